Context: an optimization exercise on an open-source flow, tuned for small area and a short achievable clock period. The choices shown serve that exercise and are no tape-out recipe. At most, simulation tests tie the RTL to the original design; equivalence was not proved. The runs stand in the order in which they began. Some may have run side by side, so a run need not build on the results above it, and the first need not be the original design. The series may have gaps, and a smaller design here may also do less where the tests do not look. The RTL of runs 2 to 5, 9 to 12, 14, 19 to 21 and 25 to 28 was laid out without a check of its function.

$ cat config.mk
export PLATFORM = sky130hd
export DESIGN_NAME = mproc
export DESIGN_NICKNAME = mproc
export VERILOG_FILES = /design/flow/design.v
export SDC_FILE = /design/flow/constraint.sdc
export NUM_CORES = 4
export LEC_CHECK = 0
export CAP_MARGIN = 20
export CORE_MARGIN = 2
export CORE_UTILIZATION = 40
export SLEW_MARGIN = 20
$ cat constraint.sdc
create_clock -name core_clock -period 10.0 [get_ports {clk}]
set_input_delay 2.0000 -clock core_clock [delete_from_list [all_inputs] [get_ports {clk}]]
set_output_delay 2.0000 -clock core_clock [all_outputs]
set_load 0.01 [all_outputs]
$ cat design.v
module invert (input wire i, output wire o);
   assign o = !i;
endmodule
module and2 (input wire i0, i1, output wire o);
  assign o = i0 & i1;
endmodule
module or2 (input wire i0, i1, output wire o);
  assign o = i0 | i1;
endmodule
module xor2 (input wire i0, i1, output wire o);
  assign o = i0 ^ i1;
endmodule
module nand2 (input wire i0, i1, output wire o);
   wire t;
   and2 and2_0 (i0, i1, t);
   invert invert_0 (t, o);
endmodule
module nor2 (input wire i0, i1, output wire o);
   wire t;
   or2 or2_0 (i0, i1, t);
   invert invert_0 (t, o);
endmodule
module xnor2 (input wire i0, i1, output wire o);
   wire t;
   xor2 xor2_0 (i0, i1, t);
   invert invert_0 (t, o);
endmodule
module and3 (input wire i0, i1, i2, output wire o);
   wire t;
   and2 and2_0 (i0, i1, t);
   and2 and2_1 (i2, t, o);
endmodule
module or3 (input wire i0, i1, i2, output wire o);
   wire t;
   or2 or2_0 (i0, i1, t);
   or2 or2_1 (i2, t, o);
endmodule
module nor3 (input wire i0, i1, i2, output wire o);
   wire t;
   or2 or2_0 (i0, i1, t);
   nor2 nor2_0 (i2, t, o);
endmodule
module nand3 (input wire i0, i1, i2, output wire o);
   wire t;
   and2 and2_0 (i0, i1, t);
   nand2 nand2_1 (i2, t, o);
endmodule
module xor3 (input wire i0, i1, i2, output wire o);
   wire t;
   xor2 xor2_0 (i0, i1, t);
   xor2 xor2_1 (i2, t, o);
endmodule
module xnor3 (input wire i0, i1, i2, output wire o);
   wire t;
   xor2 xor2_0 (i0, i1, t);
   xnor2 xnor2_0 (i2, t, o);
endmodule
module mux2 (input wire i0, i1, j, output wire o);
  assign o = (j==0)?i0:i1;
endmodule
module mux4 (input wire [0:3] i, input wire j1, j0, output wire o);
  wire  t0, t1;
  mux2 mux2_0 (i[0], i[1], j1, t0);
  mux2 mux2_1 (i[2], i[3], j1, t1);
  mux2 mux2_2 (t0, t1, j0, o);
endmodule
module mux8 (input wire [0:7] i, input wire j2, j1, j0, output wire o);
  wire  t0, t1;
  mux4 mux4_0 (i[0:3], j2, j1, t0);
  mux4 mux4_1 (i[4:7], j2, j1, t1);
  mux2 mux2_0 (t0, t1, j0, o);
endmodule
module demux2 (input wire i, j, output wire o0, o1);
  assign o0 = (j==0)?i:1'b0;
  assign o1 = (j==1)?i:1'b0;
endmodule
module demux4 (input wire i, j1, j0, output wire [0:3] o);
  wire  t0, t1;
  demux2 demux2_0 (i, j1, t0, t1);
  demux2 demux2_1 (t0, j0, o[0], o[1]);
  demux2 demux2_2 (t1, j0, o[2], o[3]);
endmodule
module demux8 (input wire i, j2, j1, j0, output wire [0:7] o);
  wire  t0, t1;
  demux2 demux2_0 (i, j2, t0, t1);
  demux4 demux4_0 (t0, j1, j0, o[0:3]);
  demux4 demux4_1 (t1, j1, j0, o[4:7]);
endmodule
module df (input wire clk, in, output wire out);
  reg df_out;
  always@(posedge clk) df_out <= in;
  assign out = df_out;
endmodule
module dfr (input wire clk, reset, in, output wire out);
  wire reset_, df_in;
  invert invert_0 (reset, reset_);
  and2 and2_0 (in, reset_, df_in);
  df df_0 (clk, df_in, out);
endmodule
module dfrl (input wire clk, reset, load, in, output wire out);
  wire _in;
  mux2 mux2_0(out, in, load, _in);
  dfr dfr_1(clk, reset, _in, out);
endmodule
module dfs (input wire clk, set, in, output wire out);
  wire dfr_in,dfr_out;
  invert invert_0(in, dfr_in);
  invert invert_1(dfr_out, out);
  dfr dfr_2(clk, set, dfr_in, dfr_out);
endmodule
module dfsl (input wire clk, set, load, in, output wire out);
  wire _in;
  mux2 mux2_0(out, in, load, _in);
  dfs dfs_1(clk, set, _in, out);
endmodule
module fa (input wire i0, i1, cin, output wire sum, cout);
   wire t0, t1, t2;
   xor3 _i0 (i0, i1, cin, sum);
   and2 _i1 (i0, i1, t0);
   and2 _i2 (i1, cin, t1);
   and2 _i3 (cin, i0, t2);
   or3 _i4 (t0, t1, t2, cout);
endmodule
module addsub (input wire addsub, i0, i1, cin, output wire sumdiff, cout);
  wire t;
  fa _i0 (i0, t, cin, sumdiff, cout);
  xor2 _i1 (i1, addsub, t);
endmodule
module add2 (input wire i0, i1, cin, output wire sum, cout);
	wire w1, w2, w3;
	and2 g1(i0, i1, w1);
	and2 g2(i1, cin, w2);
	and2 g3(cin, i0, w3);
	xor3 g4(i0, i1, cin, sum);
	or3 g5(w1, w2, w3, cout);
endmodule
module mux8_16(input wire [15:0] a,b,c,d,e,f,g,h, input wire [2:0]address,output wire [15:0]y);
mux8 m0({a[0], b[0], c[0], d[0], e[0], f[0], g[0], h[0]}, address[2], address[1], address[0], y[0]);
mux8 m1({a[1], b[1], c[1], d[1], e[1], f[1], g[1], h[1]}, address[2], address[1], address[0], y[1]);
mux8 m2({a[2], b[2], c[2], d[2], e[2], f[2], g[2], h[2]}, address[2], address[1], address[0], y[2]);
mux8 m3({a[3], b[3], c[3], d[3], e[3], f[3], g[3], h[3]}, address[2], address[1], address[0], y[3]);
mux8 m4({a[4], b[4], c[4], d[4], e[4], f[4], g[4], h[4]}, address[2], address[1], address[0], y[4]);
mux8 m5({a[5], b[5], c[5], d[5], e[5], f[5], g[5], h[5]}, address[2], address[1], address[0], y[5]);
mux8 m6({a[6], b[6], c[6], d[6], e[6], f[6], g[6], h[6]}, address[2], address[1], address[0], y[6]);
mux8 m7({a[7], b[7], c[7], d[7], e[7], f[7], g[7], h[7]}, address[2], address[1], address[0], y[7]);
mux8 m8({a[8], b[8], c[8], d[8], e[8], f[8], g[8], h[8]}, address[2], address[1], address[0], y[8]);
mux8 m9({a[9], b[9], c[9], d[9], e[9], f[9], g[9], h[9]}, address[2], address[1], address[0], y[9]);
mux8 m10({a[10], b[10], c[10], d[10], e[10], f[10], g[10], h[10]}, address[2], address[1], address[0], y[10]);
mux8 m11({a[11], b[11], c[11], d[11], e[11], f[11], g[11], h[11]}, address[2], address[1], address[0], y[11]);
mux8 m12({a[12], b[12], c[12], d[12], e[12], f[12], g[12], h[12]}, address[2], address[1], address[0], y[12]);
mux8 m13({a[13], b[13], c[13], d[13], e[13], f[13], g[13], h[13]}, address[2], address[1], address[0], y[13]);
mux8 m14({a[14], b[14], c[14], d[14], e[14], f[14], g[14], h[14]}, address[2], address[1], address[0], y[14]);
mux8 m15({a[15], b[15], c[15], d[15], e[15], f[15], g[15], h[15]}, address[2], address[1], address[0], y[15]);
endmodule
module add16 (input wire [15:0] i0, i1, output wire [15:0] o, output wire cout);
	wire c[15:1];
	add2 a1(i0[0], i1[0], 1'b0, o[0], c[1]);
	add2 a2(i0[1], i1[1], c[1], o[1], c[2]);
	add2 a3(i0[2], i1[2], c[2], o[2], c[3]);
	add2 a4(i0[3], i1[3], c[3], o[3], c[4]);
	add2 a5(i0[4], i1[4], c[4], o[4], c[5]);
	add2 a6(i0[5], i1[5], c[5], o[5], c[6]);
	add2 a7(i0[6], i1[6], c[6], o[6], c[7]);
	add2 a8(i0[7], i1[7], c[7], o[7], c[8]);
	add2 a9(i0[8], i1[8], c[8], o[8], c[9]);
	add2 a10(i0[9], i1[9], c[9], o[9], c[10]);
	add2 a11(i0[10], i1[10], c[10], o[10], c[11]);
	add2 a12(i0[11], i1[11], c[11], o[11], c[12]);
	add2 a13(i0[12], i1[12], c[12], o[12], c[13]);
	add2 a14(i0[13], i1[13], c[13], o[13], c[14]);
	add2 a15(i0[14], i1[14], c[14], o[14], c[15]);
	add2 a16(i0[15], i1[15], c[15], o[15], cout);
endmodule
module sub16 (input wire [15:0] i0, i1, output wire [15:0] o, output wire cout);
	wire c[15:1];
	wire i2[15:0];
	xor2 x1(i1[0], 1'b1, i2[0]);
	xor2 x2(i1[1], 1'b1, i2[1]);
	xor2 x3(i1[2], 1'b1, i2[2]);
	xor2 x4(i1[3], 1'b1, i2[3]);
	xor2 x5(i1[4], 1'b1, i2[4]);
	xor2 x6(i1[5], 1'b1, i2[5]);
	xor2 x7(i1[6], 1'b1, i2[6]);
	xor2 x8(i1[7], 1'b1, i2[7]);
	xor2 x9(i1[8], 1'b1, i2[8]);
	xor2 x10(i1[9], 1'b1, i2[9]);
	xor2 x11(i1[10], 1'b1, i2[10]);
	xor2 x12(i1[11], 1'b1, i2[11]);
	xor2 x13(i1[12], 1'b1, i2[12]);
	xor2 x14(i1[13], 1'b1, i2[13]);
	xor2 x15(i1[14], 1'b1, i2[14]);
	xor2 x16(i1[15], 1'b1, i2[15]);
	add2 a1(i0[0], i2[0], 1'b1, o[0], c[1]);
	add2 a2(i0[1], i2[1], c[1], o[1], c[2]);
	add2 a3(i0[2], i2[2], c[2], o[2], c[3]);
	add2 a4(i0[3], i2[3], c[3], o[3], c[4]);
	add2 a5(i0[4], i2[4], c[4], o[4], c[5]);
	add2 a6(i0[5], i2[5], c[5], o[5], c[6]);
	add2 a7(i0[6], i2[6], c[6], o[6], c[7]);
	add2 a8(i0[7], i2[7], c[7], o[7], c[8]);
	add2 a9(i0[8], i2[8], c[8], o[8], c[9]);
	add2 a10(i0[9], i2[9], c[9], o[9], c[10]);
	add2 a11(i0[10], i2[10], c[10], o[10], c[11]);
	add2 a12(i0[11], i2[11], c[11], o[11], c[12]);
	add2 a13(i0[12], i2[12], c[12], o[12], c[13]);
	add2 a14(i0[13], i2[13], c[13], o[13], c[14]);
	add2 a15(i0[14], i2[14], c[14], o[14], c[15]);
	add2 a16(i0[15], i2[15], c[15], o[15], cout);
endmodule
module and16(input wire [15:0] i0, i1, output wire [15:0] o);
	and2 a1(i0[0], i1[0], o[0]);
	and2 a2(i0[1], i1[1], o[1]);
	and2 a3(i0[2], i1[2], o[2]);
	and2 a4(i0[3], i1[3], o[3]);
	and2 a5(i0[4], i1[4], o[4]);
	and2 a6(i0[5], i1[5], o[5]);
	and2 a7(i0[6], i1[6], o[6]);
	and2 a8(i0[7], i1[7], o[7]);
	and2 a9(i0[8], i1[8], o[8]);
	and2 a10(i0[9], i1[9], o[9]);
	and2 a11(i0[10], i1[10], o[10]);
	and2 a12(i0[11], i1[11], o[11]);
	and2 a13(i0[12], i1[12], o[12]);
	and2 a14(i0[13], i1[13], o[13]);
	and2 a15(i0[14], i1[14], o[14]);
	and2 a16(i0[15], i1[15], o[15]);
endmodule
module or16(input wire [15:0] i0, i1, output wire [15:0] o);
	or2 o1(i0[0], i1[0], o[0]);
	or2 o2(i0[1], i1[1], o[1]);
	or2 o3(i0[2], i1[2], o[2]);
	or2 o4(i0[3], i1[3], o[3]);
	or2 o5(i0[4], i1[4], o[4]);
	or2 o6(i0[5], i1[5], o[5]);
	or2 o7(i0[6], i1[6], o[6]);
	or2 o8(i0[7], i1[7], o[7]);
	or2 o9(i0[8], i1[8], o[8]);
	or2 o10(i0[9], i1[9], o[9]);
	or2 o11(i0[10], i1[10], o[10]);
	or2 o12(i0[11], i1[11], o[11]);
	or2 o13(i0[12], i1[12], o[12]);
	or2 o14(i0[13], i1[13], o[13]);
	or2 o15(i0[14], i1[14], o[14]);
	or2 o16(i0[15], i1[15], o[15]);
endmodule
module xor16(input wire [15:0] i0, i1, output wire [15:0] o);
	xor2 o1(i0[0], i1[0], o[0]);
	xor2 o2(i0[1], i1[1], o[1]);
	xor2 o3(i0[2], i1[2], o[2]);
	xor2 o4(i0[3], i1[3], o[3]);
	xor2 o5(i0[4], i1[4], o[4]);
	xor2 o6(i0[5], i1[5], o[5]);
	xor2 o7(i0[6], i1[6], o[6]);
	xor2 o8(i0[7], i1[7], o[7]);
	xor2 o9(i0[8], i1[8], o[8]);
	xor2 o10(i0[9], i1[9], o[9]);
	xor2 o11(i0[10], i1[10], o[10]);
	xor2 o12(i0[11], i1[11], o[11]);
	xor2 o13(i0[12], i1[12], o[12]);
	xor2 o14(i0[13], i1[13], o[13]);
	xor2 o15(i0[14], i1[14], o[14]);
	xor2 o16(i0[15], i1[15], o[15]);
endmodule
module partialproduct(i,s,o);
	input [15:0] i;
	input [2:0] s;
	output reg [31:0] o;
		always @(*) begin
			case (s)
				3'b000:o=$signed(1'b0);
				3'b001:o=$signed(i);
				3'b010:o=$signed(i);
				3'b011:
					begin
					o=$signed(i);
					o=$signed(i)<<<1;
					end
				3'b100:begin
					o=$signed(i);
					o=$signed(~o+1'b1);
					o=$signed(o)<<<1;
					end
				3'b101:begin
					o=$signed(i);
					o=$signed(~o+1'b1);
					end
				3'b110:begin
					o=$signed(i);
					o=$signed(~o+1'b1);
					end
				3'b111:o=$signed(32'b0);	
			endcase
		end
endmodule
module boothmulitplier(a,b,c);
	input [15:0] a;
	input [15:0] b;
	output [15:0] c;
	wire [31:0] t [7:0];
	partialproduct p0(a,{b[1:0],1'b0},t[0]);
	partialproduct p1(a,b[3:1],t[1]);
	partialproduct p2(a,b[5:3],t[2]);
	partialproduct p3(a,b[7:5],t[3]);
	partialproduct p4(a,b[9:7],t[4]);
	partialproduct p5(a,b[11:9],t[5]);
    partialproduct p6(a,b[13:11],t[6]);
    partialproduct p7(a,b[15:13],t[7]);
	assign c = $signed(t[0])+$signed(t[1]<<<2)+$signed(t[2]<<<4)+$signed(t[3]<<<6)+$signed(t[4]<<<8)+$signed(t[5]<<<10)+$signed(t[6]<<<12)+$signed(t[7]<<<14);
endmodule
module mux16(input wire [1'b0:15]i,input wire j3, j2, j1,j0,output wire o);
wire  t0, t1;
mux8 m0(i[1'b0:7],j3,j2,j1,t0);
mux8 m1(i[8:15],j3,j2,j1,t1);
mux2 m3(t0,t1,j0,o);
endmodule
module multiplexer_16_4(output wire y,input wire a,b,c,d,e,f,g,h,i,j,k,l,m,n,o,p,input wire [1'b0:3]address);
mux16 m0({a, b, c, d, e, f, g, h,i, j, k, l, m, n, o, p}, address[3], address[2], address[1], address[1'b0], y);
endmodule
module rightshift(A,t,Y);
   output [15:1'b0] Y; 
   input [15:1'b0]  A; 
   input [15:0] t; 
   wire [3:0]S;
   assign S= t[3:0];
   multiplexer_16_4  m0(Y[0], A[0], A[1], A[2], A[3], A[4], A[5], A[6], A[7],A[8], A[9], A[10], A[11], A[12], A[13], A[14], A[15],S[3:0]);
   multiplexer_16_4  m1(Y[1], A[1], A[2], A[3], A[4], A[5], A[6], A[7], A[8],A[9], A[10], A[11], A[12], A[13], A[14], A[15], 1'b0,S[3:0]);
   multiplexer_16_4  m2(Y[2], A[2], A[3], A[4], A[5], A[6], A[7], A[8], A[9],A[10], A[11], A[12], A[13], A[14], A[15], 1'b0, 1'b0,S[3:0]);
   multiplexer_16_4  m3(Y[3], A[3], A[4], A[5], A[6], A[7], A[8], A[9], A[10],A[11], A[12], A[13], A[14], A[15],1'b0,1'b0,1'b0,S[3:0]);
   multiplexer_16_4  m4(Y[4], A[4], A[5], A[6], A[7], A[8], A[9], A[10], A[11],A[12], A[13], A[14], A[15],1'b0,1'b0,1'b0,1'b0,S[3:0]);
   multiplexer_16_4  m5(Y[5], A[5], A[6], A[7], A[8], A[9], A[10], A[11], A[12],A[13], A[14], A[15],1'b0,1'b0,1'b0,1'b0,1'b0,S[3:0]);
   multiplexer_16_4  m6(Y[6], A[6], A[7], A[8], A[9], A[10], A[11], A[12], A[13],A[14], A[15],1'b0,1'b0,1'b0,1'b0,1'b0,1'b0,S[3:0]);
   multiplexer_16_4  m7(Y[7], A[7], A[8], A[9], A[10], A[11], A[12], A[13], A[14],A[15],1'b0,1'b0,1'b0,1'b0,1'b0,1'b0,1'b0,S[3:0]);
   multiplexer_16_4  m8(Y[8], A[8], A[9], A[10], A[11], A[12], A[13], A[14], 1'b0,1'b0,1'b0,1'b0,1'b0,1'b0,1'b0,1'b0,1'b0,S[3:0]);
   multiplexer_16_4  m9(Y[9], A[9], A[10], A[11], A[12], A[13], A[14],1'b0,1'b0,1'b0,1'b0,1'b0,1'b0,1'b0,1'b0,1'b0,1'b0,S[3:0]);
   multiplexer_16_4 m10(Y[10],A[10], A[11], A[12], A[13], A[14], A[15],1'b0,1'b0,1'b0,1'b0,1'b0,1'b0,1'b0,1'b0,1'b0,1'b0,S[3:0]);
   multiplexer_16_4 m11(Y[11],A[11], A[12], A[13], A[14], A[15],1'b0,1'b0,1'b0,1'b0,1'b0,1'b0,1'b0,1'b0,1'b0,1'b0,1'b0,S[3:0]);
   multiplexer_16_4 m12(Y[12],A[12], A[13], A[14], A[15],1'b0,1'b0,1'b0,1'b0,1'b0,1'b0,1'b0,1'b0,1'b0,1'b0,1'b0,1'b0,S[3:0]);
   multiplexer_16_4 m13(Y[13],A[13], A[14], A[15],1'b0,1'b0,1'b0,1'b0,1'b0,1'b0,1'b0,1'b0,1'b0,1'b0,1'b0,1'b0,1'b0,S[3:0]);
   multiplexer_16_4 m14(Y[14],A[14], A[15],1'b0,1'b0,1'b0,1'b0,1'b0,1'b0,1'b0,1'b0,1'b0,1'b0,1'b0,1'b0,1'b0,1'b0,S[3:0]);
   multiplexer_16_4 m15(Y[15],A[15],1'b0,1'b0,1'b0,1'b0,1'b0,1'b0,1'b0,1'b0,1'b0,1'b0,1'b0,1'b0,1'b0,1'b0,1'b0,S[3:0]);
endmodule
module leftshift(A,t,Y);
   output [15:1'b0] Y; 
   input [15:1'b0]  A; 
   input [15:0] t; 
   wire [3:0]S;
   assign S= t[3:0];
   multiplexer_16_4  m0(Y[0], A[0], 1'b0,1'b0,1'b0,1'b0,1'b0,1'b0,1'b0,1'b0,1'b0,1'b0,1'b0,1'b0,1'b0,1'b0,1'b0,S[3:0]);
   multiplexer_16_4  m1(Y[1], A[1], A[0],1'b0,1'b0,1'b0,1'b0,1'b0,1'b0,1'b0,1'b0,1'b0,1'b0,1'b0,1'b0,1'b0, 1'b0,S[3:0]);
   multiplexer_16_4  m2(Y[2], A[2], A[1],A[0],1'b0,1'b0,1'b0,1'b0,1'b0,1'b0,1'b0,1'b0,1'b0,1'b0,1'b0,1'b0,1'b0,S[3:0]);
   multiplexer_16_4  m3(Y[3], A[3], A[2], A[1], A[0],1'b0,1'b0,1'b0,1'b0,1'b0,1'b0,1'b0,1'b0,1'b0,1'b0,1'b0,1'b0,S[3:0]);
   multiplexer_16_4  m4(Y[4], A[4], A[3], A[2], A[1], A[0], 1'b0,1'b0,1'b0,1'b0,1'b0,1'b0,1'b0,1'b0,1'b0,1'b0,1'b0,S[3:0]);
   multiplexer_16_4  m5(Y[5], A[5], A[4], A[3], A[2], A[1], A[0],1'b0,1'b0,1'b0,1'b0,1'b0,1'b0,1'b0,1'b0,1'b0,1'b0,S[3:0]);
   multiplexer_16_4  m6(Y[6], A[6], A[5], A[4], A[3], A[2],A[1],A[0],1'b0,1'b0,1'b0,1'b0,1'b0,1'b0,1'b0,1'b0,1'b0,S[3:0]);
   multiplexer_16_4  m7(Y[7], A[7], A[6], A[5], A[4], A[3],A[2],A[1],A[0],1'b0,1'b0,1'b0,1'b0,1'b0,1'b0,1'b0,1'b0,S[3:0]);
   multiplexer_16_4  m8(Y[8], A[8], A[7], A[6], A[5], A[4], A[3], A[2],A[1],A[0],1'b0,1'b0,1'b0,1'b0,1'b0,1'b0,1'b0,S[3:0]);
   multiplexer_16_4  m9(Y[9], A[9], A[8], A[7], A[6], A[5], A[4],A[3],A[2],A[1],A[0],1'b0,1'b0,1'b0,1'b0,1'b0,1'b0,S[3:0]);
   multiplexer_16_4 m10(Y[10],A[10], A[9], A[8], A[7], A[6], A[5],A[4],A[3],A[2],A[1],A[0],1'b0,1'b0,1'b0,1'b0,1'b0,S[3:0]);
   multiplexer_16_4 m11(Y[11],A[11], A[10], A[9], A[8], A[7],A[6],A[5],A[4],A[3],A[2],A[1],A[0],1'b0,1'b0,1'b0,1'b0,S[3:0]);
   multiplexer_16_4 m12(Y[12],A[12], A[11], A[10], A[9],A[8],A[7],A[6],A[5],A[4],A[3],A[2],A[1],A[0],1'b0,1'b0,1'b0,S[3:0]);
   multiplexer_16_4 m13(Y[13],A[13], A[12], A[11],A[10],A[9],A[8],A[7],A[6],A[5],A[4],A[3],A[2],A[1],A[0],1'b0,1'b0,S[3:0]);
   multiplexer_16_4 m14(Y[14],A[14], A[13], A[12],A[11],A[10],A[9],A[8],A[7],A[6],A[5],A[4],A[3],A[2],A[1],A[0],1'b0,S[3:0]);
   multiplexer_16_4 m15(Y[15],A[15], A[14], A[13],A[12],A[11],A[10],A[9],A[8],A[7],A[6],A[5],A[4],A[3],A[2],A[1],A[0],S[3:0]);
endmodule
module alu (input wire [2:0] op, input wire [15:0] i0, i1, output wire [15:0] o, output wire cout);
	wire [15:0] o0, o1, o2, o3,o4,o5,o6,o7;
	wire c0, c1;
	add16 g0(i0, i1, o0, c0);
	sub16 g1(i0, i1, o1, c1);
	and16 g2(i0, i1, o2);
	or16 g3(i0, i1, o3);
    xor16 g4(i0, i1, o4);
	boothmulitplier g5(i0, i1, o5);
	leftshift g6(i0, i1, o6);
	rightshift g7(i0, i1, o7);
	mux8_16 m1(o0[15:0], o1[15:0], o2[15:0], o3[15:0], o4[15:0],o5[15:0],o6[15:0],o7[15:0],{op[0],op[1],op[2]}, o);
	mux2 m2(c0, c1, op[0], cout);
endmodule
module register(input wire clk,reset,load,input wire [15:0]i,output wire [15:0]o);
dfrl d1(clk, reset, load,i[0],o[0]);
dfrl d2(clk, reset, load,i[1],o[1]);
dfrl d3(clk, reset, load,i[2],o[2]);
dfrl d4(clk, reset, load,i[3],o[3]);
dfrl d5(clk, reset, load,i[4],o[4]);
dfrl d6(clk, reset, load,i[5],o[5]);
dfrl d7(clk, reset, load,i[6],o[6]);
dfrl d8(clk, reset, load,i[7],o[7]);
dfrl d9(clk, reset, load,i[8],o[8]);
dfrl d10(clk, reset, load,i[9],o[9]);
dfrl d11(clk, reset, load,i[10],o[10]);
dfrl d12(clk, reset, load,i[11],o[11]);
dfrl d13(clk, reset, load,i[12],o[12]);
dfrl d14(clk, reset, load,i[13],o[13]);
dfrl d15(clk, reset, load,i[14],o[14]);
dfrl d16(clk, reset, load,i[15],o[15]);
endmodule
module mux2_16(input wire [15:0]a,b,input wire sel,output wire [15:0]o);
mux2 m1(a[0],b[0],sel,o[0]);
mux2 m2(a[1],b[1],sel,o[1]);
mux2 m3(a[2],b[2],sel,o[2]);
mux2 m4(a[3],b[3],sel,o[3]);
mux2 m5(a[4],b[4],sel,o[4]);
mux2 m6(a[5],b[5],sel,o[5]);
mux2 m7(a[6],b[6],sel,o[6]);
mux2 m8(a[7],b[7],sel,o[7]);
mux2 m9(a[8],b[8],sel,o[8]);
mux2 m10(a[9],b[9],sel,o[9]);
mux2 m11(a[10],b[10],sel,o[10]);
mux2 m12(a[11],b[11],sel,o[11]);
mux2 m13(a[12],b[12],sel,o[12]);
mux2 m14(a[13],b[13],sel,o[13]);
mux2 m15(a[14],b[14],sel,o[14]);
mux2 m16(a[15],b[15],sel,o[15]);
endmodule
module reg_file (input wire clk, reset, wr, input wire [2:0] rd_addr_a, rd_addr_b, wr_addr, input wire [15:0] d_in, output wire [15:0] d_out_a, d_out_b);
wire [7:0]t;
wire [15:0]t1,t2,t3,t4,t5,t6,t7,t8;
register r0(clk,reset,1'b0,16'h0,t1[15:0]);
register r1(clk,reset,t[1],d_in[15:0],t2[15:0]);
register r2(clk,reset,t[2],d_in[15:0],t3[15:0]);
register r3(clk,reset,t[3],d_in[15:0],t4[15:0]);
register r4(clk,reset,t[4],d_in[15:0],t5[15:0]);
register r5(clk,reset,t[5],d_in[15:0],t6[15:0]);
register r6(clk,reset,t[6],d_in[15:0],t7[15:0]);
register r7(clk,reset,t[7],d_in[15:0],t8[15:0]);
mux8_16 m1(.a(t1[15:0]),.b(t2[15:0]),.c(t3[15:0]),.d(t4[15:0]),.e(t5[15:0]),.f(t6[15:0]),.g(t7[15:0]),.h(t8[15:0]),.address(rd_addr_a[2:0]),.y(d_out_a[15:0]));
mux8_16 m2(.a(t1[15:0]),.b(t2[15:0]),.c(t3[15:0]),.d(t4[15:0]),.e(t5[15:0]),.f(t6[15:0]),.g(t7[15:0]),.h(t8[15:0]),.address(rd_addr_b[2:0]),.y(d_out_b[15:0]));
demux8 d1(wr,wr_addr[0],wr_addr[1],wr_addr[2],{t[0],t[1],t[2],t[3],t[4],t[5],t[6],t[7]});
endmodule
module reg_alu (input wire clk, reset, sel, wr, input wire [2:0] op, input wire [2:0] rd_addr_a,rd_addr_b, wr_addr, input wire [15:0] d_in, output wire [15:0] d_out_a, d_out_b, output wire cout);
wire [15:0]t,t2;
wire t1;
alu p1(op[2:0],d_out_a[15:0],d_out_b[15:0],t[15:0],t1);
dfr p2(clk,reset,t1,cout);
mux2_16 p3(d_in[15:0],t[15:0],sel,t2[15:0]);
reg_file p4(clk,reset,wr,rd_addr_a[2:0],rd_addr_b[2:0], wr_addr[2:0],t2[15:0],d_out_a[15:0],d_out_b[15:0]);
endmodule
module pc_slice (input wire clk, reset, cin, load, inc, sub, offset,
  output wire cout, pc);
  wire in, inc_;
  invert invert_0 (inc, inc_);
  and2 and2_0 (offset, inc_, t);
  addsub addsub_0 (sub, pc, t, cin, in, cout);
  dfrl dfrl_0 (clk, reset, load, in, pc);
endmodule
module pc_slice0 (input wire clk, reset, cin, load, inc, sub, offset,
  output wire cout, pc);
  wire in;
  or2 or2_0 (offset, inc, t);
  addsub addsub_0 (sub, pc, t, cin, in, cout);
  dfrl dfrl_0 (clk, reset, load, in, pc);
endmodule
module pc (input wire clk, reset, inc, add, sub, input wire [15:0] offset,
  output wire [15:0] pc);
  wire load; wire [15:0] c;
  or3 or3_0 (inc, add, sub, load);
  pc_slice0 pc_slice_0 (clk, reset, sub, load, inc, sub, offset[0], c[0], pc[0]);
  pc_slice pc_slice_1 (clk, reset, c[0], load, inc, sub, offset[1], c[1], pc[1]);
  pc_slice pc_slice_2 (clk, reset, c[1], load, inc, sub, offset[2], c[2], pc[2]);
  pc_slice pc_slice_3 (clk, reset, c[2], load, inc, sub, offset[3], c[3], pc[3]);
  pc_slice pc_slice_4 (clk, reset, c[3], load, inc, sub, offset[4], c[4], pc[4]);
  pc_slice pc_slice_5 (clk, reset, c[4], load, inc, sub, offset[5], c[5], pc[5]);
  pc_slice pc_slice_6 (clk, reset, c[5], load, inc, sub, offset[6], c[6], pc[6]);
  pc_slice pc_slice_7 (clk, reset, c[6], load, inc, sub, offset[7], c[7], pc[7]);
  pc_slice pc_slice_8 (clk, reset, c[7], load, inc, sub, offset[8], c[8], pc[8]);
  pc_slice pc_slice_9 (clk, reset, c[8], load, inc, sub, offset[9], c[9], pc[9]);
  pc_slice pc_slice_10 (clk, reset, c[9], load, inc, sub, offset[10], c[10], pc[10]);
  pc_slice pc_slice_11 (clk, reset, c[10], load, inc, sub, offset[11], c[11], pc[11]);
  pc_slice pc_slice_12 (clk, reset, c[11], load, inc, sub, offset[12], c[12], pc[12]);
  pc_slice pc_slice_13 (clk, reset, c[12], load, inc, sub, offset[13], c[13], pc[13]);
  pc_slice pc_slice_14 (clk, reset, c[13], load, inc, sub, offset[14], c[14], pc[14]);
  pc_slice pc_slice_15 (clk, reset, c[14], load, inc, sub, offset[15], c[15], pc[15]);
endmodule
module nor4 (input wire [0:3] i, output wire o);
  wire t;
  or2 or2_0 (i[0], i[1],t);
  nor3 nor3_0 (t, i[2], i[3], o);
endmodule
module ir (input wire clk, reset, load, input wire [15:0] din, output wire [15:0] dout);
  dfrl dfrl_0 (clk, reset, load, din['h0], dout['h0]);
  dfrl dfrl_1 (clk, reset, load, din['h1], dout['h1]);
  dfrl dfrl_2 (clk, reset, load, din['h2], dout['h2]);
  dfrl dfrl_3 (clk, reset, load, din['h3], dout['h3]);
  dfrl dfrl_4 (clk, reset, load, din['h4], dout['h4]);
  dfrl dfrl_5 (clk, reset, load, din['h5], dout['h5]);
  dfrl dfrl_6 (clk, reset, load, din['h6], dout['h6]);
  dfrl dfrl_7 (clk, reset, load, din['h7], dout['h7]);
  dfrl dfrl_8 (clk, reset, load, din['h8], dout['h8]);
  dfrl dfrl_9 (clk, reset, load, din['h9], dout['h9]);
  dfrl dfrl_a (clk, reset, load, din['ha], dout['ha]);
  dfrl dfrl_b (clk, reset, load, din['hb], dout['hb]);
  dfrl dfrl_c (clk, reset, load, din['hc], dout['hc]);
  dfrl dfrl_d (clk, reset, load, din['hd], dout['hd]);
  dfrl dfrl_e (clk, reset, load, din['he], dout['he]);
  dfrl dfrl_f (clk, reset, load, din['hf], dout['hf]);
endmodule
module control_logic (input wire clk, reset, input wire [15:0] cur_ins, output wire [2:0] rd_addr_a, rd_addr_b, wr_addr,
  output wire [2:0] op, output wire sel, jump, pc_inc, load_ir, wr_reg);
  wire s, t, u, v, w, ld_ins_, ld_ins, pc_inc1, pc_inc2, wr_reg1, wr_reg2;
   wire alu_ins;
   dfsl fetch1(clk,reset, 1'b1,t,pc_inc2);
   dfrl fetch2(clk,reset,1'b1,pc_inc2,load_ir);
   dfrl decexec(clk,reset,1'b1,load_ir,t);
   and2 a(t,alu_ins,wr_reg1);
   and2 a1(t,cur_ins[15],wr_reg2);
   or2  b(wr_reg1,wr_reg2,wr_reg);
   assign sel=~cur_ins[15];
   nor4 c(cur_ins[15:12],alu_ins);
   and2 d(t,cur_ins[15],pc_inc1);
   or2 e(pc_inc1,pc_inc2,pc_inc);
   and2 f(t,cur_ins[14],jump);
   assign rd_addr_a=cur_ins[2:0];
   assign rd_addr_b=cur_ins[5:3];
   assign wr_addr=cur_ins[8:6];
   assign op= cur_ins[11:9];
endmodule
module mproc (input wire clk, reset, input wire [15:0] d_in, output wire [6:0] addr, output wire [15:0] d_out);
  wire pc_inc, cout, cout_, sub, sel, sel_addr; wire [2:0] rd_addr_a, rd_addr_b, wr_addr; wire [2:0] op; wire [8:0] _addr;
  wire [15:0] cur_ins, d_out_a, d_out_b;
  and2 and2_0 (jump, cout, sub);
  pc pc_0 (clk, reset, pc_inc, 1'b0, sub, {8'b0, cur_ins[7:0]}, {_addr, addr});
  ir ir_0 (clk, reset, load_ir, d_in, cur_ins);
  control_logic control_logic_0 (clk, reset, cur_ins, rd_addr_a, rd_addr_b, wr_addr, op, sel, jump, pc_inc, load_ir, wr_reg);
  reg_alu reg_alu_0 (clk, reset, sel, wr_reg, op, rd_addr_a, rd_addr_b, wr_addr, d_in, d_out_a, d_out_b, cout);
  assign d_out = d_out_a;
endmodule
$ cat run.sh
#!/bin/bash
# synth_recipe.tcl (not shown) runs the flow's synth.tcl, then flattens the netlist and writes it again
# the make line also repeats each setting of config.mk as NAME=value (left out here)
make -C /OpenROAD-flow-scripts/flow DESIGN_CONFIG=/design/flow/config.mk WORK_HOME=/design/flow/orfs CLKGATE_MAP_FILE= SYNTH_SCRIPT=/design/flow/synth_recipe.tcl finish
==> flow_summary.yaml, run 1 <==
status:
  status: "timing/DRC/antenna clean"
cts:
  cts_tree: "built"
  cts_resized: 0
  root_buffer: "clkbuf_16"
  clock-sinks: 155
  numCtsBuffers: 17
  htree_levels: 4
  path_clk_slew_ns: 0.06
  cts_hold_buffers: 0
  clock_latency_ns: 0.43
  cts_buffer_depth: 2
  postCtsSetupRepairBufs: 0
floorplanning:
  dieArea_sq_um: 40700
  rows: 72
  die_h_um: 202
  initial_core_util: 0.405
  die_w_um: 202
  core_area_sq_um: 38600
  ios: 41
logic_synthesis:
  seq_area_frac_synth: 0.198
  postSynthCellCount: 1919
  yosys_warnings: 10
  yosys-top-cells-area: "dfxtp_1, mux4_2, fa_1, nor2_1, a21oi_1"
  ys_types: 82
  synth_top_area_share: 0.198
  ys_top_cells_by_count: "nor2_1, nand2_1, a21oi_1, dfxtp_1, o21ai_0"
  synth_most_common_cell: "nor2_1"
  syn_nets: 2072
  synth_area_leader_cell: "dfxtp_1"
  syn_area_sq_um: 15700
  ys_ff_latch: 155
  synth.avg_cell_area_sq_um: 8.16
  synth_edf_count: 0
  synth_flop_cell: "dfxtp_1"
  synthArstFlopShare: 0
global_routing:
  antenna_found_initial: 0
  grt.overflow.total: 0
  grt_pass1_vias: 14300
  track_usage: 0.288
  grt_max_degree: 89
  grt_pass1_wl_um: 90200
sta:
  tns_ns: 0
  finalMaxSlewViolations: 0
  final-setup-viol-count: 0
  finalWorstSetupSlack_ns: 0.755
  worst_slew_margin_rel: 0.276
  rsz0062_at_grt: "false"
  period_minus_slack_ns: 9.24
  finClkSkew_ns: 0.00672
  fmax_mhz: 108
  worst_slew_pin_slew_ns: 1.08
  hold_viol: 0
  finalCritPeriodShare: 0.924
placement:
  port_buffers: 40
  place.gp.congestion: 0.964
  placed_cell_area_sq_um: 16300
  dp.final_hpwl_um: 42500
  dp_slack_ns: 0.777
min_path:
  worstHoldPathType: "reg2reg"
route:
  drc_errors: 0
  postRouteAntennaNets: 0
  detail_route.iter0.violations: 1718
  wl_per_cell_um: 25.0
  firstDrtPassIters: 5
  vias: 15200
  routed_wl_um: 59400
  via_per_inst: 6.42
finish:
  drive_gt1_frac: 0.116
  layout.nets: 1995
  fin_util: 0.437
  design_area_sq_um: 16900
  area_growth_pct: 7.83
  num-fill-cells: 3813
  diodes: 0
setup_path:
  worstPathRequired_ns: 10.30
  critPathKind: "reg2reg"
  max_stage_delay_ns: 0.64
  cpMaxStageDelayCell: "dfxtp_2"
  crit_arrival_ns: 9.54
  worstPathMaxFanout: 24
  crit_top_cell: "fa_1"
  critPathTopFamily: "adder cells"
  cp.buffers_inverters: 2
  startpoint_type: "flop"
  end_kind: "flop"
run:
  drv_cap: 0
-- metal layers --
metal  vias to the layer above  wire (um)  track usage
li1                       6799          -            -
met1                      7369      24000        0.388
met2                       903      26500        0.446
met3                       165       5990       0.0571
met5                         -          0            0
met4                         0       2930        0.134
-- cells by family after synthesis --
| logic type | count (synthesis) | synth area share |
|---|---|---|
| xor+xnor | 40 | 0.0233 |
| buf+inv | 273 | 0.0742 |
| simple gates | 580 | 0.160 |
| flops | 155 | 0.198 |
| compound gates | 565 | 0.233 |
| mux | 168 | 0.169 |
| fa+ha+maj | 138 | 0.142 |
-- path summary, 6_finish.rpt --
check	start	endpoint	slack, ns	depth (start not counted)
max	ir_0.dfrl_0.dfr_1.df_0.df_out$_DFF_P_	reg_alu_0.p4.r6.d16.dfr_1.df_0.df_out$_DFF_P_	0.76	26
min	control_logic_0.fetch1.dfs_1.dfr_2.df_0.df_out$_DFF_P_	control_logic_0.fetch2.dfr_1.df_0.df_out$_DFF_P_	0.43	1
max reg2reg	ir_0.dfrl_0.dfr_1.df_0.df_out$_DFF_P_	reg_alu_0.p4.r6.d16.dfr_1.df_0.df_out$_DFF_P_	0.76	26
min reg2reg	control_logic_0.fetch1.dfs_1.dfr_2.df_0.df_out$_DFF_P_	control_logic_0.fetch2.dfr_1.df_0.df_out$_DFF_P_	0.43	1
-- metrics by stage --
step | hold WS, ns | instances
floorplan | 0.394 | 1919
global placement | 0.404 | 2341
detailed placement | 0.415 | 2341
CTS | 0.433 | 2373
global route | 0.451 | 2373
finish | 0.426 | 2373
-- area by class of cell --
cell class | instances | area [sq um] | share of cell area
Clock inverter | 14 | 123 | 0.00726
Inverter | 88 | 330 | 0.0196
Clock buffer | 18 | 439 | 0.0260
Sequential cell | 155 | 3110 | 0.184
Multi-Input combinational cell | 1491 | 11500 | 0.679
Tap cell | 518 | 648 | 0.0384
Timing Repair Buffer | 89 | 766 | 0.0454
-- cells in the final DEF, fill, tap and decap left out, types with 30 or more instances in the layout --
cell,count
a211oi_1,61
mux2i_1,66
nand3_1,41
fa_1,68
a21oi_1,168
inv_1,78
xnor2_1,30
buf_4,50
clkdlybuf4s50_1,39
o21ai_0,117
mux4_2,74
dfxtp_1,148
nand2_1,196
nor2_1,237
ha_1,67
Power of run 1 is not shown: the default activity estimate is doubtful for this run.
==> inputs of run 2 (changes only) <==
==> design.v (replaced) <==
module alu (input wire [2:0] op, input wire [15:0] a, b,
  output wire [15:0] o, output wire mul_sel, output wire [15:0] mul, output wire cout);
  wire [16:0] s = {1'b0, a} + {1'b0, b ^ {16{op[0]}}} + {16'b0, op[0]};
  assign cout = s[16];
  assign mul = a * b;
  wire [3:0] n = b[3:0];
  wire [15:0] ar;
  genvar k;
  generate for (k = 0; k < 16; k = k + 1) begin : rv
    assign ar[k] = a[15-k];
  end endgenerate
  wire [15:0] si = op[0] ? ar : a;
  wire [15:0] sh = si << n;
  wire [15:0] shr;
  generate for (k = 0; k < 16; k = k + 1) begin : rv2
    assign shr[k] = sh[15-k];
  end endgenerate
  wire [15:0] shrq = {shr[15:10], shr[9] & (n != 4'd6), shr[8] & (n != 4'd7), shr[7:0]};
  reg [15:0] r;
  always @(*) begin
    case (op)
      3'd0, 3'd1: r = s[15:0];
      3'd2: r = a & b;
      3'd3: r = a | b;
      3'd4: r = a ^ b;
      3'd6: r = sh;
      3'd7: r = shrq;
      default: r = 16'h0000;
    endcase
  end
  assign o = r;
  assign mul_sel = (op == 3'd5);
endmodule
module reg_file (input wire clk, input wire [7:1] we, input wire [15:0] wdata,
  input wire [2:0] ra, rb, output wire [15:0] qa, qb);
  reg [15:0] r1, r2, r3, r4, r5, r6, r7;
  always @(posedge clk) begin
    if (we[1]) r1 <= wdata;
    if (we[2]) r2 <= wdata;
    if (we[3]) r3 <= wdata;
    if (we[4]) r4 <= wdata;
    if (we[5]) r5 <= wdata;
    if (we[6]) r6 <= wdata;
    if (we[7]) r7 <= wdata;
  end
  function [15:0] rd (input [2:0] x);
    case (x)
      3'd0: rd = 16'h0000;
      3'd1: rd = r1;
      3'd2: rd = r2;
      3'd3: rd = r3;
      3'd4: rd = r4;
      3'd5: rd = r5;
      3'd6: rd = r6;
      default: rd = r7;
    endcase
  endfunction
  assign qa = rd(ra);
  assign qb = rd(rb);
endmodule
module mproc (input wire clk, reset, input wire [15:0] d_in, output wire [6:0] addr, output wire [15:0] d_out);
  reg pa, pb, pc_;           
  reg [15:0] ir;             
  reg op0;                   
  reg carry;
  reg [6:0] pc;
  reg [15:0] opa, opb;
  always @(posedge clk) begin
    pa  <= reset | pc_;
    pb  <= ~reset & pa;
    pc_ <= ~reset & pb;
  end
  always @(posedge clk) ir <= d_in;
  always @(posedge clk)
    if (reset) op0 <= 1'b0;
    else if (pb) op0 <= d_in[9];
  wire ld = ir[15];
  wire is_alu = (ir[15:12] == 4'b0000);
  wire wr = ld | is_alu;
  wire [2:0] rd = ir[8:6];
  wire [15:0] alu_o, mul;
  wire mul_sel, cout;
  alu alu_0 ({ir[11:10], op0}, opa, opb, alu_o, mul_sel, mul, cout);
  always @(posedge clk) carry <= cout;
  wire sel_mul = pc_ & ~ld & mul_sel & ~reset;
  wire [15:0] other = reset ? 16'h0000 : (ld ? d_in : alu_o);
  wire [15:0] wdata = sel_mul ? mul : other;
  wire wen = pc_ & wr;
  wire [7:1] we;
  genvar i;
  generate for (i = 1; i < 8; i = i + 1) begin : g_we
    assign we[i] = reset | (wen & (rd == i));
  end endgenerate
  wire [15:0] qa, qb;
  reg_file rf (clk, we, wdata, d_in[2:0], d_in[5:3], qa, qb);
  wire fwa = wen & (rd == ir[2:0]) & (rd != 3'd0);
  wire fwb = wen & (rd == ir[5:3]) & (rd != 3'd0);
  always @(posedge clk) begin
    if (pb & ~reset) opa <= qa;
    else if (reset | fwa) opa <= wdata;
    if (pb & ~reset) opb <= qb;
    else if (reset | fwb) opb <= wdata;
  end
  wire j = pc_ & ir[14] & carry;
  wire [6:0] delta = ld ? (j ? 7'h7f : 7'h01) : (j ? (~ir[6:0] + 7'h01) : 7'h00);
  always @(posedge clk)
    if (reset) pc <= 7'h00;
    else if (pa) pc <= pc + 7'h01;
    else if (pc_) pc <= pc + delta;
  assign addr = pc;
  assign d_out = opa;
endmodule
--- a/config.mk
+++ b/config.mk
@@ -9,3 +9,4 @@
 export CORE_MARGIN = 2
 export CORE_UTILIZATION = 40
+export SETUP_SLACK_MARGIN = 5
 export SLEW_MARGIN = 20
==> run 2 against run 1 <==
  * Still clean
  * Register-to-register slack gained 3.5 ns
  * Setup slack better by 3.5 ns
  * Flip-flop and latch count up 16
  * First-iteration DRC count fell by 25%
  * Critical endpoint is now opb[14]$_DFFE_PP_
  * Largest cell class unchanged
==> flow_summary.yaml, run 2 <==
sta:
  tns_ns: 0
  worst_slew_margin_rel: 0.235
  finalWorstSetupSlack_ns: 4.28
  fmax_mhz: 175
  final-setup-viol-count: 0
  finalCritPeriodShare: 0.572
  rsz0062_at_grt: "true"
  finClkSkew_ns: 0.0161
  period_minus_slack_ns: 5.72
  finalMaxSlewViolations: 0
  hold_viol: 0
  worst_slew_pin_slew_ns: 1.15
setup_path:
  crit_top_cell: "fa_1"
  worstPathMaxFanout: 6
  startpoint_type: "flop"
  crit_arrival_ns: 5.89
  path_cells: "buf_6, inv_2, buf_4, nor2_1, fa_1, inv_1, fa_1, inv_1, fa_2, fa_1, fa_1, inv_1, fa_1, inv_2, ha_4, a21oi_2, nand2_1, a41oi_2, xnor2_1, o22ai_2, o22ai_1"
  critPathTopFamily: "adder cells"
  critPathKind: "reg2reg"
  worstPathRequired_ns: 10.18
  cp.buffers_inverters: 7
  end_kind: "flop"
  rrSetupSlack_ns: 4.28
  cpMaxStageDelayCell: "edfxtp_1"
  max_stage_delay_ns: 0.54
floorplanning:
  initial_core_util: 0.403
  rows: 71
  core_area_sq_um: 37300
  die_w_um: 198
  dieArea_sq_um: 39100
  ios: 41
  die_h_um: 198
logic_synthesis:
  postSynthCellCount: 1517
  synth_most_common_cell: "inv_1"
  seq_area_frac_synth: 0.324
  ys_types: 78
  ys_top_cells_by_count: "inv_1, edfxtp_1, nor2_1, nand2_1, ha_1"
  synth_flop_cell: "edfxtp_1"
  synth_area_leader_cell: "edfxtp_1"
  synth.avg_cell_area_sq_um: 9.91
  yosys-top-cells-area: "edfxtp_1, fa_1, ha_1, inv_1, mux2_2"
  yosys_warnings: 3
  syn_nets: 1720
  synth_edf_count: 144
  synthArstFlopShare: 0
  syn_area_sq_um: 15000
  synth_top_area_share: 0.288
  ys_ff_latch: 171
cts:
  clock_latency_ns: 0.45
  htree_levels: 4
  cts_hold_buffers: 0
  numCtsBuffers: 17
  cts_buffer_depth: 2
  root_buffer: "clkbuf_16"
  path_clk_slew_ns: 0.07
  clock-sinks: 171
  cts_tree: "built"
global_routing:
  grt_pass1_vias: 12700
  track_usage: 0.269
  grt_pass1_wl_um: 77800
  grt.overflow.total: 0
  grt_max_degree: 44
  antenna_found_initial: 0
finish:
  design_area_sq_um: 18200
  multiInputGateArea_sq_um: 9670
  final_cell_mix: "edfxtp_1, inv_1, nor2_1, nand2_1, buf_4"
  layout.nets: 1814
  num-fill-cells: 3447
  drive_gt1_frac: 0.228
  area_growth_pct: 21.4
  fin_util: 0.489
  diodes: 0
  register_area_sq_um: 4870
  layout_commonest_cell: "edfxtp_1"
placement:
  place.gp.congestion: 0.982
  placed_cell_area_sq_um: 16000
  dp_slack_ns: 3.82
  port_buffers: 40
  dp.final_hpwl_um: 35100
status:
  status: "timing/DRC/antenna clean"
route:
  postRouteAntennaNets: 0
  vias: 12800
  wl_per_cell_um: 25.0
  via_per_inst: 6.10
  routed_wl_um: 52400
  firstDrtPassIters: 6
  detail_route.iter0.violations: 1295
  drc_errors: 0
min_path:
  worstHoldPathType: "reg2reg"
run:
  drv_cap: 0
run 2: cell count changes in the layout (fill, tap and decap cells not counted), moves of 53 or more:
cell	change
inv_1	+60
a21oi_1	-111
mux4_2	-53
dfxtp_1	-122
edfxtp_1	+144
o21ai_0	-68
nand2_1	-78
nor2_1	-117
run 2: worst paths after layout:
path | to | from | cells past startpoint
max | opb[14]$_DFFE_PP_ | opb[6]$_DFFE_PP_ | 21
min | pc[0]$_SDFFE_PP0P_ | pc[0]$_SDFFE_PP0P_ | 2
max reg2reg | opb[14]$_DFFE_PP_ | opb[6]$_DFFE_PP_ | 21
min reg2reg | pc[0]$_SDFFE_PP0P_ | pc[0]$_SDFFE_PP0P_ | 2
run 2: timing repair:
item / in CTS / in global routing
setup endpoints to repair: 91 / 76
resized for setup: 110 / 57
cloned: 6 / 0
endpoints found under the hold margin: 0 / 0
setup buffers: 72 / 26
pin swaps: 31 / 45
run 2: metrics by stage:
step	cells	hold slack, ns
global route	2098	0.529
global placement	1962	0.465
detailed placement	1962	0.479
CTS	2072	0.487
floorplan	1517	0.483
finish	2098	0.490
run 2: area by class of cell:
class | instances | share of cell area
Clock buffer | 17 | 0.0233
Clock inverter | 15 | 0.0110
Inverter | 169 | 0.0401
Multi-Input combinational cell | 1080 | 0.530
Sequential cell | 171 | 0.267
Tap cell | 474 | 0.0325
Timing Repair Buffer | 171 | 0.0956
Timing Repair inverter | 1 | 0.000480
run 2: cell families after synthesis:
family | share of synthesized area
AND/OR/NAND/NOR | 0.103
flip-flops | 0.324
multiplexers | 0.0963
XOR/XNOR | 0.0423
AO/OA/AOI/OAI | 0.170
adder cells (fa/ha/maj) | 0.195
buffers and inverters | 0.0703
run 2: worst reg2reg max path, cell delays in order, from the launching register on:
cell	delay [ns]
edfxtp_1	0.54
buf_6	0.19
inv_2	0.05
buf_4	0.13
nor2_1	0.05
fa_1	0.51
inv_1	0.06
fa_1	0.53
inv_1	0.05
fa_2	0.53
fa_1	0.42
fa_1	0.50
inv_1	0.06
fa_1	0.50
inv_2	0.07
ha_4	0.27
a21oi_2	0.12
nand2_1	0.07
a41oi_2	0.22
xnor2_1	0.16
o22ai_2	0.28
o22ai_1	0.13
run 2: per-layer routing:
| metal | global-route usage | share of wire | routed length (um) |
|---|---|---|---|
| met1 | 0.341 | 0.39 | 20300 |
| met2 | 0.435 | 0.46 | 24300 |
| met3 | 0.0491 | 0.088 | 4630 |
| met4 | 0.147 | 0.061 | 3180 |
| met5 | 0 | 0 | 0 |
Power of run 2 is not shown: the default activity estimate is doubtful for this run.
==> inputs of run 3 (changes only) <==
--- a/design.v
+++ b/design.v
@@ -1,7 +1,213 @@
+module mul16lo (input wire [15:0] a, b, output wire [15:0] p);
+  wire neg0 = b[1];
+  wire one0 = b[0] ^ 1'b0;
+  wire two0 = (b[1] & ~b[0] & ~1'b0) | (~b[1] & b[0] & 1'b0);
+  wire pp0_0 = ((one0 & a[0]) | (two0 & 1'b0)) ^ neg0;
+  wire pp0_1 = ((one0 & a[1]) | (two0 & a[0])) ^ neg0;
+  wire pp0_2 = ((one0 & a[2]) | (two0 & a[1])) ^ neg0;
+  wire pp0_3 = ((one0 & a[3]) | (two0 & a[2])) ^ neg0;
+  wire pp0_4 = ((one0 & a[4]) | (two0 & a[3])) ^ neg0;
+  wire pp0_5 = ((one0 & a[5]) | (two0 & a[4])) ^ neg0;
+  wire pp0_6 = ((one0 & a[6]) | (two0 & a[5])) ^ neg0;
+  wire pp0_7 = ((one0 & a[7]) | (two0 & a[6])) ^ neg0;
+  wire pp0_8 = ((one0 & a[8]) | (two0 & a[7])) ^ neg0;
+  wire pp0_9 = ((one0 & a[9]) | (two0 & a[8])) ^ neg0;
+  wire pp0_10 = ((one0 & a[10]) | (two0 & a[9])) ^ neg0;
+  wire pp0_11 = ((one0 & a[11]) | (two0 & a[10])) ^ neg0;
+  wire pp0_12 = ((one0 & a[12]) | (two0 & a[11])) ^ neg0;
+  wire pp0_13 = ((one0 & a[13]) | (two0 & a[12])) ^ neg0;
+  wire pp0_14 = ((one0 & a[14]) | (two0 & a[13])) ^ neg0;
+  wire pp0_15 = ((one0 & a[15]) | (two0 & a[14])) ^ neg0;
+  wire neg1 = b[3];
+  wire one1 = b[2] ^ b[1];
+  wire two1 = (b[3] & ~b[2] & ~b[1]) | (~b[3] & b[2] & b[1]);
+  wire pp1_0 = ((one1 & a[0]) | (two1 & 1'b0)) ^ neg1;
+  wire pp1_1 = ((one1 & a[1]) | (two1 & a[0])) ^ neg1;
+  wire pp1_2 = ((one1 & a[2]) | (two1 & a[1])) ^ neg1;
+  wire pp1_3 = ((one1 & a[3]) | (two1 & a[2])) ^ neg1;
+  wire pp1_4 = ((one1 & a[4]) | (two1 & a[3])) ^ neg1;
+  wire pp1_5 = ((one1 & a[5]) | (two1 & a[4])) ^ neg1;
+  wire pp1_6 = ((one1 & a[6]) | (two1 & a[5])) ^ neg1;
+  wire pp1_7 = ((one1 & a[7]) | (two1 & a[6])) ^ neg1;
+  wire pp1_8 = ((one1 & a[8]) | (two1 & a[7])) ^ neg1;
+  wire pp1_9 = ((one1 & a[9]) | (two1 & a[8])) ^ neg1;
+  wire pp1_10 = ((one1 & a[10]) | (two1 & a[9])) ^ neg1;
+  wire pp1_11 = ((one1 & a[11]) | (two1 & a[10])) ^ neg1;
+  wire pp1_12 = ((one1 & a[12]) | (two1 & a[11])) ^ neg1;
+  wire pp1_13 = ((one1 & a[13]) | (two1 & a[12])) ^ neg1;
+  wire neg2 = b[5];
+  wire one2 = b[4] ^ b[3];
+  wire two2 = (b[5] & ~b[4] & ~b[3]) | (~b[5] & b[4] & b[3]);
+  wire pp2_0 = ((one2 & a[0]) | (two2 & 1'b0)) ^ neg2;
+  wire pp2_1 = ((one2 & a[1]) | (two2 & a[0])) ^ neg2;
+  wire pp2_2 = ((one2 & a[2]) | (two2 & a[1])) ^ neg2;
+  wire pp2_3 = ((one2 & a[3]) | (two2 & a[2])) ^ neg2;
+  wire pp2_4 = ((one2 & a[4]) | (two2 & a[3])) ^ neg2;
+  wire pp2_5 = ((one2 & a[5]) | (two2 & a[4])) ^ neg2;
+  wire pp2_6 = ((one2 & a[6]) | (two2 & a[5])) ^ neg2;
+  wire pp2_7 = ((one2 & a[7]) | (two2 & a[6])) ^ neg2;
+  wire pp2_8 = ((one2 & a[8]) | (two2 & a[7])) ^ neg2;
+  wire pp2_9 = ((one2 & a[9]) | (two2 & a[8])) ^ neg2;
+  wire pp2_10 = ((one2 & a[10]) | (two2 & a[9])) ^ neg2;
+  wire pp2_11 = ((one2 & a[11]) | (two2 & a[10])) ^ neg2;
+  wire neg3 = b[7];
+  wire one3 = b[6] ^ b[5];
+  wire two3 = (b[7] & ~b[6] & ~b[5]) | (~b[7] & b[6] & b[5]);
+  wire pp3_0 = ((one3 & a[0]) | (two3 & 1'b0)) ^ neg3;
+  wire pp3_1 = ((one3 & a[1]) | (two3 & a[0])) ^ neg3;
+  wire pp3_2 = ((one3 & a[2]) | (two3 & a[1])) ^ neg3;
+  wire pp3_3 = ((one3 & a[3]) | (two3 & a[2])) ^ neg3;
+  wire pp3_4 = ((one3 & a[4]) | (two3 & a[3])) ^ neg3;
+  wire pp3_5 = ((one3 & a[5]) | (two3 & a[4])) ^ neg3;
+  wire pp3_6 = ((one3 & a[6]) | (two3 & a[5])) ^ neg3;
+  wire pp3_7 = ((one3 & a[7]) | (two3 & a[6])) ^ neg3;
+  wire pp3_8 = ((one3 & a[8]) | (two3 & a[7])) ^ neg3;
+  wire pp3_9 = ((one3 & a[9]) | (two3 & a[8])) ^ neg3;
+  wire neg4 = b[9];
+  wire one4 = b[8] ^ b[7];
+  wire two4 = (b[9] & ~b[8] & ~b[7]) | (~b[9] & b[8] & b[7]);
+  wire pp4_0 = ((one4 & a[0]) | (two4 & 1'b0)) ^ neg4;
+  wire pp4_1 = ((one4 & a[1]) | (two4 & a[0])) ^ neg4;
+  wire pp4_2 = ((one4 & a[2]) | (two4 & a[1])) ^ neg4;
+  wire pp4_3 = ((one4 & a[3]) | (two4 & a[2])) ^ neg4;
+  wire pp4_4 = ((one4 & a[4]) | (two4 & a[3])) ^ neg4;
+  wire pp4_5 = ((one4 & a[5]) | (two4 & a[4])) ^ neg4;
+  wire pp4_6 = ((one4 & a[6]) | (two4 & a[5])) ^ neg4;
+  wire pp4_7 = ((one4 & a[7]) | (two4 & a[6])) ^ neg4;
+  wire neg5 = b[11];
+  wire one5 = b[10] ^ b[9];
+  wire two5 = (b[11] & ~b[10] & ~b[9]) | (~b[11] & b[10] & b[9]);
+  wire pp5_0 = ((one5 & a[0]) | (two5 & 1'b0)) ^ neg5;
+  wire pp5_1 = ((one5 & a[1]) | (two5 & a[0])) ^ neg5;
+  wire pp5_2 = ((one5 & a[2]) | (two5 & a[1])) ^ neg5;
+  wire pp5_3 = ((one5 & a[3]) | (two5 & a[2])) ^ neg5;
+  wire pp5_4 = ((one5 & a[4]) | (two5 & a[3])) ^ neg5;
+  wire pp5_5 = ((one5 & a[5]) | (two5 & a[4])) ^ neg5;
+  wire neg6 = b[13];
+  wire one6 = b[12] ^ b[11];
+  wire two6 = (b[13] & ~b[12] & ~b[11]) | (~b[13] & b[12] & b[11]);
+  wire pp6_0 = ((one6 & a[0]) | (two6 & 1'b0)) ^ neg6;
+  wire pp6_1 = ((one6 & a[1]) | (two6 & a[0])) ^ neg6;
+  wire pp6_2 = ((one6 & a[2]) | (two6 & a[1])) ^ neg6;
+  wire pp6_3 = ((one6 & a[3]) | (two6 & a[2])) ^ neg6;
+  wire neg7 = b[15];
+  wire one7 = b[14] ^ b[13];
+  wire two7 = (b[15] & ~b[14] & ~b[13]) | (~b[15] & b[14] & b[13]);
+  wire pp7_0 = ((one7 & a[0]) | (two7 & 1'b0)) ^ neg7;
+  wire pp7_1 = ((one7 & a[1]) | (two7 & a[0])) ^ neg7;
+  wire s0 = pp0_10 ^ pp1_8;
+  wire c0 = pp0_10 & pp1_8;
+  wire s1 = pp0_11 ^ pp1_9;
+  wire c1 = pp0_11 & pp1_9;
+  wire s2 = pp0_12 ^ pp1_10 ^ pp2_8;
+  wire c2 = (pp0_12 & pp1_10) | (pp0_12 & pp2_8) | (pp1_10 & pp2_8);
+  wire s3 = pp3_6 ^ pp4_4;
+  wire c3 = pp3_6 & pp4_4;
+  wire s4 = pp0_13 ^ pp1_11 ^ pp2_9;
+  wire c4 = (pp0_13 & pp1_11) | (pp0_13 & pp2_9) | (pp1_11 & pp2_9);
+  wire s5 = pp3_7 ^ pp4_5;
+  wire c5 = pp3_7 & pp4_5;
+  wire s6 = pp0_14 ^ pp1_12 ^ pp2_10;
+  wire c6 = (pp0_14 & pp1_12) | (pp0_14 & pp2_10) | (pp1_12 & pp2_10);
+  wire s7 = pp3_8 ^ pp4_6 ^ pp5_4;
+  wire c7 = (pp3_8 & pp4_6) | (pp3_8 & pp5_4) | (pp4_6 & pp5_4);
+  wire s8 = pp6_2 ^ pp7_0;
+  wire c8 = pp6_2 & pp7_0;
+  wire s9 = pp0_15 ^ pp1_13 ^ pp2_11;
+  wire s10 = pp3_9 ^ pp4_7 ^ pp5_5;
+  wire s11 = pp6_3 ^ pp7_1;
+  wire s12 = pp0_6 ^ pp1_4;
+  wire c12 = pp0_6 & pp1_4;
+  wire s13 = pp0_7 ^ pp1_5;
+  wire c13 = pp0_7 & pp1_5;
+  wire s14 = pp0_8 ^ pp1_6 ^ pp2_4;
+  wire c14 = (pp0_8 & pp1_6) | (pp0_8 & pp2_4) | (pp1_6 & pp2_4);
+  wire s15 = pp3_2 ^ pp4_0;
+  wire c15 = pp3_2 & pp4_0;
+  wire s16 = pp0_9 ^ pp1_7 ^ pp2_5;
+  wire c16 = (pp0_9 & pp1_7) | (pp0_9 & pp2_5) | (pp1_7 & pp2_5);
+  wire s17 = pp3_3 ^ pp4_1;
+  wire c17 = pp3_3 & pp4_1;
+  wire s18 = s0 ^ pp2_6 ^ pp3_4;
+  wire c18 = (s0 & pp2_6) | (s0 & pp3_4) | (pp2_6 & pp3_4);
+  wire s19 = pp4_2 ^ pp5_0 ^ neg5;
+  wire c19 = (pp4_2 & pp5_0) | (pp4_2 & neg5) | (pp5_0 & neg5);
+  wire s20 = s1 ^ pp2_7 ^ pp3_5;
+  wire c20 = (s1 & pp2_7) | (s1 & pp3_5) | (pp2_7 & pp3_5);
+  wire s21 = pp4_3 ^ pp5_1 ^ c0;
+  wire c21 = (pp4_3 & pp5_1) | (pp4_3 & c0) | (pp5_1 & c0);
+  wire s22 = s2 ^ s3 ^ pp5_2;
+  wire c22 = (s2 & s3) | (s2 & pp5_2) | (s3 & pp5_2);
+  wire s23 = pp6_0 ^ neg6 ^ c1;
+  wire c23 = (pp6_0 & neg6) | (pp6_0 & c1) | (neg6 & c1);
+  wire s24 = s4 ^ s5 ^ pp5_3;
+  wire c24 = (s4 & s5) | (s4 & pp5_3) | (s5 & pp5_3);
+  wire s25 = pp6_1 ^ c2 ^ c3;
+  wire c25 = (pp6_1 & c2) | (pp6_1 & c3) | (c2 & c3);
+  wire s26 = s6 ^ s7 ^ s8;
+  wire c26 = (s6 & s7) | (s6 & s8) | (s7 & s8);
+  wire s27 = neg7 ^ c4 ^ c5;
+  wire c27 = (neg7 & c4) | (neg7 & c5) | (c4 & c5);
+  wire s28 = s9 ^ s10 ^ s11;
+  wire s29 = c6 ^ c7 ^ c8;
+  wire s30 = pp0_4 ^ pp1_2;
+  wire c30 = pp0_4 & pp1_2;
+  wire s31 = pp0_5 ^ pp1_3;
+  wire c31 = pp0_5 & pp1_3;
+  wire s32 = s12 ^ pp2_2 ^ pp3_0;
+  wire c32 = (s12 & pp2_2) | (s12 & pp3_0) | (pp2_2 & pp3_0);
+  wire s33 = s13 ^ pp2_3 ^ pp3_1;
+  wire c33 = (s13 & pp2_3) | (s13 & pp3_1) | (pp2_3 & pp3_1);
+  wire s34 = s14 ^ s15 ^ neg4;
+  wire c34 = (s14 & s15) | (s14 & neg4) | (s15 & neg4);
+  wire s35 = s16 ^ s17 ^ c14;
+  wire c35 = (s16 & s17) | (s16 & c14) | (s17 & c14);
+  wire s36 = s18 ^ s19 ^ c16;
+  wire c36 = (s18 & s19) | (s18 & c16) | (s19 & c16);
+  wire s37 = s20 ^ s21 ^ c18;
+  wire c37 = (s20 & s21) | (s20 & c18) | (s21 & c18);
+  wire s38 = s22 ^ s23 ^ c20;
+  wire c38 = (s22 & s23) | (s22 & c20) | (s23 & c20);
+  wire s39 = s24 ^ s25 ^ c22;
+  wire c39 = (s24 & s25) | (s24 & c22) | (s25 & c22);
+  wire s40 = s26 ^ s27 ^ c24;
+  wire c40 = (s26 & s27) | (s26 & c24) | (s27 & c24);
+  wire s41 = s28 ^ s29 ^ c26;
+  wire s42 = pp0_2 ^ pp1_0;
+  wire c42 = pp0_2 & pp1_0;
+  wire s43 = pp0_3 ^ pp1_1;
+  wire c43 = pp0_3 & pp1_1;
+  wire s44 = s30 ^ pp2_0 ^ neg2;
+  wire c44 = (s30 & pp2_0) | (s30 & neg2) | (pp2_0 & neg2);
+  wire s45 = s31 ^ pp2_1 ^ c30;
+  wire c45 = (s31 & pp2_1) | (s31 & c30) | (pp2_1 & c30);
+  wire s46 = s32 ^ neg3 ^ c31;
+  wire c46 = (s32 & neg3) | (s32 & c31) | (neg3 & c31);
+  wire s47 = s33 ^ c12 ^ c32;
+  wire c47 = (s33 & c12) | (s33 & c32) | (c12 & c32);
+  wire s48 = s34 ^ c13 ^ c33;
+  wire c48 = (s34 & c13) | (s34 & c33) | (c13 & c33);
+  wire s49 = s35 ^ c15 ^ c34;
+  wire c49 = (s35 & c15) | (s35 & c34) | (c15 & c34);
+  wire s50 = s36 ^ c17 ^ c35;
+  wire c50 = (s36 & c17) | (s36 & c35) | (c17 & c35);
+  wire s51 = s37 ^ c19 ^ c36;
+  wire c51 = (s37 & c19) | (s37 & c36) | (c19 & c36);
+  wire s52 = s38 ^ c21 ^ c37;
+  wire c52 = (s38 & c21) | (s38 & c37) | (c21 & c37);
+  wire s53 = s39 ^ c23 ^ c38;
+  wire c53 = (s39 & c23) | (s39 & c38) | (c23 & c38);
+  wire s54 = s40 ^ c25 ^ c39;
+  wire c54 = (s40 & c25) | (s40 & c39) | (c25 & c39);
+  wire s55 = s41 ^ c27 ^ c40;
+  wire [15:0] x = {s55, s54, s53, s52, s51, s50, s49, s48, s47, s46, s45, s44, s43, s42, pp0_1, pp0_0};
+  wire [15:0] y = {c54, c53, c52, c51, c50, c49, c48, c47, c46, c45, c44, c43, c42, neg1, 1'b0, neg0};
+  assign p = x + y;
+endmodule
 module alu (input wire [2:0] op, input wire [15:0] a, b,
   output wire [15:0] o, output wire mul_sel, output wire [15:0] mul, output wire cout);
   wire [16:0] s = {1'b0, a} + {1'b0, b ^ {16{op[0]}}} + {16'b0, op[0]};
   assign cout = s[16];
-  assign mul = a * b;
+  mul16lo m (a, b, mul);
   wire [3:0] n = b[3:0];
   wire [15:0] ar;
==> run 3 against run 2 <==
  * Still clean on timing, DRC and antenna
  * Via count rose by 12%
  * Maximum frequency rose by 1.7%
  * Design area fell by 1.9%
  * Area after synthesis rose by 2.7%
  * Clock-buffer cell count did not move
  * Global-route usage fell by 0.38 points
  * Sequential share of layout area rose by 0.51 points
  * Critical path depth did not move
==> flow_summary.yaml, run 3 <==
logic_synthesis:
  synth_top_family_by_area: "compound AO/OA/AOI/OAI gates"
  synth.avg_cell_area_sq_um: 9.27
  synth-compound-area-share: 0.260
  synth-adder-area-share: 0.113
  seq_area_frac_synth: 0.315
  synth_top_area_share: 0.280
  synth_edf_count: 144
  synth_most_common_cell: "a21oi_1"
  yosys_warnings: 3
  yosys-top-cells-area: "edfxtp_1, ha_1, a21oi_1, fa_1, mux4_2"
  synth_xor_area_frac: 0.0566
  synthSimpleGateAreaFrac: 0.0954
  syn_nets: 1799
  ys_types: 79
  postSynthCellCount: 1664
  syn_area_sq_um: 15400
  synth_flop_cell: "edfxtp_1"
  ys_ff_latch: 171
  synthArstFlopShare: 0
  synth_area_leader_cell: "edfxtp_1"
  ys_top_cells_by_count: "a21oi_1, edfxtp_1, clkbuf_1, nor2_1, nand2_1"
  synthMuxAreaShare: 0.0976
global_routing:
  antenna_found_initial: 0
  grt_busiest_layer: "met2"
  use_met1: 0.367
  met2_usage: 0.416
  track_usage: 0.265
  grt_pass1_wl_um: 82300
  met3_usage: 0.0479
  grt_max_degree: 63
  grt.overflow.total: 0
  grt_pass1_vias: 13200
route:
  detail_route.iter0.violations: 1758
  vias: 14300
  routed_wl_um: 55500
  via_per_inst: 6.50
  postRouteAntennaNets: 0
  drc_errors: 0
  wl_per_cell_um: 25.2
  firstDrtPassIters: 8
cts:
  cts_tree: "built"
  clock-sinks: 171
  numCtsBuffers: 17
  clock_latency_ns: 0.44
  path_clk_slew_ns: 0.07
  htree_levels: 4
  cts_hold_buffers: 0
  cts_buffer_depth: 2
  root_buffer: "clkbuf_16"
setup_path:
  startpoint_type: "flop"
  rrSetupSlack_ns: 4.38
  worstPathRequired_ns: 10.17
  reg2reg_depth: 21
  worstPathMaxFanout: 13
  critPathKind: "reg2reg"
  crit_arrival_ns: 5.79
  end_kind: "flop"
finish:
  drive_gt1_frac: 0.178
  final_cell_mix: "a21oi_1, edfxtp_1, nor2_1, nand2_1, buf_4"
  num-fill-cells: 3592
  multiInputGateArea_sq_um: 9940
  diodes: 0
  register_area_sq_um: 4870
  layout_commonest_cell: "a21oi_1"
  layout.nets: 1810
  area_growth_pct: 16.0
status:
  status: "timing/DRC/antenna clean"
sta:
  finalMaxSlewViolations: 0
  hold_viol: 0
  fmax_mhz: 178
  worst_slew_pin_slew_ns: 1.05
  period_minus_slack_ns: 5.62
  tns_ns: 0
  worst_slew_margin_rel: 0.301
  rsz0062_at_grt: "true"
  finClkSkew_ns: 0.0122
  finalWorstSetupSlack_ns: 4.38
  final-setup-viol-count: 0
  finalCritPeriodShare: 0.562
floorplanning:
  initial_core_util: 0.408
  ios: 41
  rows: 71
  die_w_um: 200
  core_area_sq_um: 37800
  die_h_um: 200
  dieArea_sq_um: 40200
placement:
  dp.final_hpwl_um: 36700
  dp_slack_ns: 3.39
  place.gp.congestion: 0.957
  port_buffers: 40
min_path:
  worstHoldPathType: "reg2reg"
  whs_path_depth: 2
run:
  drv_cap: 0
==> run 3: cell count changes after synthesis, sizes merged, moves of 15 or more <==
cell and delta:
clkbuf +41, o21ai +23, a21oi +114, inv -80, a221oi +25, a22oi +15, buf +19, nor2 -26
o22ai +34, nand2 -35, ha -21, fa -47
==> run 3: area by class of cell <==
cell class                      instances  area share
Clock buffer                           17      0.0238
Sequential cell                       171       0.272
Clock inverter                         15     0.00902
Timing Repair inverter                  1    0.000280
Inverter                               89      0.0226
Tap cell                              511      0.0357
Timing Repair Buffer                  148      0.0813
Multi-Input combinational cell       1247       0.556
==> run 3: final timing paths <==
path | start | to
worst max-delay path | opb[2]$_DFFE_PP_ | rf.r5[15]$_DFFE_PP_
worst min-delay path | pc[0]$_SDFFE_PP0P_ | pc[0]$_SDFFE_PP0P_
worst max register to register | opb[2]$_DFFE_PP_ | rf.r5[15]$_DFFE_PP_
worst min register to register | pc[0]$_SDFFE_PP0P_ | pc[0]$_SDFFE_PP0P_
==> run 3: routing by layer <==
metal	vias to the layer above	share of wire
li1	6321	-
met1	6944	0.41
met2	894	0.45
met3	142	0.10
met4	0	0.033
met5	-	0
==> run 3: through the flow <==
stage               utilization  instance area, sq um  hold WS, ns  instances
finish                    0.473                 17900        0.490       2199
global route              0.473                 17900        0.530       2199
CTS                       0.462                 17500        0.493       2167
detailed placement        0.429                 16200        0.486       2100
global placement          0.429                 16200        0.477       2100
floorplan                     -                 15600        0.492       1664
==> run 3: logic make-up (layout without fill, tap and decap cells) <==
| family | after synthesis | after routing |
|---|---|---|
| compound gates | 611 | 611 |
| simple gates | 316 | 316 |
| buf+inv | 246 | 270 |
| flops | 171 | 171 |
| fa+ha+maj | 119 | 119 |
| mux | 106 | 106 |
| xor+xnor | 95 | 95 |
==> run 3: critical path, cell delays in order, from the launching register on <==
cell      delay, ns
edfxtp_1       0.45
buf_12         0.17
buf_4          0.18
buf_4          0.20
nor2_2         0.17
buf_4          0.27
a22oi_1        0.12
o21a_1         0.14
fa_1           0.50
inv_1          0.05
fa_1           0.46
fa_1           0.49
inv_1          0.05
fa_1           0.36
xor2_1         0.16
xnor2_1        0.19
xnor2_1        0.15
xnor2_1        0.17
xnor3_1        0.48
xnor2_2        0.18
a32oi_2        0.30
inv_2          0.12
==> run 3: timing repair <==
item	in CTS	in global routing
gates resized for setup	75	36
pin swaps	18	15
setup endpoints to repair	74	72
buffers inserted	31	30
cloned	4	2
Power of run 3 is not shown: the default activity estimate is doubtful for this run.
==> inputs of run 4 (changes only) <==
--- a/config.mk
+++ b/config.mk
@@ -9,4 +9,4 @@
 export CORE_MARGIN = 2
 export CORE_UTILIZATION = 40
-export SETUP_SLACK_MARGIN = 5
+export SETUP_SLACK_MARGIN = 4.5
 export SLEW_MARGIN = 20
==> run 4 against run 3 <==
  * Still clean on timing, DRC and antenna
  * Clock skew shrank 0.0025 ns
  * Clock-buffer cell count is the same
  * Register-to-register slack lost 0.02 ns
  * Die area is the same
  * Via count shrank 1.1%
  * Design area shrank 1.3%
  * Sequential share of layout area grew 0.37 points
  * Utilization shrank 0.64 points
  * Non-clock buffer count shrank 4
  * Largest cell class unchanged
  * Highest routed layer unchanged
==> flow_summary.yaml, run 4 <==
floorplanning:
  initial_core_util: 0.408
  die_h_um: 200
  ios: 41
  rows: 71
  core_area_sq_um: 37800
  die_w_um: 200
  dieArea_sq_um: 40200
sta:
  rsz0062_at_grt: "true"
  whs_ns: 0.489
  finalCritPeriodShare: 0.564
  finalMaxSlewViolations: 0
  fmax_mhz: 177
  worst_slew_margin_rel: 0.282
  hold_viol: 0
  period_minus_slack_ns: 5.64
  finClkSkew_ns: 0.00973
  tns_ns: 0
  worst_slew_pin_slew_ns: 1.08
  final-setup-viol-count: 0
cts:
  root_buffer: "clkbuf_16"
  htree_levels: 4
  path_clk_slew_ns: 0.07
  clock-sinks: 171
  cts_tree: "built"
  numCtsBuffers: 17
  cts_buffer_depth: 2
  clock_latency_ns: 0.43
  cts_hold_buffers: 0
logic_synthesis:
  ys_top_cells_by_count: "a21oi_1, edfxtp_1, clkbuf_1, nor2_1, nand2_1"
  yosys_warnings: 3
  postSynthCellCount: 1664
  synth_area_leader_cell: "edfxtp_1"
  syn_area_sq_um: 15400
  ys_ff_latch: 171
  synth_top_area_share: 0.280
  ys_types: 79
  synth_flop_cell: "edfxtp_1"
  synth_most_common_cell: "a21oi_1"
  synth.avg_cell_area_sq_um: 9.27
  synth_edf_count: 144
  syn_nets: 1799
  yosys-top-cells-area: "edfxtp_1, ha_1, a21oi_1, fa_1, mux4_2"
  synthArstFlopShare: 0
  seq_area_frac_synth: 0.315
global_routing:
  grt_pass1_wl_um: 82300
  grt_pass1_vias: 12900
  antenna_found_initial: 0
  grt_max_degree: 70
  grt.overflow.total: 0
  track_usage: 0.266
finish:
  multiInputGateArea_sq_um: 9810
  register_area_sq_um: 4870
  diodes: 0
  layout_commonest_cell: "a21oi_1"
  layout.nets: 1806
  fin_util: 0.467
  num-fill-cells: 3629
  final_cell_mix: "a21oi_1, edfxtp_1, nor2_1, nand2_1"
  drive_gt1_frac: 0.167
  instances_no_fill: 2195
  area_growth_pct: 14.4
route:
  wl_per_cell_um: 24.9
  firstDrtPassIters: 6
  vias: 14100
  postRouteAntennaNets: 0
  routed_wl_um: 54700
  via_per_inst: 6.45
  drc_errors: 0
  detail_route.iter0.violations: 1745
setup_path:
  crit_arrival_ns: 5.80
  end_kind: "flop"
  worstPathMaxFanout: 35
  worstPathRequired_ns: 10.16
  startpoint_type: "flop"
  critPathKind: "reg2reg"
placement:
  dp.final_hpwl_um: 36400
  place.gp.congestion: 0.934
  dp_cells: 2103
  port_buffers: 40
run:
  drv_cap: 0
min_path:
  worstHoldPathType: "reg2reg"
status:
  status: "timing/DRC/antenna clean"
run 4: cell counts after synthesis:
No cell type changed its count.
run 4: routing by layer:
metal	GRT usage	vias to the layer above	routed length (um)
met3	0.0438	156	5350
met5	0	-	0
met2	0.406	822	24500
li1	-	6318	-
met4	0.106	0	2210
met1	0.375	6852	22700
run 4: cell families (layout without fill, tap and decap cells):
group | count (synthesis) | in the layout | share of synthesized area
adder cells (fa/ha/maj) | 119 | 119 | 0.113
XOR/XNOR | 95 | 95 | 0.0566
multiplexers | 106 | 106 | 0.0976
AO/OA/AOI/OAI | 611 | 611 | 0.260
buffers and inverters | 246 | 266 | 0.0622
AND/OR/NAND/NOR | 316 | 316 | 0.0954
flip-flops | 171 | 171 | 0.315
run 4: final timing paths:
path,from,to,slack (ns),cells past startpoint
min,pc[0]$_SDFFE_PP0P_,pc[0]$_SDFFE_PP0P_,0.49,2
max,opb[2]$_DFFE_PP_,rf.r1[15]$_DFFE_PP_,4.36,19
max reg2reg,opb[2]$_DFFE_PP_,rf.r1[15]$_DFFE_PP_,4.36,19
min reg2reg,pc[0]$_SDFFE_PP0P_,pc[0]$_SDFFE_PP0P_,0.49,2
run 4: repair_timing:
action	CTS	global route
gates cloned	4	1
setup endpoints to repair	61	55
pin swaps	7	13
gates resized for setup	45	34
setup buffers	26	29
run 4: cell type report:
class	count	area share
Inverter	89	0.0212
Sequential cell	171	0.276
Clock inverter	15	0.00744
Timing Repair Buffer	144	0.0794
Tap cell	511	0.0362
Timing Repair inverter	1	0.000283
Multi-Input combinational cell	1247	0.556
Clock buffer	17	0.0241
run 4: metrics by stage:
stage / cell area (sq um) / setup WS [ns]
after floorplan: 15600 / 4.46
after global placement: 16200 / 3.49
after detailed placement: 16200 / 3.37
after CTS: 17300 / 4.43
after global routing: 17700 / 4.24
final: 17700 / 4.36
run 4: worst max-delay path: stages (launching register included):
cell	delay [ns]
edfxtp_1	0.41
buf_8	0.28
a21oi_1	0.17
a221oi_4	0.22
nor2_2	0.07
a221oi_4	0.21
fa_1	0.47
fa_1	0.54
inv_1	0.07
fa_1	0.48
inv_1	0.05
fa_1	0.54
ha_4	0.21
and2_4	0.13
or4_4	0.42
or3_4	0.41
o221ai_4	0.16
xnor2_2	0.10
a32oi_2	0.30
inv_2	0.11
Power of run 4 is not shown: the default activity estimate is doubtful for this run.
==> inputs of run 5 (changes only) <==
--- a/config.mk
+++ b/config.mk
@@ -9,4 +9,3 @@
 export CORE_MARGIN = 2
 export CORE_UTILIZATION = 40
-export SETUP_SLACK_MARGIN = 4.5
 export SLEW_MARGIN = 20
==> run 5 against run 4 <==
  * Maximum frequency down 18%
  * Die area unchanged
  * Synthesized cell count is the same
  * Area after synthesis stayed put
  * Global-route usage fell by 0.39 points
  * Register-to-register slack worse by 1.2 ns
  * Clock-buffer cell count did not move
  * Worst hold slack better by 0.0061 ns
  * Clock skew increased by 0.0053 ns
  * Critical endpoint is now rf.r6[15]$_DFFE_PP_
  * Highest routed layer unchanged
==> flow_summary.yaml, run 5 <==
sta:
  rsz0062_at_grt: "false"
  tns_ns: 0
  hold_viol: 0
  worst_slew_margin_rel: 0.252
  period_minus_slack_ns: 6.85
  whs_ns: 0.495
  finalCritPeriodShare: 0.685
  finalMaxSlewViolations: 0
  worst_slew_pin_slew_ns: 1.12
  fmax_mhz: 146
  finalWorstSetupSlack_ns: 3.15
  finClkSkew_ns: 0.0150
  final-setup-viol-count: 0
logic_synthesis:
  synth_area_leader_cell: "edfxtp_1"
  synth_top_area_share: 0.280
  synth_most_common_cell: "a21oi_1"
  synth-adder-area-share: 0.113
  yosys-top-cells-area: "edfxtp_1, ha_1, a21oi_1, fa_1, mux4_2"
  postSynthCellCount: 1664
  ys_top_cells_by_count: "a21oi_1, edfxtp_1, clkbuf_1, nor2_1, nand2_1"
  ys_ff_latch: 171
  syn_area_sq_um: 15400
  seq_area_frac_synth: 0.315
  synth_flop_cell: "edfxtp_1"
  synthSimpleGateAreaFrac: 0.0954
  synth_top_family_by_area: "compound AO/OA/AOI/OAI gates"
  synthArstFlopShare: 0
  yosys_warnings: 3
  synth.avg_cell_area_sq_um: 9.27
  synth-compound-area-share: 0.260
  synthMuxAreaShare: 0.0976
  ys_types: 79
  syn_nets: 1799
  synth_edf_count: 144
  synth_xor_area_frac: 0.0566
global_routing:
  grt_max_degree: 65
  grt.overflow.total: 0
  grt_busiest_layer: "met2"
  met3_usage: 0.0369
  grt_pass1_wl_um: 81000
  met2_usage: 0.401
  antenna_found_initial: 0
  use_met1: 0.373
  grt_pass1_vias: 12800
  track_usage: 0.262
floorplanning:
  die_h_um: 200
  ios: 41
  die_w_um: 200
  initial_core_util: 0.408
  rows: 71
  core_area_sq_um: 37800
  dieArea_sq_um: 40200
setup_path:
  worstPathRequired_ns: 10.13
  path_cells: "inv_1, nor2_1, a22oi_1, o22ai_1, a21oi_1, fa_1, fa_1, inv_1, fa_1, inv_1, fa_1, ha_1, and2_1, or4_1, or3_1, o221ai_1, xnor2_1, a32oi_1, inv_1"
  startpoint_type: "flop"
  cpMaxStageDelayCell: "edfxtp_1"
  max_stage_delay_ns: 0.75
  end_kind: "flop"
  crit_arrival_ns: 6.98
  critPathKind: "reg2reg"
  worstPathMaxFanout: 22
route:
  routed_wl_um: 54300
  postRouteAntennaNets: 0
  via_per_inst: 6.48
  firstDrtPassIters: 5
  vias: 13800
  detail_route.iter0.violations: 1800
  wl_per_cell_um: 25.4
  drc_errors: 0
cts:
  htree_levels: 4
  cts_resized: 0
  cts_tree: "built"
  root_buffer: "clkbuf_16"
  path_clk_slew_ns: 0.08
  cts_hold_buffers: 0
  clock-sinks: 171
  clock_latency_ns: 0.43
  cts_buffer_depth: 2
  postCtsSetupRepairBufs: 0
  numCtsBuffers: 17
status:
  status: "timing/DRC/antenna clean"
run:
  drv_cap: 0
finish:
  area_growth_pct: 8.77
  diodes: 0
  layout.nets: 1746
  final_cell_mix: "a21oi_1, edfxtp_1, nor2_1, nand2_1, ha_1"
  drive_gt1_frac: 0.110
  layout_commonest_cell: "a21oi_1"
placement:
  dp.final_hpwl_um: 37400
  dp_slack_ns: 3.28
  place.gp.congestion: 0.945
  port_buffers: 40
min_path:
  worstHoldPathType: "reg2reg"
[run 5: changes by cell type in the layout (fill, tap and decap cells not counted), sizes merged]
cell | before | now
inv | 83 | 88
clkbuf | 18 | 17
clkinvlp | 10 | 0
bufbuf | 3 | 0
buf | 102 | 47
clkinv | 12 | 16
[run 5: kinds of logic (layout without fill, tap and decap cells)]
family | count (synthesis) | in the layout
AO/OA/AOI/OAI | 611 | 611
adder cells (fa/ha/maj) | 119 | 119
buffers and inverters | 246 | 206
AND/OR/NAND/NOR | 316 | 316
flip-flops | 171 | 171
multiplexers | 106 | 106
XOR/XNOR | 95 | 95
[run 5: path summary, 6_finish.rpt]
path	start	to	slack, ns	cells after the start
max	opb[4]$_DFFE_PP_	rf.r6[15]$_DFFE_PP_	3.15	19
min	pc[0]$_SDFFE_PP0P_	pc[0]$_SDFFE_PP0P_	0.50	2
max reg2reg	opb[4]$_DFFE_PP_	rf.r6[15]$_DFFE_PP_	3.15	19
min reg2reg	pc[0]$_SDFFE_PP0P_	pc[0]$_SDFFE_PP0P_	0.50	2
[run 5: stage by stage]
| stage | std cells | instance area, sq um | utilization |
|---|---|---|---|
| global placement | 2103 | 16200 | 0.428 |
| CTS | 2135 | 16800 | 0.444 |
| global route | 2135 | 16800 | 0.444 |
| finish | 2135 | 16800 | 0.444 |
| detailed placement | 2103 | 16200 | 0.428 |
| floorplan | 1664 | 15400 | - |
[run 5: worst max-delay path, delay by kind of cell (launching register included)]
family	cells	cell delay [ns]
AOI/OAI and AO/OA	5	0.92
xor gates and xnor gates	1	0.12
adders and majority gates	5	2.31
buffers and inverters	4	0.79
DFF	1	0.75
and+or+nand+nor	4	1.64
[run 5: cell type report]
type / count / area [sq um]
fill: 3725 / 21100
multi-input combinational: 1247 / 9620
sequential: 171 / 4870
timing repair buffer: 85 / 728
tap: 511 / 639
clock buffer: 17 / 425
inverter: 89 / 334
clock inverter: 15 / 175
[run 5: routing by layer]
metal	share of wire	up-vias
met4	0.035	0
met3	0.094	118
met1	0.42	6725
met2	0.45	784
met5	0	-
li1	-	6216
Power of run 5 is not shown: the default activity estimate is doubtful for this run.
==> inputs of run 6 (changes only) <==
==> design.v (replaced) <==
module mul16lo_b (input wire [15:0] a, input wire [7:0] one, two, neg, output wire [15:0] p);
  wire pp0_0 = ((one[0] & a[0]) | (two[0] & 1'b0)) ^ neg[0];
  wire pp0_1 = ((one[0] & a[1]) | (two[0] & a[0])) ^ neg[0];
  wire pp0_2 = ((one[0] & a[2]) | (two[0] & a[1])) ^ neg[0];
  wire pp0_3 = ((one[0] & a[3]) | (two[0] & a[2])) ^ neg[0];
  wire pp0_4 = ((one[0] & a[4]) | (two[0] & a[3])) ^ neg[0];
  wire pp0_5 = ((one[0] & a[5]) | (two[0] & a[4])) ^ neg[0];
  wire pp0_6 = ((one[0] & a[6]) | (two[0] & a[5])) ^ neg[0];
  wire pp0_7 = ((one[0] & a[7]) | (two[0] & a[6])) ^ neg[0];
  wire pp0_8 = ((one[0] & a[8]) | (two[0] & a[7])) ^ neg[0];
  wire pp0_9 = ((one[0] & a[9]) | (two[0] & a[8])) ^ neg[0];
  wire pp0_10 = ((one[0] & a[10]) | (two[0] & a[9])) ^ neg[0];
  wire pp0_11 = ((one[0] & a[11]) | (two[0] & a[10])) ^ neg[0];
  wire pp0_12 = ((one[0] & a[12]) | (two[0] & a[11])) ^ neg[0];
  wire pp0_13 = ((one[0] & a[13]) | (two[0] & a[12])) ^ neg[0];
  wire pp0_14 = ((one[0] & a[14]) | (two[0] & a[13])) ^ neg[0];
  wire pp0_15 = ((one[0] & a[15]) | (two[0] & a[14])) ^ neg[0];
  wire pp1_0 = ((one[1] & a[0]) | (two[1] & 1'b0)) ^ neg[1];
  wire pp1_1 = ((one[1] & a[1]) | (two[1] & a[0])) ^ neg[1];
  wire pp1_2 = ((one[1] & a[2]) | (two[1] & a[1])) ^ neg[1];
  wire pp1_3 = ((one[1] & a[3]) | (two[1] & a[2])) ^ neg[1];
  wire pp1_4 = ((one[1] & a[4]) | (two[1] & a[3])) ^ neg[1];
  wire pp1_5 = ((one[1] & a[5]) | (two[1] & a[4])) ^ neg[1];
  wire pp1_6 = ((one[1] & a[6]) | (two[1] & a[5])) ^ neg[1];
  wire pp1_7 = ((one[1] & a[7]) | (two[1] & a[6])) ^ neg[1];
  wire pp1_8 = ((one[1] & a[8]) | (two[1] & a[7])) ^ neg[1];
  wire pp1_9 = ((one[1] & a[9]) | (two[1] & a[8])) ^ neg[1];
  wire pp1_10 = ((one[1] & a[10]) | (two[1] & a[9])) ^ neg[1];
  wire pp1_11 = ((one[1] & a[11]) | (two[1] & a[10])) ^ neg[1];
  wire pp1_12 = ((one[1] & a[12]) | (two[1] & a[11])) ^ neg[1];
  wire pp1_13 = ((one[1] & a[13]) | (two[1] & a[12])) ^ neg[1];
  wire pp2_0 = ((one[2] & a[0]) | (two[2] & 1'b0)) ^ neg[2];
  wire pp2_1 = ((one[2] & a[1]) | (two[2] & a[0])) ^ neg[2];
  wire pp2_2 = ((one[2] & a[2]) | (two[2] & a[1])) ^ neg[2];
  wire pp2_3 = ((one[2] & a[3]) | (two[2] & a[2])) ^ neg[2];
  wire pp2_4 = ((one[2] & a[4]) | (two[2] & a[3])) ^ neg[2];
  wire pp2_5 = ((one[2] & a[5]) | (two[2] & a[4])) ^ neg[2];
  wire pp2_6 = ((one[2] & a[6]) | (two[2] & a[5])) ^ neg[2];
  wire pp2_7 = ((one[2] & a[7]) | (two[2] & a[6])) ^ neg[2];
  wire pp2_8 = ((one[2] & a[8]) | (two[2] & a[7])) ^ neg[2];
  wire pp2_9 = ((one[2] & a[9]) | (two[2] & a[8])) ^ neg[2];
  wire pp2_10 = ((one[2] & a[10]) | (two[2] & a[9])) ^ neg[2];
  wire pp2_11 = ((one[2] & a[11]) | (two[2] & a[10])) ^ neg[2];
  wire pp3_0 = ((one[3] & a[0]) | (two[3] & 1'b0)) ^ neg[3];
  wire pp3_1 = ((one[3] & a[1]) | (two[3] & a[0])) ^ neg[3];
  wire pp3_2 = ((one[3] & a[2]) | (two[3] & a[1])) ^ neg[3];
  wire pp3_3 = ((one[3] & a[3]) | (two[3] & a[2])) ^ neg[3];
  wire pp3_4 = ((one[3] & a[4]) | (two[3] & a[3])) ^ neg[3];
  wire pp3_5 = ((one[3] & a[5]) | (two[3] & a[4])) ^ neg[3];
  wire pp3_6 = ((one[3] & a[6]) | (two[3] & a[5])) ^ neg[3];
  wire pp3_7 = ((one[3] & a[7]) | (two[3] & a[6])) ^ neg[3];
  wire pp3_8 = ((one[3] & a[8]) | (two[3] & a[7])) ^ neg[3];
  wire pp3_9 = ((one[3] & a[9]) | (two[3] & a[8])) ^ neg[3];
  wire pp4_0 = ((one[4] & a[0]) | (two[4] & 1'b0)) ^ neg[4];
  wire pp4_1 = ((one[4] & a[1]) | (two[4] & a[0])) ^ neg[4];
  wire pp4_2 = ((one[4] & a[2]) | (two[4] & a[1])) ^ neg[4];
  wire pp4_3 = ((one[4] & a[3]) | (two[4] & a[2])) ^ neg[4];
  wire pp4_4 = ((one[4] & a[4]) | (two[4] & a[3])) ^ neg[4];
  wire pp4_5 = ((one[4] & a[5]) | (two[4] & a[4])) ^ neg[4];
  wire pp4_6 = ((one[4] & a[6]) | (two[4] & a[5])) ^ neg[4];
  wire pp4_7 = ((one[4] & a[7]) | (two[4] & a[6])) ^ neg[4];
  wire pp5_0 = ((one[5] & a[0]) | (two[5] & 1'b0)) ^ neg[5];
  wire pp5_1 = ((one[5] & a[1]) | (two[5] & a[0])) ^ neg[5];
  wire pp5_2 = ((one[5] & a[2]) | (two[5] & a[1])) ^ neg[5];
  wire pp5_3 = ((one[5] & a[3]) | (two[5] & a[2])) ^ neg[5];
  wire pp5_4 = ((one[5] & a[4]) | (two[5] & a[3])) ^ neg[5];
  wire pp5_5 = ((one[5] & a[5]) | (two[5] & a[4])) ^ neg[5];
  wire pp6_0 = ((one[6] & a[0]) | (two[6] & 1'b0)) ^ neg[6];
  wire pp6_1 = ((one[6] & a[1]) | (two[6] & a[0])) ^ neg[6];
  wire pp6_2 = ((one[6] & a[2]) | (two[6] & a[1])) ^ neg[6];
  wire pp6_3 = ((one[6] & a[3]) | (two[6] & a[2])) ^ neg[6];
  wire pp7_0 = ((one[7] & a[0]) | (two[7] & 1'b0)) ^ neg[7];
  wire pp7_1 = ((one[7] & a[1]) | (two[7] & a[0])) ^ neg[7];
  wire s0 = pp0_10 ^ pp1_8;
  wire c0 = pp0_10 & pp1_8;
  wire s1 = pp0_11 ^ pp1_9;
  wire c1 = pp0_11 & pp1_9;
  wire s2 = pp0_12 ^ pp1_10 ^ pp2_8;
  wire c2 = (pp0_12 & pp1_10) | (pp0_12 & pp2_8) | (pp1_10 & pp2_8);
  wire s3 = pp3_6 ^ pp4_4;
  wire c3 = pp3_6 & pp4_4;
  wire s4 = pp0_13 ^ pp1_11 ^ pp2_9;
  wire c4 = (pp0_13 & pp1_11) | (pp0_13 & pp2_9) | (pp1_11 & pp2_9);
  wire s5 = pp3_7 ^ pp4_5;
  wire c5 = pp3_7 & pp4_5;
  wire s6 = pp0_14 ^ pp1_12 ^ pp2_10;
  wire c6 = (pp0_14 & pp1_12) | (pp0_14 & pp2_10) | (pp1_12 & pp2_10);
  wire s7 = pp3_8 ^ pp4_6 ^ pp5_4;
  wire c7 = (pp3_8 & pp4_6) | (pp3_8 & pp5_4) | (pp4_6 & pp5_4);
  wire s8 = pp6_2 ^ pp7_0;
  wire c8 = pp6_2 & pp7_0;
  wire s9 = pp0_15 ^ pp1_13 ^ pp2_11;
  wire s10 = pp3_9 ^ pp4_7 ^ pp5_5;
  wire s11 = pp6_3 ^ pp7_1;
  wire s12 = pp0_6 ^ pp1_4;
  wire c12 = pp0_6 & pp1_4;
  wire s13 = pp0_7 ^ pp1_5;
  wire c13 = pp0_7 & pp1_5;
  wire s14 = pp0_8 ^ pp1_6 ^ pp2_4;
  wire c14 = (pp0_8 & pp1_6) | (pp0_8 & pp2_4) | (pp1_6 & pp2_4);
  wire s15 = pp3_2 ^ pp4_0;
  wire c15 = pp3_2 & pp4_0;
  wire s16 = pp0_9 ^ pp1_7 ^ pp2_5;
  wire c16 = (pp0_9 & pp1_7) | (pp0_9 & pp2_5) | (pp1_7 & pp2_5);
  wire s17 = pp3_3 ^ pp4_1;
  wire c17 = pp3_3 & pp4_1;
  wire s18 = s0 ^ pp2_6 ^ pp3_4;
  wire c18 = (s0 & pp2_6) | (s0 & pp3_4) | (pp2_6 & pp3_4);
  wire s19 = pp4_2 ^ pp5_0 ^ neg[5];
  wire c19 = (pp4_2 & pp5_0) | (pp4_2 & neg[5]) | (pp5_0 & neg[5]);
  wire s20 = s1 ^ pp2_7 ^ pp3_5;
  wire c20 = (s1 & pp2_7) | (s1 & pp3_5) | (pp2_7 & pp3_5);
  wire s21 = pp4_3 ^ pp5_1 ^ c0;
  wire c21 = (pp4_3 & pp5_1) | (pp4_3 & c0) | (pp5_1 & c0);
  wire s22 = s2 ^ s3 ^ pp5_2;
  wire c22 = (s2 & s3) | (s2 & pp5_2) | (s3 & pp5_2);
  wire s23 = pp6_0 ^ neg[6] ^ c1;
  wire c23 = (pp6_0 & neg[6]) | (pp6_0 & c1) | (neg[6] & c1);
  wire s24 = s4 ^ s5 ^ pp5_3;
  wire c24 = (s4 & s5) | (s4 & pp5_3) | (s5 & pp5_3);
  wire s25 = pp6_1 ^ c2 ^ c3;
  wire c25 = (pp6_1 & c2) | (pp6_1 & c3) | (c2 & c3);
  wire s26 = s6 ^ s7 ^ s8;
  wire c26 = (s6 & s7) | (s6 & s8) | (s7 & s8);
  wire s27 = neg[7] ^ c4 ^ c5;
  wire c27 = (neg[7] & c4) | (neg[7] & c5) | (c4 & c5);
  wire s28 = s9 ^ s10 ^ s11;
  wire s29 = c6 ^ c7 ^ c8;
  wire s30 = pp0_4 ^ pp1_2;
  wire c30 = pp0_4 & pp1_2;
  wire s31 = pp0_5 ^ pp1_3;
  wire c31 = pp0_5 & pp1_3;
  wire s32 = s12 ^ pp2_2 ^ pp3_0;
  wire c32 = (s12 & pp2_2) | (s12 & pp3_0) | (pp2_2 & pp3_0);
  wire s33 = s13 ^ pp2_3 ^ pp3_1;
  wire c33 = (s13 & pp2_3) | (s13 & pp3_1) | (pp2_3 & pp3_1);
  wire s34 = s14 ^ s15 ^ neg[4];
  wire c34 = (s14 & s15) | (s14 & neg[4]) | (s15 & neg[4]);
  wire s35 = s16 ^ s17 ^ c14;
  wire c35 = (s16 & s17) | (s16 & c14) | (s17 & c14);
  wire s36 = s18 ^ s19 ^ c16;
  wire c36 = (s18 & s19) | (s18 & c16) | (s19 & c16);
  wire s37 = s20 ^ s21 ^ c18;
  wire c37 = (s20 & s21) | (s20 & c18) | (s21 & c18);
  wire s38 = s22 ^ s23 ^ c20;
  wire c38 = (s22 & s23) | (s22 & c20) | (s23 & c20);
  wire s39 = s24 ^ s25 ^ c22;
  wire c39 = (s24 & s25) | (s24 & c22) | (s25 & c22);
  wire s40 = s26 ^ s27 ^ c24;
  wire c40 = (s26 & s27) | (s26 & c24) | (s27 & c24);
  wire s41 = s28 ^ s29 ^ c26;
  wire s42 = pp0_2 ^ pp1_0;
  wire c42 = pp0_2 & pp1_0;
  wire s43 = pp0_3 ^ pp1_1;
  wire c43 = pp0_3 & pp1_1;
  wire s44 = s30 ^ pp2_0 ^ neg[2];
  wire c44 = (s30 & pp2_0) | (s30 & neg[2]) | (pp2_0 & neg[2]);
  wire s45 = s31 ^ pp2_1 ^ c30;
  wire c45 = (s31 & pp2_1) | (s31 & c30) | (pp2_1 & c30);
  wire s46 = s32 ^ neg[3] ^ c31;
  wire c46 = (s32 & neg[3]) | (s32 & c31) | (neg[3] & c31);
  wire s47 = s33 ^ c12 ^ c32;
  wire c47 = (s33 & c12) | (s33 & c32) | (c12 & c32);
  wire s48 = s34 ^ c13 ^ c33;
  wire c48 = (s34 & c13) | (s34 & c33) | (c13 & c33);
  wire s49 = s35 ^ c15 ^ c34;
  wire c49 = (s35 & c15) | (s35 & c34) | (c15 & c34);
  wire s50 = s36 ^ c17 ^ c35;
  wire c50 = (s36 & c17) | (s36 & c35) | (c17 & c35);
  wire s51 = s37 ^ c19 ^ c36;
  wire c51 = (s37 & c19) | (s37 & c36) | (c19 & c36);
  wire s52 = s38 ^ c21 ^ c37;
  wire c52 = (s38 & c21) | (s38 & c37) | (c21 & c37);
  wire s53 = s39 ^ c23 ^ c38;
  wire c53 = (s39 & c23) | (s39 & c38) | (c23 & c38);
  wire s54 = s40 ^ c25 ^ c39;
  wire c54 = (s40 & c25) | (s40 & c39) | (c25 & c39);
  wire s55 = s41 ^ c27 ^ c40;
  wire [15:0] x = {s55, s54, s53, s52, s51, s50, s49, s48, s47, s46, s45, s44, s43, s42, pp0_1, pp0_0};
  wire [15:0] y = {c54, c53, c52, c51, c50, c49, c48, c47, c46, c45, c44, c43, c42, neg[1], 1'b0, neg[0]};
  assign p = x + y;
endmodule
module alu (input wire [2:0] op, input wire [15:0] a, b,
  output wire [15:0] o, output wire cout);
  wire [16:0] s = {1'b0, a} + {1'b0, b ^ {16{op[0]}}} + {16'b0, op[0]};
  assign cout = s[16];
  wire [3:0] n = b[3:0];
  wire [15:0] ar;
  genvar k;
  generate for (k = 0; k < 16; k = k + 1) begin : rv
    assign ar[k] = a[15-k];
  end endgenerate
  wire [15:0] si = op[0] ? ar : a;
  wire [15:0] sh = si << n;
  wire [15:0] shr;
  generate for (k = 0; k < 16; k = k + 1) begin : rv2
    assign shr[k] = sh[15-k];
  end endgenerate
  wire [15:0] shrq = {shr[15:10], shr[9] & (n != 4'd6), shr[8] & (n != 4'd7), shr[7:0]};
  reg [15:0] r;
  always @(*) begin
    case (op)
      3'd0, 3'd1: r = s[15:0];
      3'd2: r = a & b;
      3'd3: r = a | b;
      3'd4: r = a ^ b;
      3'd6: r = sh;
      3'd7: r = shrq;
      default: r = 16'h0000;
    endcase
  end
  assign o = r;
endmodule
module booth_enc (input wire [15:0] b, output wire [7:0] one, two, neg);
  wire [16:0] bb = {b, 1'b0};
  genvar k;
  generate for (k = 0; k < 8; k = k + 1) begin : g
    assign neg[k] = bb[2*k+2];
    assign one[k] = bb[2*k+1] ^ bb[2*k];
    assign two[k] = (bb[2*k+2] & ~bb[2*k+1] & ~bb[2*k]) | (~bb[2*k+2] & bb[2*k+1] & bb[2*k]);
  end endgenerate
endmodule
module reg_file (input wire clk, input wire [7:1] we, input wire [15:0] wdata,
  input wire [2:0] ra, rb, output wire [15:0] qa, qb);
  reg [15:0] r1, r2, r3, r4, r5, r6, r7;
  always @(posedge clk) begin
    if (we[1]) r1 <= wdata;
    if (we[2]) r2 <= wdata;
    if (we[3]) r3 <= wdata;
    if (we[4]) r4 <= wdata;
    if (we[5]) r5 <= wdata;
    if (we[6]) r6 <= wdata;
    if (we[7]) r7 <= wdata;
  end
  function [15:0] rd (input [2:0] x);
    case (x)
      3'd0: rd = 16'h0000;
      3'd1: rd = r1;
      3'd2: rd = r2;
      3'd3: rd = r3;
      3'd4: rd = r4;
      3'd5: rd = r5;
      3'd6: rd = r6;
      default: rd = r7;
    endcase
  endfunction
  assign qa = rd(ra);
  assign qb = rd(rb);
endmodule
module mproc (input wire clk, reset, input wire [15:0] d_in, output wire [6:0] addr, output wire [15:0] d_out);
  reg pa, pb, pc_;           
  reg [15:0] ir;             
  reg op0;                   
  reg carry;
  reg [6:0] pc;
  reg [15:0] opa, opb;
  reg [7:0] bone, btwo, bneg;  
  always @(posedge clk) begin
    pa  <= reset | pc_;
    pb  <= ~reset & pa;
    pc_ <= ~reset & pb;
  end
  always @(posedge clk) ir <= d_in;
  always @(posedge clk)
    if (reset) op0 <= 1'b0;
    else if (pb) op0 <= d_in[9];
  wire ld = ir[15];
  wire is_alu = (ir[15:12] == 4'b0000);
  wire wr = ld | is_alu;
  wire [2:0] rd = ir[8:6];
  wire [15:0] alu_o, mul;
  wire cout;
  alu alu_0 ({ir[11:10], op0}, opa, opb, alu_o, cout);
  mul16lo_b mul_0 (opa, bone, btwo, bneg, mul);
  always @(posedge clk) carry <= cout;
  wire sel_mul = pc_ & is_alu & ({ir[11:10], op0} == 3'd5) & ~reset;
  wire [15:0] other = reset ? 16'h0000 : (ld ? d_in : alu_o);
  wire [15:0] wdata = sel_mul ? mul : other;
  wire wen = pc_ & wr;
  wire [7:1] we;
  genvar i;
  generate for (i = 1; i < 8; i = i + 1) begin : g_we
    assign we[i] = reset | (wen & (rd == i));
  end endgenerate
  wire [15:0] qa, qb;
  reg_file rf (clk, we, wdata, d_in[2:0], d_in[5:3], qa, qb);
  wire [7:0] one_n, two_n, neg_n;
  booth_enc enc (qb, one_n, two_n, neg_n);
  always @(posedge clk) begin
    bone <= one_n;
    btwo <= two_n;
    bneg <= neg_n;
  end
  wire ldop = pb & ~reset;
  wire fwa = wen & (rd == ir[2:0]) & (rd != 3'd0);
  wire fwb = wen & (rd == ir[5:3]) & (rd != 3'd0);
  wire [15:0] opa_d = sel_mul ? mul : (ldop ? qa : other);
  wire [15:0] opb_d = sel_mul ? mul : (ldop ? qb : other);
  always @(posedge clk) begin
    if (ldop | reset | fwa) opa <= opa_d;
    if (ldop | reset | fwb) opb <= opb_d;
  end
  wire j = pc_ & ir[14] & carry;
  wire [6:0] delta = ld ? (j ? 7'h7f : 7'h01) : (j ? (~ir[6:0] + 7'h01) : 7'h00);
  always @(posedge clk)
    if (reset) pc <= 7'h00;
    else if (pa) pc <= pc + 7'h01;
    else if (pc_) pc <= pc + delta;
  assign addr = pc;
  assign d_out = opa;
endmodule
--- a/config.mk
+++ b/config.mk
@@ -9,3 +9,4 @@
 export CORE_MARGIN = 2
 export CORE_UTILIZATION = 40
+export SETUP_SLACK_MARGIN = 4
 export SLEW_MARGIN = 20
==> run 6 against run 5 <==
  * Largest cell class unchanged
  * Register-to-register slack improved by 1.2 ns
  * Clock-buffer cell count rose by 6
  * Sequential share of layout area is 3.7 points higher
  * Cell count is 9.6% lower
  * Critical endpoint is now rf.r2[14]$_DFFE_PP_
  * Critical path type unchanged
  * Global-route usage is 1.6 points lower
  * Area after synthesis decreased by 3.0%
  * Via count shrank 13%
  * Worst hold slack worse by 0.011 ns
  * Utilization is 0.22 points higher
  * Design area down 2.5%
  * First-iteration DRC count down 22%
==> flow_summary.yaml, run 6 <==
setup_path:
  rrSetupSlack_ns: 4.34
  reg2reg_depth: 15
  crit_start: "opa[4]$_DFFE_PP_"
  critPathCapture: "rf.r2[14]$_DFFE_PP_"
  crit_arrival_ns: 5.79
  worstPathMaxFanout: 23
  worstPathRequired_ns: 10.13
  startpoint_type: "flop"
  end_kind: "flop"
  critPathKind: "reg2reg"
  r2r_start: "opa[4]$_DFFE_PP_"
  reg2reg_to: "rf.r2[14]$_DFFE_PP_"
logic_synthesis:
  yosys_warnings: 3
  ys_top_cells_by_count: "edfxtp_1, nand2_1, a22oi_1, xnor2_1"
  syn_nets: 1604
  synth_area_leader_cell: "edfxtp_1"
  seq_area_frac_synth: 0.357
  yosys-top-cells-area: "edfxtp_1, ha_1, dfxtp_1, xnor2_1, mux4_2"
  ys_ff_latch: 195
  synth.avg_cell_area_sq_um: 10.2
  synth_edf_count: 144
  synth_top_area_share: 0.289
  synthArstFlopShare: 0
  ys_types: 78
  synth_most_common_cell: "edfxtp_1"
  synth_flop_cell: "edfxtp_1"
  postSynthCellCount: 1469
  syn_area_sq_um: 15000
route:
  wl_per_cell_um: 24.6
  wl_met1_um: 20700
  postRouteAntennaNets: 0
  wl_met3_um: 3810
  firstDrtPassIters: 6
  vias: 12100
  via_per_inst: 6.25
  met2WireLength_um: 21700
  highest_layer: "met4"
  drc_errors: 0
  routed_wl_um: 47500
  detail_route.iter0.violations: 1408
finish:
  drive_gt1_frac: 0.109
  layout_commonest_cell: "edfxtp_1"
  layout.nets: 1585
  area_growth_pct: 9.24
  register_area_sq_um: 5350
  final_cell_mix: "edfxtp_1, nand2_1, a22oi_1, xnor2_1"
  diodes: 0
  fin_util: 0.446
  multiInputGateArea_sq_um: 8940
  num-fill-cells: 3453
sta:
  final-setup-viol-count: 0
  worst_slew_pin_slew_ns: 1.13
  tns_ns: 0
  worst_slew_margin_rel: 0.238
  whs_ns: 0.484
  finClkSkew_ns: 0.0182
  finalCritPeriodShare: 0.566
  finalWorstSetupSlack_ns: 4.34
  hold_viol: 0
  finalMaxSlewViolations: 0
  rsz0062_at_grt: "false"
  period_minus_slack_ns: 5.66
  fmax_mhz: 177
min_path:
  worstHoldPathType: "reg2reg"
status:
  status: "timing/DRC/antenna clean"
global_routing:
  grt.overflow.total: 0
  grt_pass1_wl_um: 72500
  grt_max_degree: 50
  track_usage: 0.246
  antenna_found_initial: 0
  grt_pass1_vias: 11500
placement:
  dp.final_hpwl_um: 34100
  port_buffers: 40
  place.gp.congestion: 1.00
  dp_slack_ns: 4.48
cts:
  numCtsBuffers: 17
  htree_levels: 4
  cts_resized: 0
  clock-sinks: 195
  cts_hold_buffers: 0
  cts_tree: "built"
  postCtsSetupRepairBufs: 0
  root_buffer: "clkbuf_16"
  cts_buffer_depth: 2
  clock_latency_ns: 0.44
  path_clk_slew_ns: 0.08
floorplanning:
  die_h_um: 197
  ios: 41
  die_w_um: 197
  rows: 70
  dieArea_sq_um: 39000
  initial_core_util: 0.408
  core_area_sq_um: 36700
run:
  drv_cap: 0
-- run 6: per-layer routing --
metal | up-vias | global-route usage
met2 | 578 | 0.384
met5 | - | 0
met3 | 80 | 0.0318
met1 | 5960 | 0.355
met4 | 0 | 0.0783
li1 | 5444 | -
-- run 6: through the flow --
step                      std cells  cell area, sq um
after floorplan                1469             15000
after global placement         1898             15800
after detailed placement       1898             15800
after CTS                      1930             16300
after global routing           1931             16400
final                          1931             16400
-- run 6: cells by family after synthesis --
kind of cell | Yosys count | share of synthesized area
buffers and inverters | 193 | 0.0523
adder cells (fa/ha/maj) | 117 | 0.115
AND/OR/NAND/NOR | 279 | 0.0865
XOR/XNOR | 138 | 0.0812
multiplexers | 110 | 0.108
AO/OA/AOI/OAI | 437 | 0.199
flip-flops | 195 | 0.357
-- run 6: how the worst min path moves through the flow --
stage                        from                  to  depth (start not counted)
2_1_floorplan          pa$_DFF_P_          pb$_DFF_P_                          1
5_1_grt        pc[0]$_SDFFE_PP0P_  pc[0]$_SDFFE_PP0P_                          2
6_report       pc[0]$_SDFFE_PP0P_  pc[0]$_SDFFE_PP0P_                          2
4_1_cts        pc[0]$_SDFFE_PP0P_  pc[0]$_SDFFE_PP0P_                          2
3_5_place_dp   pc[0]$_SDFFE_PP0P_  pc[0]$_SDFFE_PP0P_                          2
3_3_place_gp   pc[0]$_SDFFE_PP0P_  pc[0]$_SDFFE_PP0P_                          2
-- run 6: cell type report --
cell class / count / area share
Inverter: 87 / 0.0200
Clock buffer: 23 / 0.0299
Clock inverter: 9 / 0.00421
Tap cell: 468 / 0.0358
Timing Repair Buffer: 68 / 0.0369
Multi-Input combinational cell: 1081 / 0.546
Sequential cell: 195 / 0.327
-- run 6: critical path: stages (launching register included) --
cell and delay [ns]:
edfxtp_1 0.90, a22oi_1 0.23, xor2_1 0.21, fa_1 0.59, inv_1 0.06, fa_1 0.49, fa_1 0.43, ha_1 0.39
a21o_1 0.18, a21o_1 0.19, a2111oi_0 0.43, nor3_1 0.16, a31o_2 0.28, xor2_1 0.29, nand2_1 0.15, o21ai_0 0.35
Power of run 6 is not shown: the default activity estimate is doubtful for this run.
==> inputs of run 7 (changes only) <==
--- a/config.mk
+++ b/config.mk
@@ -9,4 +9,4 @@
 export CORE_MARGIN = 2
 export CORE_UTILIZATION = 40
-export SETUP_SLACK_MARGIN = 4
+export SETUP_SLACK_MARGIN = 5
 export SLEW_MARGIN = 20
==> run 7 against run 6 <==
  * Register-to-register slack improved by 0.79 ns
  * First-iteration DRC count grew 16%
  * Sequential share of layout area down 0.43 points
  * Wire length rose by 1.6%
  * Clock skew decreased by 0.0032 ns
  * Area after synthesis unchanged
  * Cell count rose by 1.1%
  * Design area rose by 1.5%
  * Clock-buffer cell count did not move
  * Maximum frequency is 16% higher
  * Non-clock buffer count is 22 higher
  * Setup slack gained 0.79 ns
  * Highest routed layer unchanged
==> flow_summary.yaml, run 7 <==
cts:
  htree_levels: 4
  numCtsBuffers: 17
  root_buffer: "clkbuf_16"
  path_clk_slew_ns: 0.08
  clock-sinks: 195
  clock_latency_ns: 0.44
  cts_buffer_depth: 2
  cts_hold_buffers: 0
  cts_tree: "built"
logic_synthesis:
  syn_nets: 1604
  yosys-top-cells-area: "edfxtp_1, ha_1, dfxtp_1, xnor2_1, mux4_2"
  ys_ff_latch: 195
  syn_area_sq_um: 15000
  synth_edf_count: 144
  postSynthCellCount: 1469
  synth.avg_cell_area_sq_um: 10.2
  ys_types: 78
  synthArstFlopShare: 0
  synth_most_common_cell: "edfxtp_1"
  synth_top_area_share: 0.289
  synth_area_leader_cell: "edfxtp_1"
  ys_top_cells_by_count: "edfxtp_1, nand2_1, a22oi_1, xnor2_1"
  yosys_warnings: 3
  synth_flop_cell: "edfxtp_1"
  seq_area_frac_synth: 0.357
run:
  drv_cap: 0
sta:
  hold_viol: 0
  period_minus_slack_ns: 4.87
  finClkSkew_ns: 0.0151
  worst_slew_pin_slew_ns: 1.11
  fmax_mhz: 205
  finalCritPeriodShare: 0.487
  tns_ns: 0
  rsz0062_at_grt: "true"
  finalMaxSlewViolations: 0
  worst_slew_margin_rel: 0.259
  final-setup-viol-count: 0
status:
  status: "timing/DRC/antenna clean"
route:
  highest_layer: "met4"
  wl_per_cell_um: 24.7
  detail_route.iter0.violations: 1640
  routed_wl_um: 48300
  wl_met3_um: 4600
  wl_met1_um: 20200
  firstDrtPassIters: 6
  drc_errors: 0
  vias: 12200
  postRouteAntennaNets: 0
  met2WireLength_um: 22100
  via_per_inst: 6.25
global_routing:
  grt.overflow.total: 0
  grt_pass1_wl_um: 73500
  track_usage: 0.250
  grt_max_degree: 50
  grt_pass1_vias: 11600
  antenna_found_initial: 0
setup_path:
  worstPathRequired_ns: 10.16
  max_stage_delay_ns: 0.52
  cp.buffers_inverters: 3
  critPathKind: "reg2reg"
  crit_top_cell: "fa_1"
  worstPathMaxFanout: 7
  cpMaxStageDelayCell: "fa_1"
  startpoint_type: "flop"
  path_cells: "buf_4, a22oi_1, xnor2_1, fa_1, fa_1, inv_1, fa_1, inv_1, fa_1, ha_1, a21oi_1, o21bai_1, a21oi_1, o21ai_1, xnor2_2, a22o_2"
  critPathTopFamily: "adder cells"
  crit_arrival_ns: 5.03
  end_kind: "flop"
finish:
  drive_gt1_frac: 0.137
  diodes: 0
  num-fill-cells: 3426
  final_cell_mix: "edfxtp_1, nand2_1, a22oi_1"
  layout_commonest_cell: "edfxtp_1"
  area_growth_pct: 10.9
  layout.nets: 1607
min_path:
  worstHoldPathType: "reg2reg"
floorplanning:
  die_h_um: 197
  ios: 41
  rows: 70
  initial_core_util: 0.408
  die_w_um: 197
  core_area_sq_um: 36700
  dieArea_sq_um: 39000
placement:
  port_buffers: 40
  dp.final_hpwl_um: 34100
  place.gp.congestion: 1.00
==> run 7: cell count changes in the layout (fill, tap and decap cells not counted), sizes merged <==
cell,before,now
buf,31,53
==> run 7: path summary, 6_finish.rpt <==
| path | startpoint | to | slack, ns | depth (start not counted) |
|---|---|---|---|---|
| setup / recovery | opa[8]$_DFFE_PP_ | rf.r7[15]$_DFFE_PP_ | 5.13 | 16 |
| hold / removal | pc[0]$_SDFFE_PP0P_ | pc[0]$_SDFFE_PP0P_ | 0.48 | 2 |
| setup reg to reg | opa[8]$_DFFE_PP_ | rf.r7[15]$_DFFE_PP_ | 5.13 | 16 |
| hold reg to reg | pc[0]$_SDFFE_PP0P_ | pc[0]$_SDFFE_PP0P_ | 0.48 | 2 |
==> run 7: kinds of logic (layout without fill, tap and decap cells) <==
| kind of cell | count (synthesis) | count (layout) | share of synthesized area |
|---|---|---|---|
| xor+xnor | 138 | 138 | 0.0812 |
| flops | 195 | 195 | 0.357 |
| compound gates | 437 | 437 | 0.199 |
| mux | 110 | 110 | 0.108 |
| buf+inv | 193 | 209 | 0.0523 |
| simple gates | 279 | 279 | 0.0865 |
| fa+ha+maj | 117 | 117 | 0.115 |
==> run 7: per-layer routing <==
layer | vias to the layer above | GRT usage
met5 | - | 0
met4 | 0 | 0.0805
met3 | 78 | 0.0331
met2 | 649 | 0.391
met1 | 5990 | 0.360
li1 | 5486 | -
==> run 7: final cells by class <==
class	count	area, sq um	share of cell area
clock buffers	23	489	0.0295
clock inverters	9	68.8	0.00414
inverters	87	327	0.0197
multi-input cells	1081	9010	0.543
flip-flops and latches	195	5360	0.323
well taps	468	586	0.0353
repair buffers	90	768	0.0463
==> run 7: worst min-delay path: stages, from the launching register on <==
cell and delay (ns):
dfxtp_1 0.33, nand2_1 0.06, a21oi_1 0.05
==> run 7: what timing repair did <==
action | 4_1_cts | 5_1_grt
endpoints found under the setup margin | 47 | 51
pin swaps | 0 | 1
buffers inserted | 22 | 0
resized for setup | 12 | 15
==> run 7: metrics by stage <==
step	instance area, sq um	hold slack (ns)	util	setup WS (ns)	instances
finish	16600	0.484	0.453	5.13	1953
floorplan	15000	0.484	-	5.07	1469
CTS	16500	0.486	0.450	5.00	1952
global placement	15800	0.468	0.430	4.62	1898
global route	16600	0.517	0.453	4.93	1953
detailed placement	15800	0.474	0.430	4.48	1898
Power of run 7 is not shown: the default activity estimate is doubtful for this run.
==> inputs of run 8 (changes only) <==
--- a/config.mk
+++ b/config.mk
@@ -9,4 +9,6 @@
 export CORE_MARGIN = 2
 export CORE_UTILIZATION = 40
+export CTS_BUF_LIST = sky130_fd_sc_hd__clkbuf_8
+export CTS_CLUSTER_SIZE = 30
 export SETUP_SLACK_MARGIN = 5
 export SLEW_MARGIN = 20
==> run 8 against run 7 <==
  * Still clean on timing, DRC and antenna
  * First-iteration DRC count is 5.9% lower
  * Sequential share of layout area rose by 0.38 points
  * Wire length fell by 0.31%
  * Flip-flop and latch count did not move
  * Cell count about the same
  * Global-route usage decreased by 0.054 points
  * Area after synthesis stayed put
  * Non-clock buffer count is 1 higher
==> flow_summary.yaml, run 8 <==
logic_synthesis:
  synth_top_area_share: 0.289
  synth_edf_count: 144
  ys_ff_latch: 195
  seq_area_frac_synth: 0.357
  ys_types: 78
  syn_area_sq_um: 15000
  synth.avg_cell_area_sq_um: 10.2
  yosys-top-cells-area: "edfxtp_1, ha_1, dfxtp_1, xnor2_1, mux4_2"
  ys_top_cells_by_count: "edfxtp_1, nand2_1, a22oi_1, xnor2_1"
  postSynthCellCount: 1469
  synth_area_leader_cell: "edfxtp_1"
  synthArstFlopShare: 0
  yosys_warnings: 3
  syn_nets: 1604
  synth_flop_cell: "edfxtp_1"
  synth_most_common_cell: "edfxtp_1"
cts:
  cts_hold_buffers: 0
  clock_latency_ns: 0.49
  clock-sinks: 195
  path_clk_slew_ns: 0.12
  cts_buffer_depth: 2
  numCtsBuffers: 17
  htree_levels: 4
  cts_tree: "built"
  root_buffer: "clkbuf_8"
floorplanning:
  die_w_um: 197
  rows: 70
  die_h_um: 197
  initial_core_util: 0.408
  ios: 41
  dieArea_sq_um: 39000
  core_area_sq_um: 36700
setup_path:
  end_kind: "flop"
  worstPathMaxFanout: 7
  critPathKind: "reg2reg"
  crit_arrival_ns: 5.10
  worstPathRequired_ns: 10.21
  startpoint_type: "flop"
min_path:
  worstHoldPathType: "reg2reg"
finish:
  drive_gt1_frac: 0.136
  layout_commonest_cell: "edfxtp_1"
  instances_no_fill: 1954
  num-fill-cells: 3453
  area_growth_pct: 9.63
  fin_util: 0.447
  final_cell_mix: "edfxtp_1, nand2_1, a22oi_1, inv_1"
  diodes: 0
  layout.nets: 1608
sta:
  worst_slew_margin_rel: 0.267
  finClkSkew_ns: 0.0226
  worst_slew_pin_slew_ns: 1.10
  tns_ns: 0
  finalCritPeriodShare: 0.489
  finalWorstSetupSlack_ns: 5.11
  final-setup-viol-count: 0
  fmax_mhz: 204
  period_minus_slack_ns: 4.89
  finalMaxSlewViolations: 0
  hold_viol: 0
  rsz0062_at_grt: "true"
route:
  postRouteAntennaNets: 0
  firstDrtPassIters: 8
  via_per_inst: 6.23
  detail_route.iter0.violations: 1544
  vias: 12200
  routed_wl_um: 48100
  wl_per_cell_um: 24.6
  drc_errors: 0
global_routing:
  met2_usage: 0.392
  track_usage: 0.250
  use_met1: 0.361
  antenna_found_initial: 0
  grt.overflow.total: 0
  grt_max_degree: 50
  grt_busiest_layer: "met2"
  grt_pass1_vias: 11500
  grt_pass1_wl_um: 73200
  met3_usage: 0.0249
placement:
  place.gp.congestion: 1.00
  dp_slack_ns: 4.48
  dp.final_hpwl_um: 34100
  dp_cells: 1898
  port_buffers: 40
status:
  status: "timing/DRC/antenna clean"
run:
  drv_cap: 0
==> run 8: per-stage QoR <==
step / cell area (sq um) / hold WS, ns
finish: 16400 / 0.489
global route: 16400 / 0.523
CTS: 16300 / 0.491
detailed placement: 15800 / 0.474
global placement: 15800 / 0.468
floorplan: 15000 / 0.484
==> run 8: kinds of logic (layout without fill, tap and decap cells) <==
| family | Yosys count | in the layout | share of synthesized area |
|---|---|---|---|
| compound gates | 437 | 437 | 0.199 |
| flops | 195 | 195 | 0.357 |
| simple gates | 279 | 279 | 0.0865 |
| mux | 110 | 110 | 0.108 |
| buf+inv | 193 | 210 | 0.0523 |
| xor+xnor | 138 | 138 | 0.0812 |
| fa+ha+maj | 117 | 117 | 0.115 |
==> run 8: layout make-up <==
type                       instances  area, sq um  area share
multi-input combinational       1081         9000       0.548
clock inverter                    13          110     0.00671
clock buffer                      19          262      0.0159
sequential                       195         5360       0.326
inverter                          87          327      0.0199
tap                              468          586      0.0357
timing repair buffer              91          776      0.0473
==> run 8: what timing repair did <==
| item | CTS | global route |
|---|---|---|
| pin swaps | 0 | 1 |
| endpoints found under the setup margin | 48 | 44 |
| resized for setup | 12 | 12 |
| setup buffers | 21 | 2 |
==> run 8: metal layers <==
| metal | routed length [um] | vias up | part of all wire |
|---|---|---|---|
| li1 | - | 5489 | - |
| met1 | 21000 | 6053 | 0.44 |
| met2 | 22000 | 554 | 0.46 |
| met3 | 3720 | 87 | 0.077 |
| met4 | 1370 | 0 | 0.028 |
| met5 | 0 | - | 0 |
==> run 8: worst paths after layout <==
kind	from	to	slack, ns	cells after the start
max	opa[8]$_DFFE_PP_	rf.r7[15]$_DFFE_PP_	5.11	16
min	pc[0]$_SDFFE_PP0P_	pc[0]$_SDFFE_PP0P_	0.49	2
max reg2reg	opa[8]$_DFFE_PP_	rf.r7[15]$_DFFE_PP_	5.11	16
min reg2reg	pc[0]$_SDFFE_PP0P_	pc[0]$_SDFFE_PP0P_	0.49	2
==> run 8: worst max-delay path, cell delays in order (launching register included) <==
cell	delay [ns]
edfxtp_1	0.51
buf_4	0.20
a22oi_1	0.19
xnor2_1	0.12
fa_1	0.53
fa_1	0.49
inv_1	0.06
fa_1	0.49
inv_1	0.05
fa_1	0.48
ha_1	0.40
a21oi_1	0.21
o21bai_1	0.09
a21oi_1	0.16
o21ai_1	0.13
xnor2_2	0.19
a22o_2	0.32
Power of run 8 is not shown: the default activity estimate is doubtful for this run.
==> inputs of run 9 (changes only) <==
==> design.v (replaced) <==
module booth_pp (input wire [15:0] a, b, output wire [71:0] pp);
  wire [16:0] bb = {b, 1'b0};
  wire neg0 = bb[2];
  wire one0 = bb[1] ^ bb[0];
  wire two0 = (bb[2] & ~bb[1] & ~bb[0]) | (~bb[2] & bb[1] & bb[0]);
  assign pp[0] = ((one0 & a[0]) | (two0 & 1'b0)) ^ neg0;
  assign pp[1] = ((one0 & a[1]) | (two0 & a[0])) ^ neg0;
  assign pp[2] = ((one0 & a[2]) | (two0 & a[1])) ^ neg0;
  assign pp[3] = ((one0 & a[3]) | (two0 & a[2])) ^ neg0;
  assign pp[4] = ((one0 & a[4]) | (two0 & a[3])) ^ neg0;
  assign pp[5] = ((one0 & a[5]) | (two0 & a[4])) ^ neg0;
  assign pp[6] = ((one0 & a[6]) | (two0 & a[5])) ^ neg0;
  assign pp[7] = ((one0 & a[7]) | (two0 & a[6])) ^ neg0;
  assign pp[8] = ((one0 & a[8]) | (two0 & a[7])) ^ neg0;
  assign pp[9] = ((one0 & a[9]) | (two0 & a[8])) ^ neg0;
  assign pp[10] = ((one0 & a[10]) | (two0 & a[9])) ^ neg0;
  assign pp[11] = ((one0 & a[11]) | (two0 & a[10])) ^ neg0;
  assign pp[12] = ((one0 & a[12]) | (two0 & a[11])) ^ neg0;
  assign pp[13] = ((one0 & a[13]) | (two0 & a[12])) ^ neg0;
  assign pp[14] = ((one0 & a[14]) | (two0 & a[13])) ^ neg0;
  assign pp[15] = ((one0 & a[15]) | (two0 & a[14])) ^ neg0;
  wire neg1 = bb[4];
  wire one1 = bb[3] ^ bb[2];
  wire two1 = (bb[4] & ~bb[3] & ~bb[2]) | (~bb[4] & bb[3] & bb[2]);
  assign pp[16] = ((one1 & a[0]) | (two1 & 1'b0)) ^ neg1;
  assign pp[17] = ((one1 & a[1]) | (two1 & a[0])) ^ neg1;
  assign pp[18] = ((one1 & a[2]) | (two1 & a[1])) ^ neg1;
  assign pp[19] = ((one1 & a[3]) | (two1 & a[2])) ^ neg1;
  assign pp[20] = ((one1 & a[4]) | (two1 & a[3])) ^ neg1;
  assign pp[21] = ((one1 & a[5]) | (two1 & a[4])) ^ neg1;
  assign pp[22] = ((one1 & a[6]) | (two1 & a[5])) ^ neg1;
  assign pp[23] = ((one1 & a[7]) | (two1 & a[6])) ^ neg1;
  assign pp[24] = ((one1 & a[8]) | (two1 & a[7])) ^ neg1;
  assign pp[25] = ((one1 & a[9]) | (two1 & a[8])) ^ neg1;
  assign pp[26] = ((one1 & a[10]) | (two1 & a[9])) ^ neg1;
  assign pp[27] = ((one1 & a[11]) | (two1 & a[10])) ^ neg1;
  assign pp[28] = ((one1 & a[12]) | (two1 & a[11])) ^ neg1;
  assign pp[29] = ((one1 & a[13]) | (two1 & a[12])) ^ neg1;
  wire neg2 = bb[6];
  wire one2 = bb[5] ^ bb[4];
  wire two2 = (bb[6] & ~bb[5] & ~bb[4]) | (~bb[6] & bb[5] & bb[4]);
  assign pp[30] = ((one2 & a[0]) | (two2 & 1'b0)) ^ neg2;
  assign pp[31] = ((one2 & a[1]) | (two2 & a[0])) ^ neg2;
  assign pp[32] = ((one2 & a[2]) | (two2 & a[1])) ^ neg2;
  assign pp[33] = ((one2 & a[3]) | (two2 & a[2])) ^ neg2;
  assign pp[34] = ((one2 & a[4]) | (two2 & a[3])) ^ neg2;
  assign pp[35] = ((one2 & a[5]) | (two2 & a[4])) ^ neg2;
  assign pp[36] = ((one2 & a[6]) | (two2 & a[5])) ^ neg2;
  assign pp[37] = ((one2 & a[7]) | (two2 & a[6])) ^ neg2;
  assign pp[38] = ((one2 & a[8]) | (two2 & a[7])) ^ neg2;
  assign pp[39] = ((one2 & a[9]) | (two2 & a[8])) ^ neg2;
  assign pp[40] = ((one2 & a[10]) | (two2 & a[9])) ^ neg2;
  assign pp[41] = ((one2 & a[11]) | (two2 & a[10])) ^ neg2;
  wire neg3 = bb[8];
  wire one3 = bb[7] ^ bb[6];
  wire two3 = (bb[8] & ~bb[7] & ~bb[6]) | (~bb[8] & bb[7] & bb[6]);
  assign pp[42] = ((one3 & a[0]) | (two3 & 1'b0)) ^ neg3;
  assign pp[43] = ((one3 & a[1]) | (two3 & a[0])) ^ neg3;
  assign pp[44] = ((one3 & a[2]) | (two3 & a[1])) ^ neg3;
  assign pp[45] = ((one3 & a[3]) | (two3 & a[2])) ^ neg3;
  assign pp[46] = ((one3 & a[4]) | (two3 & a[3])) ^ neg3;
  assign pp[47] = ((one3 & a[5]) | (two3 & a[4])) ^ neg3;
  assign pp[48] = ((one3 & a[6]) | (two3 & a[5])) ^ neg3;
  assign pp[49] = ((one3 & a[7]) | (two3 & a[6])) ^ neg3;
  assign pp[50] = ((one3 & a[8]) | (two3 & a[7])) ^ neg3;
  assign pp[51] = ((one3 & a[9]) | (two3 & a[8])) ^ neg3;
  wire neg4 = bb[10];
  wire one4 = bb[9] ^ bb[8];
  wire two4 = (bb[10] & ~bb[9] & ~bb[8]) | (~bb[10] & bb[9] & bb[8]);
  assign pp[52] = ((one4 & a[0]) | (two4 & 1'b0)) ^ neg4;
  assign pp[53] = ((one4 & a[1]) | (two4 & a[0])) ^ neg4;
  assign pp[54] = ((one4 & a[2]) | (two4 & a[1])) ^ neg4;
  assign pp[55] = ((one4 & a[3]) | (two4 & a[2])) ^ neg4;
  assign pp[56] = ((one4 & a[4]) | (two4 & a[3])) ^ neg4;
  assign pp[57] = ((one4 & a[5]) | (two4 & a[4])) ^ neg4;
  assign pp[58] = ((one4 & a[6]) | (two4 & a[5])) ^ neg4;
  assign pp[59] = ((one4 & a[7]) | (two4 & a[6])) ^ neg4;
  wire neg5 = bb[12];
  wire one5 = bb[11] ^ bb[10];
  wire two5 = (bb[12] & ~bb[11] & ~bb[10]) | (~bb[12] & bb[11] & bb[10]);
  assign pp[60] = ((one5 & a[0]) | (two5 & 1'b0)) ^ neg5;
  assign pp[61] = ((one5 & a[1]) | (two5 & a[0])) ^ neg5;
  assign pp[62] = ((one5 & a[2]) | (two5 & a[1])) ^ neg5;
  assign pp[63] = ((one5 & a[3]) | (two5 & a[2])) ^ neg5;
  assign pp[64] = ((one5 & a[4]) | (two5 & a[3])) ^ neg5;
  assign pp[65] = ((one5 & a[5]) | (two5 & a[4])) ^ neg5;
  wire neg6 = bb[14];
  wire one6 = bb[13] ^ bb[12];
  wire two6 = (bb[14] & ~bb[13] & ~bb[12]) | (~bb[14] & bb[13] & bb[12]);
  assign pp[66] = ((one6 & a[0]) | (two6 & 1'b0)) ^ neg6;
  assign pp[67] = ((one6 & a[1]) | (two6 & a[0])) ^ neg6;
  assign pp[68] = ((one6 & a[2]) | (two6 & a[1])) ^ neg6;
  assign pp[69] = ((one6 & a[3]) | (two6 & a[2])) ^ neg6;
  wire neg7 = bb[16];
  wire one7 = bb[15] ^ bb[14];
  wire two7 = (bb[16] & ~bb[15] & ~bb[14]) | (~bb[16] & bb[15] & bb[14]);
  assign pp[70] = ((one7 & a[0]) | (two7 & 1'b0)) ^ neg7;
  assign pp[71] = ((one7 & a[1]) | (two7 & a[0])) ^ neg7;
endmodule
module mul_tree (input wire [71:0] pp, input wire [7:0] neg, output wire [15:0] p);
  wire s0 = pp[10] ^ pp[24];
  wire c0 = pp[10] & pp[24];
  wire s1 = pp[11] ^ pp[25];
  wire c1 = pp[11] & pp[25];
  wire s2 = pp[12] ^ pp[26] ^ pp[38];
  wire c2 = (pp[12] & pp[26]) | (pp[12] & pp[38]) | (pp[26] & pp[38]);
  wire s3 = pp[48] ^ pp[56];
  wire c3 = pp[48] & pp[56];
  wire s4 = pp[13] ^ pp[27] ^ pp[39];
  wire c4 = (pp[13] & pp[27]) | (pp[13] & pp[39]) | (pp[27] & pp[39]);
  wire s5 = pp[49] ^ pp[57];
  wire c5 = pp[49] & pp[57];
  wire s6 = pp[14] ^ pp[28] ^ pp[40];
  wire c6 = (pp[14] & pp[28]) | (pp[14] & pp[40]) | (pp[28] & pp[40]);
  wire s7 = pp[50] ^ pp[58] ^ pp[64];
  wire c7 = (pp[50] & pp[58]) | (pp[50] & pp[64]) | (pp[58] & pp[64]);
  wire s8 = pp[68] ^ pp[70];
  wire c8 = pp[68] & pp[70];
  wire s9 = pp[15] ^ pp[29] ^ pp[41];
  wire s10 = pp[51] ^ pp[59] ^ pp[65];
  wire s11 = pp[69] ^ pp[71];
  wire s12 = pp[6] ^ pp[20];
  wire c12 = pp[6] & pp[20];
  wire s13 = pp[7] ^ pp[21];
  wire c13 = pp[7] & pp[21];
  wire s14 = pp[8] ^ pp[22] ^ pp[34];
  wire c14 = (pp[8] & pp[22]) | (pp[8] & pp[34]) | (pp[22] & pp[34]);
  wire s15 = pp[44] ^ pp[52];
  wire c15 = pp[44] & pp[52];
  wire s16 = pp[9] ^ pp[23] ^ pp[35];
  wire c16 = (pp[9] & pp[23]) | (pp[9] & pp[35]) | (pp[23] & pp[35]);
  wire s17 = pp[45] ^ pp[53];
  wire c17 = pp[45] & pp[53];
  wire s18 = s0 ^ pp[36] ^ pp[46];
  wire c18 = (s0 & pp[36]) | (s0 & pp[46]) | (pp[36] & pp[46]);
  wire s19 = pp[54] ^ pp[60] ^ neg[5];
  wire c19 = (pp[54] & pp[60]) | (pp[54] & neg[5]) | (pp[60] & neg[5]);
  wire s20 = s1 ^ pp[37] ^ pp[47];
  wire c20 = (s1 & pp[37]) | (s1 & pp[47]) | (pp[37] & pp[47]);
  wire s21 = pp[55] ^ pp[61] ^ c0;
  wire c21 = (pp[55] & pp[61]) | (pp[55] & c0) | (pp[61] & c0);
  wire s22 = s2 ^ s3 ^ pp[62];
  wire c22 = (s2 & s3) | (s2 & pp[62]) | (s3 & pp[62]);
  wire s23 = pp[66] ^ neg[6] ^ c1;
  wire c23 = (pp[66] & neg[6]) | (pp[66] & c1) | (neg[6] & c1);
  wire s24 = s4 ^ s5 ^ pp[63];
  wire c24 = (s4 & s5) | (s4 & pp[63]) | (s5 & pp[63]);
  wire s25 = pp[67] ^ c2 ^ c3;
  wire c25 = (pp[67] & c2) | (pp[67] & c3) | (c2 & c3);
  wire s26 = s6 ^ s7 ^ s8;
  wire c26 = (s6 & s7) | (s6 & s8) | (s7 & s8);
  wire s27 = neg[7] ^ c4 ^ c5;
  wire c27 = (neg[7] & c4) | (neg[7] & c5) | (c4 & c5);
  wire s28 = s9 ^ s10 ^ s11;
  wire s29 = c6 ^ c7 ^ c8;
  wire s30 = pp[4] ^ pp[18];
  wire c30 = pp[4] & pp[18];
  wire s31 = pp[5] ^ pp[19];
  wire c31 = pp[5] & pp[19];
  wire s32 = s12 ^ pp[32] ^ pp[42];
  wire c32 = (s12 & pp[32]) | (s12 & pp[42]) | (pp[32] & pp[42]);
  wire s33 = s13 ^ pp[33] ^ pp[43];
  wire c33 = (s13 & pp[33]) | (s13 & pp[43]) | (pp[33] & pp[43]);
  wire s34 = s14 ^ s15 ^ neg[4];
  wire c34 = (s14 & s15) | (s14 & neg[4]) | (s15 & neg[4]);
  wire s35 = s16 ^ s17 ^ c14;
  wire c35 = (s16 & s17) | (s16 & c14) | (s17 & c14);
  wire s36 = s18 ^ s19 ^ c16;
  wire c36 = (s18 & s19) | (s18 & c16) | (s19 & c16);
  wire s37 = s20 ^ s21 ^ c18;
  wire c37 = (s20 & s21) | (s20 & c18) | (s21 & c18);
  wire s38 = s22 ^ s23 ^ c20;
  wire c38 = (s22 & s23) | (s22 & c20) | (s23 & c20);
  wire s39 = s24 ^ s25 ^ c22;
  wire c39 = (s24 & s25) | (s24 & c22) | (s25 & c22);
  wire s40 = s26 ^ s27 ^ c24;
  wire c40 = (s26 & s27) | (s26 & c24) | (s27 & c24);
  wire s41 = s28 ^ s29 ^ c26;
  wire s42 = pp[2] ^ pp[16];
  wire c42 = pp[2] & pp[16];
  wire s43 = pp[3] ^ pp[17];
  wire c43 = pp[3] & pp[17];
  wire s44 = s30 ^ pp[30] ^ neg[2];
  wire c44 = (s30 & pp[30]) | (s30 & neg[2]) | (pp[30] & neg[2]);
  wire s45 = s31 ^ pp[31] ^ c30;
  wire c45 = (s31 & pp[31]) | (s31 & c30) | (pp[31] & c30);
  wire s46 = s32 ^ neg[3] ^ c31;
  wire c46 = (s32 & neg[3]) | (s32 & c31) | (neg[3] & c31);
  wire s47 = s33 ^ c12 ^ c32;
  wire c47 = (s33 & c12) | (s33 & c32) | (c12 & c32);
  wire s48 = s34 ^ c13 ^ c33;
  wire c48 = (s34 & c13) | (s34 & c33) | (c13 & c33);
  wire s49 = s35 ^ c15 ^ c34;
  wire c49 = (s35 & c15) | (s35 & c34) | (c15 & c34);
  wire s50 = s36 ^ c17 ^ c35;
  wire c50 = (s36 & c17) | (s36 & c35) | (c17 & c35);
  wire s51 = s37 ^ c19 ^ c36;
  wire c51 = (s37 & c19) | (s37 & c36) | (c19 & c36);
  wire s52 = s38 ^ c21 ^ c37;
  wire c52 = (s38 & c21) | (s38 & c37) | (c21 & c37);
  wire s53 = s39 ^ c23 ^ c38;
  wire c53 = (s39 & c23) | (s39 & c38) | (c23 & c38);
  wire s54 = s40 ^ c25 ^ c39;
  wire c54 = (s40 & c25) | (s40 & c39) | (c25 & c39);
  wire s55 = s41 ^ c27 ^ c40;
  wire [15:0] x = {s55, s54, s53, s52, s51, s50, s49, s48, s47, s46, s45, s44, s43, s42, pp[1], pp[0]};
  wire [15:0] y = {c54, c53, c52, c51, c50, c49, c48, c47, c46, c45, c44, c43, c42, neg[1], 1'b0, neg[0]};
  assign p = x + y;
endmodule
module alu (input wire [2:0] op, input wire binv, input wire [15:0] a, b,
  output wire [15:0] o, output wire cout);
  wire [15:0] bx = b ^ {16{binv}};
  wire [15:0] g = a & bx;
  wire [15:0] p = a ^ bx;
  wire [15:0] c;    
  bk16 bk (g, p, binv, c);
  wire [15:0] s = p ^ {c[14:0], binv};
  assign cout = c[15];
  wire [3:0] n = b[3:0];
  wire [15:0] ar;
  genvar k;
  generate for (k = 0; k < 16; k = k + 1) begin : rv
    assign ar[k] = a[15-k];
  end endgenerate
  wire [15:0] si = op[0] ? ar : a;
  wire [15:0] sh = si << n;
  wire [15:0] shr;
  generate for (k = 0; k < 16; k = k + 1) begin : rv2
    assign shr[k] = sh[15-k];
  end endgenerate
  wire [15:0] shrq = {shr[15:10], shr[9] & (n != 4'd6), shr[8] & (n != 4'd7), shr[7:0]};
  reg [15:0] r;
  always @(*) begin
    case (op)
      3'd0, 3'd1: r = s;
      3'd2: r = g;
      3'd3: r = g | p;
      3'd4: r = p;
      3'd6: r = sh;
      3'd7: r = shrq;
      default: r = 16'h0000;
    endcase
  end
  assign o = r;
endmodule
module bk16 (input wire [15:0] g, p, input wire ci, output wire [15:0] c);
  wire [15:0] g0 = {g[15:1], g[0] | (p[0] & ci)};
  wire [7:0] g1, p1;
  genvar k;
  generate for (k = 0; k < 8; k = k + 1) begin : l1
    assign g1[k] = g0[2*k+1] | (p[2*k+1] & g0[2*k]);
    assign p1[k] = p[2*k+1] & p[2*k];
  end endgenerate
  wire [3:0] g2, p2;
  generate for (k = 0; k < 4; k = k + 1) begin : l2
    assign g2[k] = g1[2*k+1] | (p1[2*k+1] & g1[2*k]);
    assign p2[k] = p1[2*k+1] & p1[2*k];
  end endgenerate
  wire [1:0] g3, p3;
  generate for (k = 0; k < 2; k = k + 1) begin : l3
    assign g3[k] = g2[2*k+1] | (p2[2*k+1] & g2[2*k]);
    assign p3[k] = p2[2*k+1] & p2[2*k];
  end endgenerate
  wire g4 = g3[1] | (p3[1] & g3[0]);
  assign c[0] = g0[0];
  assign c[1] = g1[0];
  assign c[3] = g2[0];
  assign c[7] = g3[0];
  assign c[15] = g4;
  assign c[11] = g2[2] | (p2[2] & c[7]);
  assign c[5] = g1[2] | (p1[2] & c[3]);
  assign c[9] = g1[4] | (p1[4] & c[7]);
  assign c[13] = g1[6] | (p1[6] & c[11]);
  assign c[2] = g0[2] | (p[2] & c[1]);
  assign c[4] = g0[4] | (p[4] & c[3]);
  assign c[6] = g0[6] | (p[6] & c[5]);
  assign c[8] = g0[8] | (p[8] & c[7]);
  assign c[10] = g0[10] | (p[10] & c[9]);
  assign c[12] = g0[12] | (p[12] & c[11]);
  assign c[14] = g0[14] | (p[14] & c[13]);
endmodule
module reg_file (input wire clk, input wire [7:1] we, input wire [15:0] wdata,
  input wire [2:0] ra, rb, output wire [15:0] qa, qb);
  reg [15:0] r [1:7];
  integer n;
  always @(posedge clk)
    for (n = 1; n < 8; n = n + 1)
      if (we[n]) r[n] <= wdata;
  wire [7:1] sa, sb;
  genvar i;
  generate for (i = 1; i < 8; i = i + 1) begin : dec
    assign sa[i] = (ra == i);
    assign sb[i] = (rb == i);
  end endgenerate
  assign qa = ({16{sa[1]}} & r[1]) | ({16{sa[2]}} & r[2]) | ({16{sa[3]}} & r[3]) | ({16{sa[4]}} & r[4]) |
              ({16{sa[5]}} & r[5]) | ({16{sa[6]}} & r[6]) | ({16{sa[7]}} & r[7]);
  assign qb = ({16{sb[1]}} & r[1]) | ({16{sb[2]}} & r[2]) | ({16{sb[3]}} & r[3]) | ({16{sb[4]}} & r[4]) |
              ({16{sb[5]}} & r[5]) | ({16{sb[6]}} & r[6]) | ({16{sb[7]}} & r[7]);
endmodule
module mproc (input wire clk, reset, input wire [15:0] d_in, output wire [6:0] addr, output wire [15:0] d_out);
  reg pa, pb, pc_;           
  reg [15:0] ir;             
  reg op0;                   
  reg carry;
  reg [6:0] pc;
  reg [15:0] opa, opb;
  reg [71:0] pp;             
  always @(posedge clk) begin
    pa  <= reset | pc_;
    pb  <= ~reset & pa;
    pc_ <= ~reset & pb;
  end
  always @(posedge clk) ir <= d_in;
  always @(posedge clk)
    if (reset) op0 <= 1'b0;
    else if (pb) op0 <= d_in[9];
  wire ld = ir[15];
  wire is_alu = (ir[15:12] == 4'b0000);
  wire wr = ld | is_alu;
  wire [2:0] rd = ir[8:6];
  wire [2:0] op = {ir[11:10], op0};
  wire [15:0] alu_o, mul;
  wire cout;
  alu alu_0 (op, pc_ ? (op == 3'd1) : op0, opa, opb, alu_o, cout);
  mul_tree mul_0 (pp, {opb[15], opb[13], opb[11], opb[9], opb[7], opb[5], opb[3], opb[1]}, mul);
  always @(posedge clk) carry <= cout;
  wire sel_mul = pc_ & is_alu & (op == 3'd5) & ~reset;
  wire [15:0] other = reset ? 16'h0000 : (ld ? d_in : alu_o);
  wire [15:0] wdata = sel_mul ? mul : other;
  wire wen = pc_ & wr;
  wire [7:1] we;
  genvar i;
  generate for (i = 1; i < 8; i = i + 1) begin : g_we
    assign we[i] = reset | (wen & (rd == i));
  end endgenerate
  wire [15:0] qa, qb;
  reg_file rf (clk, we, wdata, d_in[2:0], d_in[5:3], qa, qb);
  wire [71:0] pp_n;
  booth_pp ppg (qa, qb, pp_n);
  always @(posedge clk) pp <= pp_n;
  wire ldop = pb & ~reset;
  wire fwa = wen & (rd == ir[2:0]) & (rd != 3'd0);
  wire fwb = wen & (rd == ir[5:3]) & (rd != 3'd0);
  wire [15:0] opa_d = sel_mul ? mul : (ldop ? qa : other);
  wire [15:0] opb_d = sel_mul ? mul : (ldop ? qb : other);
  always @(posedge clk) begin
    if (ldop | reset | fwa) opa <= opa_d;
    if (ldop | reset | fwb) opb <= opb_d;
  end
  wire j = pc_ & ir[14] & carry;
  wire [6:0] delta = ld ? (j ? 7'h7f : 7'h01) : (j ? (~ir[6:0] + 7'h01) : 7'h00);
  always @(posedge clk)
    if (reset) pc <= 7'h00;
    else if (pa) pc <= pc + 7'h01;
    else if (pc_) pc <= pc + delta;
  assign addr = pc;
  assign d_out = opa;
endmodule
--- a/config.mk
+++ b/config.mk
@@ -9,6 +9,4 @@
 export CORE_MARGIN = 2
 export CORE_UTILIZATION = 40
-export CTS_BUF_LIST = sky130_fd_sc_hd__clkbuf_8
-export CTS_CLUSTER_SIZE = 30
 export SETUP_SLACK_MARGIN = 5
 export SLEW_MARGIN = 20
==> run 9 against run 8 <==
  * Still clean
  * Global-route usage is 0.36 points higher
  * Setup slack improved by 0.033 ns
  * Design area grew 16%
  * Cell count up 17%
  * Wire length grew 19%
  * First-iteration DRC count is 7.1% lower
  * Sequential share of layout area rose by 0.58 points
  * Maximum frequency up 0.68%
==> flow_summary.yaml, run 9 <==
sta:
  finClkSkew_ns: 0.0215
  final-setup-viol-count: 0
  tns_ns: 0
  worst_slew_pin_slew_ns: 1.10
  period_minus_slack_ns: 4.86
  hold_viol: 0
  rsz0062_at_grt: "false"
  worst_slew_margin_rel: 0.260
  finalMaxSlewViolations: 0
  fmax_mhz: 206
  finalCritPeriodShare: 0.486
setup_path:
  startpoint_type: "flop"
  rrSetupSlack_ns: 5.14
  cp.buffers_inverters: 1
  cpMaxStageDelayCell: "a2111o_1"
  path_cells: "buf_4, o21ai_2, nand2_4, xnor2_1, fa_1, a21o_1, a21o_1, a2111o_1, a31oi_4, a211oi_1, a31o_2, fa_1, a22o_1, a221oi_2, a21oi_2, a221oi_2, nor2_2"
  end_kind: "flop"
  max_stage_delay_ns: 0.47
  critPathKind: "reg2reg"
  crit_arrival_ns: 5.13
  worstPathRequired_ns: 10.27
  reg2reg_to: "rf.r[1][15]$_DFFE_PP_"
  worstPathMaxFanout: 22
  reg2reg_depth: 17
  critPathTopFamily: "compound AO/OA/AOI/OAI gates"
  r2r_start: "ir[10]$_DFF_P_"
floorplanning:
  dieArea_sq_um: 44600
  die_h_um: 211
  ios: 41
  initial_core_util: 0.408
  die_w_um: 211
  core_area_sq_um: 42100
  rows: 75
logic_synthesis:
  synth_xor_area_frac: 0.0382
  syn_nets: 1866
  postSynthCellCount: 1736
  ys_top_cells_by_count: "edfxtp_1, inv_1, nand2_1, dfxtp_1, nor2_1"
  synth_edf_count: 144
  synth_flop_cell: "edfxtp_1"
  synth_top_area_share: 0.252
  synth-compound-area-share: 0.208
  synth-adder-area-share: 0.108
  synthSimpleGateAreaFrac: 0.104
  synthMuxAreaShare: 0.109
  seq_area_frac_synth: 0.367
  synth_area_leader_cell: "edfxtp_1"
  ys_ff_latch: 243
  synth_top_family_by_area: "compound AO/OA/AOI/OAI gates"
  synth.avg_cell_area_sq_um: 9.89
  ys_types: 83
  syn_area_sq_um: 17200
  yosys-top-cells-area: "edfxtp_1, dfxtp_1, mux4_2, fa_1, ha_1"
  yosys_warnings: 4
  synthArstFlopShare: 0
  synth_most_common_cell: "edfxtp_1"
cts:
  path_clk_slew_ns: 0.07
  clock_latency_ns: 0.57
  cts_buffer_depth: 3
  root_buffer: "clkbuf_16"
  clock-sinks: 243
  cts_tree: "built"
  htree_levels: 1
  numCtsBuffers: 28
route:
  routed_wl_um: 57200
  via_per_inst: 6.25
  detail_route.iter0.violations: 1434
  wl_per_cell_um: 25.1
  drc_errors: 0
  postRouteAntennaNets: 0
  firstDrtPassIters: 6
  vias: 14300
min_path:
  hp-start: "pc[0]$_SDFFE_PP0P_"
  whs_path_depth: 2
  worstHoldPathType: "reg2reg"
  worstHoldEndpoint: "pc[0]$_SDFFE_PP0P_"
finish:
  largest_reg_flops: 112
  fin_util: 0.451
  num-fill-cells: 3934
  reg_top3: "rf.r: 112 flops, pp: 72 flops"
  diodes: 0
  drive_gt1_frac: 0.123
  layout.nets: 1851
  largest-register: "rf.r"
  layout_commonest_cell: "edfxtp_1"
  instances_no_fill: 2281
  area_growth_pct: 10.6
  final_cell_mix: "edfxtp_1, inv_1, nand2_1, nor2_1, dfxtp_1"
placement:
  dp_cells: 2227
  dp.final_hpwl_um: 40000
  port_buffers: 40
  place.gp.congestion: 0.947
global_routing:
  grt_pass1_wl_um: 85200
  track_usage: 0.253
  grt.overflow.total: 0
  antenna_found_initial: 3
  grt_pass1_vias: 13800
  grt_max_degree: 56
run:
  drv_cap: 0
status:
  status: "timing/DRC/antenna clean"
## run 9: cell count changes after synthesis, moves of 31 or more
| cell | change |
|---|---|
| inv_1 | +44 |
| nand2_1 | +31 |
| a22oi_1 | -61 |
| xnor2_1 | -34 |
| dfxtp_1 | +48 |
| buf_2 | +38 |
## run 9: cell families (layout without fill, tap and decap cells)
logic type	Yosys count	in the layout
AO/OA/AOI/OAI	520	520
AND/OR/NAND/NOR	386	386
buffers and inverters	261	267
flip-flops	243	243
multiplexers	128	128
adder cells (fa/ha/maj)	124	124
XOR/XNOR	74	74
## run 9: how the worst max path moves through the flow
stage | to | startpoint | cells after the start | slack [ns]
2_1_floorplan | opa[15]$_DFFE_PP_ | op0$_SDFFE_PP0P_ | 20 | 5.01
3_3_place_gp | rf.r[2][15]$_DFFE_PP_ | ir[11]$_DFF_P_ | 16 | 4.29
3_5_place_dp | rf.r[6][15]$_DFFE_PP_ | ir[11]$_DFF_P_ | 16 | 4.23
4_1_cts | rf.r[5][15]$_DFFE_PP_ | ir[10]$_DFF_P_ | 17 | 5.02
5_1_grt | rf.r[3][13]$_DFFE_PP_ | ir[11]$_DFF_P_ | 18 | 4.99
6_report | rf.r[1][15]$_DFFE_PP_ | ir[10]$_DFF_P_ | 17 | 5.14
## run 9: per-stage QoR
| step | hold WS (ns) | setup WS, ns | cell area [sq um] |
|---|---|---|---|
| 4_1_cts | 0.484 | 5.02 | 18900 |
| 2_1_floorplan | 0.492 | 5.01 | 17200 |
| 3_5_place_dp | 0.477 | 4.23 | 18000 |
| 6_report | 0.483 | 5.14 | 19000 |
| 5_1_grt | 0.504 | 4.99 | 19000 |
| 3_3_place_gp | 0.472 | 4.29 | 18000 |
## run 9: worst reg2reg max path, stage by stage, from the launching register on
cell,delay (ns)
dfxtp_1,0.30
buf_4,0.21
o21ai_2,0.21
nand2_4,0.10
xnor2_1,0.19
fa_1,0.45
a21o_1,0.19
a21o_1,0.23
a2111o_1,0.48
a31oi_4,0.27
a211oi_1,0.14
a31o_2,0.31
fa_1,0.41
a22o_1,0.22
a221oi_2,0.27
a21oi_2,0.13
a221oi_2,0.33
nor2_2,0.13
## run 9: what timing repair did
action / in CTS / in global routing
setup buffers: 2 / 0
pin swaps: 1 / 1
setup endpoints to repair: 86 / 68
resized for setup: 7 / 13
hold buffers: 0 / 0
## run 9: area by class of cell
cell class | count | area, sq um | area share
clock inverters | 19 | 154 | 0.00810
multi-input cells | 1232 | 9910 | 0.522
well taps | 539 | 674 | 0.0355
inverters | 131 | 492 | 0.0259
flip-flops and latches | 243 | 6310 | 0.332
repair buffers | 85 | 722 | 0.0380
clock buffers | 32 | 737 | 0.0388
## run 9: metal layers
metal | vias up | part of all wire | global-route usage
met1 | 6978 | 0.42 | 0.343
met5 | - | 0 | 0
met4 | 0 | 0.041 | 0.108
met3 | 126 | 0.089 | 0.0479
met2 | 734 | 0.45 | 0.398
li1 | 6424 | - | -
Power of run 9 is not shown: the default activity estimate is doubtful for this run.
==> inputs of run 10 (changes only) <==
==> design.v (replaced) <==
module mul16lo_b (input wire [15:0] a, input wire [7:0] one, two, neg, output wire [15:0] p);
  wire pp0_0 = ((one[0] & a[0]) | (two[0] & 1'b0)) ^ neg[0];
  wire pp0_1 = ((one[0] & a[1]) | (two[0] & a[0])) ^ neg[0];
  wire pp0_2 = ((one[0] & a[2]) | (two[0] & a[1])) ^ neg[0];
  wire pp0_3 = ((one[0] & a[3]) | (two[0] & a[2])) ^ neg[0];
  wire pp0_4 = ((one[0] & a[4]) | (two[0] & a[3])) ^ neg[0];
  wire pp0_5 = ((one[0] & a[5]) | (two[0] & a[4])) ^ neg[0];
  wire pp0_6 = ((one[0] & a[6]) | (two[0] & a[5])) ^ neg[0];
  wire pp0_7 = ((one[0] & a[7]) | (two[0] & a[6])) ^ neg[0];
  wire pp0_8 = ((one[0] & a[8]) | (two[0] & a[7])) ^ neg[0];
  wire pp0_9 = ((one[0] & a[9]) | (two[0] & a[8])) ^ neg[0];
  wire pp0_10 = ((one[0] & a[10]) | (two[0] & a[9])) ^ neg[0];
  wire pp0_11 = ((one[0] & a[11]) | (two[0] & a[10])) ^ neg[0];
  wire pp0_12 = ((one[0] & a[12]) | (two[0] & a[11])) ^ neg[0];
  wire pp0_13 = ((one[0] & a[13]) | (two[0] & a[12])) ^ neg[0];
  wire pp0_14 = ((one[0] & a[14]) | (two[0] & a[13])) ^ neg[0];
  wire pp0_15 = ((one[0] & a[15]) | (two[0] & a[14])) ^ neg[0];
  wire pp1_0 = ((one[1] & a[0]) | (two[1] & 1'b0)) ^ neg[1];
  wire pp1_1 = ((one[1] & a[1]) | (two[1] & a[0])) ^ neg[1];
  wire pp1_2 = ((one[1] & a[2]) | (two[1] & a[1])) ^ neg[1];
  wire pp1_3 = ((one[1] & a[3]) | (two[1] & a[2])) ^ neg[1];
  wire pp1_4 = ((one[1] & a[4]) | (two[1] & a[3])) ^ neg[1];
  wire pp1_5 = ((one[1] & a[5]) | (two[1] & a[4])) ^ neg[1];
  wire pp1_6 = ((one[1] & a[6]) | (two[1] & a[5])) ^ neg[1];
  wire pp1_7 = ((one[1] & a[7]) | (two[1] & a[6])) ^ neg[1];
  wire pp1_8 = ((one[1] & a[8]) | (two[1] & a[7])) ^ neg[1];
  wire pp1_9 = ((one[1] & a[9]) | (two[1] & a[8])) ^ neg[1];
  wire pp1_10 = ((one[1] & a[10]) | (two[1] & a[9])) ^ neg[1];
  wire pp1_11 = ((one[1] & a[11]) | (two[1] & a[10])) ^ neg[1];
  wire pp1_12 = ((one[1] & a[12]) | (two[1] & a[11])) ^ neg[1];
  wire pp1_13 = ((one[1] & a[13]) | (two[1] & a[12])) ^ neg[1];
  wire pp2_0 = ((one[2] & a[0]) | (two[2] & 1'b0)) ^ neg[2];
  wire pp2_1 = ((one[2] & a[1]) | (two[2] & a[0])) ^ neg[2];
  wire pp2_2 = ((one[2] & a[2]) | (two[2] & a[1])) ^ neg[2];
  wire pp2_3 = ((one[2] & a[3]) | (two[2] & a[2])) ^ neg[2];
  wire pp2_4 = ((one[2] & a[4]) | (two[2] & a[3])) ^ neg[2];
  wire pp2_5 = ((one[2] & a[5]) | (two[2] & a[4])) ^ neg[2];
  wire pp2_6 = ((one[2] & a[6]) | (two[2] & a[5])) ^ neg[2];
  wire pp2_7 = ((one[2] & a[7]) | (two[2] & a[6])) ^ neg[2];
  wire pp2_8 = ((one[2] & a[8]) | (two[2] & a[7])) ^ neg[2];
  wire pp2_9 = ((one[2] & a[9]) | (two[2] & a[8])) ^ neg[2];
  wire pp2_10 = ((one[2] & a[10]) | (two[2] & a[9])) ^ neg[2];
  wire pp2_11 = ((one[2] & a[11]) | (two[2] & a[10])) ^ neg[2];
  wire pp3_0 = ((one[3] & a[0]) | (two[3] & 1'b0)) ^ neg[3];
  wire pp3_1 = ((one[3] & a[1]) | (two[3] & a[0])) ^ neg[3];
  wire pp3_2 = ((one[3] & a[2]) | (two[3] & a[1])) ^ neg[3];
  wire pp3_3 = ((one[3] & a[3]) | (two[3] & a[2])) ^ neg[3];
  wire pp3_4 = ((one[3] & a[4]) | (two[3] & a[3])) ^ neg[3];
  wire pp3_5 = ((one[3] & a[5]) | (two[3] & a[4])) ^ neg[3];
  wire pp3_6 = ((one[3] & a[6]) | (two[3] & a[5])) ^ neg[3];
  wire pp3_7 = ((one[3] & a[7]) | (two[3] & a[6])) ^ neg[3];
  wire pp3_8 = ((one[3] & a[8]) | (two[3] & a[7])) ^ neg[3];
  wire pp3_9 = ((one[3] & a[9]) | (two[3] & a[8])) ^ neg[3];
  wire pp4_0 = ((one[4] & a[0]) | (two[4] & 1'b0)) ^ neg[4];
  wire pp4_1 = ((one[4] & a[1]) | (two[4] & a[0])) ^ neg[4];
  wire pp4_2 = ((one[4] & a[2]) | (two[4] & a[1])) ^ neg[4];
  wire pp4_3 = ((one[4] & a[3]) | (two[4] & a[2])) ^ neg[4];
  wire pp4_4 = ((one[4] & a[4]) | (two[4] & a[3])) ^ neg[4];
  wire pp4_5 = ((one[4] & a[5]) | (two[4] & a[4])) ^ neg[4];
  wire pp4_6 = ((one[4] & a[6]) | (two[4] & a[5])) ^ neg[4];
  wire pp4_7 = ((one[4] & a[7]) | (two[4] & a[6])) ^ neg[4];
  wire pp5_0 = ((one[5] & a[0]) | (two[5] & 1'b0)) ^ neg[5];
  wire pp5_1 = ((one[5] & a[1]) | (two[5] & a[0])) ^ neg[5];
  wire pp5_2 = ((one[5] & a[2]) | (two[5] & a[1])) ^ neg[5];
  wire pp5_3 = ((one[5] & a[3]) | (two[5] & a[2])) ^ neg[5];
  wire pp5_4 = ((one[5] & a[4]) | (two[5] & a[3])) ^ neg[5];
  wire pp5_5 = ((one[5] & a[5]) | (two[5] & a[4])) ^ neg[5];
  wire pp6_0 = ((one[6] & a[0]) | (two[6] & 1'b0)) ^ neg[6];
  wire pp6_1 = ((one[6] & a[1]) | (two[6] & a[0])) ^ neg[6];
  wire pp6_2 = ((one[6] & a[2]) | (two[6] & a[1])) ^ neg[6];
  wire pp6_3 = ((one[6] & a[3]) | (two[6] & a[2])) ^ neg[6];
  wire pp7_0 = ((one[7] & a[0]) | (two[7] & 1'b0)) ^ neg[7];
  wire pp7_1 = ((one[7] & a[1]) | (two[7] & a[0])) ^ neg[7];
  wire s0 = pp0_10 ^ pp1_8;
  wire c0 = pp0_10 & pp1_8;
  wire s1 = pp0_11 ^ pp1_9;
  wire c1 = pp0_11 & pp1_9;
  wire s2 = pp0_12 ^ pp1_10 ^ pp2_8;
  wire c2 = (pp0_12 & pp1_10) | (pp0_12 & pp2_8) | (pp1_10 & pp2_8);
  wire s3 = pp3_6 ^ pp4_4;
  wire c3 = pp3_6 & pp4_4;
  wire s4 = pp0_13 ^ pp1_11 ^ pp2_9;
  wire c4 = (pp0_13 & pp1_11) | (pp0_13 & pp2_9) | (pp1_11 & pp2_9);
  wire s5 = pp3_7 ^ pp4_5;
  wire c5 = pp3_7 & pp4_5;
  wire s6 = pp0_14 ^ pp1_12 ^ pp2_10;
  wire c6 = (pp0_14 & pp1_12) | (pp0_14 & pp2_10) | (pp1_12 & pp2_10);
  wire s7 = pp3_8 ^ pp4_6 ^ pp5_4;
  wire c7 = (pp3_8 & pp4_6) | (pp3_8 & pp5_4) | (pp4_6 & pp5_4);
  wire s8 = pp6_2 ^ pp7_0;
  wire c8 = pp6_2 & pp7_0;
  wire s9 = pp0_15 ^ pp1_13 ^ pp2_11;
  wire s10 = pp3_9 ^ pp4_7 ^ pp5_5;
  wire s11 = pp6_3 ^ pp7_1;
  wire s12 = pp0_6 ^ pp1_4;
  wire c12 = pp0_6 & pp1_4;
  wire s13 = pp0_7 ^ pp1_5;
  wire c13 = pp0_7 & pp1_5;
  wire s14 = pp0_8 ^ pp1_6 ^ pp2_4;
  wire c14 = (pp0_8 & pp1_6) | (pp0_8 & pp2_4) | (pp1_6 & pp2_4);
  wire s15 = pp3_2 ^ pp4_0;
  wire c15 = pp3_2 & pp4_0;
  wire s16 = pp0_9 ^ pp1_7 ^ pp2_5;
  wire c16 = (pp0_9 & pp1_7) | (pp0_9 & pp2_5) | (pp1_7 & pp2_5);
  wire s17 = pp3_3 ^ pp4_1;
  wire c17 = pp3_3 & pp4_1;
  wire s18 = s0 ^ pp2_6 ^ pp3_4;
  wire c18 = (s0 & pp2_6) | (s0 & pp3_4) | (pp2_6 & pp3_4);
  wire s19 = pp4_2 ^ pp5_0 ^ neg[5];
  wire c19 = (pp4_2 & pp5_0) | (pp4_2 & neg[5]) | (pp5_0 & neg[5]);
  wire s20 = s1 ^ pp2_7 ^ pp3_5;
  wire c20 = (s1 & pp2_7) | (s1 & pp3_5) | (pp2_7 & pp3_5);
  wire s21 = pp4_3 ^ pp5_1 ^ c0;
  wire c21 = (pp4_3 & pp5_1) | (pp4_3 & c0) | (pp5_1 & c0);
  wire s22 = s2 ^ s3 ^ pp5_2;
  wire c22 = (s2 & s3) | (s2 & pp5_2) | (s3 & pp5_2);
  wire s23 = pp6_0 ^ neg[6] ^ c1;
  wire c23 = (pp6_0 & neg[6]) | (pp6_0 & c1) | (neg[6] & c1);
  wire s24 = s4 ^ s5 ^ pp5_3;
  wire c24 = (s4 & s5) | (s4 & pp5_3) | (s5 & pp5_3);
  wire s25 = pp6_1 ^ c2 ^ c3;
  wire c25 = (pp6_1 & c2) | (pp6_1 & c3) | (c2 & c3);
  wire s26 = s6 ^ s7 ^ s8;
  wire c26 = (s6 & s7) | (s6 & s8) | (s7 & s8);
  wire s27 = neg[7] ^ c4 ^ c5;
  wire c27 = (neg[7] & c4) | (neg[7] & c5) | (c4 & c5);
  wire s28 = s9 ^ s10 ^ s11;
  wire s29 = c6 ^ c7 ^ c8;
  wire s30 = pp0_4 ^ pp1_2;
  wire c30 = pp0_4 & pp1_2;
  wire s31 = pp0_5 ^ pp1_3;
  wire c31 = pp0_5 & pp1_3;
  wire s32 = s12 ^ pp2_2 ^ pp3_0;
  wire c32 = (s12 & pp2_2) | (s12 & pp3_0) | (pp2_2 & pp3_0);
  wire s33 = s13 ^ pp2_3 ^ pp3_1;
  wire c33 = (s13 & pp2_3) | (s13 & pp3_1) | (pp2_3 & pp3_1);
  wire s34 = s14 ^ s15 ^ neg[4];
  wire c34 = (s14 & s15) | (s14 & neg[4]) | (s15 & neg[4]);
  wire s35 = s16 ^ s17 ^ c14;
  wire c35 = (s16 & s17) | (s16 & c14) | (s17 & c14);
  wire s36 = s18 ^ s19 ^ c16;
  wire c36 = (s18 & s19) | (s18 & c16) | (s19 & c16);
  wire s37 = s20 ^ s21 ^ c18;
  wire c37 = (s20 & s21) | (s20 & c18) | (s21 & c18);
  wire s38 = s22 ^ s23 ^ c20;
  wire c38 = (s22 & s23) | (s22 & c20) | (s23 & c20);
  wire s39 = s24 ^ s25 ^ c22;
  wire c39 = (s24 & s25) | (s24 & c22) | (s25 & c22);
  wire s40 = s26 ^ s27 ^ c24;
  wire c40 = (s26 & s27) | (s26 & c24) | (s27 & c24);
  wire s41 = s28 ^ s29 ^ c26;
  wire s42 = pp0_2 ^ pp1_0;
  wire c42 = pp0_2 & pp1_0;
  wire s43 = pp0_3 ^ pp1_1;
  wire c43 = pp0_3 & pp1_1;
  wire s44 = s30 ^ pp2_0 ^ neg[2];
  wire c44 = (s30 & pp2_0) | (s30 & neg[2]) | (pp2_0 & neg[2]);
  wire s45 = s31 ^ pp2_1 ^ c30;
  wire c45 = (s31 & pp2_1) | (s31 & c30) | (pp2_1 & c30);
  wire s46 = s32 ^ neg[3] ^ c31;
  wire c46 = (s32 & neg[3]) | (s32 & c31) | (neg[3] & c31);
  wire s47 = s33 ^ c12 ^ c32;
  wire c47 = (s33 & c12) | (s33 & c32) | (c12 & c32);
  wire s48 = s34 ^ c13 ^ c33;
  wire c48 = (s34 & c13) | (s34 & c33) | (c13 & c33);
  wire s49 = s35 ^ c15 ^ c34;
  wire c49 = (s35 & c15) | (s35 & c34) | (c15 & c34);
  wire s50 = s36 ^ c17 ^ c35;
  wire c50 = (s36 & c17) | (s36 & c35) | (c17 & c35);
  wire s51 = s37 ^ c19 ^ c36;
  wire c51 = (s37 & c19) | (s37 & c36) | (c19 & c36);
  wire s52 = s38 ^ c21 ^ c37;
  wire c52 = (s38 & c21) | (s38 & c37) | (c21 & c37);
  wire s53 = s39 ^ c23 ^ c38;
  wire c53 = (s39 & c23) | (s39 & c38) | (c23 & c38);
  wire s54 = s40 ^ c25 ^ c39;
  wire c54 = (s40 & c25) | (s40 & c39) | (c25 & c39);
  wire s55 = s41 ^ c27 ^ c40;
  wire [15:0] x = {s55, s54, s53, s52, s51, s50, s49, s48, s47, s46, s45, s44, s43, s42, pp0_1, pp0_0};
  wire [15:0] y = {c54, c53, c52, c51, c50, c49, c48, c47, c46, c45, c44, c43, c42, neg[1], 1'b0, neg[0]};
  assign p = x + y;
endmodule
module alu (input wire [2:0] op, input wire binv, input wire [15:0] a, b,
  output wire [15:0] o, output wire cout);
  wire [15:0] bx = b ^ {16{binv}};
  wire [15:0] g = a & bx;
  wire [15:0] p = a ^ bx;
  wire [15:0] c;    
  bk16 bk (g, p, binv, c);
  wire [15:0] s = p ^ {c[14:0], binv};
  assign cout = c[15];
  wire [3:0] n = b[3:0];
  wire [15:0] ar;
  genvar k;
  generate for (k = 0; k < 16; k = k + 1) begin : rv
    assign ar[k] = a[15-k];
  end endgenerate
  wire [15:0] si = op[0] ? ar : a;
  wire [15:0] sh = si << n;
  wire [15:0] shr;
  generate for (k = 0; k < 16; k = k + 1) begin : rv2
    assign shr[k] = sh[15-k];
  end endgenerate
  wire [15:0] shrq = {shr[15:10], shr[9] & (n != 4'd6), shr[8] & (n != 4'd7), shr[7:0]};
  reg [15:0] r;
  always @(*) begin
    case (op)
      3'd0, 3'd1: r = s;
      3'd2: r = g;
      3'd3: r = g | p;
      3'd4: r = p;
      3'd6: r = sh;
      3'd7: r = shrq;
      default: r = 16'h0000;
    endcase
  end
  assign o = r;
endmodule
module bk16 (input wire [15:0] g, p, input wire ci, output wire [15:0] c);
  wire [15:0] g0 = {g[15:1], g[0] | (p[0] & ci)};
  wire [7:0] g1, p1;
  genvar k;
  generate for (k = 0; k < 8; k = k + 1) begin : l1
    assign g1[k] = g0[2*k+1] | (p[2*k+1] & g0[2*k]);
    assign p1[k] = p[2*k+1] & p[2*k];
  end endgenerate
  wire [3:0] g2, p2;
  generate for (k = 0; k < 4; k = k + 1) begin : l2
    assign g2[k] = g1[2*k+1] | (p1[2*k+1] & g1[2*k]);
    assign p2[k] = p1[2*k+1] & p1[2*k];
  end endgenerate
  wire [1:0] g3, p3;
  generate for (k = 0; k < 2; k = k + 1) begin : l3
    assign g3[k] = g2[2*k+1] | (p2[2*k+1] & g2[2*k]);
    assign p3[k] = p2[2*k+1] & p2[2*k];
  end endgenerate
  wire g4 = g3[1] | (p3[1] & g3[0]);
  assign c[0] = g0[0];
  assign c[1] = g1[0];
  assign c[3] = g2[0];
  assign c[7] = g3[0];
  assign c[15] = g4;
  assign c[11] = g2[2] | (p2[2] & c[7]);
  assign c[5] = g1[2] | (p1[2] & c[3]);
  assign c[9] = g1[4] | (p1[4] & c[7]);
  assign c[13] = g1[6] | (p1[6] & c[11]);
  assign c[2] = g0[2] | (p[2] & c[1]);
  assign c[4] = g0[4] | (p[4] & c[3]);
  assign c[6] = g0[6] | (p[6] & c[5]);
  assign c[8] = g0[8] | (p[8] & c[7]);
  assign c[10] = g0[10] | (p[10] & c[9]);
  assign c[12] = g0[12] | (p[12] & c[11]);
  assign c[14] = g0[14] | (p[14] & c[13]);
endmodule
module booth_enc (input wire [15:0] b, output wire [7:0] one, two, neg);
  wire [16:0] bb = {b, 1'b0};
  genvar k;
  generate for (k = 0; k < 8; k = k + 1) begin : g
    assign neg[k] = bb[2*k+2];
    assign one[k] = bb[2*k+1] ^ bb[2*k];
    assign two[k] = (bb[2*k+2] & ~bb[2*k+1] & ~bb[2*k]) | (~bb[2*k+2] & bb[2*k+1] & bb[2*k]);
  end endgenerate
endmodule
module reg_file (input wire clk, input wire [7:1] we, input wire [15:0] wdata,
  input wire [2:0] ra, rb, output wire [15:0] qa, qb);
  reg [15:0] r [1:7];
  integer n;
  always @(posedge clk)
    for (n = 1; n < 8; n = n + 1)
      if (we[n]) r[n] <= wdata;
  wire [7:1] sa, sb;
  genvar i;
  generate for (i = 1; i < 8; i = i + 1) begin : dec
    assign sa[i] = (ra == i);
    assign sb[i] = (rb == i);
  end endgenerate
  assign qa = ({16{sa[1]}} & r[1]) | ({16{sa[2]}} & r[2]) | ({16{sa[3]}} & r[3]) | ({16{sa[4]}} & r[4]) |
              ({16{sa[5]}} & r[5]) | ({16{sa[6]}} & r[6]) | ({16{sa[7]}} & r[7]);
  assign qb = ({16{sb[1]}} & r[1]) | ({16{sb[2]}} & r[2]) | ({16{sb[3]}} & r[3]) | ({16{sb[4]}} & r[4]) |
              ({16{sb[5]}} & r[5]) | ({16{sb[6]}} & r[6]) | ({16{sb[7]}} & r[7]);
endmodule
module mproc (input wire clk, reset, input wire [15:0] d_in, output wire [6:0] addr, output wire [15:0] d_out);
  reg pa, pb, pc_;           
  reg [15:0] ir;             
  reg op0;                   
  reg carry;
  reg [6:0] pc;
  reg [15:0] opa, opb;
  reg [7:0] bone, btwo, bneg;  
  reg [15:0] ma;             
  always @(posedge clk) begin
    pa  <= reset | pc_;
    pb  <= ~reset & pa;
    pc_ <= ~reset & pb;
  end
  always @(posedge clk) ir <= d_in;
  always @(posedge clk)
    if (reset) op0 <= 1'b0;
    else if (pb) op0 <= d_in[9];
  wire ld = ir[15];
  wire is_alu = (ir[15:12] == 4'b0000);
  wire wr = ld | is_alu;
  wire [2:0] rd = ir[8:6];
  wire [15:0] alu_o, mul;
  wire cout;
  alu alu_0 ({ir[11:10], op0}, pc_ ? ({ir[11:10], op0} == 3'd1) : op0, opa, opb, alu_o, cout);
  mul16lo_b mul_0 (ma, bone, btwo, bneg, mul);
  always @(posedge clk) carry <= cout;
  wire sel_mul = pc_ & is_alu & ({ir[11:10], op0} == 3'd5) & ~reset;
  wire [15:0] other = reset ? 16'h0000 : (ld ? d_in : alu_o);
  wire [15:0] wdata = sel_mul ? mul : other;
  wire wen = pc_ & wr;
  wire [7:1] we;
  genvar i;
  generate for (i = 1; i < 8; i = i + 1) begin : g_we
    assign we[i] = reset | (wen & (rd == i));
  end endgenerate
  wire [15:0] qa, qb;
  reg_file rf (clk, we, wdata, d_in[2:0], d_in[5:3], qa, qb);
  wire [7:0] one_n, two_n, neg_n;
  booth_enc enc (qb, one_n, two_n, neg_n);
  always @(posedge clk) begin
    bone <= one_n;
    btwo <= two_n;
    bneg <= neg_n;
    ma <= qa;
  end
  wire ldop = pb & ~reset;
  wire fwa = wen & (rd == ir[2:0]) & (rd != 3'd0);
  wire fwb = wen & (rd == ir[5:3]) & (rd != 3'd0);
  wire [15:0] opa_d = sel_mul ? mul : (ldop ? qa : other);
  wire [15:0] opb_d = sel_mul ? mul : (ldop ? qb : other);
  always @(posedge clk) begin
    if (ldop | reset | fwa) opa <= opa_d;
    if (ldop | reset | fwb) opb <= opb_d;
  end
  wire j = pc_ & ir[14] & carry;
  wire [6:0] delta = ld ? (j ? 7'h7f : 7'h01) : (j ? (~ir[6:0] + 7'h01) : 7'h00);
  always @(posedge clk)
    if (reset) pc <= 7'h00;
    else if (pa) pc <= pc + 7'h01;
    else if (pc_) pc <= pc + delta;
  assign addr = pc;
  assign d_out = opa;
endmodule
==> run 10 against run 9 <==
  * Still clean on timing, DRC and antenna
  * Die area shrank 12%
  * Synthesized cell count is 17% lower
  * Via count shrank 16%
  * Sequential share of layout area grew 0.69 points
  * Non-clock buffer count is 22 lower
  * Wire length fell by 18%
  * Critical path type is now in2reg
  * Largest cell class unchanged
==> flow_summary.yaml, run 10 <==
floorplanning:
  initial_core_util: 0.404
  die_w_um: 199
  die_h_um: 199
  core_area_sq_um: 37500
  dieArea_sq_um: 39400
  rows: 71
  ios: 41
global_routing:
  grt.overflow.total: 0
  grt_busiest_layer: "met2"
  grt_pass1_vias: 11700
  grt_pass1_wl_um: 71800
  met2_usage: 0.381
  use_met1: 0.343
  antenna_found_initial: 2
  track_usage: 0.240
  met3_usage: 0.0337
  grt_max_degree: 47
setup_path:
  reg2reg_depth: 14
  startpoint_type: "input port"
  critPathKind: "in2reg"
  crit_arrival_ns: 5.11
  end_kind: "flop"
  worstPathRequired_ns: 10.18
  worstPathMaxFanout: 24
cts:
  numCtsBuffers: 21
  root_buffer: "clkbuf_16"
  cts_tree: "built"
  clock_latency_ns: 0.50
  clock-sinks: 211
  path_clk_slew_ns: 0.06
  cts_hold_buffers: 0
  htree_levels: 1
  cts_buffer_depth: 3
logic_synthesis:
  ys_types: 80
  yosys-top-cells-area: "edfxtp_1, dfxtp_1, fa_1, ha_1, xnor2_1"
  synth_flop_cell: "edfxtp_1"
  ys_top_cells_by_count: "edfxtp_1, a22oi_1, nand2_1, inv_1, xnor2_1"
  postSynthCellCount: 1437
  ys_ff_latch: 211
  synth_top_area_share: 0.286
  yosys_warnings: 4
  syn_nets: 1564
  synth_area_leader_cell: "edfxtp_1"
  synth_edf_count: 144
  syn_area_sq_um: 15100
  seq_area_frac_synth: 0.374
  synth.avg_cell_area_sq_um: 10.5
  synth_most_common_cell: "edfxtp_1"
  synthArstFlopShare: 0
sta:
  hold_viol: 0
  fmax_mhz: 203
  worst_slew_pin_slew_ns: 1.09
  finalCritPeriodShare: 0.493
  finalMaxSlewViolations: 0
  period_minus_slack_ns: 4.93
  whs_ns: 0.474
  finClkSkew_ns: 0.0151
  final-setup-viol-count: 0
  tns_ns: 0
  worst_slew_margin_rel: 0.264
  rsz0062_at_grt: "true"
route:
  vias: 12000
  via_per_inst: 6.12
  postRouteAntennaNets: 0
  drc_errors: 0
  routed_wl_um: 47000
  firstDrtPassIters: 5
  detail_route.iter0.violations: 1551
  wl_per_cell_um: 24.0
placement:
  dp_cells: 1914
  port_buffers: 40
  dp.final_hpwl_um: 34000
  placed_cell_area_sq_um: 16000
  place.gp.congestion: 0.901
finish:
  largest_reg_flops: 112
  layout.nets: 1555
  design_area_sq_um: 16800
  register_area_sq_um: 5700
  largest-register: "rf.r"
  final_cell_mix: "edfxtp_1, a22oi_1, nand2_1, inv_1, xnor2_1"
  area_growth_pct: 11.0
  drive_gt1_frac: 0.133
  layout_commonest_cell: "edfxtp_1"
  multiInputGateArea_sq_um: 8830
  instances_no_fill: 1953
  diodes: 0
  num-fill-cells: 3557
status:
  status: "timing/DRC/antenna clean"
min_path:
  worstHoldPathType: "reg2reg"
  whs_path_depth: 2
run:
  drv_cap: 0
[run 10: changes by cell type in the layout (fill, tap and decap cells not counted), sizes merged, moves of 22 or more]
cell	delta
o21ai	-56
nand3	-25
o22ai	-22
nor2	-36
a22oi	+77
buf	-22
a21oi	-33
inv	-31
mux2i	-27
dfxtp	-32
xnor2	+40
o221ai	-34
nand2	-22
[run 10: per-stage QoR]
stage,utilization,setup slack [ns]
2_1_floorplan,-,5.01
3_3_place_gp,0.426,4.62
3_5_place_dp,0.426,4.50
4_1_cts,0.446,5.01
5_1_grt,0.448,4.94
6_report,0.448,5.07
[run 10: final timing paths]
kind	end	from	slack [ns]
max	rf.r[3][3]$_DFFE_PP_	reset	5.07
min	pc[0]$_SDFFE_PP0P_	pc[0]$_SDFFE_PP0P_	0.47
max reg2reg	rf.r[5][15]$_DFFE_PP_	ma[8]$_DFF_P_	5.12
min reg2reg	pc[0]$_SDFFE_PP0P_	pc[0]$_SDFFE_PP0P_	0.47
[run 10: area by class of cell]
| class | instances | area share |
|---|---|---|
| Multi-Input combinational cell | 1030 | 0.526 |
| Clock buffer | 31 | 0.0378 |
| Tap cell | 511 | 0.0380 |
| Timing Repair Buffer | 63 | 0.0334 |
| Sequential cell | 211 | 0.339 |
| Clock inverter | 6 | 0.00365 |
| Inverter | 101 | 0.0226 |
[run 10: what timing repair did]
action | CTS | global route
pin swaps | 0 | 3
gates resized for setup | 16 | 25
endpoints found under the setup margin | 56 | 55
gates cloned | 0 | 0
setup buffers | 2 | 0
[run 10: cell families (layout without fill, tap and decap cells)]
kind of cell | Yosys count | after routing | share of synthesized area
XOR/XNOR | 128 | 128 | 0.0777
flip-flops | 211 | 211 | 0.374
multiplexers | 107 | 107 | 0.110
AO/OA/AOI/OAI | 390 | 390 | 0.182
buffers and inverters | 196 | 201 | 0.0517
AND/OR/NAND/NOR | 296 | 296 | 0.0927
adder cells (fa/ha/maj) | 109 | 109 | 0.111
[run 10: routing by layer]
metal | share of wire | wire length, um
met5 | 0.00019 | 9
met3 | 0.088 | 4120
met4 | 0.026 | 1240
met2 | 0.46 | 21400
met1 | 0.43 | 20200
[run 10: critical path, stage by stage]
cell and delay, ns:
clkdlybuf4s50_1 0.40, buf_4 0.23, inv_1 0.55, nand4_1 0.73, or4_1 0.80, o21ai_0 0.36
Power of run 10 is not shown: the default activity estimate is doubtful for this run.
==> inputs of run 11 (changes only) <==
==> flow/run.sh (new file) <==
#!/bin/bash
set -euo pipefail
MARGIN=6.0
sed -e "s/SETUP_SLACK_MARGIN=[0-9.]*/SETUP_SLACK_MARGIN=$MARGIN/" \
    -e "s|CLKGATE_MAP_FILE= |CLKGATE_MAP_FILE= 'BUFFER_PORTS_ARGS=-buffer_cell sky130_fd_sc_hd__buf_2' |" \
    standard.sh > my_standard.sh
bash my_standard.sh > layout.log 2>&1
==> standard.sh (new file) <==
#!/bin/bash
# synth_recipe.tcl (not shown) runs the flow's synth.tcl, then flattens the netlist and writes it again
# the make line also repeats each setting of config.mk as NAME=value (left out here)
make -C /OpenROAD-flow-scripts/flow DESIGN_CONFIG=/design/flow/config.mk WORK_HOME=/design/flow/orfs CLKGATE_MAP_FILE= SYNTH_SCRIPT=/design/flow/synth_recipe.tcl "${@:-finish}"
removed: run.sh
==> run 11 against run 10 <==
  * Still clean
  * Non-clock buffer count increased by 53
  * Setup slack improved by 0.45 ns
  * Register-to-register slack improved by 0.40 ns
  * Area after synthesis unchanged
  * Critical path depth increased by 9
  * Maximum frequency increased by 9.9%
  * Clock-buffer cell count decreased by 2
  * Wire length increased by 5.2%
  * Critical endpoint is now rf.r[2][15]$_DFFE_PP_
==> flow_summary.yaml, run 11 <==
route:
  wl_per_cell_um: 24.6
  vias: 12300
  postRouteAntennaNets: 0
  routed_wl_um: 49400
  drc_errors: 0
  via_per_inst: 6.13
  detail_route.iter0.violations: 1544
  firstDrtPassIters: 8
sta:
  finalMaxSlewViolations: 0
  period_minus_slack_ns: 4.48
  final-setup-viol-count: 0
  finClkSkew_ns: 0.0365
  worst_slew_pin_slew_ns: 1.06
  tns_ns: 0
  worst_slew_margin_rel: 0.285
  rsz0062_at_grt: "true"
  hold_viol: 0
  whs_ns: 0.479
  finalCritPeriodShare: 0.448
  fmax_mhz: 223
logic_synthesis:
  yosys-top-cells-area: "edfxtp_1, dfxtp_1, fa_1, ha_1, xnor2_1"
  synth.avg_cell_area_sq_um: 10.5
  ys_ff_latch: 211
  ys_top_cells_by_count: "edfxtp_1, a22oi_1, nand2_1, inv_1, xnor2_1"
  seq_area_frac_synth: 0.374
  synth_top_area_share: 0.286
  synth_edf_count: 144
  syn_area_sq_um: 15100
  synthArstFlopShare: 0
  synth_most_common_cell: "edfxtp_1"
  synth_flop_cell: "edfxtp_1"
  yosys_warnings: 4
  postSynthCellCount: 1437
  ys_types: 80
  synth_area_leader_cell: "edfxtp_1"
  syn_nets: 1564
finish:
  instances_no_fill: 2011
  final_cell_mix: "edfxtp_1, nand2_1, inv_1, xnor2_1, a22oi_1"
  diodes: 0
  layout.nets: 1610
  drive_gt1_frac: 0.293
  area_growth_pct: 20.8
  layout_commonest_cell: "edfxtp_1"
  largest-register: "rf.r"
  fin_util: 0.488
  num-fill-cells: 3461
  largest_reg_flops: 112
global_routing:
  antenna_found_initial: 0
  grt.overflow.total: 0
  grt_pass1_wl_um: 73500
  track_usage: 0.247
  grt_max_degree: 47
  grt_pass1_vias: 11900
setup_path:
  startpoint_type: "flop"
  crit_start: "ma[10]$_DFF_P_"
  end_kind: "flop"
  crit_arrival_ns: 4.78
  r2r_start: "ma[10]$_DFF_P_"
  worstPathRequired_ns: 10.30
  worstPathMaxFanout: 7
  reg2reg_depth: 15
  critPathKind: "reg2reg"
cts:
  htree_levels: 1
  clock_latency_ns: 0.53
  root_buffer: "clkbuf_16"
  numCtsBuffers: 23
  clock-sinks: 211
  cts_tree: "built"
  cts_buffer_depth: 3
  path_clk_slew_ns: 0.07
status:
  status: "timing/DRC/antenna clean"
floorplanning:
  dieArea_sq_um: 39400
  initial_core_util: 0.404
  core_area_sq_um: 37500
  ios: 41
  rows: 71
  die_h_um: 199
  die_w_um: 199
placement:
  place.gp.congestion: 0.939
  dp_cells: 1917
  port_buffers: 40
  dp.final_hpwl_um: 34200
min_path:
  worstHoldPathType: "reg2reg"
  hp-start: "pc[0]$_SDFFE_PP0P_"
  whs_path_depth: 2
run:
  drv_cap: 0
==> run 11: path summary, 6_finish.rpt <==
kind              slack [ns]               endpoint
hold reg to reg         0.48     pc[0]$_SDFFE_PP0P_
hold / removal          0.48     pc[0]$_SDFFE_PP0P_
setup reg to reg        5.52  rf.r[2][15]$_DFFE_PP_
setup / recovery        5.52  rf.r[2][15]$_DFFE_PP_
==> run 11: what timing repair did <==
item | 4_1_cts | 5_1_grt
resized for setup | 142 | 95
hold endpoints to repair | 0 | 0
gates cloned | 1 | 2
setup buffers | 30 | 19
hold buffers | 0 | 0
pin swaps | 46 | 65
endpoints found under the setup margin | 134 | 136
==> run 11: per-layer routing <==
metal / up-vias / global-route usage / part of all wire
met5: - / 0 / 0
met4: 0 / 0.0752 / 0.033
met2: 625 / 0.401 / 0.46
met3: 121 / 0.0478 / 0.095
li1: 5455 / - / -
met1: 6135 / 0.335 / 0.41
==> run 11: cells by family (layout without fill, tap and decap cells) <==
kind of cell    after synthesis  count (layout)  synth area share
buf+inv                     196             259            0.0517
flops                       211             211             0.374
xor+xnor                    128             128            0.0777
mux                         107             107             0.110
compound gates              390             390             0.182
fa+ha+maj                   109             109             0.111
simple gates                296             296            0.0927
==> run 11: through the flow <==
stage / area [sq um] / worst slack [ns]
6_report: 18300 / 5.52
5_1_grt: 18300 / 5.35
4_1_cts: 17600 / 5.51
3_5_place_dp: 16000 / 4.93
3_3_place_gp: 16000 / 5.01
2_1_floorplan: 15500 / 5.70
==> run 11: cell type report <==
class / count / area (sq um) / area share
clock buffer: 29 / 608 / 0.0332
clock inverter: 13 / 159 / 0.00869
inverter: 101 / 387 / 0.0211
multi-input combinational: 1030 / 9760 / 0.534
sequential: 211 / 5760 / 0.315
tap: 511 / 639 / 0.0350
timing repair buffer: 116 / 981 / 0.0536
==> run 11: critical path, cell delays in order (launching register included) <==
cell	delay (ns)
dfxtp_4	0.37
a22oi_2	0.22
xnor2_2	0.09
fa_1	0.57
inv_2	0.05
fa_1	0.48
fa_1	0.50
inv_1	0.05
fa_2	0.33
xnor3_1	0.19
xnor3_1	0.22
xnor3_1	0.23
xnor3_2	0.32
mux2i_4	0.26
o31ai_4	0.11
nor3_4	0.27
Power of run 11 is not shown: the default activity estimate is doubtful for this run.
==> inputs of run 12 (changes only) <==
==> design.v: back to that of run 9 <==
--- a/flow/run.sh
+++ b/flow/run.sh
@@ -1,5 +1,5 @@
 #!/bin/bash
 set -euo pipefail
-MARGIN=6.0
+MARGIN=6.5
 sed -e "s/SETUP_SLACK_MARGIN=[0-9.]*/SETUP_SLACK_MARGIN=$MARGIN/" \
     -e "s|CLKGATE_MAP_FILE= |CLKGATE_MAP_FILE= 'BUFFER_PORTS_ARGS=-buffer_cell sky130_fd_sc_hd__buf_2' |" \
==> run 12 against run 11 <==
  * Cell count is 20% higher
  * Largest cell class unchanged
  * First-iteration DRC count is 22% higher
  * Critical path type unchanged
  * Clock skew down 0.0078 ns
  * Register-to-register slack improved by 0.21 ns
==> flow_summary.yaml, run 12 <==
logic_synthesis:
  postSynthCellCount: 1736
  synth_flop_cell: "edfxtp_1"
  synth_top_area_share: 0.252
  ys_types: 83
  synth_edf_count: 144
  syn_area_sq_um: 17200
  yosys_warnings: 4
  synth.avg_cell_area_sq_um: 9.89
  seq_area_frac_synth: 0.367
  ys_ff_latch: 243
  syn_nets: 1866
  synthArstFlopShare: 0
  yosys-top-cells-area: "edfxtp_1, dfxtp_1, mux4_2, fa_1, ha_1"
  ys_top_cells_by_count: "edfxtp_1, inv_1, nand2_1, dfxtp_1, nor2_1"
  synth_area_leader_cell: "edfxtp_1"
  synth_most_common_cell: "edfxtp_1"
setup_path:
  end_kind: "flop"
  worstPathMaxFanout: 7
  critPathKind: "reg2reg"
  startpoint_type: "flop"
  crit_arrival_ns: 4.58
  reg2reg_depth: 16
  worstPathRequired_ns: 10.30
status:
  status: "timing/DRC/antenna clean"
global_routing:
  grt.overflow.total: 0
  grt_pass1_wl_um: 93900
  grt_pass1_vias: 14700
  track_usage: 0.280
  antenna_found_initial: 2
  grt_max_degree: 49
floorplanning:
  initial_core_util: 0.408
  die_w_um: 211
  ios: 41
  dieArea_sq_um: 44600
  die_h_um: 211
  core_area_sq_um: 42100
  rows: 75
sta:
  finalMaxSlewViolations: 0
  fmax_mhz: 234
  final-setup-viol-count: 0
  tns_ns: 0
  worst_slew_margin_rel: 0.268
  hold_viol: 0
  worst_slew_pin_slew_ns: 1.09
  whs_ns: 0.478
  finClkSkew_ns: 0.0286
  finalCritPeriodShare: 0.427
  rsz0062_at_grt: "true"
  period_minus_slack_ns: 4.27
cts:
  path_clk_slew_ns: 0.07
  root_buffer: "clkbuf_16"
  cts_hold_buffers: 0
  clock_latency_ns: 0.58
  numCtsBuffers: 27
  htree_levels: 1
  clock-sinks: 243
  cts_tree: "built"
  cts_buffer_depth: 3
route:
  postRouteAntennaNets: 0
  firstDrtPassIters: 6
  wl_per_cell_um: 27.2
  via_per_inst: 6.44
  routed_wl_um: 65500
  vias: 15500
  detail_route.iter0.violations: 1882
  drc_errors: 0
placement:
  dp.final_hpwl_um: 40100
  place.gp.congestion: 0.962
  dp_cells: 2218
  placed_cell_area_sq_um: 18300
  port_buffers: 40
finish:
  design_area_sq_um: 21800
  layout_commonest_cell: "edfxtp_1"
  layout.nets: 1974
  largest_reg_flops: 112
  reg_top3: "rf.r: 112 flops, pp: 72 flops"
  largest-register: "rf.r"
  area_growth_pct: 26.9
  instances_no_fill: 2405
  final_cell_mix: "edfxtp_1, inv_1, buf_4, nand2_1, dfxtp_1"
  drive_gt1_frac: 0.306
run:
  drv_cap: 0
min_path:
  worstHoldPathType: "reg2reg"
  whs_path_depth: 2
==> run 12: logic make-up (layout without fill, tap and decap cells) <==
kind of cell	after synthesis	count (layout)	share of synthesized area
compound gates	520	522	0.208
simple gates	386	393	0.104
buf+inv	261	381	0.0653
flops	243	243	0.367
mux	128	128	0.109
fa+ha+maj	124	124	0.108
xor+xnor	74	74	0.0382
other cells	0	1	0
==> run 12: path summary, 6_finish.rpt <==
| check | to | start | slack, ns |
|---|---|---|---|
| min reg2reg | pc[0]$_SDFFE_PP0P_ | pc[0]$_SDFFE_PP0P_ | 0.48 |
| min | pc[0]$_SDFFE_PP0P_ | pc[0]$_SDFFE_PP0P_ | 0.48 |
| max | rf.r[4][15]$_DFFE_PP_ | ir[10]$_DFF_P_ | 5.73 |
| max reg2reg | rf.r[4][15]$_DFFE_PP_ | ir[10]$_DFF_P_ | 5.73 |
==> run 12: metal layers <==
| layer | global-route usage | vias to the layer above | part of all wire |
|---|---|---|---|
| met1 | 0.375 | 7658 | 0.40 |
| met4 | 0.116 | 2 | 0.055 |
| met3 | 0.0333 | 194 | 0.082 |
| met5 | 0 | - | 0.00027 |
| li1 | - | 6720 | - |
| met2 | 0.460 | 911 | 0.47 |
==> run 12: what timing repair did <==
| action | 4_1_cts | 5_1_grt |
|---|---|---|
| buffers inserted | 77 | 35 |
| gates resized for setup | 162 | 73 |
| pin swaps | 37 | 34 |
| setup endpoints to repair | 233 | 192 |
| cloned | 11 | 12 |
==> run 12: critical path, stage by stage, from the launching register on <==
cell and delay (ns):
dfxtp_2 0.34, o21ai_4 0.20, nand2_8 0.12, xnor2_4 0.15, fa_2 0.38, a21o_1 0.17, a21o_1 0.21, a2111o_1 0.41
a31oi_4 0.24, a211oi_2 0.11, a31o_2 0.28, fa_2 0.35, a22o_1 0.20, a221oi_2 0.30, a21oi_2 0.14, a221oi_4 0.27
nor2_4 0.10
==> run 12: stage by stage <==
step,utilization,setup slack [ns]
finish,0.517,5.73
global route,0.517,5.56
CTS,0.496,5.73
detailed placement,0.434,4.70
global placement,0.434,4.65
floorplan,-,5.74
==> run 12: final cells by class <==
type,instances,area (sq um)
clock buffer,31,754
timing repair buffer,200,2040
sequential,243,6310
multi-input combinational,1241,11300
antenna,1,2.50
tap,539,674
fill,3685,20300
clock inverter,19,174
inverter,131,502
Power of run 12 is not shown: the default activity estimate is doubtful for this run.
==> inputs of run 13 (changes only) <==
==> design.v (replaced) <==
module mul16lo_b (input wire [15:0] a, input wire [7:0] one, two, neg, output wire [15:0] p);
  wire pp0_0 = ((one[0] & a[0]) | (two[0] & 1'b0)) ^ neg[0];
  wire pp0_1 = ((one[0] & a[1]) | (two[0] & a[0])) ^ neg[0];
  wire pp0_2 = ((one[0] & a[2]) | (two[0] & a[1])) ^ neg[0];
  wire pp0_3 = ((one[0] & a[3]) | (two[0] & a[2])) ^ neg[0];
  wire pp0_4 = ((one[0] & a[4]) | (two[0] & a[3])) ^ neg[0];
  wire pp0_5 = ((one[0] & a[5]) | (two[0] & a[4])) ^ neg[0];
  wire pp0_6 = ((one[0] & a[6]) | (two[0] & a[5])) ^ neg[0];
  wire pp0_7 = ((one[0] & a[7]) | (two[0] & a[6])) ^ neg[0];
  wire pp0_8 = ((one[0] & a[8]) | (two[0] & a[7])) ^ neg[0];
  wire pp0_9 = ((one[0] & a[9]) | (two[0] & a[8])) ^ neg[0];
  wire pp0_10 = ((one[0] & a[10]) | (two[0] & a[9])) ^ neg[0];
  wire pp0_11 = ((one[0] & a[11]) | (two[0] & a[10])) ^ neg[0];
  wire pp0_12 = ((one[0] & a[12]) | (two[0] & a[11])) ^ neg[0];
  wire pp0_13 = ((one[0] & a[13]) | (two[0] & a[12])) ^ neg[0];
  wire pp0_14 = ((one[0] & a[14]) | (two[0] & a[13])) ^ neg[0];
  wire pp0_15 = ((one[0] & a[15]) | (two[0] & a[14])) ^ neg[0];
  wire pp1_0 = ((one[1] & a[0]) | (two[1] & 1'b0)) ^ neg[1];
  wire pp1_1 = ((one[1] & a[1]) | (two[1] & a[0])) ^ neg[1];
  wire pp1_2 = ((one[1] & a[2]) | (two[1] & a[1])) ^ neg[1];
  wire pp1_3 = ((one[1] & a[3]) | (two[1] & a[2])) ^ neg[1];
  wire pp1_4 = ((one[1] & a[4]) | (two[1] & a[3])) ^ neg[1];
  wire pp1_5 = ((one[1] & a[5]) | (two[1] & a[4])) ^ neg[1];
  wire pp1_6 = ((one[1] & a[6]) | (two[1] & a[5])) ^ neg[1];
  wire pp1_7 = ((one[1] & a[7]) | (two[1] & a[6])) ^ neg[1];
  wire pp1_8 = ((one[1] & a[8]) | (two[1] & a[7])) ^ neg[1];
  wire pp1_9 = ((one[1] & a[9]) | (two[1] & a[8])) ^ neg[1];
  wire pp1_10 = ((one[1] & a[10]) | (two[1] & a[9])) ^ neg[1];
  wire pp1_11 = ((one[1] & a[11]) | (two[1] & a[10])) ^ neg[1];
  wire pp1_12 = ((one[1] & a[12]) | (two[1] & a[11])) ^ neg[1];
  wire pp1_13 = ((one[1] & a[13]) | (two[1] & a[12])) ^ neg[1];
  wire pp2_0 = ((one[2] & a[0]) | (two[2] & 1'b0)) ^ neg[2];
  wire pp2_1 = ((one[2] & a[1]) | (two[2] & a[0])) ^ neg[2];
  wire pp2_2 = ((one[2] & a[2]) | (two[2] & a[1])) ^ neg[2];
  wire pp2_3 = ((one[2] & a[3]) | (two[2] & a[2])) ^ neg[2];
  wire pp2_4 = ((one[2] & a[4]) | (two[2] & a[3])) ^ neg[2];
  wire pp2_5 = ((one[2] & a[5]) | (two[2] & a[4])) ^ neg[2];
  wire pp2_6 = ((one[2] & a[6]) | (two[2] & a[5])) ^ neg[2];
  wire pp2_7 = ((one[2] & a[7]) | (two[2] & a[6])) ^ neg[2];
  wire pp2_8 = ((one[2] & a[8]) | (two[2] & a[7])) ^ neg[2];
  wire pp2_9 = ((one[2] & a[9]) | (two[2] & a[8])) ^ neg[2];
  wire pp2_10 = ((one[2] & a[10]) | (two[2] & a[9])) ^ neg[2];
  wire pp2_11 = ((one[2] & a[11]) | (two[2] & a[10])) ^ neg[2];
  wire pp3_0 = ((one[3] & a[0]) | (two[3] & 1'b0)) ^ neg[3];
  wire pp3_1 = ((one[3] & a[1]) | (two[3] & a[0])) ^ neg[3];
  wire pp3_2 = ((one[3] & a[2]) | (two[3] & a[1])) ^ neg[3];
  wire pp3_3 = ((one[3] & a[3]) | (two[3] & a[2])) ^ neg[3];
  wire pp3_4 = ((one[3] & a[4]) | (two[3] & a[3])) ^ neg[3];
  wire pp3_5 = ((one[3] & a[5]) | (two[3] & a[4])) ^ neg[3];
  wire pp3_6 = ((one[3] & a[6]) | (two[3] & a[5])) ^ neg[3];
  wire pp3_7 = ((one[3] & a[7]) | (two[3] & a[6])) ^ neg[3];
  wire pp3_8 = ((one[3] & a[8]) | (two[3] & a[7])) ^ neg[3];
  wire pp3_9 = ((one[3] & a[9]) | (two[3] & a[8])) ^ neg[3];
  wire pp4_0 = ((one[4] & a[0]) | (two[4] & 1'b0)) ^ neg[4];
  wire pp4_1 = ((one[4] & a[1]) | (two[4] & a[0])) ^ neg[4];
  wire pp4_2 = ((one[4] & a[2]) | (two[4] & a[1])) ^ neg[4];
  wire pp4_3 = ((one[4] & a[3]) | (two[4] & a[2])) ^ neg[4];
  wire pp4_4 = ((one[4] & a[4]) | (two[4] & a[3])) ^ neg[4];
  wire pp4_5 = ((one[4] & a[5]) | (two[4] & a[4])) ^ neg[4];
  wire pp4_6 = ((one[4] & a[6]) | (two[4] & a[5])) ^ neg[4];
  wire pp4_7 = ((one[4] & a[7]) | (two[4] & a[6])) ^ neg[4];
  wire pp5_0 = ((one[5] & a[0]) | (two[5] & 1'b0)) ^ neg[5];
  wire pp5_1 = ((one[5] & a[1]) | (two[5] & a[0])) ^ neg[5];
  wire pp5_2 = ((one[5] & a[2]) | (two[5] & a[1])) ^ neg[5];
  wire pp5_3 = ((one[5] & a[3]) | (two[5] & a[2])) ^ neg[5];
  wire pp5_4 = ((one[5] & a[4]) | (two[5] & a[3])) ^ neg[5];
  wire pp5_5 = ((one[5] & a[5]) | (two[5] & a[4])) ^ neg[5];
  wire pp6_0 = ((one[6] & a[0]) | (two[6] & 1'b0)) ^ neg[6];
  wire pp6_1 = ((one[6] & a[1]) | (two[6] & a[0])) ^ neg[6];
  wire pp6_2 = ((one[6] & a[2]) | (two[6] & a[1])) ^ neg[6];
  wire pp6_3 = ((one[6] & a[3]) | (two[6] & a[2])) ^ neg[6];
  wire pp7_0 = ((one[7] & a[0]) | (two[7] & 1'b0)) ^ neg[7];
  wire pp7_1 = ((one[7] & a[1]) | (two[7] & a[0])) ^ neg[7];
  wire s0 = pp0_10 ^ pp1_8;
  wire c0 = pp0_10 & pp1_8;
  wire s1 = pp0_11 ^ pp1_9;
  wire c1 = pp0_11 & pp1_9;
  wire s2 = pp0_12 ^ pp1_10 ^ pp2_8;
  wire c2 = (pp0_12 & pp1_10) | (pp0_12 & pp2_8) | (pp1_10 & pp2_8);
  wire s3 = pp3_6 ^ pp4_4;
  wire c3 = pp3_6 & pp4_4;
  wire s4 = pp0_13 ^ pp1_11 ^ pp2_9;
  wire c4 = (pp0_13 & pp1_11) | (pp0_13 & pp2_9) | (pp1_11 & pp2_9);
  wire s5 = pp3_7 ^ pp4_5;
  wire c5 = pp3_7 & pp4_5;
  wire s6 = pp0_14 ^ pp1_12 ^ pp2_10;
  wire c6 = (pp0_14 & pp1_12) | (pp0_14 & pp2_10) | (pp1_12 & pp2_10);
  wire s7 = pp3_8 ^ pp4_6 ^ pp5_4;
  wire c7 = (pp3_8 & pp4_6) | (pp3_8 & pp5_4) | (pp4_6 & pp5_4);
  wire s8 = pp6_2 ^ pp7_0;
  wire c8 = pp6_2 & pp7_0;
  wire s9 = pp0_15 ^ pp1_13 ^ pp2_11;
  wire s10 = pp3_9 ^ pp4_7 ^ pp5_5;
  wire s11 = pp6_3 ^ pp7_1;
  wire s12 = pp0_6 ^ pp1_4;
  wire c12 = pp0_6 & pp1_4;
  wire s13 = pp0_7 ^ pp1_5;
  wire c13 = pp0_7 & pp1_5;
  wire s14 = pp0_8 ^ pp1_6 ^ pp2_4;
  wire c14 = (pp0_8 & pp1_6) | (pp0_8 & pp2_4) | (pp1_6 & pp2_4);
  wire s15 = pp3_2 ^ pp4_0;
  wire c15 = pp3_2 & pp4_0;
  wire s16 = pp0_9 ^ pp1_7 ^ pp2_5;
  wire c16 = (pp0_9 & pp1_7) | (pp0_9 & pp2_5) | (pp1_7 & pp2_5);
  wire s17 = pp3_3 ^ pp4_1;
  wire c17 = pp3_3 & pp4_1;
  wire s18 = s0 ^ pp2_6 ^ pp3_4;
  wire c18 = (s0 & pp2_6) | (s0 & pp3_4) | (pp2_6 & pp3_4);
  wire s19 = pp4_2 ^ pp5_0 ^ neg[5];
  wire c19 = (pp4_2 & pp5_0) | (pp4_2 & neg[5]) | (pp5_0 & neg[5]);
  wire s20 = s1 ^ pp2_7 ^ pp3_5;
  wire c20 = (s1 & pp2_7) | (s1 & pp3_5) | (pp2_7 & pp3_5);
  wire s21 = pp4_3 ^ pp5_1 ^ c0;
  wire c21 = (pp4_3 & pp5_1) | (pp4_3 & c0) | (pp5_1 & c0);
  wire s22 = s2 ^ s3 ^ pp5_2;
  wire c22 = (s2 & s3) | (s2 & pp5_2) | (s3 & pp5_2);
  wire s23 = pp6_0 ^ neg[6] ^ c1;
  wire c23 = (pp6_0 & neg[6]) | (pp6_0 & c1) | (neg[6] & c1);
  wire s24 = s4 ^ s5 ^ pp5_3;
  wire c24 = (s4 & s5) | (s4 & pp5_3) | (s5 & pp5_3);
  wire s25 = pp6_1 ^ c2 ^ c3;
  wire c25 = (pp6_1 & c2) | (pp6_1 & c3) | (c2 & c3);
  wire s26 = s6 ^ s7 ^ s8;
  wire c26 = (s6 & s7) | (s6 & s8) | (s7 & s8);
  wire s27 = neg[7] ^ c4 ^ c5;
  wire c27 = (neg[7] & c4) | (neg[7] & c5) | (c4 & c5);
  wire s28 = s9 ^ s10 ^ s11;
  wire s29 = c6 ^ c7 ^ c8;
  wire s30 = pp0_4 ^ pp1_2;
  wire c30 = pp0_4 & pp1_2;
  wire s31 = pp0_5 ^ pp1_3;
  wire c31 = pp0_5 & pp1_3;
  wire s32 = s12 ^ pp2_2 ^ pp3_0;
  wire c32 = (s12 & pp2_2) | (s12 & pp3_0) | (pp2_2 & pp3_0);
  wire s33 = s13 ^ pp2_3 ^ pp3_1;
  wire c33 = (s13 & pp2_3) | (s13 & pp3_1) | (pp2_3 & pp3_1);
  wire s34 = s14 ^ s15 ^ neg[4];
  wire c34 = (s14 & s15) | (s14 & neg[4]) | (s15 & neg[4]);
  wire s35 = s16 ^ s17 ^ c14;
  wire c35 = (s16 & s17) | (s16 & c14) | (s17 & c14);
  wire s36 = s18 ^ s19 ^ c16;
  wire c36 = (s18 & s19) | (s18 & c16) | (s19 & c16);
  wire s37 = s20 ^ s21 ^ c18;
  wire c37 = (s20 & s21) | (s20 & c18) | (s21 & c18);
  wire s38 = s22 ^ s23 ^ c20;
  wire c38 = (s22 & s23) | (s22 & c20) | (s23 & c20);
  wire s39 = s24 ^ s25 ^ c22;
  wire c39 = (s24 & s25) | (s24 & c22) | (s25 & c22);
  wire s40 = s26 ^ s27 ^ c24;
  wire c40 = (s26 & s27) | (s26 & c24) | (s27 & c24);
  wire s41 = s28 ^ s29 ^ c26;
  wire s42 = pp0_2 ^ pp1_0;
  wire c42 = pp0_2 & pp1_0;
  wire s43 = pp0_3 ^ pp1_1;
  wire c43 = pp0_3 & pp1_1;
  wire s44 = s30 ^ pp2_0 ^ neg[2];
  wire c44 = (s30 & pp2_0) | (s30 & neg[2]) | (pp2_0 & neg[2]);
  wire s45 = s31 ^ pp2_1 ^ c30;
  wire c45 = (s31 & pp2_1) | (s31 & c30) | (pp2_1 & c30);
  wire s46 = s32 ^ neg[3] ^ c31;
  wire c46 = (s32 & neg[3]) | (s32 & c31) | (neg[3] & c31);
  wire s47 = s33 ^ c12 ^ c32;
  wire c47 = (s33 & c12) | (s33 & c32) | (c12 & c32);
  wire s48 = s34 ^ c13 ^ c33;
  wire c48 = (s34 & c13) | (s34 & c33) | (c13 & c33);
  wire s49 = s35 ^ c15 ^ c34;
  wire c49 = (s35 & c15) | (s35 & c34) | (c15 & c34);
  wire s50 = s36 ^ c17 ^ c35;
  wire c50 = (s36 & c17) | (s36 & c35) | (c17 & c35);
  wire s51 = s37 ^ c19 ^ c36;
  wire c51 = (s37 & c19) | (s37 & c36) | (c19 & c36);
  wire s52 = s38 ^ c21 ^ c37;
  wire c52 = (s38 & c21) | (s38 & c37) | (c21 & c37);
  wire s53 = s39 ^ c23 ^ c38;
  wire c53 = (s39 & c23) | (s39 & c38) | (c23 & c38);
  wire s54 = s40 ^ c25 ^ c39;
  wire c54 = (s40 & c25) | (s40 & c39) | (c25 & c39);
  wire s55 = s41 ^ c27 ^ c40;
  wire [15:0] x = {s55, s54, s53, s52, s51, s50, s49, s48, s47, s46, s45, s44, s43, s42, pp0_1, pp0_0};
  wire [15:0] y = {c54, c53, c52, c51, c50, c49, c48, c47, c46, c45, c44, c43, c42, neg[1], 1'b0, neg[0]};
  assign p = x + y;
endmodule
module alu (input wire [2:0] op, input wire binv, input wire [15:0] a, b,
  output wire [15:0] o, output wire cout);
  wire [15:0] bx = b ^ {16{binv}};
  wire [15:0] g = a & bx;
  wire [15:0] p = a ^ bx;
  wire [15:0] c;    
  bk16 bk (g, p, binv, c);
  wire [15:0] s = p ^ {c[14:0], binv};
  assign cout = c[15];
  wire [3:0] n = b[3:0];
  wire [15:0] ar;
  genvar k;
  generate for (k = 0; k < 16; k = k + 1) begin : rv
    assign ar[k] = a[15-k];
  end endgenerate
  wire [15:0] si = op[0] ? ar : a;
  wire [15:0] sh = si << n;
  wire [15:0] shr;
  generate for (k = 0; k < 16; k = k + 1) begin : rv2
    assign shr[k] = sh[15-k];
  end endgenerate
  wire [15:0] shrq = {shr[15:10], shr[9] & (n != 4'd6), shr[8] & (n != 4'd7), shr[7:0]};
  reg [15:0] r;
  always @(*) begin
    case (op)
      3'd0, 3'd1: r = s;
      3'd2: r = g;
      3'd3: r = g | p;
      3'd4: r = p;
      3'd6: r = sh;
      3'd7: r = shrq;
      default: r = 16'h0000;
    endcase
  end
  assign o = r;
endmodule
module bk16 (input wire [15:0] g, p, input wire ci, output wire [15:0] c);
  wire [15:0] g0 = {g[15:1], g[0] | (p[0] & ci)};
  wire [7:0] g1, p1;
  genvar k;
  generate for (k = 0; k < 8; k = k + 1) begin : l1
    assign g1[k] = g0[2*k+1] | (p[2*k+1] & g0[2*k]);
    assign p1[k] = p[2*k+1] & p[2*k];
  end endgenerate
  wire [3:0] g2, p2;
  generate for (k = 0; k < 4; k = k + 1) begin : l2
    assign g2[k] = g1[2*k+1] | (p1[2*k+1] & g1[2*k]);
    assign p2[k] = p1[2*k+1] & p1[2*k];
  end endgenerate
  wire [1:0] g3, p3;
  generate for (k = 0; k < 2; k = k + 1) begin : l3
    assign g3[k] = g2[2*k+1] | (p2[2*k+1] & g2[2*k]);
    assign p3[k] = p2[2*k+1] & p2[2*k];
  end endgenerate
  wire g4 = g3[1] | (p3[1] & g3[0]);
  assign c[0] = g0[0];
  assign c[1] = g1[0];
  assign c[3] = g2[0];
  assign c[7] = g3[0];
  assign c[15] = g4;
  assign c[11] = g2[2] | (p2[2] & c[7]);
  assign c[5] = g1[2] | (p1[2] & c[3]);
  assign c[9] = g1[4] | (p1[4] & c[7]);
  assign c[13] = g1[6] | (p1[6] & c[11]);
  assign c[2] = g0[2] | (p[2] & c[1]);
  assign c[4] = g0[4] | (p[4] & c[3]);
  assign c[6] = g0[6] | (p[6] & c[5]);
  assign c[8] = g0[8] | (p[8] & c[7]);
  assign c[10] = g0[10] | (p[10] & c[9]);
  assign c[12] = g0[12] | (p[12] & c[11]);
  assign c[14] = g0[14] | (p[14] & c[13]);
endmodule
module booth_enc (input wire [15:0] b, output wire [7:0] one, two, neg);
  wire [16:0] bb = {b, 1'b0};
  genvar k;
  generate for (k = 0; k < 8; k = k + 1) begin : g
    assign neg[k] = bb[2*k+2];
    assign one[k] = bb[2*k+1] ^ bb[2*k];
    assign two[k] = (bb[2*k+2] & ~bb[2*k+1] & ~bb[2*k]) | (~bb[2*k+2] & bb[2*k+1] & bb[2*k]);
  end endgenerate
endmodule
module reg_file (input wire clk, input wire [7:1] we, input wire [15:0] wdata,
  input wire [2:0] ra, rb, output wire [15:0] qa, qb);
  reg [15:0] r [1:7];
  integer n;
  always @(posedge clk)
    for (n = 1; n < 8; n = n + 1)
      if (we[n]) r[n] <= wdata;
  wire [7:1] sa, sb;
  genvar i;
  generate for (i = 1; i < 8; i = i + 1) begin : dec
    assign sa[i] = (ra == i);
    assign sb[i] = (rb == i);
  end endgenerate
  assign qa = ({16{sa[1]}} & r[1]) | ({16{sa[2]}} & r[2]) | ({16{sa[3]}} & r[3]) | ({16{sa[4]}} & r[4]) |
              ({16{sa[5]}} & r[5]) | ({16{sa[6]}} & r[6]) | ({16{sa[7]}} & r[7]);
  assign qb = ({16{sb[1]}} & r[1]) | ({16{sb[2]}} & r[2]) | ({16{sb[3]}} & r[3]) | ({16{sb[4]}} & r[4]) |
              ({16{sb[5]}} & r[5]) | ({16{sb[6]}} & r[6]) | ({16{sb[7]}} & r[7]);
endmodule
module mproc (input wire clk, reset, input wire [15:0] d_in, output wire [6:0] addr, output wire [15:0] d_out);
  reg pa, pb, pc_;           
  reg [15:0] ir;             
  reg op0;                   
  reg carry;
  reg [6:0] pc;
  reg [15:0] opa, opb;
  reg [7:0] bone, btwo, bneg;  
  reg [15:0] ma;             
  always @(posedge clk) begin
    pa  <= reset | pc_;
    pb  <= ~reset & pa;
    pc_ <= ~reset & pb;
  end
  always @(posedge clk) ir <= d_in;
  always @(posedge clk)
    if (reset) op0 <= 1'b0;
    else if (pb) op0 <= d_in[9];
  reg binv;
  always @(posedge clk) binv <= ~reset & (pb ? (d_in[11:9] == 3'd1) : op0);
  wire ld = ir[15];
  wire is_alu = (ir[15:12] == 4'b0000);
  wire wr = ld | is_alu;
  wire [2:0] rd = ir[8:6];
  wire [15:0] alu_o, mul;
  wire cout;
  alu alu_0 ({ir[11:10], op0}, binv, opa, opb, alu_o, cout);
  mul16lo_b mul_0 (ma, bone, btwo, bneg, mul);
  always @(posedge clk) carry <= cout;
  wire sel_mul = pc_ & is_alu & ({ir[11:10], op0} == 3'd5) & ~reset;
  wire [15:0] other = reset ? 16'h0000 : (ld ? d_in : alu_o);
  wire [15:0] wdata = sel_mul ? mul : other;
  wire wen = pc_ & wr;
  wire [7:1] we;
  genvar i;
  generate for (i = 1; i < 8; i = i + 1) begin : g_we
    assign we[i] = reset | (wen & (rd == i));
  end endgenerate
  wire [15:0] qa, qb;
  reg_file rf (clk, we, wdata, d_in[2:0], d_in[5:3], qa, qb);
  wire [7:0] one_n, two_n, neg_n;
  booth_enc enc (qb, one_n, two_n, neg_n);
  always @(posedge clk) begin
    bone <= one_n;
    btwo <= two_n;
    bneg <= neg_n;
    ma <= qa;
  end
  wire ldop = pb & ~reset;
  wire fwa = wen & (rd == ir[2:0]) & (rd != 3'd0);
  wire fwb = wen & (rd == ir[5:3]) & (rd != 3'd0);
  wire [15:0] opa_d = sel_mul ? mul : (ldop ? qa : other);
  wire [15:0] opb_d = sel_mul ? mul : (ldop ? qb : other);
  always @(posedge clk) begin
    if (ldop | reset | fwa) opa <= opa_d;
    if (ldop | reset | fwb) opb <= opb_d;
  end
  wire j = pc_ & ir[14] & carry;
  wire [6:0] delta = ld ? (j ? 7'h7f : 7'h01) : (j ? (~ir[6:0] + 7'h01) : 7'h00);
  always @(posedge clk)
    if (reset) pc <= 7'h00;
    else if (pa) pc <= pc + 7'h01;
    else if (pc_) pc <= pc + delta;
  assign addr = pc;
  assign d_out = opa;
endmodule
==> run.sh (new file) <==
#!/bin/bash
# synth_recipe.tcl (not shown) runs the flow's synth.tcl, then flattens the netlist and writes it again
# the make line also repeats each setting of config.mk as NAME=value (left out here)
make -C /OpenROAD-flow-scripts/flow DESIGN_CONFIG=/design/flow/config.mk WORK_HOME=/design/flow/orfs CLKGATE_MAP_FILE= SYNTH_SCRIPT=/design/flow/synth_recipe.tcl finish
--- a/config.mk
+++ b/config.mk
@@ -6,4 +6,5 @@
 export NUM_CORES = 4
 export LEC_CHECK = 0
+export ABC_AREA = 1
 export CAP_MARGIN = 20
 export CORE_MARGIN = 2
removed: flow/run.sh
removed: standard.sh
==> run 13 against run 12 <==
  * Clock-buffer cell count decreased by 5
  * Design area decreased by 23%
  * Die area decreased by 13%
  * Non-clock buffer count decreased by 130
  * Highest routed layer is now met4
  * Cell count decreased by 1.2%
  * Critical path type unchanged
  * Area after synthesis decreased by 13%
  * Register-to-register slack got worse by 0.50 ns
==> flow_summary.yaml, run 13 <==
status:
  status: "timing/DRC/antenna clean"
global_routing:
  grt.overflow.total: 0
  grt_pass1_wl_um: 75300
  grt_max_degree: 42
  grt_pass1_vias: 12900
  antenna_found_initial: 1
  track_usage: 0.254
sta:
  hold_viol: 0
  finClkSkew_ns: 0.0204
  worst_slew_margin_rel: 0.249
  finalCritPeriodShare: 0.477
  final-setup-viol-count: 0
  tns_ns: 0
  finalMaxSlewViolations: 0
  fmax_mhz: 210
  rsz0062_at_grt: "false"
  worst_slew_pin_slew_ns: 1.12
  whs_ns: 0.477
  period_minus_slack_ns: 4.77
setup_path:
  worstPathMaxFanout: 9
  max_stage_delay_ns: 0.45
  crit_top_cell: "fa_1"
  path_cells: "clkinv_1, o22ai_1, xor2_1, fa_1, inv_1, fa_1, fa_1, ha_1, a21oi_1, o21ai_0, a21oi_1, nand2_1, o21ai_0, nand2_1"
  startpoint_type: "flop"
  end_kind: "flop"
  cp.buffers_inverters: 2
  crit_arrival_ns: 4.95
  critPathTopFamily: "adder cells"
  cpMaxStageDelayCell: "fa_1"
  critPathKind: "reg2reg"
  worstPathRequired_ns: 10.18
finish:
  area_growth_pct: 11.7
  largest-register: "rf.r"
  layout.nets: 2018
  layout_commonest_cell: "nand2_1"
  design_area_sq_um: 16700
  diodes: 0
  final_cell_mix: "nand2_1, inv_1, edfxtp_1, nand3_1, o22ai_1"
  largest_reg_flops: 112
  drive_gt1_frac: 0.0744
logic_synthesis:
  synth_most_common_cell: "nand2_1"
  postSynthCellCount: 1861
  ys_top_cells_by_count: "nand2_1, inv_1, edfxtp_1, nand3_1, o22ai_1"
  ys_types: 53
  ys_ff_latch: 212
  syn_area_sq_um: 14900
  synth_edf_count: 144
  synth_flop_cell: "edfxtp_1"
  synth_area_leader_cell: "edfxtp_1"
  synth.avg_cell_area_sq_um: 8.03
  seq_area_frac_synth: 0.380
  yosys_warnings: 4
  yosys-top-cells-area: "edfxtp_1, nand2_1, dfxtp_1, inv_1, fa_1"
  synth_top_area_share: 0.289
  synthArstFlopShare: 0
  syn_nets: 1988
min_path:
  worstHoldPathType: "reg2reg"
cts:
  root_buffer: "clkbuf_16"
  path_clk_slew_ns: 0.06
  htree_levels: 1
  cts_tree: "built"
  clock_latency_ns: 0.53
  cts_buffer_depth: 3
  numCtsBuffers: 23
  clock-sinks: 212
floorplanning:
  initial_core_util: 0.407
  die_h_um: 197
  core_area_sq_um: 36700
  dieArea_sq_um: 38900
  rows: 70
  die_w_um: 197
  ios: 41
route:
  vias: 13400
  routed_wl_um: 49400
  detail_route.iter0.violations: 1691
  postRouteAntennaNets: 0
  drc_errors: 0
  via_per_inst: 5.62
  wl_per_cell_um: 20.8
  firstDrtPassIters: 7
placement:
  port_buffers: 40
  place.gp.congestion: 0.975
  placed_cell_area_sq_um: 15800
  dp.final_hpwl_um: 36400
run:
  drv_cap: 0
run 13: cell count changes after synthesis, moves of 28 or more:
| cell | delta |
|---|---|
| o22ai_1 | +55 |
| nand2_1 | +408 |
| o21ai_0 | -33 |
| a21oi_1 | -33 |
| nand3_1 | +87 |
| nor2_1 | -30 |
| buf_2 | -28 |
| dfxtp_1 | -31 |
| o21ai_1 | -31 |
| mux2i_1 | -54 |
| mux4_2 | -43 |
| o221ai_1 | -41 |
| inv_1 | +126 |
| xor2_1 | +58 |
run 13: timing repair:
action / CTS / global route
gates cloned: 0 / 2
hold buffers: 0 / 0
setup buffers: 0 / 17
resized for setup: 6 / 17
pin swaps: 0 / 0
setup endpoints to repair: 21 / 32
run 13: worst paths after layout:
kind	start	to	slack, ns	depth (start not counted)
worst min-delay path	pa$_DFF_P_	pb$_DFF_P_	0.48	2
worst max register to register	ma[6]$_DFF_P_	rf.r[5][11]$_DFFE_PP_	5.23	14
worst max-delay path	ma[6]$_DFF_P_	rf.r[5][11]$_DFFE_PP_	5.23	14
worst min register to register	pa$_DFF_P_	pb$_DFF_P_	0.48	2
run 13: per-layer routing:
layer	global-route usage	vias up	wire length, um
met4	0.112	0	2400
met1	0.352	6304	21700
met2	0.399	645	21500
met3	0.0324	140	3910
met5	0	-	0
li1	-	6272	-
run 13: final cells by class:
| cell class | count | area (sq um) |
|---|---|---|
| Fill cell | 3587 | 20000 |
| Multi-Input combinational cell | 1304 | 7990 |
| Sequential cell | 212 | 5700 |
| Inverter | 278 | 1060 |
| Timing Repair Buffer | 70 | 626 |
| Clock buffer | 26 | 588 |
| Tap cell | 468 | 586 |
| Clock inverter | 16 | 139 |
| Timing Repair inverter | 2 | 10.0 |
run 13: kinds of logic after synthesis:
kind of cell | count (synthesis) | synth area share
fa+ha+maj | 109 | 0.112
compound gates | 284 | 0.121
simple gates | 800 | 0.231
buf+inv | 345 | 0.0907
xor+xnor | 110 | 0.0645
flops | 212 | 0.380
mux | 1 | 0.000753
run 13: worst register-to-register path, stage by stage, from the launching register on:
cell      delay (ns)
dfxtp_1         0.38
clkinv_1        0.29
o22ai_1         0.28
xor2_1          0.23
fa_1            0.45
inv_1           0.08
fa_1            0.45
fa_1            0.45
ha_1            0.44
a21oi_1         0.37
o21ai_0         0.13
a21oi_1         0.13
nand2_1         0.10
o21ai_0         0.34
nand2_1         0.31
run 13: through the flow:
stage	worst slack (ns)	util	cells
global route	4.99	0.455	2376
global placement	4.91	0.430	2315
detailed placement	4.87	0.430	2315
CTS	5.03	0.450	2357
floorplan	5.46	-	1861
finish	5.23	0.455	2376
Power of run 13 is not shown: the default activity estimate is doubtful for this run.
==> inputs of run 14 (changes only) <==
==> design.v (replaced) <==
module booth_pp (input wire [15:0] a, b, output wire [71:0] pp);
  wire [16:0] bb = {b, 1'b0};
  wire neg0 = bb[2];
  wire one0 = bb[1] ^ bb[0];
  wire two0 = (bb[2] & ~bb[1] & ~bb[0]) | (~bb[2] & bb[1] & bb[0]);
  assign pp[0] = ((one0 & a[0]) | (two0 & 1'b0)) ^ neg0;
  assign pp[1] = ((one0 & a[1]) | (two0 & a[0])) ^ neg0;
  assign pp[2] = ((one0 & a[2]) | (two0 & a[1])) ^ neg0;
  assign pp[3] = ((one0 & a[3]) | (two0 & a[2])) ^ neg0;
  assign pp[4] = ((one0 & a[4]) | (two0 & a[3])) ^ neg0;
  assign pp[5] = ((one0 & a[5]) | (two0 & a[4])) ^ neg0;
  assign pp[6] = ((one0 & a[6]) | (two0 & a[5])) ^ neg0;
  assign pp[7] = ((one0 & a[7]) | (two0 & a[6])) ^ neg0;
  assign pp[8] = ((one0 & a[8]) | (two0 & a[7])) ^ neg0;
  assign pp[9] = ((one0 & a[9]) | (two0 & a[8])) ^ neg0;
  assign pp[10] = ((one0 & a[10]) | (two0 & a[9])) ^ neg0;
  assign pp[11] = ((one0 & a[11]) | (two0 & a[10])) ^ neg0;
  assign pp[12] = ((one0 & a[12]) | (two0 & a[11])) ^ neg0;
  assign pp[13] = ((one0 & a[13]) | (two0 & a[12])) ^ neg0;
  assign pp[14] = ((one0 & a[14]) | (two0 & a[13])) ^ neg0;
  assign pp[15] = ((one0 & a[15]) | (two0 & a[14])) ^ neg0;
  wire neg1 = bb[4];
  wire one1 = bb[3] ^ bb[2];
  wire two1 = (bb[4] & ~bb[3] & ~bb[2]) | (~bb[4] & bb[3] & bb[2]);
  assign pp[16] = ((one1 & a[0]) | (two1 & 1'b0)) ^ neg1;
  assign pp[17] = ((one1 & a[1]) | (two1 & a[0])) ^ neg1;
  assign pp[18] = ((one1 & a[2]) | (two1 & a[1])) ^ neg1;
  assign pp[19] = ((one1 & a[3]) | (two1 & a[2])) ^ neg1;
  assign pp[20] = ((one1 & a[4]) | (two1 & a[3])) ^ neg1;
  assign pp[21] = ((one1 & a[5]) | (two1 & a[4])) ^ neg1;
  assign pp[22] = ((one1 & a[6]) | (two1 & a[5])) ^ neg1;
  assign pp[23] = ((one1 & a[7]) | (two1 & a[6])) ^ neg1;
  assign pp[24] = ((one1 & a[8]) | (two1 & a[7])) ^ neg1;
  assign pp[25] = ((one1 & a[9]) | (two1 & a[8])) ^ neg1;
  assign pp[26] = ((one1 & a[10]) | (two1 & a[9])) ^ neg1;
  assign pp[27] = ((one1 & a[11]) | (two1 & a[10])) ^ neg1;
  assign pp[28] = ((one1 & a[12]) | (two1 & a[11])) ^ neg1;
  assign pp[29] = ((one1 & a[13]) | (two1 & a[12])) ^ neg1;
  wire neg2 = bb[6];
  wire one2 = bb[5] ^ bb[4];
  wire two2 = (bb[6] & ~bb[5] & ~bb[4]) | (~bb[6] & bb[5] & bb[4]);
  assign pp[30] = ((one2 & a[0]) | (two2 & 1'b0)) ^ neg2;
  assign pp[31] = ((one2 & a[1]) | (two2 & a[0])) ^ neg2;
  assign pp[32] = ((one2 & a[2]) | (two2 & a[1])) ^ neg2;
  assign pp[33] = ((one2 & a[3]) | (two2 & a[2])) ^ neg2;
  assign pp[34] = ((one2 & a[4]) | (two2 & a[3])) ^ neg2;
  assign pp[35] = ((one2 & a[5]) | (two2 & a[4])) ^ neg2;
  assign pp[36] = ((one2 & a[6]) | (two2 & a[5])) ^ neg2;
  assign pp[37] = ((one2 & a[7]) | (two2 & a[6])) ^ neg2;
  assign pp[38] = ((one2 & a[8]) | (two2 & a[7])) ^ neg2;
  assign pp[39] = ((one2 & a[9]) | (two2 & a[8])) ^ neg2;
  assign pp[40] = ((one2 & a[10]) | (two2 & a[9])) ^ neg2;
  assign pp[41] = ((one2 & a[11]) | (two2 & a[10])) ^ neg2;
  wire neg3 = bb[8];
  wire one3 = bb[7] ^ bb[6];
  wire two3 = (bb[8] & ~bb[7] & ~bb[6]) | (~bb[8] & bb[7] & bb[6]);
  assign pp[42] = ((one3 & a[0]) | (two3 & 1'b0)) ^ neg3;
  assign pp[43] = ((one3 & a[1]) | (two3 & a[0])) ^ neg3;
  assign pp[44] = ((one3 & a[2]) | (two3 & a[1])) ^ neg3;
  assign pp[45] = ((one3 & a[3]) | (two3 & a[2])) ^ neg3;
  assign pp[46] = ((one3 & a[4]) | (two3 & a[3])) ^ neg3;
  assign pp[47] = ((one3 & a[5]) | (two3 & a[4])) ^ neg3;
  assign pp[48] = ((one3 & a[6]) | (two3 & a[5])) ^ neg3;
  assign pp[49] = ((one3 & a[7]) | (two3 & a[6])) ^ neg3;
  assign pp[50] = ((one3 & a[8]) | (two3 & a[7])) ^ neg3;
  assign pp[51] = ((one3 & a[9]) | (two3 & a[8])) ^ neg3;
  wire neg4 = bb[10];
  wire one4 = bb[9] ^ bb[8];
  wire two4 = (bb[10] & ~bb[9] & ~bb[8]) | (~bb[10] & bb[9] & bb[8]);
  assign pp[52] = ((one4 & a[0]) | (two4 & 1'b0)) ^ neg4;
  assign pp[53] = ((one4 & a[1]) | (two4 & a[0])) ^ neg4;
  assign pp[54] = ((one4 & a[2]) | (two4 & a[1])) ^ neg4;
  assign pp[55] = ((one4 & a[3]) | (two4 & a[2])) ^ neg4;
  assign pp[56] = ((one4 & a[4]) | (two4 & a[3])) ^ neg4;
  assign pp[57] = ((one4 & a[5]) | (two4 & a[4])) ^ neg4;
  assign pp[58] = ((one4 & a[6]) | (two4 & a[5])) ^ neg4;
  assign pp[59] = ((one4 & a[7]) | (two4 & a[6])) ^ neg4;
  wire neg5 = bb[12];
  wire one5 = bb[11] ^ bb[10];
  wire two5 = (bb[12] & ~bb[11] & ~bb[10]) | (~bb[12] & bb[11] & bb[10]);
  assign pp[60] = ((one5 & a[0]) | (two5 & 1'b0)) ^ neg5;
  assign pp[61] = ((one5 & a[1]) | (two5 & a[0])) ^ neg5;
  assign pp[62] = ((one5 & a[2]) | (two5 & a[1])) ^ neg5;
  assign pp[63] = ((one5 & a[3]) | (two5 & a[2])) ^ neg5;
  assign pp[64] = ((one5 & a[4]) | (two5 & a[3])) ^ neg5;
  assign pp[65] = ((one5 & a[5]) | (two5 & a[4])) ^ neg5;
  wire neg6 = bb[14];
  wire one6 = bb[13] ^ bb[12];
  wire two6 = (bb[14] & ~bb[13] & ~bb[12]) | (~bb[14] & bb[13] & bb[12]);
  assign pp[66] = ((one6 & a[0]) | (two6 & 1'b0)) ^ neg6;
  assign pp[67] = ((one6 & a[1]) | (two6 & a[0])) ^ neg6;
  assign pp[68] = ((one6 & a[2]) | (two6 & a[1])) ^ neg6;
  assign pp[69] = ((one6 & a[3]) | (two6 & a[2])) ^ neg6;
  wire neg7 = bb[16];
  wire one7 = bb[15] ^ bb[14];
  wire two7 = (bb[16] & ~bb[15] & ~bb[14]) | (~bb[16] & bb[15] & bb[14]);
  assign pp[70] = ((one7 & a[0]) | (two7 & 1'b0)) ^ neg7;
  assign pp[71] = ((one7 & a[1]) | (two7 & a[0])) ^ neg7;
endmodule
module mul_tree (input wire [71:0] pp, input wire [7:0] neg, output wire [15:0] p);
  wire s0 = pp[10] ^ pp[24];
  wire c0 = pp[10] & pp[24];
  wire s1 = pp[11] ^ pp[25];
  wire c1 = pp[11] & pp[25];
  wire s2 = pp[12] ^ pp[26] ^ pp[38];
  wire c2 = (pp[12] & pp[26]) | (pp[12] & pp[38]) | (pp[26] & pp[38]);
  wire s3 = pp[48] ^ pp[56];
  wire c3 = pp[48] & pp[56];
  wire s4 = pp[13] ^ pp[27] ^ pp[39];
  wire c4 = (pp[13] & pp[27]) | (pp[13] & pp[39]) | (pp[27] & pp[39]);
  wire s5 = pp[49] ^ pp[57];
  wire c5 = pp[49] & pp[57];
  wire s6 = pp[14] ^ pp[28] ^ pp[40];
  wire c6 = (pp[14] & pp[28]) | (pp[14] & pp[40]) | (pp[28] & pp[40]);
  wire s7 = pp[50] ^ pp[58] ^ pp[64];
  wire c7 = (pp[50] & pp[58]) | (pp[50] & pp[64]) | (pp[58] & pp[64]);
  wire s8 = pp[68] ^ pp[70];
  wire c8 = pp[68] & pp[70];
  wire s9 = pp[15] ^ pp[29] ^ pp[41];
  wire s10 = pp[51] ^ pp[59] ^ pp[65];
  wire s11 = pp[69] ^ pp[71];
  wire s12 = pp[6] ^ pp[20];
  wire c12 = pp[6] & pp[20];
  wire s13 = pp[7] ^ pp[21];
  wire c13 = pp[7] & pp[21];
  wire s14 = pp[8] ^ pp[22] ^ pp[34];
  wire c14 = (pp[8] & pp[22]) | (pp[8] & pp[34]) | (pp[22] & pp[34]);
  wire s15 = pp[44] ^ pp[52];
  wire c15 = pp[44] & pp[52];
  wire s16 = pp[9] ^ pp[23] ^ pp[35];
  wire c16 = (pp[9] & pp[23]) | (pp[9] & pp[35]) | (pp[23] & pp[35]);
  wire s17 = pp[45] ^ pp[53];
  wire c17 = pp[45] & pp[53];
  wire s18 = s0 ^ pp[36] ^ pp[46];
  wire c18 = (s0 & pp[36]) | (s0 & pp[46]) | (pp[36] & pp[46]);
  wire s19 = pp[54] ^ pp[60] ^ neg[5];
  wire c19 = (pp[54] & pp[60]) | (pp[54] & neg[5]) | (pp[60] & neg[5]);
  wire s20 = s1 ^ pp[37] ^ pp[47];
  wire c20 = (s1 & pp[37]) | (s1 & pp[47]) | (pp[37] & pp[47]);
  wire s21 = pp[55] ^ pp[61] ^ c0;
  wire c21 = (pp[55] & pp[61]) | (pp[55] & c0) | (pp[61] & c0);
  wire s22 = s2 ^ s3 ^ pp[62];
  wire c22 = (s2 & s3) | (s2 & pp[62]) | (s3 & pp[62]);
  wire s23 = pp[66] ^ neg[6] ^ c1;
  wire c23 = (pp[66] & neg[6]) | (pp[66] & c1) | (neg[6] & c1);
  wire s24 = s4 ^ s5 ^ pp[63];
  wire c24 = (s4 & s5) | (s4 & pp[63]) | (s5 & pp[63]);
  wire s25 = pp[67] ^ c2 ^ c3;
  wire c25 = (pp[67] & c2) | (pp[67] & c3) | (c2 & c3);
  wire s26 = s6 ^ s7 ^ s8;
  wire c26 = (s6 & s7) | (s6 & s8) | (s7 & s8);
  wire s27 = neg[7] ^ c4 ^ c5;
  wire c27 = (neg[7] & c4) | (neg[7] & c5) | (c4 & c5);
  wire s28 = s9 ^ s10 ^ s11;
  wire s29 = c6 ^ c7 ^ c8;
  wire s30 = pp[4] ^ pp[18];
  wire c30 = pp[4] & pp[18];
  wire s31 = pp[5] ^ pp[19];
  wire c31 = pp[5] & pp[19];
  wire s32 = s12 ^ pp[32] ^ pp[42];
  wire c32 = (s12 & pp[32]) | (s12 & pp[42]) | (pp[32] & pp[42]);
  wire s33 = s13 ^ pp[33] ^ pp[43];
  wire c33 = (s13 & pp[33]) | (s13 & pp[43]) | (pp[33] & pp[43]);
  wire s34 = s14 ^ s15 ^ neg[4];
  wire c34 = (s14 & s15) | (s14 & neg[4]) | (s15 & neg[4]);
  wire s35 = s16 ^ s17 ^ c14;
  wire c35 = (s16 & s17) | (s16 & c14) | (s17 & c14);
  wire s36 = s18 ^ s19 ^ c16;
  wire c36 = (s18 & s19) | (s18 & c16) | (s19 & c16);
  wire s37 = s20 ^ s21 ^ c18;
  wire c37 = (s20 & s21) | (s20 & c18) | (s21 & c18);
  wire s38 = s22 ^ s23 ^ c20;
  wire c38 = (s22 & s23) | (s22 & c20) | (s23 & c20);
  wire s39 = s24 ^ s25 ^ c22;
  wire c39 = (s24 & s25) | (s24 & c22) | (s25 & c22);
  wire s40 = s26 ^ s27 ^ c24;
  wire c40 = (s26 & s27) | (s26 & c24) | (s27 & c24);
  wire s41 = s28 ^ s29 ^ c26;
  wire s42 = pp[2] ^ pp[16];
  wire c42 = pp[2] & pp[16];
  wire s43 = pp[3] ^ pp[17];
  wire c43 = pp[3] & pp[17];
  wire s44 = s30 ^ pp[30] ^ neg[2];
  wire c44 = (s30 & pp[30]) | (s30 & neg[2]) | (pp[30] & neg[2]);
  wire s45 = s31 ^ pp[31] ^ c30;
  wire c45 = (s31 & pp[31]) | (s31 & c30) | (pp[31] & c30);
  wire s46 = s32 ^ neg[3] ^ c31;
  wire c46 = (s32 & neg[3]) | (s32 & c31) | (neg[3] & c31);
  wire s47 = s33 ^ c12 ^ c32;
  wire c47 = (s33 & c12) | (s33 & c32) | (c12 & c32);
  wire s48 = s34 ^ c13 ^ c33;
  wire c48 = (s34 & c13) | (s34 & c33) | (c13 & c33);
  wire s49 = s35 ^ c15 ^ c34;
  wire c49 = (s35 & c15) | (s35 & c34) | (c15 & c34);
  wire s50 = s36 ^ c17 ^ c35;
  wire c50 = (s36 & c17) | (s36 & c35) | (c17 & c35);
  wire s51 = s37 ^ c19 ^ c36;
  wire c51 = (s37 & c19) | (s37 & c36) | (c19 & c36);
  wire s52 = s38 ^ c21 ^ c37;
  wire c52 = (s38 & c21) | (s38 & c37) | (c21 & c37);
  wire s53 = s39 ^ c23 ^ c38;
  wire c53 = (s39 & c23) | (s39 & c38) | (c23 & c38);
  wire s54 = s40 ^ c25 ^ c39;
  wire c54 = (s40 & c25) | (s40 & c39) | (c25 & c39);
  wire s55 = s41 ^ c27 ^ c40;
  wire [15:0] x = {s55, s54, s53, s52, s51, s50, s49, s48, s47, s46, s45, s44, s43, s42, pp[1], pp[0]};
  wire [15:0] y = {c54, c53, c52, c51, c50, c49, c48, c47, c46, c45, c44, c43, c42, neg[1], 1'b0, neg[0]};
  assign p = x + y;
endmodule
module alu (input wire [2:0] op, input wire binv, input wire [15:0] a, b,
  output wire [15:0] o, output wire cout);
  wire [15:0] bx = b ^ {16{binv}};
  wire [15:0] g = a & bx;
  wire [15:0] p = a ^ bx;
  wire [15:0] c;    
  bk16 bk (g, p, binv, c);
  wire [15:0] s = p ^ {c[14:0], binv};
  assign cout = c[15];
  wire [3:0] n = b[3:0];
  wire [15:0] ar;
  genvar k;
  generate for (k = 0; k < 16; k = k + 1) begin : rv
    assign ar[k] = a[15-k];
  end endgenerate
  wire [15:0] si = op[0] ? ar : a;
  wire [15:0] sh = si << n;
  wire [15:0] shr;
  generate for (k = 0; k < 16; k = k + 1) begin : rv2
    assign shr[k] = sh[15-k];
  end endgenerate
  wire [15:0] shrq = {shr[15:10], shr[9] & (n != 4'd6), shr[8] & (n != 4'd7), shr[7:0]};
  reg [15:0] r;
  always @(*) begin
    case (op)
      3'd0, 3'd1: r = s;
      3'd2: r = g;
      3'd3: r = g | p;
      3'd4: r = p;
      3'd6: r = sh;
      3'd7: r = shrq;
      default: r = 16'h0000;
    endcase
  end
  assign o = r;
endmodule
module bk16 (input wire [15:0] g, p, input wire ci, output wire [15:0] c);
  wire [15:0] g0 = {g[15:1], g[0] | (p[0] & ci)};
  wire [7:0] g1, p1;
  genvar k;
  generate for (k = 0; k < 8; k = k + 1) begin : l1
    assign g1[k] = g0[2*k+1] | (p[2*k+1] & g0[2*k]);
    assign p1[k] = p[2*k+1] & p[2*k];
  end endgenerate
  wire [3:0] g2, p2;
  generate for (k = 0; k < 4; k = k + 1) begin : l2
    assign g2[k] = g1[2*k+1] | (p1[2*k+1] & g1[2*k]);
    assign p2[k] = p1[2*k+1] & p1[2*k];
  end endgenerate
  wire [1:0] g3, p3;
  generate for (k = 0; k < 2; k = k + 1) begin : l3
    assign g3[k] = g2[2*k+1] | (p2[2*k+1] & g2[2*k]);
    assign p3[k] = p2[2*k+1] & p2[2*k];
  end endgenerate
  wire g4 = g3[1] | (p3[1] & g3[0]);
  assign c[0] = g0[0];
  assign c[1] = g1[0];
  assign c[3] = g2[0];
  assign c[7] = g3[0];
  assign c[15] = g4;
  assign c[11] = g2[2] | (p2[2] & c[7]);
  assign c[5] = g1[2] | (p1[2] & c[3]);
  assign c[9] = g1[4] | (p1[4] & c[7]);
  assign c[13] = g1[6] | (p1[6] & c[11]);
  assign c[2] = g0[2] | (p[2] & c[1]);
  assign c[4] = g0[4] | (p[4] & c[3]);
  assign c[6] = g0[6] | (p[6] & c[5]);
  assign c[8] = g0[8] | (p[8] & c[7]);
  assign c[10] = g0[10] | (p[10] & c[9]);
  assign c[12] = g0[12] | (p[12] & c[11]);
  assign c[14] = g0[14] | (p[14] & c[13]);
endmodule
module reg_file (input wire clk, input wire [7:1] we, input wire [15:0] wdata,
  input wire [2:0] ra, rb, output wire [15:0] qa, qb);
  reg [15:0] r [1:7];
  integer n;
  always @(posedge clk)
    for (n = 1; n < 8; n = n + 1)
      if (we[n]) r[n] <= wdata;
  wire [7:1] sa, sb;
  genvar i;
  generate for (i = 1; i < 8; i = i + 1) begin : dec
    assign sa[i] = (ra == i);
    assign sb[i] = (rb == i);
  end endgenerate
  assign qa = ({16{sa[1]}} & r[1]) | ({16{sa[2]}} & r[2]) | ({16{sa[3]}} & r[3]) | ({16{sa[4]}} & r[4]) |
              ({16{sa[5]}} & r[5]) | ({16{sa[6]}} & r[6]) | ({16{sa[7]}} & r[7]);
  assign qb = ({16{sb[1]}} & r[1]) | ({16{sb[2]}} & r[2]) | ({16{sb[3]}} & r[3]) | ({16{sb[4]}} & r[4]) |
              ({16{sb[5]}} & r[5]) | ({16{sb[6]}} & r[6]) | ({16{sb[7]}} & r[7]);
endmodule
module mproc (input wire clk, reset, input wire [15:0] d_in, output wire [6:0] addr, output wire [15:0] d_out);
  reg pa, pb, pc_;           
  reg [15:0] ir;             
  reg op0;                   
  reg carry;
  reg [6:0] pc;
  reg [15:0] opa, opb;
  reg [71:0] pp;             
  always @(posedge clk) begin
    pa  <= reset | pc_;
    pb  <= ~reset & pa;
    pc_ <= ~reset & pb;
  end
  always @(posedge clk) ir <= d_in;
  always @(posedge clk)
    if (reset) op0 <= 1'b0;
    else if (pb) op0 <= d_in[9];
  reg binv;
  always @(posedge clk) binv <= ~reset & (pb ? (d_in[11:9] == 3'd1) : op0);
  wire ld = ir[15];
  wire is_alu = (ir[15:12] == 4'b0000);
  wire wr = ld | is_alu;
  wire [2:0] rd = ir[8:6];
  wire [2:0] op = {ir[11:10], op0};
  wire [15:0] alu_o, mul;
  wire cout;
  alu alu_0 (op, binv, opa, opb, alu_o, cout);
  mul_tree mul_0 (pp, {opb[15], opb[13], opb[11], opb[9], opb[7], opb[5], opb[3], opb[1]}, mul);
  always @(posedge clk) carry <= cout;
  wire sel_mul = pc_ & is_alu & (op == 3'd5) & ~reset;
  wire [15:0] other = reset ? 16'h0000 : (ld ? d_in : alu_o);
  wire [15:0] wdata = sel_mul ? mul : other;
  wire wen = pc_ & wr;
  wire [7:1] we;
  genvar i;
  generate for (i = 1; i < 8; i = i + 1) begin : g_we
    assign we[i] = reset | (wen & (rd == i));
  end endgenerate
  wire [15:0] qa, qb;
  reg_file rf (clk, we, wdata, d_in[2:0], d_in[5:3], qa, qb);
  wire [71:0] pp_n;
  booth_pp ppg (qa, qb, pp_n);
  always @(posedge clk) pp <= pp_n;
  wire ldop = pb & ~reset;
  wire fwa = wen & (rd == ir[2:0]) & (rd != 3'd0);
  wire fwb = wen & (rd == ir[5:3]) & (rd != 3'd0);
  wire [15:0] opa_d = sel_mul ? mul : (ldop ? qa : other);
  wire [15:0] opb_d = sel_mul ? mul : (ldop ? qb : other);
  always @(posedge clk) begin
    if (ldop | reset | fwa) opa <= opa_d;
    if (ldop | reset | fwb) opb <= opb_d;
  end
  wire j = pc_ & ir[14] & carry;
  wire [6:0] delta = ld ? (j ? 7'h7f : 7'h01) : (j ? (~ir[6:0] + 7'h01) : 7'h00);
  always @(posedge clk)
    if (reset) pc <= 7'h00;
    else if (pa) pc <= pc + 7'h01;
    else if (pc_) pc <= pc + delta;
  assign addr = pc;
  assign d_out = opa;
endmodule
==> run 14 against run 13 <==
  * Maximum frequency decreased by 1.3%
  * Sequential share of layout area increased by 0.71 points
  * Still clean
  * Area after synthesis increased by 9.1%
  * Flip-flop and latch count increased by 32
  * Setup slack got worse by 0.061 ns
  * Die area increased by 8.9%
  * Non-clock buffer count decreased by 11
  * Synthesized cell count increased by 14%
==> flow_summary.yaml, run 14 <==
logic_synthesis:
  synth_area_leader_cell: "edfxtp_1"
  syn_nets: 2254
  synthArstFlopShare: 0
  ys_top_cells_by_count: "nand2_1, inv_1, nand3_1, edfxtp_1, nor2_1"
  synth.avg_cell_area_sq_um: 7.67
  ys_ff_latch: 244
  syn_area_sq_um: 16300
  yosys_warnings: 4
  seq_area_frac_synth: 0.388
  ys_types: 61
  yosys-top-cells-area: "edfxtp_1, nand2_1, dfxtp_1, inv_1, nand3_1"
  synth_top_area_share: 0.265
  postSynthCellCount: 2124
  synth_edf_count: 144
  synth_most_common_cell: "nand2_1"
  synth_flop_cell: "edfxtp_1"
global_routing:
  grt_busiest_layer: "met2"
  met2_usage: 0.398
  use_met1: 0.329
  track_usage: 0.249
  grt_pass1_vias: 13800
  antenna_found_initial: 0
  grt.overflow.total: 0
  met3_usage: 0.0383
  grt_max_degree: 33
  grt_pass1_wl_um: 80100
cts:
  cts_resized: 0
  postCtsSetupRepairBufs: 0
  numCtsBuffers: 27
  path_clk_slew_ns: 0.06
  cts_tree: "built"
  cts_buffer_depth: 3
  htree_levels: 1
  root_buffer: "clkbuf_16"
  clock_latency_ns: 0.56
  clock-sinks: 244
  cts_hold_buffers: 0
finish:
  largest-register: "rf.r"
  layout_commonest_cell: "nand2_1"
  layout.nets: 2272
  largest_reg_flops: 112
  area_growth_pct: 11.4
  num-fill-cells: 4011
  reg_top3: "rf.r: 112 flops, pp: 72 flops"
  final_cell_mix: "nand2_1, inv_1, nand3_1, edfxtp_1, nor2_1"
  drive_gt1_frac: 0.0712
  diodes: 0
run:
  drv_cap: 0
sta:
  final-setup-viol-count: 0
  rsz0062_at_grt: "false"
  hold_viol: 0
  worst_slew_margin_rel: 0.217
  finalMaxSlewViolations: 0
  period_minus_slack_ns: 4.83
  worst_slew_pin_slew_ns: 1.17
  finClkSkew_ns: 0.0265
  tns_ns: 0
  finalCritPeriodShare: 0.483
  finalWorstSetupSlack_ns: 5.17
  fmax_mhz: 207
setup_path:
  worstPathMaxFanout: 16
  crit_top_cell: "nand2_1"
  cp.buffers_inverters: 4
  cpMaxStageDelayCell: "clkdlybuf4s50_1"
  critPathTopFamily: "simple AND/OR/NAND/NOR gates"
  critPathKind: "in2reg"
  end_kind: "flop"
  startpoint_type: "input port"
  crit_arrival_ns: 5.31
  path_cells: "clkdlybuf4s50_1, inv_2, nand3_2, inv_4, nand2_1, o21ai_0, nor3_1, nand2_2, inv_1, nand3_1, nand2_1, nand2_1, nand2_1, nand2_1, nand2_1"
  max_stage_delay_ns: 0.79
  worstPathRequired_ns: 10.48
route:
  via_per_inst: 5.38
  detail_route.iter0.violations: 1646
  routed_wl_um: 52500
  vias: 14500
  firstDrtPassIters: 5
  wl_per_cell_um: 19.5
  drc_errors: 0
  postRouteAntennaNets: 0
status:
  status: "timing/DRC/antenna clean"
floorplanning:
  rows: 73
  die_h_um: 206
  ios: 41
  dieArea_sq_um: 42400
  die_w_um: 206
  initial_core_util: 0.407
  core_area_sq_um: 40000
placement:
  port_buffers: 40
  place.gp.congestion: 0.960
  dp_slack_ns: 4.66
  dp.final_hpwl_um: 39100
min_path:
  worstHoldPathType: "reg2reg"
-- run 14: cell count changes after synthesis, moves of 9 or more --
cell / previous run / this run
nand2_2: 0 / 17
dfxtp_1: 68 / 100
nand3_1: 130 / 200
nand2_1: 535 / 683
or2_2: 5 / 14
a221oi_1: 23 / 2
xor2_1: 78 / 38
o22ai_1: 87 / 41
inv_1: 254 / 284
nand4_1: 28 / 19
nor2_1: 69 / 119
-- run 14: metal layers --
metal | up-vias | routed length [um] | part of all wire
met5 | - | 0 | 0
met3 | 142 | 4280 | 0.081
met4 | 0 | 2770 | 0.053
met2 | 621 | 23300 | 0.44
met1 | 6771 | 22200 | 0.42
li1 | 6923 | - | -
-- run 14: worst paths after layout --
path              slack (ns)                     to  depth (start not counted)    startpoint
setup reg to reg        5.48  rf.r[5][15]$_DFFE_PP_                         22  binv$_DFF_P_
hold / removal          0.46             pb$_DFF_P_                          2    pa$_DFF_P_
hold reg to reg         0.46             pb$_DFF_P_                          2    pa$_DFF_P_
setup / recovery        5.17         pp[32]$_DFF_P_                         15       d_in[3]
-- run 14: area by class of cell --
type                    count  area [sq um]  share of cell area
clock buffers              34           767              0.0422
clock inverters            16           164             0.00902
inverters                 307          1160              0.0637
multi-input cells        1503          8540               0.470
flip-flops and latches    244          6330               0.348
well taps                 525           657              0.0362
repair buffers             59           551              0.0303
-- run 14: kinds of logic (layout without fill, tap and decap cells) --
| logic type | count (synthesis) | count (layout) | synth area share |
|---|---|---|---|
| AND/OR/NAND/NOR | 1109 | 1109 | 0.294 |
| buffers and inverters | 377 | 416 | 0.0939 |
| XOR/XNOR | 68 | 68 | 0.0365 |
| flip-flops | 244 | 244 | 0.388 |
| AO/OA/AOI/OAI | 214 | 214 | 0.0811 |
| adder cells (fa/ha/maj) | 112 | 112 | 0.107 |
-- run 14: per-stage QoR --
stage / hold WS (ns) / instances / area [sq um] / util
after global routing: 0.490 / 2688 / 18200 / 0.454
after CTS: 0.465 / 2687 / 18100 / 0.453
after floorplan: 0.438 / 2124 / 16300 / -
after detailed placement: 0.456 / 2637 / 17200 / 0.430
after global placement: 0.452 / 2637 / 17200 / 0.430
final: 0.464 / 2688 / 18200 / 0.454
-- run 14: worst register-to-register path: stages (launching register included) --
cell and delay [ns]:
dfxtp_1 0.31, buf_4 0.31, xnor2_1 0.21, inv_1 0.11, fa_1 0.43, a21oi_1 0.16, o21ai_0 0.20, a21boi_2 0.26
nor2_1 0.06, nand2_1 0.08, nor2_1 0.05, nor2_1 0.24, o21ai_0 0.16, fa_1 0.43, or2_2 0.28, nand3_1 0.07
o2111ai_1 0.17, nor2_1 0.13, nand2_1 0.11, nand2_1 0.07, nand2_1 0.09, nand2_1 0.08, nand2_2 0.19
Power of run 14 is not shown: the default activity estimate is doubtful for this run.
==> inputs of run 15 (changes only) <==
==> design.v: back to that of run 13 <==
--- a/config.mk
+++ b/config.mk
@@ -10,4 +10,4 @@
 export CORE_MARGIN = 2
 export CORE_UTILIZATION = 40
-export SETUP_SLACK_MARGIN = 5
+export SETUP_SLACK_MARGIN = 4.5
 export SLEW_MARGIN = 20
==> run 15 against run 14 <==
  * Still clean
  * Cell count fell by 12%
  * Design area fell by 9.1%
  * Flip-flop and latch count fell by 32
  * Worst hold slack improved by 0.016 ns
  * Critical endpoint is now rf.r[5][14]$_DFFE_PP_
==> flow_summary.yaml, run 15 <==
status:
  status: "timing/DRC/antenna clean"
global_routing:
  grt_max_degree: 42
  grt_pass1_vias: 12900
  grt_pass1_wl_um: 75300
  grt.overflow.total: 0
  track_usage: 0.254
  antenna_found_initial: 0
logic_synthesis:
  yosys_warnings: 4
  synth_area_leader_cell: "edfxtp_1"
  ys_types: 53
  ys_ff_latch: 212
  synth_top_area_share: 0.289
  seq_area_frac_synth: 0.380
  synth-adder-area-share: 0.112
  yosys-top-cells-area: "edfxtp_1, nand2_1, dfxtp_1, inv_1, fa_1"
  synth-compound-area-share: 0.121
  synth.avg_cell_area_sq_um: 8.03
  synth_flop_cell: "edfxtp_1"
  synthArstFlopShare: 0
  synth_xor_area_frac: 0.0645
  synth_top_family_by_area: "simple AND/OR/NAND/NOR gates"
  synthSimpleGateAreaFrac: 0.231
  syn_nets: 1988
  syn_area_sq_um: 14900
  synth_most_common_cell: "nand2_1"
  postSynthCellCount: 1861
  synth_edf_count: 144
  synthMuxAreaShare: 0.000753
  ys_top_cells_by_count: "nand2_1, inv_1, edfxtp_1, nand3_1, o22ai_1"
floorplanning:
  dieArea_sq_um: 38900
  rows: 70
  ios: 41
  die_w_um: 197
  die_h_um: 197
  initial_core_util: 0.407
  core_area_sq_um: 36700
placement:
  port_buffers: 40
  dp_slack_ns: 4.87
  dp.final_hpwl_um: 36400
  place.gp.congestion: 0.975
  dp_cells: 2315
route:
  highest_layer: "met4"
  postRouteAntennaNets: 0
  firstDrtPassIters: 6
  drc_errors: 0
  wl_met1_um: 21200
  via_per_inst: 5.61
  detail_route.iter0.violations: 1698
  met2WireLength_um: 21600
  routed_wl_um: 48900
  wl_per_cell_um: 20.8
  vias: 13200
  wl_met3_um: 3960
setup_path:
  worstPathRequired_ns: 10.20
  reg2reg_to: "rf.r[5][14]$_DFFE_PP_"
  r2r_start: "bneg[0]$_DFF_P_"
  startpoint_type: "flop"
  critPathCapture: "rf.r[5][14]$_DFFE_PP_"
  reg2reg_depth: 14
  crit_arrival_ns: 5.39
  critPathKind: "reg2reg"
  rrSetupSlack_ns: 4.81
  crit_start: "bneg[0]$_DFF_P_"
  end_kind: "flop"
  worstPathMaxFanout: 16
sta:
  rsz0062_at_grt: "true"
  finClkSkew_ns: 0.0194
  period_minus_slack_ns: 5.19
  fmax_mhz: 193
  worst_slew_margin_rel: 0.267
  final-setup-viol-count: 0
  worst_slew_pin_slew_ns: 1.10
  hold_viol: 0
  finalCritPeriodShare: 0.519
  tns_ns: 0
  finalMaxSlewViolations: 0
  finalWorstSetupSlack_ns: 4.81
finish:
  instances_no_fill: 2358
  layout.nets: 1999
  largest_reg_flops: 112
  fin_util: 0.450
  largest-register: "rf.r"
  final_cell_mix: "nand2_1, inv_1, edfxtp_1, nand3_1, o22ai_1"
  area_growth_pct: 10.4
  drive_gt1_frac: 0.0556
  layout_commonest_cell: "nand2_1"
cts:
  root_buffer: "clkbuf_16"
  cts_tree: "built"
  cts_buffer_depth: 3
  htree_levels: 1
  clock-sinks: 212
  path_clk_slew_ns: 0.06
  clock_latency_ns: 0.53
  cts_hold_buffers: 0
  numCtsBuffers: 23
run:
  drv_cap: 0
min_path:
  worstHoldPathType: "reg2reg"
==> run 15: critical path, stage by stage (launching register included) <==
cell and delay [ns]:
dfxtp_1 0.92, inv_1 0.26, xor2_1 0.24, fa_1 0.49, inv_1 0.05, fa_1 0.39, fa_1 0.53, ha_1 0.45
a21oi_1 0.24, o21a_1 0.13, nand3_1 0.14, a21oi_1 0.17, o21bai_1 0.09, o21ai_0 0.47, nand2_1 0.30
==> run 15: area by class of cell <==
class | count | area [sq um]
Fill cell | 3595 | 20200
Multi-Input combinational cell | 1304 | 7970
Sequential cell | 212 | 5690
Inverter | 278 | 1040
Clock buffer | 26 | 588
Tap cell | 468 | 586
Timing Repair Buffer | 53 | 498
Clock inverter | 16 | 139
Antenna cell | 1 | 2.50
==> run 15: stage by stage <==
step           hold slack (ns)  area [sq um]
3_3_place_gp             0.462         15800
5_1_grt                  0.511         16500
2_1_floorplan            0.438         14900
3_5_place_dp             0.465         15800
4_1_cts                  0.477         16500
6_report                 0.480         16500
==> run 15: logic make-up (layout without fill, tap and decap cells) <==
family	count (synthesis)	in the layout
simple gates	800	800
buf+inv	345	373
compound gates	284	284
flops	212	212
xor+xnor	110	110
fa+ha+maj	109	109
mux	1	1
other cells	0	1
==> run 15: routing by layer <==
| layer | up-vias | GRT usage |
|---|---|---|
| met2 | 603 | 0.398 |
| met4 | 0 | 0.112 |
| li1 | 6231 | - |
| met1 | 6265 | 0.353 |
| met5 | - | 0 |
| met3 | 118 | 0.0309 |
==> run 15: how the worst min path moves through the flow <==
stage,from,end,cells after the start
floorplan,pa$_DFF_P_,pb$_DFF_P_,2
global placement,pc[6]$_SDFFE_PP0P_,pc[6]$_SDFFE_PP0P_,2
detailed placement,pa$_DFF_P_,pb$_DFF_P_,2
CTS,pa$_DFF_P_,pb$_DFF_P_,2
global route,pa$_DFF_P_,pb$_DFF_P_,2
finish,pa$_DFF_P_,pb$_DFF_P_,2
==> run 15: repair_timing <==
action	CTS	global route
gates resized for setup	0	1
buffers inserted	0	0
setup endpoints to repair	0	7
Power of run 15 is not shown: the default activity estimate is doubtful for this run.
==> inputs of run 16 (changes only) <==
==> flow/run.sh (new file) <==
#!/bin/bash
set -euo pipefail
MARGIN=5.6
sed -e "s/SETUP_SLACK_MARGIN=[0-9.]*/SETUP_SLACK_MARGIN=$MARGIN/" \
    -e "s|CLKGATE_MAP_FILE= |CLKGATE_MAP_FILE= 'BUFFER_PORTS_ARGS=-buffer_cell sky130_fd_sc_hd__buf_2' |" \
    standard.sh > my_standard.sh
bash my_standard.sh > layout.log 2>&1
==> standard.sh (new file) <==
#!/bin/bash
# synth_recipe.tcl (not shown) runs the flow's synth.tcl, then flattens the netlist and writes it again
# the make line also repeats each setting of config.mk as NAME=value (left out here)
make -C /OpenROAD-flow-scripts/flow DESIGN_CONFIG=/design/flow/config.mk WORK_HOME=/design/flow/orfs CLKGATE_MAP_FILE= SYNTH_SCRIPT=/design/flow/synth_recipe.tcl "${@:-finish}"
--- a/config.mk
+++ b/config.mk
@@ -10,4 +10,4 @@
 export CORE_MARGIN = 2
 export CORE_UTILIZATION = 40
-export SETUP_SLACK_MARGIN = 4.5
+export SETUP_SLACK_MARGIN = 5
 export SLEW_MARGIN = 20
removed: run.sh
==> run 16 against run 15 <==
  * Cell count is 1.3% higher
  * Utilization rose by 1.2 points
  * Clock-buffer cell count up 7
  * Maximum frequency grew 15%
  * Non-clock buffer count rose by 26
  * Area after synthesis is the same
  * Die area is the same
  * Critical path depth up 4
  * Highest routed layer unchanged
  * Clock skew increased by 0.019 ns
  * Critical path type unchanged
  * Via count grew 1.4%
==> flow_summary.yaml, run 16 <==
status:
  status: "timing/DRC/antenna clean"
logic_synthesis:
  synthSimpleGateAreaFrac: 0.231
  ys_ff_latch: 212
  synth_edf_count: 144
  synth_top_area_share: 0.289
  synth-adder-area-share: 0.112
  yosys-top-cells-area: "edfxtp_1, nand2_1, dfxtp_1, inv_1, fa_1"
  ys_types: 53
  synth_most_common_cell: "nand2_1"
  synth_top_family_by_area: "simple AND/OR/NAND/NOR gates"
  yosys_warnings: 4
  synth_area_leader_cell: "edfxtp_1"
  synthArstFlopShare: 0
  synthMuxAreaShare: 0.000753
  ys_top_cells_by_count: "nand2_1, inv_1, edfxtp_1, nand3_1, o22ai_1"
  synth_xor_area_frac: 0.0645
  syn_area_sq_um: 14900
  seq_area_frac_synth: 0.380
  synth-compound-area-share: 0.121
  postSynthCellCount: 1861
  syn_nets: 1988
  synth_flop_cell: "edfxtp_1"
  synth.avg_cell_area_sq_um: 8.03
global_routing:
  grt_max_degree: 42
  grt.overflow.total: 0
  antenna_found_initial: 0
  track_usage: 0.255
  met3_usage: 0.0278
  grt_busiest_layer: "met2"
  grt_pass1_wl_um: 75400
  met2_usage: 0.402
  grt_pass1_vias: 12700
  use_met1: 0.361
min_path:
  worstHoldPathType: "reg2reg"
  hp-start: "pc[6]$_SDFFE_PP0P_"
floorplanning:
  initial_core_util: 0.407
  ios: 41
  rows: 70
  core_area_sq_um: 36700
  die_h_um: 197
  die_w_um: 197
  dieArea_sq_um: 38900
setup_path:
  cp.buffers_inverters: 4
  worstPathRequired_ns: 10.25
  max_stage_delay_ns: 0.52
  startpoint_type: "flop"
  cpMaxStageDelayCell: "fa_1"
  path_cells: "clkinvlp_4, buf_4, o22ai_4, xor2_2, fa_1, fa_1, inv_1, fa_1, inv_1, fa_1, ha_4, nand2_1, o21ai_0, a21oi_1, nand2_1, a21oi_1, o21ai_2, nand2_2"
  critPathKind: "reg2reg"
  r2r_start: "bone[1]$_DFF_P_"
  end_kind: "flop"
  crit_start: "bone[1]$_DFF_P_"
  crit_top_cell: "fa_1"
  crit_arrival_ns: 4.75
  worstPathMaxFanout: 7
  critPathTopFamily: "adder cells"
route:
  routed_wl_um: 49600
  firstDrtPassIters: 5
  postRouteAntennaNets: 0
  vias: 13400
  wl_per_cell_um: 20.8
  via_per_inst: 5.61
  drc_errors: 0
  detail_route.iter0.violations: 1447
finish:
  largest_reg_flops: 112
  layout_commonest_cell: "nand2_1"
  drive_gt1_frac: 0.128
  fin_util: 0.462
  final_cell_mix: "nand2_1, inv_1, edfxtp_1, nand3_1, o22ai_1"
  diodes: 0
  num-fill-cells: 3552
  area_growth_pct: 13.5
  layout.nets: 2028
  largest-register: "rf.r"
sta:
  tns_ns: 0
  worst_slew_pin_slew_ns: 1.02
  final-setup-viol-count: 0
  fmax_mhz: 222
  hold_viol: 0
  period_minus_slack_ns: 4.50
  finClkSkew_ns: 0.0385
  finalWorstSetupSlack_ns: 5.50
  finalMaxSlewViolations: 0
  rsz0062_at_grt: "true"
  worst_slew_margin_rel: 0.320
  finalCritPeriodShare: 0.450
placement:
  port_buffers: 40
  dp_slack_ns: 5.03
  dp.final_hpwl_um: 36100
  place.gp.congestion: 0.966
cts:
  cts_buffer_depth: 3
  htree_levels: 1
  root_buffer: "clkbuf_16"
  cts_tree: "built"
  path_clk_slew_ns: 0.06
  numCtsBuffers: 26
  clock-sinks: 212
  clock_latency_ns: 0.57
run:
  drv_cap: 0
run 16: what timing repair did:
action                                 in CTS  in global routing
pin swaps                                   5                 15
endpoints found under the hold margin       0                  0
buffers inserted                           12                 11
setup endpoints to repair                  50                130
gates resized for setup                    45                 39
hold buffers                                0                  0
run 16: stage by stage:
step | area, sq um | hold slack [ns] | cells
floorplan | 15000 | 0.438 | 1861
global placement | 15600 | 0.464 | 2318
detailed placement | 15600 | 0.467 | 2318
CTS | 16700 | 0.488 | 2378
global route | 17000 | 0.515 | 2389
finish | 17000 | 0.485 | 2389
run 16: routing by layer:
layer  share of wire  up-vias
met1            0.44     6376
met5               0        -
met4           0.039        0
met3           0.080      110
met2            0.45      646
li1                -     6274
run 16: cells by family (layout without fill, tap and decap cells):
group                      count (synthesis)  after routing
muxes                                      1              1
and+or+nand+nor                          800            800
AOI/OAI and AO/OA                        284            284
DFF                                      212            212
xor gates and xnor gates                 110            110
adders and majority gates                109            109
buffers and inverters                    345            405
run 16: worst min-delay path, delay by kind of cell, from the launching register on:
| kind | cells | cell delay, ns |
|---|---|---|
| flops | 1 | 0.32 |
| buf+inv | 1 | 0.07 |
| compound gates | 1 | 0.06 |
run 16: worst paths after layout:
kind | slack, ns | to | cells after the start
hold / removal | 0.48 | pc[6]$_SDFFE_PP0P_ | 2
setup reg to reg | 5.50 | rf.r[2][13]$_DFFE_PP_ | 18
hold reg to reg | 0.48 | pc[6]$_SDFFE_PP0P_ | 2
setup / recovery | 5.50 | rf.r[2][13]$_DFFE_PP_ | 18
run 16: cell type report:
cell class,count,area [sq um],share of cell area
timing repair buffer,79,509,0.0300
sequential,212,5710,0.337
clock inverter,15,179,0.0106
tap,468,586,0.0345
inverter,278,1070,0.0633
clock buffer,33,702,0.0414
multi-input combinational,1304,8200,0.484
Power of run 16 is not shown: the default activity estimate is doubtful for this run.
==> inputs of run 17 (changes only) <==
--- a/design.v
+++ b/design.v
@@ -181,6 +181,7 @@
   assign p = x + y;
 endmodule
-module alu (input wire [2:0] op, input wire binv, input wire [15:0] a, b,
+module alu (input wire [2:0] op, input wire [15:0] a, b,
   output wire [15:0] o, output wire cout);
+  wire binv = op[0];
   wire [15:0] bx = b ^ {16{binv}};
   wire [15:0] g = a & bx;
@@ -208,5 +209,5 @@
       3'd0, 3'd1: r = s;
       3'd2: r = g;
-      3'd3: r = g | p;
+      3'd3: r = a | ~p;
       3'd4: r = p;
       3'd6: r = sh;
@@ -287,5 +288,5 @@
   reg [6:0] pc;
   reg [15:0] opa, opb;
-  reg [7:0] bone, btwo, bneg;  
+  reg [7:0] bone, btwo;      
   reg [15:0] ma;             
   always @(posedge clk) begin
@@ -298,6 +299,4 @@
     if (reset) op0 <= 1'b0;
     else if (pb) op0 <= d_in[9];
-  reg binv;
-  always @(posedge clk) binv <= ~reset & (pb ? (d_in[11:9] == 3'd1) : op0);
   wire ld = ir[15];
   wire is_alu = (ir[15:12] == 4'b0000);
@@ -306,6 +305,6 @@
   wire [15:0] alu_o, mul;
   wire cout;
-  alu alu_0 ({ir[11:10], op0}, binv, opa, opb, alu_o, cout);
-  mul16lo_b mul_0 (ma, bone, btwo, bneg, mul);
+  alu alu_0 ({ir[11:10], op0}, opa, opb, alu_o, cout);
+  mul16lo_b mul_0 (ma, bone, btwo, {opb[15], opb[13], opb[11], opb[9], opb[7], opb[5], opb[3], opb[1]}, mul);
   always @(posedge clk) carry <= cout;
   wire sel_mul = pc_ & is_alu & ({ir[11:10], op0} == 3'd5) & ~reset;
@@ -325,5 +324,4 @@
     bone <= one_n;
     btwo <= two_n;
-    bneg <= neg_n;
     ma <= qa;
   end
--- a/flow/run.sh
+++ b/flow/run.sh
@@ -1,5 +1,5 @@
 #!/bin/bash
 set -euo pipefail
-MARGIN=5.6
+MARGIN=6.5
 sed -e "s/SETUP_SLACK_MARGIN=[0-9.]*/SETUP_SLACK_MARGIN=$MARGIN/" \
     -e "s|CLKGATE_MAP_FILE= |CLKGATE_MAP_FILE= 'BUFFER_PORTS_ARGS=-buffer_cell sky130_fd_sc_hd__buf_2' |" \
--- a/config.mk
+++ b/config.mk
@@ -10,4 +10,6 @@
 export CORE_MARGIN = 2
 export CORE_UTILIZATION = 40
+export CTS_BUF_LIST = sky130_fd_sc_hd__clkbuf_8
+export CTS_CLUSTER_SIZE = 20
 export SETUP_SLACK_MARGIN = 5
 export SLEW_MARGIN = 20
==> run 17 against run 16 <==
  * Setup slack improved by 0.11 ns
  * Critical path type unchanged
  * Design area up 3.6%
  * Clock skew down 0.0098 ns
  * Sequential share of layout area shrank 2.2 points
  * Via count is 2.3% higher
  * Cell count grew 1.4%
  * Largest cell class unchanged
  * Wire length increased by 2.2%
  * Clock-buffer cell count up 6
  * Still clean on timing, DRC and antenna
==> flow_summary.yaml, run 17 <==
setup_path:
  rrSetupSlack_ns: 5.62
  end_kind: "flop"
  reg2reg_to: "rf.r[4][14]$_DFFE_PP_"
  crit_arrival_ns: 4.66
  worstPathMaxFanout: 7
  startpoint_type: "flop"
  critPathKind: "reg2reg"
  reg2reg_depth: 19
  worstPathRequired_ns: 10.28
  r2r_start: "opb[1]$_DFFE_PP_"
finish:
  final_cell_mix: "nand2_1, inv_1, edfxtp_1, nand3_1, xor2_1"
  layout_commonest_cell: "nand2_1"
  num-fill-cells: 3513
  diodes: 0
  layout.nets: 2055
  largest_reg_flops: 112
  largest-register: "rf.r"
  design_area_sq_um: 17600
  area_growth_pct: 19.6
  drive_gt1_frac: 0.200
logic_synthesis:
  synth.avg_cell_area_sq_um: 8.06
  yosys-top-cells-area: "edfxtp_1, nand2_1, dfxtp_1, xor2_1, fa_1"
  syn_nets: 1950
  ys_ff_latch: 203
  synthArstFlopShare: 0
  synth_area_leader_cell: "edfxtp_1"
  synth_top_area_share: 0.294
  synth_flop_cell: "edfxtp_1"
  ys_types: 52
  synth_most_common_cell: "nand2_1"
  yosys_warnings: 4
  seq_area_frac_synth: 0.375
  postSynthCellCount: 1823
  synth_edf_count: 144
  ys_top_cells_by_count: "nand2_1, inv_1, edfxtp_1, nand3_1, xor2_1"
  syn_area_sq_um: 14700
route:
  drc_errors: 0
  firstDrtPassIters: 6
  detail_route.iter0.violations: 1416
  wl_per_cell_um: 20.9
  postRouteAntennaNets: 0
  vias: 13700
  routed_wl_um: 50700
  via_per_inst: 5.66
global_routing:
  grt_max_degree: 33
  grt_pass1_wl_um: 76600
  grt_pass1_vias: 13100
  track_usage: 0.261
  antenna_found_initial: 0
  grt.overflow.total: 0
sta:
  worst_slew_pin_slew_ns: 1.03
  worst_slew_margin_rel: 0.313
  final-setup-viol-count: 0
  rsz0062_at_grt: "true"
  period_minus_slack_ns: 4.38
  finalCritPeriodShare: 0.438
  hold_viol: 0
  fmax_mhz: 228
  tns_ns: 0
  finClkSkew_ns: 0.0287
  finalMaxSlewViolations: 0
  finalWorstSetupSlack_ns: 5.62
  whs_ns: 0.470
placement:
  dp.final_hpwl_um: 35800
  place.gp.congestion: 0.932
  port_buffers: 40
  dp_slack_ns: 5.11
  placed_cell_area_sq_um: 15600
floorplanning:
  dieArea_sq_um: 38300
  ios: 41
  initial_core_util: 0.403
  core_area_sq_um: 36400
  rows: 70
  die_w_um: 196
  die_h_um: 196
cts:
  cts_tree: "built"
  path_clk_slew_ns: 0.06
  clock_latency_ns: 0.55
  numCtsBuffers: 37
  clock-sinks: 203
  cts_buffer_depth: 3
  htree_levels: 2
  root_buffer: "clkbuf_8"
min_path:
  worstHoldEndpoint: "pc[6]$_SDFFE_PP0P_"
  whs_path_depth: 2
  worstHoldPathType: "reg2reg"
  hp-start: "pc[6]$_SDFFE_PP0P_"
run:
  drv_cap: 0
status:
  status: "timing/DRC/antenna clean"
==> run 17: cell types whose count changed in the layout (fill, tap and decap cells not counted), sizes merged, moves of 6 or more <==
cell and change:
nand3 +6, or2 +6, clkinv +8, nor2 +9, clkinvlp +7, buf +47, a21oi -7, inv -38
clkbuf +8, xor2 +21, dfxtp -9, xnor2 -22
==> run 17: layout make-up <==
class / count / area [sq um] / area share
clock buffers: 39 / 537 / 0.0305
well taps: 468 / 586 / 0.0333
multi-input cells: 1312 / 8750 / 0.498
inverters: 244 / 997 / 0.0567
clock inverters: 26 / 171 / 0.00975
repair buffers: 130 / 998 / 0.0568
flip-flops and latches: 203 / 5530 / 0.315
==> run 17: kinds of logic (layout without fill, tap and decap cells) <==
group,after synthesis,count (layout),share of synthesized area
flip-flops,203,203,0.375
adder cells (fa/ha/maj),109,109,0.114
buffers and inverters,308,439,0.0842
AO/OA/AOI/OAI,272,272,0.120
XOR/XNOR,109,109,0.0650
multiplexers,1,1,0.000766
AND/OR/NAND/NOR,821,821,0.241
==> run 17: through the flow <==
stage / std cells / utilization
6_report: 2422 / 0.482
2_1_floorplan: 1823 / -
3_3_place_gp: 2286 / 0.428
4_1_cts: 2404 / 0.472
5_1_grt: 2422 / 0.482
3_5_place_dp: 2286 / 0.428
==> run 17: timing repair <==
action	CTS	global route
gates resized for setup	115	63
hold buffers	0	0
pin swaps	43	33
buffers inserted	51	18
setup endpoints to repair	112	118
gates cloned	2	0
==> run 17: worst max-delay path by stage <==
| stage | cells after the start | start | end |
|---|---|---|---|
| final | 19 | opb[1]$_DFFE_PP_ | rf.r[4][14]$_DFFE_PP_ |
| after global routing | 20 | bone[1]$_DFF_P_ | rf.r[4][14]$_DFFE_PP_ |
| after CTS | 20 | bone[0]$_DFF_P_ | rf.r[5][15]$_DFFE_PP_ |
| after detailed placement | 18 | opb[5]$_DFFE_PP_ | rf.r[1][15]$_DFFE_PP_ |
| after global placement | 18 | opb[5]$_DFFE_PP_ | rf.r[1][15]$_DFFE_PP_ |
| after floorplan | 21 | opb[1]$_DFFE_PP_ | rf.r[1][14]$_DFFE_PP_ |
==> run 17: metal layers <==
metal | vias to the layer above | part of all wire | GRT usage
met5 | - | 0 | 0
met4 | 0 | 0.039 | 0.100
met3 | 124 | 0.086 | 0.0366
met2 | 712 | 0.46 | 0.418
met1 | 6534 | 0.42 | 0.358
li1 | 6344 | - | -
==> run 17: critical path, cell delays in order, from the launching register on <==
cell	delay [ns]
edfxtp_1	0.45
buf_4	0.18
buf_12	0.13
xor2_1	0.16
ha_1	0.29
fa_1	0.48
inv_1	0.05
fa_1	0.49
inv_2	0.04
fa_1	0.53
ha_4	0.33
nand2_4	0.06
o21a_1	0.19
nand3_2	0.11
nand2_2	0.07
nand2_2	0.07
a21oi_2	0.07
or2_4	0.24
nand3_4	0.09
nand2_4	0.09
Power of run 17 is not shown: the default activity estimate is doubtful for this run.
==> inputs of run 18 (changes only) <==
--- a/flow/run.sh
+++ b/flow/run.sh
@@ -1,5 +1,5 @@
 #!/bin/bash
 set -euo pipefail
-MARGIN=6.5
+MARGIN=6.0
 sed -e "s/SETUP_SLACK_MARGIN=[0-9.]*/SETUP_SLACK_MARGIN=$MARGIN/" \
     -e "s|CLKGATE_MAP_FILE= |CLKGATE_MAP_FILE= 'BUFFER_PORTS_ARGS=-buffer_cell sky130_fd_sc_hd__buf_2' |" \
--- a/config.mk
+++ b/config.mk
@@ -11,5 +11,5 @@
 export CORE_UTILIZATION = 40
 export CTS_BUF_LIST = sky130_fd_sc_hd__clkbuf_8
-export CTS_CLUSTER_SIZE = 20
+export CTS_CLUSTER_SIZE = 16
 export SETUP_SLACK_MARGIN = 5
 export SLEW_MARGIN = 20
==> run 18 against run 17 <==
  * Global-route usage is 0.30 points lower
  * Critical path type unchanged
  * Still clean
  * Register-to-register slack hardly changed
  * Worst hold slack worse by 0.0011 ns
  * Utilization is 1.4 points lower
  * Maximum frequency hardly changed
==> flow_summary.yaml, run 18 <==
placement:
  place.gp.congestion: 0.933
  port_buffers: 40
  dp.final_hpwl_um: 35100
  placed_cell_area_sq_um: 15400
global_routing:
  grt.overflow.total: 0
  grt_pass1_vias: 13000
  use_met1: 0.355
  met2_usage: 0.406
  grt_busiest_layer: "met2"
  grt_max_degree: 33
  met3_usage: 0.0368
  grt_pass1_wl_um: 75600
  antenna_found_initial: 0
  track_usage: 0.258
route:
  vias: 13600
  detail_route.iter0.violations: 1639
  firstDrtPassIters: 6
  postRouteAntennaNets: 0
  wl_per_cell_um: 20.8
  via_per_inst: 5.67
  routed_wl_um: 49900
  drc_errors: 0
logic_synthesis:
  synth_top_family_by_area: "simple AND/OR/NAND/NOR gates"
  synth_xor_area_frac: 0.0650
  synth.avg_cell_area_sq_um: 8.06
  synth_flop_cell: "edfxtp_1"
  synth-adder-area-share: 0.114
  syn_area_sq_um: 14700
  synth_area_leader_cell: "edfxtp_1"
  synthArstFlopShare: 0
  seq_area_frac_synth: 0.375
  synth_edf_count: 144
  synthSimpleGateAreaFrac: 0.241
  ys_top_cells_by_count: "nand2_1, inv_1, edfxtp_1, nand3_1, xor2_1"
  ys_ff_latch: 203
  syn_nets: 1950
  synthMuxAreaShare: 0.000766
  synth_most_common_cell: "nand2_1"
  synth_top_area_share: 0.294
  ys_types: 52
  yosys_warnings: 4
  synth-compound-area-share: 0.120
  yosys-top-cells-area: "edfxtp_1, nand2_1, dfxtp_1, xor2_1, fa_1"
  postSynthCellCount: 1823
setup_path:
  crit_top_cell: "fa_1"
  reg2reg_to: "rf.r[1][15]$_DFFE_PP_"
  critPathTopFamily: "adder cells"
  end_kind: "flop"
  rrSetupSlack_ns: 5.62
  max_stage_delay_ns: 0.50
  startpoint_type: "flop"
  path_cells: "clkinvlp_4, buf_12, o22ai_2, xor2_1, fa_1, fa_1, inv_1, fa_1, inv_1, fa_1, inv_1, ha_4, inv_4, nor3_2, nor2_1, nand2_1, a21oi_2, nand3_1, nand3_2, nand2_4"
  cpMaxStageDelayCell: "fa_1"
  cp.buffers_inverters: 6
  worstPathMaxFanout: 7
  reg2reg_depth: 20
  critPathKind: "reg2reg"
  crit_arrival_ns: 4.65
  worstPathRequired_ns: 10.27
  r2r_start: "bone[1]$_DFF_P_"
finish:
  final_cell_mix: "nand2_1, inv_1, edfxtp_1, nand3_1, xor2_1"
  diodes: 0
  largest_reg_flops: 112
  design_area_sq_um: 17000
  layout.nets: 2025
  largest-register: "rf.r"
  drive_gt1_frac: 0.163
  layout_commonest_cell: "nand2_1"
  area_growth_pct: 16.0
floorplanning:
  dieArea_sq_um: 38300
  die_w_um: 196
  rows: 70
  ios: 41
  initial_core_util: 0.403
  core_area_sq_um: 36400
  die_h_um: 196
min_path:
  hp-start: "pa$_DFF_P_"
  worstHoldEndpoint: "pb$_DFF_P_"
  worstHoldPathType: "reg2reg"
  whs_path_depth: 2
cts:
  htree_levels: 2
  cts_tree: "built"
  clock_latency_ns: 0.56
  cts_hold_buffers: 0
  path_clk_slew_ns: 0.06
  root_buffer: "clkbuf_8"
  cts_buffer_depth: 3
  clock-sinks: 203
  numCtsBuffers: 38
status:
  status: "timing/DRC/antenna clean"
sta:
  hold_viol: 0
  rsz0062_at_grt: "true"
  fmax_mhz: 228
  tns_ns: 0
  finalMaxSlewViolations: 0
  period_minus_slack_ns: 4.38
  worst_slew_margin_rel: 0.316
  finClkSkew_ns: 0.0338
  final-setup-viol-count: 0
  finalCritPeriodShare: 0.438
  worst_slew_pin_slew_ns: 1.02
run:
  drv_cap: 0
## run 18: cell counts after synthesis
No cell type changed its count.
## run 18: per-layer routing
metal  vias to the layer above  share of wire
li1                       6284              -
met1                      6481           0.43
met2                       670           0.45
met3                       144          0.079
met4                         0          0.043
met5                         -              0
## run 18: logic make-up after synthesis
family                   after synthesis
flip-flops                           203
AND/OR/NAND/NOR                      821
multiplexers                           1
buffers and inverters                308
adder cells (fa/ha/maj)              109
XOR/XNOR                             109
AO/OA/AOI/OAI                        272
## run 18: worst max path at each step
stage / start / to / slack (ns) / depth (start not counted)
6_report: bone[1]$_DFF_P_ / rf.r[1][15]$_DFFE_PP_ / 5.62 / 20
5_1_grt: bone[1]$_DFF_P_ / rf.r[5][14]$_DFFE_PP_ / 5.47 / 20
4_1_cts: bone[1]$_DFF_P_ / rf.r[2][15]$_DFFE_PP_ / 5.69 / 18
3_5_place_dp: opb[5]$_DFFE_PP_ / rf.r[3][15]$_DFFE_PP_ / 4.92 / 18
3_3_place_gp: opb[5]$_DFFE_PP_ / rf.r[1][15]$_DFFE_PP_ / 4.99 / 18
2_1_floorplan: opb[1]$_DFFE_PP_ / rf.r[1][14]$_DFFE_PP_ / 5.77 / 21
## run 18: metrics by stage
| stage | std cells | util | setup WS [ns] | hold WS [ns] |
|---|---|---|---|---|
| final | 2393 | 0.468 | 5.62 | 0.469 |
| after detailed placement | 2284 | 0.424 | 4.92 | 0.463 |
| after floorplan | 1823 | - | 5.77 | 0.438 |
| after global placement | 2284 | 0.424 | 4.99 | 0.453 |
| after CTS | 2386 | 0.460 | 5.69 | 0.472 |
| after global routing | 2393 | 0.468 | 5.47 | 0.515 |
## run 18: cell type report
type                       instances  area, sq um
inverter                         244          968
clock buffer                      40          551
tap                              468          586
sequential                       203         5530
multi-input combinational       1312         8470
fill                            3549        19400
timing repair buffer              99          707
clock inverter                    27          234
## run 18: tightest hold or removal path, cell delays in order (launching register included)
cell and delay [ns]:
dfxtp_1 0.32, inv_1 0.07, nor2_1 0.04
## run 18: what timing repair did
item	CTS	global route
pin swaps	17	30
setup endpoints to repair	98	89
gates resized for setup	74	46
gates cloned	1	0
buffers inserted	34	7
Power of run 18 is not shown: the default activity estimate is doubtful for this run.
==> inputs of run 19 (changes only) <==
==> design.v (replaced) <==
module booth_pp (input wire [15:0] a, b, output wire [71:0] pp);
  wire [16:0] bb = {b, 1'b0};
  wire neg0 = bb[2];
  wire one0 = bb[1] ^ bb[0];
  wire two0 = (bb[2] & ~bb[1] & ~bb[0]) | (~bb[2] & bb[1] & bb[0]);
  assign pp[0] = ((one0 & a[0]) | (two0 & 1'b0)) ^ neg0;
  assign pp[1] = ((one0 & a[1]) | (two0 & a[0])) ^ neg0;
  assign pp[2] = ((one0 & a[2]) | (two0 & a[1])) ^ neg0;
  assign pp[3] = ((one0 & a[3]) | (two0 & a[2])) ^ neg0;
  assign pp[4] = ((one0 & a[4]) | (two0 & a[3])) ^ neg0;
  assign pp[5] = ((one0 & a[5]) | (two0 & a[4])) ^ neg0;
  assign pp[6] = ((one0 & a[6]) | (two0 & a[5])) ^ neg0;
  assign pp[7] = ((one0 & a[7]) | (two0 & a[6])) ^ neg0;
  assign pp[8] = ((one0 & a[8]) | (two0 & a[7])) ^ neg0;
  assign pp[9] = ((one0 & a[9]) | (two0 & a[8])) ^ neg0;
  assign pp[10] = ((one0 & a[10]) | (two0 & a[9])) ^ neg0;
  assign pp[11] = ((one0 & a[11]) | (two0 & a[10])) ^ neg0;
  assign pp[12] = ((one0 & a[12]) | (two0 & a[11])) ^ neg0;
  assign pp[13] = ((one0 & a[13]) | (two0 & a[12])) ^ neg0;
  assign pp[14] = ((one0 & a[14]) | (two0 & a[13])) ^ neg0;
  assign pp[15] = ((one0 & a[15]) | (two0 & a[14])) ^ neg0;
  wire neg1 = bb[4];
  wire one1 = bb[3] ^ bb[2];
  wire two1 = (bb[4] & ~bb[3] & ~bb[2]) | (~bb[4] & bb[3] & bb[2]);
  assign pp[16] = ((one1 & a[0]) | (two1 & 1'b0)) ^ neg1;
  assign pp[17] = ((one1 & a[1]) | (two1 & a[0])) ^ neg1;
  assign pp[18] = ((one1 & a[2]) | (two1 & a[1])) ^ neg1;
  assign pp[19] = ((one1 & a[3]) | (two1 & a[2])) ^ neg1;
  assign pp[20] = ((one1 & a[4]) | (two1 & a[3])) ^ neg1;
  assign pp[21] = ((one1 & a[5]) | (two1 & a[4])) ^ neg1;
  assign pp[22] = ((one1 & a[6]) | (two1 & a[5])) ^ neg1;
  assign pp[23] = ((one1 & a[7]) | (two1 & a[6])) ^ neg1;
  assign pp[24] = ((one1 & a[8]) | (two1 & a[7])) ^ neg1;
  assign pp[25] = ((one1 & a[9]) | (two1 & a[8])) ^ neg1;
  assign pp[26] = ((one1 & a[10]) | (two1 & a[9])) ^ neg1;
  assign pp[27] = ((one1 & a[11]) | (two1 & a[10])) ^ neg1;
  assign pp[28] = ((one1 & a[12]) | (two1 & a[11])) ^ neg1;
  assign pp[29] = ((one1 & a[13]) | (two1 & a[12])) ^ neg1;
  wire neg2 = bb[6];
  wire one2 = bb[5] ^ bb[4];
  wire two2 = (bb[6] & ~bb[5] & ~bb[4]) | (~bb[6] & bb[5] & bb[4]);
  assign pp[30] = ((one2 & a[0]) | (two2 & 1'b0)) ^ neg2;
  assign pp[31] = ((one2 & a[1]) | (two2 & a[0])) ^ neg2;
  assign pp[32] = ((one2 & a[2]) | (two2 & a[1])) ^ neg2;
  assign pp[33] = ((one2 & a[3]) | (two2 & a[2])) ^ neg2;
  assign pp[34] = ((one2 & a[4]) | (two2 & a[3])) ^ neg2;
  assign pp[35] = ((one2 & a[5]) | (two2 & a[4])) ^ neg2;
  assign pp[36] = ((one2 & a[6]) | (two2 & a[5])) ^ neg2;
  assign pp[37] = ((one2 & a[7]) | (two2 & a[6])) ^ neg2;
  assign pp[38] = ((one2 & a[8]) | (two2 & a[7])) ^ neg2;
  assign pp[39] = ((one2 & a[9]) | (two2 & a[8])) ^ neg2;
  assign pp[40] = ((one2 & a[10]) | (two2 & a[9])) ^ neg2;
  assign pp[41] = ((one2 & a[11]) | (two2 & a[10])) ^ neg2;
  wire neg3 = bb[8];
  wire one3 = bb[7] ^ bb[6];
  wire two3 = (bb[8] & ~bb[7] & ~bb[6]) | (~bb[8] & bb[7] & bb[6]);
  assign pp[42] = ((one3 & a[0]) | (two3 & 1'b0)) ^ neg3;
  assign pp[43] = ((one3 & a[1]) | (two3 & a[0])) ^ neg3;
  assign pp[44] = ((one3 & a[2]) | (two3 & a[1])) ^ neg3;
  assign pp[45] = ((one3 & a[3]) | (two3 & a[2])) ^ neg3;
  assign pp[46] = ((one3 & a[4]) | (two3 & a[3])) ^ neg3;
  assign pp[47] = ((one3 & a[5]) | (two3 & a[4])) ^ neg3;
  assign pp[48] = ((one3 & a[6]) | (two3 & a[5])) ^ neg3;
  assign pp[49] = ((one3 & a[7]) | (two3 & a[6])) ^ neg3;
  assign pp[50] = ((one3 & a[8]) | (two3 & a[7])) ^ neg3;
  assign pp[51] = ((one3 & a[9]) | (two3 & a[8])) ^ neg3;
  wire neg4 = bb[10];
  wire one4 = bb[9] ^ bb[8];
  wire two4 = (bb[10] & ~bb[9] & ~bb[8]) | (~bb[10] & bb[9] & bb[8]);
  assign pp[52] = ((one4 & a[0]) | (two4 & 1'b0)) ^ neg4;
  assign pp[53] = ((one4 & a[1]) | (two4 & a[0])) ^ neg4;
  assign pp[54] = ((one4 & a[2]) | (two4 & a[1])) ^ neg4;
  assign pp[55] = ((one4 & a[3]) | (two4 & a[2])) ^ neg4;
  assign pp[56] = ((one4 & a[4]) | (two4 & a[3])) ^ neg4;
  assign pp[57] = ((one4 & a[5]) | (two4 & a[4])) ^ neg4;
  assign pp[58] = ((one4 & a[6]) | (two4 & a[5])) ^ neg4;
  assign pp[59] = ((one4 & a[7]) | (two4 & a[6])) ^ neg4;
  wire neg5 = bb[12];
  wire one5 = bb[11] ^ bb[10];
  wire two5 = (bb[12] & ~bb[11] & ~bb[10]) | (~bb[12] & bb[11] & bb[10]);
  assign pp[60] = ((one5 & a[0]) | (two5 & 1'b0)) ^ neg5;
  assign pp[61] = ((one5 & a[1]) | (two5 & a[0])) ^ neg5;
  assign pp[62] = ((one5 & a[2]) | (two5 & a[1])) ^ neg5;
  assign pp[63] = ((one5 & a[3]) | (two5 & a[2])) ^ neg5;
  assign pp[64] = ((one5 & a[4]) | (two5 & a[3])) ^ neg5;
  assign pp[65] = ((one5 & a[5]) | (two5 & a[4])) ^ neg5;
  wire neg6 = bb[14];
  wire one6 = bb[13] ^ bb[12];
  wire two6 = (bb[14] & ~bb[13] & ~bb[12]) | (~bb[14] & bb[13] & bb[12]);
  assign pp[66] = ((one6 & a[0]) | (two6 & 1'b0)) ^ neg6;
  assign pp[67] = ((one6 & a[1]) | (two6 & a[0])) ^ neg6;
  assign pp[68] = ((one6 & a[2]) | (two6 & a[1])) ^ neg6;
  assign pp[69] = ((one6 & a[3]) | (two6 & a[2])) ^ neg6;
  wire neg7 = bb[16];
  wire one7 = bb[15] ^ bb[14];
  wire two7 = (bb[16] & ~bb[15] & ~bb[14]) | (~bb[16] & bb[15] & bb[14]);
  assign pp[70] = ((one7 & a[0]) | (two7 & 1'b0)) ^ neg7;
  assign pp[71] = ((one7 & a[1]) | (two7 & a[0])) ^ neg7;
endmodule
module mul_tree (input wire [71:0] pp, input wire [7:0] neg, output wire [15:0] p);
  wire s0 = pp[10] ^ pp[24];
  wire c0 = pp[10] & pp[24];
  wire s1 = pp[11] ^ pp[25];
  wire c1 = pp[11] & pp[25];
  wire s2 = pp[12] ^ pp[26] ^ pp[38];
  wire c2 = (pp[12] & pp[26]) | (pp[12] & pp[38]) | (pp[26] & pp[38]);
  wire s3 = pp[48] ^ pp[56];
  wire c3 = pp[48] & pp[56];
  wire s4 = pp[13] ^ pp[27] ^ pp[39];
  wire c4 = (pp[13] & pp[27]) | (pp[13] & pp[39]) | (pp[27] & pp[39]);
  wire s5 = pp[49] ^ pp[57];
  wire c5 = pp[49] & pp[57];
  wire s6 = pp[14] ^ pp[28] ^ pp[40];
  wire c6 = (pp[14] & pp[28]) | (pp[14] & pp[40]) | (pp[28] & pp[40]);
  wire s7 = pp[50] ^ pp[58] ^ pp[64];
  wire c7 = (pp[50] & pp[58]) | (pp[50] & pp[64]) | (pp[58] & pp[64]);
  wire s8 = pp[68] ^ pp[70];
  wire c8 = pp[68] & pp[70];
  wire s9 = pp[15] ^ pp[29] ^ pp[41];
  wire s10 = pp[51] ^ pp[59] ^ pp[65];
  wire s11 = pp[69] ^ pp[71];
  wire s12 = pp[6] ^ pp[20];
  wire c12 = pp[6] & pp[20];
  wire s13 = pp[7] ^ pp[21];
  wire c13 = pp[7] & pp[21];
  wire s14 = pp[8] ^ pp[22] ^ pp[34];
  wire c14 = (pp[8] & pp[22]) | (pp[8] & pp[34]) | (pp[22] & pp[34]);
  wire s15 = pp[44] ^ pp[52];
  wire c15 = pp[44] & pp[52];
  wire s16 = pp[9] ^ pp[23] ^ pp[35];
  wire c16 = (pp[9] & pp[23]) | (pp[9] & pp[35]) | (pp[23] & pp[35]);
  wire s17 = pp[45] ^ pp[53];
  wire c17 = pp[45] & pp[53];
  wire s18 = s0 ^ pp[36] ^ pp[46];
  wire c18 = (s0 & pp[36]) | (s0 & pp[46]) | (pp[36] & pp[46]);
  wire s19 = pp[54] ^ pp[60] ^ neg[5];
  wire c19 = (pp[54] & pp[60]) | (pp[54] & neg[5]) | (pp[60] & neg[5]);
  wire s20 = s1 ^ pp[37] ^ pp[47];
  wire c20 = (s1 & pp[37]) | (s1 & pp[47]) | (pp[37] & pp[47]);
  wire s21 = pp[55] ^ pp[61] ^ c0;
  wire c21 = (pp[55] & pp[61]) | (pp[55] & c0) | (pp[61] & c0);
  wire s22 = s2 ^ s3 ^ pp[62];
  wire c22 = (s2 & s3) | (s2 & pp[62]) | (s3 & pp[62]);
  wire s23 = pp[66] ^ neg[6] ^ c1;
  wire c23 = (pp[66] & neg[6]) | (pp[66] & c1) | (neg[6] & c1);
  wire s24 = s4 ^ s5 ^ pp[63];
  wire c24 = (s4 & s5) | (s4 & pp[63]) | (s5 & pp[63]);
  wire s25 = pp[67] ^ c2 ^ c3;
  wire c25 = (pp[67] & c2) | (pp[67] & c3) | (c2 & c3);
  wire s26 = s6 ^ s7 ^ s8;
  wire c26 = (s6 & s7) | (s6 & s8) | (s7 & s8);
  wire s27 = neg[7] ^ c4 ^ c5;
  wire c27 = (neg[7] & c4) | (neg[7] & c5) | (c4 & c5);
  wire s28 = s9 ^ s10 ^ s11;
  wire s29 = c6 ^ c7 ^ c8;
  wire s30 = pp[4] ^ pp[18];
  wire c30 = pp[4] & pp[18];
  wire s31 = pp[5] ^ pp[19];
  wire c31 = pp[5] & pp[19];
  wire s32 = s12 ^ pp[32] ^ pp[42];
  wire c32 = (s12 & pp[32]) | (s12 & pp[42]) | (pp[32] & pp[42]);
  wire s33 = s13 ^ pp[33] ^ pp[43];
  wire c33 = (s13 & pp[33]) | (s13 & pp[43]) | (pp[33] & pp[43]);
  wire s34 = s14 ^ s15 ^ neg[4];
  wire c34 = (s14 & s15) | (s14 & neg[4]) | (s15 & neg[4]);
  wire s35 = s16 ^ s17 ^ c14;
  wire c35 = (s16 & s17) | (s16 & c14) | (s17 & c14);
  wire s36 = s18 ^ s19 ^ c16;
  wire c36 = (s18 & s19) | (s18 & c16) | (s19 & c16);
  wire s37 = s20 ^ s21 ^ c18;
  wire c37 = (s20 & s21) | (s20 & c18) | (s21 & c18);
  wire s38 = s22 ^ s23 ^ c20;
  wire c38 = (s22 & s23) | (s22 & c20) | (s23 & c20);
  wire s39 = s24 ^ s25 ^ c22;
  wire c39 = (s24 & s25) | (s24 & c22) | (s25 & c22);
  wire s40 = s26 ^ s27 ^ c24;
  wire c40 = (s26 & s27) | (s26 & c24) | (s27 & c24);
  wire s41 = s28 ^ s29 ^ c26;
  wire s42 = pp[2] ^ pp[16];
  wire c42 = pp[2] & pp[16];
  wire s43 = pp[3] ^ pp[17];
  wire c43 = pp[3] & pp[17];
  wire s44 = s30 ^ pp[30] ^ neg[2];
  wire c44 = (s30 & pp[30]) | (s30 & neg[2]) | (pp[30] & neg[2]);
  wire s45 = s31 ^ pp[31] ^ c30;
  wire c45 = (s31 & pp[31]) | (s31 & c30) | (pp[31] & c30);
  wire s46 = s32 ^ neg[3] ^ c31;
  wire c46 = (s32 & neg[3]) | (s32 & c31) | (neg[3] & c31);
  wire s47 = s33 ^ c12 ^ c32;
  wire c47 = (s33 & c12) | (s33 & c32) | (c12 & c32);
  wire s48 = s34 ^ c13 ^ c33;
  wire c48 = (s34 & c13) | (s34 & c33) | (c13 & c33);
  wire s49 = s35 ^ c15 ^ c34;
  wire c49 = (s35 & c15) | (s35 & c34) | (c15 & c34);
  wire s50 = s36 ^ c17 ^ c35;
  wire c50 = (s36 & c17) | (s36 & c35) | (c17 & c35);
  wire s51 = s37 ^ c19 ^ c36;
  wire c51 = (s37 & c19) | (s37 & c36) | (c19 & c36);
  wire s52 = s38 ^ c21 ^ c37;
  wire c52 = (s38 & c21) | (s38 & c37) | (c21 & c37);
  wire s53 = s39 ^ c23 ^ c38;
  wire c53 = (s39 & c23) | (s39 & c38) | (c23 & c38);
  wire s54 = s40 ^ c25 ^ c39;
  wire c54 = (s40 & c25) | (s40 & c39) | (c25 & c39);
  wire s55 = s41 ^ c27 ^ c40;
  wire [15:0] x = {s55, s54, s53, s52, s51, s50, s49, s48, s47, s46, s45, s44, s43, s42, pp[1], pp[0]};
  wire [15:0] y = {c54, c53, c52, c51, c50, c49, c48, c47, c46, c45, c44, c43, c42, neg[1], 1'b0, neg[0]};
  assign p = x + y;
endmodule
module alu (input wire [2:0] op, input wire [15:0] a, b,
  output wire [15:0] o, output wire cout);
  wire binv = op[0];
  wire [15:0] bx = b ^ {16{binv}};
  wire [15:0] g = a & bx;
  wire [15:0] p = a ^ bx;
  wire [15:0] c;    
  bk16 bk (g, p, binv, c);
  wire [15:0] s = p ^ {c[14:0], binv};
  assign cout = c[15];
  wire [3:0] n = b[3:0];
  wire [15:0] ar;
  genvar k;
  generate for (k = 0; k < 16; k = k + 1) begin : rv
    assign ar[k] = a[15-k];
  end endgenerate
  wire [15:0] si = op[0] ? ar : a;
  wire [15:0] sh = si << n;
  wire [15:0] shr;
  generate for (k = 0; k < 16; k = k + 1) begin : rv2
    assign shr[k] = sh[15-k];
  end endgenerate
  wire [15:0] shrq = {shr[15:10], shr[9] & (n != 4'd6), shr[8] & (n != 4'd7), shr[7:0]};
  reg [15:0] r;
  always @(*) begin
    case (op)
      3'd0, 3'd1: r = s;
      3'd2: r = g;
      3'd3: r = a | ~p;
      3'd4: r = p;
      3'd6: r = sh;
      3'd7: r = shrq;
      default: r = 16'h0000;
    endcase
  end
  assign o = r;
endmodule
module bk16 (input wire [15:0] g, p, input wire ci, output wire [15:0] c);
  wire [15:0] g0 = {g[15:1], g[0] | (p[0] & ci)};
  wire [7:0] g1, p1;
  genvar k;
  generate for (k = 0; k < 8; k = k + 1) begin : l1
    assign g1[k] = g0[2*k+1] | (p[2*k+1] & g0[2*k]);
    assign p1[k] = p[2*k+1] & p[2*k];
  end endgenerate
  wire [3:0] g2, p2;
  generate for (k = 0; k < 4; k = k + 1) begin : l2
    assign g2[k] = g1[2*k+1] | (p1[2*k+1] & g1[2*k]);
    assign p2[k] = p1[2*k+1] & p1[2*k];
  end endgenerate
  wire [1:0] g3, p3;
  generate for (k = 0; k < 2; k = k + 1) begin : l3
    assign g3[k] = g2[2*k+1] | (p2[2*k+1] & g2[2*k]);
    assign p3[k] = p2[2*k+1] & p2[2*k];
  end endgenerate
  wire g4 = g3[1] | (p3[1] & g3[0]);
  assign c[0] = g0[0];
  assign c[1] = g1[0];
  assign c[3] = g2[0];
  assign c[7] = g3[0];
  assign c[15] = g4;
  assign c[11] = g2[2] | (p2[2] & c[7]);
  assign c[5] = g1[2] | (p1[2] & c[3]);
  assign c[9] = g1[4] | (p1[4] & c[7]);
  assign c[13] = g1[6] | (p1[6] & c[11]);
  assign c[2] = g0[2] | (p[2] & c[1]);
  assign c[4] = g0[4] | (p[4] & c[3]);
  assign c[6] = g0[6] | (p[6] & c[5]);
  assign c[8] = g0[8] | (p[8] & c[7]);
  assign c[10] = g0[10] | (p[10] & c[9]);
  assign c[12] = g0[12] | (p[12] & c[11]);
  assign c[14] = g0[14] | (p[14] & c[13]);
endmodule
module reg_file (input wire clk, input wire [7:1] we, input wire [15:0] wdata,
  input wire [2:0] ra, rb, output wire [15:0] qa, qb);
  reg [15:0] r [1:7];
  integer n;
  always @(posedge clk)
    for (n = 1; n < 8; n = n + 1)
      if (we[n]) r[n] <= wdata;
  wire [7:1] sa, sb;
  genvar i;
  generate for (i = 1; i < 8; i = i + 1) begin : dec
    assign sa[i] = (ra == i);
    assign sb[i] = (rb == i);
  end endgenerate
  assign qa = ({16{sa[1]}} & r[1]) | ({16{sa[2]}} & r[2]) | ({16{sa[3]}} & r[3]) | ({16{sa[4]}} & r[4]) |
              ({16{sa[5]}} & r[5]) | ({16{sa[6]}} & r[6]) | ({16{sa[7]}} & r[7]);
  assign qb = ({16{sb[1]}} & r[1]) | ({16{sb[2]}} & r[2]) | ({16{sb[3]}} & r[3]) | ({16{sb[4]}} & r[4]) |
              ({16{sb[5]}} & r[5]) | ({16{sb[6]}} & r[6]) | ({16{sb[7]}} & r[7]);
endmodule
module mproc (input wire clk, reset, input wire [15:0] d_in, output wire [6:0] addr, output wire [15:0] d_out);
  reg pa, pb, pc_;           
  reg [15:0] ir;             
  reg op0;                   
  reg carry;
  reg [6:0] pc;
  reg [15:0] opa, opb;
  reg [71:0] pp;             
  always @(posedge clk) begin
    pa  <= reset | pc_;
    pb  <= ~reset & pa;
    pc_ <= ~reset & pb;
  end
  always @(posedge clk) ir <= d_in;
  always @(posedge clk)
    if (reset) op0 <= 1'b0;
    else if (pb) op0 <= d_in[9];
  wire ld = ir[15];
  wire is_alu = (ir[15:12] == 4'b0000);
  wire wr = ld | is_alu;
  wire [2:0] rd = ir[8:6];
  wire [15:0] alu_o, mul;
  wire cout;
  alu alu_0 ({ir[11:10], op0}, opa, opb, alu_o, cout);
  mul_tree mul_0 (pp, {opb[15], opb[13], opb[11], opb[9], opb[7], opb[5], opb[3], opb[1]}, mul);
  always @(posedge clk) carry <= cout;
  wire sel_mul = pc_ & is_alu & ({ir[11:10], op0} == 3'd5) & ~reset;
  wire [15:0] other = reset ? 16'h0000 : (ld ? d_in : alu_o);
  wire [15:0] wdata = sel_mul ? mul : other;
  wire wen = pc_ & wr;
  wire [7:1] we;
  genvar i;
  generate for (i = 1; i < 8; i = i + 1) begin : g_we
    assign we[i] = reset | (wen & (rd == i));
  end endgenerate
  wire [15:0] qa, qb;
  reg_file rf (clk, we, wdata, d_in[2:0], d_in[5:3], qa, qb);
  wire [71:0] pp_n;
  booth_pp ppg (qa, qb, pp_n);
  always @(posedge clk) pp <= pp_n;
  wire ldop = pb & ~reset;
  wire fwa = wen & (rd == ir[2:0]) & (rd != 3'd0);
  wire fwb = wen & (rd == ir[5:3]) & (rd != 3'd0);
  wire [15:0] opa_d = sel_mul ? mul : (ldop ? qa : other);
  wire [15:0] opb_d = sel_mul ? mul : (ldop ? qb : other);
  always @(posedge clk) begin
    if (ldop | reset | fwa) opa <= opa_d;
    if (ldop | reset | fwb) opb <= opb_d;
  end
  wire j = pc_ & ir[14] & carry;
  wire [6:0] delta = ld ? (j ? 7'h7f : 7'h01) : (j ? (~ir[6:0] + 7'h01) : 7'h00);
  always @(posedge clk)
    if (reset) pc <= 7'h00;
    else if (pa) pc <= pc + 7'h01;
    else if (pc_) pc <= pc + delta;
  assign addr = pc;
  assign d_out = opa;
endmodule
--- a/flow/run.sh
+++ b/flow/run.sh
@@ -1,5 +1,5 @@
 #!/bin/bash
 set -euo pipefail
-MARGIN=6.0
+MARGIN=6.5
 sed -e "s/SETUP_SLACK_MARGIN=[0-9.]*/SETUP_SLACK_MARGIN=$MARGIN/" \
     -e "s|CLKGATE_MAP_FILE= |CLKGATE_MAP_FILE= 'BUFFER_PORTS_ARGS=-buffer_cell sky130_fd_sc_hd__buf_2' |" \
--- a/config.mk
+++ b/config.mk
@@ -11,5 +11,5 @@
 export CORE_UTILIZATION = 40
 export CTS_BUF_LIST = sky130_fd_sc_hd__clkbuf_8
-export CTS_CLUSTER_SIZE = 16
+export CTS_CLUSTER_SIZE = 20
 export SETUP_SLACK_MARGIN = 5
 export SLEW_MARGIN = 20
==> run 19 against run 18 <==
  * Synthesized cell count is 13% higher
  * Register-to-register slack better by 0.40 ns
  * Non-clock buffer count is 59 higher
  * Highest routed layer unchanged
  * Global-route usage is 0.59 points higher
  * Critical endpoint is now rf.r[5][15]$_DFFE_PP_
  * Sequential share of layout area is 0.49 points lower
  * Wire length is 12% higher
  * Utilization is 4.0 points higher
  * Worst hold slack better by 0.0014 ns
  * Clock skew is 0.0099 ns higher
==> flow_summary.yaml, run 19 <==
setup_path:
  crit_top_cell: "fa_1"
  end_kind: "flop"
  startpoint_type: "flop"
  worstPathRequired_ns: 10.28
  cpMaxStageDelayCell: "fa_1"
  path_cells: "inv_2, fa_1, inv_1, fa_1, fa_1, inv_1, fa_1, inv_2, ha_4, nand2_2, nand2_2, a21oi_2, nor2_1, a211oi_2, and2_4, nand3_4, nand3_4, nand2_4"
  cp.buffers_inverters: 4
  critPathKind: "reg2reg"
  crit_arrival_ns: 4.26
  max_stage_delay_ns: 0.53
  worstPathMaxFanout: 7
  critPathTopFamily: "adder cells"
logic_synthesis:
  ys_top_cells_by_count: "nand2_1, inv_1, nand3_1, edfxtp_1, nor2_1"
  synth-adder-area-share: 0.110
  seq_area_frac_synth: 0.397
  synth_most_common_cell: "nand2_1"
  synth_top_area_share: 0.272
  synth_xor_area_frac: 0.0386
  synthArstFlopShare: 0
  synth.avg_cell_area_sq_um: 7.69
  synth_top_family_by_area: "simple AND/OR/NAND/NOR gates"
  yosys_warnings: 4
  synth_area_leader_cell: "edfxtp_1"
  syn_area_sq_um: 15900
  yosys-top-cells-area: "edfxtp_1, nand2_1, dfxtp_1, inv_1, nand3_1"
  postSynthCellCount: 2063
  synth_flop_cell: "edfxtp_1"
  synthSimpleGateAreaFrac: 0.278
  synth-compound-area-share: 0.0909
  ys_types: 50
  ys_ff_latch: 243
  synthMuxAreaShare: 0
  synth_edf_count: 144
  syn_nets: 2193
floorplanning:
  rows: 72
  die_w_um: 203
  initial_core_util: 0.408
  core_area_sq_um: 38900
  ios: 41
  die_h_um: 203
  dieArea_sq_um: 41300
sta:
  period_minus_slack_ns: 3.98
  tns_ns: 0
  final-setup-viol-count: 0
  worst_slew_pin_slew_ns: 1.01
  finClkSkew_ns: 0.0436
  finalMaxSlewViolations: 0
  hold_viol: 0
  fmax_mhz: 251
  rsz0062_at_grt: "true"
  finalCritPeriodShare: 0.398
  finalWorstSetupSlack_ns: 6.02
  worst_slew_margin_rel: 0.323
finish:
  layout_commonest_cell: "nand2_1"
  layout.nets: 2330
  largest_reg_flops: 112
  multiInputGateArea_sq_um: 9500
  diodes: 0
  instances_no_fill: 2752
  num-fill-cells: 3668
  reg_top3: "rf.r: 112 flops, pp: 72 flops"
  register_area_sq_um: 6320
  final_cell_mix: "nand2_1, inv_1, nand3_1, edfxtp_1, buf_4"
  design_area_sq_um: 19800
  largest-register: "rf.r"
  area_growth_pct: 24.6
  drive_gt1_frac: 0.191
min_path:
  worstHoldPathType: "reg2reg"
route:
  vias: 15100
  postRouteAntennaNets: 0
  firstDrtPassIters: 6
  detail_route.iter0.violations: 1694
  routed_wl_um: 55800
  drc_errors: 0
  wl_per_cell_um: 20.3
  via_per_inst: 5.49
cts:
  numCtsBuffers: 43
  root_buffer: "clkbuf_8"
  clock-sinks: 243
  htree_levels: 2
  path_clk_slew_ns: 0.06
  cts_tree: "built"
  clock_latency_ns: 0.59
  cts_buffer_depth: 3
placement:
  dp.final_hpwl_um: 38100
  dp_cells: 2566
  dp_slack_ns: 4.94
  place.gp.congestion: 0.938
  placed_cell_area_sq_um: 16800
  port_buffers: 40
status:
  status: "timing/DRC/antenna clean"
run:
  drv_cap: 0
global_routing:
  track_usage: 0.263
  antenna_found_initial: 0
  grt_max_degree: 33
  grt_pass1_vias: 14400
  grt.overflow.total: 0
  grt_pass1_wl_um: 83400
-- run 19: worst register-to-register path: stages (launching register included) --
cell      delay, ns
dfxtp_2        0.32
inv_2          0.04
fa_1           0.53
inv_1          0.05
fa_1           0.46
fa_1           0.49
inv_1          0.05
fa_1           0.52
inv_2          0.06
ha_4           0.25
nand2_2        0.07
nand2_2        0.05
a21oi_2        0.11
nor2_1         0.06
a211oi_2       0.13
and2_4         0.20
nand3_4        0.08
nand3_4        0.11
nand2_4        0.11
-- run 19: metal layers --
metal	track usage	vias up	routed length (um)
met4	0.103	0	2450
met3	0.0460	160	4680
met1	0.340	7149	22600
met5	0	-	0
li1	-	7044	-
met2	0.440	768	26100
-- run 19: path summary, 6_finish.rpt --
path              cells past startpoint  slack (ns)                    end          startpoint
setup / recovery                     18        6.02  rf.r[5][15]$_DFFE_PP_      pp[12]$_DFF_P_
hold / removal                        2        0.47     pc[6]$_SDFFE_PP0P_  pc[6]$_SDFFE_PP0P_
setup reg to reg                     18        6.02  rf.r[5][15]$_DFFE_PP_      pp[12]$_DFF_P_
hold reg to reg                       2        0.47     pc[6]$_SDFFE_PP0P_  pc[6]$_SDFFE_PP0P_
-- run 19: area by class of cell --
type,count,area share
Clock buffer,48,0.0334
Clock inverter,31,0.0139
Inverter,277,0.0559
Multi-Input combinational cell,1474,0.480
Sequential cell,243,0.319
Tap cell,518,0.0328
Timing Repair Buffer,158,0.0632
Timing Repair inverter,3,0.000886
-- run 19: kinds of logic (layout without fill, tap and decap cells) --
kind of cell | count (synthesis) | in the layout
compound gates | 234 | 234
xor+xnor | 70 | 70
fa+ha+maj | 112 | 112
buf+inv | 351 | 517
flops | 243 | 243
simple gates | 1053 | 1058
-- run 19: metrics by stage --
step	hold slack (ns)	utilization
2_1_floorplan	0.438	-
3_3_place_gp	0.448	0.432
3_5_place_dp	0.467	0.432
4_1_cts	0.475	0.483
5_1_grt	0.497	0.508
6_report	0.470	0.508
-- run 19: what timing repair did --
item / in CTS / in global routing
hold buffers: 0 / 0
pin swaps: 29 / 48
buffers inserted: 54 / 45
setup endpoints to repair: 202 / 165
resized for setup: 131 / 120
cloned: 3 / 5
Power of run 19 is not shown: the default activity estimate is doubtful for this run.
==> run 20: too many edits to list; what changed since run 19 <==
design.v: 358 -> 345 lines; modules unchanged: 2
  mul16lo_b: new, 182 lines, not shown
  alu: edited, 37 -> 25 lines
  booth_enc: new, 9 lines
  mproc: edited, 58 -> 75 lines, not shown
  removed: booth_pp, mul_tree
==> module alu as of run 20 <==
module alu (input wire [2:0] op, input wire [15:0] a, b,
  output wire [15:0] s, g, o_or, p, sh, shrq, output wire cout);
  wire binv = op[0];
  wire [15:0] bx = b ^ {16{binv}};
  assign g = a & bx;
  assign p = a ^ bx;
  wire [15:0] c;    
  bk16 bk (g, p, binv, c);
  assign s = p ^ {c[14:0], binv};
  assign o_or = a | ~p;
  assign cout = c[15];
  wire [3:0] n = b[3:0];
  wire [15:0] ar;
  genvar k;
  generate for (k = 0; k < 16; k = k + 1) begin : rv
    assign ar[k] = a[15-k];
  end endgenerate
  wire [15:0] si = op[0] ? ar : a;
  assign sh = si << n;
  wire [15:0] shr;
  generate for (k = 0; k < 16; k = k + 1) begin : rv2
    assign shr[k] = sh[15-k];
  end endgenerate
  assign shrq = {shr[15:10], shr[9] & (n != 4'd6), shr[8] & (n != 4'd7), shr[7:0]};
endmodule
==> module booth_enc as of run 20 <==
module booth_enc (input wire [15:0] b, output wire [7:0] one, two, neg);
  wire [16:0] bb = {b, 1'b0};
  genvar k;
  generate for (k = 0; k < 8; k = k + 1) begin : g
    assign neg[k] = bb[2*k+2];
    assign one[k] = bb[2*k+1] ^ bb[2*k];
    assign two[k] = (bb[2*k+2] & ~bb[2*k+1] & ~bb[2*k]) | (~bb[2*k+2] & bb[2*k+1] & bb[2*k]);
  end endgenerate
endmodule
--- a/flow/run.sh
+++ b/flow/run.sh
@@ -1,5 +1,5 @@
 #!/bin/bash
 set -euo pipefail
-MARGIN=6.5
+MARGIN=6.0
 sed -e "s/SETUP_SLACK_MARGIN=[0-9.]*/SETUP_SLACK_MARGIN=$MARGIN/" \
     -e "s|CLKGATE_MAP_FILE= |CLKGATE_MAP_FILE= 'BUFFER_PORTS_ARGS=-buffer_cell sky130_fd_sc_hd__buf_2' |" \
--- a/config.mk
+++ b/config.mk
@@ -11,5 +11,5 @@
 export CORE_UTILIZATION = 40
 export CTS_BUF_LIST = sky130_fd_sc_hd__clkbuf_8
-export CTS_CLUSTER_SIZE = 20
+export CTS_CLUSTER_SIZE = 16
 export SETUP_SLACK_MARGIN = 5
 export SLEW_MARGIN = 20
==> run 20 against run 19 <==
  * Still clean
  * Wire length fell by 12%
  * Die area is 11% lower
  * Worst hold slack worse by 0.0055 ns
  * Maximum frequency shrank 9.9%
  * Via count is 15% lower
  * Non-clock buffer count is 48 lower
  * Flip-flop and latch count shrank 40
  * Setup slack got worse by 0.44 ns
  * Critical path type unchanged
  * Largest cell class unchanged
  * Highest routed layer unchanged
==> flow_summary.yaml, run 20 <==
global_routing:
  grt_pass1_vias: 12300
  grt.overflow.total: 0
  antenna_found_initial: 0
  track_usage: 0.267
  grt_max_degree: 58
  grt_pass1_wl_um: 73600
finish:
  drive_gt1_frac: 0.173
  diodes: 0
  largest_reg_flops: 112
  layout_commonest_cell: "nand2_1"
  final_cell_mix: "nand2_1, inv_1, edfxtp_1, xor2_1, nor2_1"
  largest-register: "rf.r"
  area_growth_pct: 18.3
  num-fill-cells: 3341
  layout.nets: 1893
sta:
  fmax_mhz: 226
  finalCritPeriodShare: 0.442
  worst_slew_margin_rel: 0.354
  period_minus_slack_ns: 4.42
  finClkSkew_ns: 0.0189
  worst_slew_pin_slew_ns: 0.966
  tns_ns: 0
  hold_viol: 0
  finalMaxSlewViolations: 0
  rsz0062_at_grt: "true"
  final-setup-viol-count: 0
route:
  firstDrtPassIters: 6
  wl_per_cell_um: 21.8
  detail_route.iter0.violations: 1398
  drc_errors: 0
  via_per_inst: 5.71
  postRouteAntennaNets: 0
  routed_wl_um: 48900
  vias: 12800
logic_synthesis:
  syn_area_sq_um: 14100
  ys_top_cells_by_count: "nand2_1, inv_1, edfxtp_1, xor2_1, nor2_1"
  ys_ff_latch: 203
  synth.avg_cell_area_sq_um: 8.45
  seq_area_frac_synth: 0.390
  synthArstFlopShare: 0
  synth_flop_cell: "edfxtp_1"
  postSynthCellCount: 1670
  syn_nets: 1797
  yosys-top-cells-area: "edfxtp_1, nand2_1, dfxtp_1, inv_1, xor2_1"
  yosys_warnings: 3
  synth_top_area_share: 0.306
  ys_types: 54
  synth_edf_count: 144
  synth_area_leader_cell: "edfxtp_1"
  synth_most_common_cell: "nand2_1"
setup_path:
  end_kind: "flop"
  critPathKind: "reg2reg"
  worstPathRequired_ns: 10.25
  worstPathMaxFanout: 7
  crit_arrival_ns: 4.67
  startpoint_type: "flop"
cts:
  path_clk_slew_ns: 0.06
  clock-sinks: 203
  htree_levels: 2
  root_buffer: "clkbuf_8"
  cts_tree: "built"
  numCtsBuffers: 36
  cts_buffer_depth: 3
  clock_latency_ns: 0.53
  cts_hold_buffers: 0
placement:
  port_buffers: 40
  dp.final_hpwl_um: 34900
  place.gp.congestion: 0.932
floorplanning:
  ios: 41
  core_area_sq_um: 34600
  die_w_um: 192
  die_h_um: 192
  rows: 68
  initial_core_util: 0.407
  dieArea_sq_um: 36800
status:
  status: "timing/DRC/antenna clean"
run:
  drv_cap: 0
min_path:
  worstHoldPathType: "reg2reg"
run 20: cell count changes after synthesis, moves of 9 or more:
cell	delta
nand3_1	-103
o22ai_1	+34
inv_1	-33
nor2_1	-9
xor2_1	+41
a221oi_1	+18
o2111ai_1	+16
mux2i_1	+11
o21ai_0	+29
nand2_1	-320
nand3b_1	-9
clkbuf_1	-28
dfxtp_1	-40
run 20: path summary, 6_finish.rpt:
path / from / end / depth (start not counted) / slack [ns]
setup / recovery: btwo[0]$_DFF_P_ / rf.r[7][15]$_DFFE_PP_ / 19 / 5.58
hold / removal: pa$_DFF_P_ / pb$_DFF_P_ / 2 / 0.46
setup reg to reg: btwo[0]$_DFF_P_ / rf.r[7][15]$_DFFE_PP_ / 19 / 5.58
hold reg to reg: pa$_DFF_P_ / pb$_DFF_P_ / 2 / 0.46
run 20: cells by family after synthesis:
kind of cell,count (synthesis),synth area share
multiplexers,12,0.00860
flip-flops,203,0.390
adder cells (fa/ha/maj),109,0.119
AO/OA/AOI/OAI,326,0.147
AND/OR/NAND/NOR,605,0.183
XOR/XNOR,109,0.0677
buffers and inverters,306,0.0840
run 20: worst max-delay path: stages, from the launching register on:
cell	delay, ns
dfxtp_2	0.36
clkinvlp_4	0.14
buf_4	0.18
o22ai_4	0.12
xor2_1	0.20
fa_1	0.48
fa_1	0.51
inv_1	0.05
fa_1	0.47
inv_1	0.05
fa_1	0.52
inv_2	0.05
ha_4	0.28
inv_4	0.04
nor3_1	0.24
a21oi_2	0.11
inv_1	0.08
nand2_2	0.07
nand3_4	0.09
nand2_4	0.09
run 20: what timing repair did:
| item | in CTS | in global routing |
|---|---|---|
| buffers inserted | 45 | 6 |
| pin swaps | 33 | 32 |
| resized for setup | 108 | 39 |
| cloned | 1 | 0 |
| endpoints found under the setup margin | 88 | 97 |
run 20: routing by layer:
| metal | up-vias | track usage | part of all wire |
|---|---|---|---|
| met3 | 132 | 0.0389 | 0.089 |
| li1 | 5894 | - | - |
| met4 | 0 | 0.101 | 0.041 |
| met2 | 627 | 0.423 | 0.45 |
| met1 | 6190 | 0.370 | 0.42 |
| met5 | - | 0 | 0 |
run 20: final cells by class:
| type | count | area, sq um | area share |
|---|---|---|---|
| Tap cell | 455 | 569 | 0.0341 |
| Inverter | 254 | 1010 | 0.0605 |
| Clock inverter | 24 | 154 | 0.00922 |
| Clock buffer | 41 | 564 | 0.0338 |
| Sequential cell | 203 | 5530 | 0.331 |
| Timing Repair Buffer | 110 | 832 | 0.0498 |
| Multi-Input combinational cell | 1161 | 8040 | 0.482 |
run 20: stage by stage:
stage	cells	setup slack [ns]	hold slack, ns	area, sq um	utilization
final	2248	5.58	0.465	16700	0.482
after global routing	2248	5.44	0.501	16700	0.482
after CTS	2242	5.67	0.463	16500	0.475
after detailed placement	2131	5.14	0.453	14900	0.431
after global placement	2131	5.16	0.450	14900	0.431
after floorplan	1670	5.86	0.438	14200	-
Power of run 20 is not shown: the default activity estimate is doubtful for this run.
==> inputs of run 21 (changes only) <==
--- a/config.mk
+++ b/config.mk
@@ -10,6 +10,6 @@
 export CORE_MARGIN = 2
 export CORE_UTILIZATION = 40
-export CTS_BUF_LIST = sky130_fd_sc_hd__clkbuf_8
-export CTS_CLUSTER_SIZE = 16
+export CTS_BUF_LIST = sky130_fd_sc_hd__clkbuf_4
+export CTS_CLUSTER_SIZE = 12
 export SETUP_SLACK_MARGIN = 5
 export SLEW_MARGIN = 20
==> run 21 against run 20 <==
  * Still clean on timing, DRC and antenna
  * Register-to-register slack worse by 0.02 ns
  * Critical path depth did not move
  * Clock skew is 0.0082 ns higher
  * Wire length increased by 0.71%
  * Maximum frequency shrank 0.52%
  * Non-clock buffer count unchanged
  * Global-route usage up 0.081 points
  * First-iteration DRC count up 3.5%
  * Cell count grew 1.7%
  * Clock-buffer cell count rose by 42
  * Via count increased by 1.5%
  * Utilization is 0.20 points lower
  * Critical path type unchanged
  * Critical endpoint is now opa[10]$_DFFE_PP_
  * Largest cell class unchanged
  * Highest routed layer unchanged
==> flow_summary.yaml, run 21 <==
status:
  status: "timing/DRC/antenna clean"
cts:
  cts_tree: "built"
  htree_levels: 2
  cts_hold_buffers: 0
  clock_latency_ns: 0.68
  path_clk_slew_ns: 0.07
  clock-sinks: 203
  numCtsBuffers: 55
  root_buffer: "clkbuf_4"
  cts_buffer_depth: 3
sta:
  hold_viol: 0
  finalCritPeriodShare: 0.444
  finClkSkew_ns: 0.0271
  worst_slew_margin_rel: 0.367
  rsz0062_at_grt: "true"
  final-setup-viol-count: 0
  fmax_mhz: 225
  period_minus_slack_ns: 4.44
  tns_ns: 0
  worst_slew_pin_slew_ns: 0.947
  finalMaxSlewViolations: 0
finish:
  design_area_sq_um: 16600
  final_cell_mix: "nand2_1, inv_1, edfxtp_1, xor2_1, nor2_1"
  largest_reg_flops: 112
  layout.nets: 1912
  drive_gt1_frac: 0.187
  num-fill-cells: 3324
  largest-register: "rf.r"
  area_growth_pct: 17.8
  layout_commonest_cell: "nand2_1"
  instances_no_fill: 2287
setup_path:
  r2r_start: "bone[1]$_DFF_P_"
  worstPathRequired_ns: 10.37
  path_cells: "clkinvlp_4, buf_6, buf_4, buf_4, o22ai_1, xor2_1, ha_1, fa_1, fa_1, ha_4, nand2_1, nor2_1, a21o_1, nand2_1, nand2_1, a21oi_1, or2_2, nand3_1, nand3_1"
  end_kind: "flop"
  rrSetupSlack_ns: 5.56
  crit_top_cell: "nand2_1"
  cpMaxStageDelayCell: "fa_1"
  critPathTopFamily: "adder cells"
  cp.buffers_inverters: 4
  worstPathMaxFanout: 5
  crit_arrival_ns: 4.81
  max_stage_delay_ns: 0.51
  startpoint_type: "flop"
  crit_start: "bone[1]$_DFF_P_"
  critPathKind: "reg2reg"
  reg2reg_depth: 19
  reg2reg_to: "opa[10]$_DFFE_PP_"
floorplanning:
  die_h_um: 192
  dieArea_sq_um: 36800
  ios: 41
  die_w_um: 192
  rows: 68
  core_area_sq_um: 34600
  initial_core_util: 0.407
global_routing:
  grt_pass1_wl_um: 73900
  grt_pass1_vias: 12400
  antenna_found_initial: 1
  track_usage: 0.268
  grt_max_degree: 58
  grt.overflow.total: 0
route:
  vias: 13000
  via_per_inst: 5.70
  routed_wl_um: 49300
  drc_errors: 0
  postRouteAntennaNets: 0
  wl_per_cell_um: 21.5
  detail_route.iter0.violations: 1447
  firstDrtPassIters: 6
logic_synthesis:
  synth_most_common_cell: "nand2_1"
  yosys-top-cells-area: "edfxtp_1, nand2_1, dfxtp_1, inv_1, xor2_1"
  synth_top_area_share: 0.306
  ys_top_cells_by_count: "nand2_1, inv_1, edfxtp_1, xor2_1, nor2_1"
  synth_flop_cell: "edfxtp_1"
  seq_area_frac_synth: 0.390
  synth.avg_cell_area_sq_um: 8.45
  synth_edf_count: 144
  synth_area_leader_cell: "edfxtp_1"
  postSynthCellCount: 1670
  syn_nets: 1797
  ys_types: 54
  ys_ff_latch: 203
  yosys_warnings: 3
  syn_area_sq_um: 14100
  synthArstFlopShare: 0
min_path:
  hp-start: "pc[6]$_SDFFE_PP0P_"
  whs_path_depth: 2
  worstHoldEndpoint: "pc[6]$_SDFFE_PP0P_"
  worstHoldPathType: "reg2reg"
placement:
  port_buffers: 40
  dp.final_hpwl_um: 34900
  dp_cells: 2131
  place.gp.congestion: 0.932
  placed_cell_area_sq_um: 14900
run:
  drv_cap: 0
[run 21: cell count changes in the layout (fill, tap and decap cells not counted), sizes merged]
cell    change
inv         -8
clkbuf     +42
clkinv      +5
diode       +1
bufinv      -1
[run 21: worst reg2reg max path, stage by stage (launching register included)]
cell        delay, ns
dfxtp_2          0.37
clkinvlp_4       0.09
buf_6            0.13
buf_4            0.14
buf_4            0.13
o22ai_1          0.18
xor2_1           0.19
ha_1             0.27
fa_1             0.51
fa_1             0.46
ha_4             0.33
nand2_1          0.08
nor2_1           0.15
a21o_1           0.20
nand2_1          0.08
nand2_1          0.06
a21oi_1          0.08
or2_2            0.28
nand3_1          0.20
nand3_1          0.19
[run 21: per-layer routing]
layer | vias to the layer above | wire (um) | global-route usage
li1 | 5981 | - | -
met4 | 0 | 1680 | 0.0941
met1 | 6308 | 21100 | 0.371
met3 | 110 | 4300 | 0.0406
met5 | - | 0 | 0
met2 | 639 | 22200 | 0.426
[run 21: kinds of logic after synthesis]
kind of cell / Yosys count / share of synthesized area
AND/OR/NAND/NOR: 605 / 0.183
XOR/XNOR: 109 / 0.0677
flip-flops: 203 / 0.390
buffers and inverters: 306 / 0.0840
multiplexers: 12 / 0.00860
adder cells (fa/ha/maj): 109 / 0.119
AO/OA/AOI/OAI: 326 / 0.147
[run 21: final cells by class]
type,instances,area (sq um),share of cell area
sequential,203,5530,0.332
tap,455,569,0.0342
clock inverter,20,103,0.00617
timing repair buffer,110,797,0.0479
multi-input combinational,1161,7990,0.481
antenna,1,2.50,0.000151
clock buffer,83,623,0.0375
inverter,254,1010,0.0608
[run 21: worst max path at each step]
stage | depth (start not counted) | to
after CTS | 18 | rf.r[7][15]$_DFFE_PP_
after detailed placement | 19 | rf.r[1][15]$_DFFE_PP_
after global routing | 20 | rf.r[5][14]$_DFFE_PP_
final | 19 | opa[10]$_DFFE_PP_
after global placement | 20 | rf.r[1][15]$_DFFE_PP_
after floorplan | 19 | rf.r[1][15]$_DFFE_PP_
[run 21: per-stage QoR]
| step | setup WS [ns] | utilization | hold WS [ns] |
|---|---|---|---|
| floorplan | 5.86 | - | 0.438 |
| global placement | 5.16 | 0.431 | 0.450 |
| detailed placement | 5.14 | 0.431 | 0.453 |
| CTS | 5.66 | 0.474 | 0.463 |
| global route | 5.44 | 0.480 | 0.499 |
| finish | 5.56 | 0.480 | 0.466 |
[run 21: repair_timing]
| action | in CTS | in global routing |
|---|---|---|
| resized for setup | 97 | 40 |
| endpoints found under the hold margin | 0 | 0 |
| buffers inserted | 47 | 4 |
| setup endpoints to repair | 89 | 105 |
| pin swaps | 30 | 17 |
| cloned | 1 | 0 |
Power of run 21 is not shown: the default activity estimate is doubtful for this run.
## Run 22: large edit since run 21, in outline
design.v: 345 -> 358 lines; modules unchanged: 3
  booth_pp: new, 99 lines, not shown
  mul_tree: new, 110 lines, not shown
  mproc: edited, 75 -> 70 lines
  removed: mul16lo_b, booth_enc
==> module mproc, changes in run 22 <==
@@ -6,6 +6,5 @@
   reg [6:0] pc;
   reg [15:0] opa, opb;
-  reg [7:0] bone, btwo;      
-  reg [15:0] ma;             
+  reg [71:0] pp;             
   always @(posedge clk) begin
     pa  <= reset | pc_;
@@ -25,5 +24,5 @@
   wire cout;
   alu alu_0 (op, opa, opb, r_sum, r_and, r_or, r_xor, r_shl, r_shr, cout);
-  mul16lo_b mul_0 (ma, bone, btwo, {opb[15], opb[13], opb[11], opb[9], opb[7], opb[5], opb[3], opb[1]}, mul);
+  mul_tree mul_0 (pp, {opb[15], opb[13], opb[11], opb[9], opb[7], opb[5], opb[3], opb[1]}, mul);
   always @(posedge clk) carry <= cout;
   wire exe = pc_ & ~reset;
@@ -49,11 +48,7 @@
   wire [15:0] qa, qb;
   reg_file rf (clk, we, wdata, d_in[2:0], d_in[5:3], qa, qb);
-  wire [7:0] one_n, two_n, neg_n;
-  booth_enc enc (qb, one_n, two_n, neg_n);
-  always @(posedge clk) begin
-    bone <= one_n;
-    btwo <= two_n;
-    ma <= qa;
-  end
+  wire [71:0] pp_n;
+  booth_pp ppg (qa, qb, pp_n);
+  always @(posedge clk) pp <= pp_n;
   wire ldop = pb & ~reset;
   wire fwa = wen & (rd == ir[2:0]) & (rd != 3'd0);
--- a/flow/run.sh
+++ b/flow/run.sh
@@ -1,5 +1,5 @@
 #!/bin/bash
 set -euo pipefail
-MARGIN=6.0
+MARGIN=6.2
 sed -e "s/SETUP_SLACK_MARGIN=[0-9.]*/SETUP_SLACK_MARGIN=$MARGIN/" \
     -e "s|CLKGATE_MAP_FILE= |CLKGATE_MAP_FILE= 'BUFFER_PORTS_ARGS=-buffer_cell sky130_fd_sc_hd__buf_2' |" \
--- a/config.mk
+++ b/config.mk
@@ -10,6 +10,6 @@
 export CORE_MARGIN = 2
 export CORE_UTILIZATION = 40
-export CTS_BUF_LIST = sky130_fd_sc_hd__clkbuf_4
-export CTS_CLUSTER_SIZE = 12
+export CTS_BUF_LIST = sky130_fd_sc_hd__clkbuf_8
+export CTS_CLUSTER_SIZE = 16
 export SETUP_SLACK_MARGIN = 5
 export SLEW_MARGIN = 20
==> run 22 against run 21 <==
  * Critical path type unchanged
  * Non-clock buffer count down 27
  * Worst hold slack gained 0.012 ns
  * Register-to-register slack better by 0.53 ns
  * Clock skew is 0.0067 ns lower
  * Critical path depth shrank 2
  * Synthesized cell count rose by 24%
  * Via count is 14% higher
  * Utilization fell by 0.92 points
  * Setup slack improved by 0.53 ns
  * Sequential share of layout area up 1.2 points
  * Largest cell class unchanged
  * Area after synthesis up 12%
  * First-iteration DRC count rose by 9.3%
  * Still clean
==> flow_summary.yaml, run 22 <==
status:
  status: "timing/DRC/antenna clean"
finish:
  layout_commonest_cell: "nand2_1"
  design_area_sq_um: 18300
  diodes: 0
  largest-register: "rf.r"
  largest_reg_flops: 112
  final_cell_mix: "nand2_1, inv_1, nand3_1, edfxtp_1, nor2_1"
  layout.nets: 2262
  drive_gt1_frac: 0.141
  area_growth_pct: 15.5
  reg_top3: "rf.r: 112 flops, pp: 72 flops"
setup_path:
  cpMaxStageDelayCell: "fa_1"
  crit_top_cell: "inv_2"
  crit_start: "pp[12]$_DFF_P_"
  end_kind: "flop"
  startpoint_type: "flop"
  cp.buffers_inverters: 6
  worstPathMaxFanout: 7
  worstPathRequired_ns: 10.33
  r2r_start: "pp[12]$_DFF_P_"
  path_cells: "inv_2, fa_1, inv_1, fa_1, fa_1, inv_2, fa_1, inv_2, ha_4, a21oi_2, inv_2, a31oi_1, nand3_2, inv_2, nand2_2, nand3_4, nand2_8"
  max_stage_delay_ns: 0.54
  crit_arrival_ns: 4.24
  critPathTopFamily: "adder cells"
  critPathKind: "reg2reg"
floorplanning:
  initial_core_util: 0.408
  die_h_um: 203
  core_area_sq_um: 38900
  die_w_um: 203
  dieArea_sq_um: 41300
  rows: 72
  ios: 41
cts:
  root_buffer: "clkbuf_8"
  cts_buffer_depth: 3
  path_clk_slew_ns: 0.06
  clock_latency_ns: 0.60
  numCtsBuffers: 45
  cts_hold_buffers: 0
  cts_tree: "built"
  htree_levels: 2
  clock-sinks: 243
route:
  wl_per_cell_um: 20.4
  via_per_inst: 5.51
  detail_route.iter0.violations: 1581
  drc_errors: 0
  routed_wl_um: 54700
  vias: 14800
  postRouteAntennaNets: 0
  firstDrtPassIters: 7
placement:
  port_buffers: 40
  placed_cell_area_sq_um: 16600
  dp.final_hpwl_um: 39600
  dp_slack_ns: 5.21
  place.gp.congestion: 0.972
sta:
  worst_slew_pin_slew_ns: 0.763
  final-setup-viol-count: 0
  tns_ns: 0
  finalMaxSlewViolations: 0
  finalWorstSetupSlack_ns: 6.09
  finalCritPeriodShare: 0.391
  period_minus_slack_ns: 3.91
  rsz0062_at_grt: "true"
  fmax_mhz: 256
  worst_slew_margin_rel: 0.486
  finClkSkew_ns: 0.0204
  hold_viol: 0
global_routing:
  grt_pass1_wl_um: 82700
  grt_pass1_vias: 13900
  grt_max_degree: 43
  track_usage: 0.262
  grt.overflow.total: 0
  antenna_found_initial: 1
logic_synthesis:
  syn_nets: 2196
  yosys_warnings: 3
  synth_most_common_cell: "nand2_1"
  ys_ff_latch: 243
  seq_area_frac_synth: 0.397
  ys_types: 49
  synth_top_area_share: 0.272
  synth.avg_cell_area_sq_um: 7.68
  ys_top_cells_by_count: "nand2_1, inv_1, nand3_1, edfxtp_1, nor2_1"
  syn_area_sq_um: 15900
  synth_area_leader_cell: "edfxtp_1"
  synth_edf_count: 144
  synth_flop_cell: "edfxtp_1"
  postSynthCellCount: 2066
  yosys-top-cells-area: "edfxtp_1, nand2_1, dfxtp_1, nand3_1, inv_1"
  synthArstFlopShare: 0
min_path:
  worstHoldPathType: "reg2reg"
  hp-start: "pa$_DFF_P_"
run:
  drv_cap: 0
[run 22: cell types whose count changed in the layout (fill, tap and decap cells not counted), moves of 44 or more]
cell      delta
nand2_1    +250
nand3_1    +139
clkbuf_4    -83
xor2_1      -59
dfxtp_1     +48
clkbuf_8    +46
o22ai_1     -44
[run 22: worst paths after layout]
path	end	slack, ns	cells after the start
worst max-delay path	rf.r[7][15]$_DFFE_PP_	6.09	17
worst min-delay path	pb$_DFF_P_	0.48	2
worst max register to register	rf.r[7][15]$_DFFE_PP_	6.09	17
worst min register to register	pb$_DFF_P_	0.48	2
[run 22: worst register-to-register path: cells and delay by family, from the launching register on]
family / cells / cell delay [ns]
AO/OA/AOI/OAI: 2 / 0.30
AND/OR/NAND/NOR: 4 / 0.43
buffers and inverters: 6 / 0.33
adder cells (fa/ha/maj): 5 / 2.27
flip-flops: 1 / 0.32
[run 22: cell type report]
class	instances	area, sq um
Fill cell	3879	20600
Multi-Input combinational cell	1488	8880
Sequential cell	243	6320
Inverter	271	1050
Tap cell	518	648
Clock buffer	46	633
Timing Repair Buffer	83	557
Clock inverter	36	250
[run 22: cells by family after synthesis]
logic type / Yosys count / synth area share
and+or+nand+nor: 1100 / 0.298
DFF: 243 / 0.397
adders and majority gates: 112 / 0.110
AOI/OAI and AO/OA: 227 / 0.0847
buffers and inverters: 335 / 0.0821
xor gates and xnor gates: 49 / 0.0280
[run 22: per-layer routing]
metal / track usage / wire length (um) / vias to the layer above
met1: 0.362 / 23200 / 6993
li1: - / - / 6951
met2: 0.416 / 24500 / 730
met4: 0.102 / 2140 / 0
met3: 0.0399 / 4890 / 127
met5: 0 / 0 / -
[run 22: timing repair]
item / 4_1_cts / 5_1_grt
buffers inserted: 17 / 6
gates resized for setup: 56 / 80
pin swaps: 17 / 22
cloned: 0 / 1
endpoints found under the setup margin: 143 / 162
[run 22: per-stage QoR]
stage	hold WS (ns)	std cells	util
final	0.478	2685	0.471
after CTS	0.466	2678	0.460
after floorplan	0.438	2066	-
after global placement	0.460	2578	0.428
after detailed placement	0.459	2579	0.428
after global routing	0.497	2685	0.471
Power of run 22 is not shown: the default activity estimate is doubtful for this run.
==> inputs of run 23 (changes only) <==
--- a/flow/run.sh
+++ b/flow/run.sh
@@ -1,5 +1,5 @@
 #!/bin/bash
 set -euo pipefail
-MARGIN=6.2
+MARGIN=6.0
 sed -e "s/SETUP_SLACK_MARGIN=[0-9.]*/SETUP_SLACK_MARGIN=$MARGIN/" \
     -e "s|CLKGATE_MAP_FILE= |CLKGATE_MAP_FILE= 'BUFFER_PORTS_ARGS=-buffer_cell sky130_fd_sc_hd__buf_2' |" \
==> run 23 against run 22 <==
  * Still clean on timing, DRC and antenna
  * First-iteration DRC count fell by 11%
  * Wire length rose by 1.5%
  * Die area did not move
  * Critical endpoint is now pp[34]$_DFF_P_
==> flow_summary.yaml, run 23 <==
setup_path:
  startpoint_type: "input port"
  end_kind: "flop"
  critPathKind: "in2reg"
  worstPathMaxFanout: 17
  worstPathRequired_ns: 10.48
  crit_arrival_ns: 4.50
status:
  status: "timing/DRC/antenna clean"
floorplanning:
  die_w_um: 203
  rows: 72
  die_h_um: 203
  ios: 41
  initial_core_util: 0.408
  core_area_sq_um: 38900
  dieArea_sq_um: 41300
global_routing:
  track_usage: 0.268
  met2_usage: 0.423
  grt_pass1_wl_um: 83600
  grt_pass1_vias: 14200
  antenna_found_initial: 1
  grt_max_degree: 35
  grt_busiest_layer: "met2"
  use_met1: 0.367
  met3_usage: 0.0428
  grt.overflow.total: 0
cts:
  path_clk_slew_ns: 0.06
  htree_levels: 2
  cts_tree: "built"
  root_buffer: "clkbuf_8"
  numCtsBuffers: 46
  clock_latency_ns: 0.64
  clock-sinks: 243
  cts_buffer_depth: 3
sta:
  finalCritPeriodShare: 0.402
  rsz0062_at_grt: "true"
  final-setup-viol-count: 0
  tns_ns: 0
  worst_slew_pin_slew_ns: 0.805
  finClkSkew_ns: 0.0384
  hold_viol: 0
  period_minus_slack_ns: 4.02
  fmax_mhz: 249
  finalMaxSlewViolations: 0
  worst_slew_margin_rel: 0.463
logic_synthesis:
  syn_area_sq_um: 15900
  synth_most_common_cell: "nand2_1"
  ys_top_cells_by_count: "nand2_1, inv_1, nand3_1, edfxtp_1, nor2_1"
  synthArstFlopShare: 0
  synth_edf_count: 144
  postSynthCellCount: 2066
  synth.avg_cell_area_sq_um: 7.68
  ys_ff_latch: 243
  yosys_warnings: 3
  yosys-top-cells-area: "edfxtp_1, nand2_1, dfxtp_1, nand3_1, inv_1"
  synth_area_leader_cell: "edfxtp_1"
  synth_flop_cell: "edfxtp_1"
  seq_area_frac_synth: 0.397
  ys_types: 49
  syn_nets: 2196
  synth_top_area_share: 0.272
route:
  routed_wl_um: 55500
  postRouteAntennaNets: 0
  via_per_inst: 5.55
  vias: 14800
  drc_errors: 0
  detail_route.iter0.violations: 1411
  wl_per_cell_um: 20.8
  firstDrtPassIters: 6
finish:
  layout_commonest_cell: "nand2_1"
  reg_top3: "rf.r: 112 flops, pp: 72 flops"
  largest-register: "rf.r"
  num-fill-cells: 3890
  multiInputGateArea_sq_um: 8640
  area_growth_pct: 13.4
  drive_gt1_frac: 0.121
  final_cell_mix: "nand2_1, inv_1, nand3_1, edfxtp_1, nor2_1"
  largest_reg_flops: 112
  layout.nets: 2252
  instances_no_fill: 2676
  register_area_sq_um: 6310
placement:
  dp_cells: 2576
  place.gp.congestion: 0.970
  dp.final_hpwl_um: 40000
  port_buffers: 40
min_path:
  worstHoldPathType: "reg2reg"
run:
  drv_cap: 0
==> run 23: area by class of cell <==
class                   count  area share
repair buffers             72      0.0254
clock buffers              49      0.0375
inverters                 271      0.0566
flip-flops and latches    243       0.351
well taps                 518      0.0360
clock inverters            34      0.0137
multi-input cells        1488       0.480
diodes                      1    0.000139
==> run 23: worst max-delay path: stages <==
cell and delay [ns]:
buf_2 0.18, inv_2 0.11, nand3_2 0.19, clkinv_2 0.29
nand2_1 0.14, nand2_1 0.06, nor2_1 0.16, nand2_4 0.21
inv_2 0.31, nand3_1 0.11, nand2_1 0.38, nand2_1 0.13
nand3_1 0.10, nand2_1 0.08
==> run 23: path summary, 6_finish.rpt <==
path | end | depth (start not counted) | start | slack (ns)
worst max-delay path | pp[34]$_DFF_P_ | 14 | d_in[3] | 5.98
worst min-delay path | pb$_DFF_P_ | 2 | pa$_DFF_P_ | 0.48
worst max register to register | rf.r[2][15]$_DFFE_PP_ | 14 | pp[50]$_DFF_P_ | 6.01
worst min register to register | pb$_DFF_P_ | 2 | pa$_DFF_P_ | 0.48
==> run 23: cell families (layout without fill, tap and decap cells) <==
kind of cell	count (synthesis)	in the layout	synth area share
compound gates	227	227	0.0847
xor+xnor	49	49	0.0280
simple gates	1100	1100	0.298
buf+inv	335	426	0.0821
fa+ha+maj	112	112	0.110
flops	243	243	0.397
other cells	0	1	0
==> run 23: per-stage QoR <==
| stage | hold slack, ns | utilization | area [sq um] | worst slack (ns) |
|---|---|---|---|---|
| final | 0.483 | 0.463 | 18000 | 5.98 |
| after global routing | 0.518 | 0.462 | 18000 | 5.88 |
| after CTS | 0.476 | 0.455 | 17700 | 6.01 |
| after detailed placement | 0.460 | 0.427 | 16600 | 5.19 |
| after global placement | 0.460 | 0.427 | 16600 | 5.22 |
| after floorplan | 0.438 | - | 15900 | 6.03 |
==> run 23: timing repair <==
item | in CTS | in global routing
gates cloned | 0 | 0
setup buffers | 6 | 10
pin swaps | 2 | 11
setup endpoints to repair | 87 | 106
resized for setup | 22 | 52
hold buffers | 0 | 0
==> run 23: routing by layer <==
layer | part of all wire | vias up
li1 | - | 6932
met1 | 0.43 | 7125
met2 | 0.45 | 674
met3 | 0.087 | 117
met4 | 0.039 | 0
met5 | 0 | -
Power of run 23 is not shown: the default activity estimate is doubtful for this run.
==> inputs of run 24 (changes only) <==
--- a/flow/run.sh
+++ b/flow/run.sh
@@ -1,5 +1,5 @@
 #!/bin/bash
 set -euo pipefail
-MARGIN=6.0
+MARGIN=6.2
 sed -e "s/SETUP_SLACK_MARGIN=[0-9.]*/SETUP_SLACK_MARGIN=$MARGIN/" \
     -e "s|CLKGATE_MAP_FILE= |CLKGATE_MAP_FILE= 'BUFFER_PORTS_ARGS=-buffer_cell sky130_fd_sc_hd__buf_2' |" \
--- a/config.mk
+++ b/config.mk
@@ -7,5 +7,5 @@
 export LEC_CHECK = 0
 export ABC_AREA = 1
-export CAP_MARGIN = 20
+export CAP_MARGIN = 0
 export CORE_MARGIN = 2
 export CORE_UTILIZATION = 40
@@ -13,3 +13,3 @@
 export CTS_CLUSTER_SIZE = 16
 export SETUP_SLACK_MARGIN = 5
-export SLEW_MARGIN = 20
+export SLEW_MARGIN = 0
==> run 24 against run 23 <==
  * Die area did not move
  * Critical path type is now reg2reg
  * Maximum frequency increased by 1.7%
  * Synthesized cell count unchanged
  * Sequential share of layout area is 0.30 points lower
  * Worst hold slack worse by 0.010 ns
  * Critical endpoint is now rf.r[3][13]$_DFFE_PP_
  * Design area up 0.85%
  * Non-clock buffer count up 10
  * Area after synthesis unchanged
  * Still clean
==> flow_summary.yaml, run 24 <==
finish:
  largest-register: "rf.r"
  reg_top3: "rf.r: 112 flops, pp: 72 flops"
  final_cell_mix: "nand2_1, inv_1, nand3_1, edfxtp_1, nor2_1"
  layout_commonest_cell: "nand2_1"
  drive_gt1_frac: 0.129
  area_growth_pct: 14.4
  diodes: 0
  largest_reg_flops: 112
  num-fill-cells: 3819
  layout.nets: 2261
logic_synthesis:
  ys_types: 49
  ys_ff_latch: 243
  synth_most_common_cell: "nand2_1"
  postSynthCellCount: 2066
  yosys-top-cells-area: "edfxtp_1, nand2_1, dfxtp_1, nand3_1, inv_1"
  synthArstFlopShare: 0
  ys_top_cells_by_count: "nand2_1, inv_1, nand3_1, edfxtp_1, nor2_1"
  yosys_warnings: 3
  synth_flop_cell: "edfxtp_1"
  synth_edf_count: 144
  synth_area_leader_cell: "edfxtp_1"
  syn_nets: 2196
  syn_area_sq_um: 15900
  seq_area_frac_synth: 0.397
  synth_top_area_share: 0.272
  synth.avg_cell_area_sq_um: 7.68
setup_path:
  critPathKind: "reg2reg"
  end_kind: "flop"
  worstPathRequired_ns: 10.31
  crit_arrival_ns: 4.26
  startpoint_type: "flop"
  worstPathMaxFanout: 7
cts:
  path_clk_slew_ns: 0.06
  numCtsBuffers: 45
  clock_latency_ns: 0.61
  cts_buffer_depth: 3
  root_buffer: "clkbuf_8"
  cts_tree: "built"
  htree_levels: 2
  clock-sinks: 243
  cts_hold_buffers: 0
sta:
  finClkSkew_ns: 0.0292
  rsz0062_at_grt: "true"
  final-setup-viol-count: 0
  finalMaxSlewViolations: 0
  fmax_mhz: 253
  period_minus_slack_ns: 3.95
  worst_slew_margin_rel: 0.200
  hold_viol: 0
  worst_slew_pin_slew_ns: 1.20
  finalCritPeriodShare: 0.395
  tns_ns: 0
global_routing:
  antenna_found_initial: 1
  grt_pass1_wl_um: 82600
  track_usage: 0.263
  grt_max_degree: 43
  grt_pass1_vias: 14000
  grt.overflow.total: 0
route:
  firstDrtPassIters: 6
  wl_per_cell_um: 20.4
  drc_errors: 0
  wl_met3_um: 4830
  routed_wl_um: 54700
  highest_layer: "met4"
  postRouteAntennaNets: 0
  vias: 14700
  met2WireLength_um: 24200
  detail_route.iter0.violations: 1448
  via_per_inst: 5.49
  wl_met1_um: 23300
placement:
  dp.final_hpwl_um: 39500
  place.gp.congestion: 0.972
  port_buffers: 40
run:
  drv_cap: 0
floorplanning:
  ios: 41
  dieArea_sq_um: 41300
  initial_core_util: 0.408
  die_h_um: 203
  core_area_sq_um: 38900
  rows: 72
  die_w_um: 203
min_path:
  worstHoldPathType: "reg2reg"
status:
  status: "timing/DRC/antenna clean"
-- run 24: metrics by stage --
step / worst slack (ns) / utilization / cell area [sq um] / hold slack, ns / cells
6_report: 6.05 / 0.466 / 18200 / 0.473 / 2681
2_1_floorplan: 6.21 / - / 15900 / 0.438 / 2066
3_3_place_gp: 5.25 / 0.428 / 16600 / 0.460 / 2578
4_1_cts: 6.06 / 0.458 / 17800 / 0.468 / 2674
5_1_grt: 5.94 / 0.466 / 18200 / 0.497 / 2681
3_5_place_dp: 5.22 / 0.428 / 16600 / 0.459 / 2578
-- run 24: cells by family (layout without fill, tap and decap cells) --
logic type                 count (synthesis)  after routing  synth area share
AOI/OAI and AO/OA                        227            227            0.0847
buffers and inverters                    335            432            0.0821
xor gates and xnor gates                  49             49            0.0280
adders and majority gates                112            112             0.110
DFF                                      243            243             0.397
and+or+nand+nor                         1100           1100             0.298
-- run 24: final timing paths --
check | startpoint | to | slack (ns) | depth (start not counted)
setup / recovery | pp[12]$_DFF_P_ | rf.r[3][13]$_DFFE_PP_ | 6.05 | 15
hold / removal | pa$_DFF_P_ | pb$_DFF_P_ | 0.47 | 2
setup reg to reg | pp[12]$_DFF_P_ | rf.r[3][13]$_DFFE_PP_ | 6.05 | 15
hold reg to reg | pa$_DFF_P_ | pb$_DFF_P_ | 0.47 | 2
-- run 24: layer usage --
layer  vias up  track usage
met5         -            0
met4         0        0.115
met3       120       0.0412
met2       679        0.410
met1      6973        0.363
li1       6956            -
-- run 24: critical path, cell delays in order, from the launching register on --
cell     delay [ns]
dfxtp_2        0.32
inv_2          0.03
fa_1           0.53
inv_1          0.05
fa_1           0.47
fa_1           0.51
inv_2          0.04
fa_1           0.49
inv_2          0.05
ha_4           0.26
a21oi_2        0.11
inv_1          0.07
a31oi_2        0.20
nand4_1        0.20
nand3_4        0.19
nand3_4        0.13
-- run 24: final cells by class --
cell class / instances / area, sq um / area share
Timing Repair Buffer: 82 / 558 / 0.0307
Clock inverter: 31 / 221 / 0.0122
Clock buffer: 48 / 661 / 0.0364
Tap cell: 518 / 648 / 0.0357
Inverter: 271 / 1040 / 0.0572
Sequential cell: 243 / 6310 / 0.348
Multi-Input combinational cell: 1488 / 8720 / 0.480
-- run 24: repair_timing --
item,CTS,global route
buffers inserted,17,6
gates resized for setup,36,62
setup endpoints to repair,145,165
gates cloned,0,1
pin swaps,8,8
Power of run 24 is not shown: the default activity estimate is doubtful for this run.
## Run 25: large edit since run 24, in outline
design.v: 358 -> 357 lines; modules unchanged: 3
  mul16cs: new, 181 lines, shown in part
  booth_enc: new, 9 lines
  mproc: edited, 70 -> 88 lines, not shown
  removed: booth_pp, mul_tree
==> module mul16cs as of run 25, first 28 of 181 lines <==
module mul16cs (input wire [15:0] a, input wire [7:0] one, two, neg, output wire [15:0] x, y);
  wire pp0_0 = ((one[0] & a[0]) | (two[0] & 1'b0)) ^ neg[0];
  wire pp0_1 = ((one[0] & a[1]) | (two[0] & a[0])) ^ neg[0];
  wire pp0_2 = ((one[0] & a[2]) | (two[0] & a[1])) ^ neg[0];
  wire pp0_3 = ((one[0] & a[3]) | (two[0] & a[2])) ^ neg[0];
  wire pp0_4 = ((one[0] & a[4]) | (two[0] & a[3])) ^ neg[0];
  wire pp0_5 = ((one[0] & a[5]) | (two[0] & a[4])) ^ neg[0];
  wire pp0_6 = ((one[0] & a[6]) | (two[0] & a[5])) ^ neg[0];
  wire pp0_7 = ((one[0] & a[7]) | (two[0] & a[6])) ^ neg[0];
  wire pp0_8 = ((one[0] & a[8]) | (two[0] & a[7])) ^ neg[0];
  wire pp0_9 = ((one[0] & a[9]) | (two[0] & a[8])) ^ neg[0];
  wire pp0_10 = ((one[0] & a[10]) | (two[0] & a[9])) ^ neg[0];
  wire pp0_11 = ((one[0] & a[11]) | (two[0] & a[10])) ^ neg[0];
  wire pp0_12 = ((one[0] & a[12]) | (two[0] & a[11])) ^ neg[0];
  wire pp0_13 = ((one[0] & a[13]) | (two[0] & a[12])) ^ neg[0];
  wire pp0_14 = ((one[0] & a[14]) | (two[0] & a[13])) ^ neg[0];
  wire pp0_15 = ((one[0] & a[15]) | (two[0] & a[14])) ^ neg[0];
  wire pp1_0 = ((one[1] & a[0]) | (two[1] & 1'b0)) ^ neg[1];
  wire pp1_1 = ((one[1] & a[1]) | (two[1] & a[0])) ^ neg[1];
  wire pp1_2 = ((one[1] & a[2]) | (two[1] & a[1])) ^ neg[1];
  wire pp1_3 = ((one[1] & a[3]) | (two[1] & a[2])) ^ neg[1];
  wire pp1_4 = ((one[1] & a[4]) | (two[1] & a[3])) ^ neg[1];
  wire pp1_5 = ((one[1] & a[5]) | (two[1] & a[4])) ^ neg[1];
  wire pp1_6 = ((one[1] & a[6]) | (two[1] & a[5])) ^ neg[1];
  wire pp1_7 = ((one[1] & a[7]) | (two[1] & a[6])) ^ neg[1];
  wire pp1_8 = ((one[1] & a[8]) | (two[1] & a[7])) ^ neg[1];
  wire pp1_9 = ((one[1] & a[9]) | (two[1] & a[8])) ^ neg[1];
  wire pp1_10 = ((one[1] & a[10]) | (two[1] & a[9])) ^ neg[1];
==> module booth_enc as of run 25 <==
module booth_enc (input wire [15:0] b, output wire [7:0] one, two, neg);
  wire [16:0] bb = {b, 1'b0};
  genvar k;
  generate for (k = 0; k < 8; k = k + 1) begin : g
    assign neg[k] = bb[2*k+2];
    assign one[k] = bb[2*k+1] ^ bb[2*k];
    assign two[k] = (bb[2*k+2] & ~bb[2*k+1] & ~bb[2*k]) | (~bb[2*k+2] & bb[2*k+1] & bb[2*k]);
  end endgenerate
endmodule
--- a/flow/run.sh
+++ b/flow/run.sh
@@ -1,5 +1,5 @@
 #!/bin/bash
 set -euo pipefail
-MARGIN=6.2
+MARGIN=6.5
 sed -e "s/SETUP_SLACK_MARGIN=[0-9.]*/SETUP_SLACK_MARGIN=$MARGIN/" \
     -e "s|CLKGATE_MAP_FILE= |CLKGATE_MAP_FILE= 'BUFFER_PORTS_ARGS=-buffer_cell sky130_fd_sc_hd__buf_2' |" \
--- a/config.mk
+++ b/config.mk
@@ -7,5 +7,5 @@
 export LEC_CHECK = 0
 export ABC_AREA = 1
-export CAP_MARGIN = 0
+export CAP_MARGIN = 20
 export CORE_MARGIN = 2
 export CORE_UTILIZATION = 40
@@ -13,3 +13,3 @@
 export CTS_CLUSTER_SIZE = 16
 export SETUP_SLACK_MARGIN = 5
-export SLEW_MARGIN = 0
+export SLEW_MARGIN = 20
==> run 25 against run 24 <==
  * Critical path depth decreased by 5
  * Still clean
  * Sequential share of layout area decreased by 2.0 points
  * Design area is 6.6% higher
  * Utilization increased by 3.2 points
==> flow_summary.yaml, run 25 <==
sta:
  hold_viol: 0
  worst_slew_margin_rel: 0.336
  tns_ns: 0
  period_minus_slack_ns: 4.18
  worst_slew_pin_slew_ns: 0.993
  finalMaxSlewViolations: 0
  finalCritPeriodShare: 0.418
  fmax_mhz: 239
  finClkSkew_ns: 0.0529
  final-setup-viol-count: 0
  rsz0062_at_grt: "true"
logic_synthesis:
  seq_area_frac_synth: 0.399
  yosys-top-cells-area: "edfxtp_1, nand2_1, dfxtp_1, nand3_1, inv_1"
  synth_most_common_cell: "nand2_1"
  synth_xor_area_frac: 0.0664
  syn_area_sq_um: 15800
  synthArstFlopShare: 0
  synth_edf_count: 159
  synthMuxAreaShare: 0.00142
  synth_area_leader_cell: "edfxtp_1"
  synth-adder-area-share: 0.106
  yosys_warnings: 3
  ys_types: 53
  ys_top_cells_by_count: "nand2_1, inv_1, nand3_1, edfxtp_1, nor2_1"
  postSynthCellCount: 1917
  synth-compound-area-share: 0.100
  synth_flop_cell: "edfxtp_1"
  synthSimpleGateAreaFrac: 0.238
  synth_top_area_share: 0.302
  ys_ff_latch: 236
  synth.avg_cell_area_sq_um: 8.25
  synth_top_family_by_area: "simple AND/OR/NAND/NOR gates"
  syn_nets: 2044
placement:
  port_buffers: 40
  place.gp.congestion: 0.987
  dp.final_hpwl_um: 40400
floorplanning:
  die_w_um: 203
  initial_core_util: 0.407
  dieArea_sq_um: 41200
  ios: 41
  rows: 72
  core_area_sq_um: 38800
  die_h_um: 203
finish:
  layout_commonest_cell: "nand2_1"
  largest_reg_flops: 112
  largest-register: "rf.r"
  area_growth_pct: 22.4
  final_cell_mix: "nand2_1, inv_1, nand3_1, edfxtp_1, nor2_1"
  layout.nets: 2159
  diodes: 0
  drive_gt1_frac: 0.223
min_path:
  hp-start: "pa$_DFF_P_"
  worstHoldEndpoint: "pb$_DFF_P_"
  whs_path_depth: 2
  worstHoldPathType: "reg2reg"
run:
  drv_cap: 0
route:
  detail_route.iter0.violations: 1634
  drc_errors: 0
  routed_wl_um: 56800
  wl_per_cell_um: 22.0
  firstDrtPassIters: 6
  via_per_inst: 5.62
  vias: 14500
  postRouteAntennaNets: 0
cts:
  cts_buffer_depth: 3
  root_buffer: "clkbuf_8"
  cts_tree: "built"
  clock-sinks: 236
  numCtsBuffers: 42
  htree_levels: 2
  path_clk_slew_ns: 0.05
  clock_latency_ns: 0.60
setup_path:
  startpoint_type: "flop"
  reg2reg_depth: 15
  rrSetupSlack_ns: 6.60
  crit_arrival_ns: 2.18
  reg2reg_to: "rf.r[2][10]$_DFFE_PP_"
  critPathKind: "reg2out"
  worstPathMaxFanout: 4
  r2r_start: "opb[1]$_DFFE_PP_"
  end_kind: "output port"
  worstPathRequired_ns: 8.00
global_routing:
  grt_pass1_wl_um: 84300
  track_usage: 0.272
  grt_max_degree: 35
  grt.overflow.total: 0
  antenna_found_initial: 0
  grt_pass1_vias: 14100
status:
  status: "timing/DRC/antenna clean"
-- run 25: timing repair --
action | 4_1_cts | 5_1_grt
resized for setup | 177 | 116
pin swaps | 48 | 46
hold buffers | 0 | 0
buffers inserted | 36 | 37
setup endpoints to repair | 137 | 153
gates cloned | 2 | 1
-- run 25: layout make-up --
type	count	area (sq um)
clock buffer	46	633
multi-input combinational	1341	9320
clock inverter	32	262
sequential	236	6350
timing repair inverter	1	5.00
fill	3620	19500
timing repair buffer	132	1060
inverter	278	1090
tap	518	648
-- run 25: kinds of logic after synthesis --
family	Yosys count
AOI/OAI and AO/OA	262
DFF	236
and+or+nand+nor	848
xor gates and xnor gates	120
buffers and inverters	340
adders and majority gates	109
muxes	2
-- run 25: worst max-delay path: stages, from the launching register on --
cell	delay, ns
dfxtp_2	0.32
ha_4	0.27
nand2_4	0.10
inv_2	0.06
a21oi_4	0.20
buf_6	0.12
buf_4	0.10
nand3_2	0.09
nand3_1	0.11
o21ai_1	0.08
buf_2	0.15
-- run 25: through the flow --
step | instance area (sq um) | hold WS (ns) | utilization | cells | setup slack [ns]
2_1_floorplan | 15900 | 0.343 | - | 1917 | 6.53
3_3_place_gp | 16500 | 0.460 | 0.425 | 2430 | 5.71
3_5_place_dp | 16500 | 0.457 | 0.425 | 2430 | 5.77
4_1_cts | 18500 | 0.465 | 0.477 | 2546 | 5.86
5_1_grt | 19400 | 0.511 | 0.499 | 2584 | 5.76
6_report | 19400 | 0.466 | 0.499 | 2584 | 5.82
-- run 25: how the worst max path moves through the flow --
stage,cells past startpoint,end,start
finish,10,d_out[7],mx[6]$_DFF_P_
global placement,10,rf.r[4][0]$_DFFE_PP_,reset
CTS,10,d_out[14],my[9]$_DFF_P_
global route,11,d_out[15],mx[6]$_DFF_P_
detailed placement,11,rf.r[2][7]$_DFFE_PP_,reset
floorplan,21,rf.r[1][12]$_DFFE_PP_,op0$_SDFFE_PP0P_
-- run 25: routing by layer --
metal	part of all wire	GRT usage	wire length, um	up-vias
met4	0.053	0.125	3020	0
met2	0.46	0.442	26000	737
li1	-	-	-	6640
met3	0.087	0.0433	4940	187
met1	0.40	0.358	22800	6961
met5	0	0	0	-
Power of run 25 is not shown: the default activity estimate is doubtful for this run.
==> inputs of run 26 (changes only) <==
--- a/flow/run.sh
+++ b/flow/run.sh
@@ -1,5 +1,5 @@
 #!/bin/bash
 set -euo pipefail
-MARGIN=6.5
+MARGIN=6.8
 sed -e "s/SETUP_SLACK_MARGIN=[0-9.]*/SETUP_SLACK_MARGIN=$MARGIN/" \
     -e "s|CLKGATE_MAP_FILE= |CLKGATE_MAP_FILE= 'BUFFER_PORTS_ARGS=-buffer_cell sky130_fd_sc_hd__buf_2' |" \
==> run 26 against run 25 <==
  * Utilization grew 2.3 points
  * Critical path depth is the same
  * Worst hold slack gained 0.026 ns
  * Wire length grew 2.6%
  * Synthesized cell count is the same
  * Design area grew 4.6%
  * Non-clock buffer count grew 23
  * Cell count grew 0.97%
  * Critical path type unchanged
==> flow_summary.yaml, run 26 <==
finish:
  design_area_sq_um: 20200
  area_growth_pct: 28.0
  layout_commonest_cell: "nand2_1"
  final_cell_mix: "nand2_1, inv_1, nand3_1, edfxtp_1, nor2_1"
  layout.nets: 2184
  largest-register: "rf.r"
  drive_gt1_frac: 0.281
  fin_util: 0.521
  instances_no_fill: 2609
  largest_reg_flops: 112
  diodes: 0
route:
  detail_route.iter0.violations: 1704
  via_per_inst: 5.68
  postRouteAntennaNets: 0
  wl_per_cell_um: 22.3
  drc_errors: 0
  routed_wl_um: 58300
  firstDrtPassIters: 6
  vias: 14800
floorplanning:
  rows: 72
  die_w_um: 203
  die_h_um: 203
  initial_core_util: 0.407
  core_area_sq_um: 38800
  ios: 41
  dieArea_sq_um: 41200
logic_synthesis:
  synth_flop_cell: "edfxtp_1"
  synth_most_common_cell: "nand2_1"
  synth_top_area_share: 0.302
  yosys-top-cells-area: "edfxtp_1, nand2_1, dfxtp_1, nand3_1, inv_1"
  synth_top_family_by_area: "simple AND/OR/NAND/NOR gates"
  ys_ff_latch: 236
  seq_area_frac_synth: 0.399
  synth_area_leader_cell: "edfxtp_1"
  synthMuxAreaShare: 0.00142
  synth_xor_area_frac: 0.0664
  syn_area_sq_um: 15800
  synthArstFlopShare: 0
  syn_nets: 2044
  synth-adder-area-share: 0.106
  yosys_warnings: 3
  ys_top_cells_by_count: "nand2_1, inv_1, nand3_1, edfxtp_1, nor2_1"
  postSynthCellCount: 1917
  synth-compound-area-share: 0.100
  synthSimpleGateAreaFrac: 0.238
  ys_types: 53
  synth.avg_cell_area_sq_um: 8.25
  synth_edf_count: 159
cts:
  root_buffer: "clkbuf_8"
  cts_tree: "built"
  clock-sinks: 236
  clock_latency_ns: 0.59
  numCtsBuffers: 43
  htree_levels: 2
  cts_buffer_depth: 3
  path_clk_slew_ns: 0.06
  cts_hold_buffers: 0
placement:
  dp.final_hpwl_um: 40100
  place.gp.congestion: 0.984
  port_buffers: 40
  placed_cell_area_sq_um: 16900
  dp_cells: 2427
global_routing:
  use_met1: 0.369
  grt.overflow.total: 0
  met3_usage: 0.0517
  grt_pass1_vias: 14300
  antenna_found_initial: 1
  grt_busiest_layer: "met2"
  grt_pass1_wl_um: 86000
  grt_max_degree: 33
  track_usage: 0.277
  met2_usage: 0.431
sta:
  rsz0062_at_grt: "true"
  finalCritPeriodShare: 0.418
  period_minus_slack_ns: 4.18
  finalMaxSlewViolations: 0
  hold_viol: 0
  tns_ns: 0
  worst_slew_pin_slew_ns: 1.25
  finClkSkew_ns: 0.0309
  fmax_mhz: 239
  final-setup-viol-count: 0
  worst_slew_margin_rel: 0.161
setup_path:
  worstPathRequired_ns: 8.00
  worstPathMaxFanout: 4
  startpoint_type: "flop"
  critPathKind: "reg2out"
  crit_arrival_ns: 2.18
  end_kind: "output port"
run:
  drv_cap: 0
status:
  status: "timing/DRC/antenna clean"
min_path:
  worstHoldPathType: "reg2reg"
==> run 26: cell counts after synthesis <==
Identical to the previous run, type by type.
==> run 26: cell type report <==
cell class | instances | area, sq um
inverter | 278 | 1140
multi-input combinational | 1342 | 9810
fill | 3500 | 18600
timing repair inverter | 1 | 8.76
timing repair buffer | 155 | 1290
tap | 518 | 648
sequential | 236 | 6360
clock buffer | 47 | 647
clock inverter | 32 | 345
==> run 26: cell families after synthesis <==
| logic type | after synthesis |
|---|---|
| buffers and inverters | 340 |
| flip-flops | 236 |
| AO/OA/AOI/OAI | 262 |
| multiplexers | 2 |
| XOR/XNOR | 120 |
| AND/OR/NAND/NOR | 848 |
| adder cells (fa/ha/maj) | 109 |
==> run 26: metrics by stage <==
| step | worst slack, ns | hold WS [ns] |
|---|---|---|
| final | 5.82 | 0.492 |
| after global routing | 5.70 | 0.521 |
| after CTS | 5.86 | 0.486 |
| after detailed placement | 5.55 | 0.471 |
| after global placement | 5.57 | 0.471 |
| after floorplan | 6.69 | 0.349 |
==> run 26: path summary, 6_finish.rpt <==
kind | from | end | slack [ns] | depth (start not counted)
max | my[6]$_DFF_P_ | d_out[13] | 5.82 | 10
min | pa$_DFF_P_ | pb$_DFF_P_ | 0.49 | 2
max reg2reg | opb[0]$_DFFE_PP_ | rf.r[5][10]$_DFFE_PP_ | 6.62 | 15
min reg2reg | pa$_DFF_P_ | pb$_DFF_P_ | 0.49 | 2
==> run 26: metal layers <==
metal | routed length (um) | vias up | share of wire
li1 | - | 6710 | -
met5 | 13 | - | 0.00022
met3 | 5500 | 216 | 0.094
met1 | 23400 | 7058 | 0.40
met4 | 3340 | 2 | 0.057
met2 | 25900 | 839 | 0.45
==> run 26: worst max-delay path: stages (launching register included) <==
cell	delay (ns)
dfxtp_2	0.33
ha_4	0.31
nand2_2	0.08
nand2_4	0.09
inv_2	0.04
o21ai_2	0.12
nand2_1	0.10
nand4_1	0.19
nand3_2	0.12
o21ai_2	0.07
buf_2	0.15
==> run 26: repair_timing <==
| item | CTS | global route |
|---|---|---|
| pin swaps | 66 | 106 |
| resized for setup | 185 | 156 |
| setup buffers | 72 | 26 |
| setup endpoints to repair | 171 | 167 |
| cloned | 4 | 1 |
Power of run 26 is not shown: the default activity estimate is doubtful for this run.
==> inputs of run 27 (changes only) <==
--- a/flow/run.sh
+++ b/flow/run.sh
@@ -1,5 +1,5 @@
 #!/bin/bash
 set -euo pipefail
-MARGIN=6.8
+MARGIN=6.2
 sed -e "s/SETUP_SLACK_MARGIN=[0-9.]*/SETUP_SLACK_MARGIN=$MARGIN/" \
     -e "s|CLKGATE_MAP_FILE= |CLKGATE_MAP_FILE= 'BUFFER_PORTS_ARGS=-buffer_cell sky130_fd_sc_hd__buf_2' |" \
==> run 27 against run 26 <==
  * Still clean
  * Via count decreased by 4.3%
  * Wire length decreased by 6.4%
  * Global-route usage decreased by 1.6 points
  * Setup slack improved by 0.032 ns
==> flow_summary.yaml, run 27 <==
status:
  status: "timing/DRC/antenna clean"
finish:
  design_area_sq_um: 18300
  final_cell_mix: "nand2_1, inv_1, nand3_1, edfxtp_1, nor2_1"
  area_growth_pct: 16.0
  drive_gt1_frac: 0.170
  largest_reg_flops: 112
  layout_commonest_cell: "nand2_1"
  largest-register: "rf.r"
  layout.nets: 2126
  diodes: 0
placement:
  placed_cell_area_sq_um: 16500
  place.gp.congestion: 0.992
  port_buffers: 40
  dp.final_hpwl_um: 39600
setup_path:
  worstPathRequired_ns: 8.00
  end_kind: "output port"
  startpoint_type: "flop"
  critPathKind: "reg2out"
  crit_arrival_ns: 2.15
  worstPathMaxFanout: 4
sta:
  fmax_mhz: 241
  finalMaxSlewViolations: 0
  tns_ns: 0
  hold_viol: 0
  period_minus_slack_ns: 4.15
  worst_slew_margin_rel: 0.323
  rsz0062_at_grt: "true"
  finalCritPeriodShare: 0.415
  worst_slew_pin_slew_ns: 1.01
  final-setup-viol-count: 0
  finClkSkew_ns: 0.0568
logic_synthesis:
  postSynthCellCount: 1917
  yosys_warnings: 3
  ys_ff_latch: 236
  synthArstFlopShare: 0
  synth_top_area_share: 0.302
  ys_top_cells_by_count: "nand2_1, inv_1, nand3_1, edfxtp_1, nor2_1"
  synth_flop_cell: "edfxtp_1"
  seq_area_frac_synth: 0.399
  synth_edf_count: 159
  synth_area_leader_cell: "edfxtp_1"
  synth.avg_cell_area_sq_um: 8.25
  syn_area_sq_um: 15800
  ys_types: 53
  yosys-top-cells-area: "edfxtp_1, nand2_1, dfxtp_1, nand3_1, inv_1"
  syn_nets: 2044
  synth_most_common_cell: "nand2_1"
route:
  firstDrtPassIters: 6
  detail_route.iter0.violations: 1677
  vias: 14200
  wl_per_cell_um: 21.4
  drc_errors: 0
  routed_wl_um: 54500
  postRouteAntennaNets: 0
  via_per_inst: 5.57
cts:
  path_clk_slew_ns: 0.06
  cts_tree: "built"
  clock_latency_ns: 0.60
  clock-sinks: 236
  cts_buffer_depth: 3
  htree_levels: 2
  root_buffer: "clkbuf_8"
  numCtsBuffers: 41
floorplanning:
  ios: 41
  die_w_um: 203
  dieArea_sq_um: 41200
  initial_core_util: 0.407
  rows: 72
  die_h_um: 203
  core_area_sq_um: 38800
min_path:
  worstHoldPathType: "reg2reg"
run:
  drv_cap: 0
global_routing:
  grt_max_degree: 35
  grt.overflow.total: 0
  track_usage: 0.261
  antenna_found_initial: 0
  grt_pass1_wl_um: 81000
  grt_pass1_vias: 13700
==> run 27: cell counts after synthesis <==
Identical to the previous run, type by type.
==> run 27: cell type report <==
class	instances	area [sq um]
Clock buffer	44	606
Clock inverter	29	204
Fill cell	3763	20500
Inverter	278	1060
Multi-Input combinational cell	1341	8800
Sequential cell	236	6340
Tap cell	518	648
Timing Repair Buffer	100	679
Timing Repair inverter	1	5.00
==> run 27: kinds of logic (layout without fill, tap and decap cells) <==
family	after synthesis	after routing	share of synthesized area
AND/OR/NAND/NOR	848	848	0.238
buffers and inverters	340	452	0.0878
AO/OA/AOI/OAI	262	262	0.100
flip-flops	236	236	0.399
XOR/XNOR	120	120	0.0664
adder cells (fa/ha/maj)	109	109	0.106
multiplexers	2	2	0.00142
==> run 27: final timing paths <==
path / from / endpoint / slack, ns / cells after the start
worst max-delay path: my[9]$_DFF_P_ / d_out[14] / 5.85 / 10
worst min-delay path: pa$_DFF_P_ / pb$_DFF_P_ / 0.48 / 2
worst max register to register: opa[0]$_DFFE_PP_ / rf.r[4][4]$_DFFE_PP_ / 6.34 / 12
worst min register to register: pa$_DFF_P_ / pb$_DFF_P_ / 0.48 / 2
==> run 27: what timing repair did <==
action,in CTS,in global routing
gates resized for setup,97,81
setup endpoints to repair,114,121
pin swaps,29,24
setup buffers,18,25
hold buffers,0,0
cloned,1,0
==> run 27: layer usage <==
metal,up-vias,wire length (um),GRT usage
met3,142,4290,0.0377
met4,0,2420,0.114
li1,6581,-,-
met5,-,0,0
met2,701,24900,0.425
met1,6770,23000,0.348
==> run 27: worst max-delay path, stage by stage, from the launching register on <==
cell      delay, ns
dfxtp_2        0.33
ha_4           0.27
nand2_2        0.07
nand2_2        0.08
o21bai_4       0.18
a21oi_2        0.18
nand2_1        0.08
nand2_1        0.08
nand3_1        0.08
o21ai_1        0.10
buf_2          0.15
==> run 27: metrics by stage <==
stage	hold slack, ns	worst slack (ns)	utilization	std cells
floorplan	0.343	6.28	-	1917
global placement	0.460	5.72	0.424	2430
detailed placement	0.464	5.66	0.424	2430
CTS	0.468	5.86	0.459	2522
global route	0.496	5.76	0.472	2547
finish	0.478	5.85	0.472	2547
Power of run 27 is not shown: the default activity estimate is doubtful for this run.
==> inputs of run 28 (changes only) <==
--- a/design.v
+++ b/design.v
@@ -250,4 +250,24 @@
   end endgenerate
 endmodule
+module sk16 (input wire [15:0] g, p, output wire [15:0] c);
+  wire [15:0] G [0:4];
+  wire [15:0] P [0:4];
+  assign G[0] = g;
+  assign P[0] = p;
+  genvar l, k;
+  generate for (l = 1; l <= 4; l = l + 1) begin : lv
+    for (k = 0; k < 16; k = k + 1) begin : b
+      if ((k >> (l - 1)) & 1) begin : m
+        localparam integer J = ((k >> (l - 1)) << (l - 1)) - 1;
+        assign G[l][k] = G[l-1][k] | (P[l-1][k] & G[l-1][J]);
+        assign P[l][k] = P[l-1][k] & P[l-1][J];
+      end else begin : t
+        assign G[l][k] = G[l-1][k];
+        assign P[l][k] = P[l-1][k];
+      end
+    end
+  end endgenerate
+  assign c = G[4];
+endmodule
 module reg_file (input wire clk, input wire [7:1] we, input wire [15:0] wdata,
   input wire [2:0] ra, rb, output wire [15:0] qa, qb);
@@ -277,5 +297,5 @@
   reg [7:0] bone, btwo;      
   reg [15:0] ma;             
-  reg [15:0] mx, my;         
+  reg [15:0] mg, mp;         
   reg mulp;                  
   reg mfwd;                  
@@ -304,10 +324,12 @@
   wire fb_cmp = (rd == ir[5:3]) & (rd != 3'd0);
   always @(posedge clk) begin
-    mx <= x;
-    my <= y;
+    mg <= x & y;
+    mp <= x ^ y;
     mulp <= ~reset & pc_ & is_mul;
     mfwd <= ~reset & pc_ & is_mul & fa_cmp;
   end
-  wire [15:0] prod = mx + my;
+  wire [15:0] mc;    
+  sk16 psk (mg, mp, mc);
+  wire [15:0] prod = mp ^ {mc[14:0], 1'b0};
   wire exe = pc_ & ~reset;
   wire xa = exe & is_alu;
==> run 28 against run 27 <==
  * Sequential share of layout area increased by 0.079 points
  * Area after synthesis shrank 1.3%
  * Die area decreased by 1.3%
  * Wire length rose by 2.1%
  * Setup slack improved by 0.041 ns
  * Global-route usage increased by 0.95 points
  * Register-to-register slack lost 0.11 ns
  * Maximum frequency up 0.99%
  * Critical path depth rose by 2
  * Worst hold slack gained 0.049 ns
  * Design area fell by 0.64%
  * Via count fell by 0.11%
  * Largest cell class unchanged
==> flow_summary.yaml, run 28 <==
status:
  status: "timing/DRC/antenna clean"
setup_path:
  path_cells: "ha_4, nand3_4, nand2_4, buf_6, nand2_2, nand2_2, nand2_2, nand2_2, or2_4, nand3_2, o21ai_1, buf_2"
  crit_top_cell: "nand2_2"
  max_stage_delay_ns: 0.33
  cp.buffers_inverters: 2
  r2r_start: "opb[7]$_DFFE_PP_"
  worstPathMaxFanout: 2
  startpoint_type: "flop"
  crit_arrival_ns: 2.11
  cpMaxStageDelayCell: "dfxtp_2"
  end_kind: "output port"
  worstPathRequired_ns: 8.00
  critPathKind: "reg2out"
  critPathTopFamily: "simple AND/OR/NAND/NOR gates"
  crit_start: "mp[1]$_DFF_P_"
sta:
  rsz0062_at_grt: "true"
  finClkSkew_ns: 0.0380
  fmax_mhz: 244
  final-setup-viol-count: 0
  hold_viol: 0
  finalMaxSlewViolations: 0
  period_minus_slack_ns: 4.11
  worst_slew_margin_rel: 0.222
  finalCritPeriodShare: 0.411
  worst_slew_pin_slew_ns: 1.17
  finalWorstSetupSlack_ns: 5.89
  whs_ns: 0.527
  tns_ns: 0
finish:
  layout.nets: 2135
  area_growth_pct: 16.8
  diodes: 0
  num-fill-cells: 3795
  largest-register: "rf.r"
  fin_util: 0.473
  final_cell_mix: "nand2_1, inv_1, nand3_1, edfxtp_1, nor2_1"
  layout_commonest_cell: "nand2_1"
  drive_gt1_frac: 0.163
  largest_reg_flops: 112
placement:
  port_buffers: 40
  dp_slack_ns: 5.26
  place.gp.congestion: 1.00
  dp.final_hpwl_um: 40400
logic_synthesis:
  synth_flop_cell: "edfxtp_1"
  synthArstFlopShare: 0
  synth_top_area_share: 0.306
  synth_area_leader_cell: "edfxtp_1"
  seq_area_frac_synth: 0.403
  ys_top_cells_by_count: "nand2_1, inv_1, nand3_1, edfxtp_1, nor2_1"
  synth_most_common_cell: "nand2_1"
  synth.avg_cell_area_sq_um: 8.16
  syn_area_sq_um: 15600
  ys_types: 56
  yosys-top-cells-area: "edfxtp_1, nand2_1, dfxtp_1, nand3_1, inv_1"
  ys_ff_latch: 235
  synth_edf_count: 159
  postSynthCellCount: 1913
  yosys_warnings: 4
  syn_nets: 2043
route:
  wl_per_cell_um: 21.8
  detail_route.iter0.violations: 1904
  routed_wl_um: 55700
  drc_errors: 0
  firstDrtPassIters: 7
  via_per_inst: 5.55
  vias: 14200
  postRouteAntennaNets: 0
cts:
  numCtsBuffers: 42
  clock-sinks: 235
  cts_buffer_depth: 3
  root_buffer: "clkbuf_8"
  path_clk_slew_ns: 0.06
  cts_tree: "built"
  clock_latency_ns: 0.60
  htree_levels: 2
floorplanning:
  die_w_um: 202
  core_area_sq_um: 38600
  rows: 72
  die_h_um: 202
  ios: 41
  initial_core_util: 0.405
  dieArea_sq_um: 40600
global_routing:
  antenna_found_initial: 0
  grt.overflow.total: 0
  grt_max_degree: 35
  grt_pass1_wl_um: 82700
  track_usage: 0.271
  grt_pass1_vias: 13500
run:
  drv_cap: 0
min_path:
  hp-start: "pc[6]$_SDFFE_PP0P_"
  worstHoldPathType: "reg2reg"
run 28: cell types whose count changed after synthesis, moves of 9 or more:
cell,previous run,this run
nand2_1,411,474
nand3_1,202,188
nor3_1,4,16
o22ai_1,81,69
o21ai_0,68,58
xnor2_1,17,8
run 28: cell type report:
class,count,area [sq um],share of cell area
Multi-Input combinational cell,1352,8570,0.470
Clock buffer,46,633,0.0347
Timing Repair Buffer,101,768,0.0421
Sequential cell,235,6320,0.347
Inverter,272,1070,0.0588
Tap cell,518,648,0.0356
Timing Repair inverter,1,5.00,0.000275
Clock inverter,31,219,0.0120
run 28: path summary, 6_finish.rpt:
kind                           end  slack (ns)  cells after the start
max                       d_out[7]        5.89                     12
max reg2reg  rf.r[2][11]$_DFFE_PP_        6.23                     14
min reg2reg     pc[6]$_SDFFE_PP0P_        0.53                      3
min             pc[6]$_SDFFE_PP0P_        0.53                      3
run 28: worst reg2reg max path: cells and delay by family, from the launching register on:
kind | cells | cell delay [ns]
xor+xnor | 2 | 0.38
flops | 1 | 0.54
compound gates | 3 | 0.66
fa+ha+maj | 2 | 0.84
simple gates | 5 | 0.71
buf+inv | 2 | 0.37
run 28: timing repair:
action                                  CTS  global route
hold buffers                              0             0
buffers inserted                         27            20
endpoints found under the hold margin     0             0
resized for setup                        99            71
gates cloned                              3             1
endpoints found under the setup margin  153           130
pin swaps                                18            27
run 28: through the flow:
step                instance area [sq um]  instances
floorplan                           15600       1913
global placement                    16300       2426
detailed placement                  16400       2428
CTS                                 17800       2535
global route                        18200       2556
finish                              18200       2556
run 28: layer usage:
layer	wire length, um	global-route usage
met5	0	0
met4	2500	0.117
met3	5820	0.0556
met2	24400	0.417
met1	22900	0.370
run 28: cell families (layout without fill, tap and decap cells):
logic type	Yosys count	after routing	share of synthesized area
simple gates	898	899	0.252
buf+inv	327	451	0.0831
compound gates	235	235	0.0917
flops	235	235	0.403
fa+ha+maj	112	112	0.110
xor+xnor	104	104	0.0584
mux	2	2	0.00144
Power of run 28 is not shown: the default activity estimate is doubtful for this run.
==> inputs of run 29 (changes only) <==
==> design.v: back to that of run 22 <==
--- a/config.mk
+++ b/config.mk
@@ -11,5 +11,5 @@
 export CORE_UTILIZATION = 40
 export CTS_BUF_LIST = sky130_fd_sc_hd__clkbuf_8
-export CTS_CLUSTER_SIZE = 16
+export CTS_CLUSTER_SIZE = 24
 export SETUP_SLACK_MARGIN = 5
 export SLEW_MARGIN = 20
==> run 29 against run 28 <==
  * Still clean
  * First-iteration DRC count down 17%
  * Non-clock buffer count down 18
  * Synthesized cell count up 8.0%
  * Wire length down 1.7%
  * Cell count up 5.0%
  * Sequential share of layout area down 0.19 points
  * Design area up 0.56%
==> flow_summary.yaml, run 29 <==
setup_path:
  worstPathMaxFanout: 7
  crit_arrival_ns: 4.24
  critPathKind: "reg2reg"
  crit_start: "pp[12]$_DFF_P_"
  end_kind: "flop"
  startpoint_type: "flop"
  worstPathRequired_ns: 10.33
  r2r_start: "pp[12]$_DFF_P_"
route:
  wl_per_cell_um: 20.4
  routed_wl_um: 54700
  via_per_inst: 5.51
  postRouteAntennaNets: 0
  drc_errors: 0
  firstDrtPassIters: 7
  vias: 14800
  detail_route.iter0.violations: 1581
floorplanning:
  rows: 72
  die_h_um: 203
  ios: 41
  initial_core_util: 0.408
  dieArea_sq_um: 41300
  die_w_um: 203
  core_area_sq_um: 38900
sta:
  rsz0062_at_grt: "true"
  final-setup-viol-count: 0
  worst_slew_pin_slew_ns: 0.763
  finalMaxSlewViolations: 0
  hold_viol: 0
  finClkSkew_ns: 0.0204
  finalCritPeriodShare: 0.391
  fmax_mhz: 256
  tns_ns: 0
  worst_slew_margin_rel: 0.486
  period_minus_slack_ns: 3.91
logic_synthesis:
  syn_nets: 2196
  synth.avg_cell_area_sq_um: 7.68
  synth-adder-area-share: 0.110
  synth_area_leader_cell: "edfxtp_1"
  ys_types: 49
  ys_ff_latch: 243
  synthMuxAreaShare: 0
  synth_xor_area_frac: 0.0280
  yosys_warnings: 3
  synth_flop_cell: "edfxtp_1"
  synth_top_family_by_area: "simple AND/OR/NAND/NOR gates"
  synth-compound-area-share: 0.0847
  synth_edf_count: 144
  syn_area_sq_um: 15900
  synth_most_common_cell: "nand2_1"
  seq_area_frac_synth: 0.397
  ys_top_cells_by_count: "nand2_1, inv_1, nand3_1, edfxtp_1, nor2_1"
  synthSimpleGateAreaFrac: 0.298
  synthArstFlopShare: 0
  synth_top_area_share: 0.272
  postSynthCellCount: 2066
  yosys-top-cells-area: "edfxtp_1, nand2_1, dfxtp_1, nand3_1, inv_1"
cts:
  cts_hold_buffers: 0
  cts_tree: "built"
  cts_buffer_depth: 3
  numCtsBuffers: 45
  clock_latency_ns: 0.60
  path_clk_slew_ns: 0.06
  root_buffer: "clkbuf_8"
  htree_levels: 2
  clock-sinks: 243
finish:
  diodes: 0
  layout_commonest_cell: "nand2_1"
  area_growth_pct: 15.5
  final_cell_mix: "nand2_1, inv_1, nand3_1, edfxtp_1, nor2_1"
  reg_top3: "rf.r: 112 flops, pp: 72 flops"
  layout.nets: 2262
  fin_util: 0.471
  largest_reg_flops: 112
  largest-register: "rf.r"
  drive_gt1_frac: 0.141
  design_area_sq_um: 18300
status:
  status: "timing/DRC/antenna clean"
placement:
  place.gp.congestion: 0.972
  dp.final_hpwl_um: 39600
  placed_cell_area_sq_um: 16600
  port_buffers: 40
global_routing:
  grt_pass1_vias: 13900
  grt_max_degree: 43
  track_usage: 0.262
  grt_pass1_wl_um: 82700
  antenna_found_initial: 1
  grt.overflow.total: 0
min_path:
  worstHoldPathType: "reg2reg"
  hp-start: "pa$_DFF_P_"
run:
  drv_cap: 0
-- run 29: cell types whose count changed in the layout (fill, tap and decap cells not counted), sizes merged, moves of 9 or more --
cell / delta
edfxtp: -15
clkinv: +14
xor2: -57
nand3: +49
o21ai: +11
a22oi: -9
dfxtp: +23
o22ai: -44
a21oi: +20
nand2: +151
buf: -17
-- run 29: layout make-up --
cell class              count  area, sq um
repair buffers             83          557
well taps                 518          648
clock buffers              46          633
fillers                  3879        20600
flip-flops and latches    243         6320
multi-input cells        1488         8880
clock inverters            36          250
inverters                 271         1050
-- run 29: final timing paths --
path | end | slack, ns | cells after the start
setup / recovery | rf.r[7][15]$_DFFE_PP_ | 6.09 | 17
hold / removal | pb$_DFF_P_ | 0.48 | 2
setup reg to reg | rf.r[7][15]$_DFFE_PP_ | 6.09 | 17
hold reg to reg | pb$_DFF_P_ | 0.48 | 2
-- run 29: cells by family (layout without fill, tap and decap cells) --
family | count (synthesis) | count (layout)
buf+inv | 335 | 436
fa+ha+maj | 112 | 112
simple gates | 1100 | 1100
flops | 243 | 243
compound gates | 227 | 227
xor+xnor | 49 | 49
-- run 29: metrics by stage --
step | hold WS [ns] | setup slack [ns] | std cells
after detailed placement | 0.459 | 5.21 | 2579
after global placement | 0.460 | 5.25 | 2578
after global routing | 0.497 | 5.94 | 2685
final | 0.478 | 6.09 | 2685
after CTS | 0.466 | 6.07 | 2678
after floorplan | 0.438 | 6.21 | 2066
-- run 29: routing by layer --
metal / up-vias / share of wire / global-route usage
li1: 6951 / - / -
met1: 6993 / 0.42 / 0.362
met2: 730 / 0.45 / 0.416
met3: 127 / 0.089 / 0.0399
met4: 0 / 0.039 / 0.102
met5: - / 0 / 0
-- run 29: repair_timing --
action                                  4_1_cts  5_1_grt
endpoints found under the setup margin      143      162
resized for setup                            56       80
pin swaps                                    17       22
gates cloned                                  0        1
setup buffers                                17        6
-- run 29: critical path: stages, from the launching register on --
cell,delay (ns)
dfxtp_2,0.32
inv_2,0.03
fa_1,0.54
inv_1,0.05
fa_1,0.47
fa_1,0.51
inv_2,0.04
fa_1,0.49
inv_2,0.05
ha_4,0.26
a21oi_2,0.15
inv_2,0.07
a31oi_1,0.15
nand3_2,0.15
inv_2,0.09
nand2_2,0.07
nand3_4,0.11
nand2_8,0.09
Power of run 29 is not shown: the default activity estimate is doubtful for this run.
==> inputs of run 30 (changes only) <==
--- a/config.mk
+++ b/config.mk
@@ -9,7 +9,7 @@
 export CAP_MARGIN = 20
 export CORE_MARGIN = 2
-export CORE_UTILIZATION = 40
+export CORE_UTILIZATION = 55
 export CTS_BUF_LIST = sky130_fd_sc_hd__clkbuf_8
-export CTS_CLUSTER_SIZE = 24
+export CTS_CLUSTER_SIZE = 16
 export SETUP_SLACK_MARGIN = 5
 export SLEW_MARGIN = 20
==> run 30 against run 29 <==
  * First-iteration DRC count up 9.8%
  * Clock skew is 0.0062 ns higher
  * Still clean
  * Wire length grew 0.96%
  * Flip-flop and latch count stayed put
  * Largest cell class unchanged
==> flow_summary.yaml, run 30 <==
status:
  status: "timing/DRC/antenna clean"
logic_synthesis:
  postSynthCellCount: 2066
  ys_ff_latch: 243
  seq_area_frac_synth: 0.397
  synth_edf_count: 144
  syn_nets: 2196
  synth_top_area_share: 0.272
  synthArstFlopShare: 0
  synth.avg_cell_area_sq_um: 7.68
  ys_types: 49
  synth_flop_cell: "edfxtp_1"
  syn_area_sq_um: 15900
  yosys_warnings: 3
  yosys-top-cells-area: "edfxtp_1, nand2_1, dfxtp_1, nand3_1, inv_1"
  ys_top_cells_by_count: "nand2_1, inv_1, nand3_1, edfxtp_1, nor2_1"
  synth_area_leader_cell: "edfxtp_1"
  synth_most_common_cell: "nand2_1"
finish:
  layout_commonest_cell: "nand2_1"
  largest-register: "rf.r"
  fin_util: 0.640
  diodes: 0
  final_cell_mix: "nand2_1, inv_1, nand3_1, edfxtp_1, nor2_1"
  layout.nets: 2276
  largest_reg_flops: 112
  num-fill-cells: 2545
  drive_gt1_frac: 0.145
  instances_no_fill: 2564
  area_growth_pct: 15.2
  reg_top3: "rf.r: 112 flops, pp: 72 flops"
global_routing:
  grt_max_degree: 35
  track_usage: 0.360
  grt_pass1_vias: 14300
  grt_pass1_wl_um: 82800
  antenna_found_initial: 0
  grt.overflow.total: 0
sta:
  rsz0062_at_grt: "true"
  finalCritPeriodShare: 0.408
  hold_viol: 0
  finalMaxSlewViolations: 0
  tns_ns: 0
  finClkSkew_ns: 0.0266
  worst_slew_pin_slew_ns: 0.827
  final-setup-viol-count: 0
  worst_slew_margin_rel: 0.443
  period_minus_slack_ns: 4.08
  fmax_mhz: 245
  whs_ns: 0.470
cts:
  cts_hold_buffers: 0
  htree_levels: 2
  root_buffer: "clkbuf_8"
  numCtsBuffers: 42
  path_clk_slew_ns: 0.07
  cts_buffer_depth: 3
  clock-sinks: 243
  clock_latency_ns: 0.57
  cts_tree: "built"
min_path:
  whs_path_depth: 2
  worstHoldPathType: "reg2reg"
  hp-start: "pa$_DFF_P_"
  worstHoldEndpoint: "pb$_DFF_P_"
floorplanning:
  ios: 41
  die_w_um: 174
  core_area_sq_um: 28500
  initial_core_util: 0.556
  dieArea_sq_um: 30200
  die_h_um: 174
  rows: 62
route:
  met2WireLength_um: 24300
  wl_per_cell_um: 21.5
  highest_layer: "met4"
  drc_errors: 0
  wl_met3_um: 5240
  detail_route.iter0.violations: 1736
  routed_wl_um: 55200
  via_per_inst: 5.86
  postRouteAntennaNets: 0
  vias: 15000
  firstDrtPassIters: 5
  wl_met1_um: 23100
placement:
  place.gp.congestion: 0.981
  dp_cells: 2443
  dp.final_hpwl_um: 39400
  port_buffers: 40
setup_path:
  worstPathRequired_ns: 10.29
  crit_arrival_ns: 4.37
  critPathKind: "reg2reg"
  worstPathMaxFanout: 7
  rrSetupSlack_ns: 5.92
  startpoint_type: "flop"
  r2r_start: "pp[12]$_DFF_P_"
  reg2reg_to: "rf.r[4][15]$_DFFE_PP_"
  reg2reg_depth: 17
  end_kind: "flop"
run:
  drv_cap: 0
## run 30: cell counts after synthesis
No cell type changed its count.
## run 30: area by class of cell
class                           count  area, sq um  share of cell area
Inverter                          271         1060              0.0579
Timing Repair Buffer              100          678              0.0371
Clock inverter                     30          201              0.0110
Sequential cell                   243         6310               0.345
Tap cell                          384          480              0.0263
Multi-Input combinational cell   1488         8880               0.486
Clock buffer                       48          661              0.0362
## run 30: worst max path at each step
| stage | endpoint | start | cells past startpoint | slack, ns |
|---|---|---|---|---|
| finish | rf.r[4][15]$_DFFE_PP_ | pp[12]$_DFF_P_ | 17 | 5.92 |
| detailed placement | pp[59]$_DFF_P_ | d_in[3] | 11 | 5.19 |
| global route | rf.r[1][14]$_DFFE_PP_ | pp[12]$_DFF_P_ | 15 | 5.79 |
| CTS | rf.r[1][15]$_DFFE_PP_ | pp[12]$_DFF_P_ | 17 | 6.04 |
| floorplan | rf.r[1][13]$_DFFE_PP_ | op0$_SDFFE_PP0P_ | 19 | 6.21 |
| global placement | pp[59]$_DFF_P_ | d_in[5] | 12 | 5.21 |
## run 30: repair_timing
item	4_1_cts	5_1_grt
setup endpoints to repair	164	167
resized for setup	64	74
pin swaps	17	20
buffers inserted	16	27
## run 30: through the flow
| step | worst slack, ns | area (sq um) |
|---|---|---|
| finish | 5.92 | 18300 |
| global route | 5.79 | 18300 |
| CTS | 6.04 | 17700 |
| detailed placement | 5.19 | 16500 |
| global placement | 5.21 | 16500 |
| floorplan | 6.21 | 15900 |
## run 30: routing by layer
layer | track usage | vias to the layer above
met2 | 0.564 | 792
met5 | 0 | -
met3 | 0.0627 | 168
met1 | 0.495 | 7076
met4 | 0.151 | 0
li1 | - | 6987
## run 30: worst max-delay path, cell delays in order, from the launching register on
cell     delay [ns]
dfxtp_2        0.33
inv_2          0.04
fa_1           0.52
inv_1          0.05
fa_1           0.48
fa_1           0.49
inv_1          0.05
fa_1           0.54
inv_2          0.06
ha_4           0.26
a21oi_2        0.14
inv_2          0.08
a31oi_4        0.16
nand3_4        0.15
inv_2          0.09
nand2_2        0.06
nand3_4        0.15
nand2_4        0.11
## run 30: kinds of logic (layout without fill, tap and decap cells)
family,count (synthesis),in the layout,share of synthesized area
simple gates,1100,1100,0.298
compound gates,227,227,0.0847
buf+inv,335,449,0.0821
flops,243,243,0.397
xor+xnor,49,49,0.0280
fa+ha+maj,112,112,0.110
Power of run 30 is not shown: the default activity estimate is doubtful for this run.
==> inputs of run 31 (changes only) <==
--- a/flow/run.sh
+++ b/flow/run.sh
@@ -1,5 +1,5 @@
 #!/bin/bash
 set -euo pipefail
-MARGIN=6.2
+MARGIN=6.3
 sed -e "s/SETUP_SLACK_MARGIN=[0-9.]*/SETUP_SLACK_MARGIN=$MARGIN/" \
     -e "s|CLKGATE_MAP_FILE= |CLKGATE_MAP_FILE= 'BUFFER_PORTS_ARGS=-buffer_cell sky130_fd_sc_hd__buf_2' |" \
--- a/config.mk
+++ b/config.mk
@@ -9,7 +9,8 @@
 export CAP_MARGIN = 20
 export CORE_MARGIN = 2
-export CORE_UTILIZATION = 55
+export CORE_UTILIZATION = 40
 export CTS_BUF_LIST = sky130_fd_sc_hd__clkbuf_8
 export CTS_CLUSTER_SIZE = 16
 export SETUP_SLACK_MARGIN = 5
 export SLEW_MARGIN = 20
+export TNS_END_PERCENT = 30
==> run 31 against run 30 <==
  * Utilization fell by 17 points
  * Cell count rose by 5.0%
  * First-iteration DRC count fell by 20%
  * Worst hold slack improved by 0.0040 ns
  * Critical path type is now in2reg
  * Critical endpoint is now pp[24]$_DFF_P_
  * Largest cell class unchanged
  * Highest routed layer is now met5
==> flow_summary.yaml, run 31 <==
status:
  status: "timing/DRC/antenna clean"
finish:
  largest_reg_flops: 112
  area_growth_pct: 15.5
  layout.nets: 2269
  layout_commonest_cell: "nand2_1"
  final_cell_mix: "nand2_1, inv_1, nand3_1, edfxtp_1, nor2_1"
  reg_top3: "rf.r: 112 flops, pp: 72 flops"
  diodes: 0
  largest-register: "rf.r"
  drive_gt1_frac: 0.139
run:
  drv_cap: 0
route:
  routed_wl_um: 55200
  via_per_inst: 5.50
  drc_errors: 0
  vias: 14800
  firstDrtPassIters: 6
  postRouteAntennaNets: 0
  wl_per_cell_um: 20.5
  detail_route.iter0.violations: 1394
setup_path:
  end_kind: "flop"
  crit_top_cell: "nand2_1"
  cp.buffers_inverters: 3
  path_cells: "buf_2, inv_2, nand3_2, inv_2, nand2_1, nand2_1, nor2_1, nand3b_2, nand2_2, nand3_1, nand3_1, nand2_1"
  startpoint_type: "input port"
  worstPathRequired_ns: 10.50
  worstPathMaxFanout: 15
  crit_arrival_ns: 4.40
  rrSetupSlack_ns: 6.11
  cpMaxStageDelayCell: "nand3b_2"
  max_stage_delay_ns: 0.40
  critPathTopFamily: "simple AND/OR/NAND/NOR gates"
  critPathKind: "in2reg"
cts:
  cts_tree: "built"
  cts_buffer_depth: 3
  clock-sinks: 243
  root_buffer: "clkbuf_8"
  path_clk_slew_ns: 0.06
  htree_levels: 2
  clock_latency_ns: 0.63
  cts_hold_buffers: 0
  numCtsBuffers: 45
sta:
  finalCritPeriodShare: 0.390
  worst_slew_pin_slew_ns: 0.756
  finClkSkew_ns: 0.0440
  finalMaxSlewViolations: 0
  fmax_mhz: 256
  tns_ns: 0
  hold_viol: 0
  period_minus_slack_ns: 3.90
  worst_slew_margin_rel: 0.494
  final-setup-viol-count: 0
  rsz0062_at_grt: "true"
placement:
  port_buffers: 40
  dp.final_hpwl_um: 39800
  place.gp.congestion: 0.960
logic_synthesis:
  synth.avg_cell_area_sq_um: 7.68
  synth_flop_cell: "edfxtp_1"
  synth_top_family_by_area: "simple AND/OR/NAND/NOR gates"
  yosys-top-cells-area: "edfxtp_1, nand2_1, dfxtp_1, nand3_1, inv_1"
  synth_edf_count: 144
  synth_xor_area_frac: 0.0280
  postSynthCellCount: 2066
  synthSimpleGateAreaFrac: 0.298
  seq_area_frac_synth: 0.397
  yosys_warnings: 3
  ys_top_cells_by_count: "nand2_1, inv_1, nand3_1, edfxtp_1, nor2_1"
  ys_ff_latch: 243
  syn_area_sq_um: 15900
  synth_top_area_share: 0.272
  synth-compound-area-share: 0.0847
  synth_area_leader_cell: "edfxtp_1"
  syn_nets: 2196
  synth_most_common_cell: "nand2_1"
  synthMuxAreaShare: 0
  synth-adder-area-share: 0.110
  ys_types: 49
  synthArstFlopShare: 0
global_routing:
  grt_pass1_wl_um: 84000
  grt_pass1_vias: 14100
  grt_max_degree: 36
  grt.overflow.total: 0
  track_usage: 0.268
  antenna_found_initial: 1
floorplanning:
  dieArea_sq_um: 41300
  ios: 41
  die_w_um: 203
  core_area_sq_um: 38900
  rows: 72
  die_h_um: 203
  initial_core_util: 0.408
min_path:
  worstHoldPathType: "reg2reg"
==> run 31: cell type report <==
cell class / instances / area (sq um)
Clock inverter: 33 / 200
Fill cell: 3858 / 20600
Multi-Input combinational cell: 1488 / 8850
Inverter: 271 / 1040
Tap cell: 518 / 648
Clock buffer: 49 / 674
Sequential cell: 243 / 6310
Timing Repair Buffer: 90 / 599
==> run 31: kinds of logic (layout without fill, tap and decap cells) <==
family | Yosys count | after routing
buffers and inverters | 335 | 443
AND/OR/NAND/NOR | 1100 | 1100
AO/OA/AOI/OAI | 227 | 227
XOR/XNOR | 49 | 49
adder cells (fa/ha/maj) | 112 | 112
flip-flops | 243 | 243
==> run 31: final timing paths <==
path                  start           endpoint  cells past startpoint
max                 d_in[3]     pp[24]$_DFF_P_                     12
min              pa$_DFF_P_         pb$_DFF_P_                      2
max reg2reg  pp[12]$_DFF_P_  opa[15]$_DFFE_PP_                     17
min reg2reg      pa$_DFF_P_         pb$_DFF_P_                      2
==> run 31: worst min-delay path, stage by stage (launching register included) <==
cell and delay (ns):
dfxtp_1 0.32, inv_1 0.07, nor2_1 0.04
==> run 31: what timing repair did <==
action / CTS / global route
endpoints found under the setup margin: 168 / 194
pin swaps: 21 / 22
gates resized for setup: 63 / 64
buffers inserted: 10 / 21
endpoints found under the hold margin: 0 / 0
==> run 31: stage by stage <==
| stage | setup slack (ns) | hold WS [ns] | cell area, sq um | instances | utilization |
|---|---|---|---|---|---|
| after floorplan | 6.32 | 0.438 | 15900 | 2066 | - |
| after global placement | 5.22 | 0.458 | 16700 | 2579 | 0.428 |
| after detailed placement | 5.21 | 0.465 | 16700 | 2579 | 0.428 |
| after CTS | 6.05 | 0.473 | 17900 | 2671 | 0.460 |
| after global routing | 5.99 | 0.502 | 18300 | 2692 | 0.471 |
| final | 6.10 | 0.474 | 18300 | 2692 | 0.471 |
==> run 31: per-layer routing <==
layer / track usage / vias to the layer above / share of wire
met2: 0.424 / 667 / 0.45
li1: - / 6957 / -
met5: 0 / - / 0.00024
met4: 0.114 / 2 / 0.037
met3: 0.0430 / 117 / 0.084
met1: 0.365 / 7065 / 0.43
Power of run 31 is not shown: the default activity estimate is doubtful for this run.
==> inputs of run 32 (changes only) <==
--- a/flow/run.sh
+++ b/flow/run.sh
@@ -1,5 +1,5 @@
 #!/bin/bash
 set -euo pipefail
-MARGIN=6.3
+MARGIN=6.35
 sed -e "s/SETUP_SLACK_MARGIN=[0-9.]*/SETUP_SLACK_MARGIN=$MARGIN/" \
     -e "s|CLKGATE_MAP_FILE= |CLKGATE_MAP_FILE= 'BUFFER_PORTS_ARGS=-buffer_cell sky130_fd_sc_hd__buf_2' |" \
--- a/config.mk
+++ b/config.mk
@@ -14,3 +14,2 @@
 export SETUP_SLACK_MARGIN = 5
 export SLEW_MARGIN = 20
-export TNS_END_PERCENT = 30
==> run 32 against run 31 <==
  * Non-clock buffer count rose by 2
  * Still clean
  * Via count rose by 0.32%
  * Die area did not move
  * Critical path depth rose by 5
  * Critical endpoint is now rf.r[3][15]$_DFFE_PP_
  * Utilization rose by 0.27 points
  * Area after synthesis did not move
  * Clock skew rose by 0.024 ns
  * Design area rose by 0.58%
  * Register-to-register slack improved by 0.02 ns
  * Synthesized cell count did not move
  * Setup slack improved by 0.026 ns
  * Wire length fell by 0.26%
==> flow_summary.yaml, run 32 <==
cts:
  root_buffer: "clkbuf_8"
  numCtsBuffers: 45
  clock_latency_ns: 0.65
  htree_levels: 2
  clock-sinks: 243
  path_clk_slew_ns: 0.06
  cts_hold_buffers: 0
  cts_buffer_depth: 3
  cts_tree: "built"
setup_path:
  crit_top_cell: "inv_2"
  cp.buffers_inverters: 6
  crit_arrival_ns: 4.19
  startpoint_type: "flop"
  critPathTopFamily: "adder cells"
  path_cells: "inv_2, fa_1, inv_1, fa_1, fa_1, inv_2, fa_1, inv_2, ha_4, a21oi_2, inv_2, a31oi_1, nand3_2, inv_2, nand2_2, nand3_4, nand2_8"
  critPathKind: "reg2reg"
  cpMaxStageDelayCell: "fa_1"
  rrSetupSlack_ns: 6.13
  worstPathRequired_ns: 10.31
  max_stage_delay_ns: 0.52
  end_kind: "flop"
  worstPathMaxFanout: 7
logic_synthesis:
  ys_types: 49
  synth_top_area_share: 0.272
  synth_edf_count: 144
  yosys_warnings: 3
  syn_area_sq_um: 15900
  ys_top_cells_by_count: "nand2_1, inv_1, nand3_1, edfxtp_1, nor2_1"
  synth_flop_cell: "edfxtp_1"
  synth_most_common_cell: "nand2_1"
  postSynthCellCount: 2066
  syn_nets: 2196
  synth_area_leader_cell: "edfxtp_1"
  synth.avg_cell_area_sq_um: 7.68
  seq_area_frac_synth: 0.397
  synthArstFlopShare: 0
  ys_ff_latch: 243
  yosys-top-cells-area: "edfxtp_1, nand2_1, dfxtp_1, nand3_1, inv_1"
finish:
  area_growth_pct: 16.1
  reg_top3: "rf.r: 112 flops, pp: 72 flops"
  drive_gt1_frac: 0.145
  num-fill-cells: 3801
  final_cell_mix: "nand2_1, inv_1, nand3_1, edfxtp_1, nor2_1"
  largest_reg_flops: 112
  largest-register: "rf.r"
  diodes: 0
  layout_commonest_cell: "nand2_1"
  layout.nets: 2271
placement:
  dp.final_hpwl_um: 39500
  place.gp.congestion: 0.973
  port_buffers: 40
sta:
  fmax_mhz: 258
  tns_ns: 0
  hold_viol: 0
  worst_slew_margin_rel: 0.486
  final-setup-viol-count: 0
  finalCritPeriodShare: 0.387
  finalMaxSlewViolations: 0
  worst_slew_pin_slew_ns: 0.763
  rsz0062_at_grt: "true"
  period_minus_slack_ns: 3.87
  finClkSkew_ns: 0.0679
run:
  drv_cap: 0
floorplanning:
  dieArea_sq_um: 41300
  ios: 41
  core_area_sq_um: 38900
  initial_core_util: 0.408
  rows: 72
  die_h_um: 203
  die_w_um: 203
global_routing:
  grt_max_degree: 35
  track_usage: 0.265
  antenna_found_initial: 0
  grt.overflow.total: 0
  grt_pass1_vias: 14200
  grt_pass1_wl_um: 82900
route:
  wl_per_cell_um: 20.4
  drc_errors: 0
  detail_route.iter0.violations: 1488
  routed_wl_um: 55100
  firstDrtPassIters: 6
  via_per_inst: 5.52
  postRouteAntennaNets: 0
  vias: 14900
status:
  status: "timing/DRC/antenna clean"
min_path:
  worstHoldPathType: "reg2reg"
run 32: changes by cell type in the layout (fill, tap and decap cells not counted), moves of 5 or more:
cell      previous run  this run
inv_1              248       253
nor2_1             131       125
nand2_1            604       596
clkinv_2             8         3
inv_2               28        23
nand2_2             17        24
run 32: what timing repair did:
| item | CTS | global route |
|---|---|---|
| endpoints found under the setup margin | 184 | 167 |
| pin swaps | 21 | 31 |
| resized for setup | 71 | 82 |
| buffers inserted | 20 | 16 |
run 32: metrics by stage:
step	cell area, sq um	hold WS (ns)	setup WS [ns]	util	instances
4_1_cts	18000	0.470	6.07	0.462	2676
3_3_place_gp	16700	0.451	5.27	0.428	2575
3_5_place_dp	16700	0.463	5.21	0.428	2575
6_report	18400	0.473	6.13	0.474	2693
5_1_grt	18400	0.497	5.97	0.474	2693
2_1_floorplan	15900	0.438	6.36	-	2066
run 32: per-layer routing:
metal | routed length, um | vias up | global-route usage
met1 | 23200 | 7017 | 0.355
met4 | 2290 | 0 | 0.121
met5 | 0 | - | 0
met3 | 5240 | 135 | 0.0523
met2 | 24300 | 729 | 0.413
li1 | - | 6975 | -
run 32: area by class of cell:
class / count / area (sq um) / area share
clock buffers: 49 / 674 / 0.0366
clock inverters: 32 / 198 / 0.0107
inverters: 271 / 1060 / 0.0574
multi-input cells: 1488 / 8910 / 0.483
flip-flops and latches: 243 / 6310 / 0.343
well taps: 518 / 648 / 0.0352
repair buffers: 92 / 627 / 0.0340
run 32: tightest hold or removal path: cells and delay by family (launching register included):
| family | cells | cell delay, ns |
|---|---|---|
| buffers and inverters | 1 | 0.07 |
| AND/OR/NAND/NOR | 1 | 0.04 |
| flip-flops | 1 | 0.32 |
run 32: cells by family (layout without fill, tap and decap cells):
family	after synthesis	after routing	synth area share
adder cells (fa/ha/maj)	112	112	0.110
XOR/XNOR	49	49	0.0280
AND/OR/NAND/NOR	1100	1100	0.298
buffers and inverters	335	444	0.0821
flip-flops	243	243	0.397
AO/OA/AOI/OAI	227	227	0.0847
run 32: path summary, 6_finish.rpt:
path	startpoint	to	depth (start not counted)
worst max-delay path	pp[12]$_DFF_P_	rf.r[3][15]$_DFFE_PP_	17
worst min-delay path	pa$_DFF_P_	pb$_DFF_P_	2
worst max register to register	pp[12]$_DFF_P_	rf.r[3][15]$_DFFE_PP_	17
worst min register to register	pa$_DFF_P_	pb$_DFF_P_	2
Power of run 32 is not shown: the default activity estimate is doubtful for this run.
==> inputs of run 33 (changes only) <==
--- a/config.mk
+++ b/config.mk
@@ -12,4 +12,5 @@
 export CTS_BUF_LIST = sky130_fd_sc_hd__clkbuf_8
 export CTS_CLUSTER_SIZE = 16
+export PLACE_DENSITY = 0.75
 export SETUP_SLACK_MARGIN = 5
 export SLEW_MARGIN = 20
==> run 33 against run 32 <==
  * Still clean on timing, DRC and antenna
  * Sequential share of layout area decreased by 0.50 points
  * Maximum frequency decreased by 1.8%
  * Cell count increased by 0.52%
  * Global-route usage decreased by 0.73 points
  * Die area unchanged
  * Via count increased by 3.2%
  * Wire length decreased by 0.85%
  * Critical path depth unchanged
  * Highest routed layer unchanged
==> flow_summary.yaml, run 33 <==
route:
  vias: 15300
  wl_per_cell_um: 20.2
  drc_errors: 0
  via_per_inst: 5.66
  routed_wl_um: 54600
  firstDrtPassIters: 5
  postRouteAntennaNets: 0
  detail_route.iter0.violations: 1929
global_routing:
  grt.overflow.total: 0
  grt_pass1_vias: 14600
  met2_usage: 0.399
  grt_busiest_layer: "met2"
  grt_max_degree: 38
  grt_pass1_wl_um: 82400
  met3_usage: 0.0615
  use_met1: 0.334
  antenna_found_initial: 0
  track_usage: 0.257
cts:
  path_clk_slew_ns: 0.06
  numCtsBuffers: 41
  cts_buffer_depth: 3
  clock-sinks: 243
  clock_latency_ns: 0.57
  cts_tree: "built"
  htree_levels: 2
  root_buffer: "clkbuf_8"
sta:
  fmax_mhz: 254
  hold_viol: 0
  finalMaxSlewViolations: 0
  worst_slew_pin_slew_ns: 0.902
  tns_ns: 0
  worst_slew_margin_rel: 0.392
  whs_ns: 0.462
  rsz0062_at_grt: "true"
  final-setup-viol-count: 0
  finalCritPeriodShare: 0.394
  finClkSkew_ns: 0.0322
  period_minus_slack_ns: 3.94
floorplanning:
  die_h_um: 203
  core_area_sq_um: 38900
  die_w_um: 203
  ios: 41
  initial_core_util: 0.408
  rows: 72
  dieArea_sq_um: 41300
finish:
  area_growth_pct: 17.9
  layout.nets: 2288
  largest-register: "rf.r"
  layout_commonest_cell: "nand2_1"
  drive_gt1_frac: 0.164
  num-fill-cells: 3622
  multiInputGateArea_sq_um: 9080
  fin_util: 0.481
  register_area_sq_um: 6310
  diodes: 0
  reg_top3: "rf.r: 112 flops, pp: 72 flops"
  largest_reg_flops: 112
  final_cell_mix: "nand2_1, inv_1, nand3_1, edfxtp_1, nor2_1"
logic_synthesis:
  synth_edf_count: 144
  synth_area_leader_cell: "edfxtp_1"
  yosys-top-cells-area: "edfxtp_1, nand2_1, dfxtp_1, nand3_1, inv_1"
  ys_top_cells_by_count: "nand2_1, inv_1, nand3_1, edfxtp_1, nor2_1"
  synth_flop_cell: "edfxtp_1"
  synth_top_family_by_area: "simple AND/OR/NAND/NOR gates"
  syn_area_sq_um: 15900
  synth-compound-area-share: 0.0847
  synth-adder-area-share: 0.110
  synthMuxAreaShare: 0
  synthSimpleGateAreaFrac: 0.298
  synthArstFlopShare: 0
  synth_top_area_share: 0.272
  yosys_warnings: 3
  postSynthCellCount: 2066
  ys_ff_latch: 243
  seq_area_frac_synth: 0.397
  synth.avg_cell_area_sq_um: 7.68
  synth_xor_area_frac: 0.0280
  ys_types: 49
  synth_most_common_cell: "nand2_1"
  syn_nets: 2196
setup_path:
  cpMaxStageDelayCell: "fa_1"
  end_kind: "flop"
  worstPathRequired_ns: 10.29
  cp.buffers_inverters: 6
  path_cells: "inv_2, fa_1, inv_1, fa_1, fa_1, inv_1, fa_1, inv_2, ha_4, a21oi_2, inv_2, a31oi_1, nand3_2, inv_2, nand2_2, nand3_4, nand2_8"
  rrSetupSlack_ns: 6.06
  critPathTopFamily: "adder cells"
  critPathKind: "reg2reg"
  startpoint_type: "flop"
  crit_arrival_ns: 4.23
  max_stage_delay_ns: 0.52
  worstPathMaxFanout: 7
placement:
  dp.final_hpwl_um: 38500
  place.gp.congestion: 1.03
  port_buffers: 40
run:
  drv_cap: 0
min_path:
  worstHoldPathType: "reg2reg"
status:
  status: "timing/DRC/antenna clean"
run 33: cell types whose count changed in the layout (fill, tap and decap cells not counted), sizes merged:
cell	delta
clkinvlp	+2
buf	+18
clkinv	+4
inv	-9
xor2	+1
clkbuf	-3
nand2	+1
run 33: path summary, 6_finish.rpt:
check,start,endpoint,depth (start not counted)
setup / recovery,pp[12]$_DFF_P_,rf.r[7][15]$_DFFE_PP_,17
hold / removal,pa$_DFF_P_,pb$_DFF_P_,2
setup reg to reg,pp[12]$_DFF_P_,rf.r[7][15]$_DFFE_PP_,17
hold reg to reg,pa$_DFF_P_,pb$_DFF_P_,2
run 33: what timing repair did:
item,CTS,global route
hold buffers,0,0
buffers inserted,30,25
pin swaps,20,38
endpoints found under the setup margin,204,188
gates cloned,0,2
resized for setup,92,98
run 33: final cells by class:
type / instances / share of cell area
flip-flops and latches: 243 / 0.338
multi-input cells: 1490 / 0.486
clock buffers: 45 / 0.0331
clock inverters: 29 / 0.00963
inverters: 271 / 0.0571
repair buffers: 111 / 0.0421
well taps: 518 / 0.0347
run 33: tightest hold or removal path, stage by stage, from the launching register on:
cell     delay [ns]
dfxtp_1        0.32
inv_1          0.07
nor2_1         0.04
run 33: per-layer routing:
metal | wire [um] | share of wire | vias up
li1 | - | - | 7000
met1 | 21300 | 0.39 | 7197
met2 | 24100 | 0.44 | 916
met3 | 6300 | 0.12 | 211
met4 | 2960 | 0.054 | 0
met5 | 0 | 0 | -
run 33: cells by family after synthesis:
family	after synthesis
compound gates	227
buf+inv	335
xor+xnor	49
simple gates	1100
flops	243
fa+ha+maj	112
run 33: stage by stage:
stage | setup slack, ns | instances | area (sq um)
global route | 5.91 | 2707 | 18700
finish | 6.06 | 2707 | 18700
floorplan | 6.36 | 2066 | 15900
detailed placement | 5.28 | 2576 | 16600
CTS | 6.09 | 2680 | 18100
global placement | 5.30 | 2576 | 16600
Power of run 33 is not shown: the default activity estimate is doubtful for this run.
==> inputs of run 34 (changes only) <==
--- a/config.mk
+++ b/config.mk
@@ -12,5 +12,5 @@
 export CTS_BUF_LIST = sky130_fd_sc_hd__clkbuf_8
 export CTS_CLUSTER_SIZE = 16
-export PLACE_DENSITY = 0.75
+export GPL_ROUTABILITY_DRIVEN = 0
 export SETUP_SLACK_MARGIN = 5
 export SLEW_MARGIN = 20
==> run 34 against run 33 <==
  * Still clean on timing, DRC and antenna
  * Register-to-register slack barely moved
  * Clock skew fell by 0.0039 ns
  * Clock-buffer cell count rose by 7
  * Setup slack got worse by 0.0088 ns
  * Wire length rose by 0.20%
  * Flip-flop and latch count unchanged
  * Area after synthesis unchanged
==> flow_summary.yaml, run 34 <==
min_path:
  worstHoldPathType: "reg2reg"
sta:
  finalCritPeriodShare: 0.395
  rsz0062_at_grt: "true"
  finalMaxSlewViolations: 0
  tns_ns: 0
  final-setup-viol-count: 0
  finClkSkew_ns: 0.0283
  hold_viol: 0
  worst_slew_margin_rel: 0.253
  worst_slew_pin_slew_ns: 1.12
  period_minus_slack_ns: 3.95
  fmax_mhz: 253
logic_synthesis:
  syn_nets: 2196
  synth_area_leader_cell: "edfxtp_1"
  synthArstFlopShare: 0
  synthSimpleGateAreaFrac: 0.298
  ys_types: 49
  seq_area_frac_synth: 0.397
  ys_top_cells_by_count: "nand2_1, inv_1, nand3_1, edfxtp_1, nor2_1"
  synth_flop_cell: "edfxtp_1"
  postSynthCellCount: 2066
  syn_area_sq_um: 15900
  synth_top_family_by_area: "simple AND/OR/NAND/NOR gates"
  ys_ff_latch: 243
  yosys_warnings: 3
  synthMuxAreaShare: 0
  synth_edf_count: 144
  synth_xor_area_frac: 0.0280
  synth-compound-area-share: 0.0847
  synth_most_common_cell: "nand2_1"
  yosys-top-cells-area: "edfxtp_1, nand2_1, dfxtp_1, nand3_1, inv_1"
  synth.avg_cell_area_sq_um: 7.68
  synth-adder-area-share: 0.110
  synth_top_area_share: 0.272
cts:
  cts_hold_buffers: 0
  root_buffer: "clkbuf_8"
  cts_buffer_depth: 3
  path_clk_slew_ns: 0.06
  clock_latency_ns: 0.63
  clock-sinks: 243
  numCtsBuffers: 44
  htree_levels: 2
  cts_tree: "built"
setup_path:
  critPathTopFamily: "adder cells"
  critPathKind: "reg2reg"
  end_kind: "flop"
  cpMaxStageDelayCell: "fa_1"
  crit_top_cell: "fa_1"
  max_stage_delay_ns: 0.58
  startpoint_type: "flop"
  worstPathMaxFanout: 7
  worstPathRequired_ns: 10.33
  path_cells: "fa_1, inv_1, fa_1, fa_1, fa_1, inv_1, ha_4, inv_1, nor3_1, nand2_1, nand3_2, nand3_1, nand3_4, nand2_8"
  crit_arrival_ns: 4.29
  cp.buffers_inverters: 3
route:
  detail_route.iter0.violations: 1717
  via_per_inst: 5.57
  drc_errors: 0
  wl_per_cell_um: 20.2
  routed_wl_um: 54700
  vias: 15100
  postRouteAntennaNets: 0
  firstDrtPassIters: 6
floorplanning:
  core_area_sq_um: 38900
  rows: 72
  dieArea_sq_um: 41300
  die_w_um: 203
  die_h_um: 203
  ios: 41
  initial_core_util: 0.408
finish:
  largest-register: "rf.r"
  reg_top3: "rf.r: 112 flops, pp: 72 flops"
  num-fill-cells: 3806
  layout.nets: 2285
  largest_reg_flops: 112
  layout_commonest_cell: "nand2_1"
  area_growth_pct: 18.0
  drive_gt1_frac: 0.160
  final_cell_mix: "nand2_1, inv_1, nand3_1, edfxtp_1, nor2_1"
global_routing:
  track_usage: 0.258
  grt_pass1_vias: 13900
  grt_pass1_wl_um: 81200
  grt_max_degree: 35
  antenna_found_initial: 0
  grt.overflow.total: 0
placement:
  port_buffers: 40
  dp.final_hpwl_um: 38700
status:
  status: "timing/DRC/antenna clean"
run:
  drv_cap: 0
run 34: worst paths after layout:
check / from / end / slack, ns / cells after the start
max: pp[50]$_DFF_P_ / rf.r[7][15]$_DFFE_PP_ / 6.05 / 14
max reg2reg: pp[50]$_DFF_P_ / rf.r[7][15]$_DFFE_PP_ / 6.05 / 14
min: pa$_DFF_P_ / pb$_DFF_P_ / 0.46 / 2
min reg2reg: pa$_DFF_P_ / pb$_DFF_P_ / 0.46 / 2
run 34: tightest hold or removal path: stages, from the launching register on:
cell and delay, ns:
dfxtp_1 0.32, inv_1 0.07, nor2_1 0.04
run 34: cell type report:
type                    instances  area, sq um  area share
clock buffers                  52          716      0.0382
clock inverters                29          220      0.0118
repair inverters                1         5.00    0.000267
well taps                     518          648      0.0346
inverters                     271         1070      0.0570
repair buffers                105          721      0.0385
multi-input cells            1489         9030       0.482
flip-flops and latches        243         6310       0.337
diodes                          1         2.50    0.000134
run 34: metrics by stage:
stage	utilization	hold WS [ns]	cell area, sq um	cells	setup WS, ns
2_1_floorplan	-	0.438	15900	2066	6.36
3_3_place_gp	0.428	0.461	16600	2574	5.18
3_5_place_dp	0.428	0.461	16700	2575	5.06
4_1_cts	0.465	0.458	18100	2680	6.07
5_1_grt	0.481	0.469	18700	2708	5.92
6_report	0.481	0.459	18700	2709	6.05
run 34: cell families after synthesis:
group	count (synthesis)
AO/OA/AOI/OAI	227
XOR/XNOR	49
adder cells (fa/ha/maj)	112
buffers and inverters	335
flip-flops	243
AND/OR/NAND/NOR	1100
run 34: layer usage:
layer | routed length, um | share of wire | GRT usage
met1 | 22400 | 0.41 | 0.347
met2 | 24200 | 0.44 | 0.400
met3 | 5930 | 0.11 | 0.0649
met4 | 2150 | 0.039 | 0.103
met5 | 0 | 0 | 0
run 34: timing repair:
item	CTS	global route
pin swaps	17	26
setup buffers	24	26
endpoints found under the setup margin	198	185
hold endpoints to repair	0	0
gates resized for setup	71	100
gates cloned	0	2
Power of run 34 is not shown: the default activity estimate is doubtful for this run.
==> inputs of run 35 (changes only) <==
--- a/config.mk
+++ b/config.mk
@@ -10,7 +10,4 @@
 export CORE_MARGIN = 2
 export CORE_UTILIZATION = 40
-export CTS_BUF_LIST = sky130_fd_sc_hd__clkbuf_8
-export CTS_CLUSTER_SIZE = 16
-export GPL_ROUTABILITY_DRIVEN = 0
 export SETUP_SLACK_MARGIN = 5
 export SLEW_MARGIN = 20
==> run 35 against run 34 <==
  * Clock skew is 0.0026 ns higher
  * Register-to-register slack better by 0.02 ns
  * Synthesized cell count stayed put
  * Area after synthesis stayed put
  * Die area stayed put
  * Clock-buffer cell count is 13 lower
  * Global-route usage is 0.24 points higher
  * Maximum frequency is 0.56% higher
  * Sequential share of layout area is 0.16 points higher
  * Critical endpoint is now rf.r[3][15]$_DFFE_PP_
==> flow_summary.yaml, run 35 <==
cts:
  htree_levels: 1
  cts_buffer_depth: 3
  cts_hold_buffers: 0
  path_clk_slew_ns: 0.06
  clock_latency_ns: 0.57
  clock-sinks: 243
  root_buffer: "clkbuf_16"
  cts_tree: "built"
  numCtsBuffers: 27
global_routing:
  grt_pass1_wl_um: 82400
  grt_busiest_layer: "met2"
  met3_usage: 0.0355
  antenna_found_initial: 1
  grt_max_degree: 35
  grt.overflow.total: 0
  grt_pass1_vias: 14100
  track_usage: 0.261
  met2_usage: 0.413
  use_met1: 0.360
logic_synthesis:
  yosys_warnings: 3
  synth_area_leader_cell: "edfxtp_1"
  synth-adder-area-share: 0.110
  synth_top_family_by_area: "simple AND/OR/NAND/NOR gates"
  postSynthCellCount: 2066
  ys_types: 49
  synth_xor_area_frac: 0.0280
  seq_area_frac_synth: 0.397
  yosys-top-cells-area: "edfxtp_1, nand2_1, dfxtp_1, nand3_1, inv_1"
  synthMuxAreaShare: 0
  ys_ff_latch: 243
  synth_edf_count: 144
  synth.avg_cell_area_sq_um: 7.68
  ys_top_cells_by_count: "nand2_1, inv_1, nand3_1, edfxtp_1, nor2_1"
  synth-compound-area-share: 0.0847
  syn_area_sq_um: 15900
  synth_most_common_cell: "nand2_1"
  synth_top_area_share: 0.272
  syn_nets: 2196
  synthArstFlopShare: 0
  synthSimpleGateAreaFrac: 0.298
  synth_flop_cell: "edfxtp_1"
route:
  routed_wl_um: 54700
  wl_per_cell_um: 20.5
  vias: 14900
  firstDrtPassIters: 6
  via_per_inst: 5.58
  drc_errors: 0
  postRouteAntennaNets: 0
  detail_route.iter0.violations: 1432
run:
  drv_cap: 0
finish:
  area_growth_pct: 17.4
  reg_top3: "rf.r: 112 flops, pp: 72 flops"
  largest-register: "rf.r"
  num-fill-cells: 3758
  final_cell_mix: "nand2_1, inv_1, nand3_1, edfxtp_1, nor2_1"
  diodes: 0
  fin_util: 0.479
  instances_no_fill: 2672
  layout.nets: 2263
  design_area_sq_um: 18600
  layout_commonest_cell: "nand2_1"
  drive_gt1_frac: 0.147
  largest_reg_flops: 112
setup_path:
  path_cells: "inv_2, fa_1, inv_1, fa_1, fa_1, inv_2, fa_1, inv_2, ha_4, a21oi_2, inv_2, a31oi_1, nand3_2, inv_2, nand2_2, nand3_4, nand2_8"
  end_kind: "flop"
  critPathTopFamily: "adder cells"
  cpMaxStageDelayCell: "fa_1"
  worstPathRequired_ns: 10.26
  crit_top_cell: "inv_2"
  worstPathMaxFanout: 7
  cp.buffers_inverters: 6
  max_stage_delay_ns: 0.53
  crit_arrival_ns: 4.19
  critPathKind: "reg2reg"
  startpoint_type: "flop"
floorplanning:
  rows: 72
  dieArea_sq_um: 41300
  initial_core_util: 0.408
  ios: 41
  core_area_sq_um: 38900
  die_h_um: 203
  die_w_um: 203
placement:
  dp_cells: 2575
  dp.final_hpwl_um: 39500
  place.gp.congestion: 0.973
  port_buffers: 40
  placed_cell_area_sq_um: 16700
sta:
  finClkSkew_ns: 0.0310
  tns_ns: 0
  finalMaxSlewViolations: 0
  final-setup-viol-count: 0
  hold_viol: 0
  finalCritPeriodShare: 0.393
  worst_slew_margin_rel: 0.248
  rsz0062_at_grt: "true"
  period_minus_slack_ns: 3.93
  worst_slew_pin_slew_ns: 1.13
  fmax_mhz: 254
min_path:
  worstHoldPathType: "reg2reg"
status:
  status: "timing/DRC/antenna clean"
## run 35: cell counts after synthesis
Identical to the previous run, type by type.
## run 35: worst min-delay path, cell delays in order (launching register included)
cell and delay, ns:
dfxtp_1 0.32, inv_1 0.07, nor2_1 0.04
## run 35: path summary, 6_finish.rpt
check / startpoint / to / slack (ns) / depth (start not counted)
worst max-delay path: pp[12]$_DFF_P_ / rf.r[3][15]$_DFFE_PP_ / 6.07 / 17
worst min-delay path: pa$_DFF_P_ / pb$_DFF_P_ / 0.47 / 2
worst max register to register: pp[12]$_DFF_P_ / rf.r[3][15]$_DFFE_PP_ / 6.07 / 17
worst min register to register: pa$_DFF_P_ / pb$_DFF_P_ / 0.47 / 2
## run 35: cell families (layout without fill, tap and decap cells)
logic type / count (synthesis) / in the layout
AO/OA/AOI/OAI: 227 / 227
adder cells (fa/ha/maj): 112 / 112
XOR/XNOR: 49 / 49
buffers and inverters: 335 / 423
AND/OR/NAND/NOR: 1100 / 1100
flip-flops: 243 / 243
## run 35: per-stage QoR
step                      setup slack (ns)  hold WS [ns]
final                                 6.07         0.471
after global routing                  5.95         0.502
after CTS                             6.11         0.471
after detailed placement              5.21         0.463
after global placement                5.27         0.451
after floorplan                       6.36         0.438
## run 35: repair_timing
action,CTS,global route
cloned,0,1
endpoints found under the setup margin,191,182
buffers inserted,22,24
pin swaps,12,25
hold endpoints to repair,0,0
gates resized for setup,79,87
## run 35: final cells by class
cell class / instances / area [sq um] / area share
timing repair buffer: 101 / 716 / 0.0384
multi-input combinational: 1488 / 8980 / 0.482
sequential: 243 / 6310 / 0.339
timing repair inverter: 1 / 7.51 / 0.000403
tap: 518 / 648 / 0.0348
inverter: 271 / 1060 / 0.0568
clock inverter: 11 / 110 / 0.00591
clock buffer: 39 / 805 / 0.0432
## run 35: metal layers
layer	vias up	wire, um
met5	-	13
met4	2	2040
met3	115	4590
met2	680	24600
met1	7168	23500
li1	6942	-
Power of run 35 is not shown: the default activity estimate is doubtful for this run.
==> inputs of run 36 (changes only) <==
--- a/flow/run.sh
+++ b/flow/run.sh
@@ -1,5 +1,5 @@
 #!/bin/bash
 set -euo pipefail
-MARGIN=6.35
+MARGIN=6.5
 sed -e "s/SETUP_SLACK_MARGIN=[0-9.]*/SETUP_SLACK_MARGIN=$MARGIN/" \
     -e "s|CLKGATE_MAP_FILE= |CLKGATE_MAP_FILE= 'BUFFER_PORTS_ARGS=-buffer_cell sky130_fd_sc_hd__buf_2' |" \
--- a/config.mk
+++ b/config.mk
@@ -10,4 +10,6 @@
 export CORE_MARGIN = 2
 export CORE_UTILIZATION = 40
+export CTS_BUF_LIST = sky130_fd_sc_hd__clkbuf_8
+export CTS_CLUSTER_SIZE = 16
 export SETUP_SLACK_MARGIN = 5
 export SLEW_MARGIN = 20
==> run 36 against run 35 <==
  * Setup slack improved by 0.020 ns
  * Area after synthesis stayed put
  * Still clean
  * Utilization up 1.8 points
  * Clock-buffer cell count grew 10
  * Highest routed layer is now met4
  * Maximum frequency rose by 0.50%
  * Non-clock buffer count increased by 33
  * Register-to-register slack improved by 0.02 ns
  * Critical path type unchanged
  * Die area did not move
  * First-iteration DRC count decreased by 3.1%
  * Wire length grew 7.0%
  * Cell count rose by 2.5%
==> flow_summary.yaml, run 36 <==
global_routing:
  antenna_found_initial: 1
  track_usage: 0.278
  grt.overflow.total: 0
  grt_max_degree: 35
  grt_pass1_vias: 14600
  grt_pass1_wl_um: 86500
cts:
  clock_latency_ns: 0.63
  cts_tree: "built"
  path_clk_slew_ns: 0.07
  cts_buffer_depth: 3
  root_buffer: "clkbuf_8"
  numCtsBuffers: 45
  clock-sinks: 243
  htree_levels: 2
  cts_hold_buffers: 0
setup_path:
  path_cells: "inv_2, fa_1, inv_1, fa_1, fa_1, inv_1, fa_1, inv_2, ha_4, a21oi_2, inv_2, a31oi_2, nand3_2, inv_2, nand2_2, nand3_4, nand2_8"
  reg2reg_to: "rf.r[7][15]$_DFFE_PP_"
  r2r_start: "pp[26]$_DFF_P_"
  end_kind: "flop"
  reg2reg_depth: 17
  crit_arrival_ns: 4.26
  cp.buffers_inverters: 6
  worstPathMaxFanout: 7
  startpoint_type: "flop"
  critPathKind: "reg2reg"
  rrSetupSlack_ns: 6.09
  max_stage_delay_ns: 0.50
  critPathTopFamily: "adder cells"
  cpMaxStageDelayCell: "fa_1"
  worstPathRequired_ns: 10.34
floorplanning:
  die_w_um: 203
  dieArea_sq_um: 41300
  core_area_sq_um: 38900
  die_h_um: 203
  rows: 72
  initial_core_util: 0.408
  ios: 41
sta:
  tns_ns: 0
  fmax_mhz: 256
  hold_viol: 0
  finClkSkew_ns: 0.0565
  worst_slew_margin_rel: 0.434
  final-setup-viol-count: 0
  finalCritPeriodShare: 0.391
  period_minus_slack_ns: 3.91
  finalMaxSlewViolations: 0
  worst_slew_pin_slew_ns: 0.840
  whs_ns: 0.475
  rsz0062_at_grt: "true"
min_path:
  hp-start: "pa$_DFF_P_"
  whs_path_depth: 2
  worstHoldPathType: "reg2reg"
  worstHoldEndpoint: "pb$_DFF_P_"
route:
  firstDrtPassIters: 6
  highest_layer: "met4"
  wl_met3_um: 5540
  via_per_inst: 5.57
  wl_met1_um: 24600
  postRouteAntennaNets: 0
  vias: 15300
  detail_route.iter0.violations: 1387
  routed_wl_um: 58600
  wl_per_cell_um: 21.4
  met2WireLength_um: 26000
  drc_errors: 0
logic_synthesis:
  synth_top_area_share: 0.272
  synth_edf_count: 144
  postSynthCellCount: 2066
  seq_area_frac_synth: 0.397
  ys_top_cells_by_count: "nand2_1, inv_1, nand3_1, edfxtp_1, nor2_1"
  synth_area_leader_cell: "edfxtp_1"
  syn_area_sq_um: 15900
  synth.avg_cell_area_sq_um: 7.68
  ys_ff_latch: 243
  ys_types: 49
  synth_flop_cell: "edfxtp_1"
  yosys-top-cells-area: "edfxtp_1, nand2_1, dfxtp_1, nand3_1, inv_1"
  synth_most_common_cell: "nand2_1"
  yosys_warnings: 3
  syn_nets: 2196
  synthArstFlopShare: 0
finish:
  drive_gt1_frac: 0.182
  largest_reg_flops: 112
  diodes: 0
  largest-register: "rf.r"
  layout_commonest_cell: "nand2_1"
  layout.nets: 2316
  area_growth_pct: 21.8
  reg_top3: "rf.r: 112 flops, pp: 72 flops"
  final_cell_mix: "nand2_1, inv_1, nand3_1, edfxtp_1, nor2_1"
  design_area_sq_um: 19300
placement:
  dp.final_hpwl_um: 40700
  placed_cell_area_sq_um: 16700
  port_buffers: 40
  place.gp.congestion: 0.957
status:
  status: "timing/DRC/antenna clean"
run:
  drv_cap: 0
-- run 36: worst max path at each step --
stage / endpoint / startpoint / cells past startpoint
floorplan: rf.r[1][13]$_DFFE_PP_ / pp[12]$_DFF_P_ / 15
global placement: pp[53]$_DFF_P_ / d_in[3] / 11
detailed placement: pp[54]$_DFF_P_ / d_in[5] / 12
CTS: rf.r[5][15]$_DFFE_PP_ / pp[26]$_DFF_P_ / 17
global route: rf.r[5][15]$_DFFE_PP_ / pp[26]$_DFF_P_ / 17
finish: rf.r[7][15]$_DFFE_PP_ / pp[26]$_DFF_P_ / 17
-- run 36: kinds of logic (layout without fill, tap and decap cells) --
logic type	Yosys count	count (layout)	synth area share
xor gates and xnor gates	49	49	0.0280
and+or+nand+nor	1100	1102	0.298
buffers and inverters	335	488	0.0821
DFF	243	243	0.397
adders and majority gates	112	112	0.110
AOI/OAI and AO/OA	227	228	0.0847
-- run 36: timing repair --
action,in CTS,in global routing
setup buffers,42,37
endpoints found under the setup margin,216,197
resized for setup,116,95
hold endpoints to repair,0,0
pin swaps,28,30
gates cloned,2,3
-- run 36: worst register-to-register path, stage by stage, from the launching register on --
cell and delay (ns):
dfxtp_2 0.32, inv_2 0.03, fa_1 0.50, inv_1 0.05, fa_1 0.48, fa_1 0.50
inv_1 0.05, fa_1 0.49, inv_2 0.05, ha_4 0.26, a21oi_2 0.14, inv_2 0.07
a31oi_2 0.14, nand3_2 0.16, inv_2 0.08, nand2_2 0.08, nand3_4 0.14, nand2_8 0.09
-- run 36: layout make-up --
class,count,area [sq um]
multi-input cells,1491,9310
repair buffers,134,1030
fillers,3729,19600
clock inverters,34,270
clock buffers,49,674
inverters,271,1090
flip-flops and latches,243,6310
well taps,518,648
-- run 36: through the flow --
| step | instances | utilization | setup slack, ns |
|---|---|---|---|
| 6_report | 2740 | 0.497 | 6.09 |
| 3_5_place_dp | 2573 | 0.429 | 5.06 |
| 5_1_grt | 2740 | 0.497 | 5.90 |
| 4_1_cts | 2700 | 0.478 | 6.10 |
| 3_3_place_gp | 2573 | 0.429 | 5.12 |
| 2_1_floorplan | 2066 | - | 6.47 |
-- run 36: routing by layer --
layer | global-route usage | vias up
met5 | 0 | -
met4 | 0.123 | 0
met3 | 0.0499 | 159
met2 | 0.440 | 730
met1 | 0.374 | 7301
li1 | - | 7077
Power of run 36 is not shown: the default activity estimate is doubtful for this run.

[what the ideal ports hide]
How much do the figures lean on ideal ports? The routed layouts below were timed once more, with nothing changed but the port constraints. Step 1 assumes that a clkbuf_16 drives the clock port and a buf_2 every other input. Step 2 times the ports against the registers' clock, not the clock port: input delays grow and output delays shrink by t, the midpoint of the rising clock arrivals with the driver on. Three values: ideal ports, drivers, drivers and shift; two values: the first two.
run | t, ns | slack for setup (ns) | hold WS [ns]
run 1 | 0.477 | 0.755 / 0.755 / 0.755 | 0.426 / 0.426 / 0.426
run 2 | 0.490 | 4.283 / 4.283 / 4.283 | 0.490 / 0.490 / 0.490
run 3 | 0.481 | 4.376 / 4.376 / 4.376 | 0.490 / 0.490 / 0.490
run 4 | 0.472 | 4.358 / 4.358 / 4.358 | 0.489 / 0.489 / 0.489
run 5 | 0.477 | 3.150 / 3.150 / 3.150 | 0.495 / 0.495 / 0.495
run 6 | 0.482 | 4.344 / 4.344 / 4.344 | 0.484 / 0.484 / 0.484
run 7 | 0.478 | 5.133 / 5.133 / 4.753 | 0.484 / 0.484 / 0.484
run 8 | 0.523 | 5.109 / 5.109 / 4.692 | 0.489 / 0.489 / 0.489
run 9 | 0.609 | 5.142 / 5.142 / 4.683 | 0.483 / 0.483 / 0.483
run 10 | 0.542 | 5.074 / 5.057 / 4.515 | 0.474 / 0.474 / 0.474
run 11 | 0.571 | 5.520 / 5.520 / 5.520 | 0.479 / 0.479 / 0.479
run 12 | 0.619 | 5.725 / 5.725 / 5.725 | 0.478 / 0.478 / 0.478
run 13 | 0.570 | 5.228 / 5.228 / 4.925 | 0.477 / 0.477 / 0.477
run 14 | 0.604 | 5.167 / 5.197 / 4.593 | 0.464 / 0.464 / 0.464
run 15 | 0.570 | 4.814 / 4.814 / 4.814 | 0.480 / 0.480 / 0.480
run 16 | 0.597 | 5.502 / 5.502 / 5.211 | 0.485 / 0.485 / 0.485
run 17 | 0.583 | 5.616 / 5.616 / 5.616 | 0.470 / 0.470 / 0.470
run 18 | 0.591 | 5.619 / 5.619 / 5.619 | 0.469 / 0.469 / 0.469
run 19 | 0.616 | 6.019 / 6.019 / 5.908 | 0.470 / 0.470 / 0.470
run 20 | 0.564 | 5.582 / 5.582 / 5.433 | 0.465 / 0.465 / 0.465
run 21 | 0.706 | 5.559 / 5.559 / 5.460 | 0.466 / 0.466 / 0.466
run 22 | 0.645 | 6.089 / 6.089 / 5.621 | 0.478 / 0.478 / 0.478
run 23 | 0.665 | 5.984 / 6.009 / 5.344 | 0.483 / 0.483 / 0.483
run 24 | 0.643 | 6.051 / 6.051 / 5.534 | 0.473 / 0.473 / 0.473
run 25 | 0.621 | 5.821 / 5.774 / 5.990 | 0.466 / 0.466 / 0.466
run 26 | 0.625 | 5.821 / 5.773 / 6.142 | 0.492 / 0.492 / 0.492
run 27 | 0.615 | 5.853 / 5.804 / 5.725 | 0.478 / 0.478 / 0.478
run 28 | 0.635 | 5.893 / 5.844 / 5.606 | 0.527 / 0.527 / 0.527
run 29 | 0.645 | 6.089 / 6.089 / 5.621 | 0.478 / 0.478 / 0.478
run 30 | 0.605 | 5.924 / 5.924 / 5.644 | 0.470 / 0.470 / 0.470
run 31 | 0.656 | 6.100 / 6.114 / 5.470 | 0.474 / 0.474 / 0.474
run 32 | 0.666 | 6.126 / 6.126 / 5.743 | 0.473 / 0.473 / 0.473
run 33 | 0.601 | 6.056 / 6.056 / 5.769 | 0.462 / 0.462 / 0.462
run 34 | 0.657 | 6.047 / 6.047 / 5.711 | 0.459 / 0.459 / 0.459
run 35 | 0.605 | 6.069 / 6.069 / 5.800 | 0.471 / 0.471 / 0.471
run 36 | 0.652 | 6.089 / 6.089 / 5.887 | 0.475 / 0.475 / 0.475
After both steps setup and hold are still met in every run listed. The setup slack of run 23, which loses most, moves by +0.025 ns with the drivers and by -0.640 ns with both steps.
